What follows belongs to an exercise in optimizing a design on an open flow for small area, a short achievable clock period and few clock cycles; a production flow would make more cautious choices. RTL that was checked went through simulation tests only; none was proved equivalent to the original. Runs are listed by start time; runs that overlapped did not see each other's results, and the first one shown may already differ from the original design. The series may have gaps, and a smaller design here may also do less where the tests do not look. Function not checked in runs 3 to 12, 20, 21 and 25: the RTL went through the layout flow alone. Power and IR drop assume default switching activity.

`config.mk`:
```
export PLATFORM = sky130hd
export DESIGN_NAME = poly2mono
export DESIGN_NICKNAME = poly2mono
export VERILOG_FILES = /design/flow/design.v
export SDC_FILE = /design/flow/constraint.sdc
export NUM_CORES = 4
export LEC_CHECK = 0
export CAP_MARGIN = 20
export CORE_MARGIN = 2
export CORE_UTILIZATION = 40
export SLEW_MARGIN = 20
```
`constraint.sdc`:
```
create_clock -name core_clock -period 6.0 [get_ports {clk}]
set_input_delay 1.2000 -clock core_clock [delete_from_list [all_inputs] [get_ports {clk}]]
set_output_delay 1.2000 -clock core_clock [all_outputs]
set_load 0.01 [all_outputs]
```
`design.v`:
```
module ptcam #(
  parameter DWIDTH = 19,
  parameter MEMSIZE = 16
)(
  input  logic              clk,
  input  logic              reset_n,
  input  logic [AWIDTH-1:0] w_addr,
  input  logic [DWIDTH-1:0] w_din,
  input  logic [DWIDTH-1:0] w_mask,
  input  logic              w_en,
  input  logic [AWIDTH-1:0] r_addr,
  output logic [DWIDTH-1:0] r_dout,
  input  logic [DWIDTH-1:0] search_din,
  input  logic [DWIDTH-1:0] search_mask,
  input  logic              search_en,
  output logic              search_valid,
  output logic [DWIDTH-1:0] search_dout,
  output logic [AWIDTH-1:0] search_addr_out,
  output logic              search_notfound
);
  localparam AWIDTH = $clog2(MEMSIZE);
  integer i;
  logic [MEMSIZE-1:0][DWIDTH-1:0] mem;
  always_ff @(posedge clk) begin
    if (~reset_n) begin
      for (i=0; i<MEMSIZE; i=i+1)
        mem[i] <= 0;
    end
    else if (w_en)
      mem[w_addr] <= (w_din & w_mask) | (mem[w_addr] & ~w_mask);
  end
  always_ff @(posedge clk)
    r_dout <= mem[r_addr];
  logic [DWIDTH-1:0] search_din_str;
  logic [DWIDTH-1:0] search_mask_str;
  logic [AWIDTH-1:0] search_addr;
  logic search_busy;
  logic search_match, end_of_search;
  assign search_match = (mem[search_addr] & search_mask_str) == (search_din_str & search_mask_str);
  assign end_of_search = search_addr == MEMSIZE-1;
  always_ff @(posedge clk) begin
    if (~search_busy & search_en) begin
      search_din_str <= search_din;
      search_mask_str <= search_mask;
    end
  end
  always_ff @(posedge clk) begin
    if (~reset_n)
      search_busy <= 1'b0;
    else if (search_busy & (search_match | end_of_search))
      search_busy <= 1'b0;
    else if (~search_busy & search_en)
      search_busy <= 1'b1;
  end
  always_ff @(posedge clk) begin
    if (~reset_n)
      search_addr <= 0;
    else if (search_busy) begin
      if (search_match | end_of_search)
        search_addr <= 0;
      else
        search_addr <= search_addr + 1;
    end
  end
  always_ff @(posedge clk) begin
    if (~reset_n)
      search_dout <= 0;
    else if (search_match)
      search_dout <= mem[search_addr];
  end
  always_ff @(posedge clk) begin
    if (~reset_n)
      search_addr_out <= 0;
    else if (search_match)
      search_addr_out <= search_addr;
  end
  always_ff @(posedge clk) begin
    if (~reset_n)
      search_notfound <= 1'b0;
    else if (search_match)
      search_notfound <= 1'b0;
    else if (end_of_search)
      search_notfound <= 1'b1;
  end
  always_ff @(posedge clk)
    search_valid <= search_busy & (end_of_search | search_match);
endmodule
module poly2mono #(
  parameter MAX_VOICE = 16
)(
  input  logic       clk,
  input  logic       reset_n,
  output logic       ready,
  input  logic       valid_in,
  input  logic       note_on_in,
  input  logic [6:0] note_num_in,
  input  logic [6:0] velocity_in,
  output logic       note_on_out,
  output logic [6:0] note_num_out,
  output logic [6:0] velocity_out
);
  typedef enum logic [3:0] {
    S_IDLE,
    S_STORE_INPUT,
    S_SEARCH_SAME_NOTE,
    S_SEARCH_SAME_NOTE_WAIT,
    S_UPDATE_VELOCITY,
    S_SEARCH_NONACTIVE,
    S_SEARCH_NONACTIVE_WAIT,
    S_UPDATE_LIST,
    S_CLEAR_ACTIVE,
    S_CHECK_VOICES,
    S_SEARCH_LAST_VOICED,
    S_SEARCH_LAST_VOICED_WAIT,
    S_UPDATE_TO_LAST_VOICED,
    S_SEARCH_PRIORITY,
    S_SEARCH_PRIORITY_WAIT,
    S_UPDATE_PRIORITY
  } t_state;
  typedef enum logic [18:0] {
    M_ACTIVE = {1'b1, 18'b0},
    M_PRIORITY = {1'b0, ~4'b0, 14'b0},
    M_NOTENUM = {5'b0, ~7'b0, 7'b0},
    M_VELOCITY = {12'b0, ~7'b0}
  } t_mask;
  t_state state;
  logic note_on_str;
  logic [6:0] note_num_str, velocity_str;
  logic [3:0] w_addr, search_addr_out;
  logic [18:0] w_din, search_din, search_dout;
  logic [18:0] w_mask, search_mask;   
  logic w_en, search_en, search_valid, search_notfound;
  logic [3:0] search_addr_out_str;
  logic [18:0] search_dout_str;
  logic [4:0] voices;
  logic [3:0] pcount;
  ptcam ptcam_i (
    .r_addr (4'd0),
    .r_dout (),
    .*
  );
  always_ff @(posedge clk) begin
    if (~reset_n)
      state <= S_IDLE;
    else if (state == S_UPDATE_VELOCITY)
      state <= S_IDLE;
    else if (state == S_UPDATE_LIST)
      state <= S_IDLE;
    else if (state == S_UPDATE_TO_LAST_VOICED)
      state <= S_IDLE;
    else if (state == S_IDLE & valid_in)
      state <= S_STORE_INPUT;
    else if (state == S_STORE_INPUT)
      state <= S_SEARCH_SAME_NOTE;
    else if (state == S_SEARCH_SAME_NOTE)
      state <= S_SEARCH_SAME_NOTE_WAIT;
    else if (state == S_SEARCH_SAME_NOTE_WAIT & search_valid) begin
      if (note_on_str & |velocity_str)
        state <= search_notfound ? S_SEARCH_NONACTIVE : S_UPDATE_VELOCITY;
      else
        state <= search_notfound ? S_IDLE : S_CLEAR_ACTIVE;
    end
    else if (state == S_SEARCH_NONACTIVE)
      state <= S_SEARCH_NONACTIVE_WAIT;
    else if (state == S_SEARCH_NONACTIVE_WAIT & search_valid)
      state <= search_notfound ? S_IDLE : S_UPDATE_LIST;
    else if (state == S_CLEAR_ACTIVE)
      state <= S_CHECK_VOICES;
    else if (state == S_CHECK_VOICES) begin
      if (voices[3:0] == pcount)
        state <= S_SEARCH_LAST_VOICED;
      else if (|voices)
        state <= S_SEARCH_PRIORITY;
      else
        state <= S_IDLE;
    end
    else if (state == S_SEARCH_LAST_VOICED)
      state <= S_SEARCH_LAST_VOICED_WAIT;
    else if (state == S_SEARCH_LAST_VOICED_WAIT & search_valid)
      state <= S_UPDATE_TO_LAST_VOICED;
    else if (state == S_SEARCH_PRIORITY)
      state <= S_SEARCH_PRIORITY_WAIT;
    else if (state == S_SEARCH_PRIORITY_WAIT & search_valid)
      state <= S_UPDATE_PRIORITY;
    else if (state == S_UPDATE_PRIORITY)
      state <= (pcount == voices[3:0]) ? S_IDLE : S_SEARCH_PRIORITY;
  end
  always_ff @(posedge clk) begin
    if (state == S_IDLE & valid_in) begin
      note_on_str <= note_on_in;
      note_num_str <= note_num_in;
      velocity_str <= velocity_in;
    end
  end
  always_ff @(posedge clk) begin
    if (state == S_SEARCH_SAME_NOTE)
      search_din <= {1'b1, 4'b0, note_num_str, 7'b0};
    else if (state == S_SEARCH_NONACTIVE)
      search_din <= {1'b0, 4'b0, 7'b0, 7'b0};
    else if (state == S_SEARCH_LAST_VOICED)
      search_din <= {1'b1, pcount - 4'd1, 7'b0, 7'b0};
    else if (state == S_SEARCH_PRIORITY)
      search_din <= {1'b1, pcount, 7'b0, 7'b0};
  end
  always_ff @(posedge clk) begin
    if (state == S_SEARCH_SAME_NOTE)
      search_mask <= M_ACTIVE | M_NOTENUM;
    else if (state == S_SEARCH_NONACTIVE)
      search_mask <= M_ACTIVE;
    else if (state == S_SEARCH_LAST_VOICED)
      search_mask <= M_ACTIVE | M_PRIORITY;
    else if (state == S_SEARCH_PRIORITY)
      search_mask <= M_ACTIVE | M_PRIORITY;
  end
  always_ff @(posedge clk) begin
    if (state == S_SEARCH_SAME_NOTE)
      search_en <= 1'b1;
    else if (state == S_SEARCH_NONACTIVE)
      search_en <= 1'b1;
    else if (state == S_SEARCH_LAST_VOICED)
      search_en <= 1'b1;
    else if (state == S_SEARCH_PRIORITY)
      search_en <= 1'b1;
    else
      search_en <= 1'b0;
  end
  always_ff @(posedge clk) begin
    if (search_valid)
      search_addr_out_str <= search_addr_out;
  end
  always_ff @(posedge clk) begin
    if (search_valid)
      search_dout_str <= search_dout;
  end
  always_ff @(posedge clk) begin
    if (state == S_UPDATE_VELOCITY)
      w_addr <= search_addr_out_str;
    else if (state == S_UPDATE_LIST)
      w_addr <= search_addr_out_str;
    else if (state == S_CLEAR_ACTIVE)
      w_addr <= search_addr_out_str;
    else if (state == S_UPDATE_PRIORITY)
      w_addr <= search_addr_out_str;
  end
  always_ff @(posedge clk) begin
    if (state == S_UPDATE_VELOCITY)
      w_din <= {1'b0, 4'b0, 7'b0, velocity_str};
    else if (state == S_UPDATE_LIST)
      w_din <= {1'b1, voices[3:0], note_num_str, velocity_str};
    else if (state == S_CLEAR_ACTIVE)
      w_din <= {1'b0, 4'b0, 7'b0, 7'b0};
    else if (state == S_UPDATE_PRIORITY)
      w_din <= {1'b0, pcount - 4'd1, 7'b0, 7'b0};
  end
  always_ff @(posedge clk) begin
    if (state == S_UPDATE_VELOCITY)
      w_mask <= M_VELOCITY;
    else if (state == S_UPDATE_LIST)
      w_mask <= M_ACTIVE | M_PRIORITY | M_NOTENUM | M_VELOCITY;
    else if (state == S_CLEAR_ACTIVE)
      w_mask <= M_ACTIVE;
    else if (state == S_UPDATE_PRIORITY)
      w_mask <= M_PRIORITY;
  end
  always_ff @(posedge clk) begin
    if (state == S_UPDATE_VELOCITY)
      w_en <= 1'b1;
    else if (state == S_UPDATE_LIST)
      w_en <= 1'b1;
    else if (state == S_CLEAR_ACTIVE)
      w_en <= 1'b1;
    else if (state == S_UPDATE_PRIORITY)
      w_en <= 1'b1;
    else
      w_en <= 1'b0;
  end
  always @(posedge clk) begin
    if (~reset_n)
      voices <= 5'd0;
    else if (state == S_UPDATE_LIST)
      voices <= voices + 5'd1;
    else if (state == S_CLEAR_ACTIVE)
      voices <= voices - 5'd1;
  end
  always @(posedge clk) begin
    if (state == S_CLEAR_ACTIVE)
      pcount <= search_dout_str[17:14];
    else if (state == S_UPDATE_PRIORITY & pcount != voices[3:0])
      pcount <= pcount + 4'd1;
  end
  always @(posedge clk) begin
    if (~reset_n)
      note_on_out <= 1'b0;
    else if (state == S_STORE_INPUT & ~voices[4] & note_on_str & |velocity_str)
      note_on_out <= 1'b1;
    else if (state == S_CHECK_VOICES & ~|voices)
      note_on_out <= 1'b0;
  end
  always @(posedge clk) begin
    if (~reset_n)
      note_num_out <= 7'd0;
    else if (state == S_STORE_INPUT & ~voices[4] & note_on_str & |velocity_str)
      note_num_out <= note_num_str;
    else if (state == S_UPDATE_TO_LAST_VOICED)
      note_num_out <= search_dout_str[13:7];
  end
  always @(posedge clk) begin
    if (~reset_n)
      velocity_out <= 7'd0;
    else if (state == S_STORE_INPUT & ~voices[4] & note_on_str & |velocity_str)
      velocity_out <= velocity_str;
    else if (state == S_UPDATE_TO_LAST_VOICED)
      velocity_out <= search_dout_str[6:0];
  end
  assign ready = state == S_IDLE;
endmodule
```
`run.sh`:
```
#!/bin/bash
# synth_recipe.tcl (not shown) runs the flow's synth.tcl, then flattens the netlist and writes it again
# the make line also repeats each setting of config.mk as NAME=value (left out here)
make -C /OpenROAD-flow-scripts/flow DESIGN_CONFIG=/design/flow/config.mk WORK_HOME=/design/flow/orfs CLKGATE_MAP_FILE= SYNTH_SCRIPT=/design/flow/synth_recipe.tcl finish
```
==> run notes, run 1 <==
status - finished clean
Worst Hold Class - reg2reg
WL final - 74,600 microns
peak supply drop - 0.254 mV
sequential element share of the synthesized area - 0.451
post-CTS setup buffers - 0
Crit Path Max Fanout - 42
RSZ-0062 raised after global routing - false
layout cells sized above 1 - 0.127
Top delay family on crit path - compound AO/OA/AOI/OAI gates
clock latency on the worst-skew pair - 0.60 ns
Post-Synthesis Cells - 2,224
synthesis warning total - 2
Bufs and invs on worst path - 0
Slowest cell on crit path - dfxtp_4
Synth cell types - 63
Max-cap violations - 0
number of core rows - 85
ys flop type - dfxtp_1
final worst-path cycle share - 0.655
Worst setup EP type - register
Detail Route Antenna Nets - 0
I/O pins - 34
most common cell after layout, fill and taps aside - nor2_1
CP arrival - 4.45 ns
Worst-path clk slew - 0.06 ns
placed inst area - 22,800 sq um
pre-CTS WS - 2.12 ns
initial antenna violation count - 0
CTS tree - built
gr usage total - 0.262
Slew HR - 0.165
initial core utilization - 0.404
endpoints failing hold - 0
syn_area_per_cell - 9.79 sq um
synth top area cells - dfxtp_1 35%, mux4_2 10%, edfxtp_1 10%, nor2_1 8.4%, a22oi_1 8.4%
CP peak stage delay - 0.90 ns
P per Cell Area - 260 nW/um^2
die width - 237 microns
EDFF count, synth - 73
cell chain of the critical path - mux4_2, a22o_1, a221oi_2, xnor2_1, a41o_1, a211o_1, or4_1, a21oi_1
vias - 18,500
Die Ht - 237 microns
setup TNS - 0 ns
CTS Root Cell - clkbuf_16
area of the multi-input gates - 11,300 sq um
pin count of the biggest net entering global routing - 168
cts repair resizes - 0
P_leak - 8.33 nW
cts hold-fix bufs - 0
Final setup violation count - 0
minimum clock period - 3.93 ns
H-tree levels - 2
number of diodes - 0
worst hold slack - 0.416 ns
# nets final - 2,200
Slew @ Worst Pin - 1.24 ns
fill cell count - 4,914
clock buffer depth - 3
Core ar. - 53,800 sq um
async set-reset flop share out of synthesis - 0
Mapped Area - 21,800 sq um
Vias/cell - 6.37
grt total ovfl - 0
HPWL Detailed - 44,600 microns
Seq cells post-synth - 454
drt wl/cell - 25.7 microns
Sink Count - 454
number of buffers inserted by port buffering - 33
Setup Skew - 0.0204 ns
vias in the first global route - 17,600
Residual DRC - 0
WP data required - 6.52 ns
Peak Freq - 0.254 GHz
Max Slew Vio Count - 0
1st-iter DRT viols - 2,287
worst setup margin - 2.07 ns
CTS Buf Count - 48
kind of start point of the critical path - register
WS Path Type - reg2reg
Die Area - 56,300 sq um
cell area after layout - 24,500 sq um
top-area cell type share of the netlist area - 0.350
Power Total - 0.00637 W
drt first pass iters - 8
Sequential cell area - 9830 sq um
global placer's final weighted congestion - 0.867
P&R area growth vs syn - 12.4%
commonest cells after routing, fill and taps aside - 474 x nor2_1, 378 x dfxtp_1, 243 x a22oi_1, 116 x mux2i_1, 98 x mux4_2
largest area contributor in the netlist - dfxtp_1
first-pass GRT wire length - 113,000 microns
routing by layer:
metal,vias up,track usage,share of wire
met2,1065,0.399,0.44
li1,8154,-,-
met1,9119,0.362,0.41
met3,157,0.0625,0.11
met5,-,0,0
met4,0,0.0997,0.033
per-stage QoR:
step	utilization	instances
floorplan	-	2224
global placement	0.423	2816
detailed placement	0.423	2816
CTS	0.452	2904
global route	0.454	2905
finish	0.454	2905
area by class of cell:
cell class	count	share of cell area
Timing Repair Buffer	90	0.0317
Sequential cell	454	0.402
Tap cell	696	0.0356
Clock inverter	20	0.00691
Inverter	23	0.00384
Clock buffer	68	0.0576
Multi-Input combinational cell	1554	0.462
synth_stat cells (3+ instances only):
cell type and count:
mux2_2 3, o21ai_0 64, and3_1 14, buf_6 4, a221o_1 3, a22o_1 12, and2_1 11, mux4_1 15
dfxtp_1 381, or2_2 8, o221ai_1 24, o211ai_1 4, mux2i_1 116, o31ai_1 23, inv_1 21, nor3_1 86
edfxtp_1 73, a211oi_1 24, a21oi_1 76, a31oi_1 3, nand2b_1 8, a221oi_1 4, a21o_1 5, buf_1 14
or4_1 4, a211o_1 4, nand3_1 37, xnor2_1 22, mux4_2 98, nor2_1 488, clkbuf_1 147, xor2_1 5
buf_2 24, nor2b_1 10, a22oi_1 243, o22ai_1 23, ha_1 10, nand2_1 77, nand4_1 3
logic make-up after synthesis:
logic type | count (synthesis) | share of synthesized area
xor+xnor | 27 | 0.0109
simple gates | 753 | 0.145
compound gates | 531 | 0.170
fa+ha+maj | 11 | 0.00667
mux | 232 | 0.174
buf+inv | 216 | 0.0419
flops | 454 | 0.451
power by group:
| group | internal, W | leakage [nW] | switching, W |
|---|---|---|---|
| Sequential | 0.00312 | 3.76 | 0.0000367 |
| Combinational | 0.0000823 | 3.81 | 0.000136 |
| Clock | 0.00172 | 0.763 | 0.00127 |
flip-flops by register name (all words and copies together) (netlist names), 5 cells and up:
| signal | flops |
|---|---|
| search_din | 12 |
| search_dout_str | 18 |
| velocity_str | 7 |
| voices | 5 |
| ptcam_i.search_din_str | 12 |
| ptcam_i.mem | 304 |
| ptcam_i.search_dout | 18 |
| note_num_out | 7 |
| note_num_str | 7 |
| velocity_out | 7 |
| w_din | 18 |
final timing paths:
check,cells after the start,to,start,slack (ns)
worst max register to register,8,ptcam_i.search_dout[12],ptcam_i.search_addr[0],2.07
worst max-delay path,8,ptcam_i.search_dout[12],ptcam_i.search_addr[0],2.07
worst min register to register,0,w_addr[1],search_addr_out_str[1],0.42
worst min-delay path,0,w_addr[1],search_addr_out_str[1],0.42
Testbench counts, summed over its fixed seeds: cycles 795,683.
==> run 2, diff against run 1 <==
==> design.v (replaced) <==
module poly2mono #(
  parameter MAX_VOICE = 16
)(
  input  logic       clk,
  input  logic       reset_n,
  output logic       ready,
  input  logic       valid_in,
  input  logic       note_on_in,
  input  logic [6:0] note_num_in,
  input  logic [6:0] velocity_in,
  output logic       note_on_out,
  output logic [6:0] note_num_out,
  output logic [6:0] velocity_out
);
  localparam N = 16;
  logic       p_on, p_off;
  logic [6:0] p_note, p_vel;
  logic [6:0] e_note [0:N-1];
  logic [6:0] e_vel  [0:N-1];
  logic [4:0] cnt;
  logic [6:0] onote_r, ovel_r;
  logic [N-1:0] valid, match, pre;
  logic hit, full, push, rm, on_eff, rm_top;
  assign ready = 1'b1;
  always_ff @(posedge clk) begin
    p_on   <= reset_n & valid_in & note_on_in & (|velocity_in);
    p_off  <= reset_n & valid_in & ~(note_on_in & (|velocity_in));
    p_note <= note_num_in;
    p_vel  <= velocity_in;
  end
  always_comb begin
    for (int i = 0; i < N; i++) begin
      valid[i] = cnt > i;
      match[i] = valid[i] & (e_note[i] == p_note);
    end
    pre[0] = match[0];
    for (int i = 1; i < N; i++)
      pre[i] = pre[i-1] | match[i];
  end
  assign hit    = |match;
  assign full   = cnt[4];
  assign push   = p_on & ~hit & ~full;
  assign rm     = p_off & hit;
  assign on_eff = p_on & ~full;
  assign rm_top = p_off & match[0];
  always_ff @(posedge clk) begin
    if (push) begin
      e_note[0] <= p_note;
      e_vel[0]  <= p_vel;
    end else if (p_off & match[0]) begin
      e_note[0] <= e_note[1];
      e_vel[0]  <= e_vel[1];
    end else if (p_on & match[0])
      e_vel[0]  <= p_vel;
    for (int i = 1; i < N-1; i++) begin
      if (push) begin
        e_note[i] <= e_note[i-1];
        e_vel[i]  <= e_vel[i-1];
      end else if (p_off & pre[i]) begin
        e_note[i] <= e_note[i+1];
        e_vel[i]  <= e_vel[i+1];
      end else if (p_on & match[i])
        e_vel[i]  <= p_vel;
    end
    if (push) begin
      e_note[N-1] <= e_note[N-2];
      e_vel[N-1]  <= e_vel[N-2];
    end else if (p_on & match[N-1])
      e_vel[N-1]  <= p_vel;
  end
  always_ff @(posedge clk) begin
    if (~reset_n)
      cnt <= 5'd0;
    else if (push)
      cnt <= cnt + 5'd1;
    else if (rm)
      cnt <= cnt - 5'd1;
  end
  always_comb begin
    if (on_eff) begin
      note_num_out = p_note;
      velocity_out = p_vel;
    end else if (rm_top) begin
      note_num_out = (cnt == 5'd1) ? e_note[0] : e_note[1];
      velocity_out = (cnt == 5'd1) ? e_vel[0]  : e_vel[1];
    end else begin
      note_num_out = onote_r;
      velocity_out = ovel_r;
    end
  end
  assign note_on_out = push | ((cnt != 5'd0) & ~(rm & (cnt == 5'd1)));
  always_ff @(posedge clk) begin
    if (~reset_n) begin
      onote_r <= 7'd0;
      ovel_r  <= 7'd0;
    end else begin
      onote_r <= note_num_out;
      ovel_r  <= velocity_out;
    end
  end
endmodule
==> run notes, run 2 <==
status - finished clean (unchanged)
H-tree levels - 1 (was 2)
HP Start - e_note[14][0] (was search_addr_out_str[1])
peak supply drop - 0.232 mV (was 0.254 mV)
vias - 8,781 (was 18,500)
initial core utilization - 0.407 (was 0.404)
mux share of post-synthesis cell area - 0.190 (was 0.174)
number of diodes - 0 (unchanged)
Seq cells post-synth - 259 (was 454)
Post-Synth Adder-Cell Area - 0.00533 (was 0.00667)
Max Slew Vio Count - 0 (unchanged)
FF-to-FF Start - p_note[3] (was ptcam_i.search_addr[0])
Worst Reg2Reg Path Length in Cells - 9 (was 8)
clock buffer depth - 3 (unchanged)
CTS tree - built (unchanged)
initial antenna violation count - 0 (unchanged)
Worst Hold Class - reg2reg (unchanged)
cell chain of the critical path - xor2_1, nor3_1, and3_1, or4b_2, or2_1, or3_1, a32o_1, nand2_1, clkdlybuf4s50_1 (was mux4_2, a22o_1, a221oi_2, xnor2_1, a41o_1, a211o_1, or4_1, a21oi_1)
CP arrival - 4.58 ns (was 4.45 ns)
Synth cell types - 58 (was 63)
Worst setup EP type - output port (was register)
async set-reset flop share out of synthesis - 0 (unchanged)
post-CTS setup buffers - 0 (unchanged)
first-pass GRT wire length - 50,100 microns (was 113,000 microns)
gr usage total - 0.172 (was 0.262)
hold endpoint - e_note[15][0] (was w_addr[1])
Min-Delay Path Depth - 0 (unchanged)
largest area contributor in the netlist - edfxtp_1 (was dfxtp_1)
Die Area - 36,800 sq um (was 56,300 sq um)
pin count of the biggest net entering global routing - 181 (was 168)
endpoints failing hold - 0 (unchanged)
# nets final - 1,175 (was 2,200)
biggest regs - e_note: 112 flops, e_vel: 112 flops
Residual DRC - 0 (unchanged)
area of the multi-input gates - 6070 sq um (was 11,300 sq um)
CP peak stage delay - 1.04 ns (was 0.90 ns)
Die Ht - 192 microns (was 237 microns)
number of buffers inserted by port buffering - 32 (was 33)
synth top area cells - edfxtp_1 48%, mux2_4 9.2%, mux2i_1 7.2%, dfxtp_1 5.0%, xor2_1 4.2% (was dfxtp_1 35%, mux4_2 10%, edfxtp_1 10%, nor2_1 8.4%, a22oi_1 8.4%)
most common cell after layout, fill and taps aside - edfxtp_1 (was nor2_1)
WP data required - 4.80 ns (was 6.52 ns)
minimum clock period - 5.78 ns (was 3.93 ns)
number of core rows - 68 (was 85)
Top delay family on crit path - simple AND/OR/NAND/NOR gates (was compound AO/OA/AOI/OAI gates)
Peak Freq - 0.173 GHz (was 0.254 GHz)
Power Total - 0.00411 W (was 0.00637 W)
Final setup violation count - 0 (unchanged)
Max-cap violations - 0 (unchanged)
final worst-path cycle share - 0.963 (was 0.655)
kind of start point of the critical path - register (unchanged)
Synth Area in Compound Gates - 0.0771 (was 0.170)
Vias/cell - 5.39 (was 6.37)
most common cell in the netlist - edfxtp_1 (was nor2_1)
drt wl/cell - 19.3 microns (was 25.7 microns)
Core ar. - 34,600 sq um (was 53,800 sq um)
top-area cell type share of the netlist area - 0.477 (was 0.350)
Slowest cell on crit path - dfxtp_1 (was dfxtp_4)
end of the worst register-to-register path - e_vel[14][4] (was ptcam_i.search_dout[12])
clock latency on the worst-skew pair - 0.55 ns (was 0.60 ns)
1st-iter DRT viols - 656 (was 2,287)
Bufs and invs on worst path - 1 (was 0)
synthesis warning total - 3 (was 2)
commonest cells after routing, fill and taps aside - 224 x edfxtp_1, 117 x nor2_1, 114 x a21oi_1, 102 x mux2i_1, 86 x mux2_4 (was 474 x nor2_1, 378 x dfxtp_1, 243 x a22oi_1, 116 x mux2i_1, 98 x mux4_2)
Slew HR - 0.274 (was 0.165)
global placer's final weighted congestion - 0.825 (was 0.867)
Sink Count - 259 (was 454)
syn_area_per_cell - 12.2 sq um (was 9.79 sq um)
largest family of logic cells by synthesized area - multiplexers (unchanged)
grt total ovfl - 0 (unchanged)
Worst R2R Setup Slack - 0.97 ns (was 2.07 ns)
cts repair resizes - 0 (unchanged)
P_leak - 6.24 nW (was 8.33 nW)
die width - 192 microns (was 237 microns)
XOR/XNOR Fraction of Synth Area - 0.0696 (was 0.0109)
fill cell count - 3,139 (was 4,914)
RSZ-0062 raised after global routing - false (unchanged)
layout cells sized above 1 - 0.170 (was 0.127)
I/O pins - 34 (unchanged)
Post-synth top cells - 224 x edfxtp_1, 118 x nor2_1, 114 x a21oi_1 (was 488 x nor2_1, 381 x dfxtp_1, 243 x a22oi_1)
CTS Buf Count - 28 (was 48)
Mapped Area - 14,100 sq um (was 21,800 sq um)
P&R area growth vs syn - 10.1% (was 12.4%)
Slew @ Worst Pin - 1.07 ns (was 1.24 ns)
setup TNS - 0 ns (unchanged)
Simple-Gate Fraction of Synth Area - 0.0867 (was 0.145)
Crit Path Max Fanout - 18 (was 42)
WS Path Type - reg2out (was reg2reg)
Detail Route Antenna Nets - 0 (unchanged)
drt first pass iters - 5 (was 8)
sequential element share of the synthesized area - 0.527 (was 0.451)
WL final - 31,400 microns (was 74,600 microns)
P per Cell Area - 265 nW/um^2 (was 260 nW/um^2)
Post-Synthesis Cells - 1,158 (was 2,224)
Sequential cell area - 7430 sq um (was 9830 sq um)
ys flop type - edfxtp_1 (was dfxtp_1)
cts hold-fix bufs - 0 (unchanged)
EDFF count, synth - 224 (was 73)
vias in the first global route - 8,749 (was 17,600)
HPWL Detailed - 22,300 microns (was 44,600 microns)
Setup Skew - 0.0107 ns (was 0.0204 ns)
Worst-path clk slew - 0.07 ns (was 0.06 ns)
CTS Root Cell - clkbuf_16 (unchanged)
run 2: changes by cell type in the layout (fill, tap and decap cells not counted), sizes merged, moves of 63 or more:
cell | previous run | this run
mux4 | 113 | 0
nor2 | 488 | 118
nor3 | 86 | 10
a22oi | 243 | 1
dfxtp | 381 | 35
xor2 | 5 | 68
edfxtp | 73 | 224
mux2 | 3 | 119
run 2: worst max-delay path by stage:
stage	from	end	slack, ns	cells after the start
finish	p_note[3]	note_on_out	0.22	9
global route	p_note[3]	note_on_out	0.01	9
CTS	p_note[3]	note_on_out	0.20	9
detailed placement	p_note[3]	note_on_out	0.80	9
global placement	p_note[3]	note_on_out	0.84	9
floorplan	cnt[1]	note_on_out	1.50	15
run 2: through the flow:
stage / utilization / std cells / setup WS (ns) / hold slack (ns) / area [sq um]
after floorplan: - / 1158 / 1.50 / 0.465 / 14100
after global placement: 0.422 / 1576 / 0.843 / 0.509 / 14600
after detailed placement: 0.422 / 1576 / 0.799 / 0.513 / 14600
after CTS: 0.448 / 1628 / 0.200 / 0.532 / 15500
after global routing: 0.448 / 1628 / 0.0116 / 0.535 / 15500
final: 0.448 / 1628 / 0.221 / 0.524 / 15500
run 2: layer usage:
layer / vias to the layer above / GRT usage / routed length [microns] / share of wire
li1: 4193 / - / - / -
met1: 4391 / 0.270 / 16200 / 0.52
met2: 161 / 0.255 / 13400 / 0.43
met3: 36 / 0.0232 / 1300 / 0.041
met4: 0 / 0.0284 / 430 / 0.014
met5: - / 0 / 0 / 0
run 2: worst register-to-register path, stage by stage (launching register included):
cell and delay (ns):
dfxtp_1 1.04, xor2_1 0.13, or4_1 0.55, a211oi_1 0.41, or4_1 0.30, or3b_4 0.18
or3_4 0.33, buf_12 0.55, and2_1 0.70, nand2_1 0.46
run 2: kinds of logic after synthesis:
group / count (synthesis)
compound gates: 190
mux: 221
flops: 259
xor+xnor: 112
simple gates: 264
fa+ha+maj: 6
buf+inv: 105
other cells: 1
run 2: where the power goes:
| group | switching [W] | internal, W |
|---|---|---|
| sequential | 0.0000698 | 0.00203 |
| clock | 0.000719 | 0.000991 |
| combinational | 0.000153 | 0.000155 |
| total | 0.000941 | 0.00317 |
run 2: area by class of cell:
| class | count | area share |
|---|---|---|
| Inverter | 16 | 0.00387 |
| Clock buffer | 35 | 0.0469 |
| Multi-Input combinational cell | 794 | 0.391 |
| Sequential cell | 259 | 0.479 |
| Timing Repair Buffer | 52 | 0.0311 |
| Tap cell | 455 | 0.0367 |
| Clock inverter | 17 | 0.0115 |
Testbench counts for the RTL of run 2, summed over its fixed seeds: cycles 24,000.
==> run 3, diff against run 2 <==
--- a/design.v
+++ b/design.v
@@ -43,30 +43,31 @@
   assign rm     = p_off & hit;
   assign on_eff = p_on & ~full;
   assign rm_top = p_off & match[0];
+  logic [N-1:0] dn, ld, hold_n, hold_v;
+  logic [6:0] nx_note [0:N-1];
+  logic [6:0] nx_vel  [0:N-1];
+  always_comb begin
+    for (int i = 0; i < N; i++) begin
+      dn[i]     = (i < N-1) & p_off & pre[i];
+      ld[i]     = p_on & match[i];
+      hold_n[i] = ~push & ~dn[i];
+      hold_v[i] = ~push & ~dn[i] & ~ld[i];
+    end
+    nx_note[0] = ({7{push}} & p_note) | ({7{dn[0]}} & e_note[1]) | ({7{hold_n[0]}} & e_note[0]);
+    nx_vel[0]  = ({7{push | ld[0]}} & p_vel) | ({7{dn[0]}} & e_vel[1]) | ({7{hold_v[0]}} & e_vel[0]);
+    for (int i = 1; i < N-1; i++) begin
+      nx_note[i] = ({7{push}} & e_note[i-1]) | ({7{dn[i]}} & e_note[i+1]) | ({7{hold_n[i]}} & e_note[i]);
+      nx_vel[i]  = ({7{push}} & e_vel[i-1]) | ({7{dn[i]}} & e_vel[i+1]) | ({7{ld[i]}} & p_vel)
+                 | ({7{hold_v[i]}} & e_vel[i]);
+    end
+    nx_note[N-1] = ({7{push}} & e_note[N-2]) | ({7{hold_n[N-1]}} & e_note[N-1]);
+    nx_vel[N-1]  = ({7{push}} & e_vel[N-2]) | ({7{ld[N-1]}} & p_vel) | ({7{hold_v[N-1]}} & e_vel[N-1]);
+  end
   always_ff @(posedge clk) begin
-    if (push) begin
-      e_note[0] <= p_note;
-      e_vel[0]  <= p_vel;
-    end else if (p_off & match[0]) begin
-      e_note[0] <= e_note[1];
-      e_vel[0]  <= e_vel[1];
-    end else if (p_on & match[0])
-      e_vel[0]  <= p_vel;
-    for (int i = 1; i < N-1; i++) begin
-      if (push) begin
-        e_note[i] <= e_note[i-1];
-        e_vel[i]  <= e_vel[i-1];
-      end else if (p_off & pre[i]) begin
-        e_note[i] <= e_note[i+1];
-        e_vel[i]  <= e_vel[i+1];
-      end else if (p_on & match[i])
-        e_vel[i]  <= p_vel;
+    for (int i = 0; i < N; i++) begin
+      e_note[i] <= nx_note[i];
+      e_vel[i]  <= nx_vel[i];
     end
-    if (push) begin
-      e_note[N-1] <= e_note[N-2];
-      e_vel[N-1]  <= e_vel[N-2];
-    end else if (p_on & match[N-1])
-      e_vel[N-1]  <= p_vel;
   end
   always_ff @(posedge clk) begin
     if (~reset_n)
@@ -88,7 +89,7 @@
       velocity_out = ovel_r;
     end
   end
-  assign note_on_out = push | ((cnt != 5'd0) & ~(rm & (cnt == 5'd1)));
+  assign note_on_out = p_on | ((cnt != 5'd0) & ~(p_off & match[0] & (cnt == 5'd1)));
   always_ff @(posedge clk) begin
     if (~reset_n) begin
       onote_r <= 7'd0;
--- a/config.mk
+++ b/config.mk
@@ -8,4 +8,5 @@
 export CAP_MARGIN = 20
 export CORE_MARGIN = 2
 export CORE_UTILIZATION = 40
+export SETUP_SLACK_MARGIN = 3
 export SLEW_MARGIN = 20
==> run notes, run 3 <==
synth top area cells - dfxtp_1 41%, a22o_1 11%, a221o_1 8.2%, xnor2_1 6.7%, a21o_1 5.3% (was edfxtp_1 48%, mux2_4 9.2%, mux2i_1 7.2%, dfxtp_1 5.0%, xor2_1 4.2%)
EDFF count, synth - 7 (was 224)
H-tree levels - 1 (unchanged)
first-pass GRT wire length - 56,800 microns (was 50,100 microns)
Sink Count - 259 (unchanged)
Mapped Area - 12,300 sq um (was 14,100 sq um)
peak supply drop - 0.202 mV (was 0.232 mV)
sequential element share of the synthesized area - 0.426 (was 0.527)
minimum clock period - 3.62 ns (was 5.78 ns)
Residual DRC - 0 (unchanged)
Die Area - 32,200 sq um (was 36,800 sq um)
WS Path Type - reg2out (unchanged)
P_leak - 6.57 nW (was 6.24 nW)
vias - 10,700 (was 8,781)
initial core utilization - 0.404 (was 0.407)
number of core rows - 64 (was 68)
clock buffer depth - 3 (unchanged)
vias in the first global route - 9,989 (was 8,749)
CTS Buf Count - 28 (unchanged)
drt first pass iters - 5 (unchanged)
die width - 180 microns (was 192 microns)
Worst setup EP type - output port (unchanged)
Post-synth top cells - 252 x dfxtp_1, 161 x a22o_1, 101 x a221o_1 (was 224 x edfxtp_1, 118 x nor2_1, 114 x a21oi_1)
layout cells sized above 1 - 0.217 (was 0.170)
HPWL Detailed - 22,300 microns (about the same)
status - finished clean (unchanged)
pre-CTS WS - 2.08 ns (was 0.799 ns)
Vias/cell - 6.23 (was 5.39)
number of buffers inserted by port buffering - 32 (unchanged)
CP arrival - 2.42 ns (was 4.58 ns)
worst setup margin - 2.38 ns (was 0.221 ns)
cell area after layout - 15,800 sq um (was 15,500 sq um)
HP Start - e_vel[15][0] (was e_note[14][0])
grt total ovfl - 0 (unchanged)
global placer's final weighted congestion - 0.840 (was 0.825)
Biggest register - e_vel
biggest regs - e_vel: 112 flops, e_note: 105 flops (was e_note: 112 flops, e_vel: 112 flops)
top-area cell type share of the netlist area - 0.409 (was 0.477)
placed cells - 1,587 (was 1,576)
WP data required - 4.80 ns (about the same)
RSZ-0062 raised after global routing - true (was false)
P per Cell Area - 300 nW/um^2 (was 265 nW/um^2)
CTS tree - built (unchanged)
crit path from - p_note[2] (was p_note[3])
largest area contributor in the netlist - dfxtp_1 (was edfxtp_1)
Final setup violation count - 0 (unchanged)
number of diodes - 0 (unchanged)
clock latency on the worst-skew pair - 0.55 ns (about the same)
kind of start point of the critical path - register (unchanged)
Core ar. - 30,500 sq um (was 34,600 sq um)
Max-cap violations - 0 (unchanged)
gr usage total - 0.212 (was 0.172)
Die Ht - 180 microns (was 192 microns)
Seq cells post-synth - 259 (unchanged)
initial antenna violation count - 0 (unchanged)
Synth cell types - 61 (was 58)
Sequential cell area - 5270 sq um (was 7430 sq um)
# nets final - 1,326 (was 1,175)
endpoints failing hold - 0 (unchanged)
WL final - 39,000 microns (was 31,400 microns)
setup TNS - 0 ns (unchanged)
I/O pins - 34 (unchanged)
pin count of the biggest net entering global routing - 69 (was 181)
cts hold-fix bufs - 0 (unchanged)
Max Slew Vio Count - 0 (unchanged)
area of the multi-input gates - 7170 sq um (was 6070 sq um)
Power Total - 0.00475 W (was 0.00411 W)
1st-iter DRT viols - 1,006 (was 656)
syn_area_per_cell - 10.0 sq um (was 12.2 sq um)
ys flop type - dfxtp_1 (was edfxtp_1)
Peak Freq - 0.276 GHz (was 0.173 GHz)
final worst-path cycle share - 0.604 (was 0.963)
fill cell count - 2,683 (was 3,139)
Finished Layout Cells - 1,717 (was 1,628)
Detail Route Antenna Nets - 0 (unchanged)
most common cell after layout, fill and taps aside - dfxtp_1 (was edfxtp_1)
most common cell in the netlist - dfxtp_1 (was edfxtp_1)
Post-Synthesis Cells - 1,228 (was 1,158)
FF-to-FF Start - p_note[6] (was p_note[3])
Slew @ Worst Pin - 0.827 ns (was 1.07 ns)
Worst-path clk slew - 0.06 ns (was 0.07 ns)
Largest register FFs - 112
async set-reset flop share out of synthesis - 0 (unchanged)
synthesis warning total - 5 (was 3)
commonest cells after routing, fill and taps aside - 244 x dfxtp_1, 161 x a22o_1, 101 x a221o_1, 95 x xnor2_1, 86 x a21o_1 (was 224 x edfxtp_1, 117 x nor2_1, 114 x a21oi_1, 102 x mux2i_1, 86 x mux2_4)
Slew HR - 0.446 (was 0.274)
placed inst area - 12,900 sq um (was 14,600 sq um)
drt wl/cell - 22.7 microns (was 19.3 microns)
Worst Hold Class - reg2reg (unchanged)
Crit Path Max Fanout - 7 (was 18)
CTS Root Cell - clkbuf_16 (unchanged)
Setup Skew - 0.00904 ns (was 0.0107 ns)
P&R area growth vs syn - 28.2% (was 10.1%)
run 3: metal layers:
metal / vias up / global-route usage / share of wire
met1: 5377 / 0.318 / 0.46
met3: 68 / 0.0231 / 0.058
met2: 360 / 0.320 / 0.46
met4: 0 / 0.0615 / 0.026
met5: - / 0 / 0
li1: 4885 / - / -
run 3: metrics by stage:
stage / util / hold WS (ns)
after global placement: 0.423 / 0.439
after floorplan: - / 0.427
after global routing: 0.518 / 0.477
after CTS: 0.480 / 0.463
after detailed placement: 0.423 / 0.449
final: 0.518 / 0.456
run 3: power by group:
group | leakage, nW | internal, W | switching (W)
Clock | 0.466 | 0.00106 | 0.000716
Combinational | 3.98 | 0.000405 | 0.000301
Sequential | 2.13 | 0.00197 | 0.000290
Total | 6.57 | 0.00344 | 0.00131
run 3: cell type report:
type	count	area share
Clock buffer	43	0.0543
Clock inverter	6	0.00507
Inverter	23	0.00546
Multi-Input combinational cell	851	0.454
Sequential cell	259	0.334
Tap cell	396	0.0313
Timing Repair Buffer	139	0.117
run 3: kinds of logic (layout without fill, tap and decap cells):
group | Yosys count | count (layout) | share of synthesized area
AOI/OAI and AO/OA | 457 | 457 | 0.310
muxes | 37 | 37 | 0.0316
and+or+nand+nor | 235 | 238 | 0.100
DFF | 259 | 259 | 0.426
xor gates and xnor gates | 112 | 112 | 0.0796
buffers and inverters | 121 | 211 | 0.0461
other | 1 | 1 | 0.000304
adders and majority gates | 6 | 6 | 0.00609
run 3: what timing repair did:
action	4_1_cts	5_1_grt
setup endpoints to repair	244	242
setup buffers	17	32
gates resized for setup	199	110
cloned	9	23
pin swaps	23	99
run 3: worst max-delay path, cell delays in order (launching register included):
cell	delay, ns
dfxtp_2	0.33
buf_12	0.12
xor2_2	0.14
nor4_1	0.28
and3_4	0.35
nand2_8	0.11
nand2_1	0.09
o21ai_1	0.06
mux2_4	0.27
buf_6	0.12
run 3: path summary, 6_finish.rpt:
check | end | depth (start not counted) | slack (ns)
min | e_vel[15][0] | 1 | 0.46
min reg2reg | e_vel[15][0] | 1 | 0.46
max | note_num_out[6] | 9 | 2.38
max reg2reg | e_vel[12][4] | 13 | 2.85
==> run 4, diff against run 3 <==
--- a/config.mk
+++ b/config.mk
@@ -8,5 +8,5 @@
 export CAP_MARGIN = 20
 export CORE_MARGIN = 2
 export CORE_UTILIZATION = 40
-export SETUP_SLACK_MARGIN = 3
+export SETUP_SLACK_MARGIN = 0
 export SLEW_MARGIN = 20
==> run notes, run 4 <==
Worst R2R Setup Slack - 2.08 ns (was 2.85 ns)
cell area after layout - 13,800 sq um (was 15,800 sq um)
Max-cap violations - 0 (unchanged)
Die Area - 32,200 sq um (unchanged)
kind of start point of the critical path - register (unchanged)
Int Pwr - 0.00336 W (was 0.00344 W)
# nets final - 1,242 (was 1,326)
EDFF count, synth - 7 (unchanged)
initial antenna violation count - 0 (unchanged)
CTS Buf Count - 28 (unchanged)
drt first pass iters - 5 (unchanged)
Residual DRC - 0 (unchanged)
post-CTS setup buffers - 0 (was 17)
Final setup violation count - 0 (unchanged)
post-layout util - 0.453 (was 0.518)
RSZ-0062 raised after global routing - false (was true)
biggest regs - e_vel: 112 flops, e_note: 105 flops (unchanged)
clock latency on the worst-skew pair - 0.55 ns (about the same)
I/O pins - 34 (unchanged)
async set-reset flop share out of synthesis - 0 (unchanged)
sequential element share of the synthesized area - 0.426 (unchanged)
worst setup margin - 1.05 ns (was 2.38 ns)
drt wl/cell - 19.2 microns (was 22.7 microns)
H-tree levels - 1 (unchanged)
Largest register FFs - 112 (unchanged)
WP data required - 4.80 ns (about the same)
Vias/cell - 5.93 (was 6.23)
Worst Hold Class - reg2reg (unchanged)
Peak Freq - 0.202 GHz (was 0.276 GHz)
CP peak stage delay - 0.58 ns (was 0.35 ns)
P&R area growth vs syn - 12.2% (was 28.2%)
crit path from - p_note[2] (unchanged)
Top delay family on crit path - simple AND/OR/NAND/NOR gates (unchanged)
end of the worst register-to-register path - e_vel[0][4] (was e_vel[12][4])
Detail Route Antenna Nets - 0 (unchanged)
ys flop type - dfxtp_1 (unchanged)
Mapped Area - 12,300 sq um (unchanged)
most frequent CP cell - nand2_1
synthesis warning total - 5 (unchanged)
initial core utilization - 0.404 (unchanged)
gr usage total - 0.190 (was 0.212)
Finished Layout Cells - 1,635 (was 1,717)
P_leak - 5.67 nW (was 6.57 nW)
Post-Synthesis Cells - 1,228 (unchanged)
fill cell count - 2,875 (was 2,683)
HPWL Detailed - 22,000 microns (was 22,300 microns)
Biggest register - e_vel (unchanged)
cts hold-fix bufs - 0 (unchanged)
CP arrival - 3.75 ns (was 2.42 ns)
Crit Path Max Fanout - 28 (was 7)
first-pass GRT wire length - 51,900 microns (was 56,800 microns)
cell chain of the critical path - buf_4, xor2_1, nor4_1, and3_1, nand2_1, nand2_1, o21ai_0, mux2_2, clkdlybuf4s50_1 (was buf_12, xor2_2, nor4_1, and3_4, nand2_8, nand2_1, o21ai_1, mux2_4, buf_6)
Worst-path clk slew - 0.06 ns (about the same)
number of core rows - 64 (unchanged)
Worst Reg2Reg Path Length in Cells - 11 (was 13)
synth top area cells - dfxtp_1 41%, a22o_1 11%, a221o_1 8.2%, xnor2_1 6.7%, a21o_1 5.3% (unchanged)
vias - 9,694 (was 10,700)
pin count of the biggest net entering global routing - 137 (was 69)
commonest cells after routing, fill and taps aside - 252 x dfxtp_1, 161 x a22o_1, 101 x a221o_1, 95 x xnor2_1, 87 x a21o_1 (was 244 x dfxtp_1, 161 x a22o_1, 101 x a221o_1, 95 x xnor2_1, 86 x a21o_1)
Synth cell types - 61 (unchanged)
Worst setup EP type - output port (unchanged)
Flop pwr share - 0.493 (was 0.477)
P per Cell Area - 330 nW/um^2 (was 300 nW/um^2)
status - finished clean (unchanged)
WS Path Type - reg2out (unchanged)
Die Ht - 180 microns (unchanged)
Psw - 0.00120 W (was 0.00131 W)
CP endpoint - note_num_out[2] (was note_num_out[6])
vias in the first global route - 9,353 (was 9,989)
pre-CTS WS - 1.66 ns (was 2.08 ns)
FF-to-FF Start - cnt[1] (was p_note[6])
number of diodes - 0 (unchanged)
Clk network pwr share - 0.384 (was 0.374)
CTS tree - built (unchanged)
Bufs and invs on worst path - 2 (unchanged)
clock buffer depth - 3 (unchanged)
1st-iter DRT viols - 757 (was 1,006)
Slowest cell on crit path - nand2_1 (was and3_4)
Post-synth top cells - 252 x dfxtp_1, 161 x a22o_1, 101 x a221o_1 (unchanged)
Slew @ Worst Pin - 0.923 ns (was 0.827 ns)
CTS Root Cell - clkbuf_16 (unchanged)
final worst-path cycle share - 0.825 (was 0.604)
WL final - 31,400 microns (was 39,000 microns)
syn_area_per_cell - 10.0 sq um (unchanged)
endpoints failing hold - 0 (unchanged)
setup TNS - 0 ns (unchanged)
die width - 180 microns (unchanged)
top-area cell type share of the netlist area - 0.409 (unchanged)
Seq cells post-synth - 259 (unchanged)
placed cells - 1,584 (was 1,587)
grt total ovfl - 0 (unchanged)
Worst path depth - 9 (unchanged)
cts repair resizes - 0 (was 199)
Setup Skew - 0.0209 ns (was 0.00904 ns)
Slew HR - 0.385 (was 0.446)
peak supply drop - 0.220 mV (was 0.202 mV)
Switching Fraction - 0.264 (was 0.275)
Core ar. - 30,500 sq um (unchanged)
Max Slew Vio Count - 0 (unchanged)
largest area contributor in the netlist - dfxtp_1 (unchanged)
placed inst area - 12,900 sq um (about the same)
most common cell after layout, fill and taps aside - dfxtp_1 (unchanged)
minimum clock period - 4.95 ns (was 3.62 ns)
Comb power frac - 0.123 (was 0.149)
most common cell in the netlist - dfxtp_1 (unchanged)
layout cells sized above 1 - 0.0759 (was 0.217)
number of buffers inserted by port buffering - 32 (unchanged)
Sink Count - 259 (unchanged)
global placer's final weighted congestion - 0.838 (was 0.840)
run 4: worst min path at each step:
stage	slack [ns]	cells after the start	end	startpoint
after floorplan	0.43	1	e_vel[15][0]	e_vel[15][0]
after global placement	0.44	1	e_vel[15][4]	e_vel[15][4]
after detailed placement	0.44	1	e_vel[15][2]	e_vel[15][2]
after CTS	0.46	1	e_vel[15][2]	e_vel[15][2]
after global routing	0.48	1	e_vel[15][3]	e_vel[15][3]
final	0.45	1	e_vel[15][2]	e_vel[15][2]
run 4: final cells by class:
| cell class | instances | area [sq um] | area share |
|---|---|---|---|
| sequential | 259 | 5260 | 0.380 |
| tap | 396 | 495 | 0.0358 |
| timing repair buffer | 58 | 541 | 0.0391 |
| multi-input combinational | 848 | 6510 | 0.471 |
| clock buffer | 40 | 807 | 0.0583 |
| inverter | 23 | 86.3 | 0.00624 |
| clock inverter | 11 | 133 | 0.00959 |
run 4: layer usage:
layer,track usage,wire [microns],up-vias
met3,0.0229,1160,32
met2,0.286,13600,192
met4,0.0351,485,0
li1,-,-,4685
met1,0.292,16200,4785
met5,0,0,-
run 4: power groups by stage:
stage | Clock, W | Combinational, W | Sequential, W
6_report | 0.00175 | 0.000562 | 0.00225
3_5_place_dp | 0 | 0.000559 | 0.00228
2_1_floorplan | 0 | 0.000477 | 0.00218
5_1_grt | 0.00186 | 0.000623 | 0.00229
3_3_place_gp | 0 | 0.000549 | 0.00229
4_1_cts | 0.00178 | 0.000562 | 0.00225
run 4: through the flow:
stage / power [W] / hold slack, ns
floorplan: 0.00266 / 0.427
global placement: 0.00283 / 0.436
detailed placement: 0.00284 / 0.443
CTS: 0.00459 / 0.457
global route: 0.00477 / 0.478
finish: 0.00456 / 0.454
run 4: logic make-up after synthesis:
family | after synthesis | share of synthesized area
AND/OR/NAND/NOR | 235 | 0.100
other | 1 | 0.000304
adder cells (fa/ha/maj) | 6 | 0.00609
multiplexers | 37 | 0.0316
AO/OA/AOI/OAI | 457 | 0.310
flip-flops | 259 | 0.426
XOR/XNOR | 112 | 0.0796
buffers and inverters | 121 | 0.0461
==> run 5, diff against run 4 <==
==> design.v (replaced) <==
module poly2mono #(
  parameter MAX_VOICE = 16
)(
  input  logic       clk,
  input  logic       reset_n,
  output logic       ready,
  input  logic       valid_in,
  input  logic       note_on_in,
  input  logic [6:0] note_num_in,
  input  logic [6:0] velocity_in,
  output logic       note_on_out,
  output logic [6:0] note_num_out,
  output logic [6:0] velocity_out
);
  localparam N = 16;
  logic       p_on, p_off;
  logic [6:0] p_note, p_vel;
  logic [6:0] e_note [0:N-1];
  logic [6:0] e_vel  [0:N-1];
  logic [4:0] cnt;
  assign ready = 1'b1;
  logic [N-1:0] valid, match, pre, dn, ld, hold_n, hold_v;
  logic hit, full, push, rm;
  logic [6:0] nx_note [0:N-1];
  logic [6:0] nx_vel  [0:N-1];
  logic [4:0] cnt_nx;
  always_comb begin
    for (int i = 0; i < N; i++) begin
      valid[i] = cnt > i;
      match[i] = valid[i] & (e_note[i] == p_note);
    end
    pre[0] = match[0];
    for (int i = 1; i < N; i++)
      pre[i] = pre[i-1] | match[i];
  end
  assign hit  = |match;
  assign full = cnt[4];
  assign push = p_on & ~hit & ~full;
  assign rm   = p_off & hit;
  always_comb begin
    for (int i = 0; i < N; i++) begin
      dn[i]     = (i < N-1) & p_off & pre[i];
      ld[i]     = p_on & match[i];
      hold_n[i] = ~push & ~dn[i];
      hold_v[i] = ~push & ~dn[i] & ~ld[i];
    end
    nx_note[0] = ({7{push}} & p_note) | ({7{dn[0]}} & e_note[1]) | ({7{hold_n[0]}} & e_note[0]);
    nx_vel[0]  = ({7{push | ld[0]}} & p_vel) | ({7{dn[0]}} & e_vel[1]) | ({7{hold_v[0]}} & e_vel[0]);
    for (int i = 1; i < N-1; i++) begin
      nx_note[i] = ({7{push}} & e_note[i-1]) | ({7{dn[i]}} & e_note[i+1]) | ({7{hold_n[i]}} & e_note[i]);
      nx_vel[i]  = ({7{push}} & e_vel[i-1]) | ({7{dn[i]}} & e_vel[i+1]) | ({7{ld[i]}} & p_vel)
                 | ({7{hold_v[i]}} & e_vel[i]);
    end
    nx_note[N-1] = ({7{push}} & e_note[N-2]) | ({7{hold_n[N-1]}} & e_note[N-1]);
    nx_vel[N-1]  = ({7{push}} & e_vel[N-2]) | ({7{ld[N-1]}} & p_vel) | ({7{hold_v[N-1]}} & e_vel[N-1]);
  end
  always_ff @(posedge clk) begin
    for (int i = 0; i < N; i++) begin
      e_note[i] <= nx_note[i];
      e_vel[i]  <= nx_vel[i];
    end
  end
  assign cnt_nx = push ? cnt + 5'd1 : rm ? cnt - 5'd1 : cnt;
  always_ff @(posedge clk) begin
    if (~reset_n)
      cnt <= 5'd0;
    else
      cnt <= cnt_nx;
  end
  logic in_is_on, in_on, in_off;
  assign in_is_on = note_on_in & (|velocity_in);
  assign in_on    = reset_n & valid_in & in_is_on;
  assign in_off   = reset_n & valid_in & ~in_is_on;
  always_ff @(posedge clk) begin
    p_on   <= in_on;
    p_off  <= in_off;
    p_note <= note_num_in;
    p_vel  <= velocity_in;
  end
  logic eq_p, eq_0, eq_1, top_hit, one_nx;
  assign eq_p = note_num_in == p_note;
  assign eq_0 = note_num_in == e_note[0];
  assign eq_1 = note_num_in == e_note[1];
  assign top_hit = push  ? eq_p
                 : dn[0] ? (valid[1] & eq_1)
                 :         (valid[0] & eq_0);
  assign one_nx = cnt_nx == 5'd1;
  always_ff @(posedge clk) begin
    if (~reset_n) begin
      note_on_out  <= 1'b0;
      note_num_out <= 7'd0;
      velocity_out <= 7'd0;
    end else if (in_on) begin
      note_on_out <= 1'b1;
      if (~cnt_nx[4]) begin
        note_num_out <= note_num_in;
        velocity_out <= velocity_in;
      end
    end else if (in_off & top_hit) begin
      note_on_out  <= ~one_nx;
      note_num_out <= one_nx ? nx_note[0] : nx_note[1];
      velocity_out <= one_nx ? nx_vel[0]  : nx_vel[1];
    end
  end
endmodule
--- a/config.mk
+++ b/config.mk
@@ -8,5 +8,4 @@
 export CAP_MARGIN = 20
 export CORE_MARGIN = 2
 export CORE_UTILIZATION = 40
-export SETUP_SLACK_MARGIN = 0
 export SLEW_MARGIN = 20
==> run notes, run 5 <==
highest routed layer - met4 (unchanged)
Crit Path Max Fanout - 24 (was 28)
synthesis warning total - 5 (unchanged)
cts repair resizes - 0 (unchanged)
clock latency on the worst-skew pair - 0.57 ns (was 0.55 ns)
Die Area - 32,600 sq um (was 32,200 sq um)
Post-synth top cells - 297 x nand2_1, 253 x dfxtp_1, 86 x a22oi_1 (was 252 x dfxtp_1, 161 x a22o_1, 101 x a221o_1)
worst setup margin - 0.882 ns (was 1.05 ns)
CTS tree - built (unchanged)
post-CTS setup buffers - 0 (unchanged)
I/O pins - 34 (unchanged)
gr usage total - 0.211 (was 0.190)
routed wl met3 - 1830 microns (was 1160 microns)
Residual DRC - 0 (unchanged)
Mapped Area - 12,500 sq um (was 12,300 sq um)
initial core utilization - 0.407 (was 0.404)
placed inst area - 13,100 sq um (was 12,900 sq um)
minimum clock period - 5.12 ns (was 4.95 ns)
die width - 181 microns (was 180 microns)
Top delay family on crit path - simple AND/OR/NAND/NOR gates (unchanged)
Slew HR - 0.236 (was 0.385)
Worst Hold Class - reg2reg (unchanged)
most frequent CP cell - or4_1 (was nand2_1)
syn_area_per_cell - 8.77 sq um (was 10.0 sq um)
EDFF count, synth - 7 (unchanged)
end of the worst register-to-register path - note_num_out[4] (was e_vel[0][4])
P_leak - 5.77 nW (was 5.67 nW)
P per Cell Area - 354 nW/um^2 (was 330 nW/um^2)
grt total ovfl - 0 (unchanged)
pre-CTS WS - 0.966 ns (was 1.66 ns)
layout cells sized above 1 - 0.0646 (was 0.0759)
ys flop type - dfxtp_1 (unchanged)
final worst-path cycle share - 0.853 (was 0.825)
Largest register FFs - 112 (unchanged)
vias in the first global route - 10,600 (was 9,353)
CP endpoint - note_num_out[4] (was note_num_out[2])
HPWL Detailed - 25,500 microns (was 22,000 microns)
largest area contributor in the netlist - dfxtp_1 (unchanged)
Biggest register - e_vel (unchanged)
Detail Route Antenna Nets - 0 (unchanged)
Finished Layout Cells - 1,836 (was 1,635)
Post-Synthesis Cells - 1,423 (was 1,228)
Slowest cell on crit path - nor3_4 (was nand2_1)
P&R area growth vs syn - 12.9% (was 12.2%)
number of diodes - 0 (unchanged)
Min-Delay Path Depth - 2 (was 1)
FF-to-FF Start - cnt[1] (unchanged)
Seq cells post-synth - 260 (was 259)
metal1 wirelength - 16,800 microns (was 16,200 microns)
Setup Skew - 0.0138 ns (was 0.0209 ns)
clock buffer depth - 3 (unchanged)
CP arrival - 5.58 ns (was 3.75 ns)
Slew @ Worst Pin - 1.14 ns (was 0.923 ns)
first-pass GRT wire length - 57,900 microns (was 51,900 microns)
cell chain of the critical path - inv_1, ha_1, o21ba_2, a31oi_1, nor3_1, or3_1, or4_1, nor3_4, a211o_1, nand2_1, or4_1, a31o_1 (was buf_4, xor2_1, nor4_1, and3_1, nand2_1, nand2_1, o21ai_0, mux2_2, clkdlybuf4s50_1)
1st-iter DRT viols - 1,244 (was 757)
number of core rows - 64 (unchanged)
Vias/cell - 5.97 (was 5.93)
global placer's final weighted congestion - 0.886 (was 0.838)
Synth cell types - 61 (unchanged)
vias - 11,000 (was 9,694)
pin count of the biggest net entering global routing - 121 (was 137)
WL final - 35,500 microns (was 31,400 microns)
met2 wire length - 16,400 microns (was 13,600 microns)
most common cell in the netlist - nand2_1 (was dfxtp_1)
fill cell count - 2,953 (was 2,875)
number of buffers inserted by port buffering - 32 (unchanged)
WS Path Type - reg2reg (was reg2out)
top-area cell type share of the netlist area - 0.406 (was 0.409)
status - finished clean (unchanged)
crit path from - cnt[1] (was p_note[2])
most common cell after layout, fill and taps aside - nand2_1 (was dfxtp_1)
initial antenna violation count - 0 (unchanged)
kind of start point of the critical path - register (unchanged)
Sink Count - 260 (was 259)
Worst path depth - 12 (was 9)
cell area after layout - 14,100 sq um (was 13,800 sq um)
Final setup violation count - 0 (unchanged)
Core ar. - 30,700 sq um (was 30,500 sq um)
commonest cells after routing, fill and taps aside - 297 x nand2_1, 253 x dfxtp_1, 86 x a22oi_1, 84 x a222oi_1, 74 x xnor2_1 (was 252 x dfxtp_1, 161 x a22o_1, 101 x a221o_1, 95 x xnor2_1, 87 x a21o_1)
WP data required - 6.46 ns (was 4.80 ns)
biggest regs - e_vel: 112 flops, e_note: 105 flops (unchanged)
drt wl/cell - 19.3 microns (was 19.2 microns)
CP peak stage delay - 0.92 ns (was 0.58 ns)
synth top area cells - dfxtp_1 41%, nand2_1 8.9%, a222oi_1 6.7%, xnor2_1 5.2%, a22oi_1 5.2% (was dfxtp_1 41%, a22o_1 11%, a221o_1 8.2%, xnor2_1 6.7%, a21o_1 5.3%)
CTS Buf Count - 29 (was 28)
Max Slew Vio Count - 0 (unchanged)
placed cells - 1,782 (was 1,584)
peak supply drop - 0.244 mV (was 0.220 mV)
Worst setup EP type - register (was output port)
RSZ-0062 raised after global routing - false (unchanged)
cts hold-fix bufs - 0 (unchanged)
endpoints failing hold - 0 (unchanged)
drt first pass iters - 8 (was 5)
sequential element share of the synthesized area - 0.423 (was 0.426)
setup TNS - 0 ns (unchanged)
Worst R2R Setup Slack - 0.88 ns (was 2.08 ns)
Bufs and invs on worst path - 1 (was 2)
CTS Root Cell - clkbuf_16 (unchanged)
async set-reset flop share out of synthesis - 0 (unchanged)
# nets final - 1,441 (was 1,242)
Worst-path clk slew - 0.06 ns (about the same)
H-tree levels - 1 (unchanged)
Peak Freq - 0.195 GHz (was 0.202 GHz)
Worst Reg2Reg Path Length in Cells - 12 (was 11)
Max-cap violations - 0 (unchanged)
Die Ht - 181 microns (was 180 microns)
==> run 5: kinds of logic after synthesis <==
kind of cell	synth area share
flip-flops	0.423
XOR/XNOR	0.0962
buffers and inverters	0.0529
multiplexers	0.000802
other	0.000301
AND/OR/NAND/NOR	0.177
AO/OA/AOI/OAI	0.244
adder cells (fa/ha/maj)	0.00602
==> run 5: worst min-delay path by stage <==
| stage | startpoint | to | slack [ns] |
|---|---|---|---|
| final | e_vel[15][0] | e_vel[15][0] | 0.44 |
| after global routing | e_vel[15][0] | e_vel[15][0] | 0.47 |
| after CTS | e_vel[15][0] | e_vel[15][0] | 0.44 |
| after detailed placement | e_vel[15][0] | e_vel[15][0] | 0.44 |
| after global placement | e_vel[15][0] | e_vel[15][0] | 0.43 |
| after floorplan | e_vel[15][0] | e_vel[15][0] | 0.42 |
==> run 5: through the flow <==
stage	hold slack, ns	total power [W]	util
floorplan	0.422	0.00287	-
CTS	0.445	0.00500	0.459
finish	0.443	0.00498	0.459
detailed placement	0.436	0.00313	0.426
global placement	0.434	0.00312	0.426
global route	0.470	0.00520	0.459
==> run 5: where the power goes <==
group | leakage [nW] | internal, W | switching, W
registers | 2.14 | 0.00205 | 0.000400
clock network | 0.492 | 0.00112 | 0.000750
logic | 3.13 | 0.000334 | 0.000331
==> run 5: layout make-up <==
| type | count | area [sq um] | share of cell area |
|---|---|---|---|
| Multi-Input combinational cell | 1010 | 6540 | 0.465 |
| Sequential cell | 260 | 5280 | 0.375 |
| Clock buffer | 32 | 747 | 0.0530 |
| Timing Repair Buffer | 63 | 566 | 0.0402 |
| Tap cell | 396 | 495 | 0.0352 |
| Clock inverter | 22 | 258 | 0.0183 |
| Inverter | 53 | 199 | 0.0141 |
==> run 5: metal layers <==
layer	track usage	up-vias
met5	0	-
met2	0.343	294
li1	-	5285
met1	0.301	5340
met3	0.0238	37
met4	0.0416	0
==> run 5: worst reg2reg max path: stages, from the launching register on <==
cell	delay (ns)
dfxtp_1	0.43
inv_1	0.24
ha_1	0.26
o21ba_2	0.19
a31oi_1	0.38
nor3_1	0.16
or3_1	0.42
or4_1	0.61
nor3_4	0.93
a211o_1	0.25
nand2_1	0.30
or4_1	0.62
a31o_1	0.22
==> run 6, diff against run 5 <==
--- a/config.mk
+++ b/config.mk
@@ -8,4 +8,6 @@
 export CAP_MARGIN = 20
 export CORE_MARGIN = 2
 export CORE_UTILIZATION = 40
+export SETUP_SLACK_MARGIN = 3.5
 export SLEW_MARGIN = 20
+export TNS_END_PERCENT = 5
==> run notes, run 6 <==
ys flop type - dfxtp_1 (unchanged)
end of the worst register-to-register path - note_num_out[4] (unchanged)
number of diodes - 0 (unchanged)
Vias/cell - 5.99 (was 5.97)
# nets final - 1,507 (was 1,441)
syn_area_per_cell - 8.77 sq um (unchanged)
P&R area growth vs syn - 23.9% (was 12.9%)
HPWL Detailed - 24,900 microns (was 25,500 microns)
async set-reset flop share out of synthesis - 0 (unchanged)
Largest register FFs - 112 (unchanged)
Synth cell types - 61 (unchanged)
Setup Skew - 0.0139 ns (was 0.0138 ns)
crit path from - cnt[1] (unchanged)
Worst-path clk slew - 0.06 ns (about the same)
Core ar. - 30,700 sq um (unchanged)
Die Ht - 181 microns (unchanged)
Post-Synthesis Cells - 1,423 (unchanged)
vias in the first global route - 11,000 (was 10,600)
biggest regs - e_vel: 112 flops, e_note: 105 flops (unchanged)
Slew @ Worst Pin - 1.13 ns (was 1.14 ns)
drt first pass iters - 8 (unchanged)
endpoints failing hold - 0 (unchanged)
CP arrival - 4.06 ns (was 5.58 ns)
FF-to-FF Start - cnt[1] (unchanged)
H-tree levels - 1 (unchanged)
gr usage total - 0.227 (was 0.211)
Slew HR - 0.244 (was 0.236)
cts hold-fix bufs - 0 (unchanged)
placed cells - 1,776 (was 1,782)
layout cells sized above 1 - 0.157 (was 0.0646)
number of buffers inserted by port buffering - 32 (unchanged)
Die Area - 32,600 sq um (unchanged)
P_leak - 6.37 nW (was 5.77 nW)
top-area cell type share of the netlist area - 0.406 (unchanged)
number of core rows - 64 (unchanged)
Finished Layout Cells - 1,901 (was 1,836)
Crit Path Max Fanout - 8 (was 24)
final worst-path cycle share - 0.601 (was 0.853)
P per Cell Area - 323 nW/um^2 (was 354 nW/um^2)
die width - 181 microns (unchanged)
Final setup violation count - 0 (unchanged)
clock buffer depth - 3 (unchanged)
global placer's final weighted congestion - 0.868 (was 0.886)
Max-cap violations - 0 (unchanged)
vias - 11,400 (was 11,000)
CP endpoint - note_num_out[4] (unchanged)
CTS Buf Count - 28 (was 29)
CTS tree - built (unchanged)
pin count of the biggest net entering global routing - 96 (was 121)
Sequential cell area - 5310 sq um (was 5280 sq um)
minimum clock period - 3.61 ns (was 5.12 ns)
Max Slew Vio Count - 0 (unchanged)
largest area contributor in the netlist - dfxtp_1 (unchanged)
Residual DRC - 0 (unchanged)
Post-synth top cells - 297 x nand2_1, 253 x dfxtp_1, 86 x a22oi_1 (unchanged)
initial core utilization - 0.407 (unchanged)
EDFF count, synth - 7 (unchanged)
CTS Root Cell - clkbuf_16 (unchanged)
fill cell count - 2,821 (was 2,953)
Worst R2R Setup Slack - 2.39 ns (was 0.88 ns)
drt wl/cell - 20.4 microns (was 19.3 microns)
Sink Count - 260 (unchanged)
Worst Hold Class - reg2reg (unchanged)
WP data required - 6.45 ns (was 6.46 ns)
status - finished clean (unchanged)
Worst setup EP type - register (unchanged)
commonest cells after routing, fill and taps aside - 296 x nand2_1, 245 x dfxtp_1, 86 x a22oi_1, 84 x a222oi_1, 73 x xnor2_1 (was 297 x nand2_1, 253 x dfxtp_1, 86 x a22oi_1, 84 x a222oi_1, 74 x xnor2_1)
synth top area cells - dfxtp_1 41%, nand2_1 8.9%, a222oi_1 6.7%, xnor2_1 5.2%, a22oi_1 5.2% (unchanged)
grt total ovfl - 0 (unchanged)
synthesis warning total - 5 (unchanged)
Mapped Area - 12,500 sq um (unchanged)
Worst Reg2Reg Path Length in Cells - 13 (was 12)
1st-iter DRT viols - 1,372 (was 1,244)
initial antenna violation count - 0 (unchanged)
clock latency on the worst-skew pair - 0.55 ns (was 0.57 ns)
WS Path Type - reg2reg (unchanged)
Seq cells post-synth - 260 (unchanged)
RSZ-0062 raised after global routing - true (was false)
area of the multi-input gates - 7040 sq um (was 6540 sq um)
first-pass GRT wire length - 61,700 microns (was 57,900 microns)
Biggest register - e_vel (unchanged)
Peak Freq - 0.277 GHz (was 0.195 GHz)
sequential element share of the synthesized area - 0.423 (unchanged)
peak supply drop - 0.236 mV (was 0.244 mV)
WL final - 38,800 microns (was 35,500 microns)
post-layout util - 0.504 (was 0.459)
kind of start point of the critical path - register (unchanged)
most common cell after layout, fill and taps aside - nand2_1 (unchanged)
most common cell in the netlist - nand2_1 (unchanged)
I/O pins - 34 (unchanged)
setup TNS - 0 ns (unchanged)
Detail Route Antenna Nets - 0 (unchanged)
Power Total - 0.00500 W (was 0.00498 W)
HP Start - e_vel[15][2] (was e_vel[15][0])
## run 6: cell counts after synthesis
Identical to the previous run, type by type.
## run 6: area by class of cell
cell class,instances,share of cell area
Clock buffer,45,0.0586
Tap cell,396,0.0321
Sequential cell,260,0.343
Multi-Input combinational cell,1010,0.456
Timing Repair Buffer,130,0.0925
Inverter,53,0.0132
Clock inverter,7,0.00494
## run 6: how the worst min path moves through the flow
stage	endpoint	slack [ns]	cells past startpoint
3_3_place_gp	e_vel[15][5]	0.43	2
6_report	e_vel[15][2]	0.44	2
3_5_place_dp	e_vel[15][2]	0.43	2
5_1_grt	e_vel[15][1]	0.47	2
4_1_cts	e_vel[15][2]	0.44	2
2_1_floorplan	e_vel[15][0]	0.42	2
## run 6: worst max-delay path: stages (launching register included)
cell     delay [ns]
dfxtp_4        0.44
ha_4           0.16
and3_4         0.19
ha_4           0.13
or4_4          0.12
nor3_2         0.03
or3_4          0.40
or4_4          0.56
nor3_4         0.24
buf_6          0.17
nor2_4         0.06
a221o_1        0.35
or4_1          0.41
a31o_1         0.22
## run 6: per-layer routing
| layer | global-route usage | vias to the layer above | share of wire |
|---|---|---|---|
| met3 | 0.0259 | 57 | 0.060 |
| met2 | 0.354 | 385 | 0.45 |
| met5 | 0 | - | 0 |
| met4 | 0.0500 | 0 | 0.018 |
| met1 | 0.335 | 5556 | 0.47 |
| li1 | - | 5398 | - |
## run 6: timing repair
item	CTS	global route
gates cloned	7	2
gates resized for setup	119	34
pin swaps	22	20
setup endpoints to repair	260	260
setup buffers	50	14
## run 6: cells by family after synthesis
kind of cell | after synthesis | synth area share
adder cells (fa/ha/maj) | 6 | 0.00602
flip-flops | 260 | 0.423
buffers and inverters | 153 | 0.0529
other | 1 | 0.000301
multiplexers | 1 | 0.000802
AND/OR/NAND/NOR | 489 | 0.177
XOR/XNOR | 137 | 0.0962
AO/OA/AOI/OAI | 376 | 0.244
## run 6: power breakdown
| part | internal (W) | leakage [nW] | switching [W] | total, W |
|---|---|---|---|---|
| Clock | 0.00107 | 0.481 | 0.000726 | 0.00180 |
| Combinational | 0.000386 | 3.74 | 0.000379 | 0.000764 |
| Sequential | 0.00204 | 2.15 | 0.000389 | 0.00243 |
| Total | 0.00350 | 6.37 | 0.00149 | 0.00500 |
## run 6: through the flow
step,hold slack [ns],cell area [sq um],setup slack [ns]
2_1_floorplan,0.422,12600,2.51
3_3_place_gp,0.432,13100,1.43
3_5_place_dp,0.433,13100,1.38
4_1_cts,0.443,15200,2.42
5_1_grt,0.466,15500,2.30
6_report,0.442,15500,2.39
==> run 7, diff against run 6 <==
--- a/design.v
+++ b/design.v
@@ -18,8 +18,9 @@
   logic [6:0] e_note [0:N-1];
   logic [6:0] e_vel  [0:N-1];
   logic [4:0] cnt;
+  logic [N-1:0] m;
   assign ready = 1'b1;
-  logic [N-1:0] valid, match, pre, dn, ld, hold_n, hold_v;
+  logic [N-1:0] valid, pre, dn, ld, hold_n, hold_v;
   logic hit, full, push, rm;
   logic [6:0] nx_note [0:N-1];
   logic [6:0] nx_vel  [0:N-1];
@@ -27,20 +28,19 @@
   always_comb begin
     for (int i = 0; i < N; i++) begin
       valid[i] = cnt > i;
-      match[i] = valid[i] & (e_note[i] == p_note);
     end
-    pre[0] = match[0];
+    pre[0] = m[0];
     for (int i = 1; i < N; i++)
-      pre[i] = pre[i-1] | match[i];
+      pre[i] = pre[i-1] | m[i];
   end
-  assign hit  = |match;
+  assign hit  = |m;
   assign full = cnt[4];
   assign push = p_on & ~hit & ~full;
   assign rm   = p_off & hit;
   always_comb begin
     for (int i = 0; i < N; i++) begin
       dn[i]     = (i < N-1) & p_off & pre[i];
-      ld[i]     = p_on & match[i];
+      ld[i]     = p_on & m[i];
       hold_n[i] = ~push & ~dn[i];
       hold_v[i] = ~push & ~dn[i] & ~ld[i];
     end
@@ -77,13 +77,19 @@
     p_note <= note_num_in;
     p_vel  <= velocity_in;
   end
-  logic eq_p, eq_0, eq_1, top_hit, one_nx;
-  assign eq_p = note_num_in == p_note;
-  assign eq_0 = note_num_in == e_note[0];
-  assign eq_1 = note_num_in == e_note[1];
-  assign top_hit = push  ? eq_p
-                 : dn[0] ? (valid[1] & eq_1)
-                 :         (valid[0] & eq_0);
+  logic [N:0] v;    
+  logic [N-1:0] m_nx;
+  logic top_hit, one_nx;
+  always_comb begin
+    v[0] = note_num_in == p_note;
+    for (int j = 0; j < N; j++)
+      v[j+1] = valid[j] & (note_num_in == e_note[j]);
+    for (int i = 0; i < N; i++)
+      m_nx[i] = push ? v[i] : (p_off & pre[i]) ? ((i < N-1) ? v[i+2] : 1'b0) : v[i+1];
+  end
+  assign top_hit = m_nx[0];
+  always_ff @(posedge clk)
+    m <= m_nx;
   assign one_nx = cnt_nx == 5'd1;
   always_ff @(posedge clk) begin
     if (~reset_n) begin
==> run notes, run 7 <==
Worst-path clk slew - 0.06 ns (about the same)
HPWL Detailed - 24,200 microns (was 24,900 microns)
die width - 181 microns (about the same)
minimum clock period - 2.77 ns (was 3.61 ns)
syn_area_per_cell - 8.71 sq um (was 8.77 sq um)
kind of start point of the critical path - register (unchanged)
Int Pwr - 0.00384 W (was 0.00350 W)
commonest cells after routing, fill and taps aside - 336 x nand2_1, 261 x dfxtp_1, 100 x a22oi_1, 77 x a222oi_1, 74 x nand3_1 (was 296 x nand2_1, 245 x dfxtp_1, 86 x a22oi_1, 84 x a222oi_1, 73 x xnor2_1)
Worst Hold Class - reg2reg (unchanged)
peak supply drop - 0.190 mV (was 0.236 mV)
synthesis warning total - 5 (unchanged)
WL final - 36,000 microns (was 38,800 microns)
final worst-path cycle share - 0.462 (was 0.601)
Die Ht - 181 microns (about the same)
CTS Root Cell - clkbuf_16 (unchanged)
Synth cell types - 57 (was 61)
largest area contributor in the netlist - dfxtp_1 (unchanged)
ys flop type - dfxtp_1 (unchanged)
Bufs and invs on worst path - 1 (unchanged)
Seq cells post-synth - 276 (was 260)
Switching Fraction - 0.307 (was 0.299)
GRT met2 Usage - 0.360 (was 0.354)
Biggest register - e_vel (unchanged)
Slowest cell on crit path - or4_4 (unchanged)
Crit Path Max Fanout - 8 (unchanged)
Post-Synthesis Cells - 1,446 (was 1,423)
RSZ-0062 raised after global routing - true (unchanged)
P per Cell Area - 370 nW/um^2 (was 323 nW/um^2)
# nets final - 1,493 (was 1,507)
P&R area growth vs syn - 18.8% (was 23.9%)
initial antenna violation count - 0 (unchanged)
clock latency on the worst-skew pair - 0.57 ns (was 0.55 ns)
CTS Buf Count - 30 (was 28)
drt wl/cell - 19.1 microns (was 20.4 microns)
Core ar. - 30,800 sq um (was 30,700 sq um)
Peak Freq - 0.361 GHz (was 0.277 GHz)
layout cells sized above 1 - 0.125 (was 0.157)
Mapped Area - 12,600 sq um (was 12,500 sq um)
Setup Skew - 0.0280 ns (was 0.0139 ns)
vias - 11,000 (was 11,400)
1st-iter DRT viols - 1,166 (was 1,372)
CP peak stage delay - 0.63 ns (was 0.56 ns)
synth top area cells - dfxtp_1 43%, nand2_1 10%, a222oi_1 6.1%, a22oi_1 6.0%, xnor2_1 4.7% (was dfxtp_1 41%, nand2_1 8.9%, a222oi_1 6.7%, xnor2_1 5.2%, a22oi_1 5.2%)
Psw - 0.00170 W (was 0.00149 W)
Detail Route Antenna Nets - 0 (unchanged)
endpoints failing hold - 0 (unchanged)
Simple-Gate Fraction of Synth Area - 0.207 (was 0.177)
clock buffer depth - 3 (unchanged)
Vias/cell - 5.82 (was 5.99)
Worst R2R Setup Slack - 3.23 ns (was 2.39 ns)
biggest regs - e_vel: 112 flops, e_note: 105 flops, m: 16 flops (was e_vel: 112 flops, e_note: 105 flops)
Post-synth top cells - 341 x nand2_1, 269 x dfxtp_1, 100 x a22oi_1 (was 297 x nand2_1, 253 x dfxtp_1, 86 x a22oi_1)
EDFF count, synth - 7 (unchanged)
Finished Layout Cells - 1,888 (was 1,901)
number of buffers inserted by port buffering - 32 (unchanged)
grt total ovfl - 0 (unchanged)
Max Slew Vio Count - 0 (unchanged)
number of diodes - 0 (unchanged)
placed cells - 1,789 (was 1,776)
XOR/XNOR Fraction of Synth Area - 0.0848 (was 0.0962)
Sequential cell area - 5610 sq um (was 5310 sq um)
Slew HR - 0.402 (was 0.244)
setup TNS - 0 ns (unchanged)
sequential element share of the synthesized area - 0.444 (was 0.423)
vias in the first global route - 10,500 (was 11,000)
I/O pins - 34 (unchanged)
most common cell after layout, fill and taps aside - nand2_1 (unchanged)
area of the multi-input gates - 6820 sq um (was 7040 sq um)
mux share of post-synthesis cell area - 0.00397 (was 0.000802)
pin count of the biggest net entering global routing - 86 (was 96)
number of core rows - 64 (unchanged)
Slew @ Worst Pin - 0.896 ns (was 1.13 ns)
top-area cell type share of the netlist area - 0.427 (was 0.406)
most common cell in the netlist - nand2_1 (unchanged)
Final setup violation count - 0 (unchanged)
Clk network pwr share - 0.339 (was 0.360)
Largest register FFs - 112 (unchanged)
first-pass GRT wire length - 58,700 microns (was 61,700 microns)
WP data required - 6.43 ns (was 6.45 ns)
global placer's final weighted congestion - 0.874 (was 0.868)
Post-Synth Adder-Cell Area - 0.00596 (was 0.00602)
GRT Max-Usage Layer - met2 (unchanged)
met3 Use GR - 0.0279 (was 0.0259)
WS Path Type - reg2reg (unchanged)
gr usage total - 0.215 (was 0.227)
largest family of logic cells by synthesized area - compound AO/OA/AOI/OAI gates (unchanged)
Max-cap violations - 0 (unchanged)
drt first pass iters - 8 (unchanged)
P_leak - 6.34 nW (was 6.37 nW)
Sink Count - 276 (was 260)
cts hold-fix bufs - 0 (unchanged)
GR Layer Usage met1 - 0.292 (was 0.335)
status - finished clean (unchanged)
CTS tree - built (unchanged)
Comb power frac - 0.167 (was 0.153)
cell chain of the critical path - nor4_4, buf_4, nand4_4, a221o_1, o311a_4, or4_4, and3_4, a211o_1 (was ha_4, and3_4, ha_4, or4_4, nor3_2, or3_4, or4_4, nor3_4, buf_6, nor2_4, a221o_1, or4_1, a31o_1)
H-tree levels - 1 (unchanged)
Flop pwr share - 0.493 (was 0.487)
Die Area - 32,900 sq um (was 32,600 sq um)
fill cell count - 2,879 (was 2,821)
Residual DRC - 0 (unchanged)
async set-reset flop share out of synthesis - 0 (unchanged)
Synth Area in Compound Gates - 0.212 (was 0.244)
CP arrival - 3.20 ns (was 4.06 ns)
Worst setup EP type - register (unchanged)
Top delay family on crit path - simple AND/OR/NAND/NOR gates (unchanged)
initial core utilization - 0.409 (was 0.407)
## run 7: cell types whose count changed after synthesis, sizes merged, moves of 16 or more
cell	previous run	this run
dfxtp	253	269
a31oi	17	1
nand2	297	341
inv	53	28
nand3	27	74
o211ai	18	2
## run 7: worst paths after layout
path	depth (start not counted)	to	startpoint
worst max-delay path	8	velocity_out[3]	m[4]
worst min-delay path	2	e_vel[15][0]	e_vel[15][0]
worst max register to register	8	velocity_out[3]	m[4]
worst min register to register	2	e_vel[15][0]	e_vel[15][0]
## run 7: area by class of cell
class                      instances  area share
timing repair buffer              93      0.0604
sequential                       276       0.375
tap                              396      0.0331
clock inverter                     6     0.00368
clock buffer                      49      0.0637
inverter                          30     0.00861
multi-input combinational       1038       0.456
## run 7: power by group through the flow
stage	clock [W]	combinational (W)	sequential, W
final	0.00188	0.000926	0.00273
after global routing	0.00198	0.00104	0.00279
after CTS	0.00191	0.000907	0.00272
after detailed placement	0	0.000844	0.00275
after global placement	0	0.000824	0.00275
after floorplan	0	0.000678	0.00259
## run 7: timing repair
action	CTS	global route
gates resized for setup	113	11
pin swaps	39	4
buffers inserted	32	9
setup endpoints to repair	272	161
gates cloned	3	0
## run 7: layer usage
metal | routed length (microns) | vias to the layer above | part of all wire
li1 | - | 5351 | -
met1 | 16500 | 5283 | 0.46
met2 | 17100 | 311 | 0.47
met3 | 1730 | 51 | 0.048
met4 | 653 | 0 | 0.018
met5 | 0 | - | 0
## run 7: cells by family after synthesis
| family | count (synthesis) |
|---|---|
| compound gates | 324 |
| buf+inv | 135 |
| other cells | 1 |
| fa+ha+maj | 6 |
| flops | 276 |
| mux | 5 |
| xor+xnor | 122 |
| simple gates | 577 |
## run 7: through the flow
| step | setup WS (ns) | power, W | util | instance area (sq um) | hold slack (ns) |
|---|---|---|---|---|---|
| 3_3_place_gp | 1.72 | 0.00358 | 0.429 | 13200 | 0.431 |
| 6_report | 3.23 | 0.00554 | 0.485 | 15000 | 0.446 |
| 5_1_grt | 3.16 | 0.00581 | 0.485 | 15000 | 0.460 |
| 4_1_cts | 3.31 | 0.00553 | 0.481 | 14800 | 0.444 |
| 2_1_floorplan | 2.94 | 0.00327 | - | 12700 | 0.422 |
| 3_5_place_dp | 1.62 | 0.00360 | 0.429 | 13200 | 0.437 |
## run 7: worst min-delay path, delay by kind of cell (launching register included)
kind	cells	cell delay, ns
DFF	1	0.31
and+or+nand+nor	2	0.09
==> run 8, diff against run 7 <==
==> design.v (replaced) <==
module poly2mono #(
  parameter MAX_VOICE = 16
)(
  input  logic       clk,
  input  logic       reset_n,
  output logic       ready,
  input  logic       valid_in,
  input  logic       note_on_in,
  input  logic [6:0] note_num_in,
  input  logic [6:0] velocity_in,
  output logic       note_on_out,
  output logic [6:0] note_num_out,
  output logic [6:0] velocity_out
);
  localparam N = 16;
  logic [6:0] e_note [0:N-1];
  logic [6:0] e_vel  [0:N-1];
  logic [4:0] cnt;
  logic         s_push;
  logic [N-1:0] s_dn, s_ld;
  logic [6:0]   p_note, p_vel;
  assign ready = 1'b1;
  logic [N-1:0] hold_n, hold_v;
  logic [6:0] nx_note [0:N-1];
  logic [6:0] nx_vel  [0:N-1];
  logic [4:0] cnt_nx;
  always_comb begin
    for (int i = 0; i < N; i++) begin
      hold_n[i] = ~s_push & ~((i < N-1) & s_dn[i]);
      hold_v[i] = hold_n[i] & ~s_ld[i];
    end
    nx_note[0] = ({7{s_push}} & p_note) | ({7{s_dn[0]}} & e_note[1]) | ({7{hold_n[0]}} & e_note[0]);
    nx_vel[0]  = ({7{s_push | s_ld[0]}} & p_vel) | ({7{s_dn[0]}} & e_vel[1]) | ({7{hold_v[0]}} & e_vel[0]);
    for (int i = 1; i < N-1; i++) begin
      nx_note[i] = ({7{s_push}} & e_note[i-1]) | ({7{s_dn[i]}} & e_note[i+1]) | ({7{hold_n[i]}} & e_note[i]);
      nx_vel[i]  = ({7{s_push}} & e_vel[i-1]) | ({7{s_dn[i]}} & e_vel[i+1]) | ({7{s_ld[i]}} & p_vel)
                 | ({7{hold_v[i]}} & e_vel[i]);
    end
    nx_note[N-1] = ({7{s_push}} & e_note[N-2]) | ({7{hold_n[N-1]}} & e_note[N-1]);
    nx_vel[N-1]  = ({7{s_push}} & e_vel[N-2]) | ({7{s_ld[N-1]}} & p_vel) | ({7{hold_v[N-1]}} & e_vel[N-1]);
  end
  always_ff @(posedge clk) begin
    for (int i = 0; i < N; i++) begin
      e_note[i] <= nx_note[i];
      e_vel[i]  <= nx_vel[i];
    end
  end
  assign cnt_nx = s_push ? cnt + 5'd1 : s_dn[N-1] ? cnt - 5'd1 : cnt;
  always_ff @(posedge clk) begin
    if (~reset_n)
      cnt <= 5'd0;
    else
      cnt <= cnt_nx;
  end
  logic in_is_on, in_on, in_off;
  assign in_is_on = note_on_in & (|velocity_in);
  assign in_on    = reset_n & valid_in & in_is_on;
  assign in_off   = reset_n & valid_in & ~in_is_on;
  logic [N:0]   v;
  logic [N-1:0] m_nx, pre_nx;
  logic top_hit, one_nx;
  always_comb begin
    v[0] = note_num_in == p_note;
    for (int j = 0; j < N; j++)
      v[j+1] = (cnt > j) & (note_num_in == e_note[j]);
    for (int i = 0; i < N; i++)
      m_nx[i] = s_push ? v[i] : s_dn[i] ? ((i < N-1) ? v[i+2] : 1'b0) : v[i+1];
    pre_nx[0] = m_nx[0];
    for (int i = 1; i < N; i++)
      pre_nx[i] = pre_nx[i-1] | m_nx[i];
  end
  always_ff @(posedge clk) begin
    s_push <= in_on & ~pre_nx[N-1] & ~cnt_nx[4];
    s_dn   <= {N{in_off}} & pre_nx;
    s_ld   <= {N{in_on}} & m_nx;
    p_note <= note_num_in;
    p_vel  <= velocity_in;
  end
  assign top_hit = m_nx[0];
  assign one_nx  = cnt_nx == 5'd1;
  always_ff @(posedge clk) begin
    if (~reset_n) begin
      note_on_out  <= 1'b0;
      note_num_out <= 7'd0;
      velocity_out <= 7'd0;
    end else if (in_on) begin
      note_on_out <= 1'b1;
      if (~cnt_nx[4]) begin
        note_num_out <= note_num_in;
        velocity_out <= velocity_in;
      end
    end else if (in_off & top_hit) begin
      note_on_out  <= ~one_nx;
      note_num_out <= one_nx ? nx_note[0] : nx_note[1];
      velocity_out <= one_nx ? nx_vel[0]  : nx_vel[1];
    end
  end
endmodule
==> run notes, run 8 <==
initial antenna violation count - 0 (unchanged)
synth top area cells - dfxtp_1 42%, nand2_1 11%, a22oi_1 8.1%, xnor2_1 6.0%, a221o_1 4.3% (was dfxtp_1 43%, nand2_1 10%, a222oi_1 6.1%, a22oi_1 6.0%, xnor2_1 4.7%)
Seq cells post-synth - 291 (was 276)
sequential element share of the synthesized area - 0.432 (was 0.444)
biggest regs - e_vel: 112 flops, e_note: 105 flops (was e_vel: 112 flops, e_note: 105 flops, m: 16 flops)
CP peak stage delay - 0.29 ns (was 0.63 ns)
EDFF count, synth - 7 (unchanged)
H-tree levels - 1 (unchanged)
number of buffers inserted by port buffering - 32 (unchanged)
Crit Path Max Fanout - 6 (was 8)
Post-synth top cells - 413 x nand2_1, 284 x dfxtp_1, 147 x a22oi_1 (was 341 x nand2_1, 269 x dfxtp_1, 100 x a22oi_1)
Slowest cell on crit path - nand4_1 (was or4_4)
Detail Route Antenna Nets - 0 (unchanged)
Die Area - 35,600 sq um (was 32,900 sq um)
final worst-path cycle share - 0.448 (was 0.462)
CTS Root Cell - clkbuf_16 (unchanged)
WS Path Type - in2reg (was reg2reg)
vias in the first global route - 11,500 (was 10,500)
1st-iter DRT viols - 903 (was 1,166)
syn_area_per_cell - 8.59 sq um (was 8.71 sq um)
cell area after layout - 16,800 sq um (was 15,000 sq um)
gr usage total - 0.209 (was 0.215)
Die Ht - 189 microns (was 181 microns)
clock latency on the worst-skew pair - 0.57 ns (about the same)
RSZ-0062 raised after global routing - true (unchanged)
async set-reset flop share out of synthesis - 0 (unchanged)
I/O pins - 34 (unchanged)
number of core rows - 67 (was 64)
die width - 189 microns (was 181 microns)
Sequential cell area - 5910 sq um (was 5610 sq um)
cell chain of the critical path - buf_6, buf_12, buf_6, xnor2_2, nand4_1, buf_4, o31ai_4, o31ai_4, nand3_2, nor3_4, buf_6, buf_16, a21oi_1 (was nor4_4, buf_4, nand4_4, a221o_1, o311a_4, or4_4, and3_4, a211o_1)
most common cell after layout, fill and taps aside - nand2_1 (unchanged)
drt wl/cell - 18.7 microns (was 19.1 microns)
Synth cell types - 81 (was 57)
drt first pass iters - 6 (was 8)
WP data required - 6.50 ns (was 6.43 ns)
top-area cell type share of the netlist area - 0.417 (was 0.427)
Core ar. - 33,500 sq um (was 30,800 sq um)
P&R area growth vs syn - 23.4% (was 18.8%)
number of diodes - 0 (unchanged)
P_leak - 6.50 nW (was 6.34 nW)
CTS tree - built (unchanged)
Max-cap violations - 0 (unchanged)
Worst-path clk slew - 0.06 ns (about the same)
ys flop type - dfxtp_1 (unchanged)
WL final - 39,000 microns (was 36,000 microns)
synthesis warning total - 5 (unchanged)
minimum clock period - 2.69 ns (was 2.77 ns)
Slew HR - 0.272 (was 0.402)
HPWL Detailed - 24,700 microns (was 24,200 microns)
placed inst area - 14,000 sq um (was 13,200 sq um)
peak supply drop - 0.289 mV (was 0.190 mV)
Slew @ Worst Pin - 1.09 ns (was 0.896 ns)
Residual DRC - 0 (unchanged)
Power Total - 0.00774 W (was 0.00554 W)
Mapped Area - 13,600 sq um (was 12,600 sq um)
Biggest register - e_vel (unchanged)
vias - 12,100 (was 11,000)
Worst Hold Class - reg2reg (unchanged)
clock buffer depth - 3 (unchanged)
Setup Skew - 0.0180 ns (was 0.0280 ns)
CTS Buf Count - 31 (was 30)
most common cell in the netlist - nand2_1 (unchanged)
Vias/cell - 5.80 (was 5.82)
P per Cell Area - 460 nW/um^2 (was 370 nW/um^2)
kind of start point of the critical path - input pin (was register)
Finished Layout Cells - 2,083 (was 1,888)
initial core utilization - 0.407 (was 0.409)
CP arrival - 3.18 ns (was 3.20 ns)
setup TNS - 0 ns (unchanged)
endpoints failing hold - 0 (unchanged)
Worst setup EP type - register (unchanged)
status - finished clean (unchanged)
grt total ovfl - 0 (unchanged)
area of the multi-input gates - 7760 sq um (was 6820 sq um)
Post-Synthesis Cells - 1,587 (was 1,446)
Final setup violation count - 0 (unchanged)
Max Slew Vio Count - 0 (unchanged)
# nets final - 1,636 (was 1,493)
largest area contributor in the netlist - dfxtp_1 (unchanged)
pin count of the biggest net entering global routing - 147 (was 86)
most frequent CP cell - buf_6
Peak Freq - 0.372 GHz (was 0.361 GHz)
placed cells - 1,940 (was 1,789)
fill cell count - 3,020 (was 2,879)
global placer's final weighted congestion - 0.832 (was 0.874)
Largest register FFs - 112 (unchanged)
Sink Count - 291 (was 276)
first-pass GRT wire length - 62,200 microns (was 58,700 microns)
layout cells sized above 1 - 0.169 (was 0.125)
commonest cells after routing, fill and taps aside - 410 x nand2_1, 280 x dfxtp_1, 147 x a22oi_1, 79 x xnor2_1, 60 x buf_4 (was 336 x nand2_1, 261 x dfxtp_1, 100 x a22oi_1, 77 x a222oi_1, 74 x nand3_1)
[run 8: cell families (layout without fill, tap and decap cells)]
group	after synthesis	in the layout	synth area share
simple gates	590	591	0.192
compound gates	413	414	0.234
flops	291	291	0.432
buf+inv	162	208	0.0540
xor+xnor	122	122	0.0795
fa+ha+maj	6	6	0.00551
mux	2	2	0.00156
other cells	1	1	0.000275
[run 8: cell type report]
cell class / count / area share
Multi-Input combinational cell: 1136 / 0.461
Sequential cell: 291 / 0.351
Timing Repair Buffer: 129 / 0.0853
Tap cell: 448 / 0.0333
Clock buffer: 41 / 0.0538
Timing Repair inverter: 1 / 0.000298
Inverter: 22 / 0.00513
Clock inverter: 15 / 0.00930
[run 8: power breakdown]
group          internal, W  total [W]  switching [W]
clock              0.00118    0.00199       0.000807
sequential         0.00248    0.00318       0.000702
combinational      0.00117    0.00257        0.00140
total              0.00484    0.00774        0.00291
[run 8: what timing repair did]
| item | in CTS | in global routing |
|---|---|---|
| resized for setup | 122 | 102 |
| setup buffers | 54 | 23 |
| pin swaps | 30 | 52 |
| setup endpoints to repair | 63 | 57 |
| hold buffers | 0 | 0 |
| cloned | 9 | 0 |
[run 8: stage by stage]
| stage | util | setup slack (ns) | hold WS (ns) |
|---|---|---|---|
| final | 0.502 | 3.31 | 0.446 |
| after global routing | 0.502 | 3.29 | 0.464 |
| after CTS | 0.479 | 3.32 | 0.448 |
| after detailed placement | 0.418 | 1.59 | 0.439 |
| after global placement | 0.418 | 1.57 | 0.432 |
| after floorplan | - | 3.07 | 0.419 |
[run 8: final timing paths]
path                            depth (start not counted)  slack (ns)      startpoint           end
worst min-delay path                                    2        0.45    e_vel[15][4]  e_vel[15][4]
worst min register to register                          2        0.45    e_vel[15][4]  e_vel[15][4]
worst max-delay path                                   13        3.31  note_num_in[3]       s_dn[9]
worst max register to register                          9        3.41          cnt[2]       s_dn[9]
[run 8: routing by layer]
metal  share of wire  GRT usage
met2            0.45      0.332
met1            0.47      0.302
met5               0          0
met4           0.026     0.0553
met3           0.052     0.0229
[run 8: critical path: cells and delay by family]
kind,cells,cell delay (ns)
AND/OR/NAND/NOR,3,0.47
AO/OA/AOI/OAI,3,0.52
XOR/XNOR,1,0.13
buffers and inverters,6,0.85
==> run 9, diff against run 8 <==
==> design.v: back to that of run 7 <==
--- a/config.mk
+++ b/config.mk
@@ -7,7 +7,7 @@
 export LEC_CHECK = 0
 export CAP_MARGIN = 20
 export CORE_MARGIN = 2
-export CORE_UTILIZATION = 40
-export SETUP_SLACK_MARGIN = 3.5
+export CORE_UTILIZATION = 60
+export SETUP_SLACK_MARGIN = 3.8
 export SLEW_MARGIN = 20
 export TNS_END_PERCENT = 5
==> run notes, run 9 <==
clock latency on the worst-skew pair - 0.55 ns (was 0.57 ns)
placed inst area - 13,100 sq um (was 14,000 sq um)
grt total ovfl - 0 (unchanged)
Largest register FFs - 112 (unchanged)
Crit Path Max Fanout - 8 (was 6)
gr usage total - 0.305 (was 0.209)
pin count of the biggest net entering global routing - 132 (was 147)
number of buffers inserted by port buffering - 32 (unchanged)
Biggest register - e_vel (unchanged)
cts hold-fix bufs - 0 (unchanged)
synthesis warning total - 5 (unchanged)
RSZ-0062 raised after global routing - true (unchanged)
Slew @ Worst Pin - 0.840 ns (was 1.09 ns)
Max-cap violations - 0 (unchanged)
Post-synth top cells - 341 x nand2_1, 269 x dfxtp_1, 100 x a22oi_1 (was 413 x nand2_1, 284 x dfxtp_1, 147 x a22oi_1)
1st-iter DRT viols - 1,205 (was 903)
Post-Synthesis Cells - 1,446 (was 1,587)
Die Ht - 149 microns (was 189 microns)
Vias/cell - 6.37 (was 5.80)
CP arrival - 3.15 ns (was 3.18 ns)
number of core rows - 53 (was 67)
minimum clock period - 2.71 ns (was 2.69 ns)
Detail Route Antenna Nets - 0 (unchanged)
most common cell after layout, fill and taps aside - nand2_1 (unchanged)
drt first pass iters - 9 (was 6)
die width - 149 microns (was 189 microns)
Residual DRC - 0 (unchanged)
initial core utilization - 0.605 (was 0.407)
setup TNS - 0 ns (unchanged)
vias - 11,300 (was 12,100)
syn_area_per_cell - 8.71 sq um (was 8.59 sq um)
most common cell in the netlist - nand2_1 (unchanged)
H-tree levels - 1 (unchanged)
cell area after layout - 15,000 sq um (was 16,800 sq um)
Max Slew Vio Count - 0 (unchanged)
Worst-path clk slew - 0.06 ns (about the same)
CTS Root Cell - clkbuf_16 (unchanged)
global placer's final weighted congestion - 0.850 (was 0.832)
# nets final - 1,503 (was 1,636)
Core ar. - 20,800 sq um (was 33,500 sq um)
Mapped Area - 12,600 sq um (was 13,600 sq um)
number of diodes - 0 (unchanged)
initial antenna violation count - 0 (unchanged)
P per Cell Area - 361 nW/um^2 (was 460 nW/um^2)
HPWL Detailed - 22,800 microns (was 24,700 microns)
first-pass GRT wire length - 55,600 microns (was 62,200 microns)
EDFF count, synth - 7 (unchanged)
clock buffer depth - 3 (unchanged)
Die Area - 22,200 sq um (was 35,600 sq um)
WS Path Type - reg2reg (was in2reg)
peak supply drop - 0.336 mV (was 0.289 mV)
async set-reset flop share out of synthesis - 0 (unchanged)
Synth cell types - 57 (was 81)
CTS Buf Count - 29 (was 31)
vias in the first global route - 10,200 (was 11,500)
sequential element share of the synthesized area - 0.444 (was 0.432)
commonest cells after routing, fill and taps aside - 336 x nand2_1, 257 x dfxtp_1, 100 x a22oi_1, 77 x a222oi_1, 74 x nand3_1 (was 410 x nand2_1, 280 x dfxtp_1, 147 x a22oi_1, 79 x xnor2_1, 60 x buf_4)
Worst Hold Class - reg2reg (unchanged)
Power Total - 0.00541 W (was 0.00774 W)
WL final - 35,700 microns (was 39,000 microns)
final worst-path cycle share - 0.451 (was 0.448)
largest area contributor in the netlist - dfxtp_1 (unchanged)
kind of start point of the critical path - register (was input pin)
Final setup violation count - 0 (unchanged)
Seq cells post-synth - 276 (was 291)
Slew HR - 0.440 (was 0.272)
Sink Count - 276 (was 291)
ys flop type - dfxtp_1 (unchanged)
I/O pins - 34 (unchanged)
drt wl/cell - 20.2 microns (was 18.7 microns)
layout cells sized above 1 - 0.132 (was 0.169)
endpoints failing hold - 0 (unchanged)
P_leak - 6.44 nW (was 6.50 nW)
Peak Freq - 0.369 GHz (was 0.372 GHz)
Setup Skew - 0.00834 ns (was 0.0180 ns)
biggest regs - e_vel: 112 flops, e_note: 105 flops, m: 16 flops (was e_vel: 112 flops, e_note: 105 flops)
P&R area growth vs syn - 18.8% (was 23.4%)
synth top area cells - dfxtp_1 43%, nand2_1 10%, a222oi_1 6.1%, a22oi_1 6.0%, xnor2_1 4.7% (was dfxtp_1 42%, nand2_1 11%, a22oi_1 8.1%, xnor2_1 6.0%, a221o_1 4.3%)
status - finished clean (unchanged)
top-area cell type share of the netlist area - 0.427 (was 0.417)
WP data required - 6.44 ns (was 6.50 ns)
Worst setup EP type - register (unchanged)
CTS tree - built (unchanged)
[run 9: through the flow]
step                setup WS (ns)  hold slack (ns)  cells   util
floorplan                    2.94            0.422   1446      -
global placement             1.61            0.432   1666  0.627
detailed placement           1.58            0.436   1666  0.627
CTS                          3.37            0.446   1749  0.701
global route                 3.24            0.464   1772  0.719
finish                       3.29            0.443   1772  0.719
[run 9: where the power goes]
group / internal (W) / switching, W / total, W / leakage (nW)
Combinational: 0.000462 / 0.000486 / 0.000948 / 3.72
Sequential: 0.00228 / 0.000460 / 0.00274 / 2.27
Clock: 0.000992 / 0.000730 / 0.00172 / 0.447
[run 9: final timing paths]
kind	startpoint	end	slack (ns)	depth (start not counted)
worst max register to register	m[10]	note_num_out[0]	3.29	8
worst min register to register	e_vel[15][1]	e_vel[15][1]	0.44	2
worst max-delay path	m[10]	note_num_out[0]	3.29	8
worst min-delay path	e_vel[15][1]	e_vel[15][1]	0.44	2
[run 9: routing by layer]
layer,global-route usage,vias up,part of all wire
li1,-,5362,-
met1,0.425,5401,0.43
met2,0.501,459,0.47
met3,0.0398,63,0.070
met4,0.0814,0,0.022
met5,0,-,0
[run 9: area by class of cell]
| cell class | instances | area (sq um) |
|---|---|---|
| multi-input combinational | 1039 | 6870 |
| fill | 1628 | 5860 |
| sequential | 276 | 5620 |
| timing repair buffer | 103 | 1100 |
| clock buffer | 45 | 876 |
| tap | 275 | 344 |
| inverter | 30 | 129 |
| clock inverter | 4 | 25.0 |
[run 9: kinds of logic after synthesis]
kind of cell	after synthesis	synth area share
DFF	276	0.444
xor gates and xnor gates	122	0.0848
AOI/OAI and AO/OA	324	0.212
other	1	0.000298
adders and majority gates	6	0.00596
muxes	5	0.00397
and+or+nand+nor	577	0.207
buffers and inverters	135	0.0417
[run 9: repair_timing]
item | in CTS | in global routing
setup buffers | 31 | 20
cloned | 3 | 3
pin swaps | 43 | 10
setup endpoints to repair | 274 | 259
resized for setup | 136 | 31
[run 9: worst max-delay path, cell delays in order, from the launching register on]
cell and delay [ns]:
dfxtp_4 0.36, nor4_4 0.33, buf_4 0.19, nand4_4 0.15
a221o_1 0.33, o311a_4 0.15, or4_4 0.63, and3_4 0.23
a211o_1 0.23
==> run 10, diff against run 9 <==
--- a/config.mk
+++ b/config.mk
@@ -7,7 +7,7 @@
 export LEC_CHECK = 0
 export CAP_MARGIN = 20
 export CORE_MARGIN = 2
-export CORE_UTILIZATION = 60
-export SETUP_SLACK_MARGIN = 3.8
+export CORE_UTILIZATION = 40
+export SETUP_SLACK_MARGIN = 3.2
 export SLEW_MARGIN = 20
 export TNS_END_PERCENT = 5
==> run notes, run 10 <==
status - finished clean (unchanged)
die width - 181 microns (was 149 microns)
initial antenna violation count - 0 (unchanged)
Crit Path Max Fanout - 65 (was 8)
vias - 10,800 (was 11,300)
CP arrival - 3.32 ns (was 3.15 ns)
number of diodes - 0 (unchanged)
P&R area growth vs syn - 15.5% (was 18.8%)
Slew @ Worst Pin - 0.838 ns (was 0.840 ns)
clock buffer depth - 3 (unchanged)
initial core utilization - 0.409 (was 0.605)
Post-synth top cells - 341 x nand2_1, 269 x dfxtp_1, 100 x a22oi_1 (unchanged)
CTS Root Cell - clkbuf_16 (unchanged)
WS Path Type - reg2reg (unchanged)
Mapped Area - 12,600 sq um (unchanged)
H-tree levels - 1 (unchanged)
Max Slew Vio Count - 0 (unchanged)
Max-cap violations - 0 (unchanged)
Synth cell types - 57 (unchanged)
number of buffers inserted by port buffering - 32 (unchanged)
final worst-path cycle share - 0.476 (was 0.451)
peak supply drop - 0.190 mV (was 0.336 mV)
P per Cell Area - 377 nW/um^2 (was 361 nW/um^2)
vias in the first global route - 10,300 (was 10,200)
Finished Layout Cells - 1,862 (was 1,772)
largest area contributor in the netlist - dfxtp_1 (unchanged)
Largest register FFs - 112 (unchanged)
async set-reset flop share out of synthesis - 0 (unchanged)
Sink Count - 276 (unchanged)
kind of start point of the critical path - register (unchanged)
placed cells - 1,789 (was 1,666)
Flop pwr share - 0.498 (was 0.506)
grt total ovfl - 0 (unchanged)
Final setup violation count - 0 (unchanged)
biggest regs - e_vel: 112 flops, e_note: 105 flops, m: 16 flops (unchanged)
CP peak stage delay - 0.40 ns (was 0.63 ns)
Worst Hold Class - reg2reg (unchanged)
gr usage total - 0.210 (was 0.305)
WL final - 35,100 microns (was 35,700 microns)
Top delay family on crit path - simple AND/OR/NAND/NOR gates (unchanged)
Detail Route Antenna Nets - 0 (unchanged)
syn_area_per_cell - 8.71 sq um (unchanged)
top-area cell type share of the netlist area - 0.427 (unchanged)
layout cells sized above 1 - 0.0846 (was 0.132)
Residual DRC - 0 (unchanged)
commonest cells after routing, fill and taps aside - 336 x nand2_1, 267 x dfxtp_1, 100 x a22oi_1, 77 x a222oi_1, 74 x nand3_1 (was 336 x nand2_1, 257 x dfxtp_1, 100 x a22oi_1, 77 x a222oi_1, 74 x nand3_1)
WP data required - 6.46 ns (was 6.44 ns)
clock latency on the worst-skew pair - 0.57 ns (was 0.55 ns)
Seq cells post-synth - 276 (unchanged)
Power Total - 0.00549 W (was 0.00541 W)
RSZ-0062 raised after global routing - true (unchanged)
Core ar. - 30,800 sq um (was 20,800 sq um)
EDFF count, synth - 7 (unchanged)
Die Area - 32,900 sq um (was 22,200 sq um)
HPWL Detailed - 24,200 microns (was 22,800 microns)
drt wl/cell - 18.8 microns (was 20.2 microns)
Switching Fraction - 0.305 (was 0.310)
pin count of the biggest net entering global routing - 86 (was 132)
most common cell after layout, fill and taps aside - nand2_1 (unchanged)
Setup Skew - 0.0267 ns (was 0.00834 ns)
cell chain of the critical path - nor4_4, buf_4, and2_2, nand2_8, inv_8, nor2_1, a221o_1, and3_1, a211o_1 (was nor4_4, buf_4, nand4_4, a221o_1, o311a_4, or4_4, and3_4, a211o_1)
most common cell in the netlist - nand2_1 (unchanged)
number of core rows - 64 (was 53)
Slew HR - 0.441 (was 0.440)
minimum clock period - 2.86 ns (was 2.71 ns)
global placer's final weighted congestion - 0.874 (was 0.850)
Slowest cell on crit path - a221o_1 (was or4_4)
Biggest register - e_vel (unchanged)
drt first pass iters - 7 (was 9)
# nets final - 1,467 (was 1,503)
first-pass GRT wire length - 57,700 microns (was 55,600 microns)
synth top area cells - dfxtp_1 43%, nand2_1 10%, a222oi_1 6.1%, a22oi_1 6.0%, xnor2_1 4.7% (unchanged)
setup TNS - 0 ns (unchanged)
Int Pwr - 0.00381 W (was 0.00373 W)
Comb power frac - 0.160 (was 0.175)
sequential element share of the synthesized area - 0.444 (unchanged)
synthesis warning total - 5 (unchanged)
Clk network pwr share - 0.342 (was 0.319)
Worst-path clk slew - 0.06 ns (about the same)
CTS Buf Count - 30 (was 29)
Post-Synthesis Cells - 1,446 (unchanged)
Psw - 0.00167 W (was 0.00168 W)
I/O pins - 34 (unchanged)
Bufs and invs on worst path - 2 (was 1)
1st-iter DRT viols - 1,243 (was 1,205)
ys flop type - dfxtp_1 (unchanged)
Vias/cell - 5.82 (was 6.37)
Peak Freq - 0.350 GHz (was 0.369 GHz)
endpoints failing hold - 0 (unchanged)
Die Ht - 181 microns (was 149 microns)
P_leak - 6.18 nW (was 6.44 nW)
CTS tree - built (unchanged)
Worst setup EP type - register (unchanged)
==> run 10: cell counts after synthesis <==
No cell type changed its count.
==> run 10: final cells by class <==
type,instances,area (sq um)
Clock buffer,49,953
Tap cell,396,495
Inverter,30,120
Multi-Input combinational cell,1036,6670
Fill cell,2940,16300
Timing Repair Buffer,69,669
Sequential cell,276,5600
Clock inverter,6,55.1
==> run 10: cells by family after synthesis <==
| group | after synthesis | synth area share |
|---|---|---|
| compound gates | 324 | 0.212 |
| xor+xnor | 122 | 0.0848 |
| fa+ha+maj | 6 | 0.00596 |
| buf+inv | 135 | 0.0417 |
| flops | 276 | 0.444 |
| mux | 5 | 0.00397 |
| other cells | 1 | 0.000298 |
| simple gates | 577 | 0.207 |
==> run 10: metal layers <==
layer / track usage / up-vias / wire length [microns]
li1: - / 5296 / -
met4: 0.0491 / 0 / 647
met5: 0 / - / 0
met3: 0.0263 / 52 / 1550
met1: 0.286 / 5202 / 16300
met2: 0.353 / 283 / 16600
==> run 10: through the flow <==
step / setup slack, ns / util / area, sq um / hold slack [ns]
finish: 3.14 / 0.472 / 14600 / 0.447
global route: 3.02 / 0.472 / 14600 / 0.460
detailed placement: 1.62 / 0.429 / 13200 / 0.437
CTS: 3.08 / 0.471 / 14500 / 0.444
floorplan: 2.94 / - / 12700 / 0.422
global placement: 1.72 / 0.429 / 13200 / 0.431
==> run 10: worst paths after layout <==
kind | cells after the start | endpoint | slack [ns] | from
setup / recovery | 9 | note_num_out[0] | 3.14 | m[12]
hold / removal | 2 | e_vel[15][0] | 0.45 | e_vel[15][0]
setup reg to reg | 9 | note_num_out[0] | 3.14 | m[12]
hold reg to reg | 2 | e_vel[15][0] | 0.45 | e_vel[15][0]
==> run 10: timing repair <==
item | in CTS | in global routing
buffers inserted | 17 | 0
hold buffers | 0 | 0
pin swaps | 15 | 0
resized for setup | 51 | 9
setup endpoints to repair | 234 | 96
cloned | 1 | 0
==> run 10: power groups by stage <==
stage	Combinational [W]	Sequential, W	Clock, W
final	0.000879	0.00273	0.00187
after global routing	0.000990	0.00279	0.00198
after CTS	0.000875	0.00272	0.00191
after detailed placement	0.000844	0.00275	0
after global placement	0.000824	0.00275	0
after floorplan	0.000678	0.00259	0
==> run 10: tightest hold or removal path: cells and delay by family (launching register included) <==
kind | cells | cell delay, ns
and+or+nand+nor | 2 | 0.09
DFF | 1 | 0.31
==> run 11, diff against run 10 <==
--- a/design.v
+++ b/design.v
@@ -19,6 +19,7 @@
   logic [6:0] e_vel  [0:N-1];
   logic [4:0] cnt;
   logic [N-1:0] m;
+  logic c_0, c_1, c_2, c_15, c_16;
   assign ready = 1'b1;
   logic [N-1:0] valid, pre, dn, ld, hold_n, hold_v;
   logic hit, full, push, rm;
@@ -34,7 +35,7 @@
       pre[i] = pre[i-1] | m[i];
   end
   assign hit  = |m;
-  assign full = cnt[4];
+  assign full = c_16;
   assign push = p_on & ~hit & ~full;
   assign rm   = p_off & hit;
   always_comb begin
@@ -62,10 +63,21 @@
   end
   assign cnt_nx = push ? cnt + 5'd1 : rm ? cnt - 5'd1 : cnt;
   always_ff @(posedge clk) begin
-    if (~reset_n)
-      cnt <= 5'd0;
-    else
-      cnt <= cnt_nx;
+    if (~reset_n) begin
+      cnt  <= 5'd0;
+      c_0  <= 1'b1;
+      c_1  <= 1'b0;
+      c_2  <= 1'b0;
+      c_15 <= 1'b0;
+      c_16 <= 1'b0;
+    end else begin
+      cnt  <= cnt_nx;
+      c_0  <= cnt_nx == 5'd0;
+      c_1  <= cnt_nx == 5'd1;
+      c_2  <= cnt_nx == 5'd2;
+      c_15 <= cnt_nx == 5'd15;
+      c_16 <= cnt_nx == 5'd16;
+    end
   end
   logic in_is_on, in_on, in_off;
   assign in_is_on = note_on_in & (|velocity_in);
@@ -90,7 +102,9 @@
   assign top_hit = m_nx[0];
   always_ff @(posedge clk)
     m <= m_nx;
-  assign one_nx = cnt_nx == 5'd1;
+  logic full_nx;
+  assign one_nx  = push ? c_0 : rm ? c_2 : c_1;
+  assign full_nx = push ? c_15 : ~rm & c_16;
   always_ff @(posedge clk) begin
     if (~reset_n) begin
       note_on_out  <= 1'b0;
@@ -98,7 +112,7 @@
       velocity_out <= 7'd0;
     end else if (in_on) begin
       note_on_out <= 1'b1;
-      if (~cnt_nx[4]) begin
+      if (~full_nx) begin
         note_num_out <= note_num_in;
         velocity_out <= velocity_in;
       end
--- a/config.mk
+++ b/config.mk
@@ -8,6 +8,6 @@
 export CAP_MARGIN = 20
 export CORE_MARGIN = 2
 export CORE_UTILIZATION = 40
-export SETUP_SLACK_MARGIN = 3.2
+export SETUP_SLACK_MARGIN = 3.5
 export SLEW_MARGIN = 20
 export TNS_END_PERCENT = 5
==> run notes, run 11 <==
CTS Buf Count - 29 (was 30)
biggest regs - e_vel: 112 flops, e_note: 105 flops, m: 16 flops (unchanged)
synthesis warning total - 5 (unchanged)
Die Ht - 186 microns (was 181 microns)
kind of start point of the critical path - register (unchanged)
first-pass GRT wire length - 60,600 microns (was 57,700 microns)
clock buffer depth - 3 (unchanged)
setup TNS - 0 ns (unchanged)
FF-to-FF Start - m[1] (was m[12])
highest routed layer - met4 (unchanged)
final worst-path cycle share - 0.451 (was 0.476)
pre-CTS WS - 1.49 ns (was 1.62 ns)
WS Path Type - reg2reg (unchanged)
Core ar. - 32,600 sq um (was 30,800 sq um)
most common cell after layout, fill and taps aside - nand2_1 (unchanged)
Max Slew Vio Count - 0 (unchanged)
Max-cap violations - 0 (unchanged)
Setup Skew - 0.0166 ns (was 0.0267 ns)
number of core rows - 66 (was 64)
I/O pins - 34 (unchanged)
vias - 11,300 (was 10,800)
syn_area_per_cell - 9.05 sq um (was 8.71 sq um)
grt total ovfl - 0 (unchanged)
synth top area cells - dfxtp_1 41%, nand2_1 8.0%, a221o_1 6.9%, a22oi_1 4.9%, xnor2_1 4.2% (was dfxtp_1 43%, nand2_1 10%, a222oi_1 6.1%, a22oi_1 6.0%, xnor2_1 4.7%)
vias in the first global route - 10,900 (was 10,300)
Synth cell types - 69 (was 57)
Slew @ Worst Pin - 0.934 ns (was 0.838 ns)
HPWL Detailed - 24,500 microns (was 24,200 microns)
P per Cell Area - 335 nW/um^2 (was 377 nW/um^2)
# nets final - 1,506 (was 1,467)
Final setup violation count - 0 (unchanged)
metal1 wirelength - 17,900 microns (was 16,300 microns)
peak supply drop - 0.280 mV (was 0.190 mV)
Vias/cell - 5.81 (was 5.82)
minimum clock period - 2.70 ns (was 2.86 ns)
H-tree levels - 1 (unchanged)
post-layout util - 0.478 (was 0.472)
routed wl met3 - 1780 microns (was 1550 microns)
Post-Synthesis Cells - 1,469 (was 1,446)
CP arrival - 3.17 ns (was 3.32 ns)
cell area after layout - 15,600 sq um (was 14,600 sq um)
initial antenna violation count - 0 (unchanged)
P&R area growth vs syn - 17.1% (was 15.5%)
Detail Route Antenna Nets - 0 (unchanged)
Crit Path Max Fanout - 45 (was 65)
WP data required - 6.47 ns (was 6.46 ns)
Residual DRC - 0 (unchanged)
Worst setup EP type - register (unchanged)
largest area contributor in the netlist - dfxtp_1 (unchanged)
Largest register FFs - 112 (unchanged)
Worst Reg2Reg Path Length in Cells - 8 (was 9)
sequential element share of the synthesized area - 0.428 (was 0.444)
Seq cells post-synth - 281 (was 276)
Die Area - 34,700 sq um (was 32,900 sq um)
clock latency on the worst-skew pair - 0.55 ns (was 0.57 ns)
CTS tree - built (unchanged)
die width - 186 microns (was 181 microns)
P_leak - 6.20 nW (was 6.18 nW)
number of buffers inserted by port buffering - 32 (unchanged)
worst setup margin - 3.30 ns (was 3.14 ns)
most common cell in the netlist - nand2_1 (unchanged)
fill cell count - 3,076 (was 2,940)
CP peak stage delay - 0.54 ns (was 0.40 ns)
CTS Root Cell - clkbuf_16 (unchanged)
Power Total - 0.00522 W (was 0.00549 W)
placed inst area - 13,800 sq um (was 13,200 sq um)
Worst Hold Class - reg2reg (unchanged)
initial core utilization - 0.408 (was 0.409)
ys flop type - dfxtp_1 (unchanged)
1st-iter DRT viols - 1,046 (was 1,243)
drt wl/cell - 19.1 microns (was 18.8 microns)
Worst R2R Setup Slack - 3.30 ns (was 3.14 ns)
layout cells sized above 1 - 0.138 (was 0.0846)
async set-reset flop share out of synthesis - 0 (unchanged)
WL final - 37,200 microns (was 35,100 microns)
HP Start - e_vel[15][5] (was e_vel[15][0])
global placer's final weighted congestion - 0.808 (was 0.874)
endpoints failing hold - 0 (unchanged)
hold endpoint - e_vel[15][5] (was e_vel[15][0])
Slew HR - 0.377 (was 0.441)
gr usage total - 0.208 (was 0.210)
Worst-path clk slew - 0.06 ns (about the same)
drt first pass iters - 9 (was 7)
Biggest register - e_vel (unchanged)
top-area cell type share of the netlist area - 0.412 (was 0.427)
RSZ-0062 raised after global routing - true (unchanged)
status - finished clean (unchanged)
pin count of the biggest net entering global routing - 79 (was 86)
Peak Freq - 0.370 GHz (was 0.350 GHz)
met2 wire length - 16,700 microns (was 16,600 microns)
cell chain of the critical path - nor4_4, and4_4, nand2_8, clkinv_16, nor2_1, a221o_1, or4b_1, nor3_2 (was nor4_4, buf_4, and2_2, nand2_8, inv_8, nor2_1, a221o_1, and3_1, a211o_1)
Mapped Area - 13,300 sq um (was 12,600 sq um)
Sink Count - 281 (was 276)
Post-synth top cells - 284 x nand2_1, 274 x dfxtp_1, 92 x a221o_1 (was 341 x nand2_1, 269 x dfxtp_1, 100 x a22oi_1)
number of diodes - 0 (unchanged)
EDFF count, synth - 7 (unchanged)
Slowest cell on crit path - or4b_1 (was a221o_1)
Min-Delay Path Depth - 2 (unchanged)
end of the worst register-to-register path - c_1 (was note_num_out[0])
commonest cells after routing, fill and taps aside - 284 x nand2_1, 272 x dfxtp_1, 92 x a221o_1, 87 x a22oi_1, 64 x xnor2_1 (was 336 x nand2_1, 267 x dfxtp_1, 100 x a22oi_1, 77 x a222oi_1, 74 x nand3_1)
-- run 11: changes by cell type after synthesis, sizes merged, moves of 15 or more --
cell and delta:
nand3 -51, nand2 -56, a211o -15, buf +21, a22o +23, nor3 +18
a221o +61, a21oi +18, a222oi -42
-- run 11: where the power goes --
part	total, W	switching (W)	internal [W]	leakage (nW)
combinational	0.000838	0.000424	0.000413	3.42
clock	0.00181	0.000758	0.00105	0.471
sequential	0.00258	0.000359	0.00222	2.31
-- run 11: final cells by class --
type                       count  area, sq um  share of cell area
timing repair inverter         1         16.3             0.00104
tap                          442          553              0.0355
inverter                      26          131             0.00843
timing repair buffer         104         1020              0.0652
clock buffer                  43          880              0.0565
multi-input combinational   1039         7210               0.463
sequential                   281         5700               0.366
clock inverter                 9         75.1             0.00482
-- run 11: stage by stage --
stage               instances  hold slack [ns]
CTS                      1943            0.445
finish                   1945            0.442
global route             1945            0.456
global placement         1834            0.432
detailed placement       1834            0.434
floorplan                1469            0.423
-- run 11: layer usage --
metal / global-route usage / up-vias
met2: 0.330 / 296
li1: - / 5428
met3: 0.0250 / 61
met5: 0 / -
met4: 0.0492 / 0
met1: 0.303 / 5510
-- run 11: logic make-up after synthesis --
family | count (synthesis) | share of synthesized area
buf+inv | 152 | 0.0504
compound gates | 378 | 0.241
mux | 13 | 0.00978
fa+ha+maj | 6 | 0.00564
simple gates | 516 | 0.185
flops | 281 | 0.428
xor+xnor | 122 | 0.0803
other cells | 1 | 0.000282
-- run 11: worst max-delay path by stage --
stage / endpoint / slack [ns] / from
2_1_floorplan: note_num_out[3] / 2.89 / velocity_in[2]
3_3_place_gp: velocity_out[0] / 1.58 / velocity_in[2]
4_1_cts: note_num_out[3] / 3.29 / note_num_out[3]
3_5_place_dp: velocity_out[0] / 1.49 / velocity_in[2]
5_1_grt: c_1 / 3.21 / m[1]
6_report: c_1 / 3.30 / m[1]
-- run 11: repair_timing --
item,4_1_cts,5_1_grt
hold buffers,0,0
resized for setup,114,4
pin swaps,22,2
cloned,4,0
endpoints found under the setup margin,281,154
buffers inserted,53,2
-- run 11: worst max-delay path: cells and delay by family (launching register included) --
family	cells	cell delay, ns
buffers and inverters	1	0.20
flip-flops	1	0.37
AND/OR/NAND/NOR	6	1.68
AO/OA/AOI/OAI	1	0.37
==> run 12, diff against run 11 <==
--- a/design.v
+++ b/design.v
@@ -19,7 +19,6 @@
   logic [6:0] e_vel  [0:N-1];
   logic [4:0] cnt;
   logic [N-1:0] m;
-  logic c_0, c_1, c_2, c_15, c_16;
   assign ready = 1'b1;
   logic [N-1:0] valid, pre, dn, ld, hold_n, hold_v;
   logic hit, full, push, rm;
@@ -35,7 +34,7 @@
       pre[i] = pre[i-1] | m[i];
   end
   assign hit  = |m;
-  assign full = c_16;
+  assign full = cnt[4];
   assign push = p_on & ~hit & ~full;
   assign rm   = p_off & hit;
   always_comb begin
@@ -63,21 +62,10 @@
   end
   assign cnt_nx = push ? cnt + 5'd1 : rm ? cnt - 5'd1 : cnt;
   always_ff @(posedge clk) begin
-    if (~reset_n) begin
-      cnt  <= 5'd0;
-      c_0  <= 1'b1;
-      c_1  <= 1'b0;
-      c_2  <= 1'b0;
-      c_15 <= 1'b0;
-      c_16 <= 1'b0;
-    end else begin
-      cnt  <= cnt_nx;
-      c_0  <= cnt_nx == 5'd0;
-      c_1  <= cnt_nx == 5'd1;
-      c_2  <= cnt_nx == 5'd2;
-      c_15 <= cnt_nx == 5'd15;
-      c_16 <= cnt_nx == 5'd16;
-    end
+    if (~reset_n)
+      cnt <= 5'd0;
+    else
+      cnt <= cnt_nx;
   end
   logic in_is_on, in_on, in_off;
   assign in_is_on = note_on_in & (|velocity_in);
@@ -102,9 +90,7 @@
   assign top_hit = m_nx[0];
   always_ff @(posedge clk)
     m <= m_nx;
-  logic full_nx;
-  assign one_nx  = push ? c_0 : rm ? c_2 : c_1;
-  assign full_nx = push ? c_15 : ~rm & c_16;
+  assign one_nx = cnt_nx == 5'd1;
   always_ff @(posedge clk) begin
     if (~reset_n) begin
       note_on_out  <= 1'b0;
@@ -112,7 +98,7 @@
       velocity_out <= 7'd0;
     end else if (in_on) begin
       note_on_out <= 1'b1;
-      if (~full_nx) begin
+      if (~cnt_nx[4]) begin
         note_num_out <= note_num_in;
         velocity_out <= velocity_in;
       end
--- a/config.mk
+++ b/config.mk
@@ -7,7 +7,9 @@
 export LEC_CHECK = 0
 export CAP_MARGIN = 20
 export CORE_MARGIN = 2
-export CORE_UTILIZATION = 40
-export SETUP_SLACK_MARGIN = 3.5
+export CORE_UTILIZATION = 60
+export CTS_BUF_LIST = sky130_fd_sc_hd__clkbuf_4 sky130_fd_sc_hd__clkbuf_8
+export CTS_CLUSTER_SIZE = 30
+export SETUP_SLACK_MARGIN = 3.8
 export SLEW_MARGIN = 20
 export TNS_END_PERCENT = 5
==> run notes, run 12 <==
Detail Route Antenna Nets - 0 (unchanged)
Peak Freq - 0.357 GHz (was 0.370 GHz)
CP peak stage delay - 0.66 ns (was 0.54 ns)
Crit Path Max Fanout - 7 (was 45)
minimum clock period - 2.80 ns (was 2.70 ns)
Switching Fraction - 0.310 (was 0.295)
worst setup margin - 3.20 ns (was 3.30 ns)
most common cell in the netlist - nand2_1 (unchanged)
Bufs and invs on worst path - 2 (was 1)
# nets final - 1,501 (was 1,506)
RSZ-0062 raised after global routing - true (unchanged)
Clk network pwr share - 0.322 (was 0.346)
placed inst area - 13,100 sq um (was 13,800 sq um)
CTS tree - built (unchanged)
pre-CTS WS - 1.58 ns (was 1.49 ns)
Seq cells post-synth - 276 (was 281)
P_leak - 6.35 nW (was 6.20 nW)
setup TNS - 0 ns (unchanged)
clock latency on the worst-skew pair - 0.56 ns (was 0.55 ns)
CP arrival - 3.23 ns (was 3.17 ns)
P&R area growth vs syn - 17.0% (was 17.1%)
pin count of the biggest net entering global routing - 132 (was 79)
Worst Reg2Reg Path Length in Cells - 7 (was 8)
final worst-path cycle share - 0.467 (was 0.451)
Max Slew Vio Count - 0 (unchanged)
Int Pwr - 0.00372 W (was 0.00368 W)
Post-synth top cells - 341 x nand2_1, 269 x dfxtp_1, 100 x a22oi_1 (was 284 x nand2_1, 274 x dfxtp_1, 92 x a221o_1)
HPWL Detailed - 22,800 microns (was 24,500 microns)
top-area cell type share of the netlist area - 0.427 (was 0.412)
1st-iter DRT viols - 1,114 (was 1,046)
vias in the first global route - 10,300 (was 10,900)
first-pass GRT wire length - 55,400 microns (was 60,600 microns)
WP data required - 6.43 ns (was 6.47 ns)
Sequential cell area - 5610 sq um (was 5700 sq um)
biggest regs - e_vel: 112 flops, e_note: 105 flops, m: 16 flops (unchanged)
Worst Hold Class - reg2reg (unchanged)
peak supply drop - 0.238 mV (was 0.280 mV)
number of buffers inserted by port buffering - 32 (unchanged)
Slew HR - 0.434 (was 0.377)
number of core rows - 53 (was 66)
Die Area - 22,200 sq um (was 34,700 sq um)
sequential element share of the synthesized area - 0.444 (was 0.428)
global placer's final weighted congestion - 0.850 (was 0.808)
vias - 11,000 (was 11,300)
Min-Delay Path Depth - 2 (unchanged)
Slowest cell on crit path - clkdlybuf4s50_1 (was or4b_1)
I/O pins - 34 (unchanged)
Residual DRC - 0 (unchanged)
Largest register FFs - 112 (unchanged)
fill cell count - 1,680 (was 3,076)
Worst-path clk slew - 0.06 ns (about the same)
clock buffer depth - 3 (unchanged)
EDFF count, synth - 7 (unchanged)
initial antenna violation count - 0 (unchanged)
layout cells sized above 1 - 0.140 (was 0.138)
area of the multi-input gates - 6840 sq um (was 7210 sq um)
Max-cap violations - 0 (unchanged)
Core ar. - 20,800 sq um (was 32,600 sq um)
P per Cell Area - 365 nW/um^2 (was 335 nW/um^2)
CTS Root Cell - clkbuf_8 (was clkbuf_16)
cell chain of the critical path - clkdlybuf4s50_1, nand2_1, nor2_2, a21boi_4, a211oi_4, buf_6, a22o_1, a211o_1 (was nor4_4, and4_4, nand2_8, clkinv_16, nor2_1, a221o_1, or4b_1, nor3_2)
syn_area_per_cell - 8.71 sq um (was 9.05 sq um)
Post-Synthesis Cells - 1,446 (was 1,469)
ys flop type - dfxtp_1 (unchanged)
number of diodes - 0 (unchanged)
cell area after layout - 14,700 sq um (was 15,600 sq um)
initial core utilization - 0.605 (was 0.408)
kind of start point of the critical path - input pin (was register)
gr usage total - 0.305 (was 0.208)
WS Path Type - in2reg (was reg2reg)
Flop pwr share - 0.508 (was 0.493)
synth top area cells - dfxtp_1 43%, nand2_1 10%, a222oi_1 6.1%, a22oi_1 6.0%, xnor2_1 4.7% (was dfxtp_1 41%, nand2_1 8.0%, a221o_1 6.9%, a22oi_1 4.9%, xnor2_1 4.2%)
Setup Skew - 0.0266 ns (was 0.0166 ns)
Die Ht - 149 microns (was 186 microns)
Synth cell types - 57 (was 69)
Worst path depth - 8 (unchanged)
Final setup violation count - 0 (unchanged)
die width - 149 microns (was 186 microns)
status - finished clean (unchanged)
synthesis warning total - 5 (unchanged)
largest area contributor in the netlist - dfxtp_1 (unchanged)
Sink Count - 276 (was 281)
Worst setup EP type - register (unchanged)
Comb power frac - 0.170 (was 0.160)
Top delay family on crit path - compound AO/OA/AOI/OAI gates (was simple AND/OR/NAND/NOR gates)
Psw - 0.00167 W (was 0.00154 W)
endpoints failing hold - 0 (unchanged)
WL final - 34,800 microns (was 37,200 microns)
CTS Buf Count - 45 (was 29)
commonest cells after routing, fill and taps aside - 336 x nand2_1, 259 x dfxtp_1, 100 x a22oi_1, 77 x a222oi_1, 74 x nand3_1 (was 284 x nand2_1, 272 x dfxtp_1, 92 x a221o_1, 87 x a22oi_1, 64 x xnor2_1)
most common cell after layout, fill and taps aside - nand2_1 (unchanged)
Biggest register - e_vel (unchanged)
async set-reset flop share out of synthesis - 0 (unchanged)
Mapped Area - 12,600 sq um (was 13,300 sq um)
Vias/cell - 6.18 (was 5.81)
drt first pass iters - 7 (was 9)
Slew @ Worst Pin - 0.848 ns (was 0.934 ns)
grt total ovfl - 0 (unchanged)
H-tree levels - 2 (was 1)
drt wl/cell - 19.5 microns (was 19.1 microns)
## run 12: changes by cell type in the layout (fill, tap and decap cells not counted), sizes merged, moves of 15 or more
cell | before | now
clkbuf | 43 | 79
a222oi | 35 | 77
buf | 80 | 58
a221o | 92 | 31
a22o | 44 | 21
a211o | 0 | 15
a21oi | 41 | 22
nand2 | 285 | 342
nor3 | 34 | 16
nand3 | 23 | 74
## run 12: routing by layer
layer | wire length, microns | vias to the layer above | GRT usage
met1 | 15700 | 5237 | 0.427
met2 | 16400 | 371 | 0.496
met3 | 2110 | 50 | 0.0459
li1 | - | 5369 | -
met5 | 0 | - | 0
met4 | 574 | 0 | 0.0810
## run 12: cell families (layout without fill, tap and decap cells)
kind of cell / after synthesis / count (layout) / share of synthesized area
AOI/OAI and AO/OA: 324 / 325 / 0.212
and+or+nand+nor: 577 / 579 / 0.207
buffers and inverters: 135 / 196 / 0.0417
xor gates and xnor gates: 122 / 122 / 0.0848
muxes: 5 / 5 / 0.00397
other: 1 / 1 / 0.000298
adders and majority gates: 6 / 6 / 0.00596
DFF: 276 / 276 / 0.444
## run 12: power groups by stage
| stage | clock network [W] | registers, W | logic [W] |
|---|---|---|---|
| floorplan | 0 | 0.00259 | 0.000679 |
| detailed placement | 0 | 0.00275 | 0.000828 |
| finish | 0.00173 | 0.00274 | 0.000918 |
| CTS | 0.00176 | 0.00272 | 0.000891 |
| global route | 0.00184 | 0.00279 | 0.00102 |
| global placement | 0 | 0.00274 | 0.000807 |
## run 12: per-stage QoR
| step | total power (W) | instances | hold WS, ns | utilization |
|---|---|---|---|---|
| finish | 0.00539 | 1785 | 0.444 | 0.708 |
| detailed placement | 0.00358 | 1666 | 0.436 | 0.627 |
| floorplan | 0.00327 | 1446 | 0.422 | - |
| CTS | 0.00537 | 1777 | 0.446 | 0.700 |
| global placement | 0.00355 | 1666 | 0.432 | 0.627 |
| global route | 0.00565 | 1785 | 0.465 | 0.708 |
## run 12: worst paths after layout
check,to,from,slack [ns]
max,velocity_out[0],reset_n,3.20
min,e_vel[15][1],e_vel[15][1],0.44
max reg2reg,velocity_out[6],m[2],3.25
min reg2reg,e_vel[15][1],e_vel[15][1],0.44
## run 12: worst reg2reg max path, stage by stage, from the launching register on
cell and delay [ns]:
dfxtp_2 0.33, nor4_4 0.39, and3_4 0.33, nand2_8 0.14, o311a_4 0.37, or4_4 0.63, and3_4 0.24, a211o_1 0.21
## run 12: cell type report
type / instances / area share
clock buffers: 79 / 0.0652
inverters: 30 / 0.00874
flip-flops and latches: 276 / 0.380
well taps: 275 / 0.0233
multi-input cells: 1038 / 0.464
clock inverters: 1 / 0.000509
repair buffers: 86 / 0.0581
## run 12: what timing repair did
action	in CTS	in global routing
buffers inserted	29	7
gates cloned	2	1
hold buffers	0	0
pin swaps	36	4
endpoints found under the setup margin	274	259
resized for setup	115	25
==> run 13, diff against run 12 <==
--- a/design.v
+++ b/design.v
@@ -17,24 +17,28 @@
   logic [6:0] p_note, p_vel;
   logic [6:0] e_note [0:N-1];
   logic [6:0] e_vel  [0:N-1];
-  logic [4:0] cnt;
+  logic [N-1:0] valid;    
   logic [N-1:0] m;
+  logic hit_r;
+  logic c_0, c_1, c_2, c_15, c_16;
+  assign c_0  = ~valid[0];
+  assign c_1  = valid[0] & ~valid[1];
+  assign c_2  = valid[1] & ~valid[2];
+  assign c_15 = valid[N-2] & ~valid[N-1];
+  assign c_16 = valid[N-1];
   assign ready = 1'b1;
-  logic [N-1:0] valid, pre, dn, ld, hold_n, hold_v;
+  logic [N-1:0] pre, dn, ld, hold_n, hold_v;
   logic hit, full, push, rm;
   logic [6:0] nx_note [0:N-1];
   logic [6:0] nx_vel  [0:N-1];
-  logic [4:0] cnt_nx;
+  logic [N-1:0] valid_nx;
   always_comb begin
-    for (int i = 0; i < N; i++) begin
-      valid[i] = cnt > i;
-    end
     pre[0] = m[0];
     for (int i = 1; i < N; i++)
       pre[i] = pre[i-1] | m[i];
   end
-  assign hit  = |m;
-  assign full = cnt[4];
+  assign hit  = hit_r;
+  assign full = c_16;
   assign push = p_on & ~hit & ~full;
   assign rm   = p_off & hit;
   always_comb begin
@@ -60,12 +64,16 @@
       e_vel[i]  <= nx_vel[i];
     end
   end
-  assign cnt_nx = push ? cnt + 5'd1 : rm ? cnt - 5'd1 : cnt;
+  always_comb
+    for (int i = 0; i < N; i++)
+      valid_nx[i] = push ? ((i == 0) | valid[(i == 0) ? 0 : i-1])
+                  : rm   ? ((i < N-1) & valid[(i < N-1) ? i+1 : i])
+                  :        valid[i];
   always_ff @(posedge clk) begin
     if (~reset_n)
-      cnt <= 5'd0;
+      valid <= '0;
     else
-      cnt <= cnt_nx;
+      valid <= valid_nx;
   end
   logic in_is_on, in_on, in_off;
   assign in_is_on = note_on_in & (|velocity_in);
@@ -88,9 +96,15 @@
       m_nx[i] = push ? v[i] : (p_off & pre[i]) ? ((i < N-1) ? v[i+2] : 1'b0) : v[i+1];
   end
   assign top_hit = m_nx[0];
-  always_ff @(posedge clk)
-    m <= m_nx;
-  assign one_nx = cnt_nx == 5'd1;
+  logic hit_nx;
+  assign hit_nx = ((|v[N:1]) & ~(rm & v[0])) | (push & v[0]);
+  always_ff @(posedge clk) begin
+    m     <= m_nx;
+    hit_r <= hit_nx;
+  end
+  logic full_nx;
+  assign one_nx  = push ? c_0 : rm ? c_2 : c_1;
+  assign full_nx = push ? c_15 : ~rm & c_16;
   always_ff @(posedge clk) begin
     if (~reset_n) begin
       note_on_out  <= 1'b0;
@@ -98,7 +112,7 @@
       velocity_out <= 7'd0;
     end else if (in_on) begin
       note_on_out <= 1'b1;
-      if (~cnt_nx[4]) begin
+      if (~full_nx) begin
         note_num_out <= note_num_in;
         velocity_out <= velocity_in;
       end
--- a/config.mk
+++ b/config.mk
@@ -8,8 +8,6 @@
 export CAP_MARGIN = 20
 export CORE_MARGIN = 2
 export CORE_UTILIZATION = 60
-export CTS_BUF_LIST = sky130_fd_sc_hd__clkbuf_4 sky130_fd_sc_hd__clkbuf_8
-export CTS_CLUSTER_SIZE = 30
 export SETUP_SLACK_MARGIN = 3.8
 export SLEW_MARGIN = 20
 export TNS_END_PERCENT = 5
==> run notes, run 13 <==
status - finished clean (unchanged)
final worst-path cycle share - 0.410 (was 0.467)
vias - 12,200 (was 11,000)
Synth cell types - 61 (was 57)
# nets final - 1,575 (was 1,501)
CP peak stage delay - 0.53 ns (was 0.66 ns)
minimum clock period - 2.46 ns (was 2.80 ns)
Biggest register - e_vel (unchanged)
Post-Synthesis Cells - 1,544 (was 1,446)
ys flop type - dfxtp_1 (unchanged)
placed cells - 1,741 (was 1,666)
gr usage total - 0.322 (was 0.305)
Simple-Gate Fraction of Synth Area - 0.189 (was 0.207)
WP data required - 6.43 ns (about the same)
Largest register FFs - 112 (unchanged)
CTS Buf Count - 30 (was 45)
synthesis warning total - 5 (unchanged)
Max-cap violations - 0 (unchanged)
cts hold-fix bufs - 0 (unchanged)
Mapped Area - 13,200 sq um (was 12,600 sq um)
Slew HR - 0.359 (was 0.434)
pre-CTS WS - 1.63 ns (was 1.58 ns)
EDFF count, synth - 7 (unchanged)
most common cell after layout, fill and taps aside - nand2_1 (unchanged)
synth top area cells - dfxtp_1 42%, nand2_1 11%, a22oi_1 6.7%, xnor2_1 6.3%, a221o_1 3.9% (was dfxtp_1 43%, nand2_1 10%, a222oi_1 6.1%, a22oi_1 6.0%, xnor2_1 4.7%)
Die Area - 23,300 sq um (was 22,200 sq um)
async set-reset flop share out of synthesis - 0 (unchanged)
kind of start point of the critical path - input pin (unchanged)
vias in the first global route - 11,500 (was 10,300)
Peak Freq - 0.407 GHz (was 0.357 GHz)
mux share of post-synthesis cell area - 0.0139 (was 0.00397)
P per Cell Area - 323 nW/um^2 (was 365 nW/um^2)
Sink Count - 288 (was 276)
P&R area growth vs syn - 18.7% (was 17.0%)
drt wl/cell - 21.1 microns (was 19.5 microns)
Flop pwr share - 0.483 (was 0.508)
most common cell in the netlist - nand2_1 (unchanged)
I/O pins - 34 (unchanged)
first-pass GRT wire length - 62,400 microns (was 55,400 microns)
Detail Route Antenna Nets - 0 (unchanged)
Switching Fraction - 0.269 (was 0.310)
Clk network pwr share - 0.387 (was 0.322)
Post-synth top cells - 386 x nand2_1, 281 x dfxtp_1, 118 x a22oi_1 (was 341 x nand2_1, 269 x dfxtp_1, 100 x a22oi_1)
CP arrival - 2.89 ns (was 3.23 ns)
top-area cell type share of the netlist area - 0.425 (was 0.427)
Psw - 0.00137 W (was 0.00167 W)
P_leak - 6.40 nW (was 6.35 nW)
sequential element share of the synthesized area - 0.441 (was 0.444)
Crit Path Max Fanout - 4 (was 7)
Worst Hold Class - reg2reg (unchanged)
Post-Synth Adder-Cell Area - 0 (was 0.00596)
Setup Skew - 0.0149 ns (was 0.0266 ns)
syn_area_per_cell - 8.58 sq um (was 8.71 sq um)
cell chain of the critical path - buf_6, bufbuf_16, xnor2_2, nand4_1, nor2_4, or4_4, nor4_4, o21ai_1 (was clkdlybuf4s50_1, nand2_1, nor2_2, a21boi_4, a211oi_4, buf_6, a22o_1, a211o_1)
CTS tree - built (unchanged)
Worst-path clk slew - 0.06 ns (about the same)
layout cells sized above 1 - 0.139 (was 0.140)
1st-iter DRT viols - 1,373 (was 1,114)
CTS Root Cell - clkbuf_16 (was clkbuf_8)
initial antenna violation count - 0 (unchanged)
Worst setup EP type - register (unchanged)
Slew @ Worst Pin - 0.959 ns (was 0.848 ns)
endpoints failing hold - 0 (unchanged)
Synth Area in Compound Gates - 0.231 (was 0.212)
clock latency on the worst-skew pair - 0.56 ns (about the same)
die width - 153 microns (was 149 microns)
WS Path Type - in2reg (unchanged)
largest family of logic cells by synthesized area - compound AO/OA/AOI/OAI gates (unchanged)
Vias/cell - 6.59 (was 6.18)
H-tree levels - 1 (was 2)
WL final - 39,200 microns (was 34,800 microns)
global placer's final weighted congestion - 0.849 (was 0.850)
Die Ht - 153 microns (was 149 microns)
peak supply drop - 0.285 mV (was 0.238 mV)
Max Slew Vio Count - 0 (unchanged)
HPWL Detailed - 24,400 microns (was 22,800 microns)
Finished Layout Cells - 1,859 (was 1,785)
XOR/XNOR Fraction of Synth Area - 0.0787 (was 0.0848)
Final setup violation count - 0 (unchanged)
Comb power frac - 0.130 (was 0.170)
drt first pass iters - 10 (was 7)
number of diodes - 0 (unchanged)
grt total ovfl - 0 (unchanged)
worst setup margin - 3.54 ns (was 3.20 ns)
Slowest cell on crit path - or4_4 (was clkdlybuf4s50_1)
Residual DRC - 0 (unchanged)
number of buffers inserted by port buffering - 32 (unchanged)
Seq cells post-synth - 288 (was 276)
clock buffer depth - 3 (unchanged)
pin count of the biggest net entering global routing - 74 (was 132)
biggest regs - e_vel: 112 flops, e_note: 105 flops (was e_vel: 112 flops, e_note: 105 flops, m: 16 flops)
RSZ-0062 raised after global routing - true (unchanged)
Core ar. - 21,800 sq um (was 20,800 sq um)
Int Pwr - 0.00371 W (was 0.00372 W)
initial core utilization - 0.609 (was 0.605)
largest area contributor in the netlist - dfxtp_1 (unchanged)
number of core rows - 54 (was 53)
commonest cells after routing, fill and taps aside - 381 x nand2_1, 271 x dfxtp_1, 118 x a22oi_1, 90 x xnor2_1, 64 x nand3_1 (was 336 x nand2_1, 259 x dfxtp_1, 100 x a22oi_1, 77 x a222oi_1, 74 x nand3_1)
setup TNS - 0 ns (unchanged)
==> run 13: final cells by class <==
class | instances | area [sq um]
well taps | 280 | 350
fillers | 1688 | 6040
repair inverters | 3 | 26.3
clock buffers | 44 | 865
clock inverters | 10 | 175
inverters | 18 | 90.1
flip-flops and latches | 288 | 5850
repair buffers | 99 | 1080
multi-input cells | 1117 | 7280
==> run 13: path summary, 6_finish.rpt <==
check            startpoint           end  slack (ns)  depth (start not counted)
max          note_num_in[2]         hit_r        3.54                          8
min            e_vel[15][6]  e_vel[15][6]        0.45                          2
max reg2reg            m[8]  e_vel[14][2]        3.63                          6
min reg2reg    e_vel[15][6]  e_vel[15][6]        0.45                          2
==> run 13: repair_timing <==
| action | 4_1_cts | 5_1_grt |
|---|---|---|
| gates resized for setup | 194 | 42 |
| pin swaps | 34 | 20 |
| cloned | 14 | 3 |
| setup buffers | 26 | 21 |
| endpoints found under the setup margin | 288 | 215 |
==> run 13: per-layer routing <==
layer	vias to the layer above	track usage	share of wire
met5	-	0	0
met4	0	0.0974	0.029
met3	85	0.0438	0.078
met2	558	0.498	0.45
met1	5945	0.470	0.45
li1	5658	-	-
==> run 13: kinds of logic after synthesis <==
logic type | Yosys count
muxes | 18
xor gates and xnor gates | 119
other | 1
and+or+nand+nor | 582
AOI/OAI and AO/OA | 390
buffers and inverters | 146
DFF | 288
==> run 13: power by group through the flow <==
stage / sequential (W) / combinational (W) / clock [W]
4_1_cts: 0.00244 / 0.000629 / 0.00198
5_1_grt: 0.00248 / 0.000726 / 0.00206
3_3_place_gp: 0.00248 / 0.000554 / 0
6_report: 0.00245 / 0.000660 / 0.00196
3_5_place_dp: 0.00248 / 0.000570 / 0
2_1_floorplan: 0.00238 / 0.000478 / 0
==> run 13: through the flow <==
step	util	power, W	area (sq um)	hold slack [ns]
after floorplan	-	0.00286	13300	0.423
after global placement	0.620	0.00303	13500	0.430
after detailed placement	0.620	0.00305	13500	0.436
after CTS	0.707	0.00505	15400	0.445
after global routing	0.723	0.00526	15700	0.476
final	0.723	0.00508	15700	0.446
==> run 13: worst max-delay path, delay by kind of cell <==
family | cells | cell delay (ns)
simple gates | 4 | 1.03
buf+inv | 2 | 0.39
compound gates | 1 | 0.11
xor+xnor | 1 | 0.14
Testbench counts for the RTL of run 13, summed over its fixed seeds: cycles 24,000.
==> run 14, diff against run 13 <==
--- a/design.v
+++ b/design.v
@@ -17,22 +17,20 @@
   logic [6:0] p_note, p_vel;
   logic [6:0] e_note [0:N-1];
   logic [6:0] e_vel  [0:N-1];
-  logic [N-1:0] valid;    
+  logic [4:0] cnt;
   logic [N-1:0] m;
   logic hit_r;
   logic c_0, c_1, c_2, c_15, c_16;
-  assign c_0  = ~valid[0];
-  assign c_1  = valid[0] & ~valid[1];
-  assign c_2  = valid[1] & ~valid[2];
-  assign c_15 = valid[N-2] & ~valid[N-1];
-  assign c_16 = valid[N-1];
   assign ready = 1'b1;
-  logic [N-1:0] pre, dn, ld, hold_n, hold_v;
+  logic [N-1:0] valid, pre, dn, ld, hold_n, hold_v;
   logic hit, full, push, rm;
   logic [6:0] nx_note [0:N-1];
   logic [6:0] nx_vel  [0:N-1];
-  logic [N-1:0] valid_nx;
+  logic [4:0] cnt_nx;
   always_comb begin
+    for (int i = 0; i < N; i++) begin
+      valid[i] = cnt > i;
+    end
     pre[0] = m[0];
     for (int i = 1; i < N; i++)
       pre[i] = pre[i-1] | m[i];
@@ -64,16 +62,23 @@
       e_vel[i]  <= nx_vel[i];
     end
   end
-  always_comb
-    for (int i = 0; i < N; i++)
-      valid_nx[i] = push ? ((i == 0) | valid[(i == 0) ? 0 : i-1])
-                  : rm   ? ((i < N-1) & valid[(i < N-1) ? i+1 : i])
-                  :        valid[i];
+  assign cnt_nx = push ? cnt + 5'd1 : rm ? cnt - 5'd1 : cnt;
   always_ff @(posedge clk) begin
-    if (~reset_n)
-      valid <= '0;
-    else
-      valid <= valid_nx;
+    if (~reset_n) begin
+      cnt  <= 5'd0;
+      c_0  <= 1'b1;
+      c_1  <= 1'b0;
+      c_2  <= 1'b0;
+      c_15 <= 1'b0;
+      c_16 <= 1'b0;
+    end else begin
+      cnt  <= cnt_nx;
+      c_0  <= cnt_nx == 5'd0;
+      c_1  <= cnt_nx == 5'd1;
+      c_2  <= cnt_nx == 5'd2;
+      c_15 <= cnt_nx == 5'd15;
+      c_16 <= cnt_nx == 5'd16;
+    end
   end
   logic in_is_on, in_on, in_off;
   assign in_is_on = note_on_in & (|velocity_in);
==> run notes, run 14 <==
sequential element share of the synthesized area - 0.431 (was 0.441)
GRT Max-Usage Layer - met2 (unchanged)
CP arrival - 3.03 ns (was 2.89 ns)
met3 Use GR - 0.0364 (was 0.0438)
endpoints failing hold - 0 (unchanged)
global placer's final weighted congestion - 0.911 (was 0.849)
Post-synth top cells - 358 x nand2_1, 275 x dfxtp_1, 115 x xor2_1 (was 386 x nand2_1, 281 x dfxtp_1, 118 x a22oi_1)
WP data required - 6.48 ns (was 6.43 ns)
CTS tree - built (unchanged)
Biggest register - e_vel (unchanged)
pin count of the biggest net entering global routing - 69 (was 74)
Sink Count - 282 (was 288)
I/O pins - 34 (unchanged)
most common cell in the netlist - nand2_1 (unchanged)
GR Layer Usage met1 - 0.421 (was 0.470)
H-tree levels - 1 (unchanged)
WS Path Type - in2reg (unchanged)
drt first pass iters - 7 (was 10)
worst setup margin - 3.45 ns (was 3.54 ns)
P per Cell Area - 342 nW/um^2 (was 323 nW/um^2)
P_leak - 6.74 nW (was 6.40 nW)
RSZ-0062 raised after global routing - true (unchanged)
clock latency on the worst-skew pair - 0.56 ns (about the same)
setup TNS - 0 ns (unchanged)
async set-reset flop share out of synthesis - 0 (unchanged)
Setup Skew - 0.0173 ns (was 0.0149 ns)
cts hold-fix bufs - 0 (unchanged)
Power Total - 0.00533 W (was 0.00508 W)
layout cells sized above 1 - 0.128 (was 0.139)
Peak Freq - 0.392 GHz (was 0.407 GHz)
vias - 11,900 (was 12,200)
Max-cap violations - 0 (unchanged)
1st-iter DRT viols - 1,355 (was 1,373)
largest area contributor in the netlist - dfxtp_1 (unchanged)
pre-CTS WS - 1.54 ns (was 1.63 ns)
most common cell after layout, fill and taps aside - nand2_1 (unchanged)
number of buffers inserted by port buffering - 32 (unchanged)
fill cell count - 1,671 (was 1,688)
Slew @ Worst Pin - 0.928 ns (was 0.959 ns)
grt total ovfl - 0 (unchanged)
CTS Root Cell - clkbuf_16 (unchanged)
first-pass GRT wire length - 59,200 microns (was 62,400 microns)
commonest cells after routing, fill and taps aside - 357 x nand2_1, 273 x dfxtp_1, 114 x a22oi_1, 97 x xor2_1, 96 x nand3_1 (was 381 x nand2_1, 271 x dfxtp_1, 118 x a22oi_1, 90 x xnor2_1, 64 x nand3_1)
Slew HR - 0.378 (was 0.359)
die width - 153 microns (about the same)
Detail Route Antenna Nets - 0 (unchanged)
Worst Hold Class - reg2reg (unchanged)
Residual DRC - 0 (unchanged)
P&R area growth vs syn - 17.5% (was 18.7%)
Die Ht - 153 microns (about the same)
Max Slew Vio Count - 0 (unchanged)
Final setup violation count - 0 (unchanged)
syn_area_per_cell - 8.54 sq um (was 8.58 sq um)
WL final - 36,700 microns (was 39,200 microns)
peak supply drop - 0.264 mV (was 0.285 mV)
synth top area cells - dfxtp_1 41%, nand2_1 10%, xor2_1 7.6%, a22oi_1 6.4%, a222oi_1 4.1% (was dfxtp_1 42%, nand2_1 11%, a22oi_1 6.7%, xnor2_1 6.3%, a221o_1 3.9%)
Die Area - 23,300 sq um (about the same)
number of core rows - 54 (unchanged)
Largest register FFs - 112 (unchanged)
final worst-path cycle share - 0.426 (was 0.410)
Vias/cell - 6.38 (was 6.59)
CTS Buf Count - 31 (was 30)
Synth cell types - 64 (was 61)
top-area cell type share of the netlist area - 0.415 (was 0.425)
number of diodes - 0 (unchanged)
Post-Synthesis Cells - 1,555 (was 1,544)
# nets final - 1,586 (was 1,575)
initial core utilization - 0.610 (was 0.609)
Crit Path Max Fanout - 6 (was 4)
ys flop type - dfxtp_1 (unchanged)
biggest regs - e_vel: 112 flops, e_note: 105 flops, m: 16 flops (was e_vel: 112 flops, e_note: 105 flops)
Seq cells post-synth - 282 (was 288)
GRT met2 Usage - 0.488 (was 0.498)
vias in the first global route - 11,300 (was 11,500)
clock buffer depth - 3 (unchanged)
Worst-path clk slew - 0.06 ns (about the same)
Worst setup EP type - register (unchanged)
minimum clock period - 2.55 ns (was 2.46 ns)
Core ar. - 21,800 sq um (unchanged)
status - finished clean (unchanged)
kind of start point of the critical path - input pin (unchanged)
Mapped Area - 13,300 sq um (was 13,200 sq um)
synthesis warning total - 5 (unchanged)
drt wl/cell - 19.7 microns (was 21.1 microns)
HPWL Detailed - 23,600 microns (was 24,400 microns)
EDFF count, synth - 7 (unchanged)
gr usage total - 0.300 (was 0.322)
initial antenna violation count - 0 (unchanged)
## run 14: final cells by class
class                   count  area, sq um  area share
inverters                  29          125     0.00802
clock inverters             7         41.3     0.00265
repair buffers             92         1030      0.0662
repair inverters            1         8.76    0.000561
flip-flops and latches    282         5720       0.367
clock buffers              49          933      0.0598
multi-input cells        1125         7390       0.474
well taps                 280          350      0.0225
## run 14: final timing paths
| check | from | to | slack, ns | depth (start not counted) |
|---|---|---|---|---|
| setup / recovery | velocity_in[2] | velocity_out[3] | 3.45 | 9 |
| hold / removal | e_vel[15][3] | e_vel[15][3] | 0.45 | 2 |
| setup reg to reg | p_on | velocity_out[1] | 3.48 | 7 |
| hold reg to reg | e_vel[15][3] | e_vel[15][3] | 0.45 | 2 |
## run 14: worst max-delay path: stages
cell	delay, ns
buf_6	0.09
or4_4	0.53
o41ai_4	0.20
buf_4	0.20
o311ai_4	0.12
a41oi_4	0.23
buf_6	0.17
buf_12	0.12
mux2i_1	0.16
## run 14: stage by stage
| step | cell area (sq um) | utilization | hold WS (ns) | instances |
|---|---|---|---|---|
| 5_1_grt | 15600 | 0.717 | 0.467 | 1865 |
| 6_report | 15600 | 0.717 | 0.447 | 1865 |
| 2_1_floorplan | 13300 | - | 0.423 | 1555 |
| 3_5_place_dp | 13600 | 0.625 | 0.435 | 1767 |
| 3_3_place_gp | 13600 | 0.625 | 0.431 | 1767 |
| 4_1_cts | 15200 | 0.696 | 0.445 | 1857 |
## run 14: cell families (layout without fill, tap and decap cells)
logic type,after synthesis,count (layout),synth area share
DFF,282,282,0.431
AOI/OAI and AO/OA,360,360,0.215
and+or+nand+nor,613,614,0.203
buffers and inverters,149,178,0.0485
muxes,21,21,0.0158
xor gates and xnor gates,123,123,0.0812
other,1,1,0.000282
adders and majority gates,6,6,0.00565
## run 14: repair_timing
item	in CTS	in global routing
setup endpoints to repair	269	256
gates resized for setup	91	94
gates cloned	7	0
endpoints found under the hold margin	0	0
setup buffers	27	8
pin swaps	14	26
## run 14: power breakdown
| group | internal, W | leakage, nW | switching [W] |
|---|---|---|---|
| Sequential | 0.00224 | 2.32 | 0.000390 |
| Combinational | 0.000415 | 3.93 | 0.000472 |
| Clock | 0.00106 | 0.482 | 0.000758 |
| Total | 0.00371 | 6.74 | 0.00162 |
## run 14: metal layers
layer	wire length (microns)	share of wire
met4	950	0.026
met5	0	0
met1	16600	0.45
met2	17200	0.47
met3	2020	0.055
Testbench counts for the RTL of run 14, summed over its fixed seeds: cycles 24,000.
==> run 15, diff against run 14 <==
--- a/design.v
+++ b/design.v
@@ -17,20 +17,22 @@
   logic [6:0] p_note, p_vel;
   logic [6:0] e_note [0:N-1];
   logic [6:0] e_vel  [0:N-1];
-  logic [4:0] cnt;
+  logic [N-1:0] valid;    
   logic [N-1:0] m;
   logic hit_r;
   logic c_0, c_1, c_2, c_15, c_16;
+  assign c_0  = ~valid[0];
+  assign c_1  = valid[0] & ~valid[1];
+  assign c_2  = valid[1] & ~valid[2];
+  assign c_15 = valid[N-2] & ~valid[N-1];
+  assign c_16 = valid[N-1];
   assign ready = 1'b1;
-  logic [N-1:0] valid, pre, dn, ld, hold_n, hold_v;
+  logic [N-1:0] pre, dn, ld, hold_n, hold_v;
   logic hit, full, push, rm;
   logic [6:0] nx_note [0:N-1];
   logic [6:0] nx_vel  [0:N-1];
-  logic [4:0] cnt_nx;
+  logic [N-1:0] valid_nx;
   always_comb begin
-    for (int i = 0; i < N; i++) begin
-      valid[i] = cnt > i;
-    end
     pre[0] = m[0];
     for (int i = 1; i < N; i++)
       pre[i] = pre[i-1] | m[i];
@@ -62,23 +64,16 @@
       e_vel[i]  <= nx_vel[i];
     end
   end
-  assign cnt_nx = push ? cnt + 5'd1 : rm ? cnt - 5'd1 : cnt;
+  always_comb
+    for (int i = 0; i < N; i++)
+      valid_nx[i] = push ? ((i == 0) | valid[(i == 0) ? 0 : i-1])
+                  : rm   ? ((i < N-1) & valid[(i < N-1) ? i+1 : i])
+                  :        valid[i];
   always_ff @(posedge clk) begin
-    if (~reset_n) begin
-      cnt  <= 5'd0;
-      c_0  <= 1'b1;
-      c_1  <= 1'b0;
-      c_2  <= 1'b0;
-      c_15 <= 1'b0;
-      c_16 <= 1'b0;
-    end else begin
-      cnt  <= cnt_nx;
-      c_0  <= cnt_nx == 5'd0;
-      c_1  <= cnt_nx == 5'd1;
-      c_2  <= cnt_nx == 5'd2;
-      c_15 <= cnt_nx == 5'd15;
-      c_16 <= cnt_nx == 5'd16;
-    end
+    if (~reset_n)
+      valid <= '0;
+    else
+      valid <= valid_nx;
   end
   logic in_is_on, in_on, in_off;
   assign in_is_on = note_on_in & (|velocity_in);
--- a/config.mk
+++ b/config.mk
@@ -8,6 +8,6 @@
 export CAP_MARGIN = 20
 export CORE_MARGIN = 2
 export CORE_UTILIZATION = 60
-export SETUP_SLACK_MARGIN = 3.8
+export SETUP_SLACK_MARGIN = 4.0
 export SLEW_MARGIN = 20
 export TNS_END_PERCENT = 5
==> run notes, run 15 <==
status - finished clean (unchanged)
synth top area cells - dfxtp_1 42%, nand2_1 11%, a22oi_1 6.7%, xnor2_1 6.3%, a221o_1 3.9% (was dfxtp_1 41%, nand2_1 10%, xor2_1 7.6%, a22oi_1 6.4%, a222oi_1 4.1%)
Vias/cell - 6.50 (was 6.38)
cell area after layout - 15,600 sq um (about the same)
cts hold-fix bufs - 0 (unchanged)
number of core rows - 54 (unchanged)
largest area contributor in the netlist - dfxtp_1 (unchanged)
Crit Path Max Fanout - 11 (was 6)
Switching Fraction - 0.271 (was 0.304)
Core ar. - 21,800 sq um (unchanged)
syn_area_per_cell - 8.58 sq um (was 8.54 sq um)
vias - 12,100 (was 11,900)
WP data required - 6.44 ns (was 6.48 ns)
pin count of the biggest net entering global routing - 76 (was 69)
GR Layer Usage met1 - 0.459 (was 0.421)
Peak Freq - 0.399 GHz (was 0.392 GHz)
most common cell in the netlist - nand2_1 (unchanged)
first-pass GRT wire length - 61,900 microns (was 59,200 microns)
Die Ht - 153 microns (about the same)
Worst Hold Class - reg2reg (unchanged)
vias in the first global route - 11,300 (about the same)
RSZ-0062 raised after global routing - true (unchanged)
CP arrival - 2.95 ns (was 3.03 ns)
ys flop type - dfxtp_1 (unchanged)
async set-reset flop share out of synthesis - 0 (unchanged)
Seq cells post-synth - 288 (was 282)
CTS Root Cell - clkbuf_16 (unchanged)
placed cells - 1,742 (was 1,767)
Psw - 0.00138 W (was 0.00162 W)
drt wl/cell - 21.0 microns (was 19.7 microns)
global placer's final weighted congestion - 0.854 (was 0.911)
endpoints failing hold - 0 (unchanged)
Clk network pwr share - 0.392 (was 0.341)
Mapped Area - 13,200 sq um (was 13,300 sq um)
number of buffers inserted by port buffering - 32 (unchanged)
Int Pwr - 0.00370 W (was 0.00371 W)
commonest cells after routing, fill and taps aside - 379 x nand2_1, 275 x dfxtp_1, 118 x a22oi_1, 94 x xnor2_1, 64 x nand3_1 (was 357 x nand2_1, 273 x dfxtp_1, 114 x a22oi_1, 97 x xor2_1, 96 x nand3_1)
minimum clock period - 2.51 ns (was 2.55 ns)
Final setup violation count - 0 (unchanged)
clock buffer depth - 3 (unchanged)
Post-Synthesis Cells - 1,544 (was 1,555)
die width - 153 microns (about the same)
met3 Use GR - 0.0452 (was 0.0364)
CTS Buf Count - 31 (unchanged)
Max-cap violations - 0 (unchanged)
Detail Route Antenna Nets - 0 (unchanged)
Sink Count - 288 (was 282)
Post-synth top cells - 386 x nand2_1, 281 x dfxtp_1, 118 x a22oi_1 (was 358 x nand2_1, 275 x dfxtp_1, 115 x xor2_1)
Synth cell types - 61 (was 64)
P per Cell Area - 326 nW/um^2 (was 342 nW/um^2)
Residual DRC - 0 (unchanged)
placed inst area - 13,500 sq um (was 13,600 sq um)
top-area cell type share of the netlist area - 0.425 (was 0.415)
GRT Max-Usage Layer - met2 (unchanged)
Largest register FFs - 112 (unchanged)
P_leak - 6.35 nW (was 6.74 nW)
layout cells sized above 1 - 0.129 (was 0.128)
worst hold slack - 0.445 ns (was 0.447 ns)
I/O pins - 34 (unchanged)
post-layout util - 0.715 (was 0.717)
WL final - 39,000 microns (was 36,700 microns)
gr usage total - 0.319 (was 0.300)
final worst-path cycle share - 0.418 (was 0.426)
CTS tree - built (unchanged)
most common cell after layout, fill and taps aside - nand2_1 (unchanged)
initial core utilization - 0.609 (was 0.610)
grt total ovfl - 0 (unchanged)
Worst-path clk slew - 0.06 ns (about the same)
H-tree levels - 1 (unchanged)
setup TNS - 0 ns (unchanged)
Slew HR - 0.325 (was 0.378)
HPWL Detailed - 24,500 microns (was 23,600 microns)
WS Path Type - in2reg (unchanged)
P&R area growth vs syn - 17.5% (about the same)
clock latency on the worst-skew pair - 0.56 ns (about the same)
Flop pwr share - 0.483 (was 0.493)
Finished Layout Cells - 1,857 (was 1,865)
initial antenna violation count - 0 (unchanged)
EDFF count, synth - 7 (unchanged)
Slew @ Worst Pin - 1.01 ns (was 0.928 ns)
Max Slew Vio Count - 0 (unchanged)
biggest regs - e_vel: 112 flops, e_note: 105 flops (was e_vel: 112 flops, e_note: 105 flops, m: 16 flops)
number of diodes - 0 (unchanged)
# nets final - 1,571 (was 1,586)
drt first pass iters - 9 (was 7)
kind of start point of the critical path - input pin (unchanged)
Biggest register - e_vel (unchanged)
Worst setup EP type - register (unchanged)
1st-iter DRT viols - 1,415 (was 1,355)
sequential element share of the synthesized area - 0.441 (was 0.431)
peak supply drop - 0.292 mV (was 0.264 mV)
Comb power frac - 0.125 (was 0.166)
Setup Skew - 0.0212 ns (was 0.0173 ns)
GRT met2 Usage - 0.500 (was 0.488)
synthesis warning total - 5 (unchanged)
Die Area - 23,300 sq um (about the same)
## run 15: path summary, 6_finish.rpt
check,from,endpoint,slack [ns],cells after the start
max,note_num_in[1],hit_r,3.49,8
max reg2reg,m[8],e_note[13][4],3.49,7
min reg2reg,e_vel[15][1],e_vel[15][1],0.44,2
min,e_vel[15][1],e_vel[15][1],0.44,2
## run 15: final cells by class
class	instances	area [sq um]
timing repair inverter	3	26.3
clock buffer	47	946
tap	280	350
clock inverter	10	128
multi-input combinational	1117	7220
fill	1691	6200
inverter	18	88.8
sequential	288	5850
timing repair buffer	94	953
## run 15: cell families after synthesis
group,after synthesis,share of synthesized area
buf+inv,146,0.0466
mux,18,0.0139
xor+xnor,119,0.0787
flops,288,0.441
other cells,1,0.000283
simple gates,582,0.189
compound gates,390,0.231
## run 15: power by group through the flow
stage | Combinational (W) | Sequential, W | Clock, W
final | 0.000636 | 0.00245 | 0.00199
after global routing | 0.000705 | 0.00248 | 0.00208
after CTS | 0.000618 | 0.00244 | 0.00200
after detailed placement | 0.000570 | 0.00248 | 0
after global placement | 0.000554 | 0.00248 | 0
after floorplan | 0.000480 | 0.00238 | 0
## run 15: routing by layer
metal  wire length, microns  part of all wire
met3                   2820             0.072
met1                  17700              0.45
met4                    936             0.024
met2                  17600              0.45
met5                      0                 0
## run 15: per-stage QoR
step	total power (W)	setup slack, ns
after floorplan	0.00286	3.23
after global placement	0.00304	1.68
after detailed placement	0.00305	1.59
after CTS	0.00506	3.50
after global routing	0.00526	3.45
final	0.00507	3.49
## run 15: what timing repair did
action                                  4_1_cts  5_1_grt
buffers inserted                             27       18
pin swaps                                    19       19
endpoints found under the setup margin      289      254
gates resized for setup                     178       25
gates cloned                                  9        4
## run 15: worst max-delay path, stage by stage
cell and delay, ns:
buf_4 0.21, buf_4 0.26, xnor2_1 0.10, nand4_1 0.10, nor2_1 0.11, or4_1 0.53, nor4_1 0.31, o21ai_0 0.12
Testbench counts for the RTL of run 15, summed over its fixed seeds: cycles 24,000.
==> run 16, diff against run 15 <==
--- a/config.mk
+++ b/config.mk
@@ -8,6 +8,8 @@
 export CAP_MARGIN = 20
 export CORE_MARGIN = 2
 export CORE_UTILIZATION = 60
-export SETUP_SLACK_MARGIN = 4.0
+export CTS_CLUSTER_DIAMETER = 100
+export CTS_CLUSTER_SIZE = 30
+export SETUP_SLACK_MARGIN = 3.8
 export SLEW_MARGIN = 20
 export TNS_END_PERCENT = 5
==> run notes, run 16 <==
Core ar. - 21,800 sq um (unchanged)
gr usage total - 0.315 (was 0.319)
Clk network pwr share - 0.247 (was 0.392)
Int Pwr - 0.00290 W (was 0.00370 W)
Synth cell types - 61 (unchanged)
P&R area growth vs syn - 12.1% (was 17.5%)
Mapped Area - 13,200 sq um (unchanged)
synth top area cells - dfxtp_1 42%, nand2_1 11%, a22oi_1 6.7%, xnor2_1 6.3%, a221o_1 3.9% (unchanged)
top-area cell type share of the netlist area - 0.425 (unchanged)
Flop pwr share - 0.596 (was 0.483)
Post-synth top cells - 386 x nand2_1, 281 x dfxtp_1, 118 x a22oi_1 (unchanged)
Sink Count - 288 (unchanged)
global placer's final weighted congestion - 0.849 (was 0.854)
most common cell in the netlist - nand2_1 (unchanged)
most common cell after layout, fill and taps aside - nand2_1 (unchanged)
H-tree levels - 1 (unchanged)
number of buffers inserted by port buffering - 32 (unchanged)
Largest register FFs - 112 (unchanged)
RSZ-0062 raised after global routing - true (unchanged)
async set-reset flop share out of synthesis - 0 (unchanged)
syn_area_per_cell - 8.58 sq um (unchanged)
vias in the first global route - 11,200 (was 11,300)
die width - 153 microns (unchanged)
pin count of the biggest net entering global routing - 74 (was 76)
synthesis warning total - 5 (unchanged)
commonest cells after routing, fill and taps aside - 379 x nand2_1, 273 x dfxtp_1, 118 x a22oi_1, 91 x xnor2_1, 64 x nand3_1 (was 379 x nand2_1, 275 x dfxtp_1, 118 x a22oi_1, 94 x xnor2_1, 64 x nand3_1)
P_leak - 5.99 nW (was 6.35 nW)
initial antenna violation count - 0 (unchanged)
Detail Route Antenna Nets - 0 (unchanged)
Comb power frac - 0.157 (was 0.125)
Residual DRC - 0 (unchanged)
1st-iter DRT viols - 1,189 (was 1,415)
clock buffer depth - 3 (unchanged)
kind of start point of the critical path - input pin (unchanged)
CP arrival - 2.90 ns (was 2.95 ns)
placed inst area - 13,500 sq um (about the same)
routed wl met3 - 2800 microns (was 2820 microns)
Post-Synthesis Cells - 1,544 (unchanged)
ys flop type - dfxtp_1 (unchanged)
Max-cap violations - 0 (unchanged)
minimum clock period - 2.51 ns (about the same)
grt total ovfl - 0 (unchanged)
# nets final - 1,545 (was 1,571)
vias - 11,900 (was 12,100)
Max Slew Vio Count - 0 (unchanged)
pre-CTS WS - 1.63 ns (was 1.59 ns)
layout cells sized above 1 - 0.106 (was 0.129)
WP data required - 6.39 ns (was 6.44 ns)
peak supply drop - 0.316 mV (was 0.292 mV)
number of core rows - 54 (unchanged)
Worst-path clk slew - 0.12 ns (was 0.06 ns)
Crit Path Max Fanout - 8 (was 11)
metal1 wirelength - 17,300 microns (was 17,700 microns)
Worst R2R Setup Slack - 3.54 ns (was 3.49 ns)
Switching Fraction - 0.294 (was 0.271)
WL final - 38,200 microns (was 39,000 microns)
Final setup violation count - 0 (unchanged)
drt first pass iters - 8 (was 9)
highest routed layer - met4 (unchanged)
worst setup margin - 3.49 ns (about the same)
Vias/cell - 6.59 (was 6.50)
setup TNS - 0 ns (unchanged)
initial core utilization - 0.609 (unchanged)
Slew HR - 0.349 (was 0.325)
P per Cell Area - 277 nW/um^2 (was 326 nW/um^2)
I/O pins - 34 (unchanged)
Seq cells post-synth - 288 (unchanged)
biggest regs - e_vel: 112 flops, e_note: 105 flops (unchanged)
Setup Skew - 0.0265 ns (was 0.0212 ns)
first-pass GRT wire length - 61,000 microns (was 61,900 microns)
WS Path Type - in2reg (unchanged)
EDFF count, synth - 7 (unchanged)
Biggest register - e_vel (unchanged)
endpoints failing hold - 0 (unchanged)
status - finished clean (unchanged)
Die Area - 23,300 sq um (unchanged)
number of diodes - 0 (unchanged)
cts hold-fix bufs - 0 (unchanged)
CTS Root Cell - clkbuf_16 (unchanged)
sequential element share of the synthesized area - 0.441 (unchanged)
CTS tree - built (unchanged)
met2 wire length - 17,000 microns (was 17,600 microns)
Die Ht - 153 microns (unchanged)
largest area contributor in the netlist - dfxtp_1 (unchanged)
Worst setup EP type - register (unchanged)
HPWL Detailed - 24,400 microns (was 24,500 microns)
drt wl/cell - 21.1 microns (was 21.0 microns)
clock latency on the worst-skew pair - 0.51 ns (was 0.56 ns)
cell area after layout - 14,900 sq um (was 15,600 sq um)
final worst-path cycle share - 0.419 (was 0.418)
Slew @ Worst Pin - 0.973 ns (was 1.01 ns)
Psw - 0.00121 W (was 0.00138 W)
CTS Buf Count - 13 (was 31)
Peak Freq - 0.398 GHz (was 0.399 GHz)
Worst Hold Class - reg2reg (unchanged)
-- run 16: cell counts after synthesis --
Identical to the previous run, type by type.
-- run 16: cell families after synthesis --
family	after synthesis	share of synthesized area
AO/OA/AOI/OAI	390	0.231
XOR/XNOR	119	0.0787
buffers and inverters	146	0.0466
flip-flops	288	0.441
multiplexers	18	0.0139
other	1	0.000283
AND/OR/NAND/NOR	582	0.189
-- run 16: worst max-delay path, stage by stage --
cell and delay, ns:
buf_8 0.10, bufbuf_16 0.27, buf_4 0.14, xnor2_1 0.12, nand4_1 0.09, nor2_1 0.09
or4_1 0.43, nor4_1 0.31, o21ai_0 0.13
-- run 16: path summary, 6_finish.rpt --
check            startpoint             to  cells past startpoint
max reg2reg            m[8]  e_note[13][3]                      7
min            e_vel[15][6]   e_vel[15][6]                      2
max          note_num_in[0]          hit_r                      9
min reg2reg    e_vel[15][6]   e_vel[15][6]                      2
-- run 16: layout make-up --
cell class                 instances  area [sq um]
clock buffer                      16           337
clock inverter                     2          16.3
fill                            1817          6910
inverter                          18          92.6
multi-input combinational       1117          7220
sequential                       288          5860
tap                              280           350
timing repair buffer              86           955
timing repair inverter             3          26.3
-- run 16: per-layer routing --
layer / up-vias / track usage
met5: - / 0
met2: 493 / 0.486
li1: 5558 / -
met1: 5806 / 0.464
met4: 0 / 0.0908
met3: 68 / 0.0415
-- run 16: repair_timing --
item	CTS	global route
resized for setup	190	13
pin swaps	22	10
endpoints found under the setup margin	288	221
cloned	14	2
setup buffers	27	8
-- run 16: power groups by stage --
stage          registers [W]  logic, W  clock network, W
6_report             0.00245  0.000644           0.00102
5_1_grt              0.00248  0.000710           0.00111
4_1_cts              0.00244  0.000629           0.00105
3_5_place_dp         0.00248  0.000570                 0
3_3_place_gp         0.00248  0.000554                 0
2_1_floorplan        0.00238  0.000478                 0
-- run 16: per-stage QoR --
step                      hold WS [ns]  utilization  total power (W)  cells
after floorplan                  0.423            -          0.00286   1544
after global placement           0.430        0.620          0.00303   1741
after detailed placement         0.436        0.620          0.00305   1741
after CTS                        0.452        0.677          0.00412   1800
after global routing             0.485        0.683          0.00430   1810
final                            0.451        0.683          0.00411   1810
==> run 17, diff against run 16 <==
--- a/config.mk
+++ b/config.mk
@@ -12,4 +12,4 @@
 export CTS_CLUSTER_SIZE = 30
 export SETUP_SLACK_MARGIN = 3.8
 export SLEW_MARGIN = 20
-export TNS_END_PERCENT = 5
+export TNS_END_PERCENT = 20
==> run notes, run 17 <==
status - finished clean (unchanged)
number of buffers inserted by port buffering - 32 (unchanged)
CTS Root Cell - clkbuf_16 (unchanged)
Max Slew Vio Count - 0 (unchanged)
clock buffer depth - 3 (unchanged)
EDFF count, synth - 7 (unchanged)
CP arrival - 2.86 ns (was 2.90 ns)
pin count of the biggest net entering global routing - 73 (was 74)
grt total ovfl - 0 (unchanged)
peak supply drop - 0.206 mV (was 0.316 mV)
global placer's final weighted congestion - 0.889 (was 0.849)
I/O pins - 34 (unchanged)
CTS Buf Count - 13 (unchanged)
Post-Synthesis Cells - 1,544 (unchanged)
drt wl/cell - 22.3 microns (was 21.1 microns)
initial core utilization - 0.609 (unchanged)
Post-synth top cells - 386 x nand2_1, 281 x dfxtp_1, 118 x a22oi_1 (unchanged)
biggest regs - e_vel: 112 flops, e_note: 105 flops (unchanged)
Synth cell types - 61 (unchanged)
ys flop type - dfxtp_1 (unchanged)
kind of start point of the critical path - register (was input pin)
clock latency on the worst-skew pair - 0.49 ns (was 0.51 ns)
final worst-path cycle share - 0.407 (was 0.419)
number of core rows - 54 (unchanged)
worst hold slack - 0.454 ns (was 0.451 ns)
Worst setup EP type - register (unchanged)
Crit Path Max Fanout - 13 (was 8)
HPWL Detailed - 24,300 microns (was 24,400 microns)
gr usage total - 0.328 (was 0.315)
initial antenna violation count - 0 (unchanged)
1st-iter DRT viols - 1,530 (was 1,189)
Biggest register - e_vel (unchanged)
async set-reset flop share out of synthesis - 0 (unchanged)
synth top area cells - dfxtp_1 42%, nand2_1 11%, a22oi_1 6.7%, xnor2_1 6.3%, a221o_1 3.9% (unchanged)
most common cell in the netlist - nand2_1 (unchanged)
syn_area_per_cell - 8.58 sq um (unchanged)
Die Ht - 153 microns (unchanged)
Die Area - 23,300 sq um (unchanged)
P_leak - 6.20 nW (was 5.99 nW)
layout cells sized above 1 - 0.120 (was 0.106)
H-tree levels - 1 (unchanged)
CTS tree - built (unchanged)
Slew @ Worst Pin - 0.767 ns (was 0.973 ns)
Worst Hold Class - reg2reg (unchanged)
Detail Route Antenna Nets - 0 (unchanged)
# nets final - 1,562 (was 1,545)
Largest register FFs - 112 (unchanged)
vias in the first global route - 11,300 (was 11,200)
most common cell after layout, fill and taps aside - nand2_1 (unchanged)
largest area contributor in the netlist - dfxtp_1 (unchanged)
WP data required - 6.42 ns (was 6.39 ns)
Mapped Area - 13,200 sq um (unchanged)
die width - 153 microns (unchanged)
Setup Skew - 0.0198 ns (was 0.0265 ns)
Vias/cell - 6.61 (was 6.59)
Residual DRC - 0 (unchanged)
sequential element share of the synthesized area - 0.441 (unchanged)
P&R area growth vs syn - 15.0% (was 12.1%)
setup TNS - 0 ns (unchanged)
endpoints failing hold - 0 (unchanged)
synthesis warning total - 5 (unchanged)
Final setup violation count - 0 (unchanged)
Worst-path clk slew - 0.12 ns (about the same)
Core ar. - 21,800 sq um (unchanged)
Slew HR - 0.484 (was 0.349)
RSZ-0062 raised after global routing - true (unchanged)
commonest cells after routing, fill and taps aside - 379 x nand2_1, 275 x dfxtp_1, 117 x a22oi_1, 89 x xnor2_1, 64 x nand3_1 (was 379 x nand2_1, 273 x dfxtp_1, 118 x a22oi_1, 91 x xnor2_1, 64 x nand3_1)
Seq cells post-synth - 288 (unchanged)
Max-cap violations - 0 (unchanged)
P per Cell Area - 272 nW/um^2 (was 277 nW/um^2)
WL final - 40,700 microns (was 38,200 microns)
vias - 12,100 (was 11,900)
first-pass GRT wire length - 62,600 microns (was 61,000 microns)
Peak Freq - 0.409 GHz (was 0.398 GHz)
number of diodes - 0 (unchanged)
Sink Count - 288 (unchanged)
minimum clock period - 2.44 ns (was 2.51 ns)
drt first pass iters - 7 (was 8)
top-area cell type share of the netlist area - 0.425 (unchanged)
WS Path Type - reg2reg (was in2reg)
run 17: cell families after synthesis:
family | Yosys count | synth area share
and+or+nand+nor | 582 | 0.189
AOI/OAI and AO/OA | 390 | 0.231
DFF | 288 | 0.441
buffers and inverters | 146 | 0.0466
xor gates and xnor gates | 119 | 0.0787
muxes | 18 | 0.0139
other | 1 | 0.000283
run 17: worst paths after layout:
check               startpoint            to  slack (ns)  cells past startpoint
setup reg to reg          m[8]         m[14]        3.56                      7
hold / removal    e_vel[15][2]  e_vel[15][2]        0.45                      2
hold reg to reg   e_vel[15][2]  e_vel[15][2]        0.45                      2
setup / recovery          m[8]         m[14]        3.56                      7
run 17: stage by stage:
| step | worst slack [ns] | total power (W) | cells | utilization | instance area [sq um] |
|---|---|---|---|---|---|
| final | 3.56 | 0.00414 | 1825 | 0.700 | 15200 |
| after CTS | 3.49 | 0.00411 | 1803 | 0.684 | 14900 |
| after global routing | 3.48 | 0.00431 | 1825 | 0.700 | 15200 |
| after floorplan | 3.23 | 0.00287 | 1544 | - | 13400 |
| after detailed placement | 1.60 | 0.00306 | 1741 | 0.620 | 13500 |
| after global placement | 1.67 | 0.00304 | 1741 | 0.620 | 13500 |
run 17: where the power goes:
part	total (W)	switching, W	internal [W]
clock	0.00101	0.000607	0.000406
combinational	0.000676	0.000330	0.000346
sequential	0.00245	0.000286	0.00217
run 17: cell type report:
cell class	instances	area (sq um)
Clock buffer	15	333
Clock inverter	1	16.3
Fill cell	1744	6530
Inverter	18	95.1
Multi-Input combinational cell	1118	7280
Sequential cell	288	5850
Tap cell	280	350
Timing Repair Buffer	102	1280
Timing Repair inverter	3	26.3
run 17: critical path, stage by stage, from the launching register on:
cell and delay (ns):
dfxtp_2 0.34, or4_4 0.57, or4_4 0.49, a211o_4 0.45, buf_4 0.17, nor2_1 0.09, a21oi_1 0.06, mux2i_1 0.19
run 17: repair_timing:
item	in CTS	in global routing
cloned	18	5
gates resized for setup	188	44
pin swaps	30	22
endpoints found under the setup margin	288	210
buffers inserted	28	17
hold buffers	0	0
run 17: metal layers:
metal,vias up,part of all wire,track usage
met5,-,0,0
met4,0,0.033,0.123
met3,95,0.087,0.0475
met2,606,0.45,0.512
met1,5746,0.43,0.464
li1,5620,-,-
==> run 18, diff against run 17 <==
--- a/config.mk
+++ b/config.mk
@@ -7,9 +7,9 @@
 export LEC_CHECK = 0
 export CAP_MARGIN = 20
 export CORE_MARGIN = 2
-export CORE_UTILIZATION = 60
+export CORE_UTILIZATION = 70
 export CTS_CLUSTER_DIAMETER = 100
 export CTS_CLUSTER_SIZE = 30
 export SETUP_SLACK_MARGIN = 3.8
 export SLEW_MARGIN = 20
-export TNS_END_PERCENT = 20
+export TNS_END_PERCENT = 5
==> run notes, run 18 <==
status - finished clean (unchanged)
routed wl met3 - 3510 microns (was 3530 microns)
fill cell count - 1,215 (was 1,744)
cts hold-fix bufs - 0 (unchanged)
hold endpoint - e_vel[15][6] (was e_vel[15][2])
Worst-path clk slew - 0.12 ns (about the same)
P_leak - 5.98 nW (was 6.20 nW)
P&R area growth vs syn - 11.9% (was 15.0%)
end of the worst register-to-register path - e_vel[14][3] (was m[14])
I/O pins - 34 (unchanged)
syn_area_per_cell - 8.58 sq um (unchanged)
synthesis warning total - 5 (unchanged)
vias in the first global route - 11,200 (was 11,300)
FF-to-FF Start - m[7] (was m[8])
HPWL Detailed - 23,700 microns (was 24,300 microns)
Die Area - 20,000 sq um (was 23,300 sq um)
post-layout util - 0.795 (was 0.700)
most common cell after layout, fill and taps aside - nand2_1 (unchanged)
CP arrival - 2.85 ns (was 2.86 ns)
CTS tree - built (unchanged)
kind of start point of the critical path - input pin (was register)
vias - 12,200 (was 12,100)
Vias/cell - 6.91 (was 6.61)
Slew @ Worst Pin - 0.785 ns (was 0.767 ns)
Seq cells post-synth - 288 (unchanged)
Residual DRC - 0 (unchanged)
Synth cell types - 61 (unchanged)
Crit Path Max Fanout - 7 (was 13)
number of core rows - 50 (was 54)
layout cells sized above 1 - 0.113 (was 0.120)
P per Cell Area - 278 nW/um^2 (was 272 nW/um^2)
clock latency on the worst-skew pair - 0.49 ns (about the same)
met2 wire length - 17,600 microns (was 18,200 microns)
cell area after layout - 14,800 sq um (was 15,200 sq um)
metal1 wirelength - 16,100 microns (was 17,600 microns)
first-pass GRT wire length - 60,500 microns (was 62,600 microns)
biggest regs - e_vel: 112 flops, e_note: 105 flops (unchanged)
drt first pass iters - 9 (was 7)
Post-Synthesis Cells - 1,544 (unchanged)
pin count of the biggest net entering global routing - 95 (was 73)
async set-reset flop share out of synthesis - 0 (unchanged)
Worst Reg2Reg Path Length in Cells - 6 (was 7)
CP peak stage delay - 0.52 ns (was 0.57 ns)
WP data required - 6.39 ns (was 6.42 ns)
1st-iter DRT viols - 1,679 (was 1,530)
Power Total - 0.00412 W (was 0.00414 W)
Detail Route Antenna Nets - 0 (unchanged)
Worst Hold Class - reg2reg (unchanged)
synth top area cells - dfxtp_1 42%, nand2_1 11%, a22oi_1 6.7%, xnor2_1 6.3%, a221o_1 3.9% (unchanged)
initial core utilization - 0.710 (was 0.609)
final worst-path cycle share - 0.411 (was 0.407)
placed inst area - 13,400 sq um (was 13,500 sq um)
sequential element share of the synthesized area - 0.441 (unchanged)
Worst setup EP type - register (unchanged)
cell chain of the critical path - buf_8, buf_12, buf_4, xnor2_1, nand4_1, nor2_2, or4_4, nor4_2, o21ai_1 (was or4_4, or4_4, a211o_4, buf_4, nor2_1, a21oi_1, mux2i_1)
initial antenna violation count - 0 (unchanged)
setup TNS - 0 ns (unchanged)
H-tree levels - 1 (unchanged)
CTS Buf Count - 13 (unchanged)
RSZ-0062 raised after global routing - true (unchanged)
peak supply drop - 0.301 mV (was 0.206 mV)
EDFF count, synth - 7 (unchanged)
grt total ovfl - 0 (unchanged)
global placer's final weighted congestion - 0.903 (was 0.889)
# nets final - 1,543 (was 1,562)
Sink Count - 288 (unchanged)
Slowest cell on crit path - or4_4 (unchanged)
Die Ht - 142 microns (was 153 microns)
ys flop type - dfxtp_1 (unchanged)
Slew HR - 0.472 (was 0.484)
Top delay family on crit path - simple AND/OR/NAND/NOR gates (unchanged)
Max Slew Vio Count - 0 (unchanged)
commonest cells after routing, fill and taps aside - 381 x nand2_1, 275 x dfxtp_1, 118 x a22oi_1, 86 x xnor2_1, 64 x nand3_1 (was 379 x nand2_1, 275 x dfxtp_1, 117 x a22oi_1, 89 x xnor2_1, 64 x nand3_1)
WL final - 38,100 microns (was 40,700 microns)
most common cell in the netlist - nand2_1 (unchanged)
Peak Freq - 0.406 GHz (was 0.409 GHz)
Mapped Area - 13,200 sq um (unchanged)
die width - 142 microns (was 153 microns)
gr usage total - 0.368 (was 0.328)
top-area cell type share of the netlist area - 0.425 (unchanged)
CTS Root Cell - clkbuf_16 (unchanged)
highest routed layer - met4 (unchanged)
Largest register FFs - 112 (unchanged)
minimum clock period - 2.46 ns (was 2.44 ns)
largest area contributor in the netlist - dfxtp_1 (unchanged)
number of buffers inserted by port buffering - 32 (unchanged)
Setup Skew - 0.0152 ns (was 0.0198 ns)
Bufs and invs on worst path - 3 (was 1)
Max-cap violations - 0 (unchanged)
Worst R2R Setup Slack - 3.59 ns (was 3.56 ns)
clock buffer depth - 3 (unchanged)
Biggest register - e_vel (unchanged)
number of diodes - 0 (unchanged)
Final setup violation count - 0 (unchanged)
Core ar. - 18,600 sq um (was 21,800 sq um)
WS Path Type - in2reg (was reg2reg)
Post-synth top cells - 386 x nand2_1, 281 x dfxtp_1, 118 x a22oi_1 (unchanged)
HP Start - e_vel[15][6] (was e_vel[15][2])
endpoints failing hold - 0 (unchanged)
drt wl/cell - 21.6 microns (was 22.3 microns)
Min-Delay Path Depth - 2 (unchanged)
[run 18: cell counts after synthesis]
No cell type changed its count.
[run 18: repair_timing]
| item | 4_1_cts | 5_1_grt |
|---|---|---|
| pin swaps | 33 | 24 |
| cloned | 12 | 3 |
| buffers inserted | 29 | 8 |
| resized for setup | 198 | 30 |
| setup endpoints to repair | 289 | 201 |
[run 18: routing by layer]
| layer | up-vias | track usage |
|---|---|---|
| met3 | 92 | 0.0550 |
| met1 | 5822 | 0.519 |
| met2 | 675 | 0.598 |
| met4 | 0 | 0.0921 |
| li1 | 5577 | - |
| met5 | - | 0 |
[run 18: worst register-to-register path: stages, from the launching register on]
cell	delay (ns)
dfxtp_4	0.36
or4_4	0.53
buf_4	0.16
or4_4	0.55
a211o_4	0.43
o21ai_0	0.19
a221o_1	0.13
[run 18: kinds of logic (layout without fill, tap and decap cells)]
logic type | after synthesis | after routing | synth area share
other | 1 | 1 | 0.000283
multiplexers | 18 | 18 | 0.0139
AO/OA/AOI/OAI | 390 | 396 | 0.231
flip-flops | 288 | 288 | 0.441
buffers and inverters | 146 | 121 | 0.0466
AND/OR/NAND/NOR | 582 | 584 | 0.189
XOR/XNOR | 119 | 119 | 0.0787
[run 18: area by class of cell]
type / count / area (sq um) / share of cell area
repair inverters: 3 / 26.3 / 0.00177
clock inverters: 2 / 16.3 / 0.00110
flip-flops and latches: 288 / 5850 / 0.395
clock buffers: 15 / 333 / 0.0225
well taps: 234 / 293 / 0.0198
multi-input cells: 1118 / 7340 / 0.495
repair buffers: 83 / 865 / 0.0584
inverters: 18 / 91.3 / 0.00617
[run 18: stage by stage]
| stage | instances | worst slack (ns) | hold WS (ns) |
|---|---|---|---|
| 3_5_place_dp | 1692 | 1.50 | 0.439 |
| 5_1_grt | 1761 | 3.52 | 0.480 |
| 3_3_place_gp | 1692 | 1.67 | 0.430 |
| 4_1_cts | 1750 | 3.52 | 0.458 |
| 6_report | 1761 | 3.54 | 0.457 |
| 2_1_floorplan | 1544 | 3.23 | 0.423 |
[run 18: how the worst max path moves through the flow]
| stage | from | to | depth (start not counted) | slack, ns |
|---|---|---|---|---|
| after floorplan | note_num_in[1] | note_num_out[3] | 10 | 3.23 |
| after global placement | note_num_in[2] | velocity_out[0] | 7 | 1.67 |
| after detailed placement | note_num_in[2] | note_num_out[6] | 7 | 1.50 |
| after CTS | m[7] | e_vel[13][4] | 6 | 3.52 |
| after global routing | note_num_in[4] | hit_r | 9 | 3.52 |
| final | note_num_in[4] | hit_r | 9 | 3.54 |
[run 18: where the power goes]
group	internal (W)	switching, W
Sequential	0.00217	0.000283
Combinational	0.000329	0.000333
Clock	0.000406	0.000599
Total	0.00290	0.00122
==> run 19, diff against run 18 <==
--- a/design.v
+++ b/design.v
@@ -48,15 +48,30 @@
       hold_n[i] = ~push & ~dn[i];
       hold_v[i] = ~push & ~dn[i] & ~ld[i];
     end
-    nx_note[0] = ({7{push}} & p_note) | ({7{dn[0]}} & e_note[1]) | ({7{hold_n[0]}} & e_note[0]);
-    nx_vel[0]  = ({7{push | ld[0]}} & p_vel) | ({7{dn[0]}} & e_vel[1]) | ({7{hold_v[0]}} & e_vel[0]);
-    for (int i = 1; i < N-1; i++) begin
-      nx_note[i] = ({7{push}} & e_note[i-1]) | ({7{dn[i]}} & e_note[i+1]) | ({7{hold_n[i]}} & e_note[i]);
-      nx_vel[i]  = ({7{push}} & e_vel[i-1]) | ({7{dn[i]}} & e_vel[i+1]) | ({7{ld[i]}} & p_vel)
-                 | ({7{hold_v[i]}} & e_vel[i]);
+  end
+  for (genvar i = 0; i < N; i++) begin : g_e
+    for (genvar b = 0; b < 7; b++) begin : g_b
+      logic n_l, v_l, n_x, v_x, v_h;
+      if (i == 0) begin : g_top
+        assign n_l = p_note[b];
+        assign v_l = p_vel[b];
+      end else begin : g_mid
+        assign n_l = e_note[i-1][b];
+        assign v_l = e_vel[i-1][b];
+      end
+      if (i < N-1) begin : g_dn
+        p2m_aoi222 u_n (.a1(push), .a2(n_l), .b1(dn[i]), .b2(e_note[i+1][b]),
+                        .c1(hold_n[i]), .c2(e_note[i][b]), .y(n_x));
+        p2m_aoi222 u_v (.a1(push), .a2(v_l), .b1(dn[i]), .b2(e_vel[i+1][b]),
+                        .c1(ld[i]), .c2(p_vel[b]), .y(v_x));
+      end else begin : g_last
+        p2m_aoi22 u_n (.a1(push), .a2(n_l), .b1(hold_n[i]), .b2(e_note[i][b]), .y(n_x));
+        p2m_aoi22 u_v (.a1(push), .a2(v_l), .b1(ld[i]), .b2(p_vel[b]), .y(v_x));
+      end
+      p2m_inv   u_ni (.a(n_x), .y(nx_note[i][b]));
+      p2m_nand2 u_vh (.a(hold_v[i]), .b(e_vel[i][b]), .y(v_h));
+      p2m_nand2 u_vo (.a(v_x), .b(v_h), .y(nx_vel[i][b]));
     end
-    nx_note[N-1] = ({7{push}} & e_note[N-2]) | ({7{hold_n[N-1]}} & e_note[N-1]);
-    nx_vel[N-1]  = ({7{push}} & e_vel[N-2]) | ({7{ld[N-1]}} & p_vel) | ({7{hold_v[N-1]}} & e_vel[N-1]);
   end
   always_ff @(posedge clk) begin
     for (int i = 0; i < N; i++) begin
@@ -123,3 +138,27 @@
     end
   end
 endmodule
+module p2m_aoi222 (
+  input  logic a1, a2, b1, b2, c1, c2,
+  output logic y
+);
+  assign y = ~((a1 & a2) | (b1 & b2) | (c1 & c2));
+endmodule
+module p2m_aoi22 (
+  input  logic a1, a2, b1, b2,
+  output logic y
+);
+  assign y = ~((a1 & a2) | (b1 & b2));
+endmodule
+module p2m_nand2 (
+  input  logic a, b,
+  output logic y
+);
+  assign y = ~(a & b);
+endmodule
+module p2m_inv (
+  input  logic a,
+  output logic y
+);
+  assign y = ~a;
+endmodule
--- a/config.mk
+++ b/config.mk
@@ -12,4 +12,6 @@
 export CTS_CLUSTER_SIZE = 30
 export SETUP_SLACK_MARGIN = 3.8
 export SLEW_MARGIN = 20
-export TNS_END_PERCENT = 5
+export SYNTH_HIERARCHICAL = 1
+export SYNTH_MINIMUM_KEEP_SIZE = 0
+export TNS_END_PERCENT = 20
==> run notes, run 19 <==
peak supply drop - 0.364 mV (was 0.301 mV)
H-tree levels - 1 (unchanged)
end of the worst register-to-register path - note_num_out[3] (was e_vel[14][3])
number of diodes - 0 (unchanged)
Die Area - 18,900 sq um (was 20,000 sq um)
final worst-path cycle share - 0.459 (was 0.411)
I/O pins - 34 (unchanged)
Crit Path Max Fanout - 7 (unchanged)
RSZ-0062 raised after global routing - true (unchanged)
syn_area_per_cell - 9.52 sq um (was 8.58 sq um)
# nets final - 1,397 (was 1,543)
setup TNS - 0 ns (unchanged)
largest area contributor in the netlist - dfxtp_1 (unchanged)
P&R area growth vs syn - 15.3% (was 11.9%)
Finished Layout Cells - 1,603 (was 1,761)
CP arrival - 3.17 ns (was 2.85 ns)
biggest regs - e_note: 112 flops, e_vel: 112 flops (was e_vel: 112 flops, e_note: 105 flops)
WL final - 35,600 microns (was 38,100 microns)
Seq cells post-synth - 288 (unchanged)
CTS Buf Count - 13 (unchanged)
most common cell in the netlist - dfxtp_1 (was nand2_1)
top-area cell type share of the netlist area - 0.461 (was 0.425)
Worst Reg2Reg Path Length in Cells - 8 (was 6)
Slew HR - 0.437 (was 0.472)
Detail Route Antenna Nets - 0 (unchanged)
Max-cap violations - 0 (unchanged)
minimum clock period - 2.75 ns (was 2.46 ns)
Switching Fraction - 0.289 (was 0.295)
Synth cell types - 49 (was 61)
Worst-path clk slew - 0.12 ns (about the same)
clock buffer depth - 3 (unchanged)
Setup Skew - 0.0238 ns (was 0.0152 ns)
cts hold-fix bufs - 0 (unchanged)
Final setup violation count - 0 (unchanged)
HPWL Detailed - 21,400 microns (was 23,700 microns)
initial core utilization - 0.720 (was 0.710)
placed cells - 1,537 (was 1,692)
Die Ht - 138 microns (was 142 microns)
Vias/cell - 7.06 (was 6.91)
fill cell count - 1,016 (was 1,215)
Int Pwr - 0.00285 W (was 0.00290 W)
kind of start point of the critical path - input pin (unchanged)
clock latency on the worst-skew pair - 0.50 ns (was 0.49 ns)
CP endpoint - note_num_out[4] (was hit_r)
Worst setup EP type - register (unchanged)
P per Cell Area - 278 nW/um^2 (about the same)
P_leak - 6.22 nW (was 5.98 nW)
grt total ovfl - 0 (unchanged)
Slew @ Worst Pin - 0.842 ns (was 0.785 ns)
async set-reset flop share out of synthesis - 0 (unchanged)
initial antenna violation count - 0 (unchanged)
CTS tree - built (unchanged)
Clk network pwr share - 0.248 (was 0.244)
die width - 138 microns (was 142 microns)
vias - 11,300 (was 12,200)
Mapped Area - 12,500 sq um (was 13,200 sq um)
Post-Synthesis Cells - 1,312 (was 1,544)
layout cells sized above 1 - 0.144 (was 0.113)
most common cell after layout, fill and taps aside - dfxtp_1 (was nand2_1)
FF-to-FF Start - p_on (was m[7])
1st-iter DRT viols - 1,971 (was 1,679)
Worst R2R Setup Slack - 3.33 ns (was 3.59 ns)
sequential element share of the synthesized area - 0.461 (was 0.441)
WS Path Type - in2reg (unchanged)
drt first pass iters - 14 (was 9)
WP data required - 6.42 ns (was 6.39 ns)
number of core rows - 48 (was 50)
gr usage total - 0.361 (was 0.368)
Flop pwr share - 0.594 (was 0.595)
Core ar. - 17,400 sq um (was 18,600 sq um)
Sink Count - 288 (unchanged)
Post-synth top cells - 288 x dfxtp_1, 271 x nand2_1, 210 x a222oi_1 (was 386 x nand2_1, 281 x dfxtp_1, 118 x a22oi_1)
worst hold slack - 0.450 ns (was 0.457 ns)
ys flop type - dfxtp_1 (unchanged)
Comb power frac - 0.157 (was 0.161)
global placer's final weighted congestion - 0.854 (was 0.903)
crit path from - note_num_in[1] (was note_num_in[4])
Worst Hold Class - reg2reg (unchanged)
drt wl/cell - 22.2 microns (was 21.6 microns)
EDFF count, synth - 0 (was 7)
Residual DRC - 0 (unchanged)
vias in the first global route - 10,500 (was 11,200)
endpoints failing hold - 0 (unchanged)
first-pass GRT wire length - 54,600 microns (was 60,500 microns)
number of buffers inserted by port buffering - 32 (unchanged)
commonest cells after routing, fill and taps aside - 280 x dfxtp_1, 267 x nand2_1, 210 x a222oi_1, 116 x inv_1, 107 x xnor2_1 (was 381 x nand2_1, 275 x dfxtp_1, 118 x a22oi_1, 86 x xnor2_1, 64 x nand3_1)
CTS Root Cell - clkbuf_16 (unchanged)
synthesis warning total - 13 (was 5)
synth top area cells - dfxtp_1 46%, a222oi_1 17%, nand2_1 8.1%, xnor2_1 7.9%, inv_1 3.5% (was dfxtp_1 42%, nand2_1 11%, a22oi_1 6.7%, xnor2_1 6.3%, a221o_1 3.9%)
Psw - 0.00116 W (was 0.00122 W)
status - finished clean (unchanged)
Peak Freq - 0.363 GHz (was 0.406 GHz)
pin count of the biggest net entering global routing - 61 (was 95)
Max Slew Vio Count - 0 (unchanged)
==> run 19: cell types whose count changed in the layout (fill, tap and decap cells not counted), sizes merged, moves of 28 or more <==
cell,change
nand2,-115
a221o,-52
a222oi,+163
o21ai,-37
mux2i,+28
inv,+98
nand3,-63
a22oi,-92
==> run 19: worst min-delay path by stage <==
stage	startpoint	endpoint	depth (start not counted)
after floorplan	e_vel[15][0]	e_vel[15][0]	2
after global placement	e_vel[15][5]	e_vel[15][5]	2
after detailed placement	e_vel[15][1]	e_vel[15][1]	2
after CTS	e_vel[15][1]	e_vel[15][1]	2
after global routing	e_vel[15][5]	e_vel[15][5]	2
final	e_vel[15][4]	e_vel[15][4]	2
==> run 19: power by group through the flow <==
| stage | Clock (W) | Combinational, W | Sequential [W] |
|---|---|---|---|
| final | 0.000996 | 0.000631 | 0.00238 |
| after global routing | 0.00106 | 0.000688 | 0.00241 |
| after CTS | 0.00100 | 0.000578 | 0.00237 |
| after detailed placement | 0 | 0.000533 | 0.00241 |
| after global placement | 0 | 0.000508 | 0.00239 |
| after floorplan | 0 | 0.000432 | 0.00234 |
==> run 19: timing repair <==
action / CTS / global route
pin swaps: 52 / 29
resized for setup: 163 / 47
endpoints found under the setup margin: 276 / 242
buffers inserted: 26 / 16
cloned: 9 / 1
==> run 19: critical path, cell delays in order <==
cell and delay [ns]:
buf_2 0.12, buf_12 0.14, xnor2_2 0.18, nand4_1 0.17, or4_4 0.54, a31oi_4 0.25
o21bai_4 0.28, mux2i_1 0.30
==> run 19: cell type report <==
type / count / area [sq um] / area share
clock buffers: 13 / 325 / 0.0226
clock inverters: 1 / 16.3 / 0.00113
inverters: 119 / 467 / 0.0324
multi-input cells: 869 / 6590 / 0.458
flip-flops and latches: 288 / 5790 / 0.402
well taps: 225 / 282 / 0.0195
repair buffers: 86 / 918 / 0.0638
repair inverters: 2 / 17.5 / 0.00122
==> run 19: kinds of logic (layout without fill, tap and decap cells) <==
family | count (synthesis) | after routing | synth area share
other | 1 | 1 | 0.000300
buffers and inverters | 161 | 221 | 0.0520
multiplexers | 57 | 57 | 0.0471
flip-flops | 288 | 288 | 0.461
XOR/XNOR | 119 | 119 | 0.0834
AND/OR/NAND/NOR | 401 | 401 | 0.139
AO/OA/AOI/OAI | 285 | 291 | 0.217
==> run 19: through the flow <==
stage               power, W  worst slack [ns]  area (sq um)  utilization
floorplan            0.00277              3.13         12600            -
global placement     0.00290              1.96         13100        0.752
detailed placement   0.00294              1.85         13100        0.752
CTS                  0.00395              3.26         14100        0.814
global route         0.00416              3.20         14400        0.830
finish               0.00401              3.25         14400        0.830
==> run 19: modules after synthesis (local to each module, per instance) <==
| module | copies in the design | flip-flops and latches |
|---|---|---|
| poly2mono | 1 | 288 |
| p2m_aoi22 | 14 | 0 |
| p2m_aoi222 | 210 | 0 |
| p2m_inv | 112 | 0 |
| p2m_nand2 | 224 | 0 |
==> run 19: routing by layer <==
layer	share of wire	vias up	global-route usage
li1	-	5106	-
met1	0.39	5405	0.452
met2	0.48	645	0.599
met3	0.076	155	0.0625
met4	0.057	0	0.182
met5	0	-	0
Testbench counts for the RTL of run 19, summed over its fixed seeds: cycles 24,000.
==> run 20, diff against run 19 <==
--- a/design.v
+++ b/design.v
@@ -32,10 +32,28 @@
   logic [6:0] nx_note [0:N-1];
   logic [6:0] nx_vel  [0:N-1];
   logic [N-1:0] valid_nx;
-  always_comb begin
-    pre[0] = m[0];
-    for (int i = 1; i < N; i++)
-      pre[i] = pre[i-1] | m[i];
+  logic [N-1:0] pa, pb, pc;
+  for (genvar i = 0; i < N; i++) begin : g_pre
+    if (i >= 1) begin : g_a
+      p2m_nor2  u_a (.a(m[i]), .b(m[i-1]), .y(pa[i]));
+    end else begin : g_a0
+      p2m_inv   u_a (.a(m[i]), .y(pa[i]));
+    end
+    if (i >= 2) begin : g_b
+      p2m_nand2 u_b (.a(pa[i]), .b(pa[i-2]), .y(pb[i]));
+    end else begin : g_b0
+      p2m_inv   u_b (.a(pa[i]), .y(pb[i]));
+    end
+    if (i >= 4) begin : g_c
+      p2m_nor2  u_c (.a(pb[i]), .b(pb[i-4]), .y(pc[i]));
+    end else begin : g_c0
+      p2m_inv   u_c (.a(pb[i]), .y(pc[i]));
+    end
+    if (i >= 8) begin : g_d
+      p2m_nand2 u_d (.a(pc[i]), .b(pc[i-8]), .y(pre[i]));
+    end else begin : g_d0
+      p2m_inv   u_d (.a(pc[i]), .y(pre[i]));
+    end
   end
   assign hit  = hit_r;
   assign full = c_16;
@@ -162,3 +180,9 @@
 );
   assign y = ~a;
 endmodule
+module p2m_nor2 (
+  input  logic a, b,
+  output logic y
+);
+  assign y = ~(a | b);
+endmodule
--- a/config.mk
+++ b/config.mk
@@ -14,4 +14,4 @@
 export SLEW_MARGIN = 20
 export SYNTH_HIERARCHICAL = 1
 export SYNTH_MINIMUM_KEEP_SIZE = 0
-export TNS_END_PERCENT = 20
+export TNS_END_PERCENT = 5
==> run notes, run 20 <==
H-tree levels - 1 (unchanged)
Sink Count - 288 (unchanged)
Detail Route Antenna Nets - 0 (unchanged)
syn_area_per_cell - 9.17 sq um (was 9.52 sq um)
first-pass GRT wire length - 55,900 microns (was 54,600 microns)
WP data required - 6.42 ns (about the same)
FF-to-FF Start - p_on (unchanged)
number of buffers inserted by port buffering - 32 (unchanged)
Worst R2R Setup Slack - 3.41 ns (was 3.33 ns)
clock buffer depth - 3 (unchanged)
pre-CTS WS - 1.62 ns (was 1.85 ns)
Residual DRC - 0 (unchanged)
Core ar. - 17,900 sq um (was 17,400 sq um)
drt wl/cell - 21.0 microns (was 22.2 microns)
Final setup violation count - 0 (unchanged)
setup TNS - 0 ns (unchanged)
synth top area cells - dfxtp_1 45%, a222oi_1 17%, nand2_1 8.7%, xnor2_1 7.0%, inv_1 3.9% (was dfxtp_1 46%, a222oi_1 17%, nand2_1 8.1%, xnor2_1 7.9%, inv_1 3.5%)
cell area after layout - 14,000 sq um (was 14,400 sq um)
Die Ht - 139 microns (was 138 microns)
EDFF count, synth - 0 (unchanged)
P_leak - 6.24 nW (was 6.22 nW)
die width - 139 microns (was 138 microns)
Mapped Area - 12,700 sq um (was 12,500 sq um)
minimum clock period - 2.77 ns (was 2.75 ns)
RSZ-0062 raised after global routing - true (unchanged)
gr usage total - 0.346 (was 0.361)
Post-Synthesis Cells - 1,386 (was 1,312)
1st-iter DRT viols - 2,341 (was 1,971)
drt first pass iters - 11 (was 14)
placed inst area - 13,200 sq um (was 13,100 sq um)
number of core rows - 49 (was 48)
Worst setup EP type - register (unchanged)
worst hold slack - 0.442 ns (was 0.450 ns)
initial antenna violation count - 0 (unchanged)
Setup Skew - 0.0158 ns (was 0.0238 ns)
status - finished clean (unchanged)
vias in the first global route - 10,800 (was 10,500)
ys flop type - dfxtp_1 (unchanged)
most common cell in the netlist - nand2_1 (was dfxtp_1)
CTS Root Cell - clkbuf_16 (unchanged)
layout cells sized above 1 - 0.0810 (was 0.144)
kind of start point of the critical path - input pin (unchanged)
endpoints failing hold - 0 (unchanged)
Worst-path clk slew - 0.11 ns (was 0.12 ns)
Power Total - 0.00403 W (was 0.00401 W)
grt total ovfl - 0 (unchanged)
largest area contributor in the netlist - dfxtp_1 (unchanged)
CP endpoint - note_num_out[3] (was note_num_out[4])
Worst Hold Class - reg2reg (unchanged)
CP arrival - 3.19 ns (was 3.17 ns)
P&R area growth vs syn - 10.3% (was 15.3%)
WL final - 34,700 microns (was 35,600 microns)
Vias/cell - 6.90 (was 7.06)
Worst Reg2Reg Path Length in Cells - 5 (was 8)
Crit Path Max Fanout - 5 (was 7)
WS Path Type - in2reg (unchanged)
end of the worst register-to-register path - note_num_out[3] (unchanged)
synthesis warning total - 13 (unchanged)
commonest cells after routing, fill and taps aside - 295 x nand2_1, 286 x dfxtp_1, 210 x a222oi_1, 132 x inv_1, 101 x xnor2_1 (was 280 x dfxtp_1, 267 x nand2_1, 210 x a222oi_1, 116 x inv_1, 107 x xnor2_1)
Seq cells post-synth - 288 (unchanged)
CTS Buf Count - 13 (unchanged)
Die Area - 19,200 sq um (was 18,900 sq um)
P per Cell Area - 288 nW/um^2 (was 278 nW/um^2)
most common cell after layout, fill and taps aside - nand2_1 (was dfxtp_1)
clock latency on the worst-skew pair - 0.49 ns (was 0.50 ns)
global placer's final weighted congestion - 0.903 (was 0.854)
cts hold-fix bufs - 0 (unchanged)
final worst-path cycle share - 0.461 (was 0.459)
worst setup margin - 3.23 ns (was 3.25 ns)
initial core utilization - 0.710 (was 0.720)
biggest regs - e_note: 112 flops, e_vel: 112 flops (unchanged)
async set-reset flop share out of synthesis - 0 (unchanged)
Max Slew Vio Count - 0 (unchanged)
# nets final - 1,437 (was 1,397)
Slew @ Worst Pin - 1.03 ns (was 0.842 ns)
I/O pins - 34 (unchanged)
vias - 11,400 (was 11,300)
pin count of the biggest net entering global routing - 77 (was 61)
peak supply drop - 0.402 mV (was 0.364 mV)
sequential element share of the synthesized area - 0.454 (was 0.461)
HPWL Detailed - 22,700 microns (was 21,400 microns)
Peak Freq - 0.361 GHz (was 0.363 GHz)
number of diodes - 0 (unchanged)
Max-cap violations - 0 (unchanged)
Synth cell types - 45 (was 49)
top-area cell type share of the netlist area - 0.454 (was 0.461)
Post-synth top cells - 295 x nand2_1, 288 x dfxtp_1, 210 x a222oi_1 (was 288 x dfxtp_1, 271 x nand2_1, 210 x a222oi_1)
crit path from - note_num_in[2] (was note_num_in[1])
Slew HR - 0.307 (was 0.437)
CTS tree - built (unchanged)
==> run 20: changes by cell type after synthesis, sizes merged, moves of 7 or more <==
cell    before  now
nor2        36   61
and2        22   32
clkbuf      18   26
xnor2      113  102
xor2         6   16
mux2i       43   36
inv        118  134
nand2      271  295
==> run 20: power breakdown <==
part | switching, W | internal, W | total, W
combinational | 0.000317 | 0.000317 | 0.000634
sequential | 0.000266 | 0.00215 | 0.00241
clock | 0.000584 | 0.000400 | 0.000984
==> run 20: what timing repair did <==
| action | in CTS | in global routing |
|---|---|---|
| resized for setup | 71 | 16 |
| setup endpoints to repair | 286 | 255 |
| buffers inserted | 22 | 3 |
| pin swaps | 10 | 9 |
| cloned | 3 | 0 |
==> run 20: kinds of logic (layout without fill, tap and decap cells) <==
| group | Yosys count | after routing | synth area share |
|---|---|---|---|
| other | 1 | 1 | 0.000295 |
| DFF | 288 | 288 | 0.454 |
| buffers and inverters | 186 | 219 | 0.0597 |
| xor gates and xnor gates | 118 | 118 | 0.0813 |
| muxes | 50 | 50 | 0.0408 |
| and+or+nand+nor | 459 | 459 | 0.155 |
| AOI/OAI and AO/OA | 284 | 284 | 0.210 |
==> run 20: layer usage <==
layer	GRT usage	part of all wire	routed length (microns)
met5	0	0	0
met4	0.0920	0.022	774
met3	0.0508	0.099	3420
met2	0.582	0.47	16300
met1	0.471	0.41	14200
==> run 20: stage by stage <==
step / instances / util
after CTS: 1645 / 0.780
after floorplan: 1386 / -
final: 1648 / 0.783
after detailed placement: 1605 / 0.735
after global placement: 1605 / 0.735
after global routing: 1648 / 0.783
==> run 20: critical path, stage by stage <==
cell	delay [ns]
clkdlybuf4s15_1	0.23
buf_12	0.17
xor2_1	0.15
nor4_1	0.35
nand3_1	0.25
a31oi_4	0.24
a21o_4	0.17
buf_12	0.12
buf_12	0.12
mux2i_1	0.19
==> run 20: layout make-up <==
| class | instances | area [sq um] |
|---|---|---|
| clock inverter | 2 | 17.5 |
| timing repair inverter | 1 | 8.76 |
| clock buffer | 13 | 325 |
| tap | 229 | 287 |
| inverter | 134 | 524 |
| sequential | 288 | 5770 |
| timing repair buffer | 69 | 793 |
| multi-input combinational | 912 | 6300 |
| fill | 1230 | 3880 |
==> run 20: how the worst min path moves through the flow <==
| stage | endpoint | depth (start not counted) | from | slack, ns |
|---|---|---|---|---|
| 2_1_floorplan | e_vel[15][0] | 2 | e_vel[15][0] | 0.42 |
| 3_5_place_dp | e_vel[15][6] | 2 | e_vel[15][6] | 0.43 |
| 5_1_grt | e_vel[15][4] | 2 | e_vel[15][4] | 0.46 |
| 3_3_place_gp | e_vel[15][3] | 2 | e_vel[15][3] | 0.43 |
| 6_report | e_vel[15][6] | 2 | e_vel[15][6] | 0.44 |
| 4_1_cts | e_vel[15][4] | 2 | e_vel[15][4] | 0.44 |
==> run 20: per-module statistics from Yosys, one instance, submodules excluded <==
| module | cells inside | area (sq um) | flops+latches |
|---|---|---|---|
| p2m_aoi22 | 1 | 12.5 | 0 |
| p2m_nand2 | 1 | 3.75 | 0 |
| poly2mono | 762 | 8930 | 288 |
| p2m_nor2 | 1 | 3.75 | 0 |
| p2m_aoi222 | 1 | 10.0 | 0 |
| p2m_inv | 1 | 3.75 | 0 |
==> run 21, diff against run 20 <==
--- a/design.v
+++ b/design.v
@@ -121,16 +121,23 @@
   logic [N:0] v;    
   logic [N-1:0] m_nx;
   logic top_hit, one_nx;
+  p2m_eq7 u_eqp (.a(note_num_in), .b(p_note), .en(1'b1), .y(v[0]));
+  for (genvar j = 0; j < N; j++) begin : g_eq
+    p2m_eq7 u_eq (.a(note_num_in), .b(e_note[j]), .en(valid[j]), .y(v[j+1]));
+  end
+  logic [3:0] v_none;
+  logic v_any;
+  for (genvar q = 0; q < 4; q++) begin : g_any
+    p2m_nor4 u_o (.a(v[4*q+1]), .b(v[4*q+2]), .c(v[4*q+3]), .d(v[4*q+4]), .y(v_none[q]));
+  end
+  p2m_nand4 u_any (.a(v_none[0]), .b(v_none[1]), .c(v_none[2]), .d(v_none[3]), .y(v_any));
   always_comb begin
-    v[0] = note_num_in == p_note;
-    for (int j = 0; j < N; j++)
-      v[j+1] = valid[j] & (note_num_in == e_note[j]);
     for (int i = 0; i < N; i++)
       m_nx[i] = push ? v[i] : (p_off & pre[i]) ? ((i < N-1) ? v[i+2] : 1'b0) : v[i+1];
   end
   assign top_hit = m_nx[0];
   logic hit_nx;
-  assign hit_nx = ((|v[N:1]) & ~(rm & v[0])) | (push & v[0]);
+  assign hit_nx = (v_any & ~(rm & v[0])) | (push & v[0]);
   always_ff @(posedge clk) begin
     m     <= m_nx;
     hit_r <= hit_nx;
@@ -186,3 +193,48 @@
 );
   assign y = ~(a | b);
 endmodule
+module p2m_nor3 (
+  input  logic a, b, c,
+  output logic y
+);
+  assign y = ~(a | b | c);
+endmodule
+module p2m_nor4 (
+  input  logic a, b, c, d,
+  output logic y
+);
+  assign y = ~(a | b | c | d);
+endmodule
+module p2m_nand3 (
+  input  logic a, b, c,
+  output logic y
+);
+  assign y = ~(a & b & c);
+endmodule
+module p2m_nand4 (
+  input  logic a, b, c, d,
+  output logic y
+);
+  assign y = ~(a & b & c & d);
+endmodule
+module p2m_xnor2 (
+  input  logic a, b,
+  output logic y
+);
+  assign y = ~(a ^ b);
+endmodule
+module p2m_eq7 (
+  input  logic [6:0] a, b,
+  input  logic       en,
+  output logic       y
+);
+  logic [6:0] x;
+  logic n_lo, n_hi, n_en;
+  for (genvar k = 0; k < 7; k++) begin : g_x
+    p2m_xnor2 u_x (.a(a[k]), .b(b[k]), .y(x[k]));
+  end
+  p2m_nand4 u_lo (.a(x[0]), .b(x[1]), .c(x[2]), .d(x[3]), .y(n_lo));
+  p2m_nand3 u_hi (.a(x[4]), .b(x[5]), .c(x[6]), .y(n_hi));
+  p2m_inv   u_en (.a(en), .y(n_en));
+  p2m_nor3  u_y  (.a(n_lo), .b(n_hi), .c(n_en), .y(y));
+endmodule
==> run notes, run 21 <==
Max Slew Vio Count - 0 (unchanged)
cell area after layout - 14,300 sq um (was 14,000 sq um)
Bufs and invs on worst path - 4 (unchanged)
Synth cell types - 42 (was 45)
Slew @ Worst Pin - 0.879 ns (was 1.03 ns)
Simple-Gate Fraction of Synth Area - 0.171 (was 0.155)
P per Cell Area - 284 nW/um^2 (was 288 nW/um^2)
Crit Path Max Fanout - 13 (was 5)
cell chain of the critical path - buf_8, buf_12, buf_4, buf_4, xnor2_1, nand4_1, nor3_2, nor4_2, nand4_1, a22o_1 (was clkdlybuf4s15_1, buf_12, xor2_1, nor4_1, nand3_1, a31oi_4, a21o_4, buf_12, buf_12, mux2i_1)
vias - 11,300 (was 11,400)
crit path from - note_num_in[1] (was note_num_in[2])
initial core utilization - 0.716 (was 0.710)
global placer's final weighted congestion - 0.911 (was 0.903)
FF-to-FF Start - p_on (unchanged)
die width - 140 microns (was 139 microns)
layout cells sized above 1 - 0.0896 (was 0.0810)
placed cells - 1,655 (was 1,605)
Post-Synthesis Cells - 1,416 (was 1,386)
number of diodes - 0 (unchanged)
P_leak - 6.35 nW (was 6.24 nW)
Mapped Area - 12,900 sq um (was 12,700 sq um)
Top delay family on crit path - simple AND/OR/NAND/NOR gates (was buffers and inverters)
hold endpoint - e_vel[15][4] (was e_vel[15][6])
Peak Freq - 0.374 GHz (was 0.361 GHz)
fill cell count - 1,196 (was 1,230)
Max-cap violations - 0 (unchanged)
Worst setup EP type - register (unchanged)
drt wl/cell - 19.8 microns (was 21.0 microns)
Worst Reg2Reg Path Length in Cells - 8 (was 5)
Setup Skew - 0.0253 ns (was 0.0158 ns)
grt total ovfl - 0 (unchanged)
async set-reset flop share out of synthesis - 0 (unchanged)
peak supply drop - 0.420 mV (was 0.402 mV)
placed inst area - 13,500 sq um (was 13,200 sq um)
cts hold-fix bufs - 0 (unchanged)
most common cell after layout, fill and taps aside - nand2_1 (unchanged)
kind of start point of the critical path - input pin (unchanged)
RSZ-0062 raised after global routing - true (unchanged)
P&R area growth vs syn - 11.0% (was 10.3%)
mux share of post-synthesis cell area - 0.0233 (was 0.0408)
WL final - 33,500 microns (was 34,700 microns)
Slowest cell on crit path - nor4_2 (was nor4_1)
pin count of the biggest net entering global routing - 60 (was 77)
Sink Count - 288 (unchanged)
WS Path Type - in2reg (unchanged)
Slew HR - 0.409 (was 0.307)
Final setup violation count - 0 (unchanged)
setup TNS - 0 ns (unchanged)
end of the worst register-to-register path - note_num_out[2] (was note_num_out[3])
CP arrival - 3.08 ns (was 3.19 ns)
H-tree levels - 1 (unchanged)
initial antenna violation count - 0 (unchanged)
top-area cell type share of the netlist area - 0.447 (was 0.454)
Die Area - 19,500 sq um (was 19,200 sq um)
CTS Buf Count - 13 (unchanged)
vias in the first global route - 10,600 (was 10,800)
Detail Route Antenna Nets - 0 (unchanged)
HPWL Detailed - 22,400 microns (was 22,700 microns)
number of buffers inserted by port buffering - 32 (unchanged)
synthesis warning total - 13 (unchanged)
Residual DRC - 0 (unchanged)
first-pass GRT wire length - 54,200 microns (was 55,900 microns)
Finished Layout Cells - 1,691 (was 1,648)
Worst-path clk slew - 0.12 ns (was 0.11 ns)
WP data required - 6.41 ns (was 6.42 ns)
endpoints failing hold - 0 (unchanged)
largest family of logic cells by synthesized area - compound AO/OA/AOI/OAI gates (unchanged)
Worst R2R Setup Slack - 3.43 ns (was 3.41 ns)
biggest regs - e_note: 112 flops, e_vel: 112 flops (unchanged)
largest area contributor in the netlist - dfxtp_1 (unchanged)
XOR/XNOR Fraction of Synth Area - 0.0808 (was 0.0813)
Post-synth top cells - 301 x nand2_1, 288 x dfxtp_1, 210 x a222oi_1 (was 295 x nand2_1, 288 x dfxtp_1, 210 x a222oi_1)
Post-Synth Adder-Cell Area - 0 (unchanged)
CP peak stage delay - 0.39 ns (was 0.35 ns)
commonest cells after routing, fill and taps aside - 300 x nand2_1, 287 x dfxtp_1, 210 x a222oi_1, 147 x inv_1, 108 x xnor2_1 (was 295 x nand2_1, 286 x dfxtp_1, 210 x a222oi_1, 132 x inv_1, 101 x xnor2_1)
gr usage total - 0.330 (was 0.346)
Min-Delay Path Depth - 2 (unchanged)
Sequential cell area - 5770 sq um (about the same)
area of the multi-input gates - 6620 sq um (was 6300 sq um)
drt first pass iters - 12 (was 11)
I/O pins - 34 (unchanged)
clock latency on the worst-skew pair - 0.50 ns (was 0.49 ns)
synth top area cells - dfxtp_1 45%, a222oi_1 16%, nand2_1 8.8%, xnor2_1 8.1%, inv_1 4.3% (was dfxtp_1 45%, a222oi_1 17%, nand2_1 8.7%, xnor2_1 7.0%, inv_1 3.9%)
final worst-path cycle share - 0.445 (was 0.461)
Core ar. - 18,000 sq um (was 17,900 sq um)
HP Start - e_vel[15][4] (was e_vel[15][6])
post-layout util - 0.795 (was 0.783)
minimum clock period - 2.67 ns (was 2.77 ns)
CTS Root Cell - clkbuf_16 (unchanged)
sequential element share of the synthesized area - 0.447 (was 0.454)
clock buffer depth - 3 (unchanged)
ys flop type - dfxtp_1 (unchanged)
CTS tree - built (unchanged)
# nets final - 1,481 (was 1,437)
Seq cells post-synth - 288 (unchanged)
status - finished clean (unchanged)
number of core rows - 49 (unchanged)
Die Ht - 140 microns (was 139 microns)
syn_area_per_cell - 9.11 sq um (was 9.17 sq um)
Synth Area in Compound Gates - 0.220 (was 0.210)
EDFF count, synth - 0 (unchanged)
Worst Hold Class - reg2reg (unchanged)
most common cell in the netlist - nand2_1 (unchanged)
1st-iter DRT viols - 1,761 (was 2,341)
Vias/cell - 6.68 (was 6.90)
run 21: changes by cell type in the layout (fill, tap and decap cells not counted), sizes merged, moves of 6 or more:
| cell | previous run | this run |
|---|---|---|
| nor2 | 61 | 49 |
| and3 | 2 | 13 |
| nand4 | 30 | 18 |
| a21boi | 1 | 14 |
| xor2 | 16 | 0 |
| inv | 135 | 149 |
| nor3 | 21 | 33 |
| o31ai | 0 | 13 |
| nand3 | 4 | 18 |
| xnor2 | 102 | 119 |
| nand2b | 0 | 13 |
| nand2 | 295 | 301 |
| mux2i | 36 | 30 |
| mux2 | 14 | 0 |
run 21: worst max-delay path by stage:
stage | to | slack [ns] | depth (start not counted)
after floorplan | note_num_out[2] | 3.27 | 8
after global routing | velocity_out[1] | 3.30 | 11
final | hit_r | 3.33 | 10
after CTS | velocity_out[2] | 3.39 | 11
after detailed placement | velocity_out[2] | 2.09 | 8
after global placement | velocity_out[4] | 2.22 | 8
run 21: power by group:
group          switching (W)  total, W  leakage [nW]  internal, W
Combinational       0.000321  0.000653          3.84     0.000332
Clock               0.000597  0.000997         0.167     0.000400
Sequential          0.000261   0.00241          2.35      0.00215
run 21: final cells by class:
cell class              count  share of cell area
well taps                 229              0.0200
repair buffers             72              0.0507
repair inverters            1            0.000611
flip-flops and latches    288               0.403
multi-input cells         938               0.462
inverters                 149              0.0402
clock inverters             1             0.00114
clock buffers              13              0.0227
run 21: cell families (layout without fill, tap and decap cells):
group / Yosys count / after routing
other: 1 / 2
XOR/XNOR: 119 / 119
multiplexers: 30 / 30
AO/OA/AOI/OAI: 302 / 303
AND/OR/NAND/NOR: 484 / 484
flip-flops: 288 / 288
buffers and inverters: 192 / 236
run 21: timing repair:
| action | 4_1_cts | 5_1_grt |
|---|---|---|
| gates cloned | 2 | 0 |
| gates resized for setup | 69 | 24 |
| buffers inserted | 18 | 2 |
| pin swaps | 12 | 12 |
| setup endpoints to repair | 281 | 248 |
| endpoints found under the hold margin | 0 | 0 |
run 21: modules after synthesis (local to each module, per instance), excerpt:
| module | flops+latches | times used |
|---|---|---|
| p2m_aoi22 | 0 | 14 |
| p2m_nand3 | 0 | 17 |
| poly2mono | 288 | 1 |
| p2m_aoi222 | 0 | 210 |
| p2m_nor2 | 0 | 27 |
| p2m_nor3 | 0 | 17 |
| p2m_inv | 0 | 144 |
| p2m_nand4 | 0 | 18 |
| p2m_nor4 | 0 | 4 |
| p2m_nand2 | 0 | 246 |
| p2m_xnor2 | 0 | 119 |
run 21: per-layer routing:
metal,GRT usage,up-vias,wire length (microns)
met4,0.0774,0,724
met5,0,-,0
met2,0.573,490,16200
li1,-,5335,-
met3,0.0437,53,2400
met1,0.440,5415,14200
run 21: metrics by stage:
| step | power [W] | worst slack, ns | hold slack (ns) |
|---|---|---|---|
| floorplan | 0.00284 | 3.27 | 0.416 |
| global placement | 0.00300 | 2.22 | 0.423 |
| finish | 0.00407 | 3.33 | 0.447 |
| CTS | 0.00404 | 3.39 | 0.451 |
| detailed placement | 0.00304 | 2.09 | 0.436 |
| global route | 0.00423 | 3.30 | 0.476 |
run 21: worst min-delay path, cell delays in order, from the launching register on:
cell and delay, ns:
dfxtp_1 0.33, nand2_1 0.05, nand2_1 0.04
==> run 22, diff against run 21 <==
==> design.v: back to that of run 19 <==
==> run notes, run 22 <==
worst setup margin - 3.36 ns (was 3.33 ns)
Setup Skew - 0.0261 ns (was 0.0253 ns)
Bufs and invs on worst path - 1 (was 4)
CTS tree - built (unchanged)
CP peak stage delay - 0.55 ns (was 0.39 ns)
Peak Freq - 0.379 GHz (was 0.374 GHz)
syn_area_per_cell - 9.52 sq um (was 9.11 sq um)
pin count of the biggest net entering global routing - 87 (was 60)
die width - 138 microns (was 140 microns)
Die Ht - 138 microns (was 140 microns)
Sequential cell area - 5770 sq um (about the same)
initial core utilization - 0.720 (was 0.716)
Seq cells post-synth - 288 (unchanged)
I/O pins - 34 (unchanged)
Top delay family on crit path - buffers and inverters (was simple AND/OR/NAND/NOR gates)
peak supply drop - 0.311 mV (was 0.420 mV)
first-pass GRT wire length - 48,100 microns (was 54,200 microns)
gr usage total - 0.312 (was 0.330)
initial antenna violation count - 0 (unchanged)
pre-CTS WS - 1.88 ns (was 2.09 ns)
top-area cell type share of the netlist area - 0.461 (was 0.447)
HP Start - e_vel[15][6] (was e_vel[15][4])
Max Slew Vio Count - 0 (unchanged)
number of buffers inserted by port buffering - 32 (unchanged)
Psw - 0.00109 W (was 0.00118 W)
Slew @ Worst Pin - 0.811 ns (was 0.879 ns)
Clk network pwr share - 0.252 (was 0.245)
HPWL Detailed - 21,000 microns (was 22,400 microns)
global placer's final weighted congestion - 0.905 (was 0.911)
WP data required - 4.80 ns (was 6.41 ns)
number of diodes - 0 (unchanged)
P&R area growth vs syn - 9.29% (was 11.0%)
Worst Hold Class - reg2reg (unchanged)
layout cells sized above 1 - 0.0874 (was 0.0896)
most common cell after layout, fill and taps aside - dfxtp_1 (was nand2_1)
Final setup violation count - 0 (unchanged)
status - finished clean (unchanged)
Crit Path Max Fanout - 2 (was 13)
async set-reset flop share out of synthesis - 0 (unchanged)
Worst Reg2Reg Path Length in Cells - 7 (was 8)
vias - 10,600 (was 11,300)
1st-iter DRT viols - 1,763 (was 1,761)
end of the worst register-to-register path - e_vel[13][5] (was note_num_out[2])
P per Cell Area - 286 nW/um^2 (was 284 nW/um^2)
most common cell in the netlist - dfxtp_1 (was nand2_1)
ys flop type - dfxtp_1 (unchanged)
Min-Delay Path Depth - 2 (unchanged)
minimum clock period - 2.64 ns (was 2.67 ns)
WL final - 30,500 microns (was 33,500 microns)
Slowest cell on crit path - clkdlybuf4s50_1 (was nor4_2)
Worst setup EP type - output port (was register)
CTS Buf Count - 13 (unchanged)
final worst-path cycle share - 0.440 (was 0.445)
Detail Route Antenna Nets - 0 (unchanged)
setup TNS - 0 ns (unchanged)
placed inst area - 13,000 sq um (was 13,500 sq um)
Worst R2R Setup Slack - 3.38 ns (was 3.43 ns)
drt wl/cell - 19.5 microns (was 19.8 microns)
Max-cap violations - 0 (unchanged)
Switching Fraction - 0.280 (was 0.290)
CTS Root Cell - clkbuf_16 (unchanged)
Sink Count - 288 (unchanged)
commonest cells after routing, fill and taps aside - 284 x dfxtp_1, 271 x nand2_1, 210 x a222oi_1, 116 x inv_1, 113 x xnor2_1 (was 300 x nand2_1, 287 x dfxtp_1, 210 x a222oi_1, 147 x inv_1, 108 x xnor2_1)
area of the multi-input gates - 6290 sq um (was 6620 sq um)
cell chain of the critical path - clkdlybuf4s50_1 (was buf_8, buf_12, buf_4, buf_4, xnor2_1, nand4_1, nor3_2, nor4_2, nand4_1, a22o_1)
Post-Synthesis Cells - 1,312 (was 1,416)
FF-to-FF Start - m[0] (was p_on)
RSZ-0062 raised after global routing - true (unchanged)
drt first pass iters - 12 (unchanged)
synth top area cells - dfxtp_1 46%, a222oi_1 17%, nand2_1 8.1%, xnor2_1 7.9%, inv_1 3.5% (was dfxtp_1 45%, a222oi_1 16%, nand2_1 8.8%, xnor2_1 8.1%, inv_1 4.3%)
grt total ovfl - 0 (unchanged)
synthesis warning total - 13 (unchanged)
number of core rows - 48 (was 49)
kind of start point of the critical path - register (was input pin)
Power Total - 0.00391 W (was 0.00407 W)
sequential element share of the synthesized area - 0.461 (was 0.447)
Worst-path clk slew - 0.11 ns (was 0.12 ns)
Slew HR - 0.457 (was 0.409)
P_leak - 5.86 nW (was 6.35 nW)
Vias/cell - 6.77 (was 6.68)
cell area after layout - 13,700 sq um (was 14,300 sq um)
hold endpoint - e_vel[15][6] (was e_vel[15][4])
Die Area - 18,900 sq um (was 19,500 sq um)
Post-synth top cells - 288 x dfxtp_1, 271 x nand2_1, 210 x a222oi_1 (was 301 x nand2_1, 288 x dfxtp_1, 210 x a222oi_1)
fill cell count - 1,179 (was 1,196)
Worst path depth - 1 (was 10)
# nets final - 1,358 (was 1,481)
largest area contributor in the netlist - dfxtp_1 (unchanged)
clock latency on the worst-skew pair - 0.50 ns (about the same)
Flop pwr share - 0.606 (was 0.594)
endpoints failing hold - 0 (unchanged)
vias in the first global route - 9,606 (was 10,600)
Int Pwr - 0.00282 W (was 0.00289 W)
Core ar. - 17,400 sq um (was 18,000 sq um)
H-tree levels - 1 (unchanged)
Mapped Area - 12,500 sq um (was 12,900 sq um)
EDFF count, synth - 0 (unchanged)
clock buffer depth - 3 (unchanged)
Synth cell types - 49 (was 42)
Comb power frac - 0.142 (was 0.161)
biggest regs - e_note: 112 flops, e_vel: 112 flops (unchanged)
CP arrival - 1.44 ns (was 3.08 ns)
WS Path Type - reg2out (was in2reg)
Residual DRC - 0 (unchanged)
-- run 22: cell count changes after synthesis, sizes merged, moves of 15 or more --
cell	previous run	this run
nor3	33	17
nand2	301	271
nand3	18	3
nand4	18	35
inv	148	118
clkbuf	33	18
-- run 22: kinds of logic (layout without fill, tap and decap cells) --
logic type / Yosys count / in the layout / share of synthesized area
AO/OA/AOI/OAI: 285 / 286 / 0.217
other: 1 / 1 / 0.000300
buffers and inverters: 161 / 187 / 0.0520
AND/OR/NAND/NOR: 401 / 401 / 0.139
flip-flops: 288 / 288 / 0.461
XOR/XNOR: 119 / 119 / 0.0834
multiplexers: 57 / 57 / 0.0471
-- run 22: what timing repair did --
action / 4_1_cts / 5_1_grt
setup endpoints to repair: 278 / 257
pin swaps: 4 / 11
hold buffers: 0 / 0
gates resized for setup: 96 / 11
buffers inserted: 4 / 8
cloned: 3 / 0
-- run 22: power groups by stage --
stage / Clock (W) / Sequential [W] / Combinational [W]
after floorplan: 0 / 0.00234 / 0.000431
after global placement: 0 / 0.00239 / 0.000504
after detailed placement: 0 / 0.00241 / 0.000529
after CTS: 0.000998 / 0.00236 / 0.000543
after global routing: 0.00106 / 0.00240 / 0.000611
final: 0.000985 / 0.00237 / 0.000555
-- run 22: final cells by class --
type	instances	area share
inverter	119	0.0342
tap	225	0.0206
multi-input combinational	864	0.461
sequential	288	0.423
clock inverter	1	0.00119
clock buffer	13	0.0238
timing repair inverter	2	0.00128
timing repair buffer	52	0.0352
-- run 22: worst max path at each step --
stage / start / endpoint / slack, ns
after floorplan: velocity_in[5] / note_num_out[2] / 3.13
after global placement: note_num_in[0] / note_num_out[3] / 2.00
after detailed placement: note_num_in[5] / note_num_out[4] / 1.88
after CTS: velocity_in[1] / velocity_out[1] / 3.33
after global routing: note_num_in[5] / velocity_out[1] / 3.30
final: note_num_out[6] / note_num_out[6] / 3.36
-- run 22: per-stage QoR --
stage | instances | hold slack (ns) | util
floorplan | 1312 | 0.416 | -
global placement | 1535 | 0.423 | 0.749
detailed placement | 1535 | 0.429 | 0.749
CTS | 1556 | 0.444 | 0.781
global route | 1564 | 0.457 | 0.787
finish | 1564 | 0.443 | 0.787
-- run 22: modules after synthesis (local to each module, per instance) --
module,cell area (sq um),cells inside
poly2mono,8950,752
p2m_aoi22,12.5,1
p2m_aoi222,10.0,1
p2m_inv,3.75,1
p2m_nand2,3.75,1
-- run 22: layer usage --
metal	GRT usage	up-vias	wire length (microns)
met5	0	-	0
met4	0.111	0	915
met3	0.0353	55	1750
met2	0.541	401	15000
met1	0.404	5121	12800
li1	-	5013	-
Testbench counts for the RTL of run 22, summed over its fixed seeds: cycles 24,000.
==> run 23, diff against run 22 <==
--- a/config.mk
+++ b/config.mk
@@ -7,7 +7,7 @@
 export LEC_CHECK = 0
 export CAP_MARGIN = 20
 export CORE_MARGIN = 2
-export CORE_UTILIZATION = 70
+export CORE_UTILIZATION = 75
 export CTS_CLUSTER_DIAMETER = 100
 export CTS_CLUSTER_SIZE = 30
 export SETUP_SLACK_MARGIN = 3.8
==> run notes, run 23 <==
kind of start point of the critical path - register (unchanged)
mux share of post-synthesis cell area - 0.0471 (unchanged)
Post-Synth Adder-Cell Area - 0 (unchanged)
EDFF count, synth - 0 (unchanged)
CTS tree - built (unchanged)
P per Cell Area - 286 nW/um^2 (about the same)
die width - 133 microns (was 138 microns)
Peak Freq - 0.371 GHz (was 0.379 GHz)
RSZ-0062 raised after global routing - true (unchanged)
Seq cells post-synth - 288 (unchanged)
FF-to-FF Start - m[1] (was m[0])
end of the worst register-to-register path - e_note[13][2] (was e_vel[13][5])
CP endpoint - e_note[13][2] (was note_num_out[6])
vias - 10,700 (was 10,600)
top-area cell type share of the netlist area - 0.461 (unchanged)
CP peak stage delay - 0.58 ns (was 0.55 ns)
peak supply drop - 0.299 mV (was 0.311 mV)
Slowest cell on crit path - or4_4 (was clkdlybuf4s50_1)
commonest cells after routing, fill and taps aside - 284 x dfxtp_1, 271 x nand2_1, 210 x a222oi_1, 116 x inv_1, 113 x xnor2_1 (unchanged)
Max Slew Vio Count - 0 (unchanged)
most common cell after layout, fill and taps aside - dfxtp_1 (unchanged)
Power Total - 0.00390 W (was 0.00391 W)
initial antenna violation count - 0 (unchanged)
clock buffer depth - 3 (unchanged)
setup TNS - 0 ns (unchanged)
Post-Synthesis Cells - 1,312 (unchanged)
Slew HR - 0.463 (was 0.457)
Simple-Gate Fraction of Synth Area - 0.139 (unchanged)
Switching Fraction - 0.278 (was 0.280)
number of core rows - 47 (was 48)
Residual DRC - 0 (unchanged)
Synth cell types - 49 (unchanged)
Psw - 0.00109 W (about the same)
grt total ovfl - 0 (unchanged)
WP data required - 6.42 ns (was 4.80 ns)
Crit Path Max Fanout - 17 (was 2)
final worst-path cycle share - 0.449 (was 0.440)
# nets final - 1,353 (was 1,358)
Setup Skew - 0.0194 ns (was 0.0261 ns)
initial core utilization - 0.761 (was 0.720)
Max-cap violations - 0 (unchanged)
cell chain of the critical path - or4_4, or3b_4, nand2b_4, o21a_1, nor2_2, a222oi_1, inv_1 (was clkdlybuf4s50_1)
Flop pwr share - 0.607 (was 0.606)
async set-reset flop share out of synthesis - 0 (unchanged)
largest family of logic cells by synthesized area - compound AO/OA/AOI/OAI gates (unchanged)
1st-iter DRT viols - 1,916 (was 1,763)
Comb power frac - 0.144 (was 0.142)
HPWL Detailed - 21,100 microns (was 21,000 microns)
sequential element share of the synthesized area - 0.461 (unchanged)
WL final - 31,200 microns (was 30,500 microns)
routed wl met3 - 1760 microns (was 1750 microns)
status - finished clean (unchanged)
Worst Reg2Reg Path Length in Cells - 7 (unchanged)
biggest regs - e_note: 112 flops, e_vel: 112 flops (unchanged)
Die Area - 17,700 sq um (was 18,900 sq um)
synth top area cells - dfxtp_1 46%, a222oi_1 17%, nand2_1 8.1%, xnor2_1 7.9%, inv_1 3.5% (unchanged)
P_leak - 5.87 nW (was 5.86 nW)
clock latency on the worst-skew pair - 0.49 ns (was 0.50 ns)
CTS Buf Count - 13 (unchanged)
XOR/XNOR Fraction of Synth Area - 0.0834 (unchanged)
layout cells sized above 1 - 0.0847 (was 0.0874)
metal1 wirelength - 12,800 microns (about the same)
Post-synth top cells - 288 x dfxtp_1, 271 x nand2_1, 210 x a222oi_1 (unchanged)
drt wl/cell - 20.1 microns (was 19.5 microns)
minimum clock period - 2.70 ns (was 2.64 ns)
Mapped Area - 12,500 sq um (unchanged)
Worst setup EP type - register (was output port)
global placer's final weighted congestion - 0.933 (was 0.905)
Vias/cell - 6.91 (was 6.77)
syn_area_per_cell - 9.52 sq um (unchanged)
most common cell in the netlist - dfxtp_1 (unchanged)
Synth Area in Compound Gates - 0.217 (unchanged)
CTS Root Cell - clkbuf_16 (unchanged)
crit path from - m[1] (was note_num_out[6])
gr usage total - 0.336 (was 0.312)
cts hold-fix bufs - 0 (unchanged)
Slew @ Worst Pin - 0.800 ns (was 0.811 ns)
fill cell count - 996 (was 1,179)
synthesis warning total - 13 (unchanged)
Min-Delay Path Depth - 2 (unchanged)
Worst Hold Class - reg2reg (unchanged)
Worst-path clk slew - 0.11 ns (about the same)
Sink Count - 288 (unchanged)
Worst R2R Setup Slack - 3.30 ns (was 3.38 ns)
endpoints failing hold - 0 (unchanged)
Int Pwr - 0.00282 W (about the same)
P&R area growth vs syn - 9.36% (was 9.29%)
WS Path Type - reg2reg (was reg2out)
Clk network pwr share - 0.249 (was 0.252)
Final setup violation count - 0 (unchanged)
CP arrival - 3.11 ns (was 1.44 ns)
Detail Route Antenna Nets - 0 (unchanged)
number of diodes - 0 (unchanged)
H-tree levels - 1 (unchanged)
Die Ht - 133 microns (was 138 microns)
first-pass GRT wire length - 49,600 microns (was 48,100 microns)
Core ar. - 16,400 sq um (was 17,400 sq um)
pin count of the biggest net entering global routing - 70 (was 87)
largest area contributor in the netlist - dfxtp_1 (unchanged)
drt first pass iters - 13 (was 12)
met2 wire length - 15,700 microns (was 15,000 microns)
vias in the first global route - 9,924 (was 9,606)
highest routed layer - met4 (unchanged)
ys flop type - dfxtp_1 (unchanged)
number of buffers inserted by port buffering - 32 (unchanged)
I/O pins - 34 (unchanged)
## run 23: cell counts after synthesis
No cell type changed its count.
## run 23: worst max-delay path: cells and delay by family (launching register included)
kind	cells	cell delay [ns]
compound gates	2	0.61
buf+inv	1	0.10
simple gates	4	1.56
flops	1	0.35
## run 23: area by class of cell
class / instances / area [sq um] / area share
clock buffer: 13 / 325 / 0.0238
multi-input combinational: 864 / 6290 / 0.460
clock inverter: 1 / 16.3 / 0.00119
sequential: 288 / 5770 / 0.423
timing repair inverter: 2 / 20.0 / 0.00147
inverter: 119 / 477 / 0.0349
timing repair buffer: 47 / 487 / 0.0356
tap: 220 / 275 / 0.0201
## run 23: Yosys stat by module, one instance, submodules excluded
module | area, sq um | copies in the design
p2m_aoi22 | 12.5 | 14
p2m_aoi222 | 10.0 | 210
p2m_inv | 3.75 | 112
p2m_nand2 | 3.75 | 224
poly2mono | 8950 | 1
## run 23: logic make-up after synthesis
family	count (synthesis)
mux	57
compound gates	285
flops	288
other cells	1
buf+inv	161
simple gates	401
xor+xnor	119
## run 23: worst min path at each step
stage	startpoint	to
finish	e_vel[15][3]	e_vel[15][3]
global route	e_vel[15][4]	e_vel[15][4]
CTS	e_vel[15][4]	e_vel[15][4]
detailed placement	e_vel[15][4]	e_vel[15][4]
global placement	e_vel[15][6]	e_vel[15][6]
floorplan	e_vel[15][0]	e_vel[15][0]
## run 23: per-layer routing
metal | GRT usage | vias to the layer above
met2 | 0.609 | 514
met5 | 0 | -
met1 | 0.427 | 5147
met3 | 0.0314 | 80
met4 | 0.0950 | 0
li1 | - | 5004
## run 23: what timing repair did
item | in CTS | in global routing
pin swaps | 4 | 12
buffers inserted | 5 | 3
resized for setup | 97 | 25
setup endpoints to repair | 288 | 259
cloned | 2 | 2
## run 23: per-stage QoR
stage	hold WS [ns]	cells	area (sq um)	worst slack (ns)	utilization
global placement	0.423	1528	13000	2.01	0.791
global route	0.459	1554	13700	3.21	0.833
detailed placement	0.432	1528	13000	1.89	0.791
floorplan	0.416	1312	12600	3.13	-
CTS	0.445	1549	13500	3.33	0.824
finish	0.443	1554	13700	3.30	0.833
## run 23: power by group through the flow
stage | Combinational (W) | Sequential (W) | Clock (W)
final | 0.000563 | 0.00237 | 0.000972
after global routing | 0.000623 | 0.00240 | 0.00105
after CTS | 0.000545 | 0.00236 | 0.000989
after detailed placement | 0.000533 | 0.00240 | 0
after global placement | 0.000504 | 0.00239 | 0
after floorplan | 0.000431 | 0.00234 | 0
==> run 24, diff against run 23 <==
--- a/design.v
+++ b/design.v
@@ -32,10 +32,28 @@
   logic [6:0] nx_note [0:N-1];
   logic [6:0] nx_vel  [0:N-1];
   logic [N-1:0] valid_nx;
-  always_comb begin
-    pre[0] = m[0];
-    for (int i = 1; i < N; i++)
-      pre[i] = pre[i-1] | m[i];
+  logic [N-1:0] pa, pb, pc;
+  for (genvar i = 0; i < N; i++) begin : g_pre
+    if (i >= 1) begin : g_a
+      p2m_nor2  u_a (.a(m[i]), .b(m[i-1]), .y(pa[i]));
+    end else begin : g_a0
+      p2m_inv   u_a (.a(m[i]), .y(pa[i]));
+    end
+    if (i >= 2) begin : g_b
+      p2m_nand2 u_b (.a(pa[i]), .b(pa[i-2]), .y(pb[i]));
+    end else begin : g_b0
+      p2m_inv   u_b (.a(pa[i]), .y(pb[i]));
+    end
+    if (i >= 4) begin : g_c
+      p2m_nor2  u_c (.a(pb[i]), .b(pb[i-4]), .y(pc[i]));
+    end else begin : g_c0
+      p2m_inv   u_c (.a(pb[i]), .y(pc[i]));
+    end
+    if (i >= 8) begin : g_d
+      p2m_nand2 u_d (.a(pc[i]), .b(pc[i-8]), .y(pre[i]));
+    end else begin : g_d0
+      p2m_inv   u_d (.a(pc[i]), .y(pre[i]));
+    end
   end
   assign hit  = hit_r;
   assign full = c_16;
@@ -102,17 +120,23 @@
   end
   logic [N:0] v;    
   logic [N-1:0] m_nx;
-  logic top_hit, one_nx;
+  logic one_nx;
+  p2m_eq7 u_eqp (.a(note_num_in), .b(p_note), .en(1'b1), .y(v[0]));
+  for (genvar j = 0; j < N; j++) begin : g_eq
+    p2m_eq7 u_eq (.a(note_num_in), .b(e_note[j]), .en(valid[j]), .y(v[j+1]));
+  end
+  logic [3:0] v_none;
+  logic v_any;
+  for (genvar q = 0; q < 4; q++) begin : g_any
+    p2m_nor4 u_o (.a(v[4*q+1]), .b(v[4*q+2]), .c(v[4*q+3]), .d(v[4*q+4]), .y(v_none[q]));
+  end
+  p2m_nand4 u_any (.a(v_none[0]), .b(v_none[1]), .c(v_none[2]), .d(v_none[3]), .y(v_any));
   always_comb begin
-    v[0] = note_num_in == p_note;
-    for (int j = 0; j < N; j++)
-      v[j+1] = valid[j] & (note_num_in == e_note[j]);
     for (int i = 0; i < N; i++)
       m_nx[i] = push ? v[i] : (p_off & pre[i]) ? ((i < N-1) ? v[i+2] : 1'b0) : v[i+1];
   end
-  assign top_hit = m_nx[0];
   logic hit_nx;
-  assign hit_nx = ((|v[N:1]) & ~(rm & v[0])) | (push & v[0]);
+  assign hit_nx = (v_any & ~(rm & v[0])) | (push & v[0]);
   always_ff @(posedge clk) begin
     m     <= m_nx;
     hit_r <= hit_nx;
@@ -120,22 +144,34 @@
   logic full_nx;
   assign one_nx  = push ? c_0 : rm ? c_2 : c_1;
   assign full_nx = push ? c_15 : ~rm & c_16;
-  always_ff @(posedge clk) begin
-    if (~reset_n) begin
-      note_on_out  <= 1'b0;
-      note_num_out <= 7'd0;
-      velocity_out <= 7'd0;
-    end else if (in_on) begin
-      note_on_out <= 1'b1;
-      if (~full_nx) begin
-        note_num_out <= note_num_in;
-        velocity_out <= velocity_in;
-      end
-    end else if (in_off & top_hit) begin
-      note_on_out  <= ~one_nx;
-      note_num_out <= one_nx ? nx_note[0] : nx_note[1];
-      velocity_out <= one_nx ? nx_vel[0]  : nx_vel[1];
-    end
+  logic top_hit_n, in_off_n, s_fb, rst;
+  logic [6:0] fb_note, fb_vel, e_note_d, e_vel_d, x_note, x_vel;
+  logic fb_on, e_on_d, x_on;
+  p2m_aoi222 u_th (.a1(push), .a2(v[0]), .b1(dn[0]), .b2(v[2]), .c1(hold_n[0]), .c2(v[1]),
+                   .y(top_hit_n));
+  assign in_off_n = ~in_off;
+  p2m_nor2 u_sfb (.a(in_off_n), .b(top_hit_n), .y(s_fb));
+  assign rst = ~reset_n;
+  assign fb_on    = ~one_nx;
+  assign fb_note  = one_nx ? nx_note[0] : nx_note[1];
+  assign fb_vel   = one_nx ? nx_vel[0]  : nx_vel[1];
+  assign e_on_d   = in_on | note_on_out;
+  assign e_note_d = (in_on & ~full_nx) ? note_num_in : note_num_out;
+  assign e_vel_d  = (in_on & ~full_nx) ? velocity_in : velocity_out;
+  logic d_on;
+  logic [6:0] d_note, d_vel;
+  p2m_mux2i u_mo (.a0(e_on_d), .a1(fb_on), .s(s_fb), .y(x_on));
+  p2m_nor2  u_ro (.a(x_on), .b(rst), .y(d_on));
+  for (genvar b = 0; b < 7; b++) begin : g_o
+    p2m_mux2i u_mn (.a0(e_note_d[b]), .a1(fb_note[b]), .s(s_fb), .y(x_note[b]));
+    p2m_nor2  u_rn (.a(x_note[b]), .b(rst), .y(d_note[b]));
+    p2m_mux2i u_mv (.a0(e_vel_d[b]), .a1(fb_vel[b]), .s(s_fb), .y(x_vel[b]));
+    p2m_nor2  u_rv (.a(x_vel[b]), .b(rst), .y(d_vel[b]));
+  end
+  always_ff @(posedge clk) begin
+    note_on_out  <= d_on;
+    note_num_out <= d_note;
+    velocity_out <= d_vel;
   end
 endmodule
 module p2m_aoi222 (
@@ -162,3 +198,60 @@
 );
   assign y = ~a;
 endmodule
+module p2m_nor2 (
+  input  logic a, b,
+  output logic y
+);
+  assign y = ~(a | b);
+endmodule
+module p2m_nor3 (
+  input  logic a, b, c,
+  output logic y
+);
+  assign y = ~(a | b | c);
+endmodule
+module p2m_nor4 (
+  input  logic a, b, c, d,
+  output logic y
+);
+  assign y = ~(a | b | c | d);
+endmodule
+module p2m_nand3 (
+  input  logic a, b, c,
+  output logic y
+);
+  assign y = ~(a & b & c);
+endmodule
+module p2m_nand4 (
+  input  logic a, b, c, d,
+  output logic y
+);
+  assign y = ~(a & b & c & d);
+endmodule
+module p2m_xnor2 (
+  input  logic a, b,
+  output logic y
+);
+  assign y = ~(a ^ b);
+endmodule
+module p2m_eq7 (
+  input  logic [6:0] a, b,
+  input  logic       en,
+  output logic       y
+);
+  logic [6:0] x;
+  logic n_lo, n_hi, n_en;
+  for (genvar k = 0; k < 7; k++) begin : g_x
+    p2m_xnor2 u_x (.a(a[k]), .b(b[k]), .y(x[k]));
+  end
+  p2m_nand4 u_lo (.a(x[0]), .b(x[1]), .c(x[2]), .d(x[3]), .y(n_lo));
+  p2m_nand3 u_hi (.a(x[4]), .b(x[5]), .c(x[6]), .y(n_hi));
+  p2m_inv   u_en (.a(en), .y(n_en));
+  p2m_nor3  u_y  (.a(n_lo), .b(n_hi), .c(n_en), .y(y));
+endmodule
+module p2m_mux2i (
+  input  logic a0, a1, s,
+  output logic y
+);
+  assign y = ~(s ? a1 : a0);
+endmodule
--- a/config.mk
+++ b/config.mk
@@ -7,7 +7,7 @@
 export LEC_CHECK = 0
 export CAP_MARGIN = 20
 export CORE_MARGIN = 2
-export CORE_UTILIZATION = 75
+export CORE_UTILIZATION = 70
 export CTS_CLUSTER_DIAMETER = 100
 export CTS_CLUSTER_SIZE = 30
 export SETUP_SLACK_MARGIN = 3.8
==> run notes, run 24 <==
status - finished clean (unchanged)
GRT met2 Usage - 0.586 (was 0.609)
WL final - 32,600 microns (was 31,200 microns)
setup TNS - 0 ns (unchanged)
cell chain of the critical path - buf_6, buf_12, xnor2_4, nand4_1, nor3_2, a222oi_1, nor2_4, clkbuf_16, mux2i_2, nor2_1 (was or4_4, or3b_4, nand2b_4, o21a_1, nor2_2, a222oi_1, inv_1)
Top delay family on crit path - simple AND/OR/NAND/NOR gates (unchanged)
# nets final - 1,461 (was 1,353)
global placer's final weighted congestion - 0.904 (was 0.933)
CTS tree - built (unchanged)
Final setup violation count - 0 (unchanged)
pin count of the biggest net entering global routing - 78 (was 70)
Slew HR - 0.468 (was 0.463)
gr usage total - 0.332 (was 0.336)
Seq cells post-synth - 288 (unchanged)
top-area cell type share of the netlist area - 0.449 (was 0.461)
Flop pwr share - 0.601 (was 0.607)
first-pass GRT wire length - 54,500 microns (was 49,600 microns)
sequential element share of the synthesized area - 0.449 (was 0.461)
Synth cell types - 37 (was 49)
P per Cell Area - 276 nW/um^2 (was 286 nW/um^2)
number of core rows - 49 (was 47)
Setup Skew - 0.0183 ns (was 0.0194 ns)
Switching Fraction - 0.281 (was 0.278)
initial core utilization - 0.715 (was 0.761)
Max Slew Vio Count - 0 (unchanged)
WP data required - 6.37 ns (was 6.42 ns)
Worst setup EP type - register (unchanged)
number of diodes - 0 (unchanged)
EDFF count, synth - 0 (unchanged)
Post-Synthesis Cells - 1,382 (was 1,312)
Peak Freq - 0.409 GHz (was 0.371 GHz)
final worst-path cycle share - 0.408 (was 0.449)
placed inst area - 13,400 sq um (was 13,000 sq um)
most common cell in the netlist - nand2_1 (was dfxtp_1)
Die Ht - 139 microns (was 133 microns)
vias in the first global route - 10,900 (was 9,924)
CP arrival - 2.82 ns (was 3.11 ns)
HPWL Detailed - 21,100 microns (about the same)
number of buffers inserted by port buffering - 32 (unchanged)
drt first pass iters - 10 (was 13)
Bufs and invs on worst path - 3 (was 1)
layout cells sized above 1 - 0.128 (was 0.0847)
die width - 139 microns (was 133 microns)
Sink Count - 288 (unchanged)
most common cell after layout, fill and taps aside - nand2_1 (was dfxtp_1)
met3 Use GR - 0.0334 (was 0.0314)
I/O pins - 34 (unchanged)
CP peak stage delay - 0.24 ns (was 0.58 ns)
vias - 11,100 (was 10,700)
Power Total - 0.00396 W (was 0.00390 W)
Int Pwr - 0.00285 W (was 0.00282 W)
Post-synth top cells - 291 x nand2_1, 288 x dfxtp_1, 211 x a222oi_1 (was 288 x dfxtp_1, 271 x nand2_1, 210 x a222oi_1)
Slew @ Worst Pin - 0.795 ns (was 0.800 ns)
CTS Root Cell - clkbuf_16 (unchanged)
Die Area - 19,500 sq um (was 17,700 sq um)
minimum clock period - 2.45 ns (was 2.70 ns)
1st-iter DRT viols - 1,846 (was 1,916)
Psw - 0.00111 W (was 0.00109 W)
syn_area_per_cell - 9.30 sq um (was 9.52 sq um)
clock latency on the worst-skew pair - 0.49 ns (about the same)
Detail Route Antenna Nets - 0 (unchanged)
Max-cap violations - 0 (unchanged)
worst hold slack - 0.444 ns (was 0.443 ns)
Worst R2R Setup Slack - 3.62 ns (was 3.30 ns)
post-layout util - 0.798 (was 0.833)
endpoints failing hold - 0 (unchanged)
synthesis warning total - 13 (unchanged)
biggest regs - e_note: 112 flops, e_vel: 112 flops (unchanged)
ys flop type - dfxtp_1 (unchanged)
Slowest cell on crit path - nor3_2 (was or4_4)
drt wl/cell - 19.5 microns (was 20.1 microns)
GR Layer Usage met1 - 0.429 (was 0.427)
Comb power frac - 0.152 (was 0.144)
kind of start point of the critical path - input pin (was register)
Worst Hold Class - reg2reg (unchanged)
Crit Path Max Fanout - 7 (was 17)
P&R area growth vs syn - 11.6% (was 9.36%)
GRT Max-Usage Layer - met2 (unchanged)
H-tree levels - 1 (unchanged)
synth top area cells - dfxtp_1 45%, a222oi_1 16%, nand2_1 8.5%, xnor2_1 8.1%, inv_1 4.3% (was dfxtp_1 46%, a222oi_1 17%, nand2_1 8.1%, xnor2_1 7.9%, inv_1 3.5%)
Vias/cell - 6.66 (was 6.91)
CTS Buf Count - 13 (unchanged)
Worst-path clk slew - 0.11 ns (about the same)
async set-reset flop share out of synthesis - 0 (unchanged)
cell area after layout - 14,300 sq um (was 13,700 sq um)
grt total ovfl - 0 (unchanged)
P_leak - 6.43 nW (was 5.87 nW)
clock buffer depth - 3 (unchanged)
Mapped Area - 12,800 sq um (was 12,500 sq um)
initial antenna violation count - 0 (unchanged)
peak supply drop - 0.248 mV (was 0.299 mV)
largest area contributor in the netlist - dfxtp_1 (unchanged)
Core ar. - 18,000 sq um (was 16,400 sq um)
WS Path Type - in2reg (was reg2reg)
Residual DRC - 0 (unchanged)
Clk network pwr share - 0.247 (was 0.249)
RSZ-0062 raised after global routing - true (unchanged)
commonest cells after routing, fill and taps aside - 289 x nand2_1, 278 x dfxtp_1, 211 x a222oi_1, 145 x inv_1, 109 x xnor2_1 (was 284 x dfxtp_1, 271 x nand2_1, 210 x a222oi_1, 116 x inv_1, 113 x xnor2_1)
==> run 24: per-layer routing <==
metal / share of wire / up-vias
li1: - / 5253
met1: 0.42 / 5397
met2: 0.49 / 423
met3: 0.059 / 61
met4: 0.027 / 0
met5: 0 / -
==> run 24: modules after synthesis (local to each module, per instance), a selection <==
module | cells | flops+latches
p2m_nand3 | 1 | 0
p2m_aoi22 | 1 | 0
poly2mono | 534 | 288
p2m_mux2i | 1 | 0
p2m_nor2 | 1 | 0
p2m_nand4 | 1 | 0
p2m_nor3 | 1 | 0
p2m_aoi222 | 1 | 0
p2m_xnor2 | 1 | 0
==> run 24: power by group through the flow <==
stage	clock [W]	sequential, W	combinational, W
floorplan	0	0.00234	0.000438
global placement	0	0.00240	0.000520
detailed placement	0	0.00241	0.000546
CTS	0.000993	0.00237	0.000584
global route	0.00105	0.00241	0.000664
finish	0.000978	0.00238	0.000602
==> run 24: path summary, 6_finish.rpt <==
path,start,endpoint,cells after the start
worst max-delay path,note_num_in[3],velocity_out[5],10
worst min-delay path,e_vel[15][6],e_vel[15][6],2
worst max register to register,m[0],velocity_out[5],12
worst min register to register,e_vel[15][6],e_vel[15][6],2
==> run 24: area by class of cell <==
type | count | area, sq um
timing repair buffer | 75 | 722
clock inverter | 1 | 16.3
multi-input combinational | 916 | 6620
sequential | 288 | 5780
timing repair inverter | 2 | 17.5
tap | 229 | 287
clock buffer | 13 | 325
inverter | 147 | 569
fill | 1212 | 3630
==> run 24: timing repair <==
action,4_1_cts,5_1_grt
hold buffers,0,0
endpoints found under the setup margin,286,232
cloned,4,0
resized for setup,96,44
setup buffers,28,2
pin swaps,18,7
==> run 24: worst register-to-register path, delay by kind of cell (launching register included) <==
kind | cells | cell delay, ns
AOI/OAI and AO/OA | 1 | 0.48
muxes | 1 | 0.19
DFF | 1 | 0.42
and+or+nand+nor | 4 | 0.43
buffers and inverters | 6 | 0.76
==> run 24: cells by family after synthesis <==
kind of cell | after synthesis | share of synthesized area
compound gates | 270 | 0.200
xor+xnor | 119 | 0.0811
buf+inv | 180 | 0.0557
flops | 288 | 0.449
mux | 58 | 0.0505
other cells | 1 | 0.000292
simple gates | 466 | 0.164
==> run 24: per-stage QoR <==
step / setup WS [ns] / instances
after floorplan: 3.36 / 1383
after global placement: 1.93 / 1623
after detailed placement: 1.77 / 1623
after CTS: 3.40 / 1669
after global routing: 3.48 / 1671
final: 3.55 / 1671
Testbench counts for the RTL of run 24, summed over its fixed seeds: cycles 24,000.
==> run 25, diff against run 24 <==
--- a/design.v
+++ b/design.v
@@ -125,12 +125,20 @@
   for (genvar j = 0; j < N; j++) begin : g_eq
     p2m_eq7 u_eq (.a(note_num_in), .b(e_note[j]), .en(valid[j]), .y(v[j+1]));
   end
-  logic [3:0] v_none;
+  logic [7:0] v_o1;
+  logic [3:0] v_o2;
+  logic [1:0] v_o3;
   logic v_any;
-  for (genvar q = 0; q < 4; q++) begin : g_any
-    p2m_nor4 u_o (.a(v[4*q+1]), .b(v[4*q+2]), .c(v[4*q+3]), .d(v[4*q+4]), .y(v_none[q]));
-  end
-  p2m_nand4 u_any (.a(v_none[0]), .b(v_none[1]), .c(v_none[2]), .d(v_none[3]), .y(v_any));
+  for (genvar q = 0; q < 8; q++) begin : g_o1
+    p2m_nor2  u_o (.a(v[2*q+1]), .b(v[2*q+2]), .y(v_o1[q]));
+  end
+  for (genvar q = 0; q < 4; q++) begin : g_o2
+    p2m_nand2 u_o (.a(v_o1[2*q]), .b(v_o1[2*q+1]), .y(v_o2[q]));
+  end
+  for (genvar q = 0; q < 2; q++) begin : g_o3
+    p2m_nor2  u_o (.a(v_o2[2*q]), .b(v_o2[2*q+1]), .y(v_o3[q]));
+  end
+  p2m_nand2 u_any (.a(v_o3[0]), .b(v_o3[1]), .y(v_any));
   always_comb begin
     for (int i = 0; i < N; i++)
       m_nx[i] = push ? v[i] : (p_off & pre[i]) ? ((i < N-1) ? v[i+2] : 1'b0) : v[i+1];
==> run notes, run 25 <==
CTS Buf Count - 13 (unchanged)
P per Cell Area - 277 nW/um^2 (was 276 nW/um^2)
RSZ-0062 raised after global routing - true (unchanged)
cts hold-fix bufs - 0 (unchanged)
most common cell in the netlist - nand2_1 (unchanged)
Crit Path Max Fanout - 19 (was 7)
Bufs and invs on worst path - 3 (unchanged)
sequential element share of the synthesized area - 0.449 (unchanged)
WP data required - 6.37 ns (about the same)
Synth cell types - 36 (was 37)
end of the worst register-to-register path - note_num_out[4] (was velocity_out[5])
clock buffer depth - 3 (unchanged)
Top delay family on crit path - simple AND/OR/NAND/NOR gates (unchanged)
1st-iter DRT viols - 1,754 (was 1,846)
WS Path Type - in2reg (unchanged)
syn_area_per_cell - 9.23 sq um (was 9.30 sq um)
Worst Reg2Reg Path Length in Cells - 12 (unchanged)
most common cell after layout, fill and taps aside - nand2_1 (unchanged)
kind of start point of the critical path - input pin (unchanged)
minimum clock period - 2.52 ns (was 2.45 ns)
CTS Root Cell - clkbuf_16 (unchanged)
cell chain of the critical path - buf_12, xnor2_1, nand4_1, nor3_2, a222oi_1, nor2_4, buf_6, buf_16, mux2i_1, nor2_1 (was buf_6, buf_12, xnor2_4, nand4_1, nor3_2, a222oi_1, nor2_4, clkbuf_16, mux2i_2, nor2_1)
Post-synth top cells - 296 x nand2_1, 288 x dfxtp_1, 211 x a222oi_1 (was 291 x nand2_1, 288 x dfxtp_1, 211 x a222oi_1)
Residual DRC - 0 (unchanged)
CP peak stage delay - 0.22 ns (was 0.24 ns)
initial core utilization - 0.715 (unchanged)
P_leak - 6.41 nW (was 6.43 nW)
pre-CTS WS - 1.79 ns (was 1.77 ns)
async set-reset flop share out of synthesis - 0 (unchanged)
vias in the first global route - 10,600 (was 10,900)
Flop pwr share - 0.601 (about the same)
Mapped Area - 12,800 sq um (unchanged)
Die Area - 19,500 sq um (unchanged)
Core ar. - 18,000 sq um (unchanged)
Worst R2R Setup Slack - 3.60 ns (was 3.62 ns)
worst setup margin - 3.48 ns (was 3.55 ns)
number of buffers inserted by port buffering - 32 (unchanged)
die width - 139 microns (unchanged)
Finished Layout Cells - 1,671 (unchanged)
Worst Hold Class - reg2reg (unchanged)
peak supply drop - 0.338 mV (was 0.248 mV)
Vias/cell - 6.61 (was 6.66)
layout cells sized above 1 - 0.116 (was 0.128)
Peak Freq - 0.397 GHz (was 0.409 GHz)
hold endpoint - e_vel[15][5] (was e_vel[15][6])
vias - 11,000 (was 11,100)
H-tree levels - 1 (unchanged)
Max-cap violations - 0 (unchanged)
HPWL Detailed - 21,400 microns (was 21,100 microns)
clock latency on the worst-skew pair - 0.49 ns (about the same)
Slowest cell on crit path - xnor2_1 (was nor3_2)
Min-Delay Path Depth - 2 (unchanged)
global placer's final weighted congestion - 0.866 (was 0.904)
FF-to-FF Start - m[0] (unchanged)
grt total ovfl - 0 (unchanged)
Final setup violation count - 0 (unchanged)
HP Start - e_vel[15][5] (was e_vel[15][6])
drt wl/cell - 19.5 microns (about the same)
first-pass GRT wire length - 53,200 microns (was 54,500 microns)
placed cells - 1,632 (was 1,623)
Setup Skew - 0.0208 ns (was 0.0183 ns)
CTS tree - built (unchanged)
number of diodes - 0 (unchanged)
number of core rows - 49 (unchanged)
Max Slew Vio Count - 0 (unchanged)
final worst-path cycle share - 0.420 (was 0.408)
Seq cells post-synth - 288 (unchanged)
Post-Synthesis Cells - 1,392 (was 1,382)
Switching Fraction - 0.282 (was 0.281)
Slew @ Worst Pin - 0.814 ns (was 0.795 ns)
commonest cells after routing, fill and taps aside - 294 x nand2_1, 281 x dfxtp_1, 211 x a222oi_1, 145 x inv_1, 110 x xnor2_1 (was 289 x nand2_1, 278 x dfxtp_1, 211 x a222oi_1, 145 x inv_1, 109 x xnor2_1)
WL final - 32,600 microns (about the same)
Comb power frac - 0.150 (was 0.152)
Psw - 0.00111 W (about the same)
gr usage total - 0.324 (was 0.332)
I/O pins - 34 (unchanged)
Slew HR - 0.453 (was 0.468)
drt first pass iters - 13 (was 10)
Die Ht - 139 microns (unchanged)
initial antenna violation count - 0 (unchanged)
ys flop type - dfxtp_1 (unchanged)
synth top area cells - dfxtp_1 45%, a222oi_1 16%, nand2_1 8.6%, xnor2_1 8.1%, inv_1 4.3% (was dfxtp_1 45%, a222oi_1 16%, nand2_1 8.5%, xnor2_1 8.1%, inv_1 4.3%)
crit path from - note_num_in[0] (was note_num_in[3])
synthesis warning total - 13 (unchanged)
EDFF count, synth - 0 (unchanged)
# nets final - 1,461 (unchanged)
Detail Route Antenna Nets - 0 (unchanged)
Clk network pwr share - 0.249 (was 0.247)
endpoints failing hold - 0 (unchanged)
biggest regs - e_note: 112 flops, e_vel: 112 flops (unchanged)
Worst setup EP type - register (unchanged)
status - finished clean (unchanged)
Worst-path clk slew - 0.11 ns (about the same)
largest area contributor in the netlist - dfxtp_1 (unchanged)
P&R area growth vs syn - 10.9% (was 11.6%)
setup TNS - 0 ns (unchanged)
Sink Count - 288 (unchanged)
Int Pwr - 0.00284 W (was 0.00285 W)
pin count of the biggest net entering global routing - 75 (was 78)
CP arrival - 2.89 ns (was 2.82 ns)
top-area cell type share of the netlist area - 0.449 (unchanged)
run 25: cell count changes after synthesis, sizes merged:
cell | previous run | this run
nand4 | 18 | 17
nand2 | 291 | 296
nor2 | 63 | 73
nor4 | 5 | 1
run 25: cell families (layout without fill, tap and decap cells):
logic type             after synthesis  in the layout  share of synthesized area
other                                1              2                   0.000292
AND/OR/NAND/NOR                    476            477                      0.164
flip-flops                         288            288                      0.449
buffers and inverters              180            228                     0.0557
AO/OA/AOI/OAI                      270            270                      0.200
XOR/XNOR                           119            119                     0.0811
multiplexers                        58             58                     0.0505
run 25: how the worst max path moves through the flow:
| stage | to | cells after the start |
|---|---|---|
| after floorplan | note_num_out[0] | 7 |
| after global placement | note_on_out | 8 |
| after detailed placement | velocity_out[5] | 8 |
| after CTS | velocity_out[2] | 1 |
| after global routing | note_num_out[0] | 10 |
| final | note_num_out[0] | 10 |
run 25: Yosys stat by module, one instance, submodules excluded, a selection:
module,times used,area [sq um]
p2m_xnor2,119,8.76
p2m_aoi222,211,10.0
p2m_nor2,53,3.75
p2m_nor3,17,10.0
p2m_mux2i,15,10.0
poly2mono,1,7320
p2m_nand4,17,6.26
run 25: power by group through the flow:
stage | combinational [W] | sequential, W | clock (W)
final | 0.000591 | 0.00237 | 0.000985
after global routing | 0.000648 | 0.00240 | 0.00106
after CTS | 0.000577 | 0.00236 | 0.000999
after detailed placement | 0.000546 | 0.00241 | 0
after global placement | 0.000521 | 0.00239 | 0
after floorplan | 0.000436 | 0.00234 | 0
run 25: layer usage:
metal,vias up,global-route usage,part of all wire
met1,5341,0.434,0.43
met3,50,0.0354,0.060
li1,5236,-,-
met4,0,0.0888,0.023
met5,-,0,0
met2,415,0.560,0.49
run 25: through the flow:
stage	util	total power (W)	cell area (sq um)	hold WS, ns
detailed placement	0.747	0.00295	13400	0.433
floorplan	-	0.00278	12900	0.416
finish	0.793	0.00395	14300	0.446
global route	0.793	0.00411	14300	0.465
global placement	0.747	0.00291	13400	0.423
CTS	0.789	0.00394	14200	0.448
run 25: tightest hold or removal path, cell delays in order (launching register included):
cell,delay [ns]
dfxtp_1,0.33
nand2_1,0.05
nand2_1,0.04
run 25: final cells by class:
class	count	area [sq um]
timing repair inverter	2	17.5
fill	1205	3710
inverter	147	569
clock buffer	13	325
multi-input combinational	926	6600
sequential	288	5780
clock inverter	1	16.3
timing repair buffer	65	664
tap	229	287
run 25: what timing repair did:
action | CTS | global route
resized for setup | 96 | 43
endpoints found under the hold margin | 0 | 0
gates cloned | 4 | 0
endpoints found under the setup margin | 280 | 232
buffers inserted | 15 | 6
pin swaps | 13 | 6
==> run 26, diff against run 25 <==
--- a/design.v
+++ b/design.v
@@ -125,20 +125,12 @@
   for (genvar j = 0; j < N; j++) begin : g_eq
     p2m_eq7 u_eq (.a(note_num_in), .b(e_note[j]), .en(valid[j]), .y(v[j+1]));
   end
-  logic [7:0] v_o1;
-  logic [3:0] v_o2;
-  logic [1:0] v_o3;
+  logic [3:0] v_none;
   logic v_any;
-  for (genvar q = 0; q < 8; q++) begin : g_o1
-    p2m_nor2  u_o (.a(v[2*q+1]), .b(v[2*q+2]), .y(v_o1[q]));
-  end
-  for (genvar q = 0; q < 4; q++) begin : g_o2
-    p2m_nand2 u_o (.a(v_o1[2*q]), .b(v_o1[2*q+1]), .y(v_o2[q]));
-  end
-  for (genvar q = 0; q < 2; q++) begin : g_o3
-    p2m_nor2  u_o (.a(v_o2[2*q]), .b(v_o2[2*q+1]), .y(v_o3[q]));
-  end
-  p2m_nand2 u_any (.a(v_o3[0]), .b(v_o3[1]), .y(v_any));
+  for (genvar q = 0; q < 4; q++) begin : g_any
+    p2m_nor4 u_o (.a(v[4*q+1]), .b(v[4*q+2]), .c(v[4*q+3]), .d(v[4*q+4]), .y(v_none[q]));
+  end
+  p2m_nand4 u_any (.a(v_none[0]), .b(v_none[1]), .c(v_none[2]), .d(v_none[3]), .y(v_any));
   always_comb begin
     for (int i = 0; i < N; i++)
       m_nx[i] = push ? v[i] : (p_off & pre[i]) ? ((i < N-1) ? v[i+2] : 1'b0) : v[i+1];
--- a/config.mk
+++ b/config.mk
@@ -10,7 +10,7 @@
 export CORE_UTILIZATION = 70
 export CTS_CLUSTER_DIAMETER = 100
 export CTS_CLUSTER_SIZE = 30
-export SETUP_SLACK_MARGIN = 3.8
+export SETUP_SLACK_MARGIN = 3.6
 export SLEW_MARGIN = 20
 export SYNTH_HIERARCHICAL = 1
 export SYNTH_MINIMUM_KEEP_SIZE = 0
==> run notes, run 26 <==
Setup Skew - 0.0255 ns (was 0.0208 ns)
Power Total - 0.00396 W (was 0.00395 W)
P per Cell Area - 277 nW/um^2 (about the same)
grt total ovfl - 0 (unchanged)
drt first pass iters - 14 (was 13)
H-tree levels - 1 (unchanged)
initial antenna violation count - 0 (unchanged)
fill cell count - 1,219 (was 1,205)
P&R area growth vs syn - 11.1% (was 10.9%)
Max-cap violations - 0 (unchanged)
minimum clock period - 2.60 ns (was 2.52 ns)
WS Path Type - reg2out (was in2reg)
Synth cell types - 37 (was 36)
top-area cell type share of the netlist area - 0.449 (unchanged)
ys flop type - dfxtp_1 (unchanged)
clock latency on the worst-skew pair - 0.49 ns (about the same)
global placer's final weighted congestion - 0.904 (was 0.866)
most common cell in the netlist - nand2_1 (unchanged)
worst setup margin - 3.40 ns (was 3.48 ns)
pre-CTS WS - 1.77 ns (was 1.79 ns)
clock buffer depth - 3 (unchanged)
drt wl/cell - 19.5 microns (about the same)
Worst-path clk slew - 0.12 ns (was 0.11 ns)
largest area contributor in the netlist - dfxtp_1 (unchanged)
Peak Freq - 0.385 GHz (was 0.397 GHz)
setup TNS - 0 ns (unchanged)
Sink Count - 288 (unchanged)
initial core utilization - 0.715 (unchanged)
CTS tree - built (unchanged)
Post-Synthesis Cells - 1,382 (was 1,392)
number of diodes - 0 (unchanged)
Slew HR - 0.364 (was 0.453)
CTS Root Cell - clkbuf_16 (unchanged)
syn_area_per_cell - 9.30 sq um (was 9.23 sq um)
pin count of the biggest net entering global routing - 78 (was 75)
Worst setup EP type - output port (was register)
Residual DRC - 0 (unchanged)
EDFF count, synth - 0 (unchanged)
CP arrival - 1.40 ns (was 2.89 ns)
Worst R2R Setup Slack - 3.48 ns (was 3.60 ns)
sequential element share of the synthesized area - 0.449 (unchanged)
most common cell after layout, fill and taps aside - nand2_1 (unchanged)
Die Area - 19,500 sq um (unchanged)
kind of start point of the critical path - register (was input pin)
Final setup violation count - 0 (unchanged)
gr usage total - 0.332 (was 0.324)
WP data required - 4.80 ns (was 6.37 ns)
P_leak - 6.33 nW (was 6.41 nW)
vias in the first global route - 10,900 (was 10,600)
number of core rows - 49 (unchanged)
1st-iter DRT viols - 1,697 (was 1,754)
Post-synth top cells - 291 x nand2_1, 288 x dfxtp_1, 211 x a222oi_1 (was 296 x nand2_1, 288 x dfxtp_1, 211 x a222oi_1)
synth top area cells - dfxtp_1 45%, a222oi_1 16%, nand2_1 8.5%, xnor2_1 8.1%, inv_1 4.3% (was dfxtp_1 45%, a222oi_1 16%, nand2_1 8.6%, xnor2_1 8.1%, inv_1 4.3%)
CTS Buf Count - 13 (unchanged)
HPWL Detailed - 21,100 microns (was 21,400 microns)
Worst Hold Class - reg2reg (unchanged)
Slew @ Worst Pin - 0.948 ns (was 0.814 ns)
peak supply drop - 0.368 mV (was 0.338 mV)
final worst-path cycle share - 0.433 (was 0.420)
Core ar. - 18,000 sq um (unchanged)
first-pass GRT wire length - 54,500 microns (was 53,200 microns)
layout cells sized above 1 - 0.110 (was 0.116)
Detail Route Antenna Nets - 0 (unchanged)
placed inst area - 13,400 sq um (about the same)
Vias/cell - 6.65 (was 6.61)
Slowest cell on crit path - clkdlybuf4s50_1 (was xnor2_1)
Crit Path Max Fanout - 2 (was 19)
cts hold-fix bufs - 0 (unchanged)
Max Slew Vio Count - 0 (unchanged)
Seq cells post-synth - 288 (unchanged)
Die Ht - 139 microns (unchanged)
# nets final - 1,459 (was 1,461)
die width - 139 microns (unchanged)
vias - 11,100 (was 11,000)
RSZ-0062 raised after global routing - true (unchanged)
Bufs and invs on worst path - 1 (was 3)
CP peak stage delay - 0.55 ns (was 0.22 ns)
number of buffers inserted by port buffering - 32 (unchanged)
async set-reset flop share out of synthesis - 0 (unchanged)
commonest cells after routing, fill and taps aside - 290 x nand2_1, 286 x dfxtp_1, 211 x a222oi_1, 145 x inv_1, 110 x xnor2_1 (was 294 x nand2_1, 281 x dfxtp_1, 211 x a222oi_1, 145 x inv_1, 110 x xnor2_1)
status - finished clean (unchanged)
Mapped Area - 12,800 sq um (unchanged)
biggest regs - e_note: 112 flops, e_vel: 112 flops (unchanged)
Top delay family on crit path - buffers and inverters (was simple AND/OR/NAND/NOR gates)
I/O pins - 34 (unchanged)
post-layout util - 0.795 (was 0.793)
synthesis warning total - 13 (unchanged)
WL final - 32,500 microns (was 32,600 microns)
endpoints failing hold - 0 (unchanged)
cell area after layout - 14,300 sq um (about the same)
cell chain of the critical path - clkdlybuf4s50_1 (was buf_12, xnor2_1, nand4_1, nor3_2, a222oi_1, nor2_4, buf_6, buf_16, mux2i_1, nor2_1)
## run 26: where the power goes
| part | leakage [nW] | internal, W | switching [W] |
|---|---|---|---|
| clock | 0.167 | 0.000400 | 0.000581 |
| combinational | 3.82 | 0.000309 | 0.000288 |
| sequential | 2.35 | 0.00213 | 0.000243 |
| total | 6.33 | 0.00284 | 0.00111 |
## run 26: Yosys stat by module, one instance, submodules excluded, excerpt
module     cells inside  copies in the design  area (sq um)
p2m_nand3             1                    17          5.00
poly2mono           534                     1          7320
p2m_nor4              1                     4          12.5
p2m_nand2             1                   246          3.75
p2m_inv               1                   144          3.75
p2m_mux2i             1                    15          10.0
## run 26: area by class of cell
type                    count  area (sq um)  area share
flip-flops and latches    288          5770       0.404
clock inverters             1          16.3     0.00114
repair buffers             73           716      0.0501
clock buffers              13           325      0.0228
inverters                 147           568      0.0398
well taps                 229           287      0.0201
repair inverters            2          17.5     0.00123
multi-input cells         916          6580       0.461
## run 26: cell families (layout without fill, tap and decap cells)
logic type      count (synthesis)  count (layout)  share of synthesized area
compound gates                270             270                      0.200
xor+xnor                      119             119                     0.0811
buf+inv                       180             236                     0.0557
flops                         288             288                      0.449
mux                            58              58                     0.0505
other cells                     1               2                   0.000292
simple gates                  466             467                      0.164
## run 26: what timing repair did
action                                  4_1_cts  5_1_grt
resized for setup                            87        4
setup buffers                                28        0
gates cloned                                  4        0
pin swaps                                    16        0
endpoints found under the setup margin      247       97
## run 26: worst paths after layout
path / from / end / depth (start not counted)
setup / recovery: note_num_out[1] / note_num_out[1] / 1
hold / removal: e_vel[15][6] / e_vel[15][6] / 2
setup reg to reg: p_on / note_num_out[2] / 9
hold reg to reg: e_vel[15][6] / e_vel[15][6] / 2
## run 26: through the flow
step                      instances  hold slack (ns)
final                          1669            0.445
after global routing           1669            0.462
after CTS                      1669            0.444
after detailed placement       1623            0.430
after global placement         1623            0.423
after floorplan                1383            0.416
## run 26: layer usage
layer	vias to the layer above	wire, microns	GRT usage
met4	0	959	0.114
met5	-	0	0
li1	5249	-	-
met3	66	1800	0.0313
met2	425	15800	0.576
met1	5364	13900	0.435
Testbench counts for the RTL of run 26, summed over its fixed seeds: cycles 24,000.
==> run 27, diff against run 26 <==
--- a/config.mk
+++ b/config.mk
@@ -10,8 +10,8 @@
 export CORE_UTILIZATION = 70
 export CTS_CLUSTER_DIAMETER = 100
 export CTS_CLUSTER_SIZE = 30
-export SETUP_SLACK_MARGIN = 3.6
+export SETUP_SLACK_MARGIN = 3.8
 export SLEW_MARGIN = 20
 export SYNTH_HIERARCHICAL = 1
 export SYNTH_MINIMUM_KEEP_SIZE = 0
-export TNS_END_PERCENT = 5
+export TNS_END_PERCENT = 10
==> run notes, run 27 <==
WS Path Type - in2reg (was reg2out)
largest area contributor in the netlist - dfxtp_1 (unchanged)
Die Area - 19,500 sq um (unchanged)
Vias/cell - 6.63 (was 6.65)
# nets final - 1,461 (was 1,459)
vias - 11,100 (about the same)
Worst setup EP type - register (was output port)
Sink Count - 288 (unchanged)
CP arrival - 2.85 ns (was 1.40 ns)
biggest regs - e_note: 112 flops, e_vel: 112 flops (unchanged)
Crit Path Max Fanout - 7 (was 2)
Worst Hold Class - reg2reg (unchanged)
CTS Root Cell - clkbuf_16 (unchanged)
Synth cell types - 37 (unchanged)
CTS Buf Count - 13 (unchanged)
minimum clock period - 2.48 ns (was 2.60 ns)
die width - 139 microns (unchanged)
Core ar. - 18,000 sq um (unchanged)
Flop pwr share - 0.600 (was 0.601)
Psw - 0.00111 W (about the same)
most common cell after layout, fill and taps aside - nand2_1 (unchanged)
initial antenna violation count - 0 (unchanged)
kind of start point of the critical path - input pin (was register)
async set-reset flop share out of synthesis - 0 (unchanged)
pin count of the biggest net entering global routing - 78 (unchanged)
GRT met2 Usage - 0.586 (was 0.576)
met3 Use GR - 0.0334 (was 0.0313)
GRT Max-Usage Layer - met2 (unchanged)
syn_area_per_cell - 9.30 sq um (unchanged)
Seq cells post-synth - 288 (unchanged)
I/O pins - 34 (unchanged)
commonest cells after routing, fill and taps aside - 289 x nand2_1, 278 x dfxtp_1, 211 x a222oi_1, 145 x inv_1, 109 x xnor2_1 (was 290 x nand2_1, 286 x dfxtp_1, 211 x a222oi_1, 145 x inv_1, 110 x xnor2_1)
Post-Synth Adder-Cell Area - 0 (unchanged)
Setup Skew - 0.0214 ns (was 0.0255 ns)
initial core utilization - 0.715 (unchanged)
Clk network pwr share - 0.247 (was 0.248)
Post-synth top cells - 291 x nand2_1, 288 x dfxtp_1, 211 x a222oi_1 (unchanged)
ys flop type - dfxtp_1 (unchanged)
Slew @ Worst Pin - 0.785 ns (was 0.948 ns)
Slowest cell on crit path - mux2_2 (was clkdlybuf4s50_1)
CP peak stage delay - 0.37 ns (was 0.55 ns)
Max-cap violations - 0 (unchanged)
sequential element share of the synthesized area - 0.449 (unchanged)
cell chain of the critical path - dlygate4sd2_1, nor4_4, buf_4, a21oi_4, nand2_4, mux2_2, mux2i_1, nor2_1 (was clkdlybuf4s50_1)
peak supply drop - 0.244 mV (was 0.368 mV)
pre-CTS WS - 1.77 ns (unchanged)
most common cell in the netlist - nand2_1 (unchanged)
CTS tree - built (unchanged)
P per Cell Area - 276 nW/um^2 (was 277 nW/um^2)
P&R area growth vs syn - 11.5% (was 11.1%)
clock latency on the worst-skew pair - 0.49 ns (about the same)
Post-Synthesis Cells - 1,382 (unchanged)
Simple-Gate Fraction of Synth Area - 0.164 (unchanged)
synthesis warning total - 13 (unchanged)
XOR/XNOR Fraction of Synth Area - 0.0811 (unchanged)
vias in the first global route - 10,900 (about the same)
setup TNS - 0 ns (unchanged)
EDFF count, synth - 0 (unchanged)
first-pass GRT wire length - 54,500 microns (about the same)
worst setup margin - 3.52 ns (was 3.40 ns)
drt wl/cell - 19.6 microns (was 19.5 microns)
cell area after layout - 14,300 sq um (about the same)
WL final - 32,800 microns (was 32,500 microns)
H-tree levels - 1 (unchanged)
Final setup violation count - 0 (unchanged)
placed inst area - 13,400 sq um (unchanged)
Comb power frac - 0.152 (was 0.151)
global placer's final weighted congestion - 0.904 (unchanged)
clock buffer depth - 3 (unchanged)
Detail Route Antenna Nets - 0 (unchanged)
HPWL Detailed - 21,100 microns (unchanged)
RSZ-0062 raised after global routing - true (unchanged)
Switching Fraction - 0.281 (about the same)
endpoints failing hold - 0 (unchanged)
Bufs and invs on worst path - 2 (was 1)
Synth Area in Compound Gates - 0.200 (unchanged)
Mapped Area - 12,800 sq um (unchanged)
cts hold-fix bufs - 0 (unchanged)
grt total ovfl - 0 (unchanged)
layout cells sized above 1 - 0.134 (was 0.110)
top-area cell type share of the netlist area - 0.449 (unchanged)
number of diodes - 0 (unchanged)
Int Pwr - 0.00285 W (was 0.00284 W)
synth top area cells - dfxtp_1 45%, a222oi_1 16%, nand2_1 8.5%, xnor2_1 8.1%, inv_1 4.3% (unchanged)
Slew HR - 0.472 (was 0.364)
1st-iter DRT viols - 1,721 (was 1,697)
drt first pass iters - 10 (was 14)
final worst-path cycle share - 0.413 (was 0.433)
status - finished clean (unchanged)
GR Layer Usage met1 - 0.429 (was 0.435)
Max Slew Vio Count - 0 (unchanged)
number of core rows - 49 (unchanged)
mux share of post-synthesis cell area - 0.0505 (unchanged)
Die Ht - 139 microns (unchanged)
P_leak - 6.36 nW (was 6.33 nW)
gr usage total - 0.332 (about the same)
largest family of logic cells by synthesized area - compound AO/OA/AOI/OAI gates (unchanged)
Worst-path clk slew - 0.11 ns (was 0.12 ns)
Top delay family on crit path - simple AND/OR/NAND/NOR gates (was buffers and inverters)
Residual DRC - 0 (unchanged)
WP data required - 6.37 ns (was 4.80 ns)
Peak Freq - 0.404 GHz (was 0.385 GHz)
number of buffers inserted by port buffering - 32 (unchanged)
[run 27: modules after synthesis, one instance, submodules excluded, a selection]
module | flops+latches | cells | cell area [sq um] | copies in the design
p2m_aoi22 | 0 | 1 | 12.5 | 14
p2m_nand4 | 0 | 1 | 6.26 | 18
p2m_xnor2 | 0 | 1 | 8.76 | 119
p2m_nor2 | 0 | 1 | 3.75 | 43
p2m_nor3 | 0 | 1 | 10.0 | 17
p2m_aoi222 | 0 | 1 | 10.0 | 211
p2m_nand3 | 0 | 1 | 5.00 | 17
p2m_mux2i | 0 | 1 | 10.0 | 15
poly2mono | 288 | 534 | 7320 | 1
p2m_inv | 0 | 1 | 3.75 | 144
p2m_nand2 | 0 | 1 | 3.75 | 246
p2m_nor4 | 0 | 1 | 12.5 | 4
[run 27: metal layers]
layer	vias up	part of all wire
met5	-	0
met4	0	0.024
met3	55	0.055
met2	393	0.50
met1	5387	0.43
li1	5252	-
[run 27: power by group through the flow]
stage | clock [W] | sequential, W | combinational [W]
final | 0.000979 | 0.00238 | 0.000604
after global routing | 0.00105 | 0.00241 | 0.000666
after CTS | 0.000993 | 0.00237 | 0.000585
after detailed placement | 0 | 0.00241 | 0.000546
after global placement | 0 | 0.00240 | 0.000520
after floorplan | 0 | 0.00234 | 0.000438
[run 27: area by class of cell]
| cell class | count | area [sq um] |
|---|---|---|
| Fill cell | 1220 | 3640 |
| Inverter | 147 | 569 |
| Timing Repair Buffer | 75 | 696 |
| Timing Repair inverter | 2 | 17.5 |
| Clock buffer | 13 | 325 |
| Multi-Input combinational cell | 916 | 6640 |
| Clock inverter | 1 | 16.3 |
| Tap cell | 229 | 287 |
| Sequential cell | 288 | 5780 |
[run 27: through the flow]
step                utilization  total power, W  cells  hold WS [ns]
floorplan                     -         0.00278   1383         0.416
global placement          0.749         0.00292   1623         0.423
detailed placement        0.749         0.00295   1623         0.430
CTS                       0.796         0.00395   1669         0.444
global route              0.798         0.00412   1671         0.462
finish                    0.798         0.00396   1671         0.445
[run 27: cell families after synthesis]
group                     Yosys count
and+or+nand+nor                   466
DFF                               288
AOI/OAI and AO/OA                 270
buffers and inverters             180
xor gates and xnor gates          119
muxes                              58
other                               1
[run 27: repair_timing]
item,4_1_cts,5_1_grt
setup endpoints to repair,286,227
buffers inserted,28,2
resized for setup,98,55
gates cloned,4,0
pin swaps,18,7
[run 27: worst register-to-register path: cells and delay by family (launching register included)]
family | cells | cell delay [ns]
DFF | 1 | 0.42
and+or+nand+nor | 3 | 0.34
AOI/OAI and AO/OA | 1 | 0.38
buffers and inverters | 6 | 0.61
muxes | 2 | 0.47
[run 27: worst paths after layout]
check            startpoint         endpoint  slack, ns  cells past startpoint
min reg2reg    e_vel[15][6]     e_vel[15][6]       0.44                      2
max reg2reg            m[0]  note_num_out[4]       3.66                     12
max          velocity_in[3]  note_num_out[4]       3.52                      8
min            e_vel[15][6]     e_vel[15][6]       0.44                      2
==> run 28, diff against run 27 <==
--- a/config.mk
+++ b/config.mk
@@ -10,8 +10,8 @@
 export CORE_UTILIZATION = 70
 export CTS_CLUSTER_DIAMETER = 100
 export CTS_CLUSTER_SIZE = 30
-export SETUP_SLACK_MARGIN = 3.8
+export SETUP_SLACK_MARGIN = 4.0
 export SLEW_MARGIN = 20
 export SYNTH_HIERARCHICAL = 1
 export SYNTH_MINIMUM_KEEP_SIZE = 0
-export TNS_END_PERCENT = 10
+export TNS_END_PERCENT = 5
==> run notes, run 28 <==
Seq cells post-synth - 288 (unchanged)
Die Ht - 139 microns (unchanged)
first-pass GRT wire length - 54,100 microns (was 54,500 microns)
initial core utilization - 0.715 (unchanged)
Max-cap violations - 0 (unchanged)
Flop pwr share - 0.600 (about the same)
Worst-path clk slew - 0.11 ns (about the same)
Min-Delay Path Depth - 2 (unchanged)
P&R area growth vs syn - 11.7% (was 11.5%)
Setup Skew - 0.0227 ns (was 0.0214 ns)
Worst setup EP type - register (unchanged)
# nets final - 1,460 (was 1,461)
Detail Route Antenna Nets - 0 (unchanged)
Die Area - 19,500 sq um (unchanged)
Slew HR - 0.468 (was 0.472)
most common cell after layout, fill and taps aside - nand2_1 (unchanged)
WS Path Type - in2reg (unchanged)
HP Start - e_vel[15][6] (unchanged)
die width - 139 microns (unchanged)
Worst Reg2Reg Path Length in Cells - 9 (was 12)
pin count of the biggest net entering global routing - 78 (unchanged)
number of buffers inserted by port buffering - 32 (unchanged)
Max Slew Vio Count - 0 (unchanged)
drt first pass iters - 8 (was 10)
EDFF count, synth - 0 (unchanged)
number of diodes - 0 (unchanged)
routed wl met3 - 1840 microns (was 1810 microns)
number of core rows - 49 (unchanged)
commonest cells after routing, fill and taps aside - 290 x nand2_1, 285 x dfxtp_1, 211 x a222oi_1, 145 x inv_1, 109 x xnor2_1 (was 289 x nand2_1, 278 x dfxtp_1, 211 x a222oi_1, 145 x inv_1, 109 x xnor2_1)
CTS tree - built (unchanged)
cts hold-fix bufs - 0 (unchanged)
metal1 wirelength - 13,800 microns (was 14,000 microns)
pre-CTS WS - 1.77 ns (unchanged)
vias - 11,100 (about the same)
highest routed layer - met4 (unchanged)
grt total ovfl - 0 (unchanged)
Slowest cell on crit path - mux2_2 (unchanged)
syn_area_per_cell - 9.30 sq um (unchanged)
Final setup violation count - 0 (unchanged)
end of the worst register-to-register path - note_num_out[6] (was note_num_out[4])
Residual DRC - 0 (unchanged)
Switching Fraction - 0.281 (about the same)
post-layout util - 0.799 (was 0.798)
endpoints failing hold - 0 (unchanged)
ys flop type - dfxtp_1 (unchanged)
H-tree levels - 1 (unchanged)
CP arrival - 2.82 ns (was 2.85 ns)
Top delay family on crit path - simple AND/OR/NAND/NOR gates (unchanged)
layout cells sized above 1 - 0.119 (was 0.134)
Post-synth top cells - 291 x nand2_1, 288 x dfxtp_1, 211 x a222oi_1 (unchanged)
Worst Hold Class - reg2reg (unchanged)
Synth cell types - 37 (unchanged)
1st-iter DRT viols - 1,763 (was 1,721)
Comb power frac - 0.152 (about the same)
synthesis warning total - 13 (unchanged)
RSZ-0062 raised after global routing - true (unchanged)
Mapped Area - 12,800 sq um (unchanged)
Post-Synthesis Cells - 1,382 (unchanged)
met2 wire length - 15,800 microns (was 16,300 microns)
CTS Buf Count - 13 (unchanged)
Int Pwr - 0.00285 W (about the same)
Worst path depth - 8 (unchanged)
Bufs and invs on worst path - 2 (unchanged)
WL final - 32,400 microns (was 32,800 microns)
sequential element share of the synthesized area - 0.449 (unchanged)
peak supply drop - 0.350 mV (was 0.244 mV)
final worst-path cycle share - 0.407 (was 0.413)
global placer's final weighted congestion - 0.904 (unchanged)
HPWL Detailed - 21,100 microns (unchanged)
most common cell in the netlist - nand2_1 (unchanged)
worst setup margin - 3.56 ns (was 3.52 ns)
Vias/cell - 6.66 (was 6.63)
drt wl/cell - 19.4 microns (was 19.6 microns)
biggest regs - e_note: 112 flops, e_vel: 112 flops (unchanged)
CP peak stage delay - 0.37 ns (about the same)
kind of start point of the critical path - input pin (unchanged)
cell chain of the critical path - dlygate4sd2_1, nor4_4, buf_4, a21oi_4, nand2_4, mux2_2, mux2i_2, nor2_1 (was dlygate4sd2_1, nor4_4, buf_4, a21oi_4, nand2_4, mux2_2, mux2i_1, nor2_1)
WP data required - 6.38 ns (was 6.37 ns)
synth top area cells - dfxtp_1 45%, a222oi_1 16%, nand2_1 8.5%, xnor2_1 8.1%, inv_1 4.3% (unchanged)
P_leak - 6.37 nW (was 6.36 nW)
clock buffer depth - 3 (unchanged)
Slew @ Worst Pin - 0.792 ns (was 0.785 ns)
Sink Count - 288 (unchanged)
I/O pins - 34 (unchanged)
vias in the first global route - 10,900 (about the same)
Worst R2R Setup Slack - 3.64 ns (was 3.66 ns)
Core ar. - 18,000 sq um (unchanged)
top-area cell type share of the netlist area - 0.449 (unchanged)
Crit Path Max Fanout - 7 (unchanged)
status - finished clean (unchanged)
P per Cell Area - 276 nW/um^2 (about the same)
clock latency on the worst-skew pair - 0.49 ns (about the same)
gr usage total - 0.329 (was 0.332)
CTS Root Cell - clkbuf_16 (unchanged)
minimum clock period - 2.44 ns (was 2.48 ns)
setup TNS - 0 ns (unchanged)
Psw - 0.00111 W (about the same)
crit path from - velocity_in[5] (was velocity_in[3])
Clk network pwr share - 0.248 (was 0.247)
largest area contributor in the netlist - dfxtp_1 (unchanged)
async set-reset flop share out of synthesis - 0 (unchanged)
Peak Freq - 0.410 GHz (was 0.404 GHz)
worst hold slack - 0.444 ns (was 0.445 ns)
hold endpoint - e_vel[15][6] (unchanged)
fill cell count - 1,206 (was 1,220)
FF-to-FF Start - p_on (was m[0])
initial antenna violation count - 0 (unchanged)
## run 28: cell counts after synthesis
No cell type changed its count.
## run 28: worst max-delay path by stage
stage | to
CTS | note_num_out[4]
finish | note_num_out[3]
global route | note_num_out[3]
floorplan | note_num_out[0]
detailed placement | note_num_out[4]
global placement | note_num_out[5]
## run 28: layout make-up
| type | instances | area, sq um | share of cell area |
|---|---|---|---|
| Sequential cell | 288 | 5770 | 0.402 |
| Tap cell | 229 | 287 | 0.0200 |
| Clock inverter | 1 | 16.3 | 0.00113 |
| Clock buffer | 13 | 325 | 0.0227 |
| Timing Repair inverter | 2 | 17.5 | 0.00122 |
| Timing Repair Buffer | 74 | 733 | 0.0511 |
| Inverter | 147 | 569 | 0.0397 |
| Multi-Input combinational cell | 916 | 6630 | 0.462 |
## run 28: timing repair
| item | CTS | global route |
|---|---|---|
| resized for setup | 115 | 14 |
| cloned | 4 | 0 |
| buffers inserted | 28 | 1 |
| setup endpoints to repair | 289 | 259 |
| pin swaps | 19 | 6 |
## run 28: kinds of logic (layout without fill, tap and decap cells)
logic type	Yosys count	in the layout	share of synthesized area
and+or+nand+nor	466	467	0.164
xor gates and xnor gates	119	119	0.0811
other	1	2	0.000292
AOI/OAI and AO/OA	270	270	0.200
muxes	58	58	0.0505
DFF	288	288	0.449
buffers and inverters	180	237	0.0557
## run 28: power groups by stage
stage          Clock, W  Sequential, W  Combinational [W]
6_report       0.000982        0.00238           0.000602
5_1_grt         0.00105        0.00241           0.000665
4_1_cts        0.000993        0.00237           0.000582
3_5_place_dp          0        0.00241           0.000546
3_3_place_gp          0        0.00240           0.000520
2_1_floorplan         0        0.00234           0.000438
## run 28: worst register-to-register path: cells and delay by family, from the launching register on
family / cells / cell delay, ns
compound gates: 1 / 0.10
simple gates: 3 / 0.44
buf+inv: 3 / 0.69
mux: 2 / 0.53
flops: 1 / 0.48
## run 28: stage by stage
stage                     std cells  cell area, sq um  total power (W)
after global routing           1670             14300          0.00412
after detailed placement       1623             13400          0.00295
final                          1670             14300          0.00396
after floorplan                1383             12900          0.00278
after CTS                      1669             14300          0.00394
after global placement         1623             13400          0.00292
## run 28: per-module statistics from Yosys, one instance, submodules excluded, excerpt
module / cells inside / times used
p2m_nor4: 1 / 4
p2m_xnor2: 1 / 119
p2m_nand3: 1 / 17
p2m_aoi22: 1 / 14
p2m_inv: 1 / 144
p2m_nand2: 1 / 246
p2m_aoi222: 1 / 211
## run 28: metal layers
metal,track usage,up-vias
met2,0.574,433
met3,0.0327,64
met4,0.111,0
met1,0.430,5372
met5,0,-
li1,-,5253
==> run 29, diff against run 28 <==
--- a/config.mk
+++ b/config.mk
@@ -10,7 +10,7 @@
 export CORE_UTILIZATION = 70
 export CTS_CLUSTER_DIAMETER = 100
 export CTS_CLUSTER_SIZE = 30
-export SETUP_SLACK_MARGIN = 4.0
+export SETUP_SLACK_MARGIN = 4.3
 export SLEW_MARGIN = 20
 export SYNTH_HIERARCHICAL = 1
 export SYNTH_MINIMUM_KEEP_SIZE = 0
==> run notes, run 29 <==
status - finished clean (unchanged)
Worst Hold Class - reg2reg (unchanged)
met3 Use GR - 0.0327 (unchanged)
Crit Path Max Fanout - 7 (unchanged)
Post-synth top cells - 291 x nand2_1, 288 x dfxtp_1, 211 x a222oi_1 (unchanged)
HPWL Detailed - 21,100 microns (unchanged)
P per Cell Area - 276 nW/um^2 (about the same)
top-area cell type share of the netlist area - 0.449 (unchanged)
gr usage total - 0.329 (unchanged)
biggest regs - e_note: 112 flops, e_vel: 112 flops (unchanged)
Post-Synth Adder-Cell Area - 0 (unchanged)
endpoints failing hold - 0 (unchanged)
drt first pass iters - 13 (was 8)
clock latency on the worst-skew pair - 0.49 ns (about the same)
P&R area growth vs syn - 11.7% (about the same)
sequential element share of the synthesized area - 0.449 (unchanged)
initial antenna violation count - 0 (unchanged)
setup TNS - 0 ns (unchanged)
async set-reset flop share out of synthesis - 0 (unchanged)
Die Ht - 139 microns (unchanged)
P_leak - 6.37 nW (about the same)
# nets final - 1,460 (unchanged)
1st-iter DRT viols - 1,736 (was 1,763)
Slew HR - 0.468 (about the same)
Peak Freq - 0.408 GHz (was 0.410 GHz)
drt wl/cell - 19.4 microns (about the same)
hold endpoint - e_vel[15][6] (unchanged)
layout cells sized above 1 - 0.119 (unchanged)
Max-cap violations - 0 (unchanged)
FF-to-FF Start - p_on (unchanged)
Detail Route Antenna Nets - 0 (unchanged)
peak supply drop - 0.347 mV (was 0.350 mV)
kind of start point of the critical path - input pin (unchanged)
largest area contributor in the netlist - dfxtp_1 (unchanged)
WL final - 32,400 microns (about the same)
CTS tree - built (unchanged)
minimum clock period - 2.45 ns (was 2.44 ns)
Slew @ Worst Pin - 0.792 ns (about the same)
WS Path Type - in2reg (unchanged)
most common cell in the netlist - nand2_1 (unchanged)
Worst setup EP type - register (unchanged)
final worst-path cycle share - 0.408 (was 0.407)
CTS Root Cell - clkbuf_16 (unchanged)
number of diodes - 0 (unchanged)
Synth cell types - 37 (unchanged)
number of core rows - 49 (unchanged)
synthesis warning total - 13 (unchanged)
Post-Synthesis Cells - 1,382 (unchanged)
Seq cells post-synth - 288 (unchanged)
HP Start - e_vel[15][6] (unchanged)
Max Slew Vio Count - 0 (unchanged)
end of the worst register-to-register path - note_num_out[1] (was note_num_out[6])
GRT met2 Usage - 0.574 (unchanged)
Residual DRC - 0 (unchanged)
XOR/XNOR Fraction of Synth Area - 0.0811 (unchanged)
Worst R2R Setup Slack - 3.64 ns (about the same)
Vias/cell - 6.70 (was 6.66)
Worst Reg2Reg Path Length in Cells - 9 (unchanged)
Simple-Gate Fraction of Synth Area - 0.164 (unchanged)
commonest cells after routing, fill and taps aside - 290 x nand2_1, 285 x dfxtp_1, 211 x a222oi_1, 145 x inv_1, 109 x xnor2_1 (unchanged)
RSZ-0062 raised after global routing - true (unchanged)
most common cell after layout, fill and taps aside - nand2_1 (unchanged)
global placer's final weighted congestion - 0.904 (unchanged)
number of buffers inserted by port buffering - 32 (unchanged)
CTS Buf Count - 13 (unchanged)
Worst-path clk slew - 0.11 ns (about the same)
CP arrival - 2.83 ns (was 2.82 ns)
synth top area cells - dfxtp_1 45%, a222oi_1 16%, nand2_1 8.5%, xnor2_1 8.1%, inv_1 4.3% (unchanged)
Synth Area in Compound Gates - 0.200 (unchanged)
die width - 139 microns (unchanged)
cts hold-fix bufs - 0 (unchanged)
Final setup violation count - 0 (unchanged)
pin count of the biggest net entering global routing - 78 (unchanged)
Die Area - 19,500 sq um (unchanged)
Min-Delay Path Depth - 2 (unchanged)
fill cell count - 1,207 (was 1,206)
clock buffer depth - 3 (unchanged)
ys flop type - dfxtp_1 (unchanged)
GR Layer Usage met1 - 0.430 (unchanged)
first-pass GRT wire length - 54,100 microns (unchanged)
Core ar. - 18,000 sq um (unchanged)
mux share of post-synthesis cell area - 0.0505 (unchanged)
Sink Count - 288 (unchanged)
H-tree levels - 1 (unchanged)
GRT Max-Usage Layer - met2 (unchanged)
Setup Skew - 0.0232 ns (was 0.0227 ns)
I/O pins - 34 (unchanged)
vias - 11,200 (was 11,100)
WP data required - 6.38 ns (about the same)
largest family of logic cells by synthesized area - compound AO/OA/AOI/OAI gates (unchanged)
Mapped Area - 12,800 sq um (unchanged)
post-layout util - 0.799 (about the same)
EDFF count, synth - 0 (unchanged)
syn_area_per_cell - 9.30 sq um (unchanged)
vias in the first global route - 10,900 (unchanged)
grt total ovfl - 0 (unchanged)
initial core utilization - 0.715 (unchanged)
-- run 29: cell counts after synthesis --
No cell type changed its count.
-- run 29: kinds of logic after synthesis --
family / after synthesis
and+or+nand+nor: 466
DFF: 288
AOI/OAI and AO/OA: 270
buffers and inverters: 180
xor gates and xnor gates: 119
muxes: 58
other: 1
-- run 29: modules after synthesis (local to each module, per instance), excerpt --
module | flops+latches | copies in the design
p2m_nand3 | 0 | 17
p2m_aoi22 | 0 | 14
p2m_nor2 | 0 | 43
p2m_nor3 | 0 | 17
p2m_aoi222 | 0 | 211
p2m_inv | 0 | 144
p2m_mux2i | 0 | 15
p2m_nand2 | 0 | 246
-- run 29: per-layer routing --
| metal | wire [microns] | vias up | part of all wire |
|---|---|---|---|
| li1 | - | 5250 | - |
| met1 | 13700 | 5425 | 0.42 |
| met2 | 15900 | 448 | 0.49 |
| met3 | 1960 | 64 | 0.060 |
| met4 | 941 | 0 | 0.029 |
| met5 | 0 | - | 0 |
-- run 29: worst max path at each step --
stage,start,end,depth (start not counted)
2_1_floorplan,note_num_in[5],note_num_out[0],7
3_3_place_gp,note_num_in[2],note_num_out[5],8
3_5_place_dp,note_num_in[2],note_num_out[4],8
4_1_cts,note_num_in[0],note_num_out[4],10
5_1_grt,velocity_in[5],note_num_out[3],8
6_report,note_num_in[0],note_num_out[3],10
-- run 29: what timing repair did --
action | CTS | global route
gates resized for setup | 115 | 15
gates cloned | 4 | 0
buffers inserted | 28 | 1
pin swaps | 19 | 7
endpoints found under the setup margin | 291 | 288
-- run 29: cell type report --
cell class                      instances  area, sq um  area share
Tap cell                              229          287      0.0200
Inverter                              147          569      0.0397
Timing Repair inverter                  2         17.5     0.00122
Timing Repair Buffer                   74          737      0.0513
Clock inverter                          1         16.3     0.00113
Sequential cell                       288         5770       0.402
Multi-Input combinational cell        916         6630       0.462
Clock buffer                           13          325      0.0227
-- run 29: critical path, cell delays in order --
cell and delay (ns):
buf_6 0.09, buf_12 0.13, xnor2_1 0.18, nand4_1 0.13
nor3_2 0.25, a222oi_1 0.17, nor2_4 0.19, clkbuf_16 0.19
mux2i_2 0.22, nor2_1 0.05
-- run 29: report_power, final --
part / internal (W) / switching, W / leakage, nW
registers: 0.00213 / 0.000242 / 2.35
clock network: 0.000400 / 0.000583 / 0.167
logic: 0.000312 / 0.000291 / 3.85
-- run 29: through the flow --
stage | power (W) | worst slack, ns | hold WS (ns) | instances | instance area, sq um
6_report | 0.00396 | 3.55 | 0.445 | 1670 | 14400
4_1_cts | 0.00394 | 3.66 | 0.444 | 1669 | 14300
2_1_floorplan | 0.00278 | 3.36 | 0.416 | 1383 | 12900
5_1_grt | 0.00412 | 3.47 | 0.462 | 1670 | 14400
3_5_place_dp | 0.00295 | 1.77 | 0.430 | 1623 | 13400
3_3_place_gp | 0.00292 | 1.93 | 0.423 | 1623 | 13400

port drivers added, routing unchanged:
How much do the figures lean on ideal ports? The routed layouts below were timed once more, with nothing changed but the port constraints. Step 1: set_driving_cell puts a clkbuf_16 on clk and a buf_2 on each other input, an assumption about the parent block. Step 2 times the ports against the registers' clock, not the clock port: input delays grow and output delays shrink by t, the midpoint of the rising clock arrivals with the driver on. Slacks: no drivers / after step 1 / after step 2; pairs: no drivers / after step 1.
run | t, ns | slack for setup (ns) | worst hold slack (ns) | worst setup path after step 2 | latest minus earliest clock arrival (ns)
run 1 | 0.641 | 2.068 / 2.068 / 2.068 | 0.416 / 0.416 / 0.416 | register to register | 0.021 / 0.020
run 2 | 0.591 | 0.221 / 0.170 / 0.761 | 0.524 / 0.524 / 0.524 | register to output | 0.011 / 0.010
run 3 | 0.599 | 2.378 / 2.326 / 2.849 | 0.456 / 0.456 / 0.456 | register to register | 0.009 / 0.009
run 4 | 0.585 | 1.048 / 0.998 / 1.583 | 0.454 / 0.454 / 0.454 | register to output | 0.021 / 0.021
run 5 | 0.608 | 0.882 / 0.882 / 0.882 | 0.443 / 0.443 / 0.443 | register to register | 0.014 / 0.014
run 6 | 0.597 | 2.394 / 2.394 / 1.919 | 0.442 / 0.442 / 0.442 | input to register | 0.014 / 0.014
run 7 | 0.604 | 3.229 / 3.229 / 2.741 | 0.446 / 0.446 / 0.446 | input to register | 0.028 / 0.028
run 8 | 0.612 | 3.313 / 3.302 / 2.716 | 0.446 / 0.446 / 0.446 | input to register | 0.020 / 0.020
run 9 | 0.595 | 3.293 / 3.293 / 2.748 | 0.443 / 0.443 / 0.443 | input to register | 0.009 / 0.009
run 10 | 0.603 | 3.143 / 3.143 / 2.613 | 0.447 / 0.447 / 0.447 | input to register | 0.026 / 0.027
run 11 | 0.589 | 3.296 / 3.271 / 2.771 | 0.442 / 0.442 / 0.442 | input to register | 0.018 / 0.018
run 12 | 0.591 | 3.201 / 3.217 / 2.626 | 0.444 / 0.444 / 0.444 | input to register | 0.027 / 0.027
run 13 | 0.599 | 3.543 / 3.529 / 2.962 | 0.446 / 0.446 / 0.446 | input to register | 0.016 / 0.015
run 14 | 0.599 | 3.447 / 3.465 / 2.866 | 0.447 / 0.447 / 0.447 | input to register | 0.017 / 0.018
run 15 | 0.607 | 3.492 / 3.479 / 2.912 | 0.445 / 0.445 / 0.445 | input to register | 0.021 / 0.021
run 16 | 0.542 | 3.487 / 3.498 / 2.955 | 0.451 / 0.451 / 0.451 | input to register | 0.026 / 0.027
run 17 | 0.536 | 3.557 / 3.557 / 3.039 | 0.454 / 0.454 / 0.454 | input to register | 0.023 / 0.022
run 18 | 0.526 | 3.535 / 3.542 / 3.016 | 0.457 / 0.457 / 0.457 | input to register | 0.015 / 0.015
run 19 | 0.538 | 3.248 / 3.279 / 2.740 | 0.450 / 0.450 / 0.450 | input to register | 0.024 / 0.025
run 20 | 0.531 | 3.232 / 3.230 / 2.699 | 0.442 / 0.442 / 0.442 | input to register | 0.016 / 0.016
run 21 | 0.532 | 3.328 / 3.328 / 2.796 | 0.447 / 0.447 / 0.447 | input to register | 0.025 / 0.025
run 22 | 0.530 | 3.363 / 3.316 / 2.875 | 0.443 / 0.443 / 0.443 | input to register | 0.028 / 0.027
run 23 | 0.525 | 3.303 / 3.303 / 2.841 | 0.443 / 0.443 / 0.443 | input to register | 0.020 / 0.020
run 24 | 0.530 | 3.554 / 3.573 / 3.042 | 0.444 / 0.444 / 0.444 | input to register | 0.019 / 0.019
run 25 | 0.530 | 3.479 / 3.476 / 2.946 | 0.446 / 0.446 / 0.446 | input to register | 0.022 / 0.021
run 26 | 0.530 | 3.402 / 3.353 / 2.994 | 0.445 / 0.445 / 0.445 | input to register | 0.025 / 0.025
run 27 | 0.530 | 3.523 / 3.547 / 3.017 | 0.445 / 0.445 / 0.445 | input to register | 0.022 / 0.022
run 28 | 0.532 | 3.560 / 3.591 / 3.059 | 0.444 / 0.444 / 0.444 | input to register | 0.023 / 0.023
run 29 | 0.532 | 3.550 / 3.569 / 3.037 | 0.445 / 0.445 / 0.445 | input to register | 0.023 / 0.023
After both steps every run listed still meets setup and hold. The setup slack of run 8, which loses most, moves by -0.011 ns with the drivers and by -0.597 ns with both steps.
